From an optimization exercise on the open Yosys and OpenROAD flow, aimed at small area, a short achievable clock period and few clock cycles per item; shortcuts taken in it are not production practice.
Where RTL was checked, it was by simulation tests only, not by an equivalence proof against the original.
The runs stand in the order in which they began. Some may have run side by side, so a run need not build on the results above it, and the first need not be the original design.
Not every run is shown, and edits may drop behaviour that the tests do not exercise.
No functional check of the RTL was part of runs 1, 5, 9 to 13, 16 to 18, 21, 25, 26, 31 and 39 to 41.
Power is estimated from default activity; no workload was simulated.

$ cat run.sh
#!/bin/bash
# synth_recipe.tcl (not shown) runs the flow's synth.tcl, then flattens the netlist and writes it again
# the make line also repeats each setting of config.mk as NAME=value (left out here)
make -C /OpenROAD-flow-scripts/flow DESIGN_CONFIG=/design/flow/config.mk WORK_HOME=/design/flow/orfs CLKGATE_MAP_FILE= SYNTH_SCRIPT=/design/flow/synth_recipe.tcl finish
$ cat config.mk
export PLATFORM = sky130hd
export DESIGN_NAME = multiplier
export DESIGN_NICKNAME = multiplier
export VERILOG_FILES = /design/flow/design.v
export SDC_FILE = /design/flow/constraint.sdc
export NUM_CORES = 4
export LEC_CHECK = 0
export CAP_MARGIN = 20
export CORE_MARGIN = 2
export CORE_UTILIZATION = 40
export SLEW_MARGIN = 20
$ cat constraint.sdc
create_clock -name core_clock -period 4.0 [get_ports {clk}]
set_input_delay 0.8000 -clock core_clock [delete_from_list [all_inputs] [get_ports {clk}]]
set_output_delay 0.8000 -clock core_clock [all_outputs]
set_load 0.01 [all_outputs]
$ cat design.v
module multiplier(
							output [63:0] prod,
							output busy,
							input [31:0] mc, 
							input [31:0] mp,
							input clk,
							input rst,
							input start);
reg [31:0] A, Q, M;
reg Q_1;
reg [5:0] count;
wire [32:0] sum, difference;
always @(posedge clk)
begin
   if (rst) begin
      count <= 6'd32;
   end
   else if (start) begin
      A <= 32'b0;      
      M <= mc;
      Q <= mp;
      Q_1 <= 1'b0;      
      count <= 6'b0;
   end
   else if(busy) begin
      case ({Q[0], Q_1})
         2'b0_1 : {A, Q, Q_1} <= {sum, Q};
         2'b1_0 : {A, Q, Q_1} <= {difference, Q};
         default: {A, Q, Q_1} <= {A[31], A, Q};
      endcase
      count <= count + 1;
   end
end
alu adder (sum, {A[31], A}, {M[31], M}, 1'b0);
alu subtracter (difference, {A[31], A}, ~{M[31], M}, 1'b1);
assign busy = (count <32);
assign prod = {A, Q};
endmodule
module alu(out, a, b, cin);
output [32:0] out;
input [32:0] a;
input [32:0] b;
input cin;
assign out = a + b + cin;
endmodule
==> results.ini, run 1 <==
[grt]
overflow = 0
grt_pass1_wl_mm = 36.49
grtUsageTotal = 0.2088
grt_antenna_before_repair = 0
grt_start_max_net_pins = 62
grt_pass1_vias = 6878

[run_status]
outcome = complete, no violations

[setup_path]
worstPathMaxFanout = 12
end_kind = flip-flop
reg2reg_to = A[27]
r2r_slack_ps = 660
startpoint_type = flip-flop
r2r_start = A[9]
worstPathRequired_ps = 4120
rr_worst_depth = 10
crit_type = reg -> reg
arrival_ps = 3450

[clocking]
clk_path_buf_depth = 2
cts_hold_buf = 0
cts_max_level = 3
cts.sinks = 103
clk_pin_slew_ps = 90
insertion_delay_ps = 380
post_cts_resized = 0
post_cts_buffers = 0
root_buffer = clkbuf_16
cts_tree = built
cts_buffers = 9

[detailed_routing]
drt_wl_total_mm = 22.52
m1WireLength_mm = 10.57
wl_met3_mm = 1.262
vias = 6956
top_layer = met4
first_pass_iters = 5
drc_errors = 0
drt-initial-drc-count = 510
wl_met2_mm = 10.41
routedWlPerCell_microns = 18.12
viasPerCell = 5.596
ant_nets = 0

[sta]
tns_ps = 0
skew_ps = 14.24
finalCriticalPeriod_ps = 3335
period_share = 0.8338
setup_ws_ps = 664.8
tightest_slew_ps = 768.7
slew_headroom = 0.4875
rsz0062_at_grt = false
setup_viol_count_final = 0
finalHoldViolCount = 0
maxSlewViolCount = 0
fmax_ghz = 0.2998

[synthesis]
synth_top_cells_by_area = edfxtp_1, ha_1, a21oi_1
async_reset_ff_frac = 0
yosysSeqAreaShare = 0.3712
synth_cell_type_count = 85
synth_edf_count = 97
synth_ff_type = edfxtp_1
netlist_instances = 865
yosysWarnings = 1
post_synth.cell_area_avg_sq_um = 9.445
synth_top_area_cell = edfxtp_1
synth_top_cell_area_share = 0.3565
ys_seq_elements = 103
mappedNetlistArea_sq_mm = 0.008170

[floorplan]
core_sq_mm = 0.02017
dieArea_sq_mm = 0.02159
die_y_microns = 146.9
die_w_microns = 146.9
initial_core_util = 0.4051
ios = 132
row_count = 52

[placement]
pre_cts_ws_ps = 691.5
io_buffers = 131
place_congestion = 0.8970
dp_hpwl_mm = 16.47

[cells_and_area]
drive_above_1_share = 0.09455
fin_nets = 1104
final_common_cell = clkdlybuf4s50_1
nFillCells = 1950
area_delta_synth_final_pct = 22.51
n_antenna_cell = 0
layout_common_cells = clkdlybuf4s50_1, edfxtp_1, nor2_1, inv_1, a21oi_1

[hold_path]
holdCritStartpoint = count[4]
hold_class = reg -> reg
worstHoldPathCells = 2
min_to = count[5]

[power_and_ir_drop]
p_leak_nw = 3.808
p_per_area_mw_per_mm2 = 355.8
vdd_ir_drop_max_mv = 0.2104

[run]
maxCapViolations = 0

registers in the layout, summed over array words and instances, names as in the netlist:
register,count
count,6
Q_1,1
A,32
M,32
Q,32
kinds of logic after synthesis:
kind of cell    after synthesis  synth area share
simple gates                256            0.1545
compound gates              226            0.2012
buf+inv                     126           0.06324
flops                       103            0.3712
fa+ha+maj                    69            0.1075
xor+xnor                     48           0.05146
mux                          37           0.05084
how the worst max path moves through the flow:
stage / startpoint / to / cells after the start
floorplan: start / A[31] / 4
global placement: A[9] / A[27] / 10
detailed placement: A[9] / A[27] / 10
CTS: A[9] / A[23] / 10
global route: A[9] / A[23] / 10
finish: A[9] / A[27] / 10
report_power, final:
part | internal [mW] | switching (mW) | total (mW)
combinational | 0.540 | 0.709 | 1.25
sequential | 1.28 | 0.0586 | 1.33
clock | 0.465 | 0.513 | 0.978
total | 2.28 | 1.28 | 3.56
worst max-delay path, cell delays in order (launching register included):
cell and delay [ps]:
edfxtp_1 440, ha_1 470, nor2b_1 360, o311ai_0 180, a21oi_1 180, a21oi_2 130
o311ai_4 390, a211oi_4 150, o31a_1 320, o41ai_1 340, nand3_1 100
synth_stat cells, types with 5 or more instances:
cell type   n
o211ai_1    7
a211oi_1    5
mux2_2     31
nand3_1    20
nor4_1     11
o21a_1      6
a21oi_1    71
nand2b_1   11
o21ai_0    24
nor2b_1    23
nand4_1     9
a21o_1     10
nor3_1     36
o41ai_1     5
buf_1       5
nor2_1     77
o31ai_1     8
a221oi_1   19
a31oi_1     6
edfxtp_1   97
buf_2       9
xor2_1      8
inv_1      73
ha_1       67
nand2_1    43
xnor2_1    40
o21bai_1   11
clkbuf_1   29
dfxtp_1     6
stage by stage:
stage / cells / power, mW / utilization / instance area (sq um) / hold WS (ps)
finish: 1243 / 3.561 / 0.4963 / 10010 / 504.3
global route: 1243 / 3.752 / 0.4963 / 10010 / 525.1
global placement: 1227 / 2.591 / 0.4800 / 9681 / 464.2
detailed placement: 1227 / 2.593 / 0.4800 / 9681 / 478.4
CTS: 1243 / 3.588 / 0.4963 / 10010 / 506.4
floorplan: 865 / 2.211 / - / 8174 / 446.8
metal layers:
layer,up-vias,track usage
met5,-,0
met4,0,0.05192
met3,20,0.04441
met2,191,0.3380
met1,3366,0.2869
li1,3379,-
layout make-up:
type | count | area (sq um) | share of cell area
clock inverter | 7 | 103.9 | 0.01038
clock buffer | 9 | 225.2 | 0.02250
inverter | 77 | 289.0 | 0.02887
multi-input combinational | 636 | 4639 | 0.4635
sequential | 103 | 3033 | 0.3030
tap | 270 | 337.8 | 0.03375
timing repair buffer | 141 | 1381 | 0.1380
==> inputs of run 2 (changes only) <==
==> design.v (replaced) <==
module multiplier(
  output [63:0] prod,
  output busy,
  input [31:0] mc,
  input [31:0] mp,
  input clk,
  input rst,
  input start);
reg [31:0] M, Q, S, C;
reg [7:0] Ls, Lc;
reg t, cl, busy_r;
reg [1:0] cnt;
reg [3:0] d_one, d_two, d_neg;
wire fin = busy_r & (cnt == 2'd3);
wire it = start | (busy_r & ~fin);
function [11:0] dec;
  input [8:0] b;
  integer k;
  reg [3:0] o, w, n;
  begin
    for (k = 0; k < 4; k = k + 1) begin
      o[k] = b[2*k+1] ^ b[2*k];
      w[k] = (b[2*k+2] & ~b[2*k+1] & ~b[2*k]) | (~b[2*k+2] & b[2*k+1] & b[2*k]);
      n[k] = b[2*k+2] & ~(b[2*k+1] & b[2*k]);
    end
    dec = {n, w, o};
  end
endfunction
wire [11:0] dec0 = dec({mp[7:0], 1'b0});
wire [11:0] decn = dec(start ? mp[15:7] : Q[15:7]);
wire [31:0] Me = start ? mc : M;
wire [3:0] oe = start ? dec0[3:0] : d_one;
wire [3:0] we = start ? dec0[7:4] : d_two;
wire [3:0] ne = start ? dec0[11:8] : d_neg;
wire [31:0] Se = start ? 32'd0 : S;
wire [31:0] Ce = start ? 32'd0 : C;
wire te = start | t;
wire [32:0] Mx = {Me[31], Me};
wire [33:0] Mx2 = {Mx, 1'b0};
wire [32:0] x0 = ({33{oe[0]}} & Mx) | ({33{we[0]}} & Mx2[32:0]);
wire [32:0] p0 = x0 ^ {33{ne[0]}};
wire [33:0] pp0 = {~p0[32], p0};
wire [32:0] x1 = ({33{oe[1]}} & Mx) | ({33{we[1]}} & Mx2[32:0]);
wire [32:0] p1 = x1 ^ {33{ne[1]}};
wire [33:0] pp1 = {~p1[32], p1};
wire [32:0] x2 = ({33{oe[2]}} & Mx) | ({33{we[2]}} & Mx2[32:0]);
wire [32:0] p2 = x2 ^ {33{ne[2]}};
wire [33:0] pp2 = {~p2[32], p2};
wire [32:0] x3 = ({33{oe[3]}} & Mx) | ({33{we[3]}} & Mx2[32:0]);
wire [32:0] p3 = x3 ^ {33{ne[3]}};
wire [33:0] pp3 = {~p3[32], p3};
wire fs1 = Se[0] ^ Ce[0] ^ ne[0];
wire fc2 = (Se[0] & Ce[0]) | (ne[0] & (Se[0] ^ Ce[0]));
wire fs3 = Se[1] ^ Ce[1] ^ pp0[1];
wire fc4 = (Se[1] & Ce[1]) | (pp0[1] & (Se[1] ^ Ce[1]));
wire fs5 = Se[2] ^ Ce[2] ^ ne[1];
wire fc6 = (Se[2] & Ce[2]) | (ne[1] & (Se[2] ^ Ce[2]));
wire fs7 = pp0[2] ^ pp1[0] ^ fs5;
wire fc8 = (pp0[2] & pp1[0]) | (fs5 & (pp0[2] ^ pp1[0]));
wire fs9 = Se[3] ^ Ce[3] ^ pp0[3];
wire fc10 = (Se[3] & Ce[3]) | (pp0[3] & (Se[3] ^ Ce[3]));
wire fs11 = pp1[1] ^ fc6 ^ fs9;
wire fc12 = (pp1[1] & fc6) | (fs9 & (pp1[1] ^ fc6));
wire fs13 = Se[4] ^ Ce[4] ^ ne[2];
wire fc14 = (Se[4] & Ce[4]) | (ne[2] & (Se[4] ^ Ce[4]));
wire fs15 = pp0[4] ^ pp1[2] ^ pp2[0];
wire fc16 = (pp0[4] & pp1[2]) | (pp2[0] & (pp0[4] ^ pp1[2]));
wire fs17 = fs13 ^ fc10 ^ fs15;
wire fc18 = (fs13 & fc10) | (fs15 & (fs13 ^ fc10));
wire fs19 = Se[5] ^ Ce[5] ^ pp0[5];
wire fc20 = (Se[5] & Ce[5]) | (pp0[5] & (Se[5] ^ Ce[5]));
wire fs21 = pp1[3] ^ pp2[1] ^ fc14;
wire fc22 = (pp1[3] & pp2[1]) | (fc14 & (pp1[3] ^ pp2[1]));
wire fs23 = fc16 ^ fs19 ^ fs21;
wire fc24 = (fc16 & fs19) | (fs21 & (fc16 ^ fs19));
wire fs25 = Se[6] ^ Ce[6] ^ ne[3];
wire fc26 = (Se[6] & Ce[6]) | (ne[3] & (Se[6] ^ Ce[6]));
wire fs27 = pp0[6] ^ pp1[4] ^ pp2[2];
wire fc28 = (pp0[6] & pp1[4]) | (pp2[2] & (pp0[6] ^ pp1[4]));
wire fs29 = pp3[0] ^ fs25 ^ fc20;
wire fc30 = (pp3[0] & fs25) | (fc20 & (pp3[0] ^ fs25));
wire fs31 = fc22 ^ fs27 ^ fs29;
wire fc32 = (fc22 & fs27) | (fs29 & (fc22 ^ fs27));
wire fs33 = Se[7] ^ Ce[7] ^ pp0[7];
wire fc34 = (Se[7] & Ce[7]) | (pp0[7] & (Se[7] ^ Ce[7]));
wire fs35 = pp1[5] ^ pp2[3] ^ pp3[1];
wire fc36 = (pp1[5] & pp2[3]) | (pp3[1] & (pp1[5] ^ pp2[3]));
wire fs37 = fc26 ^ fc28 ^ fs33;
wire fc38 = (fc26 & fc28) | (fs33 & (fc26 ^ fc28));
wire fs39 = fs35 ^ fc30 ^ fs37;
wire fc40 = (fs35 & fc30) | (fs37 & (fs35 ^ fc30));
wire fs41 = Se[8] ^ Ce[8] ^ pp0[8];
wire fc42 = (Se[8] & Ce[8]) | (pp0[8] & (Se[8] ^ Ce[8]));
wire fs43 = pp1[6] ^ pp2[4] ^ pp3[2];
wire fc44 = (pp1[6] & pp2[4]) | (pp3[2] & (pp1[6] ^ pp2[4]));
wire fs45 = fc34 ^ fc36 ^ fs41;
wire fc46 = (fc34 & fc36) | (fs41 & (fc34 ^ fc36));
wire fs47 = fs43 ^ fc38 ^ fs45;
wire fc48 = (fs43 & fc38) | (fs45 & (fs43 ^ fc38));
wire fs49 = Se[9] ^ Ce[9] ^ pp0[9];
wire fc50 = (Se[9] & Ce[9]) | (pp0[9] & (Se[9] ^ Ce[9]));
wire fs51 = pp1[7] ^ pp2[5] ^ pp3[3];
wire fc52 = (pp1[7] & pp2[5]) | (pp3[3] & (pp1[7] ^ pp2[5]));
wire fs53 = fc42 ^ fc44 ^ fs49;
wire fc54 = (fc42 & fc44) | (fs49 & (fc42 ^ fc44));
wire fs55 = fs51 ^ fc46 ^ fs53;
wire fc56 = (fs51 & fc46) | (fs53 & (fs51 ^ fc46));
wire fs57 = Se[10] ^ Ce[10] ^ pp0[10];
wire fc58 = (Se[10] & Ce[10]) | (pp0[10] & (Se[10] ^ Ce[10]));
wire fs59 = pp1[8] ^ pp2[6] ^ pp3[4];
wire fc60 = (pp1[8] & pp2[6]) | (pp3[4] & (pp1[8] ^ pp2[6]));
wire fs61 = fc50 ^ fc52 ^ fs57;
wire fc62 = (fc50 & fc52) | (fs57 & (fc50 ^ fc52));
wire fs63 = fs59 ^ fc54 ^ fs61;
wire fc64 = (fs59 & fc54) | (fs61 & (fs59 ^ fc54));
wire fs65 = Se[11] ^ Ce[11] ^ pp0[11];
wire fc66 = (Se[11] & Ce[11]) | (pp0[11] & (Se[11] ^ Ce[11]));
wire fs67 = pp1[9] ^ pp2[7] ^ pp3[5];
wire fc68 = (pp1[9] & pp2[7]) | (pp3[5] & (pp1[9] ^ pp2[7]));
wire fs69 = fc58 ^ fc60 ^ fs65;
wire fc70 = (fc58 & fc60) | (fs65 & (fc58 ^ fc60));
wire fs71 = fs67 ^ fc62 ^ fs69;
wire fc72 = (fs67 & fc62) | (fs69 & (fs67 ^ fc62));
wire fs73 = Se[12] ^ Ce[12] ^ pp0[12];
wire fc74 = (Se[12] & Ce[12]) | (pp0[12] & (Se[12] ^ Ce[12]));
wire fs75 = pp1[10] ^ pp2[8] ^ pp3[6];
wire fc76 = (pp1[10] & pp2[8]) | (pp3[6] & (pp1[10] ^ pp2[8]));
wire fs77 = fc66 ^ fc68 ^ fs73;
wire fc78 = (fc66 & fc68) | (fs73 & (fc66 ^ fc68));
wire fs79 = fs75 ^ fc70 ^ fs77;
wire fc80 = (fs75 & fc70) | (fs77 & (fs75 ^ fc70));
wire fs81 = Se[13] ^ Ce[13] ^ pp0[13];
wire fc82 = (Se[13] & Ce[13]) | (pp0[13] & (Se[13] ^ Ce[13]));
wire fs83 = pp1[11] ^ pp2[9] ^ pp3[7];
wire fc84 = (pp1[11] & pp2[9]) | (pp3[7] & (pp1[11] ^ pp2[9]));
wire fs85 = fc74 ^ fc76 ^ fs81;
wire fc86 = (fc74 & fc76) | (fs81 & (fc74 ^ fc76));
wire fs87 = fs83 ^ fc78 ^ fs85;
wire fc88 = (fs83 & fc78) | (fs85 & (fs83 ^ fc78));
wire fs89 = Se[14] ^ Ce[14] ^ pp0[14];
wire fc90 = (Se[14] & Ce[14]) | (pp0[14] & (Se[14] ^ Ce[14]));
wire fs91 = pp1[12] ^ pp2[10] ^ pp3[8];
wire fc92 = (pp1[12] & pp2[10]) | (pp3[8] & (pp1[12] ^ pp2[10]));
wire fs93 = fc82 ^ fc84 ^ fs89;
wire fc94 = (fc82 & fc84) | (fs89 & (fc82 ^ fc84));
wire fs95 = fs91 ^ fc86 ^ fs93;
wire fc96 = (fs91 & fc86) | (fs93 & (fs91 ^ fc86));
wire fs97 = Se[15] ^ Ce[15] ^ pp0[15];
wire fc98 = (Se[15] & Ce[15]) | (pp0[15] & (Se[15] ^ Ce[15]));
wire fs99 = pp1[13] ^ pp2[11] ^ pp3[9];
wire fc100 = (pp1[13] & pp2[11]) | (pp3[9] & (pp1[13] ^ pp2[11]));
wire fs101 = fc90 ^ fc92 ^ fs97;
wire fc102 = (fc90 & fc92) | (fs97 & (fc90 ^ fc92));
wire fs103 = fs99 ^ fc94 ^ fs101;
wire fc104 = (fs99 & fc94) | (fs101 & (fs99 ^ fc94));
wire fs105 = Se[16] ^ Ce[16] ^ pp0[16];
wire fc106 = (Se[16] & Ce[16]) | (pp0[16] & (Se[16] ^ Ce[16]));
wire fs107 = pp1[14] ^ pp2[12] ^ pp3[10];
wire fc108 = (pp1[14] & pp2[12]) | (pp3[10] & (pp1[14] ^ pp2[12]));
wire fs109 = fc98 ^ fc100 ^ fs105;
wire fc110 = (fc98 & fc100) | (fs105 & (fc98 ^ fc100));
wire fs111 = fs107 ^ fc102 ^ fs109;
wire fc112 = (fs107 & fc102) | (fs109 & (fs107 ^ fc102));
wire fs113 = Se[17] ^ Ce[17] ^ pp0[17];
wire fc114 = (Se[17] & Ce[17]) | (pp0[17] & (Se[17] ^ Ce[17]));
wire fs115 = pp1[15] ^ pp2[13] ^ pp3[11];
wire fc116 = (pp1[15] & pp2[13]) | (pp3[11] & (pp1[15] ^ pp2[13]));
wire fs117 = fc106 ^ fc108 ^ fs113;
wire fc118 = (fc106 & fc108) | (fs113 & (fc106 ^ fc108));
wire fs119 = fs115 ^ fc110 ^ fs117;
wire fc120 = (fs115 & fc110) | (fs117 & (fs115 ^ fc110));
wire fs121 = Se[18] ^ Ce[18] ^ pp0[18];
wire fc122 = (Se[18] & Ce[18]) | (pp0[18] & (Se[18] ^ Ce[18]));
wire fs123 = pp1[16] ^ pp2[14] ^ pp3[12];
wire fc124 = (pp1[16] & pp2[14]) | (pp3[12] & (pp1[16] ^ pp2[14]));
wire fs125 = fc114 ^ fc116 ^ fs121;
wire fc126 = (fc114 & fc116) | (fs121 & (fc114 ^ fc116));
wire fs127 = fs123 ^ fc118 ^ fs125;
wire fc128 = (fs123 & fc118) | (fs125 & (fs123 ^ fc118));
wire fs129 = Se[19] ^ Ce[19] ^ pp0[19];
wire fc130 = (Se[19] & Ce[19]) | (pp0[19] & (Se[19] ^ Ce[19]));
wire fs131 = pp1[17] ^ pp2[15] ^ pp3[13];
wire fc132 = (pp1[17] & pp2[15]) | (pp3[13] & (pp1[17] ^ pp2[15]));
wire fs133 = fc122 ^ fc124 ^ fs129;
wire fc134 = (fc122 & fc124) | (fs129 & (fc122 ^ fc124));
wire fs135 = fs131 ^ fc126 ^ fs133;
wire fc136 = (fs131 & fc126) | (fs133 & (fs131 ^ fc126));
wire fs137 = Se[20] ^ Ce[20] ^ pp0[20];
wire fc138 = (Se[20] & Ce[20]) | (pp0[20] & (Se[20] ^ Ce[20]));
wire fs139 = pp1[18] ^ pp2[16] ^ pp3[14];
wire fc140 = (pp1[18] & pp2[16]) | (pp3[14] & (pp1[18] ^ pp2[16]));
wire fs141 = fc130 ^ fc132 ^ fs137;
wire fc142 = (fc130 & fc132) | (fs137 & (fc130 ^ fc132));
wire fs143 = fs139 ^ fc134 ^ fs141;
wire fc144 = (fs139 & fc134) | (fs141 & (fs139 ^ fc134));
wire fs145 = Se[21] ^ Ce[21] ^ pp0[21];
wire fc146 = (Se[21] & Ce[21]) | (pp0[21] & (Se[21] ^ Ce[21]));
wire fs147 = pp1[19] ^ pp2[17] ^ pp3[15];
wire fc148 = (pp1[19] & pp2[17]) | (pp3[15] & (pp1[19] ^ pp2[17]));
wire fs149 = fc138 ^ fc140 ^ fs145;
wire fc150 = (fc138 & fc140) | (fs145 & (fc138 ^ fc140));
wire fs151 = fs147 ^ fc142 ^ fs149;
wire fc152 = (fs147 & fc142) | (fs149 & (fs147 ^ fc142));
wire fs153 = Se[22] ^ Ce[22] ^ pp0[22];
wire fc154 = (Se[22] & Ce[22]) | (pp0[22] & (Se[22] ^ Ce[22]));
wire fs155 = pp1[20] ^ pp2[18] ^ pp3[16];
wire fc156 = (pp1[20] & pp2[18]) | (pp3[16] & (pp1[20] ^ pp2[18]));
wire fs157 = fc146 ^ fc148 ^ fs153;
wire fc158 = (fc146 & fc148) | (fs153 & (fc146 ^ fc148));
wire fs159 = fs155 ^ fc150 ^ fs157;
wire fc160 = (fs155 & fc150) | (fs157 & (fs155 ^ fc150));
wire fs161 = Se[23] ^ Ce[23] ^ pp0[23];
wire fc162 = (Se[23] & Ce[23]) | (pp0[23] & (Se[23] ^ Ce[23]));
wire fs163 = pp1[21] ^ pp2[19] ^ pp3[17];
wire fc164 = (pp1[21] & pp2[19]) | (pp3[17] & (pp1[21] ^ pp2[19]));
wire fs165 = fc154 ^ fc156 ^ fs161;
wire fc166 = (fc154 & fc156) | (fs161 & (fc154 ^ fc156));
wire fs167 = fs163 ^ fc158 ^ fs165;
wire fc168 = (fs163 & fc158) | (fs165 & (fs163 ^ fc158));
wire fs169 = Se[24] ^ Ce[24] ^ pp0[24];
wire fc170 = (Se[24] & Ce[24]) | (pp0[24] & (Se[24] ^ Ce[24]));
wire fs171 = pp1[22] ^ pp2[20] ^ pp3[18];
wire fc172 = (pp1[22] & pp2[20]) | (pp3[18] & (pp1[22] ^ pp2[20]));
wire fs173 = fc162 ^ fc164 ^ fs169;
wire fc174 = (fc162 & fc164) | (fs169 & (fc162 ^ fc164));
wire fs175 = fs171 ^ fc166 ^ fs173;
wire fc176 = (fs171 & fc166) | (fs173 & (fs171 ^ fc166));
wire fs177 = Se[25] ^ Ce[25] ^ pp0[25];
wire fc178 = (Se[25] & Ce[25]) | (pp0[25] & (Se[25] ^ Ce[25]));
wire fs179 = pp1[23] ^ pp2[21] ^ pp3[19];
wire fc180 = (pp1[23] & pp2[21]) | (pp3[19] & (pp1[23] ^ pp2[21]));
wire fs181 = fc170 ^ fc172 ^ fs177;
wire fc182 = (fc170 & fc172) | (fs177 & (fc170 ^ fc172));
wire fs183 = fs179 ^ fc174 ^ fs181;
wire fc184 = (fs179 & fc174) | (fs181 & (fs179 ^ fc174));
wire fs185 = Se[26] ^ Ce[26] ^ pp0[26];
wire fc186 = (Se[26] & Ce[26]) | (pp0[26] & (Se[26] ^ Ce[26]));
wire fs187 = pp1[24] ^ pp2[22] ^ pp3[20];
wire fc188 = (pp1[24] & pp2[22]) | (pp3[20] & (pp1[24] ^ pp2[22]));
wire fs189 = fc178 ^ fc180 ^ fs185;
wire fc190 = (fc178 & fc180) | (fs185 & (fc178 ^ fc180));
wire fs191 = fs187 ^ fc182 ^ fs189;
wire fc192 = (fs187 & fc182) | (fs189 & (fs187 ^ fc182));
wire fs193 = Se[27] ^ Ce[27] ^ pp0[27];
wire fc194 = (Se[27] & Ce[27]) | (pp0[27] & (Se[27] ^ Ce[27]));
wire fs195 = pp1[25] ^ pp2[23] ^ pp3[21];
wire fc196 = (pp1[25] & pp2[23]) | (pp3[21] & (pp1[25] ^ pp2[23]));
wire fs197 = fc186 ^ fc188 ^ fs193;
wire fc198 = (fc186 & fc188) | (fs193 & (fc186 ^ fc188));
wire fs199 = fs195 ^ fc190 ^ fs197;
wire fc200 = (fs195 & fc190) | (fs197 & (fs195 ^ fc190));
wire fs201 = Se[28] ^ Ce[28] ^ pp0[28];
wire fc202 = (Se[28] & Ce[28]) | (pp0[28] & (Se[28] ^ Ce[28]));
wire fs203 = pp1[26] ^ pp2[24] ^ pp3[22];
wire fc204 = (pp1[26] & pp2[24]) | (pp3[22] & (pp1[26] ^ pp2[24]));
wire fs205 = fc194 ^ fc196 ^ fs201;
wire fc206 = (fc194 & fc196) | (fs201 & (fc194 ^ fc196));
wire fs207 = fs203 ^ fc198 ^ fs205;
wire fc208 = (fs203 & fc198) | (fs205 & (fs203 ^ fc198));
wire fs209 = Se[29] ^ Ce[29] ^ pp0[29];
wire fc210 = (Se[29] & Ce[29]) | (pp0[29] & (Se[29] ^ Ce[29]));
wire fs211 = pp1[27] ^ pp2[25] ^ pp3[23];
wire fc212 = (pp1[27] & pp2[25]) | (pp3[23] & (pp1[27] ^ pp2[25]));
wire fs213 = fc202 ^ fc204 ^ fs209;
wire fc214 = (fc202 & fc204) | (fs209 & (fc202 ^ fc204));
wire fs215 = fs211 ^ fc206 ^ fs213;
wire fc216 = (fs211 & fc206) | (fs213 & (fs211 ^ fc206));
wire fs217 = Se[30] ^ Ce[30] ^ pp0[30];
wire fc218 = (Se[30] & Ce[30]) | (pp0[30] & (Se[30] ^ Ce[30]));
wire fs219 = pp1[28] ^ pp2[26] ^ pp3[24];
wire fc220 = (pp1[28] & pp2[26]) | (pp3[24] & (pp1[28] ^ pp2[26]));
wire fs221 = fc210 ^ fc212 ^ fs217;
wire fc222 = (fc210 & fc212) | (fs217 & (fc210 ^ fc212));
wire fs223 = fs219 ^ fc214 ^ fs221;
wire fc224 = (fs219 & fc214) | (fs221 & (fs219 ^ fc214));
wire fs225 = Se[31] ^ Ce[31] ^ pp0[31];
wire fc226 = (Se[31] & Ce[31]) | (pp0[31] & (Se[31] ^ Ce[31]));
wire fs227 = pp1[29] ^ pp2[27] ^ pp3[25];
wire fc228 = (pp1[29] & pp2[27]) | (pp3[25] & (pp1[29] ^ pp2[27]));
wire fs229 = fc218 ^ fc220 ^ fs225;
wire fc230 = (fc218 & fc220) | (fs225 & (fc218 ^ fc220));
wire fs231 = fs227 ^ fc222 ^ fs229;
wire fc232 = (fs227 & fc222) | (fs229 & (fs227 ^ fc222));
wire fs233 = ~te ^ pp0[32] ^ pp1[30];
wire fc234 = (~te & pp0[32]) | (pp1[30] & (~te ^ pp0[32]));
wire fs235 = pp2[28] ^ pp3[26] ^ fc226;
wire fc236 = (pp2[28] & pp3[26]) | (fc226 & (pp2[28] ^ pp3[26]));
wire fs237 = fc228 ^ fs233 ^ fc230;
wire fc238 = (fc228 & fs233) | (fc230 & (fc228 ^ fs233));
wire hs239 = fs235 ^ fc232;
wire hc240 = fs235 & fc232;
wire fs241 = te ^ pp0[33] ^ pp1[31];
wire fc242 = (te & pp0[33]) | (pp1[31] & (te ^ pp0[33]));
wire fs243 = pp2[29] ^ pp3[27] ^ fc234;
wire fc244 = (pp2[29] & pp3[27]) | (fc234 & (pp2[29] ^ pp3[27]));
wire fs245 = fs241 ^ fc236 ^ fs243;
wire fc246 = (fs241 & fc236) | (fs243 & (fs241 ^ fc236));
wire hs247 = fc238 ^ fs245;
wire hc248 = fc238 & fs245;
wire fs249 = 1'b1 ^ pp1[32] ^ pp2[30];
wire fc250 = (1'b1 & pp1[32]) | (pp2[30] & (1'b1 ^ pp1[32]));
wire fs251 = pp3[28] ^ fc242 ^ fs249;
wire fc252 = (pp3[28] & fc242) | (fs249 & (pp3[28] ^ fc242));
wire fs253 = fc244 ^ fs251 ^ fc246;
wire fc254 = (fc244 & fs251) | (fc246 & (fc244 ^ fs251));
wire fs255 = pp1[33] ^ pp2[31] ^ pp3[29];
wire fc256 = (pp1[33] & pp2[31]) | (pp3[29] & (pp1[33] ^ pp2[31]));
wire fs257 = fc250 ^ fs255 ^ fc252;
wire fc258 = (fc250 & fs255) | (fc252 & (fc250 ^ fs255));
wire fs259 = 1'b1 ^ pp2[32] ^ pp3[30];
wire fc260 = (1'b1 & pp2[32]) | (pp3[30] & (1'b1 ^ pp2[32]));
wire hs261 = fc256 ^ fs259;
wire hc262 = fc256 & fs259;
wire fs263 = pp2[33] ^ pp3[31] ^ fc260;
wire fc264 = (pp2[33] & pp3[31]) | (fc260 & (pp2[33] ^ pp3[31]));
wire hs265 = 1'b1 ^ pp3[32];
wire hc266 = 1'b1 & pp3[32];
wire [40:0] R0 = {1'b0, pp3[33], hs265, hc262, hs261, fs257, hc248, hc240, fs237, fc224, fc216, fc208, fc200, fc192, fc184, fc176, fc168, fc160, fc152, fc144, fc136, fc128, fc120, fc112, fc104, fc96, fc88, fc80, fc72, fc64, fc56, fc48, fc40, fc32, fc24, fc18, fc12, fc8, fc4, fc2, pp0[0]};
wire [40:0] R1 = {1'b0, hc266, fc264, fs263, fc258, fc254, fs253, hs247, hs239, fs231, fs223, fs215, fs207, fs199, fs191, fs183, fs175, fs167, fs159, fs151, fs143, fs135, fs127, fs119, fs111, fs103, fs95, fs87, fs79, fs71, fs63, fs55, fs47, fs39, fs31, fs23, fs17, fs11, fs7, fs3, fs1};
wire [40:0] Fx = {S, Ls, 1'b1} + {C, Lc, cl};
wire [39:0] F = Fx[40:1];
wire c8 = F[8] ^ S[0] ^ C[0];
always @(posedge clk) begin
  if (rst) busy_r <= 1'b0;
  else if (start) busy_r <= 1'b1;
  else if (fin) busy_r <= 1'b0;
  cnt <= start ? 2'd0 : cnt + 2'd1;
  M <= Me;
  if (start) Q <= {8'd0, mp[31:8]};
  else if (busy_r) Q <= {F[7:0], Q[31:8]};
  d_one <= decn[3:0];
  d_two <= decn[7:4];
  d_neg <= decn[11:8];
  S <= it ? R0[39:8] : F[39:8];
  C <= it ? R1[39:8] : 32'd0;
  t <= R0[40] | R1[40];
  Ls <= R0[7:0];
  Lc <= it ? R1[7:0] : 8'd0;
  cl <= busy_r & ~fin & c8;
end
assign busy = busy_r;
assign prod = {S, Q};
endmodule
==> run 2 against run 1 <==
Net effect:
- core utilization is 0.34 points lower
- sequential power is 110% higher
- non-clock buffer count is 51 higher
- final area is 59% higher
- combinational power grew to 7.4 times the previous value
- die area is 58% higher
- critical path depth is 3 higher
- clock skew is 0.58 ps higher
- power grew to 3.8 times the previous value
- largest cell class unchanged
- largest power group is now combinational cells
==> results.ini, run 2 <==
[sta]
fmax_ghz = 0.2547  ; -15%
tns_ps = 0  ; unchanged
period_share = 0.9817  ; +0.1479
slew_headroom = 0.3530  ; -0.1345
maxSlewViolCount = 0  ; unchanged
setup_viol_count_final = 0  ; unchanged
finalCriticalPeriod_ps = 3927  ; +591.8 ps
skew_ps = 14.82  ; +0.5800 ps
finalHoldViolCount = 0  ; unchanged
tightest_slew_ps = 970.5  ; +201.8 ps

[cells_and_area]
final_common_cell = dfxtp_1
area_delta_synth_final_pct = 21.93
register_area_sq_mm = 0.003443  ; +14%
nFillCells = 3066  ; +57%
drive_above_1_share = 0.1242  ; +0.02970
n_antenna_cell = 0  ; unchanged
layout_common_cells = dfxtp_1, clkdlybuf4s50_1, fa_1, a22oi_1, nand2_1
fin_nets = 1731  ; +57%
multi_input_area_sq_mm = 0.009084  ; +96%

[setup_path]
critPathLaunch = mp[3]
arrival_ps = 4260  ; +810 ps
slowest_stage = fa_1
r2r_slack_ps = 860  ; +200 ps
worstPathRequired_ps = 4330  ; +210 ps
cp_common_cell = fa_1
worstPathMaxFanout = 8  ; -4
critPathMaxStageDelay_ps = 550  ; +80 ps
startpoint_type = input pin
end_kind = flip-flop
r2r_start = d_one[0]
crit_type = in -> reg
path_cells = clkdlybuf4s50_1, buf_4, or3b_2, a31oi_4, buf_4, clkbuf_16, a22oi_1, xor2_1, fa_1, inv_1, fa_1, fa_1, nor2_1

[power_and_ir_drop]
p_per_area_mw_per_mm2 = 852.4  ; +140%
pwr-share-comb = 0.676  ; +0.325
pwr-share-seq = 0.200  ; -0.175
vdd_ir_drop_max_mv = 0.4564  ; +120%
swShare = 0.4707  ; +0.1112
power_mw = 13.60  ; +280%
p_leak_nw = 6.543  ; +72%
p_int_mw = 7.200  ; +220%
pwr-share-clk = 0.124  ; -0.151
p_switching_mw = 6.402  ; +400%

[detailed_routing]
vias = 10270  ; +48%
drc_errors = 0  ; unchanged
drt-initial-drc-count = 712  ; +40%
first_pass_iters = 5  ; unchanged
drt_wl_total_mm = 38.34  ; +70%
routedWlPerCell_microns = 19.77  ; +9.1%
ant_nets = 0  ; unchanged
viasPerCell = 5.299  ; -5.3%

[clocking]
cts_max_level = 4  ; +1
clk_pin_slew_ps = 80  ; about the same
insertion_delay_ps = 450  ; +70 ps
cts.sinks = 160  ; +55%
cts_tree = built
cts_buffers = 17  ; +8
cts_hold_buf = 0  ; unchanged
clk_path_buf_depth = 2  ; unchanged
root_buffer = clkbuf_16

[floorplan]
dieArea_sq_mm = 0.03418  ; +58%
core_sq_mm = 0.03237  ; +60%
row_count = 66  ; +27%
die_w_microns = 184.9  ; +26%
die_y_microns = 184.9  ; +26%
initial_core_util = 0.4043  ; -0.0008274
ios = 132  ; unchanged

[synthesis]
synth_cell_type_count = 70  ; -18%
post_synth.cell_area_avg_sq_um = 9.694  ; +2.6%
yosysSeqAreaShare = 0.2631  ; -0.1081
synth_edf_count = 24  ; -75%
yosysWarnings = 1  ; unchanged
ys_top_cells_by_count = dfxtp_1, fa_1, a22oi_1
synth_top_cell_area_share = 0.2081  ; -0.1485
ys_seq_elements = 160  ; +55%
mappedNetlistArea_sq_mm = 0.01309  ; +60%
synth_ff_type = dfxtp_1
synth_top_cells_by_area = dfxtp_1, fa_1, a22oi_1
async_reset_ff_frac = 0  ; unchanged
synth_top_area_cell = dfxtp_1
netlist_instances = 1350  ; +56%
yosysMostFrequentCell = dfxtp_1

[run]
maxCapViolations = 0  ; unchanged

[placement]
place_congestion = 0.8869  ; -1.1%
dp_hpwl_mm = 29.88  ; +81%
io_buffers = 131  ; unchanged

[grt]
overflow = 0  ; unchanged
grtUsageTotal = 0.2332  ; +0.02433
grt_start_max_net_pins = 60  ; -3.2%
grt_antenna_before_repair = 0  ; unchanged
grt_pass1_vias = 10660  ; +55%
grt_pass1_wl_mm = 60.40  ; +65%

[hold_path]
hold_class = reg -> reg
holdCritStartpoint = cnt[0]

[run_status]
outcome = complete, no violations

## run 2: final cells by class
class                      count  share of cell area
clock inverter                14            0.009488
clock buffer                  18             0.02823
sequential                   160              0.2158
tap                          442             0.03466
inverter                      98             0.02305
timing repair buffer         192              0.1195
multi-input combinational   1015              0.5693
## run 2: metrics by stage
stage	setup WS, ps	instance area [sq um]	hold WS (ps)	util	cells
2_1_floorplan	2.142	13110	389.6	-	1350
3_3_place_gp	-445.3	15190	401.7	0.4692	1900
3_5_place_dp	-499.0	15190	420.8	0.4692	1900
4_1_cts	0.7274	15800	432.7	0.4881	1933
5_1_grt	-3.030	15960	467.0	0.4929	1939
6_report	73.06	15960	423.6	0.4929	1939
## run 2: timing repair
| item | 4_1_cts | 5_1_grt |
|---|---|---|
| resized for setup | 0 | 13 |
| cloned | 1 | 2 |
| pin swaps | 0 | 5 |
| endpoints found under the hold margin | 0 | 0 |
| endpoints found under the setup margin | 4 | 33 |
| setup buffers | 0 | 4 |
## run 2: worst paths after layout
check / endpoint / cells past startpoint
worst max-delay path: C[10] / 13
worst min-delay path: cnt[0] / 1
worst max register to register: S[22] / 10
worst min register to register: cnt[0] / 1
## run 2: logic make-up (layout without fill, tap and decap cells)
family / Yosys count / count (layout) / share of synthesized area
xor+xnor: 165 / 165 / 0.1104
fa+ha+maj: 180 / 180 / 0.2455
mux: 81 / 81 / 0.06731
buf+inv: 176 / 322 / 0.05459
compound gates: 301 / 302 / 0.1580
flops: 160 / 160 / 0.2631
simple gates: 287 / 287 / 0.1011
## run 2: metal layers
layer | share of wire | routed length [microns] | track usage | vias up
li1 | - | - | - | 4898
met1 | 0.41 | 15830 | 0.2841 | 5047
met2 | 0.52 | 19940 | 0.4235 | 269
met3 | 0.041 | 1559 | 0.03067 | 60
met4 | 0.027 | 1020 | 0.07714 | 0
met5 | 0 | 0 | 0 | -
## run 2: power groups by stage
| stage | clock, mW | sequential, mW | combinational [mW] |
|---|---|---|---|
| 2_1_floorplan | 0 | 2.66 | 6.39 |
| 3_3_place_gp | 0 | 2.76 | 9.04 |
| 3_5_place_dp | 0 | 2.77 | 9.16 |
| 4_1_cts | 1.71 | 2.74 | 9.24 |
| 5_1_grt | 1.78 | 2.77 | 10.4 |
| 6_report | 1.69 | 2.73 | 9.19 |
## run 2: critical path: cells and delay by family
kind / cells / cell delay (ps)
adders and majority gates: 3 / 1440
buffers and inverters: 5 / 990
and+or+nand+nor: 2 / 560
AOI/OAI and AO/OA: 2 / 280
xor gates and xnor gates: 1 / 170
Testbench counts for the RTL of run 2, summed over its fixed seeds: cycles 16,000, items 3,200.
==> inputs of run 3 (changes only) <==
--- a/config.mk
+++ b/config.mk
@@ -8,4 +8,5 @@
 export CAP_MARGIN = 20
 export CORE_MARGIN = 2
 export CORE_UTILIZATION = 40
+export SETUP_SLACK_MARGIN = 1.8
 export SLEW_MARGIN = 20
==> run 3 against run 2 <==
Net effect:
- worst setup slack improved by 470 ps
- register-to-register slack improved by 50 ps
- critical endpoint is now C[24]
- largest power group unchanged
- critical path depth rose by 3
==> results.ini, run 3 <==
[power_and_ir_drop]
pwr-share-clk = 0.110  ; -0.014
p_int_mw = 8.067  ; +12%
p_leak_nw = 7.716  ; +18%
p_switching_mw = 7.064  ; +10%
power_mw = 15.13  ; +11%
pwr-share-comb = 0.708  ; +0.032
pwr-share-seq = 0.182  ; -0.018
p_per_area_mw_per_mm2 = 811.7  ; -4.8%
vdd_ir_drop_max_mv = 0.4150  ; -9.1%
swShare = 0.4669  ; -0.003795

[setup_path]
arrival_ps = 3800  ; -460 ps
critPathLaunch = mp[5]
startpoint_type = input pin
slowest_stage = fa_2
path_cells = buf_8, buf_6, buf_6, nand3b_1, a31oi_4, buf_6, buf_12, a22oi_2, xor2_1, fa_2, inv_2, fa_2, inv_2, fa_2, ha_4, and2_1
rr_worst_depth = 11  ; +1
reg2reg_to = C[24]
worstPathRequired_ps = 4350  ; +20 ps
end_kind = flip-flop
r2r_start = d_one[0]
critPathMaxStageDelay_ps = 520  ; -30 ps
crit_type = in -> reg
worst-path-buf-inv = 7  ; +2
crit_family = adder cells
r2r_slack_ps = 910  ; +50 ps
worstPathMaxFanout = 6  ; -2

[hold_path]
min_to = cnt[0]
worstHoldPathCells = 1  ; unchanged
hold_class = reg -> reg
holdCritStartpoint = cnt[0]

[floorplan]
initial_core_util = 0.4043  ; unchanged
die_w_microns = 184.9  ; unchanged
ios = 132  ; unchanged
die_y_microns = 184.9  ; unchanged
row_count = 66  ; unchanged
core_sq_mm = 0.03237  ; unchanged
dieArea_sq_mm = 0.03418  ; unchanged

[cells_and_area]
fin_cells = 2046  ; +5.5%
layout_common_cells = dfxtp_1, nand2_1, nor2_1, buf_4, xor2_1
area_delta_synth_final_pct = 42.44
multi_input_area_sq_mm = 0.01029  ; +13%
final_common_cell = dfxtp_1
nFillCells = 2730  ; -11%
drive_above_1_share = 0.3597  ; +0.2355
register_area_sq_mm = 0.003471  ; +0.80%
n_antenna_cell = 0  ; unchanged
fin_nets = 1838  ; +6.2%
postLayoutCoreUtil = 0.5758  ; +0.08291

[synthesis]
ys_top_cells_by_count = dfxtp_1, fa_1, a22oi_1
yosysSeqAreaShare = 0.2631  ; unchanged
mappedNetlistArea_sq_mm = 0.01309  ; unchanged
synth_ff_type = dfxtp_1
yosysWarnings = 1  ; unchanged
ys_seq_elements = 160  ; unchanged
yosysMostFrequentCell = dfxtp_1
synth_top_cells_by_area = dfxtp_1, fa_1, a22oi_1
synth_cell_type_count = 70  ; unchanged
post_synth.cell_area_avg_sq_um = 9.694  ; unchanged
netlist_instances = 1350  ; unchanged
synth_edf_count = 24  ; unchanged
synth_top_area_cell = dfxtp_1
async_reset_ff_frac = 0  ; unchanged
synth_top_cell_area_share = 0.2081  ; unchanged

[detailed_routing]
drc_errors = 0  ; unchanged
drt-initial-drc-count = 897  ; +26%
drt_wl_total_mm = 43.84  ; +14%
routedWlPerCell_microns = 21.43  ; +8.3%
first_pass_iters = 6  ; +1
ant_nets = 0  ; unchanged
vias = 11260  ; +9.6%
viasPerCell = 5.505  ; +3.9%

[grt]
grt_pass1_wl_mm = 66.70  ; +10%
grt_start_max_net_pins = 49  ; -18%
grtUsageTotal = 0.2593  ; +0.02610
overflow = 0  ; unchanged
grt_pass1_vias = 11600  ; +8.9%
grt_antenna_before_repair = 0  ; unchanged

[sta]
finalCriticalPeriod_ps = 3454  ; -472.9 ps
tightest_slew_ps = 738.6  ; -231.9 ps
whs_ps = 420.9  ; -2.682 ps
slew_headroom = 0.5066  ; +0.1536
maxSlewViolCount = 0  ; unchanged
skew_ps = 18.20  ; +3.388 ps
setup_viol_count_final = 0  ; unchanged
period_share = 0.8635  ; -0.1182
rsz0062_at_grt = true
fmax_ghz = 0.2895  ; +14%
finalHoldViolCount = 0  ; unchanged

[clocking]
cts_hold_buf = 0  ; unchanged
root_buffer = clkbuf_16
clk_pin_slew_ps = 70  ; about the same
clk_path_buf_depth = 2  ; unchanged
insertion_delay_ps = 470  ; +20 ps
cts_buffers = 17  ; unchanged
cts_tree = built
cts_max_level = 4  ; unchanged
cts.sinks = 160  ; unchanged

[placement]
io_buffers = 131  ; unchanged
place_congestion = 0.8693  ; -2.0%
placedCellCount = 1912  ; +0.63%
dp_hpwl_mm = 30.36  ; +1.6%

[run_status]
outcome = complete, no violations

[run]
maxCapViolations = 0  ; unchanged

run 3: cell counts after synthesis:
No cell type changed its count.
run 3: cells by family (layout without fill, tap and decap cells):
family / count (synthesis) / after routing / synth area share
AOI/OAI and AO/OA: 301 / 302 / 0.1580
and+or+nand+nor: 287 / 287 / 0.1011
adders and majority gates: 180 / 180 / 0.2455
buffers and inverters: 176 / 428 / 0.05459
xor gates and xnor gates: 165 / 165 / 0.1104
DFF: 160 / 160 / 0.2631
muxes: 81 / 82 / 0.06731
run 3: metal layers:
metal | up-vias | routed length, microns | track usage | part of all wire
met5 | - | 0 | 0 | 0
met4 | 0 | 1301 | 0.08413 | 0.030
met3 | 79 | 2254 | 0.03834 | 0.051
met2 | 423 | 22160 | 0.4544 | 0.51
met1 | 5638 | 18120 | 0.3276 | 0.41
li1 | 5123 | - | - | -
run 3: through the flow:
step                cell area [sq um]  worst slack, ps  setup TNS, ps
floorplan                       13550            302.5              0
CTS                             18110            641.7              0
global route                    18640            481.0              0
detailed placement              15550           -321.1         -12930
global placement                15550           -335.1         -11990
finish                          18640            545.9              0
run 3: worst max path at each step:
stage | endpoint | slack [ps] | cells past startpoint
finish | C[24] | 550 | 16
global route | C[24] | 480 | 16
CTS | S[26] | 640 | 14
detailed placement | S[18] | -320 | 12
global placement | S[18] | -340 | 12
floorplan | S[26] | 300 | 15
run 3: power by group through the flow:
| stage | clock network, mW | logic (mW) | registers, mW |
|---|---|---|---|
| 3_3_place_gp | 0 | 9.27 | 2.77 |
| 3_5_place_dp | 0 | 9.38 | 2.77 |
| 2_1_floorplan | 0 | 6.59 | 2.68 |
| 4_1_cts | 1.68 | 10.3 | 2.74 |
| 6_report | 1.66 | 10.7 | 2.75 |
| 5_1_grt | 1.74 | 11.8 | 2.81 |
run 3: worst reg2reg max path: cells and delay by family, from the launching register on:
family / cells / cell delay, ps
AOI/OAI and AO/OA: 1 / 190
xor gates and xnor gates: 1 / 80
adders and majority gates: 4 / 1630
and+or+nand+nor: 1 / 120
DFF: 1 / 360
buffers and inverters: 3 / 250
muxes: 1 / 360
run 3: timing repair:
item / 4_1_cts / 5_1_grt
endpoints found under the setup margin: 119 / 93
pin swaps: 173 / 55
resized for setup: 377 / 79
buffers inserted: 63 / 20
cloned: 18 / 1
run 3: layout make-up:
cell class | count | area share
clock buffer | 18 | 0.02302
clock inverter | 14 | 0.007786
inverter | 98 | 0.02007
multi-input combinational | 1016 | 0.5522
sequential | 160 | 0.1862
tap | 442 | 0.02967
timing repair buffer | 298 | 0.1811
==> inputs of run 4 (changes only) <==
--- a/design.v
+++ b/design.v
@@ -12,7 +12,7 @@
 reg [1:0] cnt;
 reg [3:0] d_one, d_two, d_neg;
 wire fin = busy_r & (cnt == 2'd3);
-wire it = start | (busy_r & ~fin);
+wire it = busy_r;
 function [11:0] dec;
   input [8:0] b;
   integer k;
@@ -26,15 +26,14 @@
     dec = {n, w, o};
   end
 endfunction
-wire [11:0] dec0 = dec({mp[7:0], 1'b0});
-wire [11:0] decn = dec(start ? mp[15:7] : Q[15:7]);
-wire [31:0] Me = start ? mc : M;
-wire [3:0] oe = start ? dec0[3:0] : d_one;
-wire [3:0] we = start ? dec0[7:4] : d_two;
-wire [3:0] ne = start ? dec0[11:8] : d_neg;
-wire [31:0] Se = start ? 32'd0 : S;
-wire [31:0] Ce = start ? 32'd0 : C;
-wire te = start | t;
+wire [11:0] decn = dec(start ? {mp[7:0], 1'b0} : Q[15:7]);
+wire [31:0] Me = M;
+wire [3:0] oe = d_one;
+wire [3:0] we = d_two;
+wire [3:0] ne = d_neg;
+wire [31:0] Se = S;
+wire [31:0] Ce = C;
+wire te = t;
 wire [32:0] Mx = {Me[31], Me};
 wire [33:0] Mx2 = {Mx, 1'b0};
 wire [32:0] x0 = ({33{oe[0]}} & Mx) | ({33{we[0]}} & Mx2[32:0]);
@@ -325,19 +324,21 @@
   else if (start) busy_r <= 1'b1;
   else if (fin) busy_r <= 1'b0;
   cnt <= start ? 2'd0 : cnt + 2'd1;
-  M <= Me;
-  if (start) Q <= {8'd0, mp[31:8]};
-  else if (busy_r) Q <= {F[7:0], Q[31:8]};
+  if (start) M <= mc;
+  if (start) Q <= mp;
+  else if (it) Q <= {F[7:0], Q[31:8]};
   d_one <= decn[3:0];
   d_two <= decn[7:4];
   d_neg <= decn[11:8];
-  S <= it ? R0[39:8] : F[39:8];
-  C <= it ? R1[39:8] : 32'd0;
-  t <= R0[40] | R1[40];
-  Ls <= R0[7:0];
-  Lc <= it ? R1[7:0] : 8'd0;
-  cl <= busy_r & ~fin & c8;
+  if (start | it) begin
+    S <= R0[39:8] & {32{~start}};
+    C <= R1[39:8] & {32{~start}};
+    t <= R0[40] | R1[40] | start;
+    Ls <= R0[7:0] & {8{~start}};
+    Lc <= R1[7:0] & {8{~start}};
+    cl <= c8 & ~start;
+  end
 end
 assign busy = busy_r;
-assign prod = {S, Q};
+assign prod = {F, Q[31:8]};
 endmodule
--- a/config.mk
+++ b/config.mk
@@ -8,5 +8,4 @@
 export CAP_MARGIN = 20
 export CORE_MARGIN = 2
 export CORE_UTILIZATION = 40
-export SETUP_SLACK_MARGIN = 1.8
 export SLEW_MARGIN = 20
==> run 4 against run 3 <==
Net effect:
- now fails the layout checks on setup timing
- highest routed layer unchanged
- die area up 1.7%
- core utilization down 8.7 points
- register-to-register slack worse by 210 ps
- non-clock buffer count down 98
- cell count down 13%
- largest cell class unchanged
- via count down 15%
- critical path depth down 4
- fmax down 14%
- global-route usage down 5.6 points
- area after synthesis up 1.8%
- synthesized cell count down 9.2%
==> results.ini, run 4 <==
[sta]
setup_viol_count_final = 3  ; +3
finalHoldViolCount = 0  ; unchanged
setup_ws_ps = -26.82  ; -572.8 ps
whs_ps = 424.7  ; +3.803 ps
skew_ps = 9.731  ; -8.473 ps
finalCriticalPeriod_ps = 4027  ; +572.8 ps
slew_headroom = 0.5661  ; +0.05955
maxSlewViolCount = 0  ; unchanged
rsz0062_at_grt = true
period_share = 1.007  ; +0.1432
fmax_ghz = 0.2483  ; -14%
tightest_slew_ps = 649.9  ; -88.69 ps

[setup_path]
worstPathRequired_ps = 3200  ; -1150 ps
rr_worst_depth = 9  ; -2
path_cells = ha_2, nand4_1, nor4_2, a22oi_1, a31oi_2, buf_4, o21ai_4, a21oi_4, buf_6, nor4b_4, a311o_1, buf_2
worst-path-buf-inv = 3  ; -4
crit_end = prod[63]
crit_type = reg -> out
critPathLaunch = S[13]
r2r_slack_ps = 700  ; -210 ps
cp.depth = 12  ; -4
reg2reg_to = C[24]
end_kind = output pin
slowest_stage = ha_2
arrival_ps = 3230  ; -570 ps
critPathMaxStageDelay_ps = 420  ; -100 ps
r2r_start = d_neg[3]
startpoint_type = flip-flop
crit_family = compound AO/OA/AOI/OAI gates
worstPathMaxFanout = 5  ; -1

[floorplan]
core_sq_mm = 0.03270  ; +1.0%
die_w_microns = 186.5  ; +0.86%
row_count = 66  ; unchanged
ios = 132  ; unchanged
dieArea_sq_mm = 0.03477  ; +1.7%
initial_core_util = 0.4072  ; +0.002957
die_y_microns = 186.5  ; +0.86%

[detailed_routing]
drt-initial-drc-count = 831  ; -7.4%
first_pass_iters = 5  ; -1
vias = 9533  ; -15%
viasPerCell = 5.365  ; -2.5%
drc_errors = 0  ; unchanged
ant_nets = 0  ; unchanged
drt_wl_total_mm = 35.20  ; -20%
routedWlPerCell_microns = 19.81  ; -7.6%

[synthesis]
yosysSeqAreaShare = 0.3337  ; +0.07062
yosysMostFrequentCell = edfxtp_1
synth_edf_count = 138  ; +480%
ys_seq_elements = 153  ; -4.4%
async_reset_ff_frac = 0  ; unchanged
mappedNetlistArea_sq_mm = 0.01332  ; +1.8%
synth_top_cell_area_share = 0.3112  ; +0.1031
yosysWarnings = 1  ; unchanged
synth_top_cells_by_area = edfxtp_1, fa_1, a22oi_1
synth_cell_type_count = 66  ; -5.7%
post_synth.cell_area_avg_sq_um = 10.86  ; +12%
ys_top_cells_by_count = edfxtp_1, fa_1, a22oi_1
synth_ff_type = edfxtp_1
netlist_instances = 1226  ; -9.2%
synth_top_area_cell = edfxtp_1

[grt]
grtUsageTotal = 0.2036  ; -0.05563
grt_start_max_net_pins = 57  ; +16%
overflow = 0  ; unchanged
grt_antenna_before_repair = 0  ; unchanged
grt_pass1_wl_mm = 55.39  ; -17%
grt_pass1_vias = 9593  ; -17%

[cells_and_area]
layout_common_cells = edfxtp_1, fa_1, a22oi_1, clkdlybuf4s50_1, inv_1
area_delta_synth_final_pct = 19.96
reg_top3 = C: 32 flops, M: 32 flops, S: 31 flops
nFillCells = 3053  ; +12%
multi_input_area_sq_mm = 0.008195  ; -20%
fin_nets = 1567  ; -15%
n_antenna_cell = 0  ; unchanged
register_area_sq_mm = 0.004447  ; +28%
final_common_cell = edfxtp_1
drive_above_1_share = 0.1446  ; -0.2152

[clocking]
cts_hold_buf = 0  ; unchanged
clk_path_buf_depth = 2  ; unchanged
cts_tree = built
cts_max_level = 4  ; unchanged
cts_buffers = 17  ; unchanged
root_buffer = clkbuf_16
clk_pin_slew_ps = 70  ; about the same
cts.sinks = 153  ; -4.4%
insertion_delay_ps = 440  ; -30 ps

[placement]
io_buffers = 131  ; unchanged
dp_hpwl_mm = 26.71  ; -12%
place_congestion = 0.8401  ; -3.4%

[run_status]
outcome = finished with violations
so.violations = setup timing

[run]
maxCapViolations = 0  ; unchanged

[hold_path]
hold_class = reg -> reg

-- run 4: cell type report --
class,count,area share
clock inverters,15,0.01034
flip-flops and latches,153,0.2784
well taps,442,0.03462
clock buffers,17,0.02663
multi-input cells,846,0.5130
repair buffers,200,0.1126
inverters,104,0.02444
-- run 4: layer usage --
layer	part of all wire	GRT usage
met4	0.020	0.05495
met2	0.45	0.3067
met1	0.48	0.3010
met3	0.051	0.03818
met5	0	0
-- run 4: cells by family (layout without fill, tap and decap cells) --
| family | Yosys count | in the layout | synth area share |
|---|---|---|---|
| adders and majority gates | 178 | 178 | 0.2394 |
| buffers and inverters | 227 | 336 | 0.07404 |
| xor gates and xnor gates | 171 | 171 | 0.1125 |
| muxes | 33 | 33 | 0.02706 |
| AOI/OAI and AO/OA | 273 | 273 | 0.1472 |
| DFF | 153 | 153 | 0.3337 |
| and+or+nand+nor | 191 | 191 | 0.06605 |
-- run 4: worst min-delay path by stage --
stage / from / endpoint / slack, ps / cells past startpoint
final: cnt[0] / cnt[0] / 420 / 1
after global routing: cnt[0] / cnt[0] / 450 / 1
after CTS: cnt[0] / cnt[0] / 430 / 1
after global placement: cnt[0] / cnt[0] / 400 / 1
after detailed placement: cnt[0] / cnt[0] / 420 / 1
after floorplan: cnt[0] / cnt[0] / 390 / 1
-- run 4: worst register-to-register path, cell delays in order (launching register included) --
cell      delay [ps]
dfxtp_1          490
clkinv_1         350
buf_4            290
xnor2_1          160
fa_1             480
fa_1             440
fa_1             400
inv_1             70
ha_1             220
nor2b_1          130
-- run 4: what timing repair did --
item	in CTS	in global routing
pin swaps	14	16
setup endpoints to repair	23	22
setup buffers	24	9
resized for setup	58	42
-- run 4: metrics by stage --
stage / instance area, sq um / utilization / setup WS [ps] / std cells / TNS (ps)
2_1_floorplan: 13320 / - / 395.5 / 1226 / 0
3_3_place_gp: 14870 / 0.4547 / 117.7 / 1712 / 0
3_5_place_dp: 14870 / 0.4547 / 61.93 / 1712 / 0
4_1_cts: 15760 / 0.4820 / -54.10 / 1768 / -62.18
5_1_grt: 15970 / 0.4885 / -143.1 / 1777 / -529.5
6_report: 15970 / 0.4885 / -26.82 / 1777 / -65.04
Testbench counts for the RTL of run 4, summed over its fixed seeds: cycles 16,000, items 3,200.
Power of run 4 is not shown: the default activity estimate is doubtful for this run.
==> inputs of run 5 (changes only) <==
--- a/design.v
+++ b/design.v
@@ -9,10 +9,10 @@
 reg [31:0] M, Q, S, C;
 reg [7:0] Ls, Lc;
 reg t, cl, busy_r;
-reg [1:0] cnt;
+reg [2:0] cnt;
 reg [3:0] d_one, d_two, d_neg;
-wire fin = busy_r & (cnt == 2'd3);
-wire it = busy_r;
+wire fin = busy_r & cnt[2];
+wire it = busy_r & ~cnt[2];
 function [11:0] dec;
   input [8:0] b;
   integer k;
@@ -323,22 +323,20 @@
   if (rst) busy_r <= 1'b0;
   else if (start) busy_r <= 1'b1;
   else if (fin) busy_r <= 1'b0;
-  cnt <= start ? 2'd0 : cnt + 2'd1;
+  cnt <= start ? 3'd0 : cnt + 3'd1;
   if (start) M <= mc;
   if (start) Q <= mp;
-  else if (it) Q <= {F[7:0], Q[31:8]};
+  else if (busy_r) Q <= {F[7:0], Q[31:8]};
   d_one <= decn[3:0];
   d_two <= decn[7:4];
   d_neg <= decn[11:8];
-  if (start | it) begin
-    S <= R0[39:8] & {32{~start}};
-    C <= R1[39:8] & {32{~start}};
-    t <= R0[40] | R1[40] | start;
-    Ls <= R0[7:0] & {8{~start}};
-    Lc <= R1[7:0] & {8{~start}};
-    cl <= c8 & ~start;
-  end
+  S <= it ? R0[39:8] : (F[39:8] & {32{~start}});
+  C <= it ? R1[39:8] : 32'd0;
+  t <= it ? (R0[40] | R1[40]) : 1'b1;
+  Ls <= it ? R0[7:0] : 8'd0;
+  Lc <= it ? R1[7:0] : 8'd0;
+  cl <= it & c8;
 end
 assign busy = busy_r;
-assign prod = {F, Q[31:8]};
+assign prod = {S, Q};
 endmodule
==> run 5 against run 4 <==
Net effect:
- global-route usage up 3.0 points
- now clean on timing, DRC and antenna
- core utilization down 1.8 points
- non-clock buffer count down 46
- wire length up 8.9%
- worst hold slack worse by 7.2 ps
- final area down 4.9%
==> results.ini, run 5 <==
[clocking]
cts_hold_buf = 0  ; unchanged
cts.sinks = 162  ; +5.9%
root_buffer = clkbuf_16
cts_buffers = 17  ; unchanged
clk_path_buf_depth = 2  ; unchanged
insertion_delay_ps = 440  ; about the same
post_cts_resized = 0  ; -100%
cts_tree = built
post_cts_buffers = 0  ; -100%
cts_max_level = 4  ; unchanged
clk_pin_slew_ps = 70  ; about the same

[detailed_routing]
routedWlPerCell_microns = 20.75  ; +4.8%
first_pass_iters = 5  ; unchanged
drt-initial-drc-count = 710  ; -15%
viasPerCell = 5.427  ; +1.2%
vias = 10020  ; +5.2%
drt_wl_total_mm = 38.33  ; +8.9%
ant_nets = 0  ; unchanged
drc_errors = 0  ; unchanged

[setup_path]
r2r_slack_ps = 920  ; +220 ps
startpoint_type = flip-flop
crit_type = reg -> reg
slowest_stage = dfxtp_1
worstPathMaxFanout = 21  ; +16
worstPathRequired_ps = 4290  ; +1090 ps
crit_family = adder cells
end_kind = flip-flop
cp_common_cell = fa_1
worst-path-buf-inv = 2  ; -1
path_cells = buf_4, a22oi_1, xnor2_1, fa_1, inv_1, fa_1, fa_1, nor2_1
critPathMaxStageDelay_ps = 670  ; +250 ps
arrival_ps = 3360  ; +130 ps

[synthesis]
post_synth.cell_area_avg_sq_um = 9.839  ; -9.4%
async_reset_ff_frac = 0  ; unchanged
synth_top_area_cell = fa_1
mappedNetlistArea_sq_mm = 0.01303  ; -2.2%
synth_ff_type = dfxtp_1
netlist_instances = 1324  ; +8.0%
synth_top_cells_by_area = fa_1, dfxtp_1, edfxtp_1
synth_top_cell_area_share = 0.1967  ; -0.1145
ys_seq_elements = 162  ; +5.9%
synth_cell_type_count = 62  ; -6.1%
yosysSeqAreaShare = 0.2981  ; -0.03559
ys_top_cells_by_count = inv_1, xnor2_1, fa_1
synth_edf_count = 64  ; -54%
yosysWarnings = 1  ; unchanged
yosysMostFrequentCell = inv_1

[power_and_ir_drop]
pwr-share-comb = 0.622
vdd_ir_drop_max_mv = 0.4728
p_int_mw = 6.113
swShare = 0.4605
p_per_area_mw_per_mm2 = 746.0
pwr-share-seq = 0.233
p_switching_mw = 5.217
p_leak_nw = 5.944
pwr-share-clk = 0.145

[hold_path]
hold_class = reg -> reg

[grt]
grt_pass1_wl_mm = 59.48  ; +7.4%
grt_pass1_vias = 10280  ; +7.2%
overflow = 0  ; unchanged
grtUsageTotal = 0.2339  ; +0.03027
grt_antenna_before_repair = 0  ; unchanged
grt_start_max_net_pins = 61  ; +7.0%

[placement]
io_buffers = 131  ; unchanged
dp_hpwl_mm = 29.86  ; +12%
dpl_cell_area_sq_mm = 0.01463  ; -1.6%
place_congestion = 0.9209  ; +9.6%

[run]
maxCapViolations = 0  ; unchanged

[sta]
maxSlewViolCount = 0  ; unchanged
slew_headroom = 0.3621  ; -0.2040
rsz0062_at_grt = false
tightest_slew_ps = 950.3  ; +300.4 ps
setup_viol_count_final = 0  ; -3
finalHoldViolCount = 0  ; unchanged
tns_ps = 0  ; +65.04 ps
period_share = 0.7689  ; -0.2379
skew_ps = 14.37  ; +4.635 ps
finalCriticalPeriod_ps = 3075  ; -951.4 ps
fmax_ghz = 0.3252  ; +31%

[floorplan]
die_w_microns = 184.5  ; -1.1%
row_count = 66  ; unchanged
initial_core_util = 0.4034  ; -0.003783
core_sq_mm = 0.03229  ; -1.3%
ios = 132  ; unchanged
die_y_microns = 184.5  ; -1.1%
dieArea_sq_mm = 0.03403  ; -2.1%

[cells_and_area]
area_delta_synth_final_pct = 16.59
final_common_cell = inv_1
n_antenna_cell = 0  ; unchanged
fin_nets = 1637  ; +4.5%
layout_common_cells = inv_1, xnor2_1, clkdlybuf4s50_1, fa_1, a22oi_1
fin_area_sq_mm = 0.01519  ; -4.9%
drive_above_1_share = 0.06548  ; -0.07909
nFillCells = 3016  ; -1.2%

[run_status]
outcome = complete, no violations

-- run 5: worst paths after layout --
check / start / end / cells past startpoint
setup / recovery: d_one[2] / C[1] / 8
setup reg to reg: d_one[2] / C[1] / 8
hold reg to reg: cnt[0] / cnt[0] / 1
hold / removal: cnt[0] / cnt[0] / 1
-- run 5: stage by stage --
step	utilization	setup WS (ps)	hold slack (ps)	total power [mW]	cells
CTS	0.4704	949.4	419.4	11.42	1847
global route	0.4704	791.8	425.0	12.37	1847
finish	0.4704	924.6	417.5	11.33	1847
floorplan	-	674.0	389.6	7.365	1324
detailed placement	0.4530	965.4	408.4	9.730	1815
global placement	0.4530	1002	398.3	9.662	1815
-- run 5: power groups by stage --
stage | combinational, mW | sequential (mW) | clock (mW)
floorplan | 4.86 | 2.51 | 0
global placement | 6.98 | 2.68 | 0
detailed placement | 7.05 | 2.68 | 0
CTS | 7.12 | 2.65 | 1.66
global route | 7.95 | 2.69 | 1.72
finish | 7.04 | 2.64 | 1.64
-- run 5: metal layers --
layer  global-route usage  up-vias  part of all wire
li1                     -     4640                 -
met1               0.2989     5046              0.42
met2               0.4202      293              0.52
met3              0.02549       45             0.042
met4              0.06144        0             0.019
met5                    0        -                 0
-- run 5: kinds of logic after synthesis --
logic type | synth area share
AND/OR/NAND/NOR | 0.07780
flip-flops | 0.2981
buffers and inverters | 0.08030
adder cells (fa/ha/maj) | 0.2447
XOR/XNOR | 0.1083
AO/OA/AOI/OAI | 0.1696
multiplexers | 0.02113
-- run 5: area by class of cell --
| type | count | area [sq um] | share of cell area |
|---|---|---|---|
| sequential | 162 | 3886 | 0.2559 |
| tap | 442 | 553.0 | 0.03641 |
| clock buffer | 17 | 425.4 | 0.02801 |
| timing repair buffer | 154 | 1481 | 0.09754 |
| inverter | 162 | 608.1 | 0.04004 |
| clock inverter | 15 | 136.4 | 0.008980 |
| multi-input combinational | 895 | 8097 | 0.5331 |
==> inputs of run 6 (changes only) <==
--- a/design.v
+++ b/design.v
@@ -9,10 +9,10 @@
 reg [31:0] M, Q, S, C;
 reg [7:0] Ls, Lc;
 reg t, cl, busy_r;
-reg [2:0] cnt;
+reg [1:0] cnt;
 reg [3:0] d_one, d_two, d_neg;
-wire fin = busy_r & cnt[2];
-wire it = busy_r & ~cnt[2];
+wire fin = busy_r & (cnt == 2'd2);
+wire it = start | busy_r;
 function [11:0] dec;
   input [8:0] b;
   integer k;
@@ -26,14 +26,15 @@
     dec = {n, w, o};
   end
 endfunction
-wire [11:0] decn = dec(start ? {mp[7:0], 1'b0} : Q[15:7]);
-wire [31:0] Me = M;
-wire [3:0] oe = d_one;
-wire [3:0] we = d_two;
-wire [3:0] ne = d_neg;
-wire [31:0] Se = S;
-wire [31:0] Ce = C;
-wire te = t;
+wire [11:0] dec0 = dec({mp[7:0], 1'b0});
+wire [11:0] decn = dec(start ? mp[15:7] : Q[15:7]);
+wire [31:0] Me = start ? mc : M;
+wire [3:0] oe = start ? dec0[3:0] : d_one;
+wire [3:0] we = start ? dec0[7:4] : d_two;
+wire [3:0] ne = start ? dec0[11:8] : d_neg;
+wire [31:0] Se = start ? 32'd0 : S;
+wire [31:0] Ce = start ? 32'd0 : C;
+wire te = start | t;
 wire [32:0] Mx = {Me[31], Me};
 wire [33:0] Mx2 = {Mx, 1'b0};
 wire [32:0] x0 = ({33{oe[0]}} & Mx) | ({33{we[0]}} & Mx2[32:0]);
@@ -323,20 +324,22 @@
   if (rst) busy_r <= 1'b0;
   else if (start) busy_r <= 1'b1;
   else if (fin) busy_r <= 1'b0;
-  cnt <= start ? 3'd0 : cnt + 3'd1;
-  if (start) M <= mc;
-  if (start) Q <= mp;
+  cnt <= start ? 2'd0 : cnt + 2'd1;
+  M <= Me;
+  if (start) Q <= {8'd0, mp[31:8]};
   else if (busy_r) Q <= {F[7:0], Q[31:8]};
   d_one <= decn[3:0];
   d_two <= decn[7:4];
   d_neg <= decn[11:8];
-  S <= it ? R0[39:8] : (F[39:8] & {32{~start}});
-  C <= it ? R1[39:8] : 32'd0;
-  t <= it ? (R0[40] | R1[40]) : 1'b1;
-  Ls <= it ? R0[7:0] : 8'd0;
-  Lc <= it ? R1[7:0] : 8'd0;
-  cl <= it & c8;
+  if (it) begin
+    S <= R0[39:8];
+    C <= R1[39:8];
+    t <= R0[40] | R1[40];
+    Ls <= R0[7:0];
+    Lc <= R1[7:0];
+    cl <= c8 & ~start;
+  end
 end
 assign busy = busy_r;
-assign prod = {S, Q};
+assign prod = {F, Q[31:8]};
 endmodule
==> run 6 against run 5 <==
Net effect:
- the layout now fails its checks (setup timing)
- non-clock buffer count rose by 153
- area after synthesis grew 1.2%
- sequential cell count shrank 10
- worst setup slack worse by 950 ps
- global-route usage shrank 1.7 points
- via count is 1.7% higher
- cell count grew 6.1%
- sequential share of layout area decreased by 2.1 points
- wire length shrank 5.5%
- synthesized cell count decreased by 4.4%
- fmax down 24%
- critical path type is now reg -> out
==> results.ini, run 6 <==
[synthesis]
synth_edf_count = 97  ; +52%
yosysSeqAreaShare = 0.3045  ; +0.006334
post_synth.cell_area_avg_sq_um = 10.41  ; +5.8%
async_reset_ff_frac = 0  ; unchanged
mappedNetlistArea_sq_mm = 0.01318  ; +1.2%
yosysMostFrequentCell = inv_1
synth_ff_type = edfxtp_1
synth_top_cell_area_share = 0.2210  ; +0.02424
netlist_instances = 1266  ; -4.4%
synth_cell_type_count = 60  ; -3.2%
synth_top_area_cell = edfxtp_1
ys_seq_elements = 152  ; -6.2%
ys_top_cells_by_count = inv_1, fa_1, a22oi_1
synth_top_cells_by_area = edfxtp_1, fa_1, dfxtp_1
yosysWarnings = 1  ; unchanged

[cells_and_area]
fin_cells = 1959  ; +6.1%
n_antenna_cell = 0  ; unchanged
area_delta_synth_final_pct = 29.37
layout_common_cells = buf_4, inv_1, fa_1, a22oi_1, clkdlybuf4s50_1
drive_above_1_share = 0.2215  ; +0.1560
fin_nets = 1751  ; +7.0%
postLayoutCoreUtil = 0.5242  ; +0.05379
reg_top3 = C: 32 flops, M: 32 flops, S: 31 flops
final_common_cell = buf_4

[detailed_routing]
drc_errors = 0  ; unchanged
ant_nets = 0  ; unchanged
viasPerCell = 5.202  ; -4.2%
routedWlPerCell_microns = 18.50  ; -11%
vias = 10190  ; +1.7%
first_pass_iters = 6  ; +1
drt-initial-drc-count = 788  ; +11%
drt_wl_total_mm = 36.24  ; -5.5%

[setup_path]
arrival_ps = 3220  ; -140 ps
reg2reg_to = C[11]
critPathLaunch = S[0]
rr_worst_depth = 9  ; +1
end_kind = output pin
worstPathRequired_ps = 3200  ; -1090 ps
r2r_start = d_one[0]
worstPathMaxFanout = 4  ; -81%
r2r_slack_ps = 920  ; about the same
crit_end = prod[56]
startpoint_type = flip-flop
crit_type = reg -> out

[clocking]
clk_pin_slew_ps = 70  ; about the same
cts_buffers = 17  ; unchanged
cts_tree = built
clk_path_buf_depth = 2  ; unchanged
insertion_delay_ps = 440  ; about the same
cts_max_level = 4  ; unchanged
cts_hold_buf = 0  ; unchanged
cts.sinks = 152  ; -6.2%
root_buffer = clkbuf_16

[sta]
tightest_slew_ps = 595.9  ; -354.4 ps
finalHoldViolCount = 0  ; unchanged
setup_viol_count_final = 1  ; +1
fmax_ghz = 0.2485  ; -24%
finalCriticalPeriod_ps = 4025  ; +949.5 ps
tns_ps = -24.89  ; -24.89 ps
slew_headroom = 0.6022  ; +0.2400
skew_ps = 14.62  ; +0.2575 ps
period_share = 1.006  ; +0.2374
setup_ws_ps = -24.89  ; -949.5 ps
maxSlewViolCount = 0  ; unchanged
rsz0062_at_grt = true

[grt]
overflow = 0  ; unchanged
grt_start_max_net_pins = 46  ; -25%
grt_pass1_wl_mm = 57.17  ; -3.9%
grt_antenna_before_repair = 0  ; unchanged
grtUsageTotal = 0.2165  ; -0.01738
grt_pass1_vias = 10520  ; +2.3%

[floorplan]
dieArea_sq_mm = 0.03443  ; +1.2%
ios = 132  ; unchanged
row_count = 66  ; unchanged
die_y_microns = 185.5  ; +0.59%
die_w_microns = 185.5  ; +0.59%
initial_core_util = 0.4052  ; +0.001735
core_sq_mm = 0.03254  ; +0.77%

[run_status]
outcome = finished with violations
so.violations = setup timing

[placement]
placedCellCount = 1917  ; +5.6%
place_congestion = 0.8999  ; -2.3%
io_buffers = 131  ; unchanged
dp_hpwl_mm = 28.23  ; -5.5%

[hold_path]
hold_class = reg -> reg

[run]
maxCapViolations = 0  ; unchanged

==> run 6: cell types whose count changed after synthesis, moves of 33 or more <==
cell,previous run,this run
edfxtp_1,64,97
xnor2_1,141,75
nand2_1,52,97
mux2_2,20,53
xor2_1,20,98
dfxtp_1,98,55
==> run 6: worst max-delay path, cell delays in order, from the launching register on <==
cell	delay [ps]
edfxtp_1	440
ha_4	280
buf_6	110
and4_4	180
a221oi_4	250
o21ai_2	120
a21oi_4	210
o221ai_4	160
a311o_1	360
a21o_1	230
a31oi_2	190
xnor2_1	120
buf_2	140
==> run 6: kinds of logic after synthesis <==
group           synth area share
compound gates            0.1431
buf+inv                  0.06957
simple gates             0.06748
fa+ha+maj                 0.2437
xor+xnor                  0.1149
flops                     0.3045
mux                      0.05666
==> run 6: layer usage <==
| layer | part of all wire | GRT usage | wire (microns) | vias up |
|---|---|---|---|---|
| met5 | 0 | 0 | 0 | - |
| met4 | 0.019 | 0.05417 | 688 | 0 |
| met3 | 0.046 | 0.03267 | 1667 | 44 |
| met2 | 0.50 | 0.3657 | 17980 | 282 |
| met1 | 0.44 | 0.2922 | 15900 | 5069 |
| li1 | - | - | - | 4795 |
==> run 6: worst min-delay path by stage <==
stage               startpoint  endpoint  slack, ps  depth (start not counted)
global route            cnt[0]    cnt[0]        440                          1
finish                  cnt[0]    cnt[0]        400                          1
global placement        cnt[0]    cnt[0]        390                          1
CTS                     cnt[0]    cnt[0]        410                          1
floorplan               cnt[0]    cnt[0]        390                          1
detailed placement      cnt[0]    cnt[0]        400                          1
==> run 6: cell type report <==
| type | count | area, sq um |
|---|---|---|
| Fill cell | 2960 | 15480 |
| Multi-Input combinational cell | 894 | 8652 |
| Sequential cell | 152 | 4014 |
| Timing Repair Buffer | 307 | 2770 |
| Tap cell | 442 | 553.0 |
| Inverter | 132 | 495.5 |
| Clock buffer | 17 | 425.4 |
| Clock inverter | 15 | 143.9 |
==> run 6: timing repair <==
action,in CTS,in global routing
endpoints found under the setup margin,26,23
pin swaps,17,24
hold endpoints to repair,0,0
setup buffers,4,8
resized for setup,74,48
==> run 6: through the flow <==
stage / hold slack [ps] / worst slack [ps] / instance area, sq um
3_3_place_gp: 394.8 / -271.2 / 16110
3_5_place_dp: 395.4 / -321.2 / 16110
5_1_grt: 435.4 / -144.7 / 17050
4_1_cts: 405.8 / -50.92 / 16790
6_report: 404.9 / -24.89 / 17050
2_1_floorplan: 385.6 / -9.944 / 13190
Testbench counts for the RTL of run 6, summed over its fixed seeds: cycles 12,800, items 3,200.
Power of run 6 is not shown: the default activity estimate is doubtful for this run.
==> inputs of run 7 (changes only) <==
--- a/config.mk
+++ b/config.mk
@@ -8,4 +8,5 @@
 export CAP_MARGIN = 20
 export CORE_MARGIN = 2
 export CORE_UTILIZATION = 40
+export SETUP_SLACK_MARGIN = 0.4
 export SLEW_MARGIN = 20
==> run 7 against run 6 <==
Net effect:
- the run now finishes clean
- wire length rose by 5.0%
- core utilization up 1.9 points
- sequential cell count unchanged
- critical path depth is 1 lower
- global-route usage grew 0.88 points
- register-to-register slack worse by 50 ps
- fmax is 2.1% higher
- sequential share of layout area fell by 0.81 points
- cell count grew 0.20%
- largest cell class unchanged
- clock skew is 4.2 ps higher
- worst setup slack improved by 82 ps
- via count rose by 1.1%
==> results.ini, run 7 <==
[floorplan]
dieArea_sq_mm = 0.03443  ; unchanged
die_y_microns = 185.5  ; unchanged
initial_core_util = 0.4052  ; unchanged
ios = 132  ; unchanged
row_count = 66  ; unchanged
core_sq_mm = 0.03254  ; unchanged
die_w_microns = 185.5  ; unchanged

[synthesis]
yosysWarnings = 1  ; unchanged
ys_seq_elements = 152  ; unchanged
yosysSeqAreaShare = 0.3045  ; unchanged
synth_cell_type_count = 60  ; unchanged
synth_edf_count = 97  ; unchanged
netlist_instances = 1266  ; unchanged
synth_top_area_cell = edfxtp_1
async_reset_ff_frac = 0  ; unchanged
synth_top_cell_area_share = 0.2210  ; unchanged
yosysMostFrequentCell = inv_1
synth_top_cells_by_area = edfxtp_1, fa_1, dfxtp_1
mappedNetlistArea_sq_mm = 0.01318  ; unchanged
post_synth.cell_area_avg_sq_um = 10.41  ; unchanged
ys_top_cells_by_count = inv_1, fa_1, a22oi_1
synth_ff_type = edfxtp_1

[cells_and_area]
final_common_cell = buf_4
n_antenna_cell = 0  ; unchanged
reg_top3 = C: 32 flops, M: 32 flops, S: 31 flops
layout_common_cells = buf_4, inv_1, fa_1, a22oi_1, edfxtp_1
fin_nets = 1755  ; +0.23%
area_delta_synth_final_pct = 33.96
drive_above_1_share = 0.2906  ; +0.06911

[sta]
finalCriticalPeriod_ps = 3943  ; -82.05 ps
period_share = 0.9857  ; -0.02051
whs_ps = 408.1  ; +3.279 ps
rsz0062_at_grt = true
finalHoldViolCount = 0  ; unchanged
fmax_ghz = 0.2536  ; +2.1%
skew_ps = 18.77  ; +4.150 ps
tightest_slew_ps = 604.2  ; +8.341 ps
slew_headroom = 0.5966  ; -0.005568
setup_viol_count_final = 0  ; -1
maxSlewViolCount = 0  ; unchanged

[clocking]
cts.sinks = 152  ; unchanged
cts_max_level = 4  ; unchanged
cts_tree = built
insertion_delay_ps = 440  ; about the same
clk_path_buf_depth = 2  ; unchanged
clk_pin_slew_ps = 70  ; about the same
cts_buffers = 17  ; unchanged
root_buffer = clkbuf_16

[run_status]
outcome = complete, no violations

[setup_path]
slowest_stage = edfxtp_1
cp_common_cell = a21o_1
worstPathMaxFanout = 4  ; unchanged
path_cells = ha_1, a21o_1, a221oi_2, o21ai_2, a21oi_4, o221ai_4, a311o_1, a21o_1, a31oi_2, xnor2_1, buf_2
worstPathRequired_ps = 3200  ; about the same
critPathMaxStageDelay_ps = 380  ; -60 ps
arrival_ps = 3140  ; -80 ps
startpoint_type = flip-flop
end_kind = output pin
crit_type = reg -> out
rr_worst_depth = 8  ; -1

[grt]
grt_antenna_before_repair = 0  ; unchanged
grt_pass1_wl_mm = 59.22  ; +3.6%
grtUsageTotal = 0.2253  ; +0.008781
grt_start_max_net_pins = 47  ; +2.2%
grt_pass1_vias = 10600  ; +0.74%
overflow = 0  ; unchanged

[placement]
place_congestion = 0.8729  ; -3.0%
io_buffers = 131  ; unchanged
dp_hpwl_mm = 28.38  ; +0.53%

[detailed_routing]
ant_nets = 0  ; unchanged
vias = 10300  ; +1.1%
first_pass_iters = 5  ; -1
drc_errors = 0  ; unchanged
drt_wl_total_mm = 38.06  ; +5.0%
routedWlPerCell_microns = 19.39  ; +4.8%
drt-initial-drc-count = 860  ; +9.1%
viasPerCell = 5.248  ; +0.88%

[hold_path]
worstHoldPathCells = 1  ; unchanged
hold_class = reg -> reg

[run]
maxCapViolations = 0  ; unchanged

## run 7: cell count changes in the layout (fill, tap and decap cells not counted), moves of 14 or more
cell             before  now
fa_2                  1   20
fa_1                127  108
inv_2                 5   22
buf_6                 6   20
clkdlybuf4s50_1     104   88
a22oi_2               1   20
mux2_2               53   39
buf_4               157  137
inv_1               127  110
a22oi_1             123  104
mux2_4                0   15
## run 7: what timing repair did
item	in CTS	in global routing
setup endpoints to repair	83	61
hold buffers	0	0
gates cloned	6	1
pin swaps	48	67
resized for setup	191	102
hold endpoints to repair	0	0
buffers inserted	18	17
## run 7: area by class of cell
class / instances / area (sq um)
multi-input combinational: 895 / 9112
sequential: 152 / 4014
timing repair buffer: 310 / 2887
fill: 2932 / 14880
tap: 442 / 553.0
inverter: 132 / 495.5
clock inverter: 14 / 147.6
clock buffer: 18 / 450.4
## run 7: worst max-delay path: cells and delay by family, from the launching register on
| family | cells | cell delay (ps) |
|---|---|---|
| compound gates | 8 | 1740 |
| flops | 1 | 380 |
| fa+ha+maj | 1 | 330 |
| buf+inv | 1 | 140 |
| xor+xnor | 1 | 120 |
## run 7: worst paths after layout
| path | startpoint | endpoint | slack [ps] |
|---|---|---|---|
| min reg2reg | cnt[0] | cnt[0] | 410 |
| max reg2reg | d_one[0] | Lc[7] | 870 |
| min | cnt[0] | cnt[0] | 410 |
| max | Ls[5] | prod[56] | 60 |
## run 7: cells by family (layout without fill, tap and decap cells)
logic type | count (synthesis) | in the layout | synth area share
compound gates | 275 | 275 | 0.1431
xor+xnor | 173 | 173 | 0.1149
fa+ha+maj | 180 | 180 | 0.2437
buf+inv | 220 | 474 | 0.06957
flops | 152 | 152 | 0.3045
mux | 68 | 69 | 0.05666
simple gates | 198 | 198 | 0.06748
## run 7: stage by stage
step | cell area, sq um | cells | util | worst slack (ps) | setup TNS (ps)
finish | 17660 | 1963 | 0.5428 | 57.15 | 0
global route | 17660 | 1963 | 0.5428 | -75.86 | -317.5
CTS | 17230 | 1945 | 0.5295 | 38.99 | 0
detailed placement | 16020 | 1889 | 0.4923 | -258.8 | -8619
global placement | 16020 | 1889 | 0.4923 | -225.6 | -7444
floorplan | 13460 | 1266 | - | 371.0 | 0
## run 7: layer usage
layer / vias up / global-route usage / part of all wire
li1: 4799 / - / -
met1: 5149 / 0.3054 / 0.45
met2: 301 / 0.3813 / 0.49
met3: 52 / 0.02896 / 0.043
met4: 0 / 0.05921 / 0.020
met5: - / 0 / 0
Power of run 7 is not shown: the default activity estimate is doubtful for this run.
==> inputs of run 8 (changes only) <==
--- a/config.mk
+++ b/config.mk
@@ -7,6 +7,6 @@
 export LEC_CHECK = 0
 export CAP_MARGIN = 20
 export CORE_MARGIN = 2
-export CORE_UTILIZATION = 40
+export CORE_UTILIZATION = 65
 export SETUP_SLACK_MARGIN = 0.4
 export SLEW_MARGIN = 20
==> run 8 against run 7 <==
Net effect:
- now fails the layout checks on setup timing
- core utilization up 32 points
- synthesized cell count unchanged
- clock skew fell by 5.5 ps
- final area down 1.7%
- wire length up 13%
- worst setup slack got worse by 310 ps
- non-clock buffer count down 14
==> results.ini, run 8 <==
[run]
maxCapViolations = 0  ; unchanged

[clocking]
insertion_delay_ps = 450  ; about the same
cts_tree = built
clk_pin_slew_ps = 80  ; about the same
clk_path_buf_depth = 2  ; unchanged
cts_max_level = 4  ; unchanged
root_buffer = clkbuf_16
cts_hold_buf = 0  ; unchanged
cts_buffers = 17  ; unchanged
cts.sinks = 152  ; unchanged

[floorplan]
ios = 132  ; unchanged
core_sq_mm = 0.02004  ; -38%
die_y_microns = 146.4  ; -21%
dieArea_sq_mm = 0.02144  ; -38%
row_count = 52  ; -21%
initial_core_util = 0.6578  ; +0.2527
die_w_microns = 146.4  ; -21%

[sta]
period_share = 1.063  ; +0.07737
tightest_slew_ps = 847.0  ; +242.8 ps
skew_ps = 13.23  ; -5.543 ps
finalCriticalPeriod_ps = 4252  ; +309.5 ps
slew_headroom = 0.4353  ; -0.1613
setup_viol_count_final = 13  ; +13
fmax_ghz = 0.2352  ; -7.3%
finalHoldViolCount = 0  ; unchanged
tns_ps = -2016  ; -2016 ps
setup_ws_ps = -252.3  ; -309.5 ps
rsz0062_at_grt = true
maxSlewViolCount = 0  ; unchanged
whs_ps = 408.5  ; +0.3340 ps

[synthesis]
synth_edf_count = 97  ; unchanged
synth_top_area_cell = edfxtp_1
async_reset_ff_frac = 0  ; unchanged
post_synth.cell_area_avg_sq_um = 10.41  ; unchanged
mappedNetlistArea_sq_mm = 0.01318  ; unchanged
netlist_instances = 1266  ; unchanged
synth_top_cells_by_area = edfxtp_1, fa_1, dfxtp_1
synth_top_cell_area_share = 0.2210  ; unchanged
yosysWarnings = 1  ; unchanged
synth_cell_type_count = 60  ; unchanged
ys_seq_elements = 152  ; unchanged
yosysSeqAreaShare = 0.3045  ; unchanged
ys_top_cells_by_count = inv_1, fa_1, a22oi_1
synth_ff_type = edfxtp_1
yosysMostFrequentCell = inv_1

[setup_path]
cp_common_cell = a21o_1
worstPathMaxFanout = 3  ; -1
r2r_start = d_two[0]
r2r_slack_ps = 770  ; -100 ps
arrival_ps = 3450  ; +310 ps
crit_type = reg -> out
startpoint_type = flip-flop
crit_family = compound AO/OA/AOI/OAI gates
rr_worst_depth = 9  ; +1
reg2reg_to = C[7]
critPathMaxStageDelay_ps = 440  ; +60 ps
slowest_stage = edfxtp_1
end_kind = output pin
worst-path-buf-inv = 2  ; +1
worstPathRequired_ps = 3200  ; about the same
path_cells = buf_6, ha_4, a21o_1, nand4_1, a21oi_2, a21oi_4, o221ai_4, a311o_1, a21o_1, a31oi_2, xnor2_1, buf_2

[grt]
grt_antenna_before_repair = 0  ; unchanged
overflow = 0  ; unchanged
grtUsageTotal = 0.3729  ; +0.1476
grt_pass1_vias = 11050  ; +4.3%
grt_start_max_net_pins = 60  ; +28%
grt_pass1_wl_mm = 61.15  ; +3.3%

[cells_and_area]
reg_top3 = C: 32 flops, M: 32 flops, S: 31 flops
fin_nets = 1740  ; -0.85%
fin_cells = 1776  ; -9.5%
final_common_cell = buf_4
drive_above_1_share = 0.2769  ; -0.01371
layout_common_cells = buf_4, inv_1, a22oi_1, fa_1, xor2_1
area_delta_synth_final_pct = 31.71
n_antenna_cell = 0  ; unchanged

[detailed_routing]
drt_wl_total_mm = 43.04  ; +13%
vias = 11250  ; +9.2%
viasPerCell = 6.333  ; +21%
drc_errors = 0  ; unchanged
drt-initial-drc-count = 1236  ; +44%
first_pass_iters = 6  ; +1
ant_nets = 0  ; unchanged
routedWlPerCell_microns = 24.23  ; +25%

[placement]
dp_hpwl_mm = 27.59  ; -2.8%
io_buffers = 131  ; unchanged
placedCellCount = 1697  ; -10%
place_congestion = 0.9157  ; +4.9%

[run_status]
so.violations = setup timing
outcome = finished with violations

[hold_path]
hold_class = reg -> reg
holdCritStartpoint = cnt[0]
worstHoldPathCells = 1  ; unchanged
min_to = cnt[0]

-- run 8: worst reg2reg max path, stage by stage, from the launching register on --
cell and delay (ps):
dfxtp_1 300, a22o_2 310, buf_12 160, buf_4 140, a22oi_1 210, xnor2_1 130
fa_1 600, fa_1 590, inv_1 70, fa_1 470
-- run 8: worst max path at each step --
stage          startpoint       end  slack [ps]  cells past startpoint
2_1_floorplan       start     C[12]         370                     11
3_3_place_gp        mp[1]     C[25]        -260                     12
3_5_place_dp        mp[1]     C[25]        -280                     12
4_1_cts             Ls[7]  prod[56]         -20                     11
5_1_grt             Ls[0]  prod[60]        -340                     14
6_report            Ls[0]  prod[56]        -250                     12
-- run 8: area by class of cell --
cell class | count | area [sq um]
clock buffer | 17 | 425.4
clock inverter | 15 | 150.1
fill | 964 | 2676
inverter | 132 | 498.0
multi-input combinational | 894 | 9117
sequential | 152 | 4014
tap | 270 | 337.8
timing repair buffer | 296 | 2820
-- run 8: through the flow --
stage / util / setup WS, ps / instance area (sq um)
after floorplan: - / 371.0 / 13460
after global placement: 0.7824 / -260.7 / 15680
after detailed placement: 0.7824 / -281.7 / 15680
after CTS: 0.8420 / -18.11 / 16870
after global routing: 0.8664 / -344.4 / 17360
final: 0.8664 / -252.3 / 17360
-- run 8: logic make-up (layout without fill, tap and decap cells) --
family,Yosys count,count (layout),share of synthesized area
buffers and inverters,220,460,0.06957
and+or+nand+nor,198,198,0.06748
AOI/OAI and AO/OA,275,275,0.1431
adders and majority gates,180,180,0.2437
xor gates and xnor gates,173,173,0.1149
muxes,68,68,0.05666
DFF,152,152,0.3045
-- run 8: metal layers --
metal / global-route usage / vias up / wire length, microns
li1: - / 4779 / -
met1: 0.4921 / 5507 / 15770
met2: 0.6264 / 783 / 21260
met3: 0.05313 / 179 / 3909
met4: 0.1519 / 0 / 2103
met5: 0 / - / 0
-- run 8: repair_timing --
| action | 4_1_cts | 5_1_grt |
|---|---|---|
| endpoints found under the setup margin | 90 | 73 |
| gates resized for setup | 175 | 101 |
| setup buffers | 19 | 24 |
| pin swaps | 53 | 56 |
| cloned | 3 | 1 |
Power of run 8 is not shown: the default activity estimate is doubtful for this run.
==> run 9: too many edits to list; what changed since run 8 <==
design.v: 345 -> 912 lines; modules unchanged: 0
  multiplier: edited, 345 -> 912 lines, not shown
--- a/config.mk
+++ b/config.mk
@@ -7,6 +7,6 @@
 export LEC_CHECK = 0
 export CAP_MARGIN = 20
 export CORE_MARGIN = 2
-export CORE_UTILIZATION = 65
+export CORE_UTILIZATION = 40
 export SETUP_SLACK_MARGIN = 0.4
 export SLEW_MARGIN = 20
==> run 9 against run 8 <==
Net effect:
- critical endpoint is now prod[58]
- via count shrank 11%
- cell count is 9.6% higher
- sequential cell count decreased by 1
- still fails the layout checks on setup timing
- synthesized cell count shrank 3.0%
- register-to-register slack improved by 70 ps
- critical path type unchanged
- core utilization decreased by 33 points
- area after synthesis grew 0.55%
==> results.ini, run 9 <==
[detailed_routing]
first_pass_iters = 5  ; -1
drt-initial-drc-count = 697  ; -44%
drt_wl_total_mm = 35.33  ; -18%
ant_nets = 0  ; unchanged
routedWlPerCell_microns = 18.15  ; -25%
vias = 9994  ; -11%
viasPerCell = 5.133  ; -19%
drc_errors = 0  ; unchanged

[cells_and_area]
layout_common_cells = inv_1, a22oi_1, buf_4, xnor2_1, fa_1
area_delta_synth_final_pct = 32.74
multi_input_area_sq_mm = 0.008971  ; -1.6%
n_antenna_cell = 0  ; unchanged
reg_top3 = C: 32 flops, M: 32 flops, S: 31 flops
fin_nets = 1768  ; +1.6%
fin_cells = 1947  ; +9.6%
nFillCells = 2893  ; +200%
drive_above_1_share = 0.2664  ; -0.01045
final_common_cell = inv_1
register_area_sq_mm = 0.003994  ; -0.50%

[sta]
tightest_slew_ps = 544.3  ; -302.7 ps
period_share = 1.030  ; -0.03293
setup_viol_count_final = 7  ; -6
finalHoldViolCount = 0  ; unchanged
tns_ps = -441.3  ; +1575 ps
rsz0062_at_grt = true
maxSlewViolCount = 0  ; unchanged
skew_ps = 21.98  ; +8.746 ps
fmax_ghz = 0.2427  ; +3.2%
slew_headroom = 0.6366  ; +0.2013
finalCriticalPeriod_ps = 4121  ; -131.7 ps
setup_ws_ps = -120.6  ; +131.7 ps

[grt]
grt_pass1_vias = 10270  ; -7.1%
overflow = 0  ; unchanged
grt_pass1_wl_mm = 55.66  ; -9.0%
grt_start_max_net_pins = 41  ; -32%
grtUsageTotal = 0.2116  ; -0.1613
grt_antenna_before_repair = 1  ; +1

[setup_path]
worstPathRequired_ps = 3200  ; about the same
end_kind = output pin
startpoint_type = flip-flop
critPathMaxStageDelay_ps = 420  ; -20 ps
critPathLaunch = S[0]
slowest_stage = a221o_2
crit_type = reg -> out
arrival_ps = 3320  ; -130 ps
worstPathMaxFanout = 3  ; unchanged
r2r_start = d_one[0]
crit_family = compound AO/OA/AOI/OAI gates
path_cells = ha_1, a21o_1, a21bo_1, a221o_2, o211ai_1, a41o_2, buf_6, mux2_4, a211oi_2, buf_2
worst-path-buf-inv = 2  ; unchanged

[synthesis]
ys_seq_elements = 151  ; -0.66%
synth_top_cell_area_share = 0.2197  ; -0.001210
synth_cell_type_count = 66  ; +10%
yosysWarnings = 1  ; unchanged
yosysSeqAreaShare = 0.3013  ; -0.003177
synth_top_area_cell = edfxtp_1
synth_top_cells_by_area = edfxtp_1, fa_1, dfxtp_1
synth_ff_type = edfxtp_1
netlist_instances = 1228  ; -3.0%
yosysMostFrequentCell = inv_1
async_reset_ff_frac = 0  ; unchanged
ys_top_cells_by_count = inv_1, fa_1, a22oi_1
synth_edf_count = 97  ; unchanged
mappedNetlistArea_sq_mm = 0.01326  ; +0.55%
post_synth.cell_area_avg_sq_um = 10.79  ; +3.7%

[clocking]
cts.sinks = 151  ; -0.66%
clk_path_buf_depth = 2  ; unchanged
clk_pin_slew_ps = 80  ; about the same
cts_hold_buf = 0  ; unchanged
cts_tree = built
root_buffer = clkbuf_16
cts_max_level = 4  ; unchanged
insertion_delay_ps = 450  ; about the same
cts_buffers = 17  ; unchanged

[placement]
pre_cts_ws_ps = -256.1  ; +25.62 ps
placedCellCount = 1877  ; +11%
io_buffers = 131  ; unchanged
dp_hpwl_mm = 26.05  ; -5.6%
place_congestion = 0.8436  ; -7.9%

[floorplan]
initial_core_util = 0.4064  ; -0.2515
row_count = 66  ; +27%
die_w_microns = 186.0  ; +27%
core_sq_mm = 0.03262  ; +63%
ios = 132  ; unchanged
die_y_microns = 186.0  ; +27%
dieArea_sq_mm = 0.03461  ; +61%

[hold_path]
holdCritStartpoint = cnt[0]
hold_class = reg -> reg

[run_status]
so.violations = setup timing
outcome = finished with violations

[run]
maxCapViolations = 0  ; unchanged

## run 9: changes by cell type after synthesis, moves of 22 or more
cell,delta
a21oi_1,-26
buf_4,-24
clkbuf_1,-22
ha_1,+24
inv_1,+45
nand2_1,-67
nor2b_1,+51
xnor2_1,+46
xor2_1,-53
## run 9: layout make-up
| type | instances | share of cell area |
|---|---|---|
| timing repair buffer | 299 | 0.1599 |
| inverter | 178 | 0.03819 |
| clock inverter | 14 | 0.008675 |
| clock buffer | 18 | 0.02496 |
| multi-input combinational | 845 | 0.5098 |
| tap | 442 | 0.03143 |
| sequential | 151 | 0.2270 |
## run 9: final timing paths
path              end  slack [ps]  cells after the start
max          prod[58]        -120                     10
min reg2reg    cnt[0]         410                      1
max reg2reg     C[26]         840                      9
min            cnt[0]         410                      1
## run 9: logic make-up (layout without fill, tap and decap cells)
group / after synthesis / in the layout / share of synthesized area
flops: 151 / 151 / 0.3013
buf+inv: 233 / 509 / 0.06730
compound gates: 220 / 220 / 0.1195
fa+ha+maj: 209 / 209 / 0.2726
simple gates: 182 / 182 / 0.07381
mux: 67 / 68 / 0.05579
xor+xnor: 166 / 166 / 0.1097
## run 9: routing by layer
| layer | GRT usage | part of all wire |
|---|---|---|
| met5 | 0 | 0.00031 |
| met4 | 0.05197 | 0.017 |
| met3 | 0.03952 | 0.051 |
| met2 | 0.3530 | 0.49 |
| met1 | 0.2843 | 0.45 |
## run 9: per-stage QoR
stage,util,area (sq um),hold slack [ps]
global route,0.5394,17600,418.5
floorplan,-,13560,385.6
detailed placement,0.4979,16240,399.8
finish,0.5394,17600,405.6
CTS,0.5320,17350,412.0
global placement,0.4979,16240,394.2
## run 9: timing repair
action                                  CTS  global route
pin swaps                                56            46
buffers inserted                         18            13
endpoints found under the setup margin   77            86
resized for setup                       246            46
cloned                                    5             2
Power of run 9 is not shown: the default activity estimate is doubtful for this run.
## Run 10: large edit since run 9, in outline
design.v: 912 -> 1034 lines; modules unchanged: 0
  multiplier: edited, 912 -> 1034 lines, not shown
==> run 10 against run 9 <==
Net effect:
- still fails the layout checks on setup timing
- clock skew shrank 2.7 ps
- die area grew 24%
- via count grew 29%
- synthesized cell count grew 31%
- first-iteration DRC count grew 46%
- critical path depth grew 6
- critical path type unchanged
==> results.ini, run 10 <==
[detailed_routing]
vias = 12890  ; +29%
drt_wl_total_mm = 50.79  ; +44%
ant_nets = 0  ; unchanged
routedWlPerCell_microns = 20.83  ; +15%
viasPerCell = 5.289  ; +3.0%
drc_errors = 0  ; unchanged
drt-initial-drc-count = 1015  ; +46%
first_pass_iters = 5  ; unchanged

[setup_path]
worstPathRequired_ps = 3200  ; about the same
critPathMaxStageDelay_ps = 420  ; about the same
crit_type = reg -> out
arrival_ps = 3440  ; +120 ps
worstPathMaxFanout = 3  ; unchanged
cp_common_cell = buf_6
end_kind = output pin
slowest_stage = edfxtp_1
path_cells = ha_4, buf_6, o211ai_1, nor3_4, o21ai_2, o211a_4, a2111oi_4, buf_6, buf_6, buf_6, nor2_4, buf_6, o21ai_4, buf_6, xor2_2, buf_2
startpoint_type = flip-flop

[clocking]
clk_path_buf_depth = 2  ; unchanged
cts_hold_buf = 0  ; unchanged
insertion_delay_ps = 480  ; +30 ps
root_buffer = clkbuf_16
cts_tree = built
clk_pin_slew_ps = 80  ; about the same
cts_max_level = 4  ; unchanged
cts.sinks = 165  ; +9.3%
cts_buffers = 17  ; unchanged

[cells_and_area]
postLayoutCoreUtil = 0.5496  ; +0.01020
nFillCells = 3408  ; +18%
register_area_sq_mm = 0.004322  ; +8.2%
fin_nets = 2207  ; +25%
reg_top3 = C: 32 flops, M: 32 flops, S: 31 flops
multi_input_area_sq_mm = 0.01201  ; +34%
n_antenna_cell = 0  ; unchanged
fin_cells = 2438  ; +25%
final_common_cell = buf_4
drive_above_1_share = 0.3935  ; +0.1270
layout_common_cells = buf_4, xnor2_1, inv_1, nand2_1, a22oi_1
area_delta_synth_final_pct = 35.96

[sta]
whs_ps = 414.7  ; +9.102 ps
setup_ws_ps = -245.0  ; -124.4 ps
rsz0062_at_grt = true
tightest_slew_ps = 773.0  ; +228.6 ps
maxSlewViolCount = 0  ; unchanged
period_share = 1.061  ; +0.03109
finalHoldViolCount = 0  ; unchanged
fmax_ghz = 0.2356  ; -2.9%
setup_viol_count_final = 18  ; +11
skew_ps = 19.28  ; -2.701 ps
slew_headroom = 0.4840  ; -0.1526
finalCriticalPeriod_ps = 4245  ; +124.4 ps

[hold_path]
hold_class = reg -> reg

[floorplan]
die_y_microns = 206.9  ; +11%
dieArea_sq_mm = 0.04281  ; +24%
row_count = 74  ; +12%
ios = 132  ; unchanged
core_sq_mm = 0.04074  ; +25%
initial_core_util = 0.4043  ; -0.002098
die_w_microns = 206.9  ; +11%

[synthesis]
yosysSeqAreaShare = 0.2619  ; -0.03936
synth_cell_type_count = 58  ; -12%
mappedNetlistArea_sq_mm = 0.01647  ; +24%
post_synth.cell_area_avg_sq_um = 10.22  ; -5.3%
synth_ff_type = edfxtp_1
synth_edf_count = 101  ; +4.1%
synth_top_cell_area_share = 0.2370  ; +0.01728
async_reset_ff_frac = 0  ; unchanged
synth_top_area_cell = fa_1
synth_top_cells_by_area = fa_1, edfxtp_1, xnor2_1
ys_seq_elements = 165  ; +9.3%
yosysMostFrequentCell = inv_1
ys_top_cells_by_count = inv_1, xnor2_1, fa_1
yosysWarnings = 1  ; unchanged
netlist_instances = 1612  ; +31%

[placement]
dp_hpwl_mm = 36.57  ; +40%
io_buffers = 131  ; unchanged
pre_cts_ws_ps = -508.3  ; -252.2 ps
place_congestion = 0.9106  ; +7.9%
placedCellCount = 2339  ; +25%

[grt]
grt_pass1_wl_mm = 76.09  ; +37%
grtUsageTotal = 0.2384  ; +0.02675
grt_antenna_before_repair = 0  ; -1
grt_pass1_vias = 13270  ; +29%
overflow = 0  ; unchanged
grt_start_max_net_pins = 67  ; +63%

[run_status]
so.violations = setup timing
outcome = finished with violations

[run]
maxCapViolations = 0  ; unchanged

==> run 10: cell types whose count changed after synthesis, sizes merged, moves of 7 or more <==
cell / delta
xnor2: +75
clkbuf: +22
a22oi: +62
fa: +62
o21ai: +10
a21oi: +11
nand2: +101
buf: +74
a31oi: -7
nor2: +32
nor2b: -41
inv: +23
ha: -24
dfxtp: +10
==> run 10: cell type report <==
| cell class | instances | share of cell area |
|---|---|---|
| Clock inverter | 15 | 0.008829 |
| Timing Repair Buffer | 412 | 0.1789 |
| Clock buffer | 17 | 0.01900 |
| Inverter | 200 | 0.03409 |
| Multi-Input combinational cell | 1097 | 0.5364 |
| Sequential cell | 165 | 0.1930 |
| Tap cell | 532 | 0.02973 |
==> run 10: repair_timing <==
action | in CTS | in global routing
setup buffers | 29 | 27
resized for setup | 374 | 214
gates cloned | 7 | 4
pin swaps | 119 | 200
setup endpoints to repair | 98 | 90
==> run 10: layer usage <==
metal / global-route usage / part of all wire
met3: 0.04160 / 0.056
met2: 0.4014 / 0.50
met5: 0 / 0
met1: 0.3040 / 0.41
met4: 0.09701 / 0.035
==> run 10: final timing paths <==
path	start	end	slack (ps)	depth (start not counted)
hold / removal	cnt[0]	cnt[0]	410	1
setup reg to reg	d_one[0]	C[22]	300	10
setup / recovery	Lc[6]	prod[55]	-240	16
hold reg to reg	cnt[0]	cnt[0]	410	1
==> run 10: worst max-delay path: cells and delay by family (launching register included) <==
kind,cells,cell delay [ps]
buf+inv,7,840
fa+ha+maj,1,300
xor+xnor,1,130
compound gates,5,1020
simple gates,2,260
flops,1,420
==> run 10: cells by family after synthesis <==
| family | Yosys count | share of synthesized area |
|---|---|---|
| AO/OA/AOI/OAI | 282 | 0.1237 |
| XOR/XNOR | 240 | 0.1276 |
| adder cells (fa/ha/maj) | 247 | 0.2765 |
| buffers and inverters | 351 | 0.09580 |
| flip-flops | 165 | 0.2619 |
| multiplexers | 68 | 0.04490 |
| AND/OR/NAND/NOR | 259 | 0.06951 |
==> run 10: metrics by stage <==
stage	setup TNS (ps)	instance area (sq um)
3_5_place_dp	-25360	19640
4_1_cts	-2824	21420
3_3_place_gp	-23210	19640
6_report	-2884	22390
2_1_floorplan	-324.1	16760
5_1_grt	-6590	22390
Power of run 10 is not shown: the default activity estimate is doubtful for this run.
==> inputs of run 11 (changes only) <==
==> design.v: back to that of run 9 <==
==> flow/run.sh (new file) <==
#!/bin/bash
# Layout flow: the standard flow (standard synthesis and ORFS steps), except
# that the port buffers inserted before global placement are buf_2 cells
# instead of the delay-cell buffers ORFS picks by default. Every input and
# output port still gets its own buffer.
set -euo pipefail
export BUFFER_PORTS_ARGS="-buffer_cell sky130_fd_sc_hd__buf_2"
bash standard.sh finish > standard_flow.log 2>&1
==> standard.sh (new file) <==
#!/bin/bash
# synth_recipe.tcl (not shown) runs the flow's synth.tcl, then flattens the netlist and writes it again
# the make line also repeats each setting of config.mk as NAME=value (left out here)
make -C /OpenROAD-flow-scripts/flow DESIGN_CONFIG=/design/flow/config.mk WORK_HOME=/design/flow/orfs CLKGATE_MAP_FILE= SYNTH_SCRIPT=/design/flow/synth_recipe.tcl "${@:-finish}"
removed: run.sh
==> run 11 against run 10 <==
Net effect:
- still fails the layout checks on setup timing
- synthesized cell count shrank 24%
- via count shrank 27%
- final area shrank 29%
- first-iteration DRC count shrank 33%
- worst hold slack lost 8.2 ps
- fmax grew 3.1%
- critical path depth shrank 7
- wire length shrank 35%
- register-to-register slack gained 600 ps
- clock skew is essentially flat
- largest cell class unchanged
==> results.ini, run 11 <==
[run_status]
outcome = finished with violations
so.violations = setup timing

[detailed_routing]
top_layer = met4
drt_wl_total_mm = 32.95  ; -35%
vias = 9434  ; -27%
wl_met3_mm = 1.647  ; -42%
viasPerCell = 5.116  ; -3.3%
drt-initial-drc-count = 675  ; -33%
routedWlPerCell_microns = 17.87  ; -14%
wl_met2_mm = 16.06  ; -37%
first_pass_iters = 7  ; +2
m1WireLength_mm = 14.88  ; -28%
ant_nets = 0  ; unchanged
drc_errors = 0  ; unchanged

[cells_and_area]
reg_top3 = C: 32 flops, M: 32 flops, S: 31 flops
fin_nets = 1665  ; -25%
multi_input_area_sq_mm = 0.008781  ; -27%
fin_cells = 1844  ; -24%
drive_above_1_share = 0.2397  ; -0.1538
area_delta_synth_final_pct = 20.42
fin_area_sq_mm = 0.01596  ; -29%
layout_common_cells = inv_1, fa_1, buf_2, a22oi_1, xnor2_1
final_common_cell = inv_1
register_area_sq_mm = 0.003994  ; -7.6%
n_antenna_cell = 0  ; unchanged
nFillCells = 3015  ; -12%

[setup_path]
end_kind = output pin
critPathLaunch = C[2]
startpoint_type = flip-flop
path_cells = ha_4, a21oi_4, a21bo_1, a221o_2, o211ai_1, a41o_2, mux2_4, a211oi_2, buf_2
crit_type = reg -> out
r2r_start = d_one[0]
slowest_stage = a221o_2
crit_family = compound AO/OA/AOI/OAI gates
worstPathRequired_ps = 3200  ; about the same
worstPathMaxFanout = 4  ; +1
worst-path-buf-inv = 1  ; -6
critPathMaxStageDelay_ps = 460  ; +40 ps
arrival_ps = 3320  ; -120 ps

[clocking]
root_buffer = clkbuf_16
clk_pin_slew_ps = 80  ; about the same
insertion_delay_ps = 440  ; -40 ps
cts_buffers = 17  ; unchanged
cts_max_level = 4  ; unchanged
cts.sinks = 151  ; -8.5%
cts_tree = built
clk_path_buf_depth = 2  ; unchanged

[floorplan]
die_y_microns = 186.0  ; -10%
dieArea_sq_mm = 0.03461  ; -19%
row_count = 66  ; -11%
initial_core_util = 0.4064  ; +0.002098
ios = 132  ; unchanged
die_w_microns = 186.0  ; -10%
core_sq_mm = 0.03262  ; -20%

[synthesis]
synth_top_area_cell = edfxtp_1
synth_top_cell_area_share = 0.2197  ; -0.01728
synth_ff_type = edfxtp_1
synth_edf_count = 97  ; -4.0%
yosysWarnings = 1  ; unchanged
async_reset_ff_frac = 0  ; unchanged
mappedNetlistArea_sq_mm = 0.01326  ; -20%
netlist_instances = 1228  ; -24%
yosysSeqAreaShare = 0.3013  ; +0.03936
ys_top_cells_by_count = inv_1, fa_1, a22oi_1
ys_seq_elements = 151  ; -8.5%
synth_top_cells_by_area = edfxtp_1, fa_1, dfxtp_1
post_synth.cell_area_avg_sq_um = 10.79  ; +5.7%
synth_cell_type_count = 66  ; +14%
yosysMostFrequentCell = inv_1

[grt]
grt_pass1_wl_mm = 52.85  ; -31%
overflow = 0  ; unchanged
grt_pass1_vias = 9714  ; -27%
grt_start_max_net_pins = 94  ; +40%
grt_antenna_before_repair = 0  ; unchanged
grtUsageTotal = 0.1998  ; -0.03855

[placement]
dpl_cell_area_sq_mm = 0.01490  ; -24%
io_buffers = 131  ; unchanged
place_congestion = 0.8204  ; -9.9%
placedCellCount = 1786  ; -24%
dp_hpwl_mm = 24.94  ; -32%
pre_cts_ws_ps = 111.1  ; +619.3 ps

[sta]
rsz0062_at_grt = true
setup_viol_count_final = 8  ; -10
tightest_slew_ps = 619.2  ; -153.7 ps
fmax_ghz = 0.2430  ; +3.1%
skew_ps = 18.88  ; -0.3972 ps
setup_ws_ps = -115.7  ; +129.3 ps
slew_headroom = 0.5872  ; +0.1032
finalHoldViolCount = 0  ; unchanged
maxSlewViolCount = 0  ; unchanged
period_share = 1.029  ; -0.03234
finalCriticalPeriod_ps = 4116  ; -129.3 ps

[hold_path]
hold_class = reg -> reg
holdCritStartpoint = cnt[0]

[run]
maxCapViolations = 0  ; unchanged

## run 11: kinds of logic (layout without fill, tap and decap cells)
logic type	count (synthesis)	in the layout	share of synthesized area
buffers and inverters	233	407	0.06730
AO/OA/AOI/OAI	220	220	0.1195
adder cells (fa/ha/maj)	209	209	0.2726
AND/OR/NAND/NOR	182	182	0.07381
XOR/XNOR	166	166	0.1097
flip-flops	151	151	0.3013
multiplexers	67	67	0.05579
## run 11: timing repair
| item | in CTS | in global routing |
|---|---|---|
| gates resized for setup | 27 | 22 |
| hold buffers | 0 | 0 |
| pin swaps | 17 | 20 |
| setup buffers | 11 | 15 |
| endpoints found under the setup margin | 29 | 30 |
## run 11: area by class of cell
cell class | instances | share of cell area
clock buffer | 17 | 0.02665
clock inverter | 15 | 0.01207
inverter | 178 | 0.04186
multi-input combinational | 844 | 0.5501
sequential | 151 | 0.2502
tap | 442 | 0.03465
timing repair buffer | 197 | 0.08442
## run 11: per-stage QoR
| stage | setup TNS, ps | util | hold slack (ps) |
|---|---|---|---|
| after global routing | -1841 | 0.4893 | 429.5 |
| after detailed placement | 0 | 0.4567 | 396.2 |
| after CTS | -218.7 | 0.4826 | 407.8 |
| after floorplan | 0 | - | 385.6 |
| after global placement | 0 | 0.4567 | 396.0 |
| final | -480.6 | 0.4893 | 406.4 |
## run 11: worst paths after layout
kind / end / cells after the start / slack, ps
max: prod[58] / 9 / -120
max reg2reg: C[9] / 8 / 900
min: cnt[0] / 1 / 410
min reg2reg: cnt[0] / 1 / 410
## run 11: metal layers
| metal | track usage | vias up |
|---|---|---|
| li1 | - | 4487 |
| met2 | 0.3331 | 231 |
| met5 | 0 | - |
| met3 | 0.03639 | 20 |
| met4 | 0.04535 | 0 |
| met1 | 0.2707 | 4696 |
Power of run 11 is not shown: the default activity estimate is doubtful for this run.
--- run 12: outline of the changes from run 11 ---
design.v: 912 -> 910 lines; modules unchanged: 0
  multiplier: edited, 912 -> 910 lines, not shown
==> run 12 against run 11 <==
Net effect:
- now clean on timing, DRC and antenna
- register-to-register slack got worse by 270 ps
- die area is 1.0% higher
- final area grew 16%
- count of clock-buffer cells in the layout unchanged
- fmax rose by 6.2%
- sequential cell count down 1
- synthesized cell count up 6.4%
- non-clock buffer count is 101 higher
- largest cell class unchanged
==> results.ini, run 12 <==
[run_status]
outcome = complete, no violations

[sta]
rsz0062_at_grt = true
whs_ps = 413.2  ; +6.777 ps
skew_ps = 13.71  ; -5.166 ps
fmax_ghz = 0.2580  ; +6.2%
maxSlewViolCount = 0  ; unchanged
finalCriticalPeriod_ps = 3876  ; -239.4 ps
slew_headroom = 0.6638  ; +0.07661
period_share = 0.9691  ; -0.05986
setup_viol_count_final = 0  ; -8
finalHoldViolCount = 0  ; unchanged
tightest_slew_ps = 499.1  ; -120.2 ps

[synthesis]
yosys.area_share.xor_xnor = 0.1118  ; +0.002122
synth_top_cells_by_area = edfxtp_1, fa_1, dfxtp_1
synth_top_family_by_area = adder cells
async_reset_ff_frac = 0  ; unchanged
synthSimpleGateAreaFrac = 0.06370  ; -0.01011
yosysMostFrequentCell = inv_1
netlist_instances = 1307  ; +6.4%
yosysSeqAreaShare = 0.2959  ; -0.005394
yosys.area_share.adder = 0.2658  ; -0.006775
mappedNetlistArea_sq_mm = 0.01340  ; +1.1%
synth_ff_type = edfxtp_1
yosysWarnings = 1  ; unchanged
post_synth.cell_area_avg_sq_um = 10.25  ; -5.1%
synth_compound_area_frac = 0.1150  ; -0.004519
synth_edf_count = 96  ; -1.0%
ys_top_cells_by_count = inv_1, fa_1, a22oi_1
synth_top_cell_area_share = 0.2152  ; -0.004541
synth_cell_type_count = 47  ; -29%
synthMuxAreaShare = 0.05408  ; -0.001704
ys_seq_elements = 150  ; -0.66%
synth_top_area_cell = edfxtp_1

[detailed_routing]
drt_wl_total_mm = 37.39  ; +13%
drt-initial-drc-count = 635  ; -5.9%
vias = 10200  ; +8.1%
routedWlPerCell_microns = 18.39  ; +2.9%
viasPerCell = 5.018  ; -1.9%
ant_nets = 0  ; unchanged
drc_errors = 0  ; unchanged
first_pass_iters = 7  ; unchanged

[setup_path]
worstPathRequired_ps = 3200  ; about the same
startpoint_type = flip-flop
cp_common_cell = buf_6
crit_type = reg -> out
worstPathMaxFanout = 3  ; -1
slowest_stage = edfxtp_1
end_kind = output pin
arrival_ps = 3080  ; -240 ps
critPathMaxStageDelay_ps = 400  ; -60 ps
path_cells = buf_6, a211oi_4, nor2_2, a2111oi_4, buf_4, a2111oi_4, buf_6, o21ai_4, o311ai_4, buf_6, a221oi_4, xnor2_1, buf_2

[grt]
grt_start_max_net_pins = 47  ; -50%
grt_antenna_before_repair = 2  ; +2
grt_pass1_wl_mm = 55.22  ; +4.5%
grt_pass1_vias = 10150  ; +4.5%
met2_usage = 0.3444  ; +0.01135
top_usage_layer = met2
grt_use_met3 = 0.02458  ; -0.01181
grtUsageTotal = 0.2016  ; +0.001778
overflow = 0  ; unchanged
grtUsageMet1 = 0.2697  ; -0.0009690

[cells_and_area]
fin_area_sq_mm = 0.01858  ; +16%
reg_top3 = M: 32 flops, C: 31 flops, S: 31 flops
fin_nets = 1846  ; +11%
drive_above_1_share = 0.4447  ; +0.2051
top_register = M
largest_reg_flops = 32
layout_common_cells = inv_1, buf_2, buf_4, edfxtp_1, fa_1
final_common_cell = inv_1
area_delta_synth_final_pct = 38.72

[clocking]
root_buffer = clkbuf_16
clk_pin_slew_ps = 80  ; about the same
cts_buffers = 17  ; unchanged
insertion_delay_ps = 450  ; about the same
clk_path_buf_depth = 2  ; unchanged
cts_hold_buf = 0  ; unchanged
cts.sinks = 150  ; -0.66%
cts_tree = built
cts_max_level = 4  ; unchanged

[hold_path]
hold_class = reg -> reg

[floorplan]
core_sq_mm = 0.03328  ; +2.0%
ios = 132  ; unchanged
initial_core_util = 0.4025  ; -0.003871
dieArea_sq_mm = 0.03497  ; +1.0%
die_w_microns = 187  ; +0.52%
die_y_microns = 187  ; +0.52%
row_count = 67  ; +1.5%

[placement]
place_congestion = 0.8419  ; +2.6%
io_buffers = 131  ; unchanged
dp_hpwl_mm = 26.50  ; +6.2%
dpl_cell_area_sq_mm = 0.01591  ; +6.8%

[run]
maxCapViolations = 0  ; unchanged

==> run 12: cell types whose count changed after synthesis, moves of 11 or more <==
cell | previous run | this run
inv_1 | 174 | 273
xor2_1 | 45 | 70
xnor2_1 | 121 | 101
buf_2 | 13 | 1
clkbuf_1 | 34 | 46
nor2_1 | 40 | 52
nor2b_1 | 62 | 51
==> run 12: worst max-delay path, delay by kind of cell (launching register included) <==
family / cells / cell delay [ps]
flops: 1 / 400
xor+xnor: 1 / 160
compound gates: 6 / 1210
simple gates: 1 / 70
buf+inv: 5 / 770
==> run 12: final cells by class <==
class                      count  area (sq um)
clock inverter                15         197.7
tap                          448         560.5
multi-input combinational    828          9834
timing repair buffer         298          2556
inverter                     275          1039
clock buffer                  17         425.4
antenna                        2         5.005
fill                        2791         14700
sequential                   150          3964
==> run 12: layer usage <==
| layer | routed length (microns) | part of all wire | vias up |
|---|---|---|---|
| met5 | 0 | 0 | - |
| met1 | 16160 | 0.43 | 5076 |
| li1 | - | - | 4814 |
| met2 | 18880 | 0.50 | 254 |
| met3 | 1543 | 0.041 | 58 |
| met4 | 809 | 0.022 | 0 |
==> run 12: final timing paths <==
check | to | cells after the start | start | slack, ps
worst min-delay path | cnt[0] | 1 | cnt[0] | 410
worst min register to register | cnt[0] | 1 | cnt[0] | 410
worst max register to register | S[15] | 10 | d_one[0] | 630
worst max-delay path | prod[62] | 13 | S[4] | 120
==> run 12: per-stage QoR <==
stage,setup WS [ps],std cells,utilization,TNS (ps)
2_1_floorplan,116.9,1307,-,0
3_3_place_gp,-121.8,1919,0.4781,-860.7
3_5_place_dp,-120.8,1919,0.4781,-1258
4_1_cts,101.8,1971,0.5046,0
5_1_grt,-22.30,2033,0.5583,-32.17
6_report,123.8,2033,0.5583,0
==> run 12: cells by family (layout without fill, tap and decap cells) <==
group	Yosys count	after routing
buf+inv	332	605
other cells	0	2
fa+ha+maj	209	209
simple gates	172	172
xor+xnor	171	171
flops	150	150
mux	66	69
compound gates	207	207
==> run 12: repair_timing <==
action                                  in CTS  in global routing
pin swaps                                   20                185
buffers inserted                            19                 48
resized for setup                           22                243
cloned                                       1                 12
endpoints found under the setup margin      30                 63
Power of run 12 is not shown: the default activity estimate is doubtful for this run.
==> run 13: too many edits to list; what changed since run 12 <==
design.v: 910 -> 1036 lines; modules unchanged: 0
  multiplier: edited, 910 -> 1036 lines, not shown
==> run 13 against run 12 <==
Net effect:
- now fails the layout checks on setup timing
- area after synthesis grew 22%
- register-to-register slack lost 590 ps
- clock skew increased by 3.5 ps
- wire length increased by 39%
- core utilization decreased by 1.8 points
- worst setup slack got worse by 140 ps
- highest routed layer unchanged
- global-route usage grew 4.2 points
- worst hold slack improved by 14 ps
- critical path type is now in -> reg
- critical endpoint is now S[22]
- non-clock buffer count increased by 49
- first-iteration DRC count grew 32%
- sequential cell count increased by 14
==> results.ini, run 13 <==
[synthesis]
yosysSeqAreaShare = 0.2626  ; -0.03331
post_synth.cell_area_avg_sq_um = 10.38  ; +1.3%
synth_top_cells_by_area = fa_1, edfxtp_1, a22oi_1
synth_ff_type = edfxtp_1
netlist_instances = 1572  ; +20%
synth_cell_type_count = 47  ; unchanged
ys_top_cells_by_count = inv_1, fa_1, a22oi_1
mappedNetlistArea_sq_mm = 0.01631  ; +22%
ys_seq_elements = 164  ; +9.3%
synth_edf_count = 100  ; +4.2%
synth_top_cell_area_share = 0.2307  ; +0.01549
async_reset_ff_frac = 0  ; unchanged
yosysWarnings = 1  ; unchanged
synth_top_area_cell = fa_1
yosysMostFrequentCell = inv_1

[floorplan]
core_sq_mm = 0.04001  ; +20%
die_w_microns = 206.0  ; +10%
row_count = 73  ; +9.0%
ios = 132  ; unchanged
dieArea_sq_mm = 0.04242  ; +21%
die_y_microns = 206.0  ; +10%
initial_core_util = 0.4078  ; +0.005304

[setup_path]
critPathLaunch = start
r2r_start = d_one[0]
worstPathMaxFanout = 5  ; +2
end_kind = flip-flop
arrival_ps = 4250  ; +1170 ps
startpoint_type = input pin
crit_type = in -> reg
worstPathRequired_ps = 4240  ; +1040 ps
rr_worst_depth = 13  ; +3
r2r_slack_ps = 40  ; -590 ps

[run]
maxCapViolations = 0  ; unchanged

[sta]
setup_ws_ps = -15.85  ; -139.6 ps
slew_headroom = 0.4726  ; -0.1911
finalCriticalPeriod_ps = 4016  ; +139.6 ps
skew_ps = 17.22  ; +3.505 ps
fmax_ghz = 0.2490  ; -3.5%
period_share = 1.004  ; +0.03491
maxSlewViolCount = 0  ; unchanged
whs_ps = 427.0  ; +13.81 ps
tns_ps = -15.85  ; -15.85 ps
setup_viol_count_final = 1  ; +1
rsz0062_at_grt = true
finalHoldViolCount = 0  ; unchanged
tightest_slew_ps = 790.0  ; +290.9 ps

[run_status]
outcome = finished with violations
so.violations = setup timing

[detailed_routing]
first_pass_iters = 5  ; -2
viasPerCell = 5.384  ; +7.3%
drt_wl_total_mm = 51.84  ; +39%
ant_nets = 0  ; unchanged
routedWlPerCell_microns = 22.18  ; +21%
vias = 12580  ; +23%
drt-initial-drc-count = 840  ; +32%
drc_errors = 0  ; unchanged

[clocking]
cts_tree = built
insertion_delay_ps = 490  ; +40 ps
cts.sinks = 164  ; +9.3%
root_buffer = clkbuf_16
clk_pin_slew_ps = 80  ; about the same
cts_buffers = 17  ; unchanged
clk_path_buf_depth = 2  ; unchanged
cts_max_level = 4  ; unchanged

[grt]
grt_pass1_vias = 13090  ; +29%
grt_use_met3 = 0.04588  ; +0.02131
grtUsageTotal = 0.2440  ; +0.04246
top_usage_layer = met2
grt_antenna_before_repair = 1  ; -1
met2_usage = 0.4144  ; +0.06999
overflow = 0  ; unchanged
grt_start_max_net_pins = 54  ; +15%
grtUsageMet1 = 0.3046  ; +0.03481
grt_pass1_wl_mm = 76.48  ; +38%

[cells_and_area]
layout_common_cells = inv_1, a22oi_1, buf_4, buf_2, fa_1
final_common_cell = inv_1
reg_top3 = M: 32 flops, C: 31 flops, S: 31 flops
fin_area_sq_mm = 0.02162  ; +16%
largest_reg_flops = 32  ; unchanged
area_delta_synth_final_pct = 32.49
drive_above_1_share = 0.4224  ; -0.02231
postLayoutCoreUtil = 0.5403  ; -0.01802
top_register = M
fin_nets = 2113  ; +14%

[hold_path]
worstHoldPathCells = 1  ; unchanged
holdCritStartpoint = cnt[0]
hold_class = reg -> reg

[placement]
dpl_cell_area_sq_mm = 0.01846  ; +16%
io_buffers = 131  ; unchanged
place_congestion = 0.9004  ; +6.9%
dp_hpwl_mm = 37.91  ; +43%

## run 13: cell types whose count changed after synthesis, sizes merged, moves of 14 or more
cell | before | now
xor2 | 70 | 119
a22oi | 124 | 186
nand2 | 33 | 47
xnor2 | 101 | 125
fa | 126 | 188
inv | 273 | 225
ha | 83 | 60
buf | 11 | 91
## run 13: per-layer routing
layer	up-vias	share of wire
li1	5588	-
met1	6429	0.40
met2	466	0.50
met3	99	0.060
met4	0	0.033
met5	-	0
## run 13: what timing repair did
item / CTS / global route
endpoints found under the hold margin: 0 / 0
gates cloned: 8 / 6
pin swaps: 96 / 106
setup endpoints to repair: 89 / 98
setup buffers: 27 / 31
hold buffers: 0 / 0
gates resized for setup: 277 / 132
## run 13: area by class of cell
cell class                 instances  area [sq um]
multi-input combinational       1043         12030
clock inverter                    14         155.1
inverter                         225         857.1
fill                            3402         18390
sequential                       164          4294
tap                              525         656.9
antenna                            1         2.502
timing repair buffer             347          3168
clock buffer                      18         450.4
## run 13: critical path, stage by stage
cell and delay, ps:
buf_16 120, nor2b_4 150, buf_6 110, a22oi_2 80, xor2_2 180, fa_1 540, inv_1 50, fa_1 490
inv_2 50, fa_2 330, fa_2 530, inv_2 40, fa_2 520, inv_2 40, ha_4 200
## run 13: metrics by stage
step | instances | worst slack [ps]
floorplan | 1572 | -513.3
global placement | 2232 | -622.5
detailed placement | 2232 | -639.0
CTS | 2299 | -8.619
global route | 2337 | -97.66
finish | 2337 | -15.85
## run 13: logic make-up after synthesis
| logic type | after synthesis | synth area share |
|---|---|---|
| flip-flops | 164 | 0.2626 |
| adder cells (fa/ha/maj) | 248 | 0.2767 |
| AND/OR/NAND/NOR | 196 | 0.05890 |
| XOR/XNOR | 244 | 0.1310 |
| buffers and inverters | 365 | 0.1005 |
| multiplexers | 70 | 0.04655 |
| AO/OA/AOI/OAI | 285 | 0.1237 |
## run 13: path summary, 6_finish.rpt
| check | endpoint |
|---|---|
| hold / removal | cnt[0] |
| setup / recovery | S[22] |
| hold reg to reg | cnt[0] |
| setup reg to reg | S[12] |
Power of run 13 is not shown: the default activity estimate is doubtful for this run.
--- run 14: outline of the changes from run 13 ---
design.v: 1036 -> 910 lines; modules unchanged: 0
  multiplier: edited, 1036 -> 910 lines, not shown
--- a/config.mk
+++ b/config.mk
@@ -8,5 +8,5 @@
 export CAP_MARGIN = 20
 export CORE_MARGIN = 2
 export CORE_UTILIZATION = 40
-export SETUP_SLACK_MARGIN = 0.4
+export SETUP_SLACK_MARGIN = 0.2
 export SLEW_MARGIN = 20
==> run 14 against run 13 <==
Net effect:
- now clean on timing, DRC and antenna
- via count is 19% lower
- final area is 18% lower
- critical path depth is 3 lower
==> results.ini, run 14 <==
[run_status]
outcome = complete, no violations

[sta]
setup_viol_count_final = 0  ; -1
whs_ps = 414.3  ; -12.76 ps
rsz0062_at_grt = true
skew_ps = 10.08  ; -7.139 ps
setup_ws_ps = 166.5  ; +182.3 ps
tightest_slew_ps = 718.7  ; -71.31 ps
tns_ps = 0  ; +15.85 ps
finalCriticalPeriod_ps = 3834  ; -182.3 ps
maxSlewViolCount = 0  ; unchanged
period_share = 0.9584  ; -0.04558
finalHoldViolCount = 0  ; unchanged
slew_headroom = 0.5175  ; +0.04482
fmax_ghz = 0.2609  ; +4.8%

[setup_path]
arrival_ps = 3030  ; -1220 ps
startpoint_type = flip-flop
worstPathRequired_ps = 3200  ; -1040 ps
critPathLaunch = S[4]
r2r_slack_ps = 240  ; +200 ps
crit_family = compound AO/OA/AOI/OAI gates
worstPathMaxFanout = 6  ; +1
worst-path-buf-inv = 4  ; -2
r2r_start = busy_r
slowest_stage = or4_1
end_kind = output pin
path_cells = buf_4, a211oi_2, nor2_2, a2111oi_4, buf_4, a211oi_4, buf_4, o21a_1, o21a_1, or4_1, o311ai_1, buf_2
cp.depth = 12  ; -3
rr_worst_depth = 13  ; unchanged
reg2reg_to = S[5]
critPathMaxStageDelay_ps = 390  ; -150 ps
crit_type = reg -> out
crit_end = prod[50]
cp_common_cell = buf_4

[synthesis]
ys_top_cells_by_count = inv_1, xnor2_1, fa_1
mappedNetlistArea_sq_mm = 0.01330  ; -18%
yosysSeqAreaShare = 0.2981  ; +0.03546
yosysMostFrequentCell = inv_1
yosysWarnings = 1  ; unchanged
netlist_instances = 1338  ; -15%
synth_top_cell_area_share = 0.2168  ; -0.01393
ys_seq_elements = 150  ; -8.5%
async_reset_ff_frac = 0  ; unchanged
post_synth.cell_area_avg_sq_um = 9.939  ; -4.2%
synth_top_area_cell = edfxtp_1
synth_ff_type = edfxtp_1
synth_top_cells_by_area = edfxtp_1, fa_1, xnor2_1
synth_cell_type_count = 53  ; +13%
synth_edf_count = 96  ; -4.0%

[cells_and_area]
area_delta_synth_final_pct = 33.46
largest_reg_flops = 32  ; unchanged
fin_nets = 1835  ; -13%
n_antenna_cell = 0  ; -1
drive_above_1_share = 0.3079  ; -0.1145
fin_area_sq_mm = 0.01775  ; -18%
top_register = M
reg_top3 = M: 32 flops, C: 31 flops, S: 31 flops
final_common_cell = inv_1
layout_common_cells = inv_1, buf_2, xnor2_1, fa_1, edfxtp_1

[detailed_routing]
first_pass_iters = 5  ; unchanged
ant_nets = 0  ; unchanged
drc_errors = 0  ; unchanged
viasPerCell = 5.082  ; -5.6%
drt_wl_total_mm = 38.15  ; -26%
vias = 10240  ; -19%
drt-initial-drc-count = 871  ; +3.7%
routedWlPerCell_microns = 18.94  ; -15%

[power_and_ir_drop]
power_mw = 13.90
vdd_ir_drop_max_mv = 0.3763
p_per_area_mw_per_mm2 = 783.2
p_leak_nw = 7.873

[floorplan]
row_count = 66  ; -9.6%
core_sq_mm = 0.03262  ; -18%
initial_core_util = 0.4077  ; about the same
die_y_microns = 186.3  ; -9.5%
ios = 132  ; unchanged
dieArea_sq_mm = 0.03472  ; -18%
die_w_microns = 186.3  ; -9.5%

[placement]
io_buffers = 131  ; unchanged
place_congestion = 0.8602  ; -4.5%
dpl_cell_area_sq_mm = 0.01603  ; -13%
pre_cts_ws_ps = -221.9  ; +417.1 ps
dp_hpwl_mm = 28.14  ; -26%

[grt]
grtUsageTotal = 0.2076  ; -0.03640
grt_pass1_wl_mm = 56.19  ; -27%
grt_antenna_before_repair = 1  ; unchanged
overflow = 0  ; unchanged
grt_pass1_vias = 10120  ; -23%
grt_start_max_net_pins = 46  ; -15%

[clocking]
clk_pin_slew_ps = 60  ; -20 ps
cts.sinks = 150  ; -8.5%
clk_path_buf_depth = 2  ; unchanged
cts_tree = built
cts_max_level = 4  ; unchanged
root_buffer = clkbuf_16
cts_buffers = 17  ; unchanged
insertion_delay_ps = 450  ; -40 ps

[hold_path]
hold_class = reg -> reg

[run]
maxCapViolations = 0  ; unchanged

==> run 14: changes by cell type after synthesis, sizes merged, moves of 23 or more <==
cell   before  now
nor2b      56    3
and2        0   58
buf        91   15
a22oi     186    1
nand2      47   24
xnor2     125  154
mux2i      23   49
fa        188  126
o22ai       0  125
mux2       47   20
xor2      119   10
ha         60   83
inv       225  306
==> run 14: worst min-delay path by stage <==
stage | from | end | depth (start not counted)
2_1_floorplan | cnt[0] | cnt[0] | 1
3_3_place_gp | cnt[0] | cnt[0] | 1
3_5_place_dp | cnt[0] | cnt[0] | 1
4_1_cts | cnt[0] | cnt[0] | 1
5_1_grt | cnt[0] | cnt[0] | 1
6_report | cnt[0] | cnt[0] | 1
==> run 14: cells by family after synthesis <==
| logic type | share of synthesized area |
|---|---|
| buffers and inverters | 0.1041 |
| and+or+nand+nor | 0.06755 |
| AOI/OAI and AO/OA | 0.1008 |
| adders and majority gates | 0.2678 |
| DFF | 0.2981 |
| xor gates and xnor gates | 0.1080 |
| muxes | 0.05382 |
==> run 14: final cells by class <==
| class | instances | area (sq um) |
|---|---|---|
| Clock buffer | 17 | 425.4 |
| Clock inverter | 15 | 212.7 |
| Fill cell | 2847 | 14870 |
| Inverter | 307 | 1155 |
| Multi-Input combinational cell | 824 | 9265 |
| Sequential cell | 150 | 3968 |
| Tap cell | 442 | 553.0 |
| Timing Repair Buffer | 259 | 2171 |
==> run 14: power breakdown <==
part	internal [mW]	switching, mW	total, mW
sequential	2.83	0.481	3.31
combinational	3.82	4.97	8.79
clock	1.06	0.747	1.81
==> run 14: worst reg2reg max path, cell delays in order (launching register included) <==
cell and delay, ps:
dfxtp_4 350, buf_12 150, clkbuf_16 170, buf_4 150, a21oi_4 300, clkbuf_16 290
o22ai_2 110, xnor2_1 170, fa_2 420, fa_1 510, inv_1 50, fa_1 530
inv_1 40, ha_1 270
==> run 14: per-stage QoR <==
stage               utilization  std cells
floorplan                     -       1338
global route             0.5442       2014
CTS                      0.5155       1981
finish                   0.5442       2014
global placement         0.4913       1937
detailed placement       0.4913       1937
==> run 14: routing by layer <==
metal | up-vias | GRT usage | part of all wire
li1 | 4792 | - | -
met1 | 5003 | 0.3144 | 0.47
met2 | 391 | 0.3025 | 0.43
met3 | 47 | 0.04740 | 0.075
met4 | 2 | 0.04185 | 0.019
met5 | - | 0 | 0.00024
==> run 14: repair_timing <==
| item | 4_1_cts | 5_1_grt |
|---|---|---|
| buffers inserted | 12 | 20 |
| gates cloned | 0 | 13 |
| gates resized for setup | 10 | 79 |
| endpoints found under the setup margin | 17 | 43 |
| hold buffers | 0 | 0 |
| pin swaps | 6 | 75 |
Testbench counts for the RTL of run 14, summed over its fixed seeds: cycles 12,800, items 3,200.
==> inputs of run 15 (changes only) <==
--- a/config.mk
+++ b/config.mk
@@ -8,5 +8,5 @@
 export CAP_MARGIN = 20
 export CORE_MARGIN = 2
 export CORE_UTILIZATION = 40
-export SETUP_SLACK_MARGIN = 0.2
+export SETUP_SLACK_MARGIN = 0.0
 export SLEW_MARGIN = 20
==> run 15 against run 14 <==
Net effect:
- still clean on timing, DRC and antenna
- power fell by 5.5%
- area after synthesis stayed put
- sequential share of layout area increased by 2.1 points
- critical path depth increased by 1
- core utilization shrank 4.7 points
==> results.ini, run 15 <==
[run_status]
outcome = complete, no violations

[setup_path]
startpoint_type = flip-flop
worstPathRequired_ps = 3200  ; about the same
worstPathMaxFanout = 3  ; -3
crit_type = reg -> out
arrival_ps = 3110  ; +80 ps
end_kind = output pin

[detailed_routing]
vias = 9745  ; -4.8%
drc_errors = 0  ; unchanged
ant_nets = 0  ; unchanged
first_pass_iters = 4  ; -1
drt-initial-drc-count = 538  ; -38%
viasPerCell = 4.882  ; -3.9%
drt_wl_total_mm = 32.33  ; -15%
routedWlPerCell_microns = 16.20  ; -14%

[synthesis]
mappedNetlistArea_sq_mm = 0.01330  ; unchanged
synth_edf_count = 96  ; unchanged
synth_top_area_cell = edfxtp_1
yosysWarnings = 1  ; unchanged
synth_ff_type = edfxtp_1
post_synth.cell_area_avg_sq_um = 9.939  ; unchanged
ys_seq_elements = 150  ; unchanged
yosysMostFrequentCell = inv_1
synth_cell_type_count = 53  ; unchanged
synth_top_cells_by_area = edfxtp_1, fa_1, xnor2_1
ys_top_cells_by_count = inv_1, xnor2_1, fa_1
yosysSeqAreaShare = 0.2981  ; unchanged
netlist_instances = 1338  ; unchanged
async_reset_ff_frac = 0  ; unchanged
synth_top_cell_area_share = 0.2168  ; unchanged

[cells_and_area]
drive_above_1_share = 0.2209  ; -0.08703
nFillCells = 3018  ; +6.0%
final_common_cell = inv_1
area_delta_synth_final_pct = 22.05
fin_cells = 1996  ; -0.89%
layout_common_cells = inv_1, xnor2_1, buf_2, fa_1, o22ai_1
reg_top3 = M: 32 flops, C: 31 flops, S: 31 flops
fin_nets = 1816  ; -1.0%
top_register = M
largest_reg_flops = 32  ; unchanged

[power_and_ir_drop]
p_int_mw = 7.254  ; -5.9%
swShare = 0.4480  ; +0.002328
p_switching_mw = 5.888  ; -5.0%
pwr-share-seq = 0.251  ; +0.013
p_per_area_mw_per_mm2 = 809.6  ; +3.4%
pwr-share-clk = 0.124  ; -0.006
pwr-share-comb = 0.625  ; -0.007
p_leak_nw = 7.369  ; -6.4%
vdd_ir_drop_max_mv = 0.3223  ; -14%

[placement]
place_congestion = 0.8061  ; -6.3%
pre_cts_ws_ps = -520.7  ; -298.8 ps
io_buffers = 131  ; unchanged
placedCellCount = 1939  ; +0.10%
dp_hpwl_mm = 25.36  ; -9.9%

[sta]
slew_headroom = 0.5592  ; +0.04174
tightest_slew_ps = 661.2  ; -57.45 ps
finalCriticalPeriod_ps = 3914  ; +80.23 ps
finalHoldViolCount = 0  ; unchanged
whs_ps = 405.7  ; -8.532 ps
rsz0062_at_grt = true
tns_ps = 0  ; unchanged
setup_ws_ps = 86.23  ; -80.23 ps
skew_ps = 13.96  ; +3.882 ps
period_share = 0.9784  ; +0.02006
maxSlewViolCount = 0  ; unchanged
fmax_ghz = 0.2555  ; -2.1%
setup_viol_count_final = 0  ; unchanged

[clocking]
insertion_delay_ps = 450  ; about the same
clk_pin_slew_ps = 80  ; +20 ps
root_buffer = clkbuf_16
clk_path_buf_depth = 2  ; unchanged
cts_max_level = 4  ; unchanged
cts.sinks = 150  ; unchanged
cts_buffers = 17  ; unchanged
cts_tree = built

[floorplan]
dieArea_sq_mm = 0.03472  ; unchanged
core_sq_mm = 0.03262  ; unchanged
initial_core_util = 0.4077  ; unchanged
die_y_microns = 186.3  ; unchanged
row_count = 66  ; unchanged
die_w_microns = 186.3  ; unchanged
ios = 132  ; unchanged

[grt]
grt_pass1_wl_mm = 52.85  ; -6.0%
grt_pass1_vias = 10050  ; -0.67%
grt_antenna_before_repair = 1  ; unchanged
grtUsageTotal = 0.1924  ; -0.01520
overflow = 0  ; unchanged
grt_start_max_net_pins = 57  ; +24%

[hold_path]
hold_class = reg -> reg

[run]
maxCapViolations = 0  ; unchanged

-- run 15: cell counts after synthesis --
Identical to the previous run, type by type.
-- run 15: stage by stage --
step / total power [mW] / util / area, sq um
6_report: 13.14 / 0.4976 / 16230
5_1_grt: 14.69 / 0.4976 / 16230
4_1_cts: 13.25 / 0.4920 / 16050
3_5_place_dp: 11.45 / 0.4697 / 15320
3_3_place_gp: 11.22 / 0.4697 / 15320
2_1_floorplan: 8.601 / - / 13470
-- run 15: path summary, 6_finish.rpt --
kind                            startpoint  endpoint  slack [ps]  cells after the start
worst max-delay path                 Lc[7]  prod[62]          90                     13
worst min-delay path                cnt[0]    cnt[0]         410                      1
worst max register to register      busy_r     S[21]         200                     13
worst min register to register      cnt[0]    cnt[0]         410                      1
-- run 15: layout make-up --
cell class / count / area, sq um / share of cell area
Multi-Input combinational cell: 824 / 8253 / 0.5084
Sequential cell: 150 / 3968 / 0.2444
Timing Repair Buffer: 240 / 1707 / 0.1051
Inverter: 307 / 1152 / 0.07099
Tap cell: 442 / 553.0 / 0.03407
Clock buffer: 18 / 439.2 / 0.02706
Clock inverter: 14 / 157.7 / 0.009712
Antenna cell: 1 / 2.502 / 0.0001542
-- run 15: kinds of logic after synthesis --
family,count (synthesis),synth area share
xor+xnor,164,0.1080
mux,69,0.05382
compound gates,210,0.1008
flops,150,0.2981
fa+ha+maj,209,0.2678
buf+inv,364,0.1041
simple gates,172,0.06755
-- run 15: critical path, stage by stage (launching register included) --
cell	delay [ps]
edfxtp_1	430
a21oi_2	210
o21ai_1	140
a2111oi_4	300
buf_4	190
a211oi_4	60
buf_12	140
buf_4	140
o211ai_1	260
nand3b_1	140
buf_6	150
o31ai_4	200
xnor2_1	150
buf_2	150
-- run 15: power groups by stage --
stage	clock network (mW)	logic, mW	registers [mW]
finish	1.63	8.21	3.30
global route	1.73	9.58	3.38
detailed placement	0	8.10	3.34
CTS	1.67	8.29	3.30
floorplan	0	5.41	3.19
global placement	0	7.90	3.32
-- run 15: what timing repair did --
| item | 4_1_cts | 5_1_grt |
|---|---|---|
| pin swaps | 14 | 15 |
| setup buffers | 12 | 12 |
| hold buffers | 0 | 0 |
| resized for setup | 8 | 18 |
| setup endpoints to repair | 10 | 41 |
-- run 15: per-layer routing --
| layer | routed length [microns] | global-route usage |
|---|---|---|
| met5 | 0 | 0 |
| met4 | 501 | 0.05785 |
| met3 | 1071 | 0.02633 |
| met2 | 15900 | 0.3274 |
| met1 | 14860 | 0.2554 |
--- run 16: outline of the changes from run 15 ---
design.v: 910 -> 1036 lines; modules unchanged: 0
  multiplier: edited, 910 -> 1036 lines, not shown
==> run 16 against run 15 <==
Net effect:
- count of clock-buffer cells in the layout unchanged
- clock skew about the same
- critical path type is now reg -> reg
- highest routed layer unchanged
- now fails the layout checks on setup timing
- non-clock buffer count up 32
- largest power group unchanged
- largest cell class unchanged
- critical endpoint is now S[20]
==> results.ini, run 16 <==
[clocking]
cts_hold_buf = 0  ; unchanged
cts_max_level = 4  ; unchanged
cts_buffers = 17  ; unchanged
clk_path_buf_depth = 2  ; unchanged
clk_pin_slew_ps = 80  ; about the same
root_buffer = clkbuf_16
cts_tree = built
insertion_delay_ps = 470  ; +20 ps
cts.sinks = 164  ; +9.3%

[setup_path]
worstPathRequired_ps = 4220  ; +1020 ps
rr_worst_depth = 14  ; +1
slowest_stage = fa_1
crit_type = reg -> reg
critPathMaxStageDelay_ps = 510  ; +80 ps
worstPathMaxFanout = 6  ; +3
cp_common_cell = fa_1
r2r_slack_ps = -10  ; -210 ps
startpoint_type = flip-flop
r2r_start = busy_r
path_cells = buf_6, buf_4, and2_4, a22oi_2, xnor2_1, fa_1, fa_1, inv_1, fa_1, inv_2, fa_1, inv_2, ha_4, ha_2
reg2reg_to = S[20]
arrival_ps = 4230  ; +1120 ps
end_kind = flip-flop

[sta]
tns_ps = -12.83  ; -12.83 ps
skew_ps = 14.28  ; +0.3198 ps
period_share = 1.003  ; +0.02476
setup_viol_count_final = 1  ; +1
tightest_slew_ps = 637.6  ; -23.64 ps
finalCriticalPeriod_ps = 4013  ; +99.06 ps
rsz0062_at_grt = true
finalHoldViolCount = 0  ; unchanged
maxSlewViolCount = 0  ; unchanged
setup_ws_ps = -12.83  ; -99.06 ps
slew_headroom = 0.5750  ; +0.01576
fmax_ghz = 0.2492  ; -2.5%

[synthesis]
synth_ff_type = edfxtp_1
yosysMostFrequentCell = inv_1
async_reset_ff_frac = 0  ; unchanged
yosysSeqAreaShare = 0.2615  ; -0.03652
synth_top_area_cell = fa_1
yosysWarnings = 1  ; unchanged
synth_edf_count = 100  ; +4.2%
synth_cell_type_count = 62  ; +17%
netlist_instances = 1617  ; +21%
post_synth.cell_area_avg_sq_um = 10.13  ; +1.9%
ys_seq_elements = 164  ; +9.3%
mappedNetlistArea_sq_mm = 0.01638  ; +23%
synth_top_cells_by_area = fa_1, edfxtp_1, xnor2_1
ys_top_cells_by_count = inv_1, xnor2_1, fa_1
synth_top_cell_area_share = 0.2298  ; +0.01299

[detailed_routing]
routedWlPerCell_microns = 20.52  ; +27%
ant_nets = 0  ; unchanged
vias = 12270  ; +26%
drt-initial-drc-count = 944  ; +75%
drc_errors = 0  ; unchanged
viasPerCell = 5.305  ; +8.7%
drt_wl_total_mm = 47.43  ; +47%
first_pass_iters = 5  ; +1

[power_and_ir_drop]
p_leak_nw = 8.221  ; +12%
power_mw = 17.13  ; +30%
p_per_area_mw_per_mm2 = 880.7  ; +8.8%
vdd_ir_drop_max_mv = 0.5002  ; +55%

[cells_and_area]
layout_common_cells = inv_1, xnor2_1, buf_2, fa_1, o22ai_1
final_common_cell = inv_1
nFillCells = 3771  ; +25%
area_delta_synth_final_pct = 18.74
multi_input_area_sq_mm = 0.01096  ; +33%
n_antenna_cell = 0  ; -1
reg_top3 = M: 32 flops, C: 31 flops, S: 31 flops
largest_reg_flops = 32  ; unchanged
fin_nets = 2082  ; +15%
register_area_sq_mm = 0.004288  ; +8.1%
drive_above_1_share = 0.2865  ; +0.06565
top_register = M

[grt]
overflow = 0  ; unchanged
grtUsageTotal = 0.2274  ; +0.03494
grt_antenna_before_repair = 0  ; -1
grt_start_max_net_pins = 94  ; +65%
grt_pass1_vias = 12620  ; +26%
grt_pass1_wl_mm = 72.50  ; +37%

[floorplan]
ios = 132  ; unchanged
core_sq_mm = 0.04065  ; +25%
row_count = 74  ; +12%
die_w_microns = 206.4  ; +11%
initial_core_util = 0.4030  ; -0.004706
die_y_microns = 206.4  ; +11%
dieArea_sq_mm = 0.04259  ; +23%

[run_status]
so.violations = setup timing
outcome = finished with violations

[placement]
io_buffers = 131  ; unchanged
place_congestion = 0.8966  ; +11%
dp_hpwl_mm = 37.08  ; +46%

[run]
maxCapViolations = 0  ; unchanged

[hold_path]
holdCritStartpoint = cnt[0]
worstHoldPathCells = 1  ; unchanged
min_to = cnt[0]
hold_class = reg -> reg

-- run 16: area by class of cell --
cell class,instances,area share
well taps,532,0.03422
flip-flops and latches,164,0.2205
multi-input cells,1058,0.5635
inverters,254,0.04915
clock buffers,18,0.02206
clock inverters,14,0.006755
repair buffers,272,0.1038
-- run 16: cell families after synthesis --
logic type / synth area share
buffers and inverters: 0.1072
AO/OA/AOI/OAI: 0.1222
adder cells (fa/ha/maj): 0.2756
XOR/XNOR: 0.1294
AND/OR/NAND/NOR: 0.05828
flip-flops: 0.2615
multiplexers: 0.04575
-- run 16: power breakdown --
part / total [mW] / switching, mW / internal, mW / leakage [nW]
logic: 11.6 / 6.51 / 5.04 / 6.37
registers: 3.92 / 0.607 / 3.31 / 1.57
clock network: 1.66 / 0.829 / 0.828 / 0.282
total: 17.1 / 7.94 / 9.18 / 8.22
-- run 16: how the worst max path moves through the flow --
stage / from / to / cells past startpoint
after global placement: mc[31] / S[22] / 14
after floorplan: mc[31] / S[22] / 13
after detailed placement: mc[31] / S[20] / 14
after CTS: busy_r / S[22] / 14
final: busy_r / S[20] / 14
after global routing: busy_r / S[22] / 14
-- run 16: repair_timing --
item | 4_1_cts | 5_1_grt
setup endpoints to repair | 40 | 45
pin swaps | 9 | 22
buffers inserted | 10 | 1
resized for setup | 14 | 49
cloned | 0 | 3
-- run 16: critical path, delay by kind of cell, from the launching register on --
family / cells / cell delay (ps)
compound gates: 1 / 170
xor+xnor: 1 / 160
fa+ha+maj: 6 / 2490
buf+inv: 5 / 410
flops: 1 / 380
simple gates: 1 / 150
-- run 16: routing by layer --
| layer | track usage | wire length, microns | vias up |
|---|---|---|---|
| met1 | 0.3084 | 20440 | 6153 |
| met3 | 0.04604 | 3503 | 58 |
| li1 | - | - | 5619 |
| met5 | 0 | 0 | - |
| met4 | 0.05918 | 972 | 0 |
| met2 | 0.3712 | 22520 | 436 |
-- run 16: per-stage QoR --
stage	std cells	cell area, sq um	hold slack (ps)	worst slack, ps	utilization
after floorplan	1617	17120	389.6	-219.5	-
after global placement	2267	18520	399.6	-318.5	0.4556
after detailed placement	2267	18520	409.9	-351.6	0.4556
after CTS	2309	19210	421.2	-23.00	0.4726
after global routing	2312	19450	436.1	-110.7	0.4785
final	2312	19450	422.4	-12.83	0.4785
--- run 17: outline of the changes from run 16 ---
design.v: 1036 -> 921 lines; modules unchanged: 0
  multiplier: edited, 1036 -> 913 lines, not shown
  mul_fa: new, 4 lines
  mul_ha: new, 4 lines
==> module mul_fa as of run 17 <==
module mul_fa(input a, input b, input c, output s, output co);
  assign s = a ^ b ^ c;
  assign co = (a & b) | (c & (a ^ b));
endmodule
==> module mul_ha as of run 17 <==
module mul_ha(input a, input b, output s, output co);
  assign s = a ^ b;
  assign co = a & b;
endmodule
--- a/config.mk
+++ b/config.mk
@@ -10,3 +10,5 @@
 export CORE_UTILIZATION = 40
 export SETUP_SLACK_MARGIN = 0.0
 export SLEW_MARGIN = 20
+export SYNTH_HIERARCHICAL = 1
+export SYNTH_MINIMUM_KEEP_SIZE = 0
==> run 17 against run 16 <==
Net effect:
- now clean on timing, DRC and antenna
- combinational power shrank 33%
- final area shrank 22%
- largest cell class unchanged
- die area shrank 23%
- area after synthesis shrank 23%
- count of clock-buffer cells in the layout is the same
- critical endpoint is now prod[53]
==> results.ini, run 17 <==
[synthesis]
ys_seq_elements = 154  ; -6.1%
async_reset_ff_frac = 0  ; unchanged
yosysMostFrequentCell = xnor2_1
synth_top_cell_area_share = 0.2344  ; +0.004668
mappedNetlistArea_sq_mm = 0.01255  ; -23%
yosysWarnings = 7  ; +6
post_synth.cell_area_avg_sq_um = 11.44  ; +13%
synth_ff_type = edfxtp_1
synth_edf_count = 98  ; -2.0%
synth_top_cells_by_area = edfxtp_1, fa_1, xnor2_1
synth_top_area_cell = edfxtp_1
netlist_instances = 1097  ; -32%
synth_cell_type_count = 51  ; -18%
yosysSeqAreaShare = 0.3237  ; +0.06220
ys_top_cells_by_count = xnor2_1, fa_1, o22ai_1

[clocking]
cts_hold_buf = 0  ; unchanged
cts_max_level = 4  ; unchanged
insertion_delay_ps = 450  ; -20 ps
cts_tree = built
clk_pin_slew_ps = 70  ; about the same
cts_buffers = 17  ; unchanged
cts.sinks = 154  ; -6.1%
root_buffer = clkbuf_16
clk_path_buf_depth = 2  ; unchanged

[cells_and_area]
layout_common_cells = xnor2_1, buf_2, fa_1, o22ai_1, edfxtp_1
drive_above_1_share = 0.2388  ; -0.04776
reg_top3 = M: 32 flops, S: 32 flops, C: 31 flops
fin_nets = 1554  ; -25%
final_common_cell = xnor2_1
area_delta_synth_final_pct = 20.90

[setup_path]
cp_common_cell = o2111ai_4
worstPathRequired_ps = 3200  ; -1020 ps
slowest_stage = or4b_4
arrival_ps = 3160  ; -1070 ps
crit_type = reg -> out
path_cells = ha_2, o211ai_1, a21oi_2, o2111ai_4, o211ai_4, a22o_4, a41oi_4, buf_4, buf_6, or4b_4, o2111ai_4, buf_2
end_kind = output pin
startpoint_type = flip-flop
critPathMaxStageDelay_ps = 490  ; -20 ps
worstPathMaxFanout = 3  ; -3

[detailed_routing]
drc_errors = 0  ; unchanged
first_pass_iters = 5  ; unchanged
ant_nets = 0  ; unchanged
vias = 8977  ; -27%
drt_wl_total_mm = 31.68  ; -33%
drt-initial-drc-count = 567  ; -40%
routedWlPerCell_microns = 18.74  ; -8.6%
viasPerCell = 5.312  ; +0.12%

[grt]
grt_use_met3 = 0.03306  ; -0.01298
overflow = 0  ; unchanged
met2_usage = 0.3367  ; -0.03446
grt_start_max_net_pins = 65  ; -31%
grt_pass1_wl_mm = 50.94  ; -30%
grt_pass1_vias = 9247  ; -27%
grt_antenna_before_repair = 4  ; +4
top_usage_layer = met2
grtUsageMet1 = 0.2639  ; -0.04446
grtUsageTotal = 0.2001  ; -0.02734

[floorplan]
initial_core_util = 0.4082  ; +0.005239
ios = 132  ; unchanged
dieArea_sq_mm = 0.03282  ; -23%
die_y_microns = 181.2  ; -12%
core_sq_mm = 0.03075  ; -24%
row_count = 64  ; -14%
die_w_microns = 181.2  ; -12%

[sta]
finalCriticalPeriod_ps = 3959  ; -53.61 ps
whs_ps = 414.9  ; -7.531 ps
slew_headroom = 0.4969  ; -0.07809
tns_ps = 0  ; +12.83 ps
period_share = 0.9898  ; -0.01340
fmax_ghz = 0.2526  ; +1.4%
maxSlewViolCount = 0  ; unchanged
rsz0062_at_grt = true
finalHoldViolCount = 0  ; unchanged
skew_ps = 12.22  ; -2.060 ps
tightest_slew_ps = 754.7  ; +117.1 ps
setup_viol_count_final = 0  ; -1

[power_and_ir_drop]
vdd_ir_drop_max_mv = 0.4865  ; -2.7%
p_per_area_mw_per_mm2 = 844.8  ; -4.1%
p_leak_nw = 6.240  ; -24%

[run]
maxCapViolations = 0  ; unchanged

[placement]
place_congestion = 0.8513  ; -5.1%
io_buffers = 131  ; unchanged
dp_hpwl_mm = 23.69  ; -36%

[run_status]
outcome = complete, no violations

[hold_path]
hold_class = reg -> reg

==> run 17: cell types whose count changed after synthesis, moves of 11 or more <==
cell	previous run	this run
xor2_1	42	12
buf_4	64	0
inv_1	251	56
nor2b_1	0	59
buf_2	27	13
nand2_1	39	20
ha_1	60	82
fa_1	188	128
a22oi_1	62	1
xnor2_1	200	157
nor2_1	68	46
and2_1	46	4
o21ai_0	21	10
==> run 17: per-module statistics from Yosys, one instance, submodules excluded <==
module	flops+latches	cell area (sq um)	copies in the design
mul_ha	0	12.51	35
multiplier	154	9553	1
mul_fa	0	20.02	128
==> run 17: final cells by class <==
| class | instances | area (sq um) |
|---|---|---|
| fill | 2830 | 15570 |
| antenna | 4 | 10.01 |
| multi-input combinational | 832 | 8304 |
| timing repair buffer | 216 | 1503 |
| inverter | 56 | 210.2 |
| clock inverter | 14 | 156.4 |
| tap | 396 | 495.5 |
| sequential | 154 | 4069 |
| clock buffer | 18 | 429.2 |
==> run 17: per-layer routing <==
metal | part of all wire | vias to the layer above
met5 | 0 | -
met4 | 0.014 | 0
met3 | 0.037 | 23
met2 | 0.50 | 204
met1 | 0.45 | 4506
li1 | - | 4244
==> run 17: metrics by stage <==
stage | total power [mW] | std cells | setup slack, ps | cell area, sq um | util
after CTS | 12.86 | 1679 | -111.8 | 15050 | 0.4893
final | 12.82 | 1690 | 40.78 | 15180 | 0.4936
after floorplan | 8.208 | 1099 | 128.6 | 12560 | -
after global placement | 10.73 | 1643 | -260.7 | 14320 | 0.4658
after detailed placement | 10.93 | 1643 | -300.0 | 14320 | 0.4658
after global routing | 14.08 | 1690 | -197.1 | 15180 | 0.4936
==> run 17: path summary, 6_finish.rpt <==
kind	start	end	slack, ps	cells after the start
worst max-delay path	cl	prod[53]	40	12
worst min-delay path	cnt[0]	cnt[0]	410	1
worst max register to register	sel_r	S[2]	240	9
worst min register to register	cnt[0]	cnt[0]	410	1
==> run 17: logic make-up (layout without fill, tap and decap cells) <==
family / after synthesis / count (layout) / synth area share
other: 1 / 7 / 0.0002987
AOI/OAI and AO/OA: 214 / 214 / 0.1093
xor gates and xnor gates: 169 / 169 / 0.1179
and+or+nand+nor: 167 / 167 / 0.07087
muxes: 69 / 69 / 0.05691
adders and majority gates: 210 / 210 / 0.2859
buffers and inverters: 113 / 304 / 0.03508
DFF: 154 / 154 / 0.3237
==> run 17: critical path, delay by kind of cell (launching register included) <==
kind	cells	cell delay [ps]
and+or+nand+nor	1	490
AOI/OAI and AO/OA	7	1230
adders and majority gates	1	180
buffers and inverters	3	440
DFF	1	360
==> run 17: timing repair <==
item	4_1_cts	5_1_grt
setup buffers	4	8
pin swaps	16	13
setup endpoints to repair	18	17
gates resized for setup	20	14
==> run 17: report_power, final <==
| group | total [mW] | switching [mW] | leakage, nW | internal, mW |
|---|---|---|---|---|
| logic | 7.75 | 4.03 | 4.47 | 3.72 |
| registers | 3.42 | 0.546 | 1.48 | 2.88 |
| clock network | 1.65 | 0.768 | 0.286 | 0.886 |
| total | 12.8 | 5.34 | 6.24 | 7.48 |
--- run 18: outline of the changes from run 17 ---
design.v: 921 -> 1107 lines; modules unchanged: 2
  multiplier: edited, 913 -> 1099 lines, not shown
==> run 18 against run 17 <==
Net effect:
- final area up 29%
- non-clock buffer count up 65
- clock power down 4%
- the layout now fails its checks (setup timing)
- wire length up 45%
==> results.ini, run 18 <==
[floorplan]
die_w_microns = 204.6  ; +13%
core_sq_mm = 0.03973  ; +29%
dieArea_sq_mm = 0.04186  ; +28%
ios = 132  ; unchanged
die_y_microns = 204.6  ; +13%
initial_core_util = 0.4051  ; -0.003142
row_count = 73  ; +14%

[setup_path]
critPathMaxStageDelay_ps = 530  ; +40 ps
crit_type = in -> reg
slowest_stage = fa_2
r2r_slack_ps = 80  ; -160 ps
worstPathMaxFanout = 8  ; +5
arrival_ps = 4230  ; +1070 ps
path_cells = buf_6, or3b_4, a21oi_4, a21oi_4, buf_12, buf_12, o22ai_2, xnor2_1, fa_1, fa_2, fa_2, fa_1, ha_1
end_kind = flip-flop
startpoint_type = input pin
worstPathRequired_ps = 4210  ; +1010 ps

[detailed_routing]
drt_wl_total_mm = 45.90  ; +45%
vias = 11560  ; +29%
viasPerCell = 5.402  ; +1.7%
drc_errors = 0  ; unchanged
drt-initial-drc-count = 846  ; +49%
first_pass_iters = 6  ; +1
routedWlPerCell_microns = 21.45  ; +14%
ant_nets = 0  ; unchanged

[power_and_ir_drop]
p_leak_nw = 7.849  ; +26%
p_per_area_mw_per_mm2 = 901.3  ; +6.7%
vdd_ir_drop_max_mv = 0.5395  ; +11%
power_mw = 17.62  ; +37%

[placement]
place_congestion = 0.8928  ; +4.9%
placedCellCount = 2083  ; +27%
dp_hpwl_mm = 36.35  ; +53%
io_buffers = 131  ; unchanged

[run_status]
so.violations = setup timing
outcome = finished with violations

[cells_and_area]
reg_top3 = M: 32 flops, S: 32 flops, C: 31 flops
final_common_cell = xnor2_1
layout_common_cells = xnor2_1, fa_1, buf_2, buf_4, edfxtp_1
fin_nets = 1949  ; +25%
nFillCells = 3593  ; +27%
fin_cells = 2140  ; +27%
n_antenna_cell = 0  ; -4
multi_input_area_sq_mm = 0.01153  ; +39%
register_area_sq_mm = 0.004389  ; +7.9%
drive_above_1_share = 0.2978  ; +0.05907
postLayoutCoreUtil = 0.4921  ; -0.001460
area_delta_synth_final_pct = 21.48

[grt]
grt_antenna_before_repair = 1  ; -3
grt_pass1_vias = 12100  ; +31%
grtUsageTotal = 0.2242  ; +0.02412
overflow = 0  ; unchanged
grt_pass1_wl_mm = 70.52  ; +38%
grt_start_max_net_pins = 52  ; -20%

[sta]
rsz0062_at_grt = true
slew_headroom = 0.4934  ; -0.003505
fmax_ghz = 0.2486  ; -1.6%
setup_viol_count_final = 4  ; +4
tightest_slew_ps = 758.9  ; +4.220 ps
setup_ws_ps = -22.48  ; -63.26 ps
finalCriticalPeriod_ps = 4022  ; +63.26 ps
finalHoldViolCount = 0  ; unchanged
period_share = 1.006  ; +0.01582
skew_ps = 10.11  ; -2.111 ps
maxSlewViolCount = 0  ; unchanged

[synthesis]
synthSimpleGateAreaFrac = 0.05830  ; -0.01256
synth_cell_type_count = 55  ; +7.8%
yosysWarnings = 7  ; unchanged
mappedNetlistArea_sq_mm = 0.01610  ; +28%
synth_top_family_by_area = adder cells
synth_top_area_cell = fa_1
netlist_instances = 1443  ; +32%
yosys.area_share.adder = 0.3072  ; +0.02136
yosysMostFrequentCell = xnor2_1
synth_top_cell_area_share = 0.2388  ; +0.004380
ys_seq_elements = 168  ; +9.1%
synth_compound_area_frac = 0.1201  ; +0.01076
async_reset_ff_frac = 0  ; unchanged
yosysSeqAreaShare = 0.2724  ; -0.05134
yosys.area_share.xor_xnor = 0.1317  ; +0.01377
synthMuxAreaShare = 0.04594  ; -0.01097
synth_edf_count = 102  ; +4.1%
post_synth.cell_area_avg_sq_um = 11.15  ; -2.5%
synth_top_cells_by_area = fa_1, edfxtp_1, xnor2_1
synth_ff_type = edfxtp_1
ys_top_cells_by_count = xnor2_1, fa_1, o22ai_1

[clocking]
cts_hold_buf = 0  ; unchanged
insertion_delay_ps = 450  ; about the same
cts.sinks = 168  ; +9.1%
cts_tree = built
root_buffer = clkbuf_16
cts_max_level = 4  ; unchanged
cts_buffers = 17  ; unchanged
clk_path_buf_depth = 2  ; unchanged
clk_pin_slew_ps = 70  ; about the same

[hold_path]
hold_class = reg -> reg

[run]
maxCapViolations = 0  ; unchanged

[run 18: area by class of cell]
class,count,area share
repair buffers,281,0.1126
clock buffers,21,0.02310
clock inverters,11,0.004479
well taps,525,0.03360
multi-input cells,1070,0.5895
flip-flops and latches,168,0.2245
inverters,64,0.01229
[run 18: worst max-delay path: cells and delay by family]
| family | cells | cell delay [ps] |
|---|---|---|
| adders and majority gates | 5 | 2100 |
| buffers and inverters | 3 | 410 |
| and+or+nand+nor | 1 | 400 |
| AOI/OAI and AO/OA | 3 | 380 |
| xor gates and xnor gates | 1 | 150 |
[run 18: through the flow]
stage                     instance area (sq um)  worst slack [ps]  hold WS (ps)  TNS [ps]
after floorplan                           16530            -187.7         389.6     -2403
after global placement                    18300            -830.6         400.8    -41900
after detailed placement                  18300            -533.5         420.7    -22300
after CTS                                 18980            -28.62         431.7    -47.30
after global routing                      19550            -104.5         462.5     -1063
final                                     19550            -22.48         428.1    -48.82
[run 18: cell families after synthesis]
| kind of cell | after synthesis |
|---|---|
| other | 1 |
| multiplexers | 72 |
| flip-flops | 168 |
| adder cells (fa/ha/maj) | 280 |
| XOR/XNOR | 242 |
| buffers and inverters | 209 |
| AO/OA/AOI/OAI | 292 |
| AND/OR/NAND/NOR | 179 |
[run 18: report_power, final]
part / leakage [nW] / internal, mW / switching (mW) / total, mW
clock: 0.266 / 0.826 / 0.759 / 1.59
combinational: 5.97 / 5.73 / 6.21 / 11.9
sequential: 1.61 / 3.43 / 0.673 / 4.10
total: 7.85 / 9.98 / 7.64 / 17.6
[run 18: Yosys stat by module (local to each module, per instance)]
| module | flip-flops and latches | cells | area, sq um |
|---|---|---|---|
| multiplier | 168 | 1214 | 11790 |
| mul_fa | 0 | 1 | 20.02 |
| mul_ha | 0 | 1 | 12.51 |
[run 18: path summary, 6_finish.rpt]
kind	from	end	cells past startpoint
setup / recovery	mp[2]	S[2]	13
hold / removal	cnt[0]	cnt[0]	1
setup reg to reg	sel_r	S[18]	10
hold reg to reg	cnt[0]	cnt[0]	1
[run 18: metal layers]
layer / global-route usage / routed length [microns] / vias to the layer above
met5: 0 / 0 / -
met4: 0.05823 / 908 / 0
met3: 0.02959 / 2044 / 52
met2: 0.3906 / 23250 / 334
met1: 0.2932 / 19700 / 5877
li1: - / - / 5298
[run 18: repair_timing]
action / in CTS / in global routing
pin swaps: 14 / 46
gates resized for setup: 14 / 72
setup buffers: 8 / 17
gates cloned: 0 / 1
endpoints found under the setup margin: 20 / 44
--- run 19: outline of the changes from run 18 ---
design.v: 1107 -> 918 lines; modules unchanged: 2
  multiplier: edited, 1099 -> 910 lines, not shown
==> run 19 against run 18 <==
Net effect:
- now clean on timing, DRC and antenna
- count of clock-buffer cells in the layout fell by 2
- synthesized cell count fell by 24%
- register-to-register slack improved by 140 ps
- critical endpoint is now prod[56]
==> results.ini, run 19 <==
[sta]
setup_viol_count_final = 0  ; -4
finalCriticalPeriod_ps = 3860  ; -162.3 ps
maxSlewViolCount = 0  ; unchanged
tns_ps = 0  ; +48.82 ps
finalHoldViolCount = 0  ; unchanged
tightest_slew_ps = 505.7  ; -253.2 ps
skew_ps = 12.20  ; +2.094 ps
rsz0062_at_grt = true
period_share = 0.9650  ; -0.04058
whs_ps = 418.8  ; -9.272 ps
fmax_ghz = 0.2591  ; +4.2%
setup_ws_ps = 139.8  ; +162.3 ps
slew_headroom = 0.6629  ; +0.1695

[synthesis]
post_synth.cell_area_avg_sq_um = 11.41  ; +2.3%
mappedNetlistArea_sq_mm = 0.01251  ; -22%
synth_edf_count = 98  ; -3.9%
synth_top_cells_by_area = edfxtp_1, fa_1, xnor2_1
yosysSeqAreaShare = 0.3218  ; +0.04937
yosysWarnings = 7  ; unchanged
synth_ff_type = edfxtp_1
synth_cell_type_count = 52  ; -5.5%
netlist_instances = 1096  ; -24%
yosysMostFrequentCell = xnor2_1
ys_top_cells_by_count = xnor2_1, fa_1, o22ai_1
synth_top_area_cell = edfxtp_1
synth_top_cell_area_share = 0.2353  ; -0.003488
async_reset_ff_frac = 0  ; unchanged
ys_seq_elements = 152  ; -9.5%

[grt]
grt_pass1_wl_mm = 51.61  ; -27%
grtUsageTotal = 0.2003  ; -0.02389
grt_antenna_before_repair = 1  ; unchanged
grt_pass1_vias = 9388  ; -22%
grt_start_max_net_pins = 46  ; -12%
grtUsageMet1 = 0.2726  ; -0.02056
grt_use_met3 = 0.03568  ; +0.006089
met2_usage = 0.3276  ; -0.06296
top_usage_layer = met2
overflow = 0  ; unchanged

[placement]
io_buffers = 131  ; unchanged
place_congestion = 0.8369  ; -6.3%
pre_cts_ws_ps = -136.5  ; +397.0 ps
dp_hpwl_mm = 23.26  ; -36%

[detailed_routing]
vias = 8954  ; -23%
drt-initial-drc-count = 610  ; -28%
drt_wl_total_mm = 31.36  ; -32%
routedWlPerCell_microns = 18.60  ; -13%
viasPerCell = 5.311  ; -1.7%
ant_nets = 0  ; unchanged
first_pass_iters = 5  ; -1
drc_errors = 0  ; unchanged

[setup_path]
reg2reg_to = S[23]
critPathLaunch = S[8]
worstPathRequired_ps = 3200  ; -1010 ps
r2r_start = busy_r
slowest_stage = edfxtp_1
end_kind = output pin
worstPathMaxFanout = 6  ; -2
arrival_ps = 3060  ; -1170 ps
rr_worst_depth = 8  ; -2
critPathMaxStageDelay_ps = 500  ; -30 ps
path_cells = a21oi_2, o21ai_0, a221oi_2, buf_4, o21ai_0, nor2_2, o21ai_2, nand2_1, nand2_1, ha_1, nor2_1, xnor2_1, buf_2
crit_family = compound AO/OA/AOI/OAI gates
crit_type = reg -> out
startpoint_type = flip-flop
r2r_slack_ps = 220  ; +140 ps
crit_end = prod[56]
worst-path-buf-inv = 2  ; -1
cp.depth = 13  ; unchanged

[power_and_ir_drop]
p_per_area_mw_per_mm2 = 830.3  ; -7.9%
power_mw = 12.44  ; -29%
p_leak_nw = 6.194  ; -21%
vdd_ir_drop_max_mv = 0.4106  ; -24%

[floorplan]
row_count = 64  ; -12%
die_y_microns = 180.8  ; -12%
ios = 132  ; unchanged
core_sq_mm = 0.03067  ; -23%
dieArea_sq_mm = 0.03269  ; -22%
die_w_microns = 180.8  ; -12%
initial_core_util = 0.4078  ; +0.002658

[clocking]
clk_path_buf_depth = 2  ; unchanged
root_buffer = clkbuf_16
cts_buffers = 17  ; unchanged
cts_tree = built
cts_max_level = 4  ; unchanged
clk_pin_slew_ps = 70  ; about the same
cts.sinks = 152  ; -9.5%
insertion_delay_ps = 450  ; about the same

[cells_and_area]
area_delta_synth_final_pct = 19.84
fin_nets = 1553  ; -20%
drive_above_1_share = 0.2289  ; -0.06897
register_area_sq_mm = 0.004028  ; -8.2%
nFillCells = 2804  ; -22%
reg_top3 = M: 32 flops, S: 32 flops, C: 31 flops
final_common_cell = xnor2_1
layout_common_cells = xnor2_1, buf_2, fa_1, o22ai_1, edfxtp_1
multi_input_area_sq_mm = 0.008222  ; -29%

[run]
maxCapViolations = 0  ; unchanged

[hold_path]
worstHoldPathCells = 1  ; unchanged
hold_class = reg -> reg

[run_status]
outcome = complete, no violations

## run 19: metal layers
layer	vias up	wire, microns
met5	-	0
met4	0	506
met3	41	1313
met2	219	15320
met1	4466	14220
li1	4228	-
## run 19: repair_timing
item                       in CTS  in global routing
hold buffers                    0                  0
pin swaps                       2                  8
setup endpoints to repair      14                  7
resized for setup               7                  5
buffers inserted                4                 10
## run 19: how the worst min path moves through the flow
stage | slack (ps) | from | end
6_report | 420 | cnt[0] | cnt[0]
5_1_grt | 430 | cnt[0] | cnt[0]
4_1_cts | 420 | cnt[0] | cnt[0]
3_5_place_dp | 410 | cnt[0] | cnt[0]
3_3_place_gp | 390 | cnt[0] | cnt[0]
2_1_floorplan | 390 | cnt[0] | cnt[0]
## run 19: layout make-up
type | count | share of cell area
sequential | 152 | 0.2687
clock inverter | 13 | 0.009100
timing repair buffer | 214 | 0.09868
inverter | 51 | 0.01277
clock buffer | 19 | 0.02889
multi-input combinational | 840 | 0.5486
tap | 396 | 0.03306
antenna | 1 | 0.0001670
## run 19: kinds of logic after synthesis
kind of cell | share of synthesized area
other | 0.0002999
and+or+nand+nor | 0.07504
AOI/OAI and AO/OA | 0.1066
DFF | 0.3218
xor gates and xnor gates | 0.1191
buffers and inverters | 0.03322
adders and majority gates | 0.2869
muxes | 0.05713
## run 19: modules after synthesis, one instance, submodules excluded
module,area (sq um),cells,times used,flip-flops and latches
multiplier,9505,933,1,152
mul_fa,20.02,1,128,0
mul_ha,12.51,1,35,0
## run 19: per-stage QoR
step	cells	instance area [sq um]	util
2_1_floorplan	1098	12510	-
3_3_place_gp	1639	14250	0.4648
3_5_place_dp	1639	14250	0.4648
4_1_cts	1675	14880	0.4853
5_1_grt	1686	14990	0.4887
6_report	1686	14990	0.4887
## run 19: worst register-to-register path, delay by kind of cell (launching register included)
family / cells / cell delay [ps]
muxes: 1 / 420
AOI/OAI and AO/OA: 1 / 180
buffers and inverters: 1 / 300
DFF: 1 / 670
adders and majority gates: 4 / 1700
xor gates and xnor gates: 1 / 250
## run 19: where the power goes
group          switching [mW]  internal [mW]  leakage [nW]  total (mW)
sequential              0.519           2.86          1.47        3.37
combinational            3.92           3.54          4.46        7.46
clock                   0.737          0.876         0.269        1.61
Testbench counts for the RTL of run 19, summed over its fixed seeds: cycles 12,800, items 3,200.
--- run 20: outline of the changes from run 19 ---
design.v: 918 -> 1044 lines; modules unchanged: 2
  multiplier: edited, 910 -> 1036 lines, not shown
--- a/config.mk
+++ b/config.mk
@@ -8,7 +8,7 @@
 export CAP_MARGIN = 20
 export CORE_MARGIN = 2
 export CORE_UTILIZATION = 40
-export SETUP_SLACK_MARGIN = 0.0
+export SETUP_SLACK_MARGIN = 0.1
 export SLEW_MARGIN = 20
 export SYNTH_HIERARCHICAL = 1
 export SYNTH_MINIMUM_KEEP_SIZE = 0
==> run 20 against run 19 <==
Net effect:
- combinational power up about 50%
- core utilization increased by 0.78 points
- worst hold slack gained 20 ps
- critical endpoint is now S[22]
- wire length increased by 47%
==> results.ini, run 20 <==
[grt]
grt_pass1_vias = 11750  ; +25%
grtUsageTotal = 0.2229  ; +0.02264
grt_antenna_before_repair = 0  ; -1
overflow = 0  ; unchanged
grt_pass1_wl_mm = 69.26  ; +34%
grt_start_max_net_pins = 63  ; +37%

[sta]
finalHoldViolCount = 0  ; unchanged
period_share = 0.9796  ; +0.01460
maxSlewViolCount = 0  ; unchanged
finalCriticalPeriod_ps = 3919  ; +58.40 ps
tightest_slew_ps = 584.7  ; +78.99 ps
slew_headroom = 0.6102  ; -0.05266
fmax_ghz = 0.2552  ; -1.5%
setup_viol_count_final = 0  ; unchanged
skew_ps = 18.32  ; +6.120 ps
rsz0062_at_grt = true

[placement]
dp_hpwl_mm = 34.96  ; +50%
place_congestion = 0.8905  ; +6.4%
placedCellCount = 2041  ; +25%
io_buffers = 131  ; unchanged

[cells_and_area]
area_delta_synth_final_pct = 22.35
layout_common_cells = xnor2_1, buf_2, fa_1, edfxtp_1, buf_4
reg_top3 = M: 32 flops, S: 32 flops, C: 31 flops
fin_nets = 1879  ; +21%
multi_input_area_sq_mm = 0.01126  ; +37%
final_common_cell = xnor2_1
nFillCells = 3489  ; +24%
register_area_sq_mm = 0.004348  ; +8.0%
drive_above_1_share = 0.3213  ; +0.09241
fin_cells = 2093  ; +24%
n_antenna_cell = 0  ; -1

[synthesis]
ys_top_cells_by_count = xnor2_1, fa_1, o22ai_1
netlist_instances = 1417  ; +29%
synth_ff_type = edfxtp_1
post_synth.cell_area_avg_sq_um = 11.09  ; -2.8%
async_reset_ff_frac = 0  ; unchanged
yosysWarnings = 7  ; unchanged
synth_top_cells_by_area = fa_1, edfxtp_1, xnor2_1
yosysSeqAreaShare = 0.2764  ; -0.04537
synth_cell_type_count = 53  ; +1.9%
mappedNetlistArea_sq_mm = 0.01572  ; +26%
ys_seq_elements = 166  ; +9.2%
yosysMostFrequentCell = xnor2_1
synth_top_area_cell = fa_1
synth_edf_count = 102  ; +4.1%
synth_top_cell_area_share = 0.2445  ; +0.009229

[setup_path]
worstPathMaxFanout = 11  ; +5
end_kind = flip-flop
arrival_ps = 4130  ; +1070 ps
startpoint_type = flip-flop
worstPathRequired_ps = 4220  ; +1020 ps
crit_type = reg -> reg

[clocking]
insertion_delay_ps = 460  ; about the same
cts_hold_buf = 0  ; unchanged
cts.sinks = 166  ; +9.2%
clk_path_buf_depth = 2  ; unchanged
clk_pin_slew_ps = 80  ; about the same
cts_buffers = 17  ; unchanged
root_buffer = clkbuf_16
cts_tree = built
cts_max_level = 4  ; unchanged

[detailed_routing]
vias = 11470  ; +28%
first_pass_iters = 5  ; unchanged
routedWlPerCell_microns = 22.03  ; +18%
drc_errors = 0  ; unchanged
drt-initial-drc-count = 763  ; +25%
drt_wl_total_mm = 46.10  ; +47%
ant_nets = 0  ; unchanged
viasPerCell = 5.482  ; +3.2%

[floorplan]
ios = 132  ; unchanged
core_sq_mm = 0.03874  ; +26%
initial_core_util = 0.4057  ; -0.002010
die_w_microns = 202.2  ; +12%
die_y_microns = 202.2  ; +12%
dieArea_sq_mm = 0.04090  ; +25%
row_count = 72  ; +13%

[power_and_ir_drop]
p_leak_nw = 7.465  ; +21%
power_mw = 16.87  ; +36%
vdd_ir_drop_max_mv = 0.4531  ; +10%
p_per_area_mw_per_mm2 = 877.1  ; +5.6%

[run]
maxCapViolations = 0  ; unchanged

[run_status]
outcome = complete, no violations

[hold_path]
hold_class = reg -> reg

run 20: cell types whose count changed in the layout (fill, tap and decap cells not counted), moves of 6 or more:
cell      change
buf_4        +34
ha_1         -31
xnor2_1      +67
fa_2         +70
o22ai_2      +33
fa_1          -6
a22oi_2      +13
clkinv_8      +7
dfxtp_1      +10
inv_1        +10
a22oi_1      +48
o22ai_1      -33
mux2i_2      +11
run 20: worst paths after layout:
path              slack [ps]  cells past startpoint     end    from
hold reg to reg          440                      1  cnt[0]  cnt[0]
setup / recovery          80                     11   S[22]  busy_r
setup reg to reg          80                     11   S[22]  busy_r
hold / removal           440                      1  cnt[0]  cnt[0]
run 20: report_power, final:
part,internal (mW),switching [mW]
logic,5.32,5.84
registers,3.35,0.655
clock network,0.845,0.854
total,9.52,7.35
run 20: cell families (layout without fill, tap and decap cells):
group | Yosys count | count (layout) | synth area share
AOI/OAI and AO/OA | 290 | 290 | 0.1216
xor gates and xnor gates | 242 | 242 | 0.1349
adders and majority gates | 250 | 250 | 0.2907
buffers and inverters | 208 | 362 | 0.06631
DFF | 166 | 166 | 0.2764
muxes | 72 | 72 | 0.04705
other | 1 | 5 | 0.0002386
and+or+nand+nor | 188 | 188 | 0.06289
run 20: critical path, cell delays in order (launching register included):
cell     delay (ps)
dfxtp_4         380
and2_4          200
buf_12          160
o21ai_4         160
xnor2_2         130
buf_4           140
fa_2            470
fa_2            430
fa_2            390
fa_1            510
fa_1            440
ha_1            280
run 20: repair_timing:
action | CTS | global route
pin swaps | 9 | 42
resized for setup | 34 | 73
setup buffers | 5 | 10
gates cloned | 1 | 4
endpoints found under the hold margin | 0 | 0
setup endpoints to repair | 59 | 63
run 20: modules after synthesis (local to each module, per instance):
module / flops+latches / cells / area, sq um
multiplier: 166 / 1218 / 11790
mul_ha: 0 / 1 / 12.51
mul_fa: 0 / 1 / 20.02
run 20: per-layer routing:
metal / wire [microns] / vias up / part of all wire / track usage
met3: 2445 / 70 / 0.053 / 0.03886
met4: 1148 / 0 / 0.025 / 0.06387
li1: - / 5149 / - / -
met2: 22990 / 387 / 0.50 / 0.3781
met1: 19510 / 5868 / 0.42 / 0.2932
met5: 0 / - / 0 / 0
run 20: layout make-up:
| class | instances | area share |
|---|---|---|
| clock buffers | 17 | 0.02212 |
| clock inverters | 15 | 0.009565 |
| inverters | 63 | 0.01243 |
| multi-input cells | 1047 | 0.5856 |
| flip-flops and latches | 166 | 0.2261 |
| well taps | 518 | 0.03370 |
| repair buffers | 267 | 0.1105 |
run 20: stage by stage:
stage | hold WS (ps) | worst slack, ps | util | TNS [ps] | area, sq um
after detailed placement | 419.7 | -435.3 | 0.4612 | -19290 | 17860
after global routing | 451.5 | -21.30 | 0.4964 | -61.03 | 19230
final | 438.4 | 81.43 | 0.4964 | 0 | 19230
after CTS | 435.7 | 67.52 | 0.4820 | 0 | 18670
after floorplan | 389.6 | -88.96 | - | -797.6 | 16300
after global placement | 399.5 | -696.2 | 0.4605 | -38480 | 17840
Testbench counts for the RTL of run 20, summed over its fixed seeds: cycles 9,600, items 3,200.
==> run 21: too many edits to list; what changed since run 20 <==
design.v: 1044 -> 923 lines; modules unchanged: 2
  multiplier: edited, 1036 -> 410 lines, not shown
  mul_cpa: new, 505 lines, not shown
--- a/config.mk
+++ b/config.mk
@@ -8,7 +8,7 @@
 export CAP_MARGIN = 20
 export CORE_MARGIN = 2
 export CORE_UTILIZATION = 40
-export SETUP_SLACK_MARGIN = 0.1
+export SETUP_SLACK_MARGIN = 0.0
 export SLEW_MARGIN = 20
 export SYNTH_HIERARCHICAL = 1
 export SYNTH_MINIMUM_KEEP_SIZE = 0
==> run 21 against run 20 <==
Net effect:
- global-route usage down 2.9 points
- non-clock buffer count down 78
- die area fell by 16%
- power decreased by 25%
- worst hold slack lost 25 ps
- highest routed layer unchanged
- combinational power decreased by 32%
- core utilization decreased by 2.8 points
- via count fell by 22%
- sequential share of layout area up 4.0 points
- area after synthesis fell by 17%
- first-iteration DRC count fell by 11%
- critical endpoint is now prod[63]
- critical path type is now reg -> out
- register-to-register slack improved by 170 ps
==> results.ini, run 21 <==
[detailed_routing]
drc_errors = 0  ; unchanged
ant_nets = 0  ; unchanged
first_pass_iters = 5  ; unchanged
routedWlPerCell_microns = 18.53  ; -16%
vias = 8990  ; -22%
drt-initial-drc-count = 677  ; -11%
viasPerCell = 5.257  ; -4.1%
drt_wl_total_mm = 31.68  ; -31%

[floorplan]
ios = 132  ; unchanged
initial_core_util = 0.4042  ; -0.001567
die_y_microns = 184.9  ; -8.6%
core_sq_mm = 0.03237  ; -16%
die_w_microns = 184.9  ; -8.6%
row_count = 66  ; -8.3%
dieArea_sq_mm = 0.03417  ; -16%

[cells_and_area]
multi_input_area_sq_mm = 0.008473  ; -25%
reg_top3 = M: 32 flops, S: 32 flops, C: 31 flops
final_common_cell = xnor2_1
layout_common_cells = xnor2_1, buf_2, fa_1, o22ai_1, edfxtp_1
postLayoutCoreUtil = 0.4679  ; -0.02850
area_delta_synth_final_pct = 15.77
register_area_sq_mm = 0.004028  ; -7.4%
fin_nets = 1531  ; -19%
drive_above_1_share = 0.2368  ; -0.08449
nFillCells = 3055  ; -12%

[grt]
overflow = 0  ; unchanged
grt_antenna_before_repair = 1  ; +1
grt_start_max_net_pins = 65  ; +3.2%
grt_pass1_vias = 9089  ; -23%
grt_pass1_wl_mm = 50.76  ; -27%
grtUsageTotal = 0.1937  ; -0.02919

[setup_path]
arrival_ps = 3140  ; -990 ps
r2r_slack_ps = 250  ; +170 ps
crit_type = reg -> out
worstPathRequired_ps = 3200  ; -1020 ps
end_kind = output pin
startpoint_type = flip-flop
worstPathMaxFanout = 6  ; -5

[sta]
fmax_ghz = 0.2539  ; -0.51%
finalHoldViolCount = 0  ; unchanged
tightest_slew_ps = 588.4  ; +3.726 ps
rsz0062_at_grt = true
slew_headroom = 0.6077  ; -0.002484
period_share = 0.9847  ; +0.005066
maxSlewViolCount = 0  ; unchanged
finalCriticalPeriod_ps = 3939  ; +20.26 ps
setup_viol_count_final = 0  ; unchanged
skew_ps = 14.98  ; -3.349 ps

[power_and_ir_drop]
p_per_area_mw_per_mm2 = 833.1  ; -5.0%
p_leak_nw = 6.130  ; -18%
power_mw = 12.62  ; -25%
vdd_ir_drop_max_mv = 0.3643  ; -20%

[placement]
dp_hpwl_mm = 24.06  ; -31%
place_congestion = 0.8212  ; -7.8%
io_buffers = 131  ; unchanged

[synthesis]
post_synth.cell_area_avg_sq_um = 11.87  ; +7.0%
yosysWarnings = 7  ; unchanged
mappedNetlistArea_sq_mm = 0.01308  ; -17%
netlist_instances = 1102  ; -22%

[clocking]
clk_path_buf_depth = 2  ; unchanged
cts_tree = built
insertion_delay_ps = 450  ; about the same
cts_buffers = 17  ; unchanged
cts.sinks = 152  ; -8.4%
cts_hold_buf = 0  ; unchanged
clk_pin_slew_ps = 80  ; about the same
cts_max_level = 4  ; unchanged
root_buffer = clkbuf_16

[run]
maxCapViolations = 0  ; unchanged

[hold_path]
hold_class = reg -> reg

[run_status]
outcome = complete, no violations

## run 21: final timing paths
check | cells after the start | startpoint | end
setup / recovery | 9 | C[12] | prod[63]
hold / removal | 1 | cnt[0] | cnt[0]
hold reg to reg | 1 | cnt[0] | cnt[0]
setup reg to reg | 10 | busy_r | S[5]
## run 21: area by class of cell
| class | instances | share of cell area |
|---|---|---|
| Inverter | 50 | 0.01239 |
| Sequential cell | 152 | 0.2659 |
| Tap cell | 442 | 0.03651 |
| Antenna cell | 1 | 0.0001652 |
| Timing Repair Buffer | 189 | 0.08607 |
| Clock inverter | 15 | 0.01148 |
| Clock buffer | 17 | 0.02809 |
| Multi-Input combinational cell | 844 | 0.5594 |
## run 21: timing repair
item	in CTS	in global routing
endpoints found under the setup margin	3	3
buffers inserted	1	2
pin swaps	0	0
cloned	0	0
gates resized for setup	2	0
## run 21: where the power goes
group	leakage (nW)	total (mW)	switching, mW	internal, mW
combinational	4.38	7.57	4.02	3.55
sequential	1.47	3.41	0.531	2.87
clock	0.285	1.65	0.804	0.841
## run 21: critical path: stages, from the launching register on
cell and delay (ps):
edfxtp_1 470, a21o_1 190, a21o_1 160, a221o_1 450
a211o_1 360, o22ai_4 220, o211ai_2 170, a2111o_1 400
o311ai_1 90, buf_2 180
## run 21: per-layer routing
metal  GRT usage  vias up  routed length (microns)
met3     0.03637       32                     1551
met1      0.2708     4514                    14770
li1            -     4219                        -
met2      0.3070      225                    14850
met5           0        -                        0
met4     0.05619        0                      503
## run 21: through the flow
| stage | setup WS (ps) | setup TNS [ps] | std cells | hold WS, ps | instance area (sq um) |
|---|---|---|---|---|---|
| 3_5_place_dp | -100.1 | -476.0 | 1674 | 405.3 | 14510 |
| 2_1_floorplan | 228.7 | 0 | 1104 | 385.6 | 13090 |
| 6_report | 61.16 | 0 | 1710 | 413.6 | 15150 |
| 3_3_place_gp | -23.49 | -23.49 | 1674 | 397.8 | 14510 |
| 4_1_cts | 22.04 | 0 | 1707 | 416.3 | 15130 |
| 5_1_grt | -65.58 | -183.7 | 1709 | 471.7 | 15140 |
==> inputs of run 22 (changes only) <==
==> design.v: back to that of run 19 <==
--- a/config.mk
+++ b/config.mk
@@ -8,6 +8,7 @@
 export CAP_MARGIN = 20
 export CORE_MARGIN = 2
 export CORE_UTILIZATION = 40
+export CTS_BUF_LIST = sky130_fd_sc_hd__clkbuf_8
 export SETUP_SLACK_MARGIN = 0.0
 export SLEW_MARGIN = 20
 export SYNTH_HIERARCHICAL = 1
==> run 22 against run 21 <==
Net effect:
- clock skew up 4.6 ps
- worst setup slack better by 28 ps
- global-route usage increased by 0.52 points
- combinational power is 1% lower
- non-clock buffer count up 26
- wire length decreased by 1.2%
- register-to-register slack improved by 140 ps
- via count hardly changed
- final area is 2.1% lower
- cell count fell by 1.3%
- sequential share of layout area increased by 0.57 points
- critical endpoint is now prod[56]
==> results.ini, run 22 <==
[run_status]
outcome = complete, no violations

[grt]
grt_pass1_wl_mm = 51.26  ; +0.98%
grtUsageTotal = 0.1989  ; +0.005172
grt_antenna_before_repair = 1  ; unchanged
grt_pass1_vias = 9354  ; +2.9%
overflow = 0  ; unchanged
grt_start_max_net_pins = 46  ; -29%

[clocking]
cts_tree = built
cts_buffers = 17  ; unchanged
cts.sinks = 152  ; unchanged
cts_max_level = 4  ; unchanged
clk_pin_slew_ps = 100  ; +20 ps
insertion_delay_ps = 500  ; +50 ps
cts_hold_buf = 0  ; unchanged
root_buffer = clkbuf_8
clk_path_buf_depth = 2  ; unchanged

[placement]
pre_cts_ws_ps = -136.5  ; -36.38 ps
io_buffers = 131  ; unchanged
place_congestion = 0.8369  ; +1.9%
dp_hpwl_mm = 23.26  ; -3.3%

[detailed_routing]
drt_wl_total_mm = 31.31  ; -1.2%
viasPerCell = 5.332  ; +1.4%
routedWlPerCell_microns = 18.56  ; +0.17%
vias = 8995  ; +0.056%
first_pass_iters = 5  ; unchanged
drc_errors = 0  ; unchanged
ant_nets = 0  ; unchanged
drt-initial-drc-count = 661  ; -2.4%

[power_and_ir_drop]
p_switching_mw = 5.139  ; -4.0%
power_mw = 12.05  ; -4.5%
p_int_mw = 6.910  ; -4.9%
pwr-share-clk = 0.098  ; -0.032
pwr-share-seq = 0.280  ; +0.010
p_per_area_mw_per_mm2 = 812.5  ; -2.5%
vdd_ir_drop_max_mv = 0.3969  ; +9.0%
pwr-share-comb = 0.621  ; +0.021
swShare = 0.4265  ; +0.002185
p_leak_nw = 6.124  ; about the same

[synthesis]
netlist_instances = 1096  ; -0.54%
post_synth.cell_area_avg_sq_um = 11.41  ; -3.9%
synth_top_cells_by_area = edfxtp_1, fa_1, xnor2_1
synth_top_area_cell = edfxtp_1
synth_top_cell_area_share = 0.2353
synth_edf_count = 98
synth_ff_type = edfxtp_1
mappedNetlistArea_sq_mm = 0.01251  ; -4.4%
yosysWarnings = 7  ; unchanged
synth_cell_type_count = 52
async_reset_ff_frac = 0
yosysSeqAreaShare = 0.3218
ys_seq_elements = 152
yosysMostFrequentCell = xnor2_1
ys_top_cells_by_count = xnor2_1, fa_1, o22ai_1

[sta]
whs_ps = 422.8  ; +9.184 ps
period_share = 0.9778  ; -0.006934
fmax_ghz = 0.2557  ; +0.71%
skew_ps = 19.56  ; +4.581 ps
finalCriticalPeriod_ps = 3911  ; -27.74 ps
finalHoldViolCount = 0  ; unchanged
setup_ws_ps = 88.90  ; +27.74 ps
rsz0062_at_grt = true
maxSlewViolCount = 0  ; unchanged
setup_viol_count_final = 0  ; unchanged
tns_ps = 0  ; unchanged

[floorplan]
row_count = 64  ; -3.0%
initial_core_util = 0.4078  ; +0.003577
die_y_microns = 180.8  ; -2.2%
ios = 132  ; unchanged
die_w_microns = 180.8  ; -2.2%
core_sq_mm = 0.03067  ; -5.3%
dieArea_sq_mm = 0.03269  ; -4.3%

[cells_and_area]
postLayoutCoreUtil = 0.4835  ; +0.01560
layout_common_cells = xnor2_1, buf_2, fa_1, o22ai_1, edfxtp_1
final_common_cell = xnor2_1
area_delta_synth_final_pct = 18.58
fin_nets = 1554  ; +1.5%
reg_top3 = M: 32 flops, S: 32 flops, C: 31 flops
nFillCells = 2819  ; -7.7%
drive_above_1_share = 0.2295  ; -0.007322

[setup_path]
worstPathMaxFanout = 3  ; -3
end_kind = output pin
crit_type = reg -> out
worstPathRequired_ps = 3200  ; about the same
startpoint_type = flip-flop
path_cells = ha_2, o211ai_1, a21oi_2, o211ai_1, buf_4, a2111oi_4, buf_4, nor2_2, o21ai_2, nand2_1, nand2_1, ha_1, nor2_1, xnor2_1, buf_2
critPathMaxStageDelay_ps = 380  ; -90 ps
arrival_ps = 3110  ; -30 ps
rr_worst_depth = 8  ; -2
slowest_stage = edfxtp_1

[hold_path]
worstHoldPathCells = 1  ; unchanged
hold_class = reg -> reg

[run]
maxCapViolations = 0  ; unchanged

-- run 22: cells by family (layout without fill, tap and decap cells) --
logic type               Yosys count  in the layout  synth area share
AO/OA/AOI/OAI                    212            212            0.1066
adder cells (fa/ha/maj)          210            210            0.2869
AND/OR/NAND/NOR                  176            176           0.07504
XOR/XNOR                         170            170            0.1191
flip-flops                       152            152            0.3218
buffers and inverters            106            298           0.03322
multiplexers                      69             69           0.05713
other                              1              4         0.0002999
-- run 22: repair_timing --
action,4_1_cts,5_1_grt
endpoints found under the setup margin,16,9
cloned,0,0
resized for setup,9,6
pin swaps,2,8
setup buffers,5,10
-- run 22: final timing paths --
check / start / endpoint / slack, ps
max: cl / prod[56] / 90
min: cnt[0] / cnt[0] / 420
max reg2reg: busy_r / S[23] / 390
min reg2reg: cnt[0] / cnt[0] / 420
-- run 22: metal layers --
metal,vias up,GRT usage,part of all wire
met5,-,0,0
met4,0,0.05387,0.015
met3,34,0.03447,0.044
met2,221,0.3255,0.49
met1,4497,0.2728,0.45
li1,4243,-,-
-- run 22: Yosys stat by module (local to each module, per instance) --
module | cells | copies in the design | flops+latches | area (sq um)
mul_ha | 1 | 35 | 0 | 12.51
multiplier | 933 | 1 | 152 | 9505
mul_fa | 1 | 128 | 0 | 20.02
-- run 22: final cells by class --
class                      count  area, sq um  area share
tap                          396        495.5     0.03341
multi-input combinational    840         8240      0.5557
antenna                        1        2.502   0.0001687
inverter                      51        191.4     0.01291
clock buffer                  17        234.0     0.01578
sequential                   152         4028      0.2716
clock inverter                15        143.9    0.009703
timing repair buffer         215         1494      0.1007
-- run 22: power groups by stage --
| stage | Sequential (mW) | Combinational, mW | Clock [mW] |
|---|---|---|---|
| global placement | 3.41 | 7.14 | 0 |
| global route | 3.45 | 8.63 | 1.28 |
| detailed placement | 3.42 | 7.33 | 0 |
| finish | 3.38 | 7.49 | 1.19 |
| floorplan | 3.23 | 4.91 | 0 |
| CTS | 3.39 | 7.51 | 1.22 |
-- run 22: through the flow --
step	area, sq um	cells
2_1_floorplan	12510	1098
3_3_place_gp	14250	1639
3_5_place_dp	14250	1639
4_1_cts	14710	1676
5_1_grt	14830	1687
6_report	14830	1687
-- run 22: worst max-delay path, delay by kind of cell (launching register included) --
kind | cells | cell delay [ps]
xor gates and xnor gates | 1 | 130
buffers and inverters | 3 | 540
and+or+nand+nor | 4 | 260
DFF | 1 | 380
AOI/OAI and AO/OA | 5 | 960
adders and majority gates | 2 | 330
Testbench counts for the RTL of run 22, summed over its fixed seeds: cycles 12,800, items 3,200.
==> inputs of run 23 (changes only) <==
==> design.v: back to that of run 20 <==
==> flow/run.sh (replaced) <==
#!/bin/bash
# Layout flow: the standard flow (standard synthesis and ORFS steps), except
# that the port buffers inserted before global placement are buf_1 cells
# instead of the delay-cell buffers ORFS picks by default. Every input and
# output port still gets its own buffer.
set -euo pipefail
export BUFFER_PORTS_ARGS="-buffer_cell sky130_fd_sc_hd__buf_1"
bash standard.sh finish > standard_flow.log 2>&1
--- a/config.mk
+++ b/config.mk
@@ -8,8 +8,7 @@
 export CAP_MARGIN = 20
 export CORE_MARGIN = 2
 export CORE_UTILIZATION = 40
-export CTS_BUF_LIST = sky130_fd_sc_hd__clkbuf_8
-export SETUP_SLACK_MARGIN = 0.0
+export SETUP_SLACK_MARGIN = 0.1
 export SLEW_MARGIN = 20
 export SYNTH_HIERARCHICAL = 1
 export SYNTH_MINIMUM_KEEP_SIZE = 0
==> run 23 against run 22 <==
Net effect:
- via count rose by 28%
- wire length rose by 48%
- fmax rose by 0.41%
- area after synthesis rose by 26%
- sequential share of layout area fell by 4.6 points
- critical path type is now in -> reg
- register-to-register slack got worse by 290 ps
- critical endpoint is now S[2]
==> results.ini, run 23 <==
[run_status]
outcome = complete, no violations

[setup_path]
r2r_start = busy_r
worst-path-buf-inv = 3  ; unchanged
r2r_slack_ps = 100  ; -290 ps
worstPathMaxFanout = 6  ; +3
reg2reg_to = S[19]
crit_family = adder cells
path_cells = buf_1, or3b_4, a21oi_4, buf_4, a21oi_4, buf_4, o22ai_2, xnor2_1, fa_2, fa_2, fa_1, fa_1, ha_1
startpoint_type = input pin
end_kind = flip-flop
arrival_ps = 4120  ; +1010 ps
slowest_stage = fa_1
worstPathRequired_ps = 4220  ; +1020 ps
critPathMaxStageDelay_ps = 500  ; +120 ps
crit_type = in -> reg
rr_worst_depth = 10  ; +2

[sta]
rsz0062_at_grt = true
fmax_ghz = 0.2567  ; +0.41%
setup_viol_count_final = 0  ; unchanged
finalCriticalPeriod_ps = 3895  ; -16.03 ps
maxSlewViolCount = 0  ; unchanged
period_share = 0.9738  ; -0.004006
skew_ps = 13.44  ; -6.118 ps
tightest_slew_ps = 624.9
slew_headroom = 0.5834
whs_ps = 431.0  ; +8.211 ps
finalHoldViolCount = 0  ; unchanged

[cells_and_area]
postLayoutCoreUtil = 0.4983  ; +0.01477
reg_top3 = M: 32 flops, S: 32 flops, C: 31 flops
layout_common_cells = xnor2_1, buf_1, fa_1, buf_4, edfxtp_1
nFillCells = 3500  ; +24%
fin_nets = 1895  ; +22%
drive_above_1_share = 0.2571  ; +0.02761
area_delta_synth_final_pct = 22.81
final_common_cell = xnor2_1
n_antenna_cell = 0  ; -1

[synthesis]
ys_seq_elements = 166  ; +9.2%
yosysMostFrequentCell = xnor2_1
ys_top_cells_by_count = xnor2_1, fa_1, o22ai_1
async_reset_ff_frac = 0  ; unchanged
post_synth.cell_area_avg_sq_um = 11.09  ; -2.8%
yosysSeqAreaShare = 0.2764  ; -0.04537
synth_top_cells_by_area = fa_1, edfxtp_1, xnor2_1
synth_edf_count = 102  ; +4.1%
mappedNetlistArea_sq_mm = 0.01572  ; +26%
yosysWarnings = 7  ; unchanged
synth_top_area_cell = fa_1
synth_cell_type_count = 53  ; +1.9%
synth_ff_type = edfxtp_1
synth_top_cell_area_share = 0.2445  ; +0.009229
netlist_instances = 1417  ; +29%

[grt]
grtUsageTotal = 0.2281  ; +0.02917
overflow = 0  ; unchanged
grt_pass1_vias = 12000  ; +28%
grt_start_max_net_pins = 63  ; +37%
grt_antenna_before_repair = 0  ; -1
grt_pass1_wl_mm = 70.35  ; +37%

[detailed_routing]
routedWlPerCell_microns = 22.01  ; +19%
vias = 11480  ; +28%
drt-initial-drc-count = 817  ; +24%
ant_nets = 0  ; unchanged
viasPerCell = 5.444  ; +2.1%
drt_wl_total_mm = 46.41  ; +48%
first_pass_iters = 5  ; unchanged
drc_errors = 0  ; unchanged

[clocking]
cts_max_level = 4  ; unchanged
clk_pin_slew_ps = 80  ; -20 ps
insertion_delay_ps = 470  ; -30 ps
cts.sinks = 166  ; +9.2%
root_buffer = clkbuf_16
cts_buffers = 17  ; unchanged
clk_path_buf_depth = 2  ; unchanged
cts_tree = built
cts_hold_buf = 0  ; unchanged

[floorplan]
ios = 132  ; unchanged
die_y_microns = 202.2  ; +12%
core_sq_mm = 0.03874  ; +26%
row_count = 72  ; +13%
dieArea_sq_mm = 0.04090  ; +25%
initial_core_util = 0.4057  ; -0.002010
die_w_microns = 202.2  ; +12%

[hold_path]
holdCritStartpoint = cnt[0]
hold_class = reg -> reg
min_to = cnt[0]
worstHoldPathCells = 1  ; unchanged

[placement]
place_congestion = 0.8700  ; +4.0%
io_buffers = 131  ; unchanged
dp_hpwl_mm = 34.74  ; +49%

[power_and_ir_drop]
p_leak_nw = 7.254  ; +18%
p_per_area_mw_per_mm2 = 868.1  ; +6.8%
vdd_ir_drop_max_mv = 0.4118  ; +3.7%

[run]
maxCapViolations = 0  ; unchanged

==> run 23: cell count changes in the layout (fill, tap and decap cells not counted), sizes merged, moves of 5 or more <==
| cell | delta |
|---|---|
| fa | +64 |
| a22oi | +61 |
| and2 | +5 |
| clkbuf | +13 |
| o21bai | +6 |
| dfxtp | +10 |
| xnor2 | +72 |
| inv | +10 |
| buf | +54 |
| mux2i | +7 |
| ha | -24 |
| nor2 | +5 |
==> run 23: timing repair <==
action | in CTS | in global routing
gates cloned | 2 | 4
gates resized for setup | 36 | 97
setup endpoints to repair | 67 | 69
setup buffers | 6 | 26
pin swaps | 5 | 67
==> run 23: stage by stage <==
| step | worst slack [ps] | setup TNS (ps) | area, sq um | total power, mW | cells |
|---|---|---|---|---|---|
| after floorplan | -88.96 | -797.6 | 16300 | 11.54 | 1421 |
| after global placement | -463.5 | -21890 | 17720 | 14.07 | 2039 |
| after detailed placement | -493.2 | -23550 | 17720 | 14.43 | 2039 |
| after CTS | 42.20 | 0 | 18560 | 16.47 | 2079 |
| after global routing | -10.98 | -10.98 | 19300 | 18.49 | 2109 |
| final | 104.9 | 0 | 19300 | 16.76 | 2109 |
==> run 23: kinds of logic after synthesis <==
group / count (synthesis) / synth area share
flip-flops: 166 / 0.2764
multiplexers: 72 / 0.04705
adder cells (fa/ha/maj): 250 / 0.2907
buffers and inverters: 208 / 0.06631
other: 1 / 0.0002386
XOR/XNOR: 242 / 0.1349
AND/OR/NAND/NOR: 188 / 0.06289
AO/OA/AOI/OAI: 290 / 0.1216
==> run 23: metal layers <==
metal  track usage  wire length (microns)
met4       0.08968                   1271
met5             0                      0
met3       0.04579                   2714
met2        0.3817                  23120
met1        0.2908                  19310
==> run 23: worst max-delay path by stage <==
stage                start        to  cells past startpoint
global placement     mp[5]     S[22]                     11
finish               mp[4]      S[2]                     13
global route        busy_r     S[22]                     10
floorplan           busy_r     S[22]                     13
detailed placement   mp[3]      S[2]                     11
CTS                  Ls[0]  prod[52]                     12
==> run 23: Yosys stat by module (local to each module, per instance) <==
module,times used,cells inside,flip-flops and latches,area (sq um)
mul_fa,192,1,0,20.02
mul_ha,7,1,0,12.51
multiplier,1,1218,166,11790
==> run 23: power by group <==
| group | internal, mW | switching [mW] |
|---|---|---|
| sequential | 3.35 | 0.647 |
| combinational | 5.13 | 5.85 |
| clock | 0.952 | 0.823 |
| total | 9.43 | 7.32 |
==> run 23: layout make-up <==
class                           count  area (sq um)  area share
Clock inverter                     14         186.4    0.009658
Inverter                           63         239.0     0.01238
Clock buffer                       18         429.2     0.02223
Sequential cell                   166          4348      0.2253
Multi-Input combinational cell   1048         11310      0.5858
Tap cell                          518         648.1     0.03358
Timing Repair Buffer              282          2145      0.1111
Testbench counts for the RTL of run 23, summed over its fixed seeds: cycles 9,600, items 3,200.
==> inputs of run 24 (changes only) <==
==> flow/run.sh (replaced) <==
#!/bin/bash
# Layout flow: the standard flow (standard synthesis and ORFS steps), except
# that the port buffers inserted before global placement are buf_2 cells
# instead of the delay-cell buffers ORFS picks by default. Every input and
# output port still gets its own buffer.
set -euo pipefail
export BUFFER_PORTS_ARGS="-buffer_cell sky130_fd_sc_hd__buf_2"
bash standard.sh finish > standard_flow.log 2>&1
--- a/config.mk
+++ b/config.mk
@@ -8,6 +8,7 @@
 export CAP_MARGIN = 20
 export CORE_MARGIN = 2
 export CORE_UTILIZATION = 40
+export CTS_BUF_LIST = sky130_fd_sc_hd__clkbuf_8
 export SETUP_SLACK_MARGIN = 0.1
 export SLEW_MARGIN = 20
 export SYNTH_HIERARCHICAL = 1
==> run 24 against run 23 <==
Net effect:
- still clean
- critical path depth decreased by 1
- register-to-register slack got worse by 20 ps
- worst hold slack got worse by 4.4 ps
- clock power decreased by 28%
- core utilization decreased by 0.10 points
- area after synthesis unchanged
- clock skew increased by 17 ps
- count of clock-buffer cells in the layout decreased by 1
- first-iteration DRC count decreased by 2.9%
- sequential power about the same
- synthesized cell count unchanged
- largest power group unchanged
==> results.ini, run 24 <==
[power_and_ir_drop]
swShare = 0.4421  ; +0.005006
p_int_mw = 9.234  ; -2.1%
vdd_ir_drop_max_mv = 0.4546  ; +10%
pwr-share-clk = 0.077  ; -0.029
pwr-share-seq = 0.242  ; +0.003
p_per_area_mw_per_mm2 = 859.3  ; -1.0%
p_leak_nw = 7.521  ; +3.7%
p_switching_mw = 7.319  ; about the same
pwr-share-comb = 0.681  ; +0.026

[sta]
tightest_slew_ps = 584.6  ; -40.34 ps
slew_headroom = 0.6103  ; +0.02690
setup_ws_ps = 85.58  ; -19.35 ps
finalHoldViolCount = 0  ; unchanged
tns_ps = 0  ; unchanged
maxSlewViolCount = 0  ; unchanged
rsz0062_at_grt = true
skew_ps = 30.40  ; +16.97 ps
fmax_ghz = 0.2555  ; -0.49%
finalCriticalPeriod_ps = 3914  ; +19.35 ps
setup_viol_count_final = 0  ; unchanged
period_share = 0.9786  ; +0.004838

[clocking]
clk_pin_slew_ps = 110  ; +30 ps
clk_path_buf_depth = 2  ; unchanged
cts_hold_buf = 0  ; unchanged
root_buffer = clkbuf_8
insertion_delay_ps = 520  ; +50 ps
cts_tree = built
cts_max_level = 4  ; unchanged
cts.sinks = 166  ; unchanged
cts_buffers = 17  ; unchanged

[synthesis]
mappedNetlistArea_sq_mm = 0.01572  ; unchanged
synth_top_cells_by_area = fa_1, edfxtp_1, xnor2_1
netlist_instances = 1417  ; unchanged
yosysSeqAreaShare = 0.2764  ; unchanged
post_synth.cell_area_avg_sq_um = 11.09  ; unchanged
ys_seq_elements = 166  ; unchanged
synth_ff_type = edfxtp_1
synth_edf_count = 102  ; unchanged
async_reset_ff_frac = 0  ; unchanged
yosysWarnings = 7  ; unchanged
synth_top_area_cell = fa_1
synth_top_cell_area_share = 0.2445  ; unchanged
ys_top_cells_by_count = xnor2_1, fa_1, o22ai_1
synth_cell_type_count = 53  ; unchanged
yosysMostFrequentCell = xnor2_1

[setup_path]
end_kind = flip-flop
crit_type = reg -> reg
rr_worst_depth = 12  ; +2
arrival_ps = 4180  ; +60 ps
startpoint_type = flip-flop
path_cells = buf_4, nand2_1, inv_4, buf_12, buf_4, xnor2_1, fa_1, fa_2, fa_2, fa_1, fa_1, ha_1
critPathLaunch = busy_r
r2r_slack_ps = 90  ; -20 ps
critPathMaxStageDelay_ps = 510  ; about the same
crit_family = adder cells
worstPathRequired_ps = 4270  ; +50 ps
cp_common_cell = fa_1
reg2reg_to = S[5]
worstPathMaxFanout = 7  ; +1
slowest_stage = fa_1
worst-path-buf-inv = 4  ; +1
r2r_start = busy_r

[cells_and_area]
layout_common_cells = xnor2_1, buf_2, buf_4, fa_1, edfxtp_1
area_delta_synth_final_pct = 22.56
drive_above_1_share = 0.3329  ; +0.07585
final_common_cell = xnor2_1
reg_top3 = M: 32 flops, S: 32 flops, C: 31 flops
fin_area_sq_mm = 0.01926  ; -0.20%
fin_nets = 1902  ; +0.37%

[placement]
dp_hpwl_mm = 34.96  ; +0.64%
place_congestion = 0.8905  ; +2.4%
io_buffers = 131  ; unchanged
pre_cts_ws_ps = -435.3  ; +57.96 ps
dpl_cell_area_sq_mm = 0.01786  ; +0.80%

[hold_path]
hold_class = in -> reg
min_to = busy_r
holdCritStartpoint = rst
worstHoldPathCells = 2  ; +1

[detailed_routing]
ant_nets = 0  ; unchanged
vias = 11480  ; unchanged
drt-initial-drc-count = 793  ; -2.9%
drt_wl_total_mm = 46.28  ; -0.28%
routedWlPerCell_microns = 21.86  ; -0.66%
viasPerCell = 5.423  ; -0.38%
first_pass_iters = 5  ; unchanged
drc_errors = 0  ; unchanged

[grt]
grtUsageMet1 = 0.2985  ; +0.007692
grt_use_met3 = 0.03579  ; -0.009997
overflow = 0  ; unchanged
grtUsageTotal = 0.2261  ; -0.002009
grt_antenna_before_repair = 1  ; +1
grt_pass1_vias = 11830  ; -1.4%
grt_start_max_net_pins = 63  ; unchanged
met2_usage = 0.3860  ; +0.004296
top_usage_layer = met2
grt_pass1_wl_mm = 70.08  ; -0.38%

[run_status]
outcome = complete, no violations

[floorplan]
die_y_microns = 202.2  ; unchanged
die_w_microns = 202.2  ; unchanged
row_count = 72  ; unchanged
initial_core_util = 0.4057  ; unchanged
core_sq_mm = 0.03874  ; unchanged
ios = 132  ; unchanged
dieArea_sq_mm = 0.04090  ; unchanged

[run]
maxCapViolations = 0  ; unchanged

## run 24: per-stage QoR
stage	utilization	instances	hold WS, ps	total power, mW
after CTS	0.4826	2088	392.7	16.18
final	0.4973	2117	426.6	16.55
after global routing	0.4973	2117	402.0	18.21
after global placement	0.4605	2040	399.5	14.30
after detailed placement	0.4612	2041	419.7	14.53
after floorplan	-	1421	389.6	11.54
## run 24: final cells by class
| type | count | area [sq um] |
|---|---|---|
| fill | 3520 | 19470 |
| inverter | 63 | 239.0 |
| timing repair buffer | 290 | 2354 |
| sequential | 166 | 4348 |
| tap | 518 | 648.1 |
| multi-input combinational | 1047 | 11250 |
| antenna | 1 | 2.502 |
| clock buffer | 17 | 234.0 |
| clock inverter | 15 | 183.9 |
## run 24: worst max-delay path by stage
stage                          end  slack, ps  depth (start not counted)
after floorplan              S[22]        -90                         13
after global placement        S[1]       -700                         11
after detailed placement     S[18]       -440                         12
after CTS                 prod[63]         40                          8
after global routing          S[5]        -20                         12
final                         S[5]         90                         12
## run 24: routing by layer
metal	vias to the layer above	wire (microns)
met2	352	23010
li1	5194	-
met3	73	2342
met1	5862	19670
met5	-	0
met4	0	1266
## run 24: power by group through the flow
stage	logic [mW]	clock network, mW	registers [mW]
floorplan	7.79	0	3.75
global placement	10.3	0	4.03
detailed placement	10.5	0	4.04
CTS	10.9	1.32	3.99
global route	12.8	1.38	4.08
finish	11.3	1.28	4.01
## run 24: what timing repair did
| action | 4_1_cts | 5_1_grt |
|---|---|---|
| pin swaps | 29 | 37 |
| resized for setup | 54 | 60 |
| endpoints found under the setup margin | 65 | 66 |
| gates cloned | 3 | 3 |
| buffers inserted | 12 | 25 |
## run 24: per-module statistics from Yosys, one instance, submodules excluded
| module | copies in the design | flops+latches | cells |
|---|---|---|---|
| mul_ha | 7 | 0 | 1 |
| multiplier | 1 | 166 | 1218 |
| mul_fa | 192 | 0 | 1 |
## run 24: kinds of logic after synthesis
logic type / count (synthesis) / synth area share
compound gates: 290 / 0.1216
fa+ha+maj: 250 / 0.2907
xor+xnor: 242 / 0.1349
buf+inv: 208 / 0.06631
simple gates: 188 / 0.06289
flops: 166 / 0.2764
mux: 72 / 0.04705
other cells: 1 / 0.0002386
==> inputs of run 25 (changes only) <==
--- a/design.v
+++ b/design.v
@@ -15,21 +15,28 @@
 reg [5:0] d_one, d_two, d_neg;
 wire fin = busy_r & (cnt == 2'd1);
 wire it = start | busy_r;
-function [17:0] dec;
-  input [12:0] b;
-  integer k;
-  reg [5:0] o, w, n;
-  begin
-    for (k = 0; k < 6; k = k + 1) begin
-      o[k] = b[2*k+1] ^ b[2*k];
-      w[k] = (b[2*k+2] ^ b[2*k+1]) & ~(b[2*k+1] ^ b[2*k]);
-      n[k] = b[2*k+2];
-    end
-    dec = {n, w, o};
-  end
-endfunction
-wire [17:0] dec0 = dec({{mp[7:0], 4'd0}, 1'b0});
-wire [17:0] decn = dec(busy_r ? Q[12:0] : {mp[19:7]});
+wire [12:0] dec0_b = {{mp[7:0], 4'd0}, 1'b0};
+wire [5:0] dec0_o, dec0_w, dec0_n;
+assign dec0_o[0] = 1'b0;
+assign dec0_w[0] = 1'b0;
+assign dec0_o[1] = 1'b0;
+assign dec0_w[1] = 1'b0;
+mul_dec ud1 (.b(dec0_b[6:4]), .o(dec0_o[2]), .w(dec0_w[2]));
+mul_dec ud2 (.b(dec0_b[8:6]), .o(dec0_o[3]), .w(dec0_w[3]));
+mul_dec ud3 (.b(dec0_b[10:8]), .o(dec0_o[4]), .w(dec0_w[4]));
+mul_dec ud4 (.b(dec0_b[12:10]), .o(dec0_o[5]), .w(dec0_w[5]));
+assign dec0_n = {dec0_b[12], dec0_b[10], dec0_b[8], dec0_b[6], dec0_b[4], dec0_b[2]};
+wire [17:0] dec0 = {dec0_n, dec0_w, dec0_o};
+wire [12:0] decn_b = busy_r ? Q[12:0] : {mp[19:7]};
+wire [5:0] decn_o, decn_w, decn_n;
+mul_dec ud5 (.b(decn_b[2:0]), .o(decn_o[0]), .w(decn_w[0]));
+mul_dec ud6 (.b(decn_b[4:2]), .o(decn_o[1]), .w(decn_w[1]));
+mul_dec ud7 (.b(decn_b[6:4]), .o(decn_o[2]), .w(decn_w[2]));
+mul_dec ud8 (.b(decn_b[8:6]), .o(decn_o[3]), .w(decn_w[3]));
+mul_dec ud9 (.b(decn_b[10:8]), .o(decn_o[4]), .w(decn_w[4]));
+mul_dec ud10 (.b(decn_b[12:10]), .o(decn_o[5]), .w(decn_w[5]));
+assign decn_n = {decn_b[12], decn_b[10], decn_b[8], decn_b[6], decn_b[4], decn_b[2]};
+wire [17:0] decn = {decn_n, decn_w, decn_o};
 wire [31:0] Me = busy_r ? M : mc;
 wire [5:0] oe = busy_r ? d_one : dec0[5:0];
 wire [5:0] we = busy_r ? d_two : dec0[11:6];
@@ -64,47 +71,47 @@
 wire fs3, fc3;
 mul_fa u3 (.a(Ce[1]), .b(Se[2]), .c(ne[1]), .s(fs3), .co(fc3));
 wire fs4, fc4;
-mul_fa u4 (.a(fs3), .b(pp0[2]), .c(pp1[0]), .s(fs4), .co(fc4));
+mul_fa u4 (.a(pp0[2]), .b(pp1[0]), .c(fs3), .s(fs4), .co(fc4));
 wire fs5, fc5;
-mul_fa u5 (.a(Ce[2]), .b(Se[3]), .c(fc3), .s(fs5), .co(fc5));
+mul_fa u5 (.a(Ce[2]), .b(Se[3]), .c(pp0[3]), .s(fs5), .co(fc5));
 wire fs6, fc6;
-mul_fa u6 (.a(pp0[3]), .b(pp1[1]), .c(fs5), .s(fs6), .co(fc6));
+mul_fa u6 (.a(pp1[1]), .b(fc3), .c(fs5), .s(fs6), .co(fc6));
 wire fs7, fc7;
 mul_fa u7 (.a(Ce[3]), .b(Se[4]), .c(ne[2]), .s(fs7), .co(fc7));
 wire fs8, fc8;
 mul_fa u8 (.a(pp0[4]), .b(pp1[2]), .c(fs7), .s(fs8), .co(fc8));
 wire fs9, fc9;
-mul_fa u9 (.a(fc5), .b(pp2[0]), .c(fs8), .s(fs9), .co(fc9));
+mul_fa u9 (.a(fc5), .b(fs8), .c(pp2[0]), .s(fs9), .co(fc9));
 wire fs10, fc10;
 mul_fa u10 (.a(Ce[4]), .b(Se[5]), .c(pp0[5]), .s(fs10), .co(fc10));
 wire fs11, fc11;
 mul_fa u11 (.a(pp1[3]), .b(fc7), .c(fs10), .s(fs11), .co(fc11));
 wire fs12, fc12;
-mul_fa u12 (.a(pp2[1]), .b(fc8), .c(fs11), .s(fs12), .co(fc12));
+mul_fa u12 (.a(fc8), .b(pp2[1]), .c(fs11), .s(fs12), .co(fc12));
 wire fs13, fc13;
 mul_fa u13 (.a(Ce[5]), .b(Se[6]), .c(ne[3]), .s(fs13), .co(fc13));
 wire fs14, fc14;
 mul_fa u14 (.a(pp0[6]), .b(pp1[4]), .c(fs13), .s(fs14), .co(fc14));
 wire fs15, fc15;
-mul_fa u15 (.a(fc10), .b(pp2[2]), .c(pp3[0]), .s(fs15), .co(fc15));
+mul_fa u15 (.a(fc10), .b(fs14), .c(pp2[2]), .s(fs15), .co(fc15));
 wire fs16, fc16;
-mul_fa u16 (.a(fs14), .b(fc11), .c(fs15), .s(fs16), .co(fc16));
+mul_fa u16 (.a(pp3[0]), .b(fc11), .c(fs15), .s(fs16), .co(fc16));
 wire fs17, fc17;
 mul_fa u17 (.a(Ce[6]), .b(Se[7]), .c(pp0[7]), .s(fs17), .co(fc17));
 wire fs18, fc18;
 mul_fa u18 (.a(pp1[5]), .b(fc13), .c(fs17), .s(fs18), .co(fc18));
 wire fs19, fc19;
-mul_fa u19 (.a(pp2[3]), .b(pp3[1]), .c(fc14), .s(fs19), .co(fc19));
+mul_fa u19 (.a(fc14), .b(pp2[3]), .c(pp3[1]), .s(fs19), .co(fc19));
 wire fs20, fc20;
-mul_fa u20 (.a(fc15), .b(fs18), .c(fs19), .s(fs20), .co(fc20));
+mul_fa u20 (.a(fs18), .b(fc15), .c(fs19), .s(fs20), .co(fc20));
 wire fs21, fc21;
 mul_fa u21 (.a(Ce[7]), .b(Se[8]), .c(ne[4]), .s(fs21), .co(fc21));
 wire fs22, fc22;
 mul_fa u22 (.a(pp0[8]), .b(pp1[6]), .c(fs21), .s(fs22), .co(fc22));
 wire fs23, fc23;
-mul_fa u23 (.a(fc17), .b(pp2[4]), .c(pp3[2]), .s(fs23), .co(fc23));
+mul_fa u23 (.a(fc17), .b(fs22), .c(pp2[4]), .s(fs23), .co(fc23));
 wire fs24, fc24;
-mul_fa u24 (.a(pp4[0]), .b(fs22), .c(fc18), .s(fs24), .co(fc24));
+mul_fa u24 (.a(pp3[2]), .b(pp4[0]), .c(fc18), .s(fs24), .co(fc24));
 wire fs25, fc25;
 mul_fa u25 (.a(fc19), .b(fs23), .c(fs24), .s(fs25), .co(fc25));
 wire fs26, fc26;
@@ -112,19 +119,19 @@
 wire fs27, fc27;
 mul_fa u27 (.a(pp1[7]), .b(fc21), .c(fs26), .s(fs27), .co(fc27));
 wire fs28, fc28;
-mul_fa u28 (.a(pp2[5]), .b(pp3[3]), .c(pp4[1]), .s(fs28), .co(fc28));
+mul_fa u28 (.a(fc22), .b(pp2[5]), .c(pp3[3]), .s(fs28), .co(fc28));
 wire fs29, fc29;
-mul_fa u29 (.a(fc22), .b(fc23), .c(fs27), .s(fs29), .co(fc29));
+mul_fa u29 (.a(pp4[1]), .b(fs27), .c(fc23), .s(fs29), .co(fc29));
 wire fs30, fc30;
-mul_fa u30 (.a(fs28), .b(fc24), .c(fs29), .s(fs30), .co(fc30));
+mul_fa u30 (.a(fc24), .b(fs28), .c(fs29), .s(fs30), .co(fc30));
 wire fs31, fc31;
 mul_fa u31 (.a(Ce[9]), .b(Se[10]), .c(ne[5]), .s(fs31), .co(fc31));
 wire fs32, fc32;
 mul_fa u32 (.a(pp0[10]), .b(pp1[8]), .c(fs31), .s(fs32), .co(fc32));
 wire fs33, fc33;
-mul_fa u33 (.a(fc26), .b(pp2[6]), .c(pp3[4]), .s(fs33), .co(fc33));
+mul_fa u33 (.a(fc26), .b(fs32), .c(pp2[6]), .s(fs33), .co(fc33));
 wire fs34, fc34;
-mul_fa u34 (.a(pp4[2]), .b(pp5[0]), .c(fs32), .s(fs34), .co(fc34));
+mul_fa u34 (.a(pp3[4]), .b(pp4[2]), .c(pp5[0]), .s(fs34), .co(fc34));
 wire fs35, fc35;
 mul_fa u35 (.a(fc27), .b(fc28), .c(fs33), .s(fs35), .co(fc35));
 wire fs36, fc36;
@@ -134,13 +141,13 @@
 wire fs38, fc38;
 mul_fa u38 (.a(pp1[9]), .b(fc31), .c(fs37), .s(fs38), .co(fc38));
 wire fs39, fc39;
-mul_fa u39 (.a(pp2[7]), .b(pp3[5]), .c(pp4[3]), .s(fs39), .co(fc39));
+mul_fa u39 (.a(fc32), .b(pp2[7]), .c(pp3[5]), .s(fs39), .co(fc39));
 wire fs40, fc40;
-mul_fa u40 (.a(pp5[1]), .b(fc32), .c(fc33), .s(fs40), .co(fc40));
+mul_fa u40 (.a(pp4[3]), .b(pp5[1]), .c(fs38), .s(fs40), .co(fc40));
 wire fs41, fc41;
-mul_fa u41 (.a(fs38), .b(fs39), .c(fc34), .s(fs41), .co(fc41));
+mul_fa u41 (.a(fc33), .b(fc34), .c(fs39), .s(fs41), .co(fc41));
 wire fs42, fc42;
-mul_fa u42 (.a(fc35), .b(fs40), .c(fs41), .s(fs42), .co(fc42));
+mul_fa u42 (.a(fs40), .b(fc35), .c(fs41), .s(fs42), .co(fc42));
 wire fs43, fc43;
 mul_fa u43 (.a(Ce[11]), .b(Se[12]), .c(pp0[12]), .s(fs43), .co(fc43));
 wire fs44, fc44;
@@ -148,9 +155,9 @@
 wire fs45, fc45;
 mul_fa u45 (.a(pp2[8]), .b(pp3[6]), .c(pp4[4]), .s(fs45), .co(fc45));
 wire fs46, fc46;
-mul_fa u46 (.a(pp5[2]), .b(fc38), .c(fc39), .s(fs46), .co(fc46));
+mul_fa u46 (.a(pp5[2]), .b(fc38), .c(fs44), .s(fs46), .co(fc46));
 wire fs47, fc47;
-mul_fa u47 (.a(fs44), .b(fs45), .c(fc40), .s(fs47), .co(fc47));
+mul_fa u47 (.a(fc39), .b(fs45), .c(fc40), .s(fs47), .co(fc47));
 wire fs48, fc48;
 mul_fa u48 (.a(fs46), .b(fc41), .c(fs47), .s(fs48), .co(fc48));
 wire fs49, fc49;
@@ -160,9 +167,9 @@
 wire fs51, fc51;
 mul_fa u51 (.a(pp2[9]), .b(pp3[7]), .c(pp4[5]), .s(fs51), .co(fc51));
 wire fs52, fc52;
-mul_fa u52 (.a(pp5[3]), .b(fc44), .c(fc45), .s(fs52), .co(fc52));
+mul_fa u52 (.a(pp5[3]), .b(fc44), .c(fs50), .s(fs52), .co(fc52));
 wire fs53, fc53;
-mul_fa u53 (.a(fs50), .b(fs51), .c(fc46), .s(fs53), .co(fc53));
+mul_fa u53 (.a(fc45), .b(fs51), .c(fc46), .s(fs53), .co(fc53));
 wire fs54, fc54;
 mul_fa u54 (.a(fs52), .b(fc47), .c(fs53), .s(fs54), .co(fc54));
 wire fs55, fc55;
@@ -172,9 +179,9 @@
 wire fs57, fc57;
 mul_fa u57 (.a(pp2[10]), .b(pp3[8]), .c(pp4[6]), .s(fs57), .co(fc57));
 wire fs58, fc58;
-mul_fa u58 (.a(pp5[4]), .b(fc50), .c(fc51), .s(fs58), .co(fc58));
+mul_fa u58 (.a(pp5[4]), .b(fc50), .c(fs56), .s(fs58), .co(fc58));
 wire fs59, fc59;
-mul_fa u59 (.a(fs56), .b(fs57), .c(fc52), .s(fs59), .co(fc59));
+mul_fa u59 (.a(fc51), .b(fs57), .c(fc52), .s(fs59), .co(fc59));
 wire fs60, fc60;
 mul_fa u60 (.a(fs58), .b(fc53), .c(fs59), .s(fs60), .co(fc60));
 wire fs61, fc61;
@@ -184,9 +191,9 @@
 wire fs63, fc63;
 mul_fa u63 (.a(pp2[11]), .b(pp3[9]), .c(pp4[7]), .s(fs63), .co(fc63));
 wire fs64, fc64;
-mul_fa u64 (.a(pp5[5]), .b(fc56), .c(fc57), .s(fs64), .co(fc64));
+mul_fa u64 (.a(pp5[5]), .b(fc56), .c(fs62), .s(fs64), .co(fc64));
 wire fs65, fc65;
-mul_fa u65 (.a(fs62), .b(fs63), .c(fc58), .s(fs65), .co(fc65));
+mul_fa u65 (.a(fc57), .b(fs63), .c(fc58), .s(fs65), .co(fc65));
 wire fs66, fc66;
 mul_fa u66 (.a(fs64), .b(fc59), .c(fs65), .s(fs66), .co(fc66));
 wire fs67, fc67;
@@ -196,9 +203,9 @@
 wire fs69, fc69;
 mul_fa u69 (.a(pp2[12]), .b(pp3[10]), .c(pp4[8]), .s(fs69), .co(fc69));
 wire fs70, fc70;
-mul_fa u70 (.a(pp5[6]), .b(fc62), .c(fc63), .s(fs70), .co(fc70));
+mul_fa u70 (.a(pp5[6]), .b(fc62), .c(fs68), .s(fs70), .co(fc70));
 wire fs71, fc71;
-mul_fa u71 (.a(fs68), .b(fs69), .c(fc64), .s(fs71), .co(fc71));
+mul_fa u71 (.a(fc63), .b(fs69), .c(fc64), .s(fs71), .co(fc71));
 wire fs72, fc72;
 mul_fa u72 (.a(fs70), .b(fc65), .c(fs71), .s(fs72), .co(fc72));
 wire fs73, fc73;
@@ -208,9 +215,9 @@
 wire fs75, fc75;
 mul_fa u75 (.a(pp2[13]), .b(pp3[11]), .c(pp4[9]), .s(fs75), .co(fc75));
 wire fs76, fc76;
-mul_fa u76 (.a(pp5[7]), .b(fc68), .c(fc69), .s(fs76), .co(fc76));
+mul_fa u76 (.a(pp5[7]), .b(fc68), .c(fs74), .s(fs76), .co(fc76));
 wire fs77, fc77;
-mul_fa u77 (.a(fs74), .b(fs75), .c(fc70), .s(fs77), .co(fc77));
+mul_fa u77 (.a(fc69), .b(fs75), .c(fc70), .s(fs77), .co(fc77));
 wire fs78, fc78;
 mul_fa u78 (.a(fs76), .b(fc71), .c(fs77), .s(fs78), .co(fc78));
 wire fs79, fc79;
@@ -220,9 +227,9 @@
 wire fs81, fc81;
 mul_fa u81 (.a(pp2[14]), .b(pp3[12]), .c(pp4[10]), .s(fs81), .co(fc81));
 wire fs82, fc82;
-mul_fa u82 (.a(pp5[8]), .b(fc74), .c(fc75), .s(fs82), .co(fc82));
+mul_fa u82 (.a(pp5[8]), .b(fc74), .c(fs80), .s(fs82), .co(fc82));
 wire fs83, fc83;
-mul_fa u83 (.a(fs80), .b(fs81), .c(fc76), .s(fs83), .co(fc83));
+mul_fa u83 (.a(fc75), .b(fs81), .c(fc76), .s(fs83), .co(fc83));
 wire fs84, fc84;
 mul_fa u84 (.a(fs82), .b(fc77), .c(fs83), .s(fs84), .co(fc84));
 wire fs85, fc85;
@@ -232,9 +239,9 @@
 wire fs87, fc87;
 mul_fa u87 (.a(pp2[15]), .b(pp3[13]), .c(pp4[11]), .s(fs87), .co(fc87));
 wire fs88, fc88;
-mul_fa u88 (.a(pp5[9]), .b(fc80), .c(fc81), .s(fs88), .co(fc88));
+mul_fa u88 (.a(pp5[9]), .b(fc80), .c(fs86), .s(fs88), .co(fc88));
 wire fs89, fc89;
-mul_fa u89 (.a(fs86), .b(fs87), .c(fc82), .s(fs89), .co(fc89));
+mul_fa u89 (.a(fc81), .b(fs87), .c(fc82), .s(fs89), .co(fc89));
 wire fs90, fc90;
 mul_fa u90 (.a(fs88), .b(fc83), .c(fs89), .s(fs90), .co(fc90));
 wire fs91, fc91;
@@ -244,9 +251,9 @@
 wire fs93, fc93;
 mul_fa u93 (.a(pp2[16]), .b(pp3[14]), .c(pp4[12]), .s(fs93), .co(fc93));
 wire fs94, fc94;
-mul_fa u94 (.a(pp5[10]), .b(fc86), .c(fc87), .s(fs94), .co(fc94));
+mul_fa u94 (.a(pp5[10]), .b(fc86), .c(fs92), .s(fs94), .co(fc94));
 wire fs95, fc95;
-mul_fa u95 (.a(fs92), .b(fs93), .c(fc88), .s(fs95), .co(fc95));
+mul_fa u95 (.a(fc87), .b(fs93), .c(fc88), .s(fs95), .co(fc95));
 wire fs96, fc96;
 mul_fa u96 (.a(fs94), .b(fc89), .c(fs95), .s(fs96), .co(fc96));
 wire fs97, fc97;
@@ -256,9 +263,9 @@
 wire fs99, fc99;
 mul_fa u99 (.a(pp2[17]), .b(pp3[15]), .c(pp4[13]), .s(fs99), .co(fc99));
 wire fs100, fc100;
-mul_fa u100 (.a(pp5[11]), .b(fc92), .c(fc93), .s(fs100), .co(fc100));
+mul_fa u100 (.a(pp5[11]), .b(fc92), .c(fs98), .s(fs100), .co(fc100));
 wire fs101, fc101;
-mul_fa u101 (.a(fs98), .b(fs99), .c(fc94), .s(fs101), .co(fc101));
+mul_fa u101 (.a(fc93), .b(fs99), .c(fc94), .s(fs101), .co(fc101));
 wire fs102, fc102;
 mul_fa u102 (.a(fs100), .b(fc95), .c(fs101), .s(fs102), .co(fc102));
 wire fs103, fc103;
@@ -268,9 +275,9 @@
 wire fs105, fc105;
 mul_fa u105 (.a(pp2[18]), .b(pp3[16]), .c(pp4[14]), .s(fs105), .co(fc105));
 wire fs106, fc106;
-mul_fa u106 (.a(pp5[12]), .b(fc98), .c(fc99), .s(fs106), .co(fc106));
+mul_fa u106 (.a(pp5[12]), .b(fc98), .c(fs104), .s(fs106), .co(fc106));
 wire fs107, fc107;
-mul_fa u107 (.a(fs104), .b(fs105), .c(fc100), .s(fs107), .co(fc107));
+mul_fa u107 (.a(fc99), .b(fs105), .c(fc100), .s(fs107), .co(fc107));
 wire fs108, fc108;
 mul_fa u108 (.a(fs106), .b(fc101), .c(fs107), .s(fs108), .co(fc108));
 wire fs109, fc109;
@@ -280,9 +287,9 @@
 wire fs111, fc111;
 mul_fa u111 (.a(pp2[19]), .b(pp3[17]), .c(pp4[15]), .s(fs111), .co(fc111));
 wire fs112, fc112;
-mul_fa u112 (.a(pp5[13]), .b(fc104), .c(fc105), .s(fs112), .co(fc112));
+mul_fa u112 (.a(pp5[13]), .b(fc104), .c(fs110), .s(fs112), .co(fc112));
 wire fs113, fc113;
-mul_fa u113 (.a(fs110), .b(fs111), .c(fc106), .s(fs113), .co(fc113));
+mul_fa u113 (.a(fc105), .b(fs111), .c(fc106), .s(fs113), .co(fc113));
 wire fs114, fc114;
 mul_fa u114 (.a(fs112), .b(fc107), .c(fs113), .s(fs114), .co(fc114));
 wire fs115, fc115;
@@ -292,9 +299,9 @@
 wire fs117, fc117;
 mul_fa u117 (.a(pp2[20]), .b(pp3[18]), .c(pp4[16]), .s(fs117), .co(fc117));
 wire fs118, fc118;
-mul_fa u118 (.a(pp5[14]), .b(fc110), .c(fc111), .s(fs118), .co(fc118));
+mul_fa u118 (.a(pp5[14]), .b(fc110), .c(fs116), .s(fs118), .co(fc118));
 wire fs119, fc119;
-mul_fa u119 (.a(fs116), .b(fs117), .c(fc112), .s(fs119), .co(fc119));
+mul_fa u119 (.a(fc111), .b(fs117), .c(fc112), .s(fs119), .co(fc119));
 wire fs120, fc120;
 mul_fa u120 (.a(fs118), .b(fc113), .c(fs119), .s(fs120), .co(fc120));
 wire fs121, fc121;
@@ -304,9 +311,9 @@
 wire fs123, fc123;
 mul_fa u123 (.a(pp2[21]), .b(pp3[19]), .c(pp4[17]), .s(fs123), .co(fc123));
 wire fs124, fc124;
-mul_fa u124 (.a(pp5[15]), .b(fc116), .c(fc117), .s(fs124), .co(fc124));
+mul_fa u124 (.a(pp5[15]), .b(fc116), .c(fs122), .s(fs124), .co(fc124));
 wire fs125, fc125;
-mul_fa u125 (.a(fs122), .b(fs123), .c(fc118), .s(fs125), .co(fc125));
+mul_fa u125 (.a(fc117), .b(fs123), .c(fc118), .s(fs125), .co(fc125));
 wire fs126, fc126;
 mul_fa u126 (.a(fs124), .b(fc119), .c(fs125), .s(fs126), .co(fc126));
 wire fs127, fc127;
@@ -316,9 +323,9 @@
 wire fs129, fc129;
 mul_fa u129 (.a(pp2[22]), .b(pp3[20]), .c(pp4[18]), .s(fs129), .co(fc129));
 wire fs130, fc130;
-mul_fa u130 (.a(pp5[16]), .b(fc122), .c(fc123), .s(fs130), .co(fc130));
+mul_fa u130 (.a(pp5[16]), .b(fc122), .c(fs128), .s(fs130), .co(fc130));
 wire fs131, fc131;
-mul_fa u131 (.a(fs128), .b(fs129), .c(fc124), .s(fs131), .co(fc131));
+mul_fa u131 (.a(fc123), .b(fs129), .c(fc124), .s(fs131), .co(fc131));
 wire fs132, fc132;
 mul_fa u132 (.a(fs130), .b(fc125), .c(fs131), .s(fs132), .co(fc132));
 wire fs133, fc133;
@@ -328,9 +335,9 @@
 wire fs135, fc135;
 mul_fa u135 (.a(pp2[23]), .b(pp3[21]), .c(pp4[19]), .s(fs135), .co(fc135));
 wire fs136, fc136;
-mul_fa u136 (.a(pp5[17]), .b(fc128), .c(fc129), .s(fs136), .co(fc136));
+mul_fa u136 (.a(pp5[17]), .b(fc128), .c(fs134), .s(fs136), .co(fc136));
 wire fs137, fc137;
-mul_fa u137 (.a(fs134), .b(fs135), .c(fc130), .s(fs137), .co(fc137));
+mul_fa u137 (.a(fc129), .b(fs135), .c(fc130), .s(fs137), .co(fc137));
 wire fs138, fc138;
 mul_fa u138 (.a(fs136), .b(fc131), .c(fs137), .s(fs138), .co(fc138));
 wire fs139, fc139;
@@ -340,9 +347,9 @@
 wire fs141, fc141;
 mul_fa u141 (.a(pp2[24]), .b(pp3[22]), .c(pp4[20]), .s(fs141), .co(fc141));
 wire fs142, fc142;
-mul_fa u142 (.a(pp5[18]), .b(fc134), .c(fc135), .s(fs142), .co(fc142));
+mul_fa u142 (.a(pp5[18]), .b(fc134), .c(fs140), .s(fs142), .co(fc142));
 wire fs143, fc143;
-mul_fa u143 (.a(fs140), .b(fs141), .c(fc136), .s(fs143), .co(fc143));
+mul_fa u143 (.a(fc135), .b(fs141), .c(fc136), .s(fs143), .co(fc143));
 wire fs144, fc144;
 mul_fa u144 (.a(fs142), .b(fc137), .c(fs143), .s(fs144), .co(fc144));
 wire fs145, fc145;
@@ -352,9 +359,9 @@
 wire fs147, fc147;
 mul_fa u147 (.a(pp2[25]), .b(pp3[23]), .c(pp4[21]), .s(fs147), .co(fc147));
 wire fs148, fc148;
-mul_fa u148 (.a(pp5[19]), .b(fc140), .c(fc141), .s(fs148), .co(fc148));
+mul_fa u148 (.a(pp5[19]), .b(fc140), .c(fs146), .s(fs148), .co(fc148));
 wire fs149, fc149;
-mul_fa u149 (.a(fs146), .b(fs147), .c(fc142), .s(fs149), .co(fc149));
+mul_fa u149 (.a(fc141), .b(fs147), .c(fc142), .s(fs149), .co(fc149));
 wire fs150, fc150;
 mul_fa u150 (.a(fs148), .b(fc143), .c(fs149), .s(fs150), .co(fc150));
 wire fs151, fc151;
@@ -364,9 +371,9 @@
 wire fs153, fc153;
 mul_fa u153 (.a(pp2[26]), .b(pp3[24]), .c(pp4[22]), .s(fs153), .co(fc153));
 wire fs154, fc154;
-mul_fa u154 (.a(pp5[20]), .b(fc146), .c(fc147), .s(fs154), .co(fc154));
+mul_fa u154 (.a(pp5[20]), .b(fc146), .c(fs152), .s(fs154), .co(fc154));
 wire fs155, fc155;
-mul_fa u155 (.a(fs152), .b(fs153), .c(fc148), .s(fs155), .co(fc155));
+mul_fa u155 (.a(fc147), .b(fs153), .c(fc148), .s(fs155), .co(fc155));
 wire fs156, fc156;
 mul_fa u156 (.a(fs154), .b(fc149), .c(fs155), .s(fs156), .co(fc156));
 wire fs157, fc157;
@@ -376,9 +383,9 @@
 wire fs159, fc159;
 mul_fa u159 (.a(pp2[27]), .b(pp3[25]), .c(pp4[23]), .s(fs159), .co(fc159));
 wire fs160, fc160;
-mul_fa u160 (.a(pp5[21]), .b(fc152), .c(fc153), .s(fs160), .co(fc160));
+mul_fa u160 (.a(pp5[21]), .b(fc152), .c(fs158), .s(fs160), .co(fc160));
 wire fs161, fc161;
-mul_fa u161 (.a(fs158), .b(fs159), .c(fc154), .s(fs161), .co(fc161));
+mul_fa u161 (.a(fc153), .b(fs159), .c(fc154), .s(fs161), .co(fc161));
 wire fs162, fc162;
 mul_fa u162 (.a(fs160), .b(fc155), .c(fs161), .s(fs162), .co(fc162));
 wire fs163, fc163;
@@ -390,9 +397,9 @@
 wire fs166, fc166;
 mul_fa u166 (.a(fc158), .b(fc159), .c(fs164), .s(fs166), .co(fc166));
 wire fs167, fc167;
-mul_fa u167 (.a(fs165), .b(fc160), .c(fs166), .s(fs167), .co(fc167));
+mul_fa u167 (.a(fs165), .b(fc160), .c(fc161), .s(fs167), .co(fc167));
 wire hs168, hc168;
-mul_ha u168 (.a(fc161), .b(fs167), .s(hs168), .co(hc168));
+mul_ha u168 (.a(fs166), .b(fs167), .s(hs168), .co(hc168));
 wire fs169, fc169;
 mul_fa u169 (.a(te), .b(pp0[33]), .c(pp1[31]), .s(fs169), .co(fc169));
 wire fs170, fc170;
@@ -412,13 +419,13 @@
 wire fs177, fc177;
 mul_fa u177 (.a(pp5[24]), .b(fs175), .c(fc170), .s(fs177), .co(fc177));
 wire fs178, fc178;
-mul_fa u178 (.a(fc171), .b(fs176), .c(fc172), .s(fs178), .co(fc178));
+mul_fa u178 (.a(fc171), .b(fs176), .c(fs177), .s(fs178), .co(fc178));
 wire fs179, fc179;
-mul_fa u179 (.a(fs177), .b(fs178), .c(fc173), .s(fs179), .co(fc179));
+mul_fa u179 (.a(fc172), .b(fs178), .c(fc173), .s(fs179), .co(fc179));
 wire fs180, fc180;
-mul_fa u180 (.a(pp1[33]), .b(pp2[31]), .c(pp3[29]), .s(fs180), .co(fc180));
+mul_fa u180 (.a(pp1[33]), .b(fc175), .c(pp2[31]), .s(fs180), .co(fc180));
 wire fs181, fc181;
-mul_fa u181 (.a(pp4[27]), .b(pp5[25]), .c(fc175), .s(fs181), .co(fc181));
+mul_fa u181 (.a(pp3[29]), .b(pp4[27]), .c(pp5[25]), .s(fs181), .co(fc181));
 wire fs182, fc182;
 mul_fa u182 (.a(fc176), .b(fs180), .c(fs181), .s(fs182), .co(fc182));
 wire fs183, fc183;
@@ -428,7 +435,7 @@
 wire fs185, fc185;
 mul_fa u185 (.a(pp4[28]), .b(pp5[26]), .c(fc180), .s(fs185), .co(fc185));
 wire fs186, fc186;
-mul_fa u186 (.a(fs184), .b(fc181), .c(fs185), .s(fs186), .co(fc186));
+mul_fa u186 (.a(fc181), .b(fs184), .c(fs185), .s(fs186), .co(fc186));
 wire hs187, hc187;
 mul_ha u187 (.a(fc182), .b(fs186), .s(hs187), .co(hc187));
 wire fs188, fc188;
@@ -1034,6 +1041,10 @@
 wire [67:0] Pfull = {F, Q[23:0]};
 assign prod = Pfull[67:4];
 endmodule
+module mul_dec(input [2:0] b, output o, output w);
+  assign o = b[1] ^ b[0];
+  assign w = b[2] ? ~(b[1] | b[0]) : (b[1] & b[0]);
+endmodule
 module mul_fa(input a, input b, input c, output s, output co);
   assign s = a ^ b ^ c;
   assign co = (a & b) | (c & (a ^ b));
--- a/config.mk
+++ b/config.mk
@@ -8,7 +8,6 @@
 export CAP_MARGIN = 20
 export CORE_MARGIN = 2
 export CORE_UTILIZATION = 40
-export CTS_BUF_LIST = sky130_fd_sc_hd__clkbuf_8
 export SETUP_SLACK_MARGIN = 0.1
 export SLEW_MARGIN = 20
 export SYNTH_HIERARCHICAL = 1
==> run 25 against run 24 <==
Net effect:
- now fails the layout checks on setup timing
- final area rose by 4.8%
- die area rose by 2.0%
- wire length rose by 3.7%
- critical path depth fell by 1
- fmax fell by 3.2%
- area after synthesis rose by 2.1%
- highest routed layer unchanged
==> results.ini, run 25 <==
[run_status]
outcome = finished with violations
so.violations = setup timing

[synthesis]
netlist_instances = 1422  ; +0.35%
yosysWarnings = 7  ; unchanged
yosys.area_share.xor_xnor = 0.1261  ; -0.008730
yosysMostFrequentCell = xnor2_1
synthSimpleGateAreaFrac = 0.06029  ; -0.002596
synth_top_family_by_area = adder cells
synth_top_cells_by_area = fa_1, edfxtp_1, xnor2_1
synth_top_area_cell = fa_1
synth_cell_type_count = 61  ; +15%
mappedNetlistArea_sq_mm = 0.01604  ; +2.1%
async_reset_ff_frac = 0  ; unchanged
synth_ff_type = edfxtp_1
synthMuxAreaShare = 0.06193  ; +0.01488
synth_compound_area_frac = 0.1124  ; -0.009163
yosysSeqAreaShare = 0.2708  ; -0.005583
synth_top_cell_area_share = 0.2396  ; -0.004940
synth_edf_count = 102  ; unchanged
ys_top_cells_by_count = xnor2_1, fa_1, o22ai_1
ys_seq_elements = 166  ; unchanged
post_synth.cell_area_avg_sq_um = 11.28  ; +1.7%
yosys.area_share.adder = 0.3004  ; +0.009727

[setup_path]
slowest_stage = fa_1
r2r_start = busy_r
critPathMaxStageDelay_ps = 580  ; +70 ps
path_cells = and2_4, buf_12, buf_12, a22oi_2, xnor2_2, fa_1, fa_2, fa_2, fa_2, fa_2, ha_4
crit_family = adder cells
end_kind = flip-flop
cp_common_cell = fa_2
worstPathMaxFanout = 9  ; +2
startpoint_type = flip-flop
crit_type = reg -> reg
r2r_slack_ps = -40  ; -130 ps
arrival_ps = 4260  ; +80 ps
critPathLaunch = busy_r
worstPathRequired_ps = 4210  ; -60 ps
worst-path-buf-inv = 2  ; -2

[clocking]
insertion_delay_ps = 460  ; -60 ps
cts_hold_buf = 0  ; unchanged
cts_buffers = 17  ; unchanged
cts_max_level = 4  ; unchanged
root_buffer = clkbuf_16
cts.sinks = 166  ; unchanged
cts_tree = built
clk_pin_slew_ps = 80  ; -30 ps
clk_path_buf_depth = 2  ; unchanged

[run]
maxCapViolations = 0  ; unchanged

[sta]
setup_ws_ps = -42.55  ; -128.1 ps
rsz0062_at_grt = true
tightest_slew_ps = 690.8  ; +106.2 ps
slew_headroom = 0.5394  ; -0.07083
period_share = 1.011  ; +0.03203
fmax_ghz = 0.2474  ; -3.2%
finalHoldViolCount = 0  ; unchanged
skew_ps = 18.07  ; -12.33 ps
tns_ps = -60.01  ; -60.01 ps
finalCriticalPeriod_ps = 4043  ; +128.1 ps
setup_viol_count_final = 4  ; +4
whs_ps = 414.7  ; -11.90 ps
maxSlewViolCount = 0  ; unchanged

[cells_and_area]
n_antenna_cell = 0  ; -1
layout_common_cells = xnor2_1, buf_2, buf_4, fa_1, o22ai_1
nFillCells = 3485  ; -0.99%
reg_top3 = M: 32 flops, S: 32 flops, C: 31 flops
fin_nets = 1954  ; +2.7%
final_common_cell = xnor2_1
drive_above_1_share = 0.3626  ; +0.02966
area_delta_synth_final_pct = 25.88

[detailed_routing]
first_pass_iters = 5  ; unchanged
routedWlPerCell_microns = 22.27  ; +1.9%
drt-initial-drc-count = 972  ; +23%
ant_nets = 0  ; unchanged
drc_errors = 0  ; unchanged
vias = 11850  ; +3.2%
viasPerCell = 5.500  ; +1.4%
drt_wl_total_mm = 47.99  ; +3.7%

[floorplan]
core_sq_mm = 0.03964  ; +2.3%
die_y_microns = 204.3  ; +1.0%
ios = 132  ; unchanged
dieArea_sq_mm = 0.04172  ; +2.0%
row_count = 73  ; +1.4%
die_w_microns = 204.3  ; +1.0%
initial_core_util = 0.4047  ; -0.001072

[grt]
grt_pass1_wl_mm = 72.53  ; +3.5%
grtUsageTotal = 0.2322  ; +0.006129
grt_start_max_net_pins = 103  ; +63%
grt_pass1_vias = 12240  ; +3.4%
grt_antenna_before_repair = 0  ; -1
overflow = 0  ; unchanged

[hold_path]
hold_class = reg -> reg
holdCritStartpoint = cnt[0]

[placement]
pre_cts_ws_ps = -480.2  ; -44.93 ps
place_congestion = 0.8812  ; -1.0%
io_buffers = 131  ; unchanged
dp_hpwl_mm = 35.50  ; +1.5%

-- run 25: cell type report --
type / instances / area, sq um / share of cell area
inverter: 76 / 300.3 / 0.01487
multi-input combinational: 1042 / 11670 / 0.5779
timing repair buffer: 314 / 2605 / 0.1290
clock buffer: 17 / 425.4 / 0.02107
clock inverter: 15 / 187.7 / 0.009294
tap: 525 / 656.9 / 0.03253
sequential: 166 / 4348 / 0.2153
-- run 25: what timing repair did --
item / CTS / global route
buffers inserted: 37 / 18
gates resized for setup: 134 / 82
gates cloned: 6 / 1
endpoints found under the setup margin: 76 / 77
pin swaps: 66 / 72
hold endpoints to repair: 0 / 0
-- run 25: path summary, 6_finish.rpt --
check                              end  cells past startpoint
worst max-delay path             S[14]                     11
worst min-delay path            cnt[0]                      1
worst max register to register   S[14]                     11
worst min register to register  cnt[0]                      1
-- run 25: per-stage QoR --
stage | util | cells | cell area, sq um
after floorplan | - | 1427 | 16440
final | 0.5094 | 2155 | 20190
after global placement | 0.4539 | 2063 | 17990
after CTS | 0.4963 | 2137 | 19670
after detailed placement | 0.4539 | 2063 | 17990
after global routing | 0.5094 | 2155 | 20190
-- run 25: worst register-to-register path, delay by kind of cell (launching register included) --
family	cells	cell delay, ps
simple gates	1	160
flops	1	360
fa+ha+maj	6	2660
compound gates	1	220
xor+xnor	1	130
buf+inv	2	290
-- run 25: routing by layer --
metal,vias to the layer above,track usage,wire length (microns),part of all wire
met3,88,0.03842,3030,0.063
met4,0,0.07039,1354,0.028
met5,-,0,0,0
met1,6007,0.3081,20110,0.42
li1,5300,-,-,-
met2,457,0.3892,23500,0.49
-- run 25: cells by family after synthesis --
logic type,Yosys count
xor+xnor,231
fa+ha+maj,270
compound gates,266
mux,91
simple gates,177
buf+inv,219
flops,166
other cells,2
-- run 25: per-module statistics from Yosys, one instance, submodules excluded --
module / times used / cells
mul_dec: 10 / 5
multiplier: 1 / 1173
mul_fa: 192 / 1
mul_ha: 7 / 1
Power of run 25 is not shown: the default activity estimate is doubtful for this run.
==> run 26: too many edits to list; what changed since run 25 <==
design.v: 1055 -> 1047 lines; modules unchanged: 2
  multiplier: edited, 1043 -> 1039 lines, not shown
  removed: mul_dec
==> run 26 against run 25 <==
Net effect:
- the layout still fails its checks (setup timing)
- die area decreased by 1.6%
- worst setup slack improved by 42 ps
- sequential share of layout area increased by 1.4 points
- core utilization decreased by 2.0 points
- final area decreased by 5.9%
- fmax increased by 1.1%
- critical endpoint is now S[20]
- cell count decreased by 2.6%
- register-to-register slack improved by 40 ps
- clock skew decreased by 0.87 ps
- area after synthesis decreased by 1.6%
- non-clock buffer count decreased by 44
==> results.ini, run 26 <==
[synthesis]
ys_top_cells_by_count = xnor2_1, fa_1, o22ai_1
synth_edf_count = 102  ; unchanged
synth_compound_area_frac = 0.1238  ; +0.01145
yosysMostFrequentCell = xnor2_1
yosys.area_share.adder = 0.2895  ; -0.01090
synthMuxAreaShare = 0.04353  ; -0.01840
yosys.area_share.xor_xnor = 0.1376  ; +0.01151
yosysSeqAreaShare = 0.2753  ; +0.004466
synthSimpleGateAreaFrac = 0.06747  ; +0.007178
yosysWarnings = 7  ; unchanged
synth_ff_type = edfxtp_1
synth_top_cell_area_share = 0.2436  ; +0.003951
synth_cell_type_count = 56  ; -8.2%
synth_top_area_cell = fa_1
async_reset_ff_frac = 0  ; unchanged
synth_top_family_by_area = adder cells
mappedNetlistArea_sq_mm = 0.01578  ; -1.6%
netlist_instances = 1420  ; -0.14%
synth_top_cells_by_area = fa_1, edfxtp_1, xnor2_1
ys_seq_elements = 166  ; unchanged
post_synth.cell_area_avg_sq_um = 11.11  ; -1.5%

[sta]
slew_headroom = 0.5928  ; +0.05332
rsz0062_at_grt = true
period_share = 1.000  ; -0.01062
skew_ps = 17.20  ; -0.8700 ps
tns_ps = -0.07594  ; +59.93 ps
finalHoldViolCount = 0  ; unchanged
tightest_slew_ps = 610.9  ; -79.98 ps
finalCriticalPeriod_ps = 4000  ; -42.47 ps
fmax_ghz = 0.2500  ; +1.1%
maxSlewViolCount = 0  ; unchanged
setup_ws_ps = -0.07594  ; +42.47 ps
setup_viol_count_final = 1  ; -3

[detailed_routing]
drc_errors = 0  ; unchanged
viasPerCell = 5.412  ; -1.6%
first_pass_iters = 5  ; unchanged
routedWlPerCell_microns = 21.38  ; -4.0%
drt-initial-drc-count = 673  ; -31%
ant_nets = 0  ; unchanged
vias = 11360  ; -4.2%
drt_wl_total_mm = 44.88  ; -6.5%

[grt]
grtUsageTotal = 0.2222  ; -0.009969
grt_pass1_wl_mm = 69.66  ; -3.9%
grt_start_max_net_pins = 39  ; -62%
grt_antenna_before_repair = 0  ; unchanged
overflow = 0  ; unchanged
grt_pass1_vias = 11880  ; -2.9%

[run_status]
outcome = finished with violations
so.violations = setup timing

[placement]
pre_cts_ws_ps = -261.6  ; +218.6 ps
dp_hpwl_mm = 34.49  ; -2.8%
io_buffers = 131  ; unchanged
placedCellCount = 2045  ; -0.87%
dpl_cell_area_sq_mm = 0.01754  ; -2.5%
place_congestion = 0.9020  ; +2.4%

[floorplan]
initial_core_util = 0.4065  ; +0.001774
ios = 132  ; unchanged
dieArea_sq_mm = 0.04106  ; -1.6%
die_y_microns = 202.6  ; -0.80%
die_w_microns = 202.6  ; -0.80%
core_sq_mm = 0.03883  ; -2.1%
row_count = 72  ; -1.4%

[setup_path]
arrival_ps = 4230  ; -30 ps
startpoint_type = flip-flop
crit_type = reg -> reg
end_kind = flip-flop
worstPathRequired_ps = 4230  ; +20 ps
worstPathMaxFanout = 14  ; +5

[cells_and_area]
multi_input_area_sq_mm = 0.01121  ; -4.0%
register_area_sq_mm = 0.004358  ; +0.23%
reg_top3 = M: 32 flops, S: 32 flops, C: 31 flops
final_common_cell = xnor2_1
area_delta_synth_final_pct = 20.39
fin_cells = 2099  ; -2.6%
fin_area_sq_mm = 0.01900  ; -5.9%
layout_common_cells = xnor2_1, fa_1, buf_2, o22ai_1, buf_4
n_antenna_cell = 0  ; unchanged
nFillCells = 3499  ; +0.40%
drive_above_1_share = 0.2929  ; -0.06972
fin_nets = 1885  ; -3.5%

[clocking]
clk_path_buf_depth = 2  ; unchanged
cts_tree = built
root_buffer = clkbuf_16
cts_max_level = 4  ; unchanged
cts_buffers = 17  ; unchanged
insertion_delay_ps = 460  ; about the same
clk_pin_slew_ps = 80  ; about the same
cts.sinks = 166  ; unchanged

[power_and_ir_drop]
p_leak_nw = 7.477
swShare = 0.4310
vdd_ir_drop_max_mv = 0.5037
p_per_area_mw_per_mm2 = 908.3
pwr-share-clk = 0.106
pwr-share-seq = 0.225
pwr-share-comb = 0.670
p_switching_mw = 7.438
p_int_mw = 9.819

[run]
maxCapViolations = 0  ; unchanged

[hold_path]
hold_class = reg -> reg

## run 26: cell count changes after synthesis, sizes merged, moves of 5 or more
cell and change:
a211oi +14, a21o +7, a21oi +13, buf -14
clkbuf +16, ha -20, inv -26, mux2 -23
nor2 +34, nor3 -5, o21ai -11, xnor2 +10
xor2 +7
## run 26: path summary, 6_finish.rpt
path                  from     end  slack (ps)  depth (start not counted)
setup / recovery  d_one[0]   S[20]       -0.08                         10
hold / removal      cnt[0]  cnt[0]         430                          1
setup reg to reg  d_one[0]   S[20]       -0.08                         10
hold reg to reg     cnt[0]  cnt[0]         430                          1
## run 26: cells by family after synthesis
kind of cell,count (synthesis)
compound gates,289
xor+xnor,248
fa+ha+maj,250
buf+inv,195
flops,166
mux,67
other cells,1
simple gates,204
## run 26: what timing repair did
action | in CTS | in global routing
cloned | 0 | 1
setup endpoints to repair | 83 | 64
gates resized for setup | 49 | 80
hold buffers | 0 | 0
endpoints found under the hold margin | 0 | 0
setup buffers | 17 | 4
pin swaps | 30 | 34
## run 26: final cells by class
class | instances | area share
Multi-Input combinational cell | 1063 | 0.5899
Timing Repair Buffer | 270 | 0.1025
Sequential cell | 166 | 0.2294
Clock inverter | 15 | 0.01192
Clock buffer | 17 | 0.02239
Inverter | 50 | 0.009878
Tap cell | 518 | 0.03411
## run 26: stage by stage
step / total power, mW / hold slack, ps / util
6_report: 17.26 / 434.2 / 0.4893
5_1_grt: 18.84 / 466.2 / 0.4893
4_1_cts: 16.65 / 435.6 / 0.4773
3_5_place_dp: 14.36 / 419.6 / 0.4518
3_3_place_gp: 14.08 / 399.7 / 0.4518
2_1_floorplan: 11.21 / 389.6 / -
## run 26: power groups by stage
stage	Clock (mW)	Combinational [mW]	Sequential, mW
floorplan	0	7.54	3.67
global placement	0	10.2	3.89
detailed placement	0	10.5	3.89
CTS	1.85	11.0	3.85
global route	1.92	13.0	3.95
finish	1.82	11.6	3.88
## run 26: modules after synthesis (local to each module, per instance)
module	flip-flops and latches	copies in the design
mul_fa	0	192
mul_ha	0	7
multiplier	166	1
## run 26: per-layer routing
metal	track usage	up-vias	share of wire
li1	-	5197	-
met1	0.2991	5768	0.44
met2	0.3733	342	0.49
met3	0.03965	53	0.049
met4	0.05240	0	0.019
met5	0	-	0
## run 26: worst max-delay path, stage by stage, from the launching register on
cell     delay (ps)
dfxtp_4         370
buf_12          150
a22oi_2         180
xnor2_1         160
fa_1            470
fa_2            390
fa_2            570
fa_2            460
fa_2            580
ha_4            230
ha_4            200
==> inputs of run 27 (changes only) <==
==> design.v: back to that of run 20 <==
--- a/config.mk
+++ b/config.mk
@@ -8,7 +8,7 @@
 export CAP_MARGIN = 20
 export CORE_MARGIN = 2
 export CORE_UTILIZATION = 40
-export SETUP_SLACK_MARGIN = 0.1
+export SETUP_SLACK_MARGIN = 0.05
 export SLEW_MARGIN = 20
 export SYNTH_HIERARCHICAL = 1
 export SYNTH_MINIMUM_KEEP_SIZE = 0
==> run 27 against run 26 <==
Net effect:
- the run now finishes clean
- non-clock buffer count grew 6
- largest power group unchanged
- critical path type unchanged
- sequential share of layout area about the same
- fmax rose by 1.1%
- via count decreased by 0.16%
- count of clock-buffer cells in the layout grew 1
- largest cell class unchanged
- critical endpoint is now Ls[11]
- sequential power rose by 2%
- sequential cell count stayed put
- worst hold slack got worse by 5.3 ps
==> results.ini, run 27 <==
[setup_path]
crit_type = reg -> reg
worstPathRequired_ps = 4210  ; -20 ps
path_cells = buf_8, mux2i_4, inv_1, fa_1, fa_1, fa_1, fa_1, fa_1, ha_1
arrival_ps = 4170  ; -60 ps
critPathMaxStageDelay_ps = 530  ; -50 ps
cp_common_cell = fa_1
worstPathMaxFanout = 14  ; unchanged
slowest_stage = fa_1
startpoint_type = flip-flop
end_kind = flip-flop

[cells_and_area]
nFillCells = 3532  ; +0.94%
area_delta_synth_final_pct = 20.45  ; about the same
final_common_cell = xnor2_1
reg_top3 = M: 32 flops, S: 32 flops, C: 31 flops
fin_nets = 1888  ; +0.16%
fin_area_sq_mm = 0.01893  ; -0.36%
postLayoutCoreUtil = 0.4887  ; -0.0006070
drive_above_1_share = 0.3049  ; +0.01207
fin_cells = 2103  ; +0.19%
layout_common_cells = xnor2_1, buf_2, fa_1, buf_4, edfxtp_1

[clocking]
cts_hold_buf = 0  ; unchanged
root_buffer = clkbuf_16
insertion_delay_ps = 460  ; about the same
cts_buffers = 17  ; unchanged
cts.sinks = 166  ; unchanged
clk_pin_slew_ps = 70  ; about the same
clk_path_buf_depth = 2  ; unchanged
cts_max_level = 4  ; unchanged
cts_tree = built

[synthesis]
synth_cell_type_count = 53  ; -5.4%
ys_top_cells_by_count = xnor2_1, fa_1, o22ai_1
netlist_instances = 1417  ; -0.21%
yosysSeqAreaShare = 0.2764  ; +0.001118
mappedNetlistArea_sq_mm = 0.01572  ; -0.40%
yosysMostFrequentCell = xnor2_1
synth_top_cell_area_share = 0.2445  ; +0.0009888
synth_top_cells_by_area = fa_1, edfxtp_1, xnor2_1
post_synth.cell_area_avg_sq_um = 11.09  ; -0.19%
synth_top_area_cell = fa_1
synth_ff_type = edfxtp_1
async_reset_ff_frac = 0  ; unchanged
ys_seq_elements = 166  ; unchanged
synth_edf_count = 102  ; unchanged
yosysWarnings = 7  ; unchanged

[sta]
period_share = 0.9889  ; -0.01115
skew_ps = 15.55  ; -1.653 ps
setup_ws_ps = 44.52  ; +44.60 ps
slew_headroom = 0.6202  ; +0.02743
rsz0062_at_grt = true
finalCriticalPeriod_ps = 3955  ; -44.60 ps
setup_viol_count_final = 0  ; -1
whs_ps = 428.9  ; -5.284 ps
fmax_ghz = 0.2528  ; +1.1%
finalHoldViolCount = 0  ; unchanged
tns_ps = 0  ; +0.07594 ps
maxSlewViolCount = 0  ; unchanged
tightest_slew_ps = 569.7  ; -41.15 ps

[floorplan]
row_count = 72  ; unchanged
die_w_microns = 202.2  ; -0.20%
initial_core_util = 0.4057  ; -0.0007021
dieArea_sq_mm = 0.04090  ; -0.40%
core_sq_mm = 0.03874  ; -0.23%
ios = 132  ; unchanged
die_y_microns = 202.2  ; -0.20%

[detailed_routing]
drt_wl_total_mm = 45.27  ; +0.86%
routedWlPerCell_microns = 21.53  ; +0.67%
ant_nets = 0  ; unchanged
drc_errors = 0  ; unchanged
first_pass_iters = 5  ; unchanged
vias = 11340  ; -0.16%
drt-initial-drc-count = 790  ; +17%
viasPerCell = 5.393  ; -0.35%

[run_status]
outcome = complete, no violations

[placement]
place_congestion = 0.9043  ; +0.25%
dpl_cell_area_sq_mm = 0.01793  ; +2.2%
dp_hpwl_mm = 35.76  ; +3.7%
placedCellCount = 2051  ; +0.29%
pre_cts_ws_ps = -259.9  ; +1.680 ps
io_buffers = 131  ; unchanged

[grt]
grt_start_max_net_pins = 67  ; +72%
grt_pass1_wl_mm = 70.37  ; +1.0%
overflow = 0  ; unchanged
grt_antenna_before_repair = 1  ; +1
grt_pass1_vias = 11860  ; -0.15%
grtUsageTotal = 0.2267  ; +0.004484

[power_and_ir_drop]
p_leak_nw = 7.438  ; -0.52%
power_mw = 16.95  ; -1.8%
p_per_area_mw_per_mm2 = 895.1  ; -1.5%
vdd_ir_drop_max_mv = 0.5215  ; +3.5%

[run]
maxCapViolations = 0  ; unchanged

[hold_path]
hold_class = reg -> reg

## run 27: path summary, 6_finish.rpt
check / startpoint / endpoint / slack [ps] / cells after the start
setup / recovery: busy_r / Ls[11] / 40 / 9
hold / removal: cnt[0] / cnt[0] / 430 / 1
setup reg to reg: busy_r / Ls[11] / 40 / 9
hold reg to reg: cnt[0] / cnt[0] / 430 / 1
## run 27: power breakdown
part	internal (mW)	switching (mW)	total, mW
Clock	0.952	0.806	1.76
Sequential	3.35	0.615	3.97
Combinational	5.24	5.98	11.2
Total	9.55	7.40	16.9
## run 27: what timing repair did
action / CTS / global route
buffers inserted: 6 / 13
endpoints found under the setup margin: 35 / 47
pin swaps: 8 / 12
gates resized for setup: 21 / 43
## run 27: kinds of logic after synthesis
group / after synthesis / share of synthesized area
AO/OA/AOI/OAI: 290 / 0.1216
other: 1 / 0.0002386
XOR/XNOR: 242 / 0.1349
adder cells (fa/ha/maj): 250 / 0.2907
multiplexers: 72 / 0.04705
AND/OR/NAND/NOR: 188 / 0.06289
buffers and inverters: 208 / 0.06631
flip-flops: 166 / 0.2764
## run 27: cell type report
| class | instances | area [sq um] | area share |
|---|---|---|---|
| tap | 518 | 648.1 | 0.03423 |
| timing repair buffer | 276 | 2067 | 0.1092 |
| multi-input combinational | 1047 | 11020 | 0.5823 |
| clock buffer | 18 | 429.2 | 0.02267 |
| sequential | 166 | 4348 | 0.2297 |
| clock inverter | 14 | 176.4 | 0.009319 |
| antenna | 1 | 2.502 | 0.0001322 |
| inverter | 63 | 236.5 | 0.01249 |
## run 27: metal layers
layer,part of all wire,routed length (microns),global-route usage,vias to the layer above
li1,-,-,-,5177
met2,0.50,22460,0.3845,298
met1,0.43,19580,0.2945,5810
met5,0,0,0,-
met3,0.051,2309,0.04595,57
met4,0.020,916,0.06387,0
## run 27: Yosys stat by module, one instance, submodules excluded
module      times used  area (sq um)  cells inside
mul_fa             192         20.02             1
mul_ha               7         12.51             1
multiplier           1         11790          1218
## run 27: critical path: cells and delay by family, from the launching register on
kind                       cells  cell delay [ps]
adders and majority gates      6             2630
muxes                          1              320
buffers and inverters          2              360
DFF                            1              420
Testbench counts for the RTL of run 27, summed over its fixed seeds: cycles 9,600, items 3,200.
==> inputs of run 28 (changes only) <==
--- a/design.v
+++ b/design.v
@@ -15,6 +15,7 @@
 reg [5:0] d_one, d_two, d_neg;
 wire fin = busy_r & (cnt == 2'd1);
 wire it = start | busy_r;
+wire dkeep = ~rst & (start | (busy_r & ~fin));   
 function [17:0] dec;
   input [12:0] b;
   integer k;
@@ -39,11 +40,13 @@
 wire te = t | ~busy_r;
 wire [32:0] Mx = {Me[31], Me};
 wire [33:0] Mx2 = {Mx, 1'b0};
-wire [32:0] x0 = ({33{oe[0]}} & Mx) | ({33{we[0]}} & Mx2[32:0]);
-wire [32:0] p0 = x0 ^ {33{ne[0]}};
+wire [32:0] Mr = {M[31], M};
+wire [33:0] Mr2 = {Mr, 1'b0};
+wire [32:0] x0 = ({33{d_one[0]}} & Mr) | ({33{d_two[0]}} & Mr2[32:0]);
+wire [32:0] p0 = x0 ^ {33{d_neg[0]}};
 wire [33:0] pp0 = {~p0[32], p0};
-wire [32:0] x1 = ({33{oe[1]}} & Mx) | ({33{we[1]}} & Mx2[32:0]);
-wire [32:0] p1 = x1 ^ {33{ne[1]}};
+wire [32:0] x1 = ({33{d_one[1]}} & Mr) | ({33{d_two[1]}} & Mr2[32:0]);
+wire [32:0] p1 = x1 ^ {33{d_neg[1]}};
 wire [33:0] pp1 = {~p1[32], p1};
 wire [32:0] x2 = ({33{oe[2]}} & Mx) | ({33{we[2]}} & Mx2[32:0]);
 wire [32:0] p2 = x2 ^ {33{ne[2]}};
@@ -64,11 +67,11 @@
 wire fs3, fc3;
 mul_fa u3 (.a(Ce[1]), .b(Se[2]), .c(ne[1]), .s(fs3), .co(fc3));
 wire fs4, fc4;
-mul_fa u4 (.a(fs3), .b(pp0[2]), .c(pp1[0]), .s(fs4), .co(fc4));
+mul_fa u4 (.a(pp0[2]), .b(pp1[0]), .c(fs3), .s(fs4), .co(fc4));
 wire fs5, fc5;
-mul_fa u5 (.a(Ce[2]), .b(Se[3]), .c(fc3), .s(fs5), .co(fc5));
+mul_fa u5 (.a(Ce[2]), .b(Se[3]), .c(pp0[3]), .s(fs5), .co(fc5));
 wire fs6, fc6;
-mul_fa u6 (.a(pp0[3]), .b(pp1[1]), .c(fs5), .s(fs6), .co(fc6));
+mul_fa u6 (.a(pp1[1]), .b(fc3), .c(fs5), .s(fs6), .co(fc6));
 wire fs7, fc7;
 mul_fa u7 (.a(Ce[3]), .b(Se[4]), .c(ne[2]), .s(fs7), .co(fc7));
 wire fs8, fc8;
@@ -80,7 +83,7 @@
 wire fs11, fc11;
 mul_fa u11 (.a(pp1[3]), .b(fc7), .c(fs10), .s(fs11), .co(fc11));
 wire fs12, fc12;
-mul_fa u12 (.a(pp2[1]), .b(fc8), .c(fs11), .s(fs12), .co(fc12));
+mul_fa u12 (.a(fc8), .b(pp2[1]), .c(fs11), .s(fs12), .co(fc12));
 wire fs13, fc13;
 mul_fa u13 (.a(Ce[5]), .b(Se[6]), .c(ne[3]), .s(fs13), .co(fc13));
 wire fs14, fc14;
@@ -94,9 +97,9 @@
 wire fs18, fc18;
 mul_fa u18 (.a(pp1[5]), .b(fc13), .c(fs17), .s(fs18), .co(fc18));
 wire fs19, fc19;
-mul_fa u19 (.a(pp2[3]), .b(pp3[1]), .c(fc14), .s(fs19), .co(fc19));
+mul_fa u19 (.a(fc14), .b(pp2[3]), .c(pp3[1]), .s(fs19), .co(fc19));
 wire fs20, fc20;
-mul_fa u20 (.a(fc15), .b(fs18), .c(fs19), .s(fs20), .co(fc20));
+mul_fa u20 (.a(fs18), .b(fc15), .c(fs19), .s(fs20), .co(fc20));
 wire fs21, fc21;
 mul_fa u21 (.a(Ce[7]), .b(Se[8]), .c(ne[4]), .s(fs21), .co(fc21));
 wire fs22, fc22;
@@ -112,9 +115,9 @@
 wire fs27, fc27;
 mul_fa u27 (.a(pp1[7]), .b(fc21), .c(fs26), .s(fs27), .co(fc27));
 wire fs28, fc28;
-mul_fa u28 (.a(pp2[5]), .b(pp3[3]), .c(pp4[1]), .s(fs28), .co(fc28));
+mul_fa u28 (.a(fc22), .b(pp2[5]), .c(pp3[3]), .s(fs28), .co(fc28));
 wire fs29, fc29;
-mul_fa u29 (.a(fc22), .b(fc23), .c(fs27), .s(fs29), .co(fc29));
+mul_fa u29 (.a(pp4[1]), .b(fs27), .c(fc23), .s(fs29), .co(fc29));
 wire fs30, fc30;
 mul_fa u30 (.a(fs28), .b(fc24), .c(fs29), .s(fs30), .co(fc30));
 wire fs31, fc31;
@@ -134,13 +137,13 @@
 wire fs38, fc38;
 mul_fa u38 (.a(pp1[9]), .b(fc31), .c(fs37), .s(fs38), .co(fc38));
 wire fs39, fc39;
-mul_fa u39 (.a(pp2[7]), .b(pp3[5]), .c(pp4[3]), .s(fs39), .co(fc39));
+mul_fa u39 (.a(fc32), .b(pp2[7]), .c(pp3[5]), .s(fs39), .co(fc39));
 wire fs40, fc40;
-mul_fa u40 (.a(pp5[1]), .b(fc32), .c(fc33), .s(fs40), .co(fc40));
+mul_fa u40 (.a(pp4[3]), .b(pp5[1]), .c(fs38), .s(fs40), .co(fc40));
 wire fs41, fc41;
-mul_fa u41 (.a(fs38), .b(fs39), .c(fc34), .s(fs41), .co(fc41));
+mul_fa u41 (.a(fc33), .b(fc34), .c(fs39), .s(fs41), .co(fc41));
 wire fs42, fc42;
-mul_fa u42 (.a(fc35), .b(fs40), .c(fs41), .s(fs42), .co(fc42));
+mul_fa u42 (.a(fs40), .b(fc35), .c(fs41), .s(fs42), .co(fc42));
 wire fs43, fc43;
 mul_fa u43 (.a(Ce[11]), .b(Se[12]), .c(pp0[12]), .s(fs43), .co(fc43));
 wire fs44, fc44;
@@ -148,9 +151,9 @@
 wire fs45, fc45;
 mul_fa u45 (.a(pp2[8]), .b(pp3[6]), .c(pp4[4]), .s(fs45), .co(fc45));
 wire fs46, fc46;
-mul_fa u46 (.a(pp5[2]), .b(fc38), .c(fc39), .s(fs46), .co(fc46));
+mul_fa u46 (.a(pp5[2]), .b(fc38), .c(fs44), .s(fs46), .co(fc46));
 wire fs47, fc47;
-mul_fa u47 (.a(fs44), .b(fs45), .c(fc40), .s(fs47), .co(fc47));
+mul_fa u47 (.a(fc39), .b(fs45), .c(fc40), .s(fs47), .co(fc47));
 wire fs48, fc48;
 mul_fa u48 (.a(fs46), .b(fc41), .c(fs47), .s(fs48), .co(fc48));
 wire fs49, fc49;
@@ -160,9 +163,9 @@
 wire fs51, fc51;
 mul_fa u51 (.a(pp2[9]), .b(pp3[7]), .c(pp4[5]), .s(fs51), .co(fc51));
 wire fs52, fc52;
-mul_fa u52 (.a(pp5[3]), .b(fc44), .c(fc45), .s(fs52), .co(fc52));
+mul_fa u52 (.a(pp5[3]), .b(fc44), .c(fs50), .s(fs52), .co(fc52));
 wire fs53, fc53;
-mul_fa u53 (.a(fs50), .b(fs51), .c(fc46), .s(fs53), .co(fc53));
+mul_fa u53 (.a(fc45), .b(fs51), .c(fc46), .s(fs53), .co(fc53));
 wire fs54, fc54;
 mul_fa u54 (.a(fs52), .b(fc47), .c(fs53), .s(fs54), .co(fc54));
 wire fs55, fc55;
@@ -172,9 +175,9 @@
 wire fs57, fc57;
 mul_fa u57 (.a(pp2[10]), .b(pp3[8]), .c(pp4[6]), .s(fs57), .co(fc57));
 wire fs58, fc58;
-mul_fa u58 (.a(pp5[4]), .b(fc50), .c(fc51), .s(fs58), .co(fc58));
+mul_fa u58 (.a(pp5[4]), .b(fc50), .c(fs56), .s(fs58), .co(fc58));
 wire fs59, fc59;
-mul_fa u59 (.a(fs56), .b(fs57), .c(fc52), .s(fs59), .co(fc59));
+mul_fa u59 (.a(fc51), .b(fs57), .c(fc52), .s(fs59), .co(fc59));
 wire fs60, fc60;
 mul_fa u60 (.a(fs58), .b(fc53), .c(fs59), .s(fs60), .co(fc60));
 wire fs61, fc61;
@@ -184,9 +187,9 @@
 wire fs63, fc63;
 mul_fa u63 (.a(pp2[11]), .b(pp3[9]), .c(pp4[7]), .s(fs63), .co(fc63));
 wire fs64, fc64;
-mul_fa u64 (.a(pp5[5]), .b(fc56), .c(fc57), .s(fs64), .co(fc64));
+mul_fa u64 (.a(pp5[5]), .b(fc56), .c(fs62), .s(fs64), .co(fc64));
 wire fs65, fc65;
-mul_fa u65 (.a(fs62), .b(fs63), .c(fc58), .s(fs65), .co(fc65));
+mul_fa u65 (.a(fc57), .b(fs63), .c(fc58), .s(fs65), .co(fc65));
 wire fs66, fc66;
 mul_fa u66 (.a(fs64), .b(fc59), .c(fs65), .s(fs66), .co(fc66));
 wire fs67, fc67;
@@ -196,9 +199,9 @@
 wire fs69, fc69;
 mul_fa u69 (.a(pp2[12]), .b(pp3[10]), .c(pp4[8]), .s(fs69), .co(fc69));
 wire fs70, fc70;
-mul_fa u70 (.a(pp5[6]), .b(fc62), .c(fc63), .s(fs70), .co(fc70));
+mul_fa u70 (.a(pp5[6]), .b(fc62), .c(fs68), .s(fs70), .co(fc70));
 wire fs71, fc71;
-mul_fa u71 (.a(fs68), .b(fs69), .c(fc64), .s(fs71), .co(fc71));
+mul_fa u71 (.a(fc63), .b(fs69), .c(fc64), .s(fs71), .co(fc71));
 wire fs72, fc72;
 mul_fa u72 (.a(fs70), .b(fc65), .c(fs71), .s(fs72), .co(fc72));
 wire fs73, fc73;
@@ -208,9 +211,9 @@
 wire fs75, fc75;
 mul_fa u75 (.a(pp2[13]), .b(pp3[11]), .c(pp4[9]), .s(fs75), .co(fc75));
 wire fs76, fc76;
-mul_fa u76 (.a(pp5[7]), .b(fc68), .c(fc69), .s(fs76), .co(fc76));
+mul_fa u76 (.a(pp5[7]), .b(fc68), .c(fs74), .s(fs76), .co(fc76));
 wire fs77, fc77;
-mul_fa u77 (.a(fs74), .b(fs75), .c(fc70), .s(fs77), .co(fc77));
+mul_fa u77 (.a(fc69), .b(fs75), .c(fc70), .s(fs77), .co(fc77));
 wire fs78, fc78;
 mul_fa u78 (.a(fs76), .b(fc71), .c(fs77), .s(fs78), .co(fc78));
 wire fs79, fc79;
@@ -220,9 +223,9 @@
 wire fs81, fc81;
 mul_fa u81 (.a(pp2[14]), .b(pp3[12]), .c(pp4[10]), .s(fs81), .co(fc81));
 wire fs82, fc82;
-mul_fa u82 (.a(pp5[8]), .b(fc74), .c(fc75), .s(fs82), .co(fc82));
+mul_fa u82 (.a(pp5[8]), .b(fc74), .c(fs80), .s(fs82), .co(fc82));
 wire fs83, fc83;
-mul_fa u83 (.a(fs80), .b(fs81), .c(fc76), .s(fs83), .co(fc83));
+mul_fa u83 (.a(fc75), .b(fs81), .c(fc76), .s(fs83), .co(fc83));
 wire fs84, fc84;
 mul_fa u84 (.a(fs82), .b(fc77), .c(fs83), .s(fs84), .co(fc84));
 wire fs85, fc85;
@@ -232,9 +235,9 @@
 wire fs87, fc87;
 mul_fa u87 (.a(pp2[15]), .b(pp3[13]), .c(pp4[11]), .s(fs87), .co(fc87));
 wire fs88, fc88;
-mul_fa u88 (.a(pp5[9]), .b(fc80), .c(fc81), .s(fs88), .co(fc88));
+mul_fa u88 (.a(pp5[9]), .b(fc80), .c(fs86), .s(fs88), .co(fc88));
 wire fs89, fc89;
-mul_fa u89 (.a(fs86), .b(fs87), .c(fc82), .s(fs89), .co(fc89));
+mul_fa u89 (.a(fc81), .b(fs87), .c(fc82), .s(fs89), .co(fc89));
 wire fs90, fc90;
 mul_fa u90 (.a(fs88), .b(fc83), .c(fs89), .s(fs90), .co(fc90));
 wire fs91, fc91;
@@ -244,9 +247,9 @@
 wire fs93, fc93;
 mul_fa u93 (.a(pp2[16]), .b(pp3[14]), .c(pp4[12]), .s(fs93), .co(fc93));
 wire fs94, fc94;
-mul_fa u94 (.a(pp5[10]), .b(fc86), .c(fc87), .s(fs94), .co(fc94));
+mul_fa u94 (.a(pp5[10]), .b(fc86), .c(fs92), .s(fs94), .co(fc94));
 wire fs95, fc95;
-mul_fa u95 (.a(fs92), .b(fs93), .c(fc88), .s(fs95), .co(fc95));
+mul_fa u95 (.a(fc87), .b(fs93), .c(fc88), .s(fs95), .co(fc95));
 wire fs96, fc96;
 mul_fa u96 (.a(fs94), .b(fc89), .c(fs95), .s(fs96), .co(fc96));
 wire fs97, fc97;
@@ -256,9 +259,9 @@
 wire fs99, fc99;
 mul_fa u99 (.a(pp2[17]), .b(pp3[15]), .c(pp4[13]), .s(fs99), .co(fc99));
 wire fs100, fc100;
-mul_fa u100 (.a(pp5[11]), .b(fc92), .c(fc93), .s(fs100), .co(fc100));
+mul_fa u100 (.a(pp5[11]), .b(fc92), .c(fs98), .s(fs100), .co(fc100));
 wire fs101, fc101;
-mul_fa u101 (.a(fs98), .b(fs99), .c(fc94), .s(fs101), .co(fc101));
+mul_fa u101 (.a(fc93), .b(fs99), .c(fc94), .s(fs101), .co(fc101));
 wire fs102, fc102;
 mul_fa u102 (.a(fs100), .b(fc95), .c(fs101), .s(fs102), .co(fc102));
 wire fs103, fc103;
@@ -268,9 +271,9 @@
 wire fs105, fc105;
 mul_fa u105 (.a(pp2[18]), .b(pp3[16]), .c(pp4[14]), .s(fs105), .co(fc105));
 wire fs106, fc106;
-mul_fa u106 (.a(pp5[12]), .b(fc98), .c(fc99), .s(fs106), .co(fc106));
+mul_fa u106 (.a(pp5[12]), .b(fc98), .c(fs104), .s(fs106), .co(fc106));
 wire fs107, fc107;
-mul_fa u107 (.a(fs104), .b(fs105), .c(fc100), .s(fs107), .co(fc107));
+mul_fa u107 (.a(fc99), .b(fs105), .c(fc100), .s(fs107), .co(fc107));
 wire fs108, fc108;
 mul_fa u108 (.a(fs106), .b(fc101), .c(fs107), .s(fs108), .co(fc108));
 wire fs109, fc109;
@@ -280,9 +283,9 @@
 wire fs111, fc111;
 mul_fa u111 (.a(pp2[19]), .b(pp3[17]), .c(pp4[15]), .s(fs111), .co(fc111));
 wire fs112, fc112;
-mul_fa u112 (.a(pp5[13]), .b(fc104), .c(fc105), .s(fs112), .co(fc112));
+mul_fa u112 (.a(pp5[13]), .b(fc104), .c(fs110), .s(fs112), .co(fc112));
 wire fs113, fc113;
-mul_fa u113 (.a(fs110), .b(fs111), .c(fc106), .s(fs113), .co(fc113));
+mul_fa u113 (.a(fc105), .b(fs111), .c(fc106), .s(fs113), .co(fc113));
 wire fs114, fc114;
 mul_fa u114 (.a(fs112), .b(fc107), .c(fs113), .s(fs114), .co(fc114));
 wire fs115, fc115;
@@ -292,9 +295,9 @@
 wire fs117, fc117;
 mul_fa u117 (.a(pp2[20]), .b(pp3[18]), .c(pp4[16]), .s(fs117), .co(fc117));
 wire fs118, fc118;
-mul_fa u118 (.a(pp5[14]), .b(fc110), .c(fc111), .s(fs118), .co(fc118));
+mul_fa u118 (.a(pp5[14]), .b(fc110), .c(fs116), .s(fs118), .co(fc118));
 wire fs119, fc119;
-mul_fa u119 (.a(fs116), .b(fs117), .c(fc112), .s(fs119), .co(fc119));
+mul_fa u119 (.a(fc111), .b(fs117), .c(fc112), .s(fs119), .co(fc119));
 wire fs120, fc120;
 mul_fa u120 (.a(fs118), .b(fc113), .c(fs119), .s(fs120), .co(fc120));
 wire fs121, fc121;
@@ -304,9 +307,9 @@
 wire fs123, fc123;
 mul_fa u123 (.a(pp2[21]), .b(pp3[19]), .c(pp4[17]), .s(fs123), .co(fc123));
 wire fs124, fc124;
-mul_fa u124 (.a(pp5[15]), .b(fc116), .c(fc117), .s(fs124), .co(fc124));
+mul_fa u124 (.a(pp5[15]), .b(fc116), .c(fs122), .s(fs124), .co(fc124));
 wire fs125, fc125;
-mul_fa u125 (.a(fs122), .b(fs123), .c(fc118), .s(fs125), .co(fc125));
+mul_fa u125 (.a(fc117), .b(fs123), .c(fc118), .s(fs125), .co(fc125));
 wire fs126, fc126;
 mul_fa u126 (.a(fs124), .b(fc119), .c(fs125), .s(fs126), .co(fc126));
 wire fs127, fc127;
@@ -316,9 +319,9 @@
 wire fs129, fc129;
 mul_fa u129 (.a(pp2[22]), .b(pp3[20]), .c(pp4[18]), .s(fs129), .co(fc129));
 wire fs130, fc130;
-mul_fa u130 (.a(pp5[16]), .b(fc122), .c(fc123), .s(fs130), .co(fc130));
+mul_fa u130 (.a(pp5[16]), .b(fc122), .c(fs128), .s(fs130), .co(fc130));
 wire fs131, fc131;
-mul_fa u131 (.a(fs128), .b(fs129), .c(fc124), .s(fs131), .co(fc131));
+mul_fa u131 (.a(fc123), .b(fs129), .c(fc124), .s(fs131), .co(fc131));
 wire fs132, fc132;
 mul_fa u132 (.a(fs130), .b(fc125), .c(fs131), .s(fs132), .co(fc132));
 wire fs133, fc133;
@@ -328,9 +331,9 @@
 wire fs135, fc135;
 mul_fa u135 (.a(pp2[23]), .b(pp3[21]), .c(pp4[19]), .s(fs135), .co(fc135));
 wire fs136, fc136;
-mul_fa u136 (.a(pp5[17]), .b(fc128), .c(fc129), .s(fs136), .co(fc136));
+mul_fa u136 (.a(pp5[17]), .b(fc128), .c(fs134), .s(fs136), .co(fc136));
 wire fs137, fc137;
-mul_fa u137 (.a(fs134), .b(fs135), .c(fc130), .s(fs137), .co(fc137));
+mul_fa u137 (.a(fc129), .b(fs135), .c(fc130), .s(fs137), .co(fc137));
 wire fs138, fc138;
 mul_fa u138 (.a(fs136), .b(fc131), .c(fs137), .s(fs138), .co(fc138));
 wire fs139, fc139;
@@ -340,9 +343,9 @@
 wire fs141, fc141;
 mul_fa u141 (.a(pp2[24]), .b(pp3[22]), .c(pp4[20]), .s(fs141), .co(fc141));
 wire fs142, fc142;
-mul_fa u142 (.a(pp5[18]), .b(fc134), .c(fc135), .s(fs142), .co(fc142));
+mul_fa u142 (.a(pp5[18]), .b(fc134), .c(fs140), .s(fs142), .co(fc142));
 wire fs143, fc143;
-mul_fa u143 (.a(fs140), .b(fs141), .c(fc136), .s(fs143), .co(fc143));
+mul_fa u143 (.a(fc135), .b(fs141), .c(fc136), .s(fs143), .co(fc143));
 wire fs144, fc144;
 mul_fa u144 (.a(fs142), .b(fc137), .c(fs143), .s(fs144), .co(fc144));
 wire fs145, fc145;
@@ -352,9 +355,9 @@
 wire fs147, fc147;
 mul_fa u147 (.a(pp2[25]), .b(pp3[23]), .c(pp4[21]), .s(fs147), .co(fc147));
 wire fs148, fc148;
-mul_fa u148 (.a(pp5[19]), .b(fc140), .c(fc141), .s(fs148), .co(fc148));
+mul_fa u148 (.a(pp5[19]), .b(fc140), .c(fs146), .s(fs148), .co(fc148));
 wire fs149, fc149;
-mul_fa u149 (.a(fs146), .b(fs147), .c(fc142), .s(fs149), .co(fc149));
+mul_fa u149 (.a(fc141), .b(fs147), .c(fc142), .s(fs149), .co(fc149));
 wire fs150, fc150;
 mul_fa u150 (.a(fs148), .b(fc143), .c(fs149), .s(fs150), .co(fc150));
 wire fs151, fc151;
@@ -364,9 +367,9 @@
 wire fs153, fc153;
 mul_fa u153 (.a(pp2[26]), .b(pp3[24]), .c(pp4[22]), .s(fs153), .co(fc153));
 wire fs154, fc154;
-mul_fa u154 (.a(pp5[20]), .b(fc146), .c(fc147), .s(fs154), .co(fc154));
+mul_fa u154 (.a(pp5[20]), .b(fc146), .c(fs152), .s(fs154), .co(fc154));
 wire fs155, fc155;
-mul_fa u155 (.a(fs152), .b(fs153), .c(fc148), .s(fs155), .co(fc155));
+mul_fa u155 (.a(fc147), .b(fs153), .c(fc148), .s(fs155), .co(fc155));
 wire fs156, fc156;
 mul_fa u156 (.a(fs154), .b(fc149), .c(fs155), .s(fs156), .co(fc156));
 wire fs157, fc157;
@@ -376,9 +379,9 @@
 wire fs159, fc159;
 mul_fa u159 (.a(pp2[27]), .b(pp3[25]), .c(pp4[23]), .s(fs159), .co(fc159));
 wire fs160, fc160;
-mul_fa u160 (.a(pp5[21]), .b(fc152), .c(fc153), .s(fs160), .co(fc160));
+mul_fa u160 (.a(pp5[21]), .b(fc152), .c(fs158), .s(fs160), .co(fc160));
 wire fs161, fc161;
-mul_fa u161 (.a(fs158), .b(fs159), .c(fc154), .s(fs161), .co(fc161));
+mul_fa u161 (.a(fc153), .b(fs159), .c(fc154), .s(fs161), .co(fc161));
 wire fs162, fc162;
 mul_fa u162 (.a(fs160), .b(fc155), .c(fs161), .s(fs162), .co(fc162));
 wire fs163, fc163;
@@ -414,7 +417,7 @@
 wire fs178, fc178;
 mul_fa u178 (.a(fc171), .b(fs176), .c(fc172), .s(fs178), .co(fc178));
 wire fs179, fc179;
-mul_fa u179 (.a(fs177), .b(fs178), .c(fc173), .s(fs179), .co(fc179));
+mul_fa u179 (.a(fs177), .b(fc173), .c(fs178), .s(fs179), .co(fc179));
 wire fs180, fc180;
 mul_fa u180 (.a(pp1[33]), .b(pp2[31]), .c(pp3[29]), .s(fs180), .co(fc180));
 wire fs181, fc181;
@@ -1018,9 +1021,9 @@
   M <= Me;
   if (start) Q <= {11'd0, {mp[31:19]}};
   else if (busy_r) Q <= {F[11:0], Q[23:12]};
-  d_one <= decn[5:0];
-  d_two <= decn[11:6];
-  d_neg <= decn[17:12];
+  d_one <= decn[5:0] & {6{dkeep}};
+  d_two <= decn[11:6] & {6{dkeep}};
+  d_neg <= decn[17:12] & {6{dkeep}};
   if (it) begin
     S <= Tp[43:12];
     C <= Tg[42:12];
--- a/config.mk
+++ b/config.mk
@@ -8,7 +8,7 @@
 export CAP_MARGIN = 20
 export CORE_MARGIN = 2
 export CORE_UTILIZATION = 40
-export SETUP_SLACK_MARGIN = 0.05
+export SETUP_SLACK_MARGIN = 0.1
 export SLEW_MARGIN = 20
 export SYNTH_HIERARCHICAL = 1
 export SYNTH_MINIMUM_KEEP_SIZE = 0
==> run 28 against run 27 <==
Net effect:
- sequential power is 2% lower
- wire length increased by 3.4%
- critical path depth did not move
- via count up 4.3%
- worst hold slack improved by 7.1 ps
- largest cell class unchanged
- highest routed layer unchanged
==> results.ini, run 28 <==
[synthesis]
yosys.area_share.adder = 0.2848  ; -0.005939
synth_compound_area_frac = 0.1326  ; +0.01101
yosysWarnings = 7  ; unchanged
post_synth.cell_area_avg_sq_um = 11.00  ; -0.85%
synth_edf_count = 102  ; unchanged
async_reset_ff_frac = 0  ; unchanged
synth_top_cell_area_share = 0.2396  ; -0.004996
mappedNetlistArea_sq_mm = 0.01605  ; +2.1%
synth_ff_type = edfxtp_1
ys_top_cells_by_count = xnor2_1, fa_1, o22ai_1
yosysSeqAreaShare = 0.2707  ; -0.005647
synth_cell_type_count = 66  ; +25%
yosysMostFrequentCell = xnor2_1
synth_top_family_by_area = adder cells
ys_seq_elements = 166  ; unchanged
synth_top_cells_by_area = fa_1, edfxtp_1, xnor2_1
synth_top_area_cell = fa_1
synthSimpleGateAreaFrac = 0.07112  ; +0.008229
netlist_instances = 1459  ; +3.0%
synthMuxAreaShare = 0.04148  ; -0.005562
yosys.area_share.xor_xnor = 0.1354  ; +0.0005200

[power_and_ir_drop]
pwr-share-clk = 0.107  ; +0.003
p_int_mw = 9.059  ; -5.1%
pwr-share-seq = 0.241  ; +0.007
vdd_ir_drop_max_mv = 0.4285  ; -18%
p_per_area_mw_per_mm2 = 852.3  ; -4.8%
pwr-share-comb = 0.651  ; -0.011
p_leak_nw = 7.493  ; +0.74%
swShare = 0.4404  ; +0.003734
p_switching_mw = 7.131  ; -3.6%

[grt]
overflow = 0  ; unchanged
grt_pass1_wl_mm = 72.26  ; +2.7%
grtUsageTotal = 0.2300  ; +0.003329
grt_start_max_net_pins = 104  ; +55%
grt_pass1_vias = 12210  ; +3.0%
grt_antenna_before_repair = 1  ; unchanged

[setup_path]
rr_worst_depth = 9  ; unchanged
path_cells = buf_12, a22oi_1, xnor2_1, fa_1, fa_1, fa_1, fa_1, fa_1, ha_1
worstPathRequired_ps = 4220  ; about the same
cp_common_cell = fa_1
crit_type = reg -> reg
startpoint_type = flip-flop
arrival_ps = 4110  ; -60 ps
worstPathMaxFanout = 20  ; +6
end_kind = flip-flop
critPathMaxStageDelay_ps = 510  ; -20 ps
reg2reg_to = S[8]
slowest_stage = fa_1
r2r_start = d_one[0]
r2r_slack_ps = 110  ; +70 ps

[clocking]
root_buffer = clkbuf_16
cts_max_level = 4  ; unchanged
clk_path_buf_depth = 2  ; unchanged
clk_pin_slew_ps = 80  ; about the same
cts_hold_buf = 0  ; unchanged
cts.sinks = 166  ; unchanged
insertion_delay_ps = 470  ; about the same
cts_tree = built
cts_buffers = 17  ; unchanged

[floorplan]
core_sq_mm = 0.03964  ; +2.3%
die_y_microns = 204.3  ; +1.0%
dieArea_sq_mm = 0.04173  ; +2.0%
die_w_microns = 204.3  ; +1.0%
row_count = 73  ; +1.4%
initial_core_util = 0.4048  ; -0.0009769
ios = 132  ; unchanged

[cells_and_area]
area_delta_synth_final_pct = 18.38
fin_nets = 1926  ; +2.0%
layout_common_cells = xnor2_1, fa_1, buf_2, o22ai_1, buf_4
drive_above_1_share = 0.2565  ; -0.04845
reg_top3 = M: 32 flops, S: 32 flops, C: 31 flops
final_common_cell = xnor2_1

[sta]
skew_ps = 14.64  ; -0.9093 ps
slew_headroom = 0.5816  ; -0.03857
maxSlewViolCount = 0  ; unchanged
whs_ps = 436.1  ; +7.126 ps
setup_ws_ps = 110.6  ; +66.06 ps
fmax_ghz = 0.2571  ; +1.7%
rsz0062_at_grt = true
finalCriticalPeriod_ps = 3889  ; -66.06 ps
setup_viol_count_final = 0  ; unchanged
tightest_slew_ps = 627.6  ; +57.86 ps
period_share = 0.9724  ; -0.01652
tns_ps = 0  ; unchanged
finalHoldViolCount = 0  ; unchanged

[hold_path]
hold_class = reg -> reg
holdCritStartpoint = cnt[0]
min_to = cnt[0]
worstHoldPathCells = 1  ; unchanged

[detailed_routing]
drt_wl_total_mm = 46.82  ; +3.4%
ant_nets = 0  ; unchanged
drc_errors = 0  ; unchanged
drt-initial-drc-count = 923  ; +17%
first_pass_iters = 5  ; unchanged
viasPerCell = 5.508  ; +2.1%
routedWlPerCell_microns = 21.80  ; +1.3%
vias = 11830  ; +4.3%

[placement]
io_buffers = 131  ; unchanged
place_congestion = 0.8795  ; -2.7%
dp_hpwl_mm = 36.63  ; +2.4%
pre_cts_ws_ps = -561.8  ; -301.9 ps

[run]
maxCapViolations = 0  ; unchanged

[run_status]
outcome = complete, no violations

-- run 28: worst max-delay path, delay by kind of cell (launching register included) --
family,cells,cell delay [ps]
AO/OA/AOI/OAI,1,280
buffers and inverters,1,160
XOR/XNOR,1,190
adder cells (fa/ha/maj),6,2600
flip-flops,1,390
-- run 28: power by group through the flow --
stage	sequential (mW)	combinational [mW]	clock (mW)
finish	3.90	10.5	1.74
detailed placement	3.93	10.2	0
floorplan	3.68	7.24	0
global placement	3.92	9.85	0
CTS	3.89	10.5	1.78
global route	3.97	11.9	1.84
-- run 28: logic make-up (layout without fill, tap and decap cells) --
| family | after synthesis | count (layout) |
|---|---|---|
| DFF | 166 | 166 |
| buffers and inverters | 203 | 362 |
| other | 1 | 6 |
| adders and majority gates | 250 | 250 |
| xor gates and xnor gates | 248 | 248 |
| and+or+nand+nor | 218 | 218 |
| AOI/OAI and AO/OA | 308 | 308 |
| muxes | 65 | 65 |
-- run 28: repair_timing --
| action | in CTS | in global routing |
|---|---|---|
| pin swaps | 7 | 26 |
| gates cloned | 0 | 1 |
| setup buffers | 9 | 13 |
| setup endpoints to repair | 53 | 36 |
| hold endpoints to repair | 0 | 0 |
| resized for setup | 18 | 44 |
-- run 28: final cells by class --
class,count,area [sq um]
antenna,1,2.502
clock buffer,18,429.2
clock inverter,14,175.2
fill,3633,20650
inverter,59,221.5
multi-input combinational,1094,11130
sequential,166,4358
tap,525,656.9
timing repair buffer,271,2021
-- run 28: worst max-delay path by stage --
stage | from | to | cells past startpoint
CTS | Ls[0] | prod[57] | 11
global placement | mp[3] | S[13] | 11
finish | d_one[0] | S[8] | 9
global route | Ls[0] | prod[58] | 12
detailed placement | mp[3] | S[9] | 11
floorplan | mp[7] | S[0] | 9
-- run 28: routing by layer --
layer / wire length [microns] / up-vias / track usage
li1: - / 5355 / -
met1: 20000 / 6022 / 0.3081
met2: 23030 / 396 / 0.3837
met3: 2677 / 58 / 0.03763
met4: 1112 / 0 / 0.06703
met5: 0 / - / 0
-- run 28: Yosys stat by module (local to each module, per instance) --
| module | times used | area [sq um] |
|---|---|---|
| multiplier | 1 | 12110 |
| mul_ha | 7 | 12.51 |
| mul_fa | 192 | 20.02 |
-- run 28: through the flow --
step                      utilization  instance area [sq um]  cells  power, mW
after floorplan                     -                  16290   1463      10.92
after global placement         0.4511                  17880   2092      13.77
after detailed placement       0.4511                  17880   2092      14.16
after CTS                      0.4709                  18670   2133      16.12
after global routing           0.4792                  18990   2148      17.71
final                          0.4792                  18990   2148      16.19
Testbench counts for the RTL of run 28, summed over its fixed seeds: cycles 9,600, items 3,200.
==> inputs of run 29 (changes only) <==
--- a/config.mk
+++ b/config.mk
@@ -7,7 +7,7 @@
 export LEC_CHECK = 0
 export CAP_MARGIN = 20
 export CORE_MARGIN = 2
-export CORE_UTILIZATION = 40
+export CORE_UTILIZATION = 50
 export SETUP_SLACK_MARGIN = 0.1
 export SLEW_MARGIN = 20
 export SYNTH_HIERARCHICAL = 1
==> run 29 against run 28 <==
Net effect:
- still clean on timing, DRC and antenna
- clock skew decreased by 4.7 ps
- cell count decreased by 5.8%
- sequential power about the same
- die area decreased by 20%
- final area decreased by 1.4%
- power decreased by 0.79%
- critical path type unchanged
==> results.ini, run 29 <==
[clocking]
cts_max_level = 4  ; unchanged
cts_tree = built
clk_path_buf_depth = 2  ; unchanged
root_buffer = clkbuf_16
cts.sinks = 166  ; unchanged
cts_buffers = 17  ; unchanged
clk_pin_slew_ps = 70  ; about the same
insertion_delay_ps = 460  ; about the same

[detailed_routing]
drt_wl_total_mm = 45.61  ; -2.6%
first_pass_iters = 5  ; unchanged
routedWlPerCell_microns = 22.55  ; +3.4%
vias = 11660  ; -1.5%
drc_errors = 0  ; unchanged
viasPerCell = 5.763  ; +4.6%
ant_nets = 0  ; unchanged
drt-initial-drc-count = 858  ; -7.0%

[synthesis]
yosysWarnings = 7  ; unchanged
synth_top_cell_area_share = 0.2396  ; unchanged
netlist_instances = 1459  ; unchanged
synth_cell_type_count = 66  ; unchanged
mappedNetlistArea_sq_mm = 0.01605  ; unchanged
ys_top_cells_by_count = xnor2_1, fa_1, o22ai_1
yosysSeqAreaShare = 0.2707  ; unchanged
post_synth.cell_area_avg_sq_um = 11.00  ; unchanged
ys_seq_elements = 166  ; unchanged
async_reset_ff_frac = 0  ; unchanged
synth_ff_type = edfxtp_1
yosysMostFrequentCell = xnor2_1
synth_edf_count = 102  ; unchanged
synth_top_cells_by_area = fa_1, edfxtp_1, xnor2_1
synth_top_area_cell = fa_1

[setup_path]
worst-path-buf-inv = 1  ; unchanged
startpoint_type = flip-flop
cp_common_cell = fa_1
worstPathRequired_ps = 4210  ; about the same
slowest_stage = fa_1
arrival_ps = 4060  ; -50 ps
critPathMaxStageDelay_ps = 510  ; about the same
end_kind = flip-flop
worstPathMaxFanout = 18  ; -10%
crit_type = reg -> reg
crit_family = adder cells
path_cells = buf_12, a22oi_1, xnor2_1, fa_1, fa_1, fa_1, fa_1, fa_1, ha_1

[power_and_ir_drop]
p_per_area_mw_per_mm2 = 857.2  ; +0.58%
vdd_ir_drop_max_mv = 0.5455  ; +27%
pwr-share-seq = 0.242  ; about the same
pwr-share-comb = 0.639  ; -0.012
p_switching_mw = 6.875  ; -3.6%
p_leak_nw = 7.500  ; +0.10%
swShare = 0.4281  ; -0.01240
power_mw = 16.06  ; -0.79%
pwr-share-clk = 0.119  ; +0.012
p_int_mw = 9.186  ; +1.4%

[sta]
skew_ps = 9.902  ; -4.737 ps
setup_viol_count_final = 0  ; unchanged
slew_headroom = 0.5825  ; +0.0008600
fmax_ghz = 0.2598  ; +1.0%
whs_ps = 422.7  ; -13.34 ps
period_share = 0.9625  ; -0.009897
rsz0062_at_grt = true
tns_ps = 0  ; unchanged
finalHoldViolCount = 0  ; unchanged
tightest_slew_ps = 626.3  ; -1.291 ps
finalCriticalPeriod_ps = 3850  ; -39.59 ps
maxSlewViolCount = 0  ; unchanged

[placement]
placedCellCount = 1974  ; -5.6%
place_congestion = 0.9515  ; +8.2%
dp_hpwl_mm = 35.61  ; -2.8%
io_buffers = 131  ; unchanged

[floorplan]
row_count = 65  ; -11%
initial_core_util = 0.5085  ; +0.1037
die_w_microns = 183.1  ; -10%
core_sq_mm = 0.03156  ; -20%
dieArea_sq_mm = 0.03354  ; -20%
ios = 132  ; unchanged
die_y_microns = 183.1  ; -10%

[grt]
met2_usage = 0.4568  ; +0.07316
grt_pass1_vias = 12070  ; -1.1%
top_usage_layer = met2
grtUsageTotal = 0.2827  ; +0.05266
overflow = 0  ; unchanged
grt_antenna_before_repair = 0  ; -1
grt_use_met3 = 0.06612  ; +0.02850
grt_pass1_wl_mm = 70.56  ; -2.3%
grt_start_max_net_pins = 60  ; -42%
grtUsageMet1 = 0.3794  ; +0.07126

[cells_and_area]
n_antenna_cell = 0  ; -1
fin_nets = 1925  ; -0.052%
layout_common_cells = xnor2_1, fa_1, buf_2, o22ai_1, buf_4
fin_cells = 2023  ; -5.8%
drive_above_1_share = 0.2486  ; -0.007862
reg_top3 = M: 32 flops, S: 32 flops, C: 31 flops
area_delta_synth_final_pct = 16.77
postLayoutCoreUtil = 0.5937  ; +0.1146
final_common_cell = xnor2_1

[run_status]
outcome = complete, no violations

[hold_path]
hold_class = reg -> reg

[run]
maxCapViolations = 0  ; unchanged

run 29: cell counts after synthesis:
Identical to the previous run, type by type.
run 29: Yosys stat by module, one instance, submodules excluded:
module / copies in the design / area (sq um) / flops+latches / cells
mul_fa: 192 / 20.02 / 0 / 1
multiplier: 1 / 12110 / 166 / 1260
mul_ha: 7 / 12.51 / 0 / 1
run 29: cells by family (layout without fill, tap and decap cells):
family / count (synthesis) / count (layout) / synth area share
muxes: 65 / 65 / 0.04148
buffers and inverters: 203 / 361 / 0.06371
AOI/OAI and AO/OA: 308 / 308 / 0.1326
xor gates and xnor gates: 248 / 248 / 0.1354
other: 1 / 5 / 0.0002337
and+or+nand+nor: 218 / 218 / 0.07112
DFF: 166 / 166 / 0.2707
adders and majority gates: 250 / 250 / 0.2848
run 29: metrics by stage:
| step | cell area [sq um] | setup slack [ps] |
|---|---|---|
| floorplan | 16290 | -17.79 |
| finish | 18740 | 150.2 |
| global placement | 17760 | -150.7 |
| CTS | 18550 | 93.05 |
| detailed placement | 17760 | -160.9 |
| global route | 18740 | 55.55 |
run 29: final cells by class:
type | instances | area [sq um]
fill | 2684 | 12820
clock buffer | 19 | 452.9
multi-input combinational | 1094 | 11020
sequential | 166 | 4353
tap | 402 | 503.0
clock inverter | 13 | 216.5
inverter | 59 | 221.5
timing repair buffer | 270 | 1971
run 29: path summary, 6_finish.rpt:
kind,from,endpoint,slack (ps),cells after the start
worst max-delay path,d_one[0],S[3],150,9
worst min-delay path,cnt[0],cnt[0],420,1
worst min register to register,cnt[0],cnt[0],420,1
worst max register to register,d_one[0],S[3],150,9
run 29: power groups by stage:
| stage | sequential [mW] | combinational (mW) | clock, mW |
|---|---|---|---|
| final | 3.89 | 10.3 | 1.91 |
| after global routing | 3.96 | 11.6 | 2.00 |
| after CTS | 3.88 | 10.2 | 1.95 |
| after detailed placement | 3.92 | 10.1 | 0 |
| after global placement | 3.91 | 9.86 | 0 |
| after floorplan | 3.68 | 7.24 | 0 |
run 29: layer usage:
layer,routed length [microns],share of wire
met1,19350,0.42
met3,3399,0.075
met5,0,0
met4,1124,0.025
met2,21730,0.48
run 29: repair_timing:
| action | 4_1_cts | 5_1_grt |
|---|---|---|
| cloned | 0 | 1 |
| buffers inserted | 7 | 9 |
| gates resized for setup | 6 | 27 |
| hold buffers | 0 | 0 |
| endpoints found under the setup margin | 17 | 45 |
| pin swaps | 4 | 8 |
==> inputs of run 30 (changes only) <==
--- a/config.mk
+++ b/config.mk
@@ -7,8 +7,8 @@
 export LEC_CHECK = 0
 export CAP_MARGIN = 20
 export CORE_MARGIN = 2
-export CORE_UTILIZATION = 50
-export SETUP_SLACK_MARGIN = 0.1
+export CORE_UTILIZATION = 40
+export SETUP_SLACK_MARGIN = 0.05
 export SLEW_MARGIN = 20
 export SYNTH_HIERARCHICAL = 1
 export SYNTH_MINIMUM_KEEP_SIZE = 0
==> run 30 against run 29 <==
Net effect:
- sequential share of layout area rose by 0.073 points
- core utilization decreased by 12 points
- largest cell class unchanged
- wire length is 1.2% higher
- non-clock buffer count decreased by 6
- combinational power barely moved
- critical path type is now reg -> out
- worst setup slack lost 80 ps
- clock skew is 6.4 ps higher
- count of clock-buffer cells in the layout down 1
- critical endpoint is now prod[57]
- highest routed layer unchanged
- final area fell by 0.31%
- clock power fell by 8%
- synthesized cell count is the same
- global-route usage is 5.5 points lower
==> results.ini, run 30 <==
[setup_path]
crit_type = reg -> out
rr_worst_depth = 9  ; unchanged
worstPathRequired_ps = 3200  ; -1010 ps
worstPathMaxFanout = 5  ; -13
slowest_stage = edfxtp_1
crit_family = simple AND/OR/NAND/NOR gates
arrival_ps = 3130  ; -930 ps
cp.depth = 10  ; +1
critPathMaxStageDelay_ps = 470  ; -40 ps
end_kind = output pin
startpoint_type = flip-flop
worst-path-buf-inv = 2  ; +1
path_cells = nand4_2, nor3_1, nand3_1, a211oi_4, a2111oi_4, buf_4, o31ai_4, a21oi_2, xnor2_2, buf_2

[synthesis]
synth_top_cells_by_area = fa_1, edfxtp_1, xnor2_1
netlist_instances = 1459  ; unchanged
yosysSeqAreaShare = 0.2707  ; unchanged
yosysMostFrequentCell = xnor2_1
async_reset_ff_frac = 0  ; unchanged
synth_ff_type = edfxtp_1
synth_top_cell_area_share = 0.2396  ; unchanged
synth_edf_count = 102  ; unchanged
ys_top_cells_by_count = xnor2_1, fa_1, o22ai_1
mappedNetlistArea_sq_mm = 0.01605  ; unchanged
synth_cell_type_count = 66  ; unchanged
synth_top_area_cell = fa_1
post_synth.cell_area_avg_sq_um = 11.00  ; unchanged
ys_seq_elements = 166  ; unchanged
yosysWarnings = 7  ; unchanged

[clocking]
clk_path_buf_depth = 2  ; unchanged
cts_max_level = 4  ; unchanged
root_buffer = clkbuf_16
clk_pin_slew_ps = 80  ; about the same
cts_tree = built
cts_buffers = 17  ; unchanged
insertion_delay_ps = 480  ; +20 ps
cts.sinks = 166  ; unchanged

[power_and_ir_drop]
p_per_area_mw_per_mm2 = 850.7  ; -0.76%
swShare = 0.4414  ; +0.01335
p_int_mw = 8.875  ; -3.4%
p_leak_nw = 7.421  ; -1.1%
pwr-share-seq = 0.245  ; +0.003
pwr-share-comb = 0.644  ; +0.005
power_mw = 15.89  ; -1.1%
vdd_ir_drop_max_mv = 0.4390  ; -20%
p_switching_mw = 7.013  ; +2.0%
pwr-share-clk = 0.111  ; -0.008

[grt]
grt_pass1_vias = 12010  ; -0.49%
grt_start_max_net_pins = 54  ; -10%
overflow = 0  ; unchanged
grt_pass1_wl_mm = 71.13  ; +0.80%
grtUsageTotal = 0.2273  ; -0.05536
grt_antenna_before_repair = 0  ; unchanged

[detailed_routing]
drt-initial-drc-count = 830  ; -3.3%
ant_nets = 0  ; unchanged
first_pass_iters = 5  ; unchanged
viasPerCell = 5.453  ; -5.4%
drc_errors = 0  ; unchanged
drt_wl_total_mm = 46.17  ; +1.2%
routedWlPerCell_microns = 21.58  ; -4.3%
vias = 11670  ; +0.10%

[cells_and_area]
reg_top3 = M: 32 flops, S: 32 flops, C: 31 flops
final_common_cell = xnor2_1
fin_cells = 2140  ; +5.8%
drive_above_1_share = 0.2353  ; -0.01332
layout_common_cells = xnor2_1, fa_1, buf_2, o22ai_1, buf_4
area_delta_synth_final_pct = 16.40
n_antenna_cell = 0  ; unchanged
fin_nets = 1919  ; -0.31%

[floorplan]
row_count = 73  ; +12%
ios = 132  ; unchanged
die_y_microns = 204.3  ; +12%
core_sq_mm = 0.03964  ; +26%
die_w_microns = 204.3  ; +12%
initial_core_util = 0.4048  ; -0.1037
dieArea_sq_mm = 0.04173  ; +24%

[sta]
finalHoldViolCount = 0  ; unchanged
setup_viol_count_final = 0  ; unchanged
tns_ps = 0  ; unchanged
period_share = 0.9824  ; +0.01995
setup_ws_ps = 70.38  ; -79.80 ps
maxSlewViolCount = 0  ; unchanged
fmax_ghz = 0.2545  ; -2.0%
slew_headroom = 0.5790  ; -0.003512
tightest_slew_ps = 631.5  ; +5.269 ps
finalCriticalPeriod_ps = 3930  ; +79.80 ps
rsz0062_at_grt = true
skew_ps = 16.26  ; +6.360 ps

[hold_path]
worstHoldPathCells = 1  ; unchanged
hold_class = reg -> reg

[placement]
placedCellCount = 2092  ; +6.0%
dp_hpwl_mm = 36.54  ; +2.6%
place_congestion = 0.8786  ; -7.7%
io_buffers = 131  ; unchanged
pre_cts_ws_ps = -379.2  ; -218.3 ps

[run_status]
outcome = complete, no violations

[run]
maxCapViolations = 0  ; unchanged

==> run 30: per-module statistics from Yosys (local to each module, per instance) <==
module,cells inside,times used,area (sq um),flip-flops and latches
mul_ha,1,7,12.51,0
mul_fa,1,192,20.02,0
multiplier,1260,1,12110,166
==> run 30: cell type report <==
class / instances / area [sq um]
clock buffer: 18 / 439.2
clock inverter: 14 / 178.9
fill: 3679 / 20960
inverter: 59 / 221.5
multi-input combinational: 1094 / 10940
sequential: 166 / 4353
tap: 525 / 656.9
timing repair buffer: 264 / 1886
==> run 30: layer usage <==
metal,wire (microns),vias to the layer above,GRT usage
met3,2284,45,0.04098
met5,0,-,0
met2,23340,339,0.3849
met4,761,0,0.06444
li1,-,5323,-
met1,19790,5963,0.2979
==> run 30: per-stage QoR <==
stage / hold WS [ps] / instance area [sq um] / util
6_report: 435.4 / 18680 / 0.4712
5_1_grt: 477.6 / 18680 / 0.4712
4_1_cts: 435.7 / 18490 / 0.4664
3_5_place_dp: 422.2 / 17830 / 0.4498
3_3_place_gp: 399.0 / 17830 / 0.4498
2_1_floorplan: 389.6 / 16260 / -
==> run 30: final timing paths <==
path,from,to,slack [ps]
setup / recovery,S[7],prod[57],70
setup reg to reg,d_two[0],S[19],100
hold reg to reg,cnt[0],cnt[0],440
hold / removal,cnt[0],cnt[0],440
==> run 30: what timing repair did <==
item	CTS	global route
hold buffers	0	0
pin swaps	2	13
resized for setup	5	16
setup endpoints to repair	9	41
hold endpoints to repair	0	0
setup buffers	3	13
==> run 30: power groups by stage <==
stage	registers, mW	logic [mW]	clock network, mW
after floorplan	3.68	7.18	0
after CTS	3.90	10.2	1.79
after global placement	3.93	9.76	0
final	3.90	10.2	1.76
after detailed placement	3.95	10.1	0
after global routing	3.98	11.4	1.84
==> run 30: kinds of logic (layout without fill, tap and decap cells) <==
logic type               count (synthesis)  in the layout  share of synthesized area
adder cells (fa/ha/maj)                250            250                     0.2848
XOR/XNOR                               248            248                     0.1354
other                                    1              5                  0.0002337
AND/OR/NAND/NOR                        218            218                    0.07112
buffers and inverters                  203            355                    0.06371
AO/OA/AOI/OAI                          308            308                     0.1326
multiplexers                            65             65                    0.04148
flip-flops                             166            166                     0.2707
==> inputs of run 31 (changes only) <==
--- a/design.v
+++ b/design.v
@@ -12,7 +12,7 @@
 reg [11:0] Ls, Lc;
 reg t, cl, busy_r;
 reg [1:0] cnt;
-reg [5:0] d_one, d_two, d_neg;
+reg [1:0] r_one, r_two, r_neg;   
 wire fin = busy_r & (cnt == 2'd1);
 wire it = start | busy_r;
 wire dkeep = ~rst & (start | (busy_r & ~fin));   
@@ -29,12 +29,15 @@
     dec = {n, w, o};
   end
 endfunction
-wire [17:0] dec0 = dec({{mp[7:0], 4'd0}, 1'b0});
-wire [17:0] decn = dec(busy_r ? Q[12:0] : {mp[19:7]});
+wire [17:0] dhi = dec({busy_r ? Q[8:0] : {mp[7:0], 1'd0}, 4'd0});
+wire [17:0] dlo = dec({8'd0, busy_r ? Q[12:8] : {mp[11:7]}});
+wire [5:0] d_one = {dhi[5:2], r_one};
+wire [5:0] d_two = {dhi[11:8], r_two};
+wire [5:0] d_neg = {dhi[17:14], r_neg};
 wire [31:0] Me = busy_r ? M : mc;
-wire [5:0] oe = busy_r ? d_one : dec0[5:0];
-wire [5:0] we = busy_r ? d_two : dec0[11:6];
-wire [5:0] ne = busy_r ? d_neg : dec0[17:12];
+wire [5:0] oe = d_one;
+wire [5:0] we = d_two;
+wire [5:0] ne = d_neg;
 wire [31:0] Se = S & {32{busy_r}};
 wire [30:0] Ce = C & {31{busy_r}};
 wire te = t | ~busy_r;
@@ -1019,11 +1022,11 @@
   else if (fin) busy_r <= 1'b0;
   cnt <= start ? 2'd0 : cnt + 2'd1;
   M <= Me;
-  if (start) Q <= {11'd0, {mp[31:19]}};
+  if (start) Q <= {3'd0, {mp[31:11]}};
   else if (busy_r) Q <= {F[11:0], Q[23:12]};
-  d_one <= decn[5:0] & {6{dkeep}};
-  d_two <= decn[11:6] & {6{dkeep}};
-  d_neg <= decn[17:12] & {6{dkeep}};
+  r_one <= dlo[1:0] & {2{dkeep}};
+  r_two <= dlo[7:6] & {2{dkeep}};
+  r_neg <= dlo[13:12] & {2{dkeep}};
   if (it) begin
     S <= Tp[43:12];
     C <= Tg[42:12];
--- a/config.mk
+++ b/config.mk
@@ -7,8 +7,8 @@
 export LEC_CHECK = 0
 export CAP_MARGIN = 20
 export CORE_MARGIN = 2
-export CORE_UTILIZATION = 40
-export SETUP_SLACK_MARGIN = 0.05
+export CORE_UTILIZATION = 50
+export SETUP_SLACK_MARGIN = 0.1
 export SLEW_MARGIN = 20
 export SYNTH_HIERARCHICAL = 1
 export SYNTH_MINIMUM_KEEP_SIZE = 0
==> run 31 against run 30 <==
Net effect:
- still clean
- sequential power grew 2%
- largest cell class unchanged
- first-iteration DRC count grew 63%
- largest power group unchanged
- fmax grew 1.0%
- synthesized cell count grew 10%
==> results.ini, run 31 <==
[sta]
setup_viol_count_final = 0  ; unchanged
tns_ps = 0  ; unchanged
period_share = 0.9725  ; -0.009874
finalHoldViolCount = 0  ; unchanged
rsz0062_at_grt = true
skew_ps = 13.16  ; -3.101 ps
slew_headroom = 0.4759  ; -0.1031
maxSlewViolCount = 0  ; unchanged
tightest_slew_ps = 780.5  ; +149.0 ps
fmax_ghz = 0.2571  ; +1.0%
finalCriticalPeriod_ps = 3890  ; -39.50 ps
whs_ps = 417.7  ; -17.76 ps

[cells_and_area]
final_common_cell = fa_1
fin_nets = 2059  ; +7.3%
reg_top3 = M: 32 flops, S: 32 flops, C: 31 flops
layout_common_cells = fa_1, buf_4, buf_2, xnor2_1, o22ai_1
nFillCells = 2850  ; -23%
multi_input_area_sq_mm = 0.01143  ; +4.5%
register_area_sq_mm = 0.004198  ; -3.6%
area_delta_synth_final_pct = 17.66
postLayoutCoreUtil = 0.5988  ; +0.1277
drive_above_1_share = 0.2644  ; +0.02909
n_antenna_cell = 0  ; unchanged

[synthesis]
synth_top_cell_area_share = 0.2321  ; -0.007439
synth_cell_type_count = 63  ; -4.5%
yosysSeqAreaShare = 0.2527  ; -0.01808
yosys.area_share.adder = 0.2759  ; -0.008844
synth_top_area_cell = fa_1
synth_edf_count = 110  ; +7.8%
yosysMostFrequentCell = fa_1
async_reset_ff_frac = 0  ; unchanged
yosysWarnings = 7  ; unchanged
netlist_instances = 1612  ; +10%
synthSimpleGateAreaFrac = 0.05546  ; -0.01566
synth_compound_area_frac = 0.2191  ; +0.08655
synth_top_family_by_area = adder cells
synthMuxAreaShare = 0.04292  ; +0.001432
ys_top_cells_by_count = fa_1, xnor2_1, o22ai_1
mappedNetlistArea_sq_mm = 0.01656  ; +3.2%
ys_seq_elements = 154  ; -7.2%
post_synth.cell_area_avg_sq_um = 10.27  ; -6.6%
synth_ff_type = edfxtp_1
synth_top_cells_by_area = fa_1, edfxtp_1, xnor2_1
yosys.area_share.xor_xnor = 0.07775  ; -0.05762

[clocking]
clk_pin_slew_ps = 70  ; about the same
insertion_delay_ps = 450  ; -30 ps
cts_buffers = 17  ; unchanged
root_buffer = clkbuf_16
clk_path_buf_depth = 2  ; unchanged
cts_tree = built
cts_hold_buf = 0  ; unchanged
cts_max_level = 4  ; unchanged
cts.sinks = 154  ; -7.2%

[hold_path]
hold_class = reg -> reg
holdCritStartpoint = cnt[0]
min_to = cnt[0]
worstHoldPathCells = 1  ; unchanged

[run_status]
outcome = complete, no violations

[detailed_routing]
drc_errors = 0  ; unchanged
first_pass_iters = 7  ; +2
vias = 13800  ; +18%
drt-initial-drc-count = 1350  ; +63%
viasPerCell = 6.283  ; +15%
routedWlPerCell_microns = 24.30  ; +13%
drt_wl_total_mm = 53.40  ; +16%
ant_nets = 0  ; unchanged

[setup_path]
rr_worst_depth = 10  ; +1
worstPathRequired_ps = 4200  ; +1000 ps
reg2reg_to = S[0]
startpoint_type = flip-flop
crit_type = reg -> reg
end_kind = flip-flop
r2r_start = busy_r
critPathMaxStageDelay_ps = 620  ; +150 ps
slowest_stage = fa_1
arrival_ps = 4090  ; +960 ps
worstPathMaxFanout = 7  ; +2
r2r_slack_ps = 110  ; about the same
path_cells = buf_12, buf_12, buf_12, and2_1, fa_1, fa_1, fa_2, fa_1, fa_1, ha_1
cp.depth = 10  ; unchanged
cp_common_cell = fa_1
crit_family = adder cells
worst-path-buf-inv = 3  ; +1

[floorplan]
core_sq_mm = 0.03254  ; -18%
ios = 132  ; unchanged
die_y_microns = 186.0  ; -9.0%
die_w_microns = 186.0  ; -9.0%
initial_core_util = 0.5090  ; +0.1042
row_count = 66  ; -9.6%
dieArea_sq_mm = 0.03459  ; -17%

[grt]
grt_pass1_vias = 13540  ; +13%
overflow = 0  ; unchanged
grt_start_max_net_pins = 73  ; +35%
grtUsageTotal = 0.3095  ; +0.08214
grt_pass1_wl_mm = 80.03  ; +13%
grt_antenna_before_repair = 0  ; unchanged

[power_and_ir_drop]
vdd_ir_drop_max_mv = 0.7987  ; +82%
power_mw = 17.46  ; +9.9%
p_per_area_mw_per_mm2 = 896.0  ; +5.3%
p_leak_nw = 7.588  ; +2.3%

[run]
maxCapViolations = 0  ; unchanged

[placement]
dp_hpwl_mm = 40.05  ; +9.6%
io_buffers = 131  ; unchanged
place_congestion = 0.9600  ; +9.3%

[run 31: changes by cell type in the layout (fill, tap and decap cells not counted), sizes merged, moves of 38 or more]
cell | before | now
buf | 264 | 310
o221ai | 0 | 93
nor2 | 65 | 27
o21ai | 13 | 108
a21oi | 48 | 121
xnor2 | 230 | 132
[run 31: cell type report]
class / count / share of cell area
clock buffer: 17 / 0.02183
clock inverter: 15 / 0.009568
inverter: 60 / 0.01156
multi-input combinational: 1194 / 0.5866
sequential: 154 / 0.2155
tap: 442 / 0.02838
timing repair buffer: 315 / 0.1266
[run 31: power by group]
part           switching, mW  internal, mW
combinational           6.40          5.39
clock                  0.763         0.944
sequential             0.652          3.31
total                   7.81          9.64
[run 31: layer usage]
metal / vias up / share of wire / global-route usage / routed length (microns)
met1: 6889 / 0.42 / 0.4424 / 22650
met3: 69 / 0.086 / 0.04578 / 4605
li1: 6128 / - / - / -
met5: - / 0 / 0 / 0
met4: 0 / 0.022 / 0.07433 / 1170
met2: 718 / 0.47 / 0.4970 / 24970
[run 31: per-stage QoR]
stage	worst slack [ps]	area [sq um]	instances
after global routing	60.26	19480	2197
final	109.9	19480	2197
after floorplan	64.64	16770	1616
after global placement	-142.4	18380	2145
after detailed placement	-146.0	18380	2145
after CTS	121.6	19050	2179
[run 31: timing repair]
item	in CTS	in global routing
setup buffers	2	13
setup endpoints to repair	37	41
cloned	0	5
pin swaps	0	13
resized for setup	3	44
[run 31: cell families after synthesis]
kind of cell	Yosys count
flops	154
mux	68
other cells	1
fa+ha+maj	250
compound gates	555
buf+inv	268
simple gates	169
xor+xnor	147
[run 31: how the worst max path moves through the flow]
stage                       from  endpoint  slack (ps)
after floorplan           busy_r    Ls[11]          60
after global placement     mp[1]     S[20]        -140
after detailed placement   mp[2]    Ls[11]        -150
after CTS                   S[0]  prod[58]         120
after global routing      busy_r     S[22]          60
final                     busy_r      S[0]         110
[run 31: Yosys stat by module (local to each module, per instance)]
module      copies in the design  flops+latches  cells
mul_fa                       192              0      1
mul_ha                         7              0      1
multiplier                     1            154   1413
[run 31: worst reg2reg max path, delay by kind of cell, from the launching register on]
| family | cells | cell delay (ps) |
|---|---|---|
| adder cells (fa/ha/maj) | 6 | 2640 |
| AND/OR/NAND/NOR | 1 | 180 |
| buffers and inverters | 3 | 420 |
| flip-flops | 1 | 400 |
==> inputs of run 32 (changes only) <==
--- a/design.v
+++ b/design.v
@@ -12,7 +12,7 @@
 reg [11:0] Ls, Lc;
 reg t, cl, busy_r;
 reg [1:0] cnt;
-reg [1:0] r_one, r_two, r_neg;   
+reg [5:0] d_one, d_two, d_neg;
 wire fin = busy_r & (cnt == 2'd1);
 wire it = start | busy_r;
 wire dkeep = ~rst & (start | (busy_r & ~fin));   
@@ -29,15 +29,12 @@
     dec = {n, w, o};
   end
 endfunction
-wire [17:0] dhi = dec({busy_r ? Q[8:0] : {mp[7:0], 1'd0}, 4'd0});
-wire [17:0] dlo = dec({8'd0, busy_r ? Q[12:8] : {mp[11:7]}});
-wire [5:0] d_one = {dhi[5:2], r_one};
-wire [5:0] d_two = {dhi[11:8], r_two};
-wire [5:0] d_neg = {dhi[17:14], r_neg};
+wire [17:0] dec0 = dec({{mp[7:0], 4'd0}, 1'b0});
+wire [17:0] decn = dec(busy_r ? Q[12:0] : {mp[19:7]});
 wire [31:0] Me = busy_r ? M : mc;
-wire [5:0] oe = d_one;
-wire [5:0] we = d_two;
-wire [5:0] ne = d_neg;
+wire [5:0] oe = busy_r ? d_one : dec0[5:0];
+wire [5:0] we = busy_r ? d_two : dec0[11:6];
+wire [5:0] ne = busy_r ? d_neg : dec0[17:12];
 wire [31:0] Se = S & {32{busy_r}};
 wire [30:0] Ce = C & {31{busy_r}};
 wire te = t | ~busy_r;
@@ -1022,11 +1019,11 @@
   else if (fin) busy_r <= 1'b0;
   cnt <= start ? 2'd0 : cnt + 2'd1;
   M <= Me;
-  if (start) Q <= {3'd0, {mp[31:11]}};
+  if (start) Q <= {11'd0, {mp[31:19]}};
   else if (busy_r) Q <= {F[11:0], Q[23:12]};
-  r_one <= dlo[1:0] & {2{dkeep}};
-  r_two <= dlo[7:6] & {2{dkeep}};
-  r_neg <= dlo[13:12] & {2{dkeep}};
+  d_one <= decn[5:0] & {6{dkeep}};
+  d_two <= decn[11:6] & {6{dkeep}};
+  d_neg <= decn[17:12] & {6{dkeep}};
   if (it) begin
     S <= Tp[43:12];
     C <= Tg[42:12];
--- a/config.mk
+++ b/config.mk
@@ -8,7 +8,7 @@
 export CAP_MARGIN = 20
 export CORE_MARGIN = 2
 export CORE_UTILIZATION = 50
-export SETUP_SLACK_MARGIN = 0.1
+export SETUP_SLACK_MARGIN = 0.05
 export SLEW_MARGIN = 20
 export SYNTH_HIERARCHICAL = 1
 export SYNTH_MINIMUM_KEEP_SIZE = 0
==> run 32 against run 31 <==
Net effect:
- global-route usage decreased by 2.9 points
- power is 11% lower
- sequential cell count rose by 12
- final area fell by 4.5%
- clock skew grew 2.5 ps
- synthesized cell count is 9.5% lower
- wire length is 15% lower
- fmax up 0.84%
- register-to-register slack improved by 30 ps
- critical path type unchanged
- largest cell class unchanged
==> results.ini, run 32 <==
[run_status]
outcome = complete, no violations

[sta]
period_share = 0.9644  ; -0.008092
finalCriticalPeriod_ps = 3858  ; -32.37 ps
tightest_slew_ps = 659.2  ; -121.3 ps
setup_ws_ps = 142.2  ; +32.37 ps
slew_headroom = 0.5605  ; +0.08464
maxSlewViolCount = 0  ; unchanged
rsz0062_at_grt = true
finalHoldViolCount = 0  ; unchanged
setup_viol_count_final = 0  ; unchanged
tns_ps = 0  ; unchanged
skew_ps = 15.67  ; +2.508 ps
fmax_ghz = 0.2592  ; +0.84%

[synthesis]
synth_ff_type = edfxtp_1
yosys.area_share.xor_xnor = 0.1354  ; +0.05762
synth_edf_count = 102  ; -7.3%
async_reset_ff_frac = 0  ; unchanged
synth_top_family_by_area = adder cells
yosysMostFrequentCell = xnor2_1
ys_seq_elements = 166  ; +7.8%
synth_top_area_cell = fa_1
synth_cell_type_count = 66  ; +4.8%
synth_compound_area_frac = 0.1326  ; -0.08655
yosys.area_share.adder = 0.2848  ; +0.008844
synth_top_cell_area_share = 0.2396  ; +0.007439
mappedNetlistArea_sq_mm = 0.01605  ; -3.1%
yosysWarnings = 7  ; unchanged
synth_top_cells_by_area = fa_1, edfxtp_1, xnor2_1
synthMuxAreaShare = 0.04148  ; -0.001432
yosysSeqAreaShare = 0.2707  ; +0.01808
post_synth.cell_area_avg_sq_um = 11.00  ; +7.1%
netlist_instances = 1459  ; -9.5%
ys_top_cells_by_count = xnor2_1, fa_1, o22ai_1
synthSimpleGateAreaFrac = 0.07112  ; +0.01566

[setup_path]
crit_type = reg -> reg
worstPathRequired_ps = 4220  ; +20 ps
arrival_ps = 4080  ; about the same
worstPathMaxFanout = 42  ; +35
critPathMaxStageDelay_ps = 580  ; -40 ps
slowest_stage = fa_1
end_kind = flip-flop
startpoint_type = flip-flop
cp_common_cell = fa_1
path_cells = buf_12, buf_12, and2_1, fa_1, fa_1, fa_1, fa_1, fa_1, ha_1

[floorplan]
row_count = 65  ; -1.5%
core_sq_mm = 0.03156  ; -3.0%
initial_core_util = 0.5085  ; about the same
dieArea_sq_mm = 0.03354  ; -3.0%
die_y_microns = 183.1  ; -1.5%
die_w_microns = 183.1  ; -1.5%
ios = 132  ; unchanged

[clocking]
root_buffer = clkbuf_16
cts_buffers = 17  ; unchanged
clk_path_buf_depth = 2  ; unchanged
clk_pin_slew_ps = 80  ; about the same
cts_max_level = 4  ; unchanged
cts.sinks = 166  ; +7.8%
insertion_delay_ps = 470  ; +20 ps
cts_tree = built

[grt]
grt_antenna_before_repair = 2  ; +2
grt_pass1_vias = 11980  ; -12%
grt_pass1_wl_mm = 70.30  ; -12%
overflow = 0  ; unchanged
grt_start_max_net_pins = 104  ; +42%
grtUsageTotal = 0.2806  ; -0.02885

[cells_and_area]
fin_cells = 2024  ; -7.9%
area_delta_synth_final_pct = 15.94
fin_nets = 1925  ; -6.5%
fin_area_sq_mm = 0.01860  ; -4.5%
final_common_cell = xnor2_1
reg_top3 = M: 32 flops, S: 32 flops, C: 31 flops
drive_above_1_share = 0.2363  ; -0.02811
layout_common_cells = xnor2_1, fa_1, buf_2, o22ai_1, buf_4

[placement]
pre_cts_ws_ps = -261.0  ; -115.0 ps
placedCellCount = 1980  ; -7.7%
dp_hpwl_mm = 35.04  ; -13%
place_congestion = 0.9094  ; -5.3%
io_buffers = 131  ; unchanged
dpl_cell_area_sq_mm = 0.01778  ; -3.2%

[power_and_ir_drop]
p_per_area_mw_per_mm2 = 832.6  ; -7.1%
pwr-share-clk = 0.111  ; +0.013
p_switching_mw = 6.791  ; -13%
p_int_mw = 8.697  ; -9.8%
pwr-share-comb = 0.639  ; -0.036
p_leak_nw = 7.454  ; -1.8%
pwr-share-seq = 0.250  ; +0.023
vdd_ir_drop_max_mv = 0.4788  ; -40%
power_mw = 15.49  ; -11%
swShare = 0.4385  ; -0.009084

[detailed_routing]
drt-initial-drc-count = 1087  ; -19%
viasPerCell = 5.792  ; -7.8%
routedWlPerCell_microns = 22.39  ; -7.9%
ant_nets = 0  ; unchanged
drc_errors = 0  ; unchanged
drt_wl_total_mm = 45.32  ; -15%
first_pass_iters = 5  ; -2
vias = 11720  ; -15%

[hold_path]
hold_class = reg -> reg

[run]
maxCapViolations = 0  ; unchanged

## run 32: cell types whose count changed after synthesis, moves of 7 or more
cell	before	now
o221ai_1	93	0
mux2_2	24	12
xnor2_1	132	230
a21oi_1	120	44
dfxtp_1	44	64
buf_2	9	16
o21ai_0	103	9
mux2i_1	44	53
clkbuf_1	120	59
nor2_1	27	65
edfxtp_1	110	102
a211oi_1	6	20
buf_1	15	5
## run 32: final timing paths
check / from / endpoint / slack (ps) / cells past startpoint
worst max-delay path: busy_r / S[0] / 140 / 9
worst min-delay path: cnt[0] / cnt[0] / 430 / 1
worst max register to register: busy_r / S[0] / 140 / 9
worst min register to register: cnt[0] / cnt[0] / 430 / 1
## run 32: power by group through the flow
stage / Clock [mW] / Combinational [mW] / Sequential [mW]
global route: 1.80 / 11.2 / 3.96
global placement: 0 / 9.53 / 3.90
CTS: 1.74 / 9.93 / 3.87
detailed placement: 0 / 9.79 / 3.91
floorplan: 0 / 7.18 / 3.68
finish: 1.72 / 9.90 / 3.87
## run 32: repair_timing
action / CTS / global route
hold buffers: 0 / 0
gates cloned: 0 / 0
pin swaps: 3 / 3
hold endpoints to repair: 0 / 0
setup buffers: 2 / 9
resized for setup: 5 / 11
endpoints found under the setup margin: 13 / 45
## run 32: final cells by class
cell class / instances / area, sq um
Fill cell: 2721 / 12950
Clock buffer: 17 / 425.4
Tap cell: 402 / 503.0
Clock inverter: 15 / 180.2
Inverter: 59 / 221.5
Multi-Input combinational cell: 1094 / 10940
Antenna cell: 1 / 2.502
Timing Repair Buffer: 270 / 1978
Sequential cell: 166 / 4353
## run 32: per-layer routing
layer  vias to the layer above  global-route usage  part of all wire
met2                       448              0.4768              0.50
met5                         -                   0                 0
met1                      5874              0.3749              0.42
met4                         0             0.08288             0.019
met3                        46             0.04051             0.060
li1                       5354                   -                 -
## run 32: cells by family after synthesis
kind of cell	Yosys count
adder cells (fa/ha/maj)	250
flip-flops	166
buffers and inverters	203
AO/OA/AOI/OAI	308
multiplexers	65
XOR/XNOR	248
AND/OR/NAND/NOR	218
other	1
## run 32: metrics by stage
step / utilization / hold slack [ps]
4_1_cts: 0.5845 / 430.5
3_5_place_dp: 0.5636 / 417.6
5_1_grt: 0.5895 / 448.0
3_3_place_gp: 0.5636 / 401.3
2_1_floorplan: - / 389.6
6_report: 0.5895 / 431.8
## run 32: critical path, delay by kind of cell, from the launching register on
family | cells | cell delay, ps
buf+inv | 2 | 300
flops | 1 | 380
fa+ha+maj | 6 | 2720
simple gates | 1 | 180
## run 32: Yosys stat by module (local to each module, per instance)
module,area (sq um),flops+latches,cells,copies in the design
multiplier,12110,166,1260,1
mul_fa,20.02,0,1,192
mul_ha,12.51,0,1,7
Testbench counts for the RTL of run 32, summed over its fixed seeds: cycles 9,600, items 3,200.
==> inputs of run 33 (changes only) <==
--- a/config.mk
+++ b/config.mk
@@ -7,8 +7,8 @@
 export LEC_CHECK = 0
 export CAP_MARGIN = 20
 export CORE_MARGIN = 2
-export CORE_UTILIZATION = 50
-export SETUP_SLACK_MARGIN = 0.05
+export CORE_UTILIZATION = 60
+export SETUP_SLACK_MARGIN = 0.1
 export SLEW_MARGIN = 20
 export SYNTH_HIERARCHICAL = 1
 export SYNTH_MINIMUM_KEEP_SIZE = 0
==> run 33 against run 32 <==
Net effect:
- critical endpoint is now S[2]
- first-iteration DRC count unchanged
- critical path depth unchanged
- global-route usage up 5.5 points
- clock skew up 2.6 ps
- register-to-register slack worse by 20 ps
- via count up 2.4%
- largest cell class unchanged
- non-clock buffer count up 15
==> results.ini, run 33 <==
[run_status]
outcome = complete, no violations

[cells_and_area]
fin_cells = 1972  ; -2.6%
final_common_cell = xnor2_1
fin_area_sq_mm = 0.01878  ; +0.93%
layout_common_cells = xnor2_1, fa_1, buf_2, buf_4, o22ai_1
fin_nets = 1940  ; +0.78%
drive_above_1_share = 0.2567  ; +0.02045
area_delta_synth_final_pct = 17.01
reg_top3 = M: 32 flops, S: 32 flops, C: 31 flops

[synthesis]
synth_top_cell_area_share = 0.2396  ; unchanged
post_synth.cell_area_avg_sq_um = 11.00  ; unchanged
synth_compound_area_frac = 0.1326  ; unchanged
synthSimpleGateAreaFrac = 0.07112  ; unchanged
yosysSeqAreaShare = 0.2707  ; unchanged
netlist_instances = 1459  ; unchanged
yosysWarnings = 7  ; unchanged
synth_top_family_by_area = adder cells
synth_top_cells_by_area = fa_1, edfxtp_1, xnor2_1
mappedNetlistArea_sq_mm = 0.01605  ; unchanged
ys_top_cells_by_count = xnor2_1, fa_1, o22ai_1
yosysMostFrequentCell = xnor2_1
yosys.area_share.adder = 0.2848  ; unchanged
yosys.area_share.xor_xnor = 0.1354  ; unchanged
synth_edf_count = 102  ; unchanged
synthMuxAreaShare = 0.04148  ; unchanged
async_reset_ff_frac = 0  ; unchanged
synth_cell_type_count = 66  ; unchanged
ys_seq_elements = 166  ; unchanged
synth_ff_type = edfxtp_1
synth_top_area_cell = fa_1

[power_and_ir_drop]
p_leak_nw = 7.552  ; +1.3%
pwr-share-comb = 0.644  ; +0.005
p_int_mw = 8.874  ; +2.0%
pwr-share-clk = 0.110  ; about the same
swShare = 0.4434  ; +0.004984
p_switching_mw = 7.070  ; +4.1%
p_per_area_mw_per_mm2 = 849.2  ; +2.0%
vdd_ir_drop_max_mv = 0.4920  ; +2.7%
pwr-share-seq = 0.247  ; -0.003

[grt]
grtUsageTotal = 0.3353  ; +0.05471
grt_start_max_net_pins = 55  ; -47%
grt_pass1_vias = 12070  ; +0.76%
grt_antenna_before_repair = 1  ; -1
grt_pass1_wl_mm = 70.44  ; +0.20%
overflow = 0  ; unchanged

[setup_path]
worstPathMaxFanout = 6  ; -86%
critPathMaxStageDelay_ps = 580  ; about the same
arrival_ps = 4060  ; -20 ps
crit_type = reg -> reg
worstPathRequired_ps = 4180  ; -40 ps
path_cells = buf_6, a22oi_2, xnor2_1, fa_1, fa_2, fa_1, fa_1, fa_1, ha_1
startpoint_type = flip-flop
end_kind = flip-flop
crit_family = adder cells
slowest_stage = fa_1
cp_common_cell = fa_1
worst-path-buf-inv = 1  ; -1

[detailed_routing]
first_pass_iters = 16  ; +11
drc_errors = 0  ; unchanged
drt-initial-drc-count = 1087  ; unchanged
routedWlPerCell_microns = 23.26  ; +3.9%
vias = 12000  ; +2.4%
drt_wl_total_mm = 45.86  ; +1.2%
ant_nets = 0  ; unchanged
viasPerCell = 6.086  ; +5.1%

[sta]
setup_viol_count_final = 0  ; unchanged
fmax_ghz = 0.2579  ; -0.51%
finalHoldViolCount = 0  ; unchanged
skew_ps = 18.26  ; +2.595 ps
finalCriticalPeriod_ps = 3878  ; +19.86 ps
whs_ps = 420.4  ; -11.35 ps
rsz0062_at_grt = true
tightest_slew_ps = 542.4  ; -116.8 ps
period_share = 0.9694  ; +0.004964
maxSlewViolCount = 0  ; unchanged
slew_headroom = 0.6346  ; +0.07406

[clocking]
cts.sinks = 166  ; unchanged
cts_max_level = 4  ; unchanged
cts_hold_buf = 0  ; unchanged
insertion_delay_ps = 450  ; -20 ps
root_buffer = clkbuf_16
clk_pin_slew_ps = 70  ; about the same
cts_tree = built
cts_buffers = 17  ; unchanged
clk_path_buf_depth = 2  ; unchanged

[placement]
place_congestion = 0.9115  ; +0.23%
io_buffers = 131  ; unchanged
dpl_cell_area_sq_mm = 0.01763  ; -0.86%
placedCellCount = 1907  ; -3.7%
dp_hpwl_mm = 34.93  ; -0.31%

[floorplan]
dieArea_sq_mm = 0.02807  ; -16%
initial_core_util = 0.6140  ; +0.1055
core_sq_mm = 0.02613  ; -17%
die_y_microns = 167.5  ; -8.5%
row_count = 59  ; -9.2%
die_w_microns = 167.5  ; -8.5%
ios = 132  ; unchanged

[hold_path]
hold_class = reg -> reg

[run]
maxCapViolations = 0  ; unchanged

-- run 33: changes by cell type in the layout (fill, tap and decap cells not counted), sizes merged --
cell / previous run / this run
clkbuf: 17 / 18
clkinvlp: 1 / 0
buf: 270 / 285
-- run 33: per-module statistics from Yosys, one instance, submodules excluded --
| module | flops+latches | cells | cell area [sq um] |
|---|---|---|---|
| mul_ha | 0 | 1 | 12.51 |
| multiplier | 166 | 1260 | 12110 |
| mul_fa | 0 | 1 | 20.02 |
-- run 33: metrics by stage --
stage / total power, mW / TNS [ps] / setup WS (ps) / utilization
after floorplan: 10.92 / -46.64 / -17.79 / -
after global placement: 13.38 / -26210 / -548.6 / 0.6747
after detailed placement: 13.67 / -26890 / -570.3 / 0.6747
after CTS: 15.70 / 0 / 70.50 / 0.7040
after global routing: 17.30 / 0 / 49.60 / 0.7185
final: 15.94 / 0 / 122.4 / 0.7185
-- run 33: cell type report --
class,instances,area (sq um)
Clock inverter,14,176.4
Multi-Input combinational cell,1094,11100
Tap cell,335,419.2
Clock buffer,18,450.4
Antenna cell,1,2.502
Sequential cell,166,4354
Fill cell,1952,7357
Timing Repair Buffer,285,2054
Inverter,59,221.5
-- run 33: final timing paths --
| check | cells past startpoint | startpoint | endpoint | slack (ps) |
|---|---|---|---|---|
| min reg2reg | 1 | cnt[0] | cnt[0] | 420 |
| min | 1 | cnt[0] | cnt[0] | 420 |
| max | 9 | d_one[0] | S[2] | 120 |
| max reg2reg | 9 | d_one[0] | S[2] | 120 |
-- run 33: kinds of logic (layout without fill, tap and decap cells) --
logic type	after synthesis	after routing
AO/OA/AOI/OAI	308	308
adder cells (fa/ha/maj)	250	250
XOR/XNOR	248	248
AND/OR/NAND/NOR	218	218
buffers and inverters	203	376
flip-flops	166	166
multiplexers	65	65
other	1	6
-- run 33: metal layers --
metal / part of all wire / up-vias / track usage
met3: 0.095 / 76 / 0.08461
met5: 0 / - / 0
li1: - / 5379 / -
met4: 0.029 / 0 / 0.1130
met2: 0.46 / 589 / 0.5208
met1: 0.41 / 5958 / 0.4635
-- run 33: power by group through the flow --
| stage | sequential, mW | clock, mW | combinational (mW) |
|---|---|---|---|
| 3_5_place_dp | 3.97 | 0 | 9.70 |
| 3_3_place_gp | 3.96 | 0 | 9.42 |
| 2_1_floorplan | 3.68 | 0 | 7.24 |
| 5_1_grt | 4.01 | 1.83 | 11.5 |
| 6_report | 3.93 | 1.75 | 10.3 |
| 4_1_cts | 3.91 | 1.76 | 10.0 |
-- run 33: what timing repair did --
item / 4_1_cts / 5_1_grt
resized for setup: 11 / 34
pin swaps: 6 / 20
endpoints found under the setup margin: 65 / 41
setup buffers: 10 / 22
==> inputs of run 34 (changes only) <==
--- a/config.mk
+++ b/config.mk
@@ -7,8 +7,8 @@
 export LEC_CHECK = 0
 export CAP_MARGIN = 20
 export CORE_MARGIN = 2
-export CORE_UTILIZATION = 60
-export SETUP_SLACK_MARGIN = 0.1
+export CORE_UTILIZATION = 55
+export SETUP_SLACK_MARGIN = 0.05
 export SLEW_MARGIN = 20
 export SYNTH_HIERARCHICAL = 1
 export SYNTH_MINIMUM_KEEP_SIZE = 0
==> run 34 against run 33 <==
Net effect:
- worst setup slack barely moved
- combinational power about the same
- synthesized cell count is the same
- cell count grew 1.5%
- clock skew decreased by 1.8 ps
- via count is 2.8% lower
- sequential cell count unchanged
==> results.ini, run 34 <==
[sta]
tightest_slew_ps = 645.5  ; +103.1 ps
skew_ps = 16.50  ; -1.764 ps
whs_ps = 413.0  ; -7.480 ps
setup_viol_count_final = 0  ; unchanged
tns_ps = 0  ; unchanged
finalHoldViolCount = 0  ; unchanged
rsz0062_at_grt = true
period_share = 0.9695  ; about the same
fmax_ghz = 0.2579  ; about the same
finalCriticalPeriod_ps = 3878  ; +0.4580 ps
slew_headroom = 0.5697  ; -0.06491
maxSlewViolCount = 0  ; unchanged

[setup_path]
r2r_start = busy_r
reg2reg_to = S[22]
crit_family = adder cells
worstPathMaxFanout = 9  ; +3
startpoint_type = flip-flop
critPathMaxStageDelay_ps = 530  ; -50 ps
worstPathRequired_ps = 4190  ; about the same
path_cells = buf_12, mux2i_4, o22ai_1, xnor2_1, fa_1, fa_2, fa_1, fa_1, ha_1
cp_common_cell = fa_1
rr_worst_depth = 9  ; unchanged
crit_type = reg -> reg
slowest_stage = fa_1
arrival_ps = 4070  ; about the same
worst-path-buf-inv = 1  ; unchanged
end_kind = flip-flop
r2r_slack_ps = 120  ; about the same

[detailed_routing]
first_pass_iters = 5  ; -11
drt_wl_total_mm = 45.48  ; -0.82%
drc_errors = 0  ; unchanged
drt-initial-drc-count = 1035  ; -4.8%
viasPerCell = 5.830  ; -4.2%
ant_nets = 0  ; unchanged
vias = 11670  ; -2.8%
routedWlPerCell_microns = 22.72  ; -2.3%

[clocking]
cts.sinks = 166  ; unchanged
clk_path_buf_depth = 2  ; unchanged
cts_buffers = 17  ; unchanged
root_buffer = clkbuf_16
cts_max_level = 4  ; unchanged
clk_pin_slew_ps = 80  ; about the same
cts_tree = built
insertion_delay_ps = 460  ; about the same
cts_hold_buf = 0  ; unchanged

[synthesis]
ys_top_cells_by_count = xnor2_1, fa_1, o22ai_1
yosysWarnings = 7  ; unchanged
ys_seq_elements = 166  ; unchanged
synth_top_cell_area_share = 0.2396  ; unchanged
mappedNetlistArea_sq_mm = 0.01605  ; unchanged
yosysSeqAreaShare = 0.2707  ; unchanged
synth_cell_type_count = 66  ; unchanged
synth_top_area_cell = fa_1
synth_top_cells_by_area = fa_1, edfxtp_1, xnor2_1
synth_ff_type = edfxtp_1
post_synth.cell_area_avg_sq_um = 11.00  ; unchanged
async_reset_ff_frac = 0  ; unchanged
netlist_instances = 1459  ; unchanged
yosysMostFrequentCell = xnor2_1
synth_edf_count = 102  ; unchanged

[power_and_ir_drop]
power_mw = 15.72  ; -1.4%
p_leak_nw = 7.436  ; -1.5%
pwr-share-comb = 0.643  ; about the same
pwr-share-clk = 0.108  ; -0.002
p_int_mw = 8.778  ; -1.1%
vdd_ir_drop_max_mv = 0.6393  ; +30%
swShare = 0.4417  ; -0.001758
p_per_area_mw_per_mm2 = 845.3  ; -0.46%
p_switching_mw = 6.944  ; -1.8%
pwr-share-seq = 0.249  ; +0.002

[grt]
grt_pass1_vias = 12000  ; -0.60%
grt_pass1_wl_mm = 70.30  ; -0.19%
grt_start_max_net_pins = 104  ; +89%
overflow = 0  ; unchanged
grtUsageTotal = 0.3058  ; -0.02950
grt_antenna_before_repair = 0  ; -1

[floorplan]
die_w_microns = 174.8  ; +4.3%
row_count = 62  ; +5.1%
die_y_microns = 174.8  ; +4.3%
dieArea_sq_mm = 0.03056  ; +8.9%
core_sq_mm = 0.02870  ; +9.8%
ios = 132  ; unchanged
initial_core_util = 0.5590  ; -0.05498

[cells_and_area]
nFillCells = 2369  ; +21%
area_delta_synth_final_pct = 15.92
postLayoutCoreUtil = 0.6480  ; -0.07048
reg_top3 = M: 32 flops, S: 32 flops, C: 31 flops
final_common_cell = xnor2_1
layout_common_cells = xnor2_1, fa_1, buf_2, o22ai_1, buf_4
fin_cells = 2002  ; +1.5%
drive_above_1_share = 0.2460  ; -0.01074
n_antenna_cell = 0  ; -1
fin_nets = 1922  ; -0.93%

[placement]
place_congestion = 0.8895  ; -2.4%
placedCellCount = 1960  ; +2.8%
dp_hpwl_mm = 35.42  ; +1.4%
io_buffers = 131  ; unchanged

[hold_path]
hold_class = reg -> reg
holdCritStartpoint = cnt[0]
worstHoldPathCells = 1  ; unchanged
min_to = cnt[0]

[run]
maxCapViolations = 0  ; unchanged

[run_status]
outcome = complete, no violations

-- run 34: modules after synthesis (local to each module, per instance) --
module	area (sq um)	cells inside	times used
mul_fa	20.02	1	192
multiplier	12110	1260	1
mul_ha	12.51	1	7
-- run 34: cell type report --
cell class	count	area, sq um	share of cell area
Clock buffer	17	425.4	0.02287
Clock inverter	15	183.9	0.009889
Inverter	59	221.5	0.01191
Multi-Input combinational cell	1094	10980	0.5905
Sequential cell	166	4359	0.2344
Tap cell	384	480.5	0.02583
Timing Repair Buffer	267	1946	0.1046
-- run 34: logic make-up (layout without fill, tap and decap cells) --
family	after synthesis	count (layout)	synth area share
adder cells (fa/ha/maj)	250	250	0.2848
XOR/XNOR	248	248	0.1354
buffers and inverters	203	358	0.06371
multiplexers	65	65	0.04148
AND/OR/NAND/NOR	218	218	0.07112
AO/OA/AOI/OAI	308	308	0.1326
other	1	5	0.0002337
flip-flops	166	166	0.2707
-- run 34: repair_timing --
action,4_1_cts,5_1_grt
setup buffers,1,8
endpoints found under the hold margin,0,0
gates resized for setup,6,33
cloned,0,1
pin swaps,1,14
endpoints found under the setup margin,40,33
-- run 34: worst max path at each step --
stage,from,end,slack (ps),depth (start not counted)
6_report,busy_r,S[22],120,9
5_1_grt,d_one[0],S[10],30,9
4_1_cts,busy_r,S[22],-2,9
3_5_place_dp,mp[1],S[22],-290,10
3_3_place_gp,mp[1],S[22],-260,10
2_1_floorplan,mp[7],S[0],-20,9
-- run 34: routing by layer --
metal | share of wire | GRT usage
met4 | 0.020 | 0.07049
met2 | 0.48 | 0.4988
met3 | 0.061 | 0.05461
met5 | 0 | 0
met1 | 0.44 | 0.4285
-- run 34: metrics by stage --
step / instance area (sq um) / setup WS, ps
after floorplan: 16260 / -17.79
after global placement: 17720 / -262.5
after detailed placement: 17720 / -286.4
after CTS: 18370 / -2.191
after global routing: 18600 / 33.23
final: 18600 / 121.9
-- run 34: power groups by stage --
| stage | Sequential (mW) | Clock [mW] | Combinational, mW |
|---|---|---|---|
| floorplan | 3.68 | 0 | 7.18 |
| global placement | 3.93 | 0 | 9.70 |
| detailed placement | 3.94 | 0 | 9.94 |
| CTS | 3.90 | 1.74 | 10.1 |
| global route | 3.98 | 1.79 | 11.4 |
| finish | 3.91 | 1.70 | 10.1 |
==> inputs of run 35 (changes only) <==
--- a/config.mk
+++ b/config.mk
@@ -8,7 +8,7 @@
 export CAP_MARGIN = 20
 export CORE_MARGIN = 2
 export CORE_UTILIZATION = 55
-export SETUP_SLACK_MARGIN = 0.05
+export SETUP_SLACK_MARGIN = 0.1
 export SLEW_MARGIN = 20
 export SYNTH_HIERARCHICAL = 1
 export SYNTH_MINIMUM_KEEP_SIZE = 0
==> run 35 against run 34 <==
Net effect:
- final area shrank 0.12%
- critical endpoint is now S[0]
- register-to-register slack gained 30 ps
- largest power group unchanged
- highest routed layer unchanged
- first-iteration DRC count shrank 11%
- count of clock-buffer cells in the layout grew 2
- sequential power shrank 1%
- sequential cell count is the same
- critical path depth is the same
- die area is the same
- still clean
- critical path type unchanged
- clock power shrank 5%
==> results.ini, run 35 <==
[run_status]
outcome = complete, no violations

[synthesis]
ys_seq_elements = 166  ; unchanged
ys_top_cells_by_count = xnor2_1, fa_1, o22ai_1
synth_top_area_cell = fa_1
synth_edf_count = 102  ; unchanged
yosysWarnings = 7  ; unchanged
mappedNetlistArea_sq_mm = 0.01605  ; unchanged
post_synth.cell_area_avg_sq_um = 11.00  ; unchanged
synth_top_cell_area_share = 0.2396  ; unchanged
async_reset_ff_frac = 0  ; unchanged
synth_ff_type = edfxtp_1
yosysMostFrequentCell = xnor2_1
synth_top_cells_by_area = fa_1, edfxtp_1, xnor2_1
netlist_instances = 1459  ; unchanged
synth_cell_type_count = 66  ; unchanged
yosysSeqAreaShare = 0.2707  ; unchanged

[sta]
tightest_slew_ps = 619.0  ; -26.49 ps
fmax_ghz = 0.2596  ; +0.68%
setup_ws_ps = 148.1  ; +26.17 ps
whs_ps = 421.9  ; +8.949 ps
period_share = 0.9630  ; -0.006543
setup_viol_count_final = 0  ; unchanged
skew_ps = 15.94  ; -0.5621 ps
finalHoldViolCount = 0  ; unchanged
maxSlewViolCount = 0  ; unchanged
tns_ps = 0  ; unchanged
rsz0062_at_grt = true
finalCriticalPeriod_ps = 3852  ; -26.17 ps
slew_headroom = 0.5873  ; +0.01766

[detailed_routing]
first_pass_iters = 5  ; unchanged
routedWlPerCell_microns = 22.44  ; -1.2%
viasPerCell = 5.858  ; +0.48%
drc_errors = 0  ; unchanged
drt_wl_total_mm = 45.21  ; -0.60%
ant_nets = 0  ; unchanged
vias = 11800  ; +1.1%
drt-initial-drc-count = 923  ; -11%

[power_and_ir_drop]
p_switching_mw = 6.863  ; -1.2%
p_per_area_mw_per_mm2 = 843.7  ; -0.18%
p_leak_nw = 7.456  ; +0.28%
pwr-share-clk = 0.103  ; -0.005
pwr-share-comb = 0.651  ; +0.008
swShare = 0.4378  ; -0.003836
vdd_ir_drop_max_mv = 0.5731  ; -10%
p_int_mw = 8.811  ; +0.38%
power_mw = 15.67  ; -0.31%
pwr-share-seq = 0.247  ; -0.002

[clocking]
clk_pin_slew_ps = 80  ; about the same
clk_path_buf_depth = 2  ; unchanged
cts_buffers = 17  ; unchanged
cts_tree = built
cts.sinks = 166  ; unchanged
cts_hold_buf = 0  ; unchanged
root_buffer = clkbuf_16
insertion_delay_ps = 450  ; about the same
cts_max_level = 4  ; unchanged

[floorplan]
row_count = 62  ; unchanged
initial_core_util = 0.5590  ; unchanged
core_sq_mm = 0.02870  ; unchanged
ios = 132  ; unchanged
die_y_microns = 174.8  ; unchanged
dieArea_sq_mm = 0.03056  ; unchanged
die_w_microns = 174.8  ; unchanged

[cells_and_area]
area_delta_synth_final_pct = 15.78
layout_common_cells = xnor2_1, fa_1, buf_2, buf_4, o22ai_1
postLayoutCoreUtil = 0.6472  ; -0.0007850
drive_above_1_share = 0.2479  ; +0.001870
fin_nets = 1934  ; +0.62%
final_common_cell = xnor2_1
reg_top3 = M: 32 flops, S: 32 flops, C: 31 flops
nFillCells = 2391  ; +0.93%

[setup_path]
r2r_slack_ps = 150  ; +30 ps
slowest_stage = fa_1
r2r_start = d_one[0]
worstPathRequired_ps = 4200  ; about the same
rr_worst_depth = 9  ; unchanged
critPathMaxStageDelay_ps = 530  ; about the same
path_cells = buf_12, a22oi_1, xnor2_1, fa_1, fa_1, fa_1, fa_1, fa_1, ha_1
cp_common_cell = fa_1
arrival_ps = 4050  ; -20 ps
worstPathMaxFanout = 16  ; +7
startpoint_type = flip-flop
crit_type = reg -> reg
reg2reg_to = S[0]
end_kind = flip-flop

[placement]
dp_hpwl_mm = 35.56  ; +0.40%
pre_cts_ws_ps = -249.8  ; +36.58 ps
io_buffers = 131  ; unchanged
place_congestion = 0.9040  ; +1.6%

[hold_path]
worstHoldPathCells = 1  ; unchanged
min_to = cnt[0]
holdCritStartpoint = cnt[0]
hold_class = reg -> reg

[grt]
grt_pass1_vias = 11920  ; -0.65%
grt_antenna_before_repair = 1  ; +1
grtUsageMet1 = 0.4261  ; -0.002385
overflow = 0  ; unchanged
met2_usage = 0.4779  ; -0.02092
top_usage_layer = met2
grt_use_met3 = 0.04569  ; -0.008921
grt_pass1_wl_mm = 69.62  ; -0.97%
grtUsageTotal = 0.3022  ; -0.003591
grt_start_max_net_pins = 59  ; -43%

[run]
maxCapViolations = 0  ; unchanged

## run 35: final cells by class
| cell class | count | area, sq um | area share |
|---|---|---|---|
| multi-input combinational | 1094 | 10990 | 0.5915 |
| sequential | 166 | 4358 | 0.2346 |
| timing repair buffer | 279 | 1983 | 0.1068 |
| tap | 384 | 480.5 | 0.02586 |
| clock buffer | 19 | 432.9 | 0.02330 |
| inverter | 59 | 221.5 | 0.01192 |
| clock inverter | 13 | 110.1 | 0.005927 |
| antenna | 1 | 2.502 | 0.0001347 |
## run 35: cells by family (layout without fill, tap and decap cells)
family	Yosys count	after routing	synth area share
XOR/XNOR	248	248	0.1354
other	1	6	0.0002337
flip-flops	166	166	0.2707
buffers and inverters	203	370	0.06371
adder cells (fa/ha/maj)	250	250	0.2848
AND/OR/NAND/NOR	218	218	0.07112
AO/OA/AOI/OAI	308	308	0.1326
multiplexers	65	65	0.04148
## run 35: worst max-delay path, delay by kind of cell (launching register included)
kind,cells,cell delay (ps)
adder cells (fa/ha/maj),6,2670
buffers and inverters,1,160
XOR/XNOR,1,170
flip-flops,1,380
AO/OA/AOI/OAI,1,200
## run 35: worst max path at each step
stage               startpoint        to  slack, ps
floorplan                mp[7]      S[0]        -20
global placement         mp[3]      S[5]       -210
detailed placement       mp[3]      S[0]       -250
CTS                   d_one[0]     S[10]        100
global route              S[0]  prod[50]         40
finish                d_one[0]      S[0]        150
## run 35: modules after synthesis, one instance, submodules excluded
module / cells / times used
multiplier: 1260 / 1
mul_fa: 1 / 192
mul_ha: 1 / 7
## run 35: power groups by stage
stage | sequential [mW] | combinational, mW | clock (mW)
after CTS | 3.89 | 10.1 | 1.63
after detailed placement | 3.92 | 9.96 | 0
final | 3.87 | 10.2 | 1.61
after floorplan | 3.68 | 7.24 | 0
after global routing | 3.94 | 11.5 | 1.70
after global placement | 3.92 | 9.77 | 0
## run 35: timing repair
item / CTS / global route
gates cloned: 0 / 0
gates resized for setup: 3 / 33
pin swaps: 2 / 20
endpoints found under the setup margin: 22 / 65
setup buffers: 3 / 21
## run 35: through the flow
stage / instances / cell area (sq um)
6_report: 2015 / 18580
5_1_grt: 2015 / 18580
4_1_cts: 1993 / 18280
3_5_place_dp: 1958 / 17690
3_3_place_gp: 1958 / 17690
2_1_floorplan: 1463 / 16290
## run 35: per-layer routing
metal / part of all wire / vias to the layer above
met1: 0.44 / 5955
li1: - / 5371
met4: 0.030 / 0
met3: 0.057 / 75
met2: 0.47 / 402
met5: 0 / -
==> inputs of run 36 (changes only) <==
--- a/config.mk
+++ b/config.mk
@@ -8,7 +8,7 @@
 export CAP_MARGIN = 20
 export CORE_MARGIN = 2
 export CORE_UTILIZATION = 55
-export SETUP_SLACK_MARGIN = 0.1
+export SETUP_SLACK_MARGIN = 0.15
 export SLEW_MARGIN = 20
 export SYNTH_HIERARCHICAL = 1
 export SYNTH_MINIMUM_KEEP_SIZE = 0
==> run 36 against run 35 <==
Net effect:
- core utilization grew 0.73 points
- clock skew shrank 1.2 ps
- via count shrank 0.33%
- critical path depth is the same
- largest power group unchanged
- register-to-register slack gained 50 ps
- sequential cell count is the same
- synthesized cell count is the same
- die area is the same
- combinational power grew 4%
- final area grew 1.1%
- clock power grew 6%
- sequential power is essentially flat
==> results.ini, run 36 <==
[floorplan]
core_sq_mm = 0.02870  ; unchanged
row_count = 62  ; unchanged
ios = 132  ; unchanged
dieArea_sq_mm = 0.03056  ; unchanged
die_y_microns = 174.8  ; unchanged
initial_core_util = 0.5590  ; unchanged
die_w_microns = 174.8  ; unchanged

[setup_path]
arrival_ps = 3980  ; -70 ps
worst-path-buf-inv = 1  ; unchanged
rr_worst_depth = 9  ; unchanged
critPathMaxStageDelay_ps = 540  ; about the same
cp.depth = 9  ; unchanged
cp_common_cell = fa_1
crit_family = adder cells
end_kind = flip-flop
slowest_stage = fa_1
path_cells = buf_12, a22oi_2, xnor2_1, fa_1, fa_1, fa_1, fa_1, fa_1, ha_1
crit_type = reg -> reg
startpoint_type = flip-flop
worstPathRequired_ps = 4180  ; -20 ps
worstPathMaxFanout = 11  ; -5

[power_and_ir_drop]
vdd_ir_drop_max_mv = 0.4555  ; -21%
p_per_area_mw_per_mm2 = 861.0  ; +2.0%
p_leak_nw = 7.461  ; about the same

[synthesis]
synthMuxAreaShare = 0.04148  ; unchanged
mappedNetlistArea_sq_mm = 0.01605  ; unchanged
synthSimpleGateAreaFrac = 0.07112  ; unchanged
yosys.area_share.adder = 0.2848  ; unchanged
synth_compound_area_frac = 0.1326  ; unchanged
synth_edf_count = 102  ; unchanged
yosysWarnings = 7  ; unchanged
post_synth.cell_area_avg_sq_um = 11.00  ; unchanged
async_reset_ff_frac = 0  ; unchanged
yosys.area_share.xor_xnor = 0.1354  ; unchanged
synth_top_family_by_area = adder cells
synth_top_cells_by_area = fa_1, edfxtp_1, xnor2_1
netlist_instances = 1459  ; unchanged
ys_top_cells_by_count = xnor2_1, fa_1, o22ai_1
synth_top_cell_area_share = 0.2396  ; unchanged
synth_ff_type = edfxtp_1
synth_cell_type_count = 66  ; unchanged
yosysMostFrequentCell = xnor2_1
synth_top_area_cell = fa_1
yosysSeqAreaShare = 0.2707  ; unchanged
ys_seq_elements = 166  ; unchanged

[cells_and_area]
drive_above_1_share = 0.2688  ; +0.02090
multi_input_area_sq_mm = 0.01116  ; +1.6%
area_delta_synth_final_pct = 17.08
fin_area_sq_mm = 0.01879  ; +1.1%
register_area_sq_mm = 0.004358  ; unchanged
reg_top3 = M: 32 flops, S: 32 flops, C: 31 flops
final_common_cell = xnor2_1
fin_nets = 1930  ; -0.21%
nFillCells = 2406  ; +0.63%
layout_common_cells = xnor2_1, fa_1, buf_2, o22ai_1, buf_4

[grt]
grt_antenna_before_repair = 1  ; unchanged
grt_pass1_wl_mm = 70.86  ; +1.8%
grt_pass1_vias = 12120  ; +1.7%
overflow = 0  ; unchanged
grt_start_max_net_pins = 65  ; +10%
grtUsageTotal = 0.3089  ; +0.006663

[sta]
finalHoldViolCount = 0  ; unchanged
maxSlewViolCount = 0  ; unchanged
slew_headroom = 0.5720  ; -0.01529
tns_ps = 0  ; unchanged
fmax_ghz = 0.2633  ; +1.4%
setup_viol_count_final = 0  ; unchanged
skew_ps = 14.77  ; -1.171 ps
finalCriticalPeriod_ps = 3798  ; -53.76 ps
rsz0062_at_grt = true
period_share = 0.9495  ; -0.01344
tightest_slew_ps = 641.9  ; +22.94 ps

[detailed_routing]
first_pass_iters = 7  ; +2
vias = 11760  ; -0.33%
drt-initial-drc-count = 807  ; -13%
drt_wl_total_mm = 45.67  ; +1.0%
viasPerCell = 5.850  ; -0.13%
routedWlPerCell_microns = 22.71  ; +1.2%
ant_nets = 0  ; unchanged
drc_errors = 0  ; unchanged

[clocking]
cts_tree = built
root_buffer = clkbuf_16
cts_buffers = 17  ; unchanged
cts.sinks = 166  ; unchanged
cts_hold_buf = 0  ; unchanged
clk_path_buf_depth = 2  ; unchanged
insertion_delay_ps = 440  ; about the same
cts_max_level = 4  ; unchanged
clk_pin_slew_ps = 70  ; about the same

[placement]
dpl_cell_area_sq_mm = 0.01774  ; +0.27%
io_buffers = 131  ; unchanged
dp_hpwl_mm = 35.58  ; about the same
place_congestion = 0.9052  ; +0.13%

[run]
maxCapViolations = 0  ; unchanged

[hold_path]
worstHoldPathCells = 1  ; unchanged
hold_class = reg -> reg

[run_status]
outcome = complete, no violations

## run 36: final timing paths
path,from,endpoint,slack [ps]
worst max-delay path,d_one[0],S[1],200
worst min-delay path,cnt[0],cnt[0],420
worst max register to register,d_one[0],S[1],200
worst min register to register,cnt[0],cnt[0],420
## run 36: worst reg2reg max path, stage by stage (launching register included)
cell,delay (ps)
dfxtp_4,390
buf_12,160
a22oi_2,180
xnor2_1,170
fa_1,480
fa_1,500
fa_1,400
fa_1,540
fa_1,440
ha_1,290
## run 36: modules after synthesis, one instance, submodules excluded
module / cells / flops+latches
mul_ha: 1 / 0
mul_fa: 1 / 0
multiplier: 1260 / 166
## run 36: repair_timing
action,CTS,global route
resized for setup,12,49
buffers inserted,6,15
gates cloned,0,0
pin swaps,4,23
endpoints found under the setup margin,53,64
## run 36: cell families after synthesis
logic type                 after synthesis
AOI/OAI and AO/OA                      308
buffers and inverters                  203
adders and majority gates              250
other                                    1
xor gates and xnor gates               248
and+or+nand+nor                        218
muxes                                   65
DFF                                    166
## run 36: routing by layer
layer,global-route usage,share of wire,up-vias
met5,0,0,-
met4,0.08611,0.024,0
met3,0.05070,0.064,50
met2,0.5089,0.48,404
met1,0.4252,0.43,5955
li1,-,-,5355
## run 36: final cells by class
cell class | instances | area share
multi-input combinational | 1094 | 0.5942
sequential | 166 | 0.2320
timing repair buffer | 275 | 0.1049
tap | 384 | 0.02558
clock buffer | 18 | 0.02338
inverter | 59 | 0.01179
clock inverter | 14 | 0.008059
antenna | 1 | 0.0001332
## run 36: metrics by stage
step           std cells  utilization  hold slack, ps  setup slack (ps)  power (mW)
2_1_floorplan       1463            -           389.6            -17.79       10.97
3_3_place_gp        1957       0.6181           398.6            -144.1       13.84
3_5_place_dp        1957       0.6181           408.3            -199.1       14.09
4_1_cts             1995       0.6429           421.5             132.8       16.03
5_1_grt             2011       0.6545           438.3             95.62       17.61
6_report            2011       0.6545           423.9             201.9       16.17
## run 36: power by group
group          leakage [nW]  internal (mW)  total, mW  switching (mW)
Clock                 0.292          0.906       1.71           0.805
Combinational          5.58           4.96       10.6            5.64
Sequential             1.59           3.23       3.87           0.643
==> inputs of run 37 (changes only) <==
--- a/config.mk
+++ b/config.mk
@@ -8,7 +8,8 @@
 export CAP_MARGIN = 20
 export CORE_MARGIN = 2
 export CORE_UTILIZATION = 55
-export SETUP_SLACK_MARGIN = 0.15
+export CTS_BUF_LIST = sky130_fd_sc_hd__clkbuf_8
+export SETUP_SLACK_MARGIN = 0.1
 export SLEW_MARGIN = 20
 export SYNTH_HIERARCHICAL = 1
 export SYNTH_MINIMUM_KEEP_SIZE = 0
==> run 37 against run 36 <==
Net effect:
- clock power shrank 31%
- clock skew grew 8.4 ps
- via count grew 0.31%
- power shrank 5.8%
- sequential power is essentially flat
- core utilization shrank 1.3 points
- global-route usage shrank 0.67 points
- final area shrank 2.0%
- synthesized cell count is the same
- sequential share of layout area grew 0.47 points
- worst setup slack lost 44 ps
- cell count grew 0.25%
- largest cell class unchanged
==> results.ini, run 37 <==
[sta]
maxSlewViolCount = 0  ; unchanged
tightest_slew_ps = 607.3  ; -34.60 ps
setup_viol_count_final = 0  ; unchanged
skew_ps = 23.19  ; +8.418 ps
period_share = 0.9606  ; +0.01106
finalCriticalPeriod_ps = 3842  ; +44.25 ps
finalHoldViolCount = 0  ; unchanged
rsz0062_at_grt = true
slew_headroom = 0.5951  ; +0.02307
fmax_ghz = 0.2603  ; -1.2%

[floorplan]
die_w_microns = 174.8  ; unchanged
initial_core_util = 0.5590  ; unchanged
row_count = 62  ; unchanged
die_y_microns = 174.8  ; unchanged
core_sq_mm = 0.02870  ; unchanged
ios = 132  ; unchanged
dieArea_sq_mm = 0.03056  ; unchanged

[synthesis]
synthMuxAreaShare = 0.04148  ; unchanged
synth_top_area_cell = fa_1
post_synth.cell_area_avg_sq_um = 11.00  ; unchanged
synthSimpleGateAreaFrac = 0.07112  ; unchanged
synth_ff_type = edfxtp_1
mappedNetlistArea_sq_mm = 0.01605  ; unchanged
netlist_instances = 1459  ; unchanged
async_reset_ff_frac = 0  ; unchanged
yosysSeqAreaShare = 0.2707  ; unchanged
yosysMostFrequentCell = xnor2_1
synth_top_cell_area_share = 0.2396  ; unchanged
yosys.area_share.xor_xnor = 0.1354  ; unchanged
yosys.area_share.adder = 0.2848  ; unchanged
yosysWarnings = 7  ; unchanged
synth_compound_area_frac = 0.1326  ; unchanged
synth_cell_type_count = 66  ; unchanged
ys_top_cells_by_count = xnor2_1, fa_1, o22ai_1
synth_top_family_by_area = adder cells
ys_seq_elements = 166  ; unchanged
synth_top_cells_by_area = fa_1, edfxtp_1, xnor2_1
synth_edf_count = 102  ; unchanged

[grt]
grt_pass1_wl_mm = 69.66  ; -1.7%
grt_antenna_before_repair = 1  ; unchanged
overflow = 0  ; unchanged
grtUsageTotal = 0.3022  ; -0.006710
grt_use_met3 = 0.04069  ; -0.01001
met2_usage = 0.4789  ; -0.02997
grt_start_max_net_pins = 59  ; -9.2%
grt_pass1_vias = 11950  ; -1.4%
grtUsageMet1 = 0.4277  ; +0.002432
top_usage_layer = met2

[cells_and_area]
fin_nets = 1935  ; +0.26%
reg_top3 = M: 32 flops, S: 32 flops, C: 31 flops
fin_cells = 2016  ; +0.25%
fin_area_sq_mm = 0.01842  ; -2.0%
drive_above_1_share = 0.2508  ; -0.01799
nFillCells = 2406  ; unchanged
final_common_cell = xnor2_1
layout_common_cells = xnor2_1, fa_1, buf_2, buf_4, o22ai_1
area_delta_synth_final_pct = 14.77

[clocking]
cts_hold_buf = 0  ; unchanged
cts_max_level = 4  ; unchanged
cts.sinks = 166  ; unchanged
cts_tree = built
root_buffer = clkbuf_8
cts_buffers = 17  ; unchanged
clk_path_buf_depth = 2  ; unchanged
clk_pin_slew_ps = 110  ; +40 ps
insertion_delay_ps = 500  ; +60 ps

[power_and_ir_drop]
swShare = 0.4458  ; +0.007740
pwr-share-seq = 0.254  ; +0.015
pwr-share-clk = 0.078  ; -0.028
vdd_ir_drop_max_mv = 0.5724  ; +26%
pwr-share-comb = 0.669  ; +0.014
p_per_area_mw_per_mm2 = 827.6  ; -3.9%
p_switching_mw = 6.794  ; -4.1%
p_int_mw = 8.446  ; -7.1%
p_leak_nw = 7.388  ; -0.98%

[setup_path]
worstPathRequired_ps = 4250  ; +70 ps
startpoint_type = flip-flop
slowest_stage = fa_1
end_kind = flip-flop
cp_common_cell = fa_1
worst-path-buf-inv = 1  ; unchanged
crit_type = reg -> reg
critPathMaxStageDelay_ps = 520  ; -20 ps
path_cells = buf_4, a22oi_1, xnor2_1, fa_1, fa_1, fa_1, fa_1, fa_1, ha_1
crit_family = adder cells
worstPathMaxFanout = 6  ; -5
arrival_ps = 4100  ; +120 ps

[placement]
dp_hpwl_mm = 35.56  ; about the same
place_congestion = 0.9040  ; -0.13%
placedCellCount = 1958  ; +0.051%
dpl_cell_area_sq_mm = 0.01769  ; -0.27%
io_buffers = 131  ; unchanged

[detailed_routing]
ant_nets = 0  ; unchanged
drt_wl_total_mm = 44.95  ; -1.6%
vias = 11800  ; +0.31%
viasPerCell = 5.854  ; about the same
routedWlPerCell_microns = 22.29  ; -1.8%
drc_errors = 0  ; unchanged
drt-initial-drc-count = 902  ; +12%
first_pass_iters = 8  ; +1

[run_status]
outcome = complete, no violations

[run]
maxCapViolations = 0  ; unchanged

[hold_path]
hold_class = reg -> reg

## run 37: area by class of cell
cell class,instances,area (sq um),area share
well taps,384,480.5,0.02609
clock buffers,17,234.0,0.01271
repair buffers,280,2003,0.1088
clock inverters,15,117.6,0.006387
diodes,1,2.502,0.0001359
multi-input cells,1094,11000,0.5972
flip-flops and latches,166,4359,0.2367
inverters,59,221.5,0.01203
## run 37: repair_timing
action | in CTS | in global routing
setup endpoints to repair | 32 | 71
resized for setup | 7 | 34
cloned | 0 | 0
pin swaps | 2 | 23
buffers inserted | 3 | 22
## run 37: cell families after synthesis
kind of cell,after synthesis
AND/OR/NAND/NOR,218
flip-flops,166
buffers and inverters,203
multiplexers,65
adder cells (fa/ha/maj),250
other,1
AO/OA/AOI/OAI,308
XOR/XNOR,248
## run 37: path summary, 6_finish.rpt
| path | startpoint | endpoint | slack, ps | depth (start not counted) |
|---|---|---|---|---|
| min | cnt[0] | cnt[0] | 420 | 1 |
| max | d_two[0] | S[0] | 160 | 9 |
| max reg2reg | d_two[0] | S[0] | 160 | 9 |
| min reg2reg | cnt[0] | cnt[0] | 420 | 1 |
## run 37: stage by stage
step | total power [mW] | hold slack, ps | worst slack, ps | util | setup TNS (ps)
CTS | 15.17 | 426.0 | 93.21 | 0.6308 | 0
global placement | 13.69 | 400.5 | -211.1 | 0.6165 | -7786
detailed placement | 13.88 | 411.9 | -249.8 | 0.6165 | -8637
floorplan | 10.92 | 389.6 | -17.79 | - | -46.64
global route | 16.69 | 459.1 | 1.402 | 0.6416 | 0
finish | 15.24 | 424.0 | 157.6 | 0.6416 | 0
## run 37: routing by layer
layer / vias to the layer above / wire length [microns]
met1: 5961 / 19710
met2: 407 / 21320
met5: - / 0
li1: 5368 / -
met4: 0 / 1374
met3: 65 / 2543
## run 37: power groups by stage
stage	Combinational [mW]	Sequential (mW)	Clock (mW)
floorplan	7.24	3.68	0
global placement	9.77	3.92	0
detailed placement	9.96	3.92	0
CTS	10.1	3.89	1.20
global route	11.5	3.94	1.27
finish	10.2	3.86	1.18
## run 37: modules after synthesis, one instance, submodules excluded
module	cells inside	flip-flops and latches
multiplier	1260	166
mul_fa	1	0
mul_ha	1	0
==> inputs of run 38 (changes only) <==
--- a/config.mk
+++ b/config.mk
@@ -9,7 +9,7 @@
 export CORE_MARGIN = 2
 export CORE_UTILIZATION = 55
 export CTS_BUF_LIST = sky130_fd_sc_hd__clkbuf_8
-export SETUP_SLACK_MARGIN = 0.1
+export SETUP_SLACK_MARGIN = 0.15
 export SLEW_MARGIN = 20
 export SYNTH_HIERARCHICAL = 1
 export SYNTH_MINIMUM_KEEP_SIZE = 0
==> run 38 against run 37 <==
Net effect:
- worst setup slack better by 28 ps
- fmax increased by 0.73%
- via count barely moved
- critical endpoint is now prod[62]
==> results.ini, run 38 <==
[synthesis]
synth_cell_type_count = 66  ; unchanged
yosysWarnings = 7  ; unchanged
synth_edf_count = 102  ; unchanged
ys_top_cells_by_count = xnor2_1, fa_1, o22ai_1
synth_top_cell_area_share = 0.2396  ; unchanged
mappedNetlistArea_sq_mm = 0.01605  ; unchanged
ys_seq_elements = 166  ; unchanged
synth_ff_type = edfxtp_1
async_reset_ff_frac = 0  ; unchanged
yosysMostFrequentCell = xnor2_1
yosysSeqAreaShare = 0.2707  ; unchanged
synth_top_cells_by_area = fa_1, edfxtp_1, xnor2_1
netlist_instances = 1459  ; unchanged
post_synth.cell_area_avg_sq_um = 11.00  ; unchanged
synth_top_area_cell = fa_1

[power_and_ir_drop]
vdd_ir_drop_max_mv = 0.4531  ; -21%
p_leak_nw = 7.384  ; about the same
power_mw = 15.73  ; +3.2%
p_per_area_mw_per_mm2 = 844.9  ; +2.1%

[cells_and_area]
reg_top3 = M: 32 flops, S: 32 flops, C: 31 flops
nFillCells = 2437  ; +1.3%
drive_above_1_share = 0.2758  ; +0.02503
final_common_cell = xnor2_1
area_delta_synth_final_pct = 16.02
fin_nets = 1932  ; -0.16%
layout_common_cells = xnor2_1, fa_1, buf_2, buf_4, o22ai_1
fin_area_sq_mm = 0.01862  ; +1.1%

[grt]
grt_pass1_wl_mm = 70.71  ; +1.5%
overflow = 0  ; unchanged
grtUsageTotal = 0.3074  ; +0.005172
grt_start_max_net_pins = 65  ; +10%
grt_pass1_vias = 12090  ; +1.2%
grt_antenna_before_repair = 1  ; unchanged

[hold_path]
min_to = cnt[0]
worstHoldPathCells = 1  ; unchanged
hold_class = reg -> reg
holdCritStartpoint = cnt[0]

[sta]
setup_viol_count_final = 0  ; unchanged
finalHoldViolCount = 0  ; unchanged
whs_ps = 428.0  ; +4.078 ps
tightest_slew_ps = 634.3  ; +26.96 ps
setup_ws_ps = 185.4  ; +27.84 ps
skew_ps = 20.39  ; -2.797 ps
tns_ps = 0  ; unchanged
slew_headroom = 0.5771  ; -0.01797
maxSlewViolCount = 0  ; unchanged
rsz0062_at_grt = true
finalCriticalPeriod_ps = 3815  ; -27.84 ps
fmax_ghz = 0.2622  ; +0.73%
period_share = 0.9536  ; -0.006960

[floorplan]
die_y_microns = 174.8  ; unchanged
initial_core_util = 0.5590  ; unchanged
row_count = 62  ; unchanged
dieArea_sq_mm = 0.03056  ; unchanged
die_w_microns = 174.8  ; unchanged
ios = 132  ; unchanged
core_sq_mm = 0.02870  ; unchanged

[setup_path]
worstPathMaxFanout = 5  ; -1
end_kind = output pin
rr_worst_depth = 9  ; unchanged
startpoint_type = flip-flop
reg2reg_to = S[12]
r2r_slack_ps = 190  ; +30 ps
r2r_start = d_two[0]
worstPathRequired_ps = 3200  ; -1050 ps
arrival_ps = 3010  ; -1090 ps
crit_type = reg -> out

[placement]
place_congestion = 0.9052  ; +0.13%
pre_cts_ws_ps = -199.1  ; +50.74 ps
dp_hpwl_mm = 35.58  ; about the same
dpl_cell_area_sq_mm = 0.01774  ; +0.27%
io_buffers = 131  ; unchanged

[detailed_routing]
drt-initial-drc-count = 922  ; +2.2%
first_pass_iters = 7  ; -1
routedWlPerCell_microns = 22.56  ; +1.2%
drt_wl_total_mm = 45.42  ; +1.1%
viasPerCell = 5.860  ; +0.12%
vias = 11800  ; -0.034%
ant_nets = 0  ; unchanged
drc_errors = 0  ; unchanged

[clocking]
insertion_delay_ps = 480  ; -20 ps
clk_path_buf_depth = 2  ; unchanged
cts.sinks = 166  ; unchanged
cts_max_level = 4  ; unchanged
cts_buffers = 17  ; unchanged
root_buffer = clkbuf_8
cts_tree = built
clk_pin_slew_ps = 100  ; about the same

[run]
maxCapViolations = 0  ; unchanged

[run_status]
outcome = complete, no violations

run 38: timing repair:
action                                  CTS  global route
resized for setup                        15            50
setup buffers                            12            11
pin swaps                                 5            32
endpoints found under the setup margin   55            38
hold buffers                              0             0
run 38: critical path, stage by stage, from the launching register on:
cell and delay (ps):
edfxtp_1 540, a21oi_2 260, o21ai_2 150, a221oi_2 310, buf_4 180, a211oi_2 100, o2111ai_1 230, buf_4 180
nand3b_1 130, a21oi_2 190, xnor2_1 120, buf_2 140
run 38: per-layer routing:
layer / global-route usage / vias up / part of all wire
met3: 0.05244 / 50 / 0.072
li1: - / 5365 / -
met1: 0.4261 / 5945 / 0.42
met5: 0 / - / 0
met2: 0.5068 / 437 / 0.48
met4: 0.07465 / 0 / 0.023
run 38: modules after synthesis (local to each module, per instance):
module	copies in the design	area, sq um	flip-flops and latches	cells
mul_ha	7	12.51	0	1
mul_fa	192	20.02	0	1
multiplier	1	12110	166	1260
run 38: final cells by class:
class                           count  area, sq um  area share
Antenna cell                        1        2.502   0.0001344
Clock buffer                       18        247.7     0.01331
Clock inverter                     14        151.4    0.008133
Inverter                           59        221.5     0.01190
Multi-Input combinational cell   1094        11180      0.6007
Sequential cell                   166         4358      0.2341
Tap cell                          384        480.5     0.02581
Timing Repair Buffer              277         1971      0.1059
run 38: worst max path at each step:
stage	startpoint	end	slack, ps
5_1_grt	Ls[0]	prod[50]	60
2_1_floorplan	mp[7]	S[0]	-20
3_3_place_gp	mp[3]	S[10]	-140
4_1_cts	cl	prod[50]	140
3_5_place_dp	mp[3]	S[2]	-200
6_report	S[8]	prod[62]	190
run 38: through the flow:
step,instances,utilization
after CTS,2001,0.6382
after global routing,2013,0.6486
after floorplan,1463,-
final,2013,0.6486
after global placement,1957,0.6181
after detailed placement,1957,0.6181
run 38: logic make-up after synthesis:
kind of cell	Yosys count	share of synthesized area
other	1	0.0002337
DFF	166	0.2707
AOI/OAI and AO/OA	308	0.1326
and+or+nand+nor	218	0.07112
adders and majority gates	250	0.2848
xor gates and xnor gates	248	0.1354
muxes	65	0.04148
buffers and inverters	203	0.06371
run 38: report_power, final:
group	internal, mW	leakage [nW]	switching, mW
sequential	3.22	1.59	0.628
combinational	4.95	5.59	5.62
clock	0.540	0.205	0.758
total	8.72	7.38	7.01
==> inputs of run 39 (changes only) <==
--- a/design.v
+++ b/design.v
@@ -8,7 +8,7 @@
   input start);
 reg [31:0] M, S;
 reg [30:0] C;
-reg [23:0] Q;
+reg [19:0] Q;
 reg [11:0] Ls, Lc;
 reg t, cl, busy_r;
 reg [1:0] cnt;
@@ -1019,11 +1019,11 @@
   else if (fin) busy_r <= 1'b0;
   cnt <= start ? 2'd0 : cnt + 2'd1;
   M <= Me;
-  if (start) Q <= {11'd0, {mp[31:19]}};
-  else if (busy_r) Q <= {F[11:0], Q[23:12]};
-  d_one <= decn[5:0] & {6{dkeep}};
-  d_two <= decn[11:6] & {6{dkeep}};
-  d_neg <= decn[17:12] & {6{dkeep}};
+  if (start) Q <= {7'd0, {mp[31:19]}};
+  else if (busy_r) Q <= {F[11:0], Q[19:12]};
+  d_one <= decn[5:0] & {{4{1'b1}}, {2{dkeep}}};
+  d_two <= decn[11:6] & {{4{1'b1}}, {2{dkeep}}};
+  d_neg <= decn[17:12] & {{4{1'b1}}, {2{dkeep}}};
   if (it) begin
     S <= Tp[43:12];
     C <= Tg[42:12];
@@ -1034,8 +1034,7 @@
   end
 end
 assign busy = busy_r;
-wire [67:0] Pfull = {F, Q[23:0]};
-assign prod = Pfull[67:4];
+assign prod = {F, Q[19:0]};   
 endmodule
 module mul_fa(input a, input b, input c, output s, output co);
   assign s = a ^ b ^ c;
--- a/config.mk
+++ b/config.mk
@@ -5,11 +5,12 @@
 export SDC_FILE = /design/flow/constraint.sdc
 export NUM_CORES = 4
 export LEC_CHECK = 0
+export ABC_AREA = 1
 export CAP_MARGIN = 20
 export CORE_MARGIN = 2
 export CORE_UTILIZATION = 55
 export CTS_BUF_LIST = sky130_fd_sc_hd__clkbuf_8
-export SETUP_SLACK_MARGIN = 0.15
+export SETUP_SLACK_MARGIN = 0.1
 export SLEW_MARGIN = 20
 export SYNTH_HIERARCHICAL = 1
 export SYNTH_MINIMUM_KEEP_SIZE = 0
==> run 39 against run 38 <==
Net effect:
- area after synthesis shrank 0.76%
- first-iteration DRC count grew 13%
- count of clock-buffer cells in the layout is the same
- largest power group unchanged
==> results.ini, run 39 <==
[sta]
rsz0062_at_grt = true
setup_viol_count_final = 0  ; unchanged
finalCriticalPeriod_ps = 3878  ; +63.09 ps
finalHoldViolCount = 0  ; unchanged
skew_ps = 18.06  ; -2.328 ps
whs_ps = 425.4  ; -2.671 ps
slew_headroom = 0.5869  ; +0.009772
period_share = 0.9694  ; +0.01577
tightest_slew_ps = 619.6  ; -14.66 ps
fmax_ghz = 0.2579  ; -1.6%
tns_ps = 0  ; unchanged
maxSlewViolCount = 0  ; unchanged

[run_status]
outcome = complete, no violations

[clocking]
cts_tree = built
cts.sinks = 162  ; -2.4%
cts_hold_buf = 0  ; unchanged
insertion_delay_ps = 510  ; +30 ps
cts_buffers = 17  ; unchanged
clk_pin_slew_ps = 100  ; about the same
clk_path_buf_depth = 2  ; unchanged
cts_max_level = 4  ; unchanged
root_buffer = clkbuf_8

[setup_path]
arrival_ps = 4140  ; +1130 ps
r2r_start = d_one[0]
crit_type = reg -> reg
worstPathMaxFanout = 9  ; +4
startpoint_type = flip-flop
worstPathRequired_ps = 4260  ; +1060 ps
end_kind = flip-flop
r2r_slack_ps = 120  ; -60 ps
rr_worst_depth = 10  ; +1
reg2reg_to = S[7]

[synthesis]
synth_top_area_cell = fa_1
post_synth.cell_area_avg_sq_um = 8.852  ; -20%
synth_top_cell_area_share = 0.2414  ; +0.001826
yosysSeqAreaShare = 0.2678  ; -0.002965
async_reset_ff_frac = 0  ; unchanged
synth_edf_count = 102  ; unchanged
yosysWarnings = 7  ; unchanged
ys_top_cells_by_count = nand2_1, inv_1, xor2_1
ys_seq_elements = 162  ; -2.4%
synth_ff_type = edfxtp_1
mappedNetlistArea_sq_mm = 0.01592  ; -0.76%
synth_cell_type_count = 42  ; -36%
netlist_instances = 1799  ; +23%
yosysMostFrequentCell = nand2_1
synth_top_cells_by_area = fa_1, edfxtp_1, xor2_1

[power_and_ir_drop]
vdd_ir_drop_max_mv = 0.4948  ; +9.2%
p_switching_mw = 7.328  ; +4.5%
pwr-share-clk = 0.084  ; about the same
swShare = 0.4557  ; +0.009945
pwr-share-seq = 0.237  ; -0.008
p_int_mw = 8.753  ; +0.41%
p_per_area_mw_per_mm2 = 876.8  ; +3.8%
pwr-share-comb = 0.679  ; +0.006
p_leak_nw = 9.359  ; +27%
power_mw = 16.08  ; +2.2%

[cells_and_area]
multi_input_area_sq_mm = 0.01063  ; -5.0%
area_delta_synth_final_pct = 15.17
nFillCells = 2447  ; +0.41%
reg_top3 = M: 32 flops, S: 32 flops, C: 31 flops
final_common_cell = nand2_1
register_area_sq_mm = 0.004275  ; -1.9%
drive_above_1_share = 0.1869  ; -0.08890
layout_common_cells = nand2_1, inv_1, xor2_1, fa_1, o22ai_1
fin_nets = 2273  ; +18%
n_antenna_cell = 0  ; -1

[floorplan]
core_sq_mm = 0.02863  ; -0.27%
dieArea_sq_mm = 0.03033  ; -0.74%
ios = 132  ; unchanged
row_count = 62  ; unchanged
initial_core_util = 0.5563  ; -0.002725
die_w_microns = 174.2  ; -0.37%
die_y_microns = 174.2  ; -0.37%

[grt]
grt_use_met3 = 0.06759  ; +0.01515
grt_pass1_vias = 12670  ; +4.8%
grt_antenna_before_repair = 1  ; unchanged
grtUsageMet1 = 0.4336  ; +0.007461
grtUsageTotal = 0.3044  ; -0.002965
grt_start_max_net_pins = 90  ; +38%
top_usage_layer = met2
met2_usage = 0.4783  ; -0.02850
grt_pass1_wl_mm = 70.48  ; -0.32%
overflow = 0  ; unchanged

[hold_path]
min_to = cnt[0]
worstHoldPathCells = 1  ; unchanged
hold_class = reg -> reg
holdCritStartpoint = cnt[0]

[detailed_routing]
first_pass_iters = 6  ; -1
drt_wl_total_mm = 44.78  ; -1.4%
ant_nets = 0  ; unchanged
vias = 12720  ; +7.8%
drc_errors = 0  ; unchanged
viasPerCell = 5.405  ; -7.8%
routedWlPerCell_microns = 19.03  ; -16%
drt-initial-drc-count = 1038  ; +13%

[placement]
dp_hpwl_mm = 34.93  ; -1.8%
place_congestion = 0.8959  ; -1.0%
io_buffers = 131  ; unchanged

[run]
maxCapViolations = 0  ; unchanged

-- run 39: cell types whose count changed after synthesis, sizes merged, moves of 25 or more --
cell    before  now
a22oi       62    1
xnor2      230   11
o21ai       13   38
inv         59  246
and2        65    1
xor2        18  207
clkbuf      59   20
nand2       31  479
o22ai      124  152
mux2i       53    3
-- run 39: cell type report --
type,instances,area share
multi-input cells,1313,0.5794
well taps,384,0.02620
flip-flops and latches,162,0.2331
repair buffers,215,0.08630
clock inverters,14,0.009688
inverters,247,0.05178
clock buffers,18,0.01351
-- run 39: logic make-up (layout without fill, tap and decap cells) --
logic type,Yosys count,count (layout),share of synthesized area
mux,3,3,0.001886
simple gates,591,591,0.1462
compound gates,246,246,0.09295
flops,162,162,0.2678
buf+inv,328,494,0.08407
other cells,1,5,0.0002355
xor+xnor,218,218,0.1199
fa+ha+maj,250,250,0.2869
-- run 39: what timing repair did --
item / CTS / global route
cloned: 0 / 4
setup endpoints to repair: 23 / 37
gates resized for setup: 5 / 61
pin swaps: 3 / 19
buffers inserted: 1 / 0
-- run 39: through the flow --
step                  util  cell area, sq um  worst slack [ps]  std cells
global route        0.6407             18340             46.53       2353
CTS                 0.6272             17950             115.9       2349
detailed placement  0.6115             17510            -117.8       2316
finish              0.6407             18340             122.4       2353
global placement    0.6115             17510            -93.89       2316
floorplan                -             16000             44.70       1803
-- run 39: how the worst max path moves through the flow --
stage                        start  endpoint  slack [ps]  cells past startpoint
final                     d_one[0]      S[7]         120                     10
after CTS                 d_one[0]      S[3]         120                     10
after floorplan              mp[7]    Ls[11]          40                     11
after detailed placement     mp[2]      S[8]        -120                     12
after global routing      d_one[0]     S[22]          50                     11
after global placement       mp[4]     S[22]         -90                     12
-- run 39: per-module statistics from Yosys (local to each module, per instance) --
module / cell area (sq um) / cells inside
mul_ha: 12.51 / 1
mul_fa: 20.02 / 1
multiplier: 11990 / 1600
-- run 39: power groups by stage --
stage                     combinational [mW]  sequential (mW)  clock (mW)
final                                   10.9             3.81        1.35
after global routing                    12.4             3.89        1.43
after CTS                               10.7             3.81        1.37
after detailed placement                10.6             3.85           0
after global placement                  10.3             3.84           0
after floorplan                         6.96             3.67           0
-- run 39: routing by layer --
metal / routed length, microns / vias up
li1: - / 6018
met1: 19870 / 6155
met2: 20530 / 484
met3: 3508 / 61
met4: 878 / 0
met5: 0 / -
-- run 39: critical path: stages, from the launching register on --
cell	delay (ps)
dfxtp_4	390
inv_8	60
clkbuf_16	170
o22ai_2	180
xor2_1	210
fa_1	460
fa_1	510
fa_1	400
fa_1	510
fa_1	450
ha_1	280
==> inputs of run 40 (changes only) <==
--- a/config.mk
+++ b/config.mk
@@ -5,11 +5,9 @@
 export SDC_FILE = /design/flow/constraint.sdc
 export NUM_CORES = 4
 export LEC_CHECK = 0
-export ABC_AREA = 1
 export CAP_MARGIN = 20
 export CORE_MARGIN = 2
 export CORE_UTILIZATION = 55
-export CTS_BUF_LIST = sky130_fd_sc_hd__clkbuf_8
 export SETUP_SLACK_MARGIN = 0.1
 export SLEW_MARGIN = 20
 export SYNTH_HIERARCHICAL = 1
==> run 40 against run 39 <==
Net effect:
- combinational power is 7% higher
- sequential cell count stayed put
- core utilization is 4.5 points higher
- clock skew is 2.6 ps higher
- worst hold slack worse by 3.1 ps
- non-clock buffer count is 56 higher
- die area is 5.1% lower
- sequential share of layout area is 0.18 points lower
- first-iteration DRC count is 6.2% higher
- wire length is 1.4% higher
- sequential power is 6.0% higher
- via count is 8.8% lower
- largest cell class unchanged
==> results.ini, run 40 <==
[synthesis]
mappedNetlistArea_sq_mm = 0.01509  ; -5.2%
synth_top_cell_area_share = 0.2546  ; +0.01327
ys_seq_elements = 162  ; unchanged
yosysMostFrequentCell = xnor2_1
ys_top_cells_by_count = xnor2_1, fa_1, o22ai_1
synth_ff_type = edfxtp_1
async_reset_ff_frac = 0  ; unchanged
synth_cell_type_count = 52  ; +24%
synth_top_cells_by_area = fa_1, edfxtp_1, xnor2_1
yosysSeqAreaShare = 0.2825  ; +0.01472
yosysWarnings = 7  ; unchanged
netlist_instances = 1341  ; -25%
synth_edf_count = 102  ; unchanged
post_synth.cell_area_avg_sq_um = 11.26  ; +27%
synth_top_area_cell = fa_1

[cells_and_area]
fin_nets = 1875  ; -18%
postLayoutCoreUtil = 0.6857  ; +0.04495
register_area_sq_mm = 0.004275  ; unchanged
drive_above_1_share = 0.2807  ; +0.09382
multi_input_area_sq_mm = 0.01095  ; +3.1%
area_delta_synth_final_pct = 22.42
nFillCells = 2097  ; -14%
layout_common_cells = xnor2_1, fa_1, buf_2, o22ai_1, buf_4
fin_area_sq_mm = 0.01848  ; +0.76%
n_antenna_cell = 0  ; unchanged
reg_top3 = M: 32 flops, S: 32 flops, C: 31 flops
fin_cells = 1912  ; -19%
final_common_cell = xnor2_1

[clocking]
clk_path_buf_depth = 2  ; unchanged
cts_buffers = 17  ; unchanged
cts.sinks = 162  ; unchanged
cts_tree = built
cts_hold_buf = 0  ; unchanged
root_buffer = clkbuf_16
cts_max_level = 4  ; unchanged
clk_pin_slew_ps = 80  ; -20 ps
insertion_delay_ps = 450  ; -60 ps

[setup_path]
worstPathRequired_ps = 4200  ; -60 ps
arrival_ps = 4110  ; -30 ps
critPathLaunch = d_one[0]
critPathMaxStageDelay_ps = 600  ; +90 ps
crit_type = reg -> reg
cp_common_cell = fa_1
startpoint_type = flip-flop
worstPathMaxFanout = 8  ; -1
slowest_stage = fa_1
r2r_start = d_one[0]
path_cells = buf_12, buf_6, a22oi_2, xnor2_2, fa_1, fa_1, fa_2, fa_1, fa_1, ha_1
end_kind = flip-flop

[power_and_ir_drop]
power_mw = 17.54  ; +9.1%
pwr-share-comb = 0.667  ; -0.012
p_per_area_mw_per_mm2 = 949.1  ; +8.2%
swShare = 0.4474  ; -0.008356
p_int_mw = 9.692  ; +11%
p_leak_nw = 7.330  ; -22%
vdd_ir_drop_max_mv = 0.6868  ; +39%
pwr-share-clk = 0.102  ; +0.018
pwr-share-seq = 0.230  ; -0.007
p_switching_mw = 7.846  ; +7.1%

[floorplan]
die_y_microns = 169.7  ; -2.6%
row_count = 60  ; -3.2%
dieArea_sq_mm = 0.02879  ; -5.1%
ios = 132  ; unchanged
initial_core_util = 0.5601  ; +0.003776
core_sq_mm = 0.02695  ; -5.8%
die_w_microns = 169.7  ; -2.6%

[sta]
setup_ws_ps = 88.47  ; -33.89 ps
maxSlewViolCount = 0  ; unchanged
period_share = 0.9779  ; +0.008474
whs_ps = 422.3  ; -3.062 ps
finalCriticalPeriod_ps = 3912  ; +33.89 ps
fmax_ghz = 0.2557  ; -0.87%
rsz0062_at_grt = true
finalHoldViolCount = 0  ; unchanged
tns_ps = 0  ; unchanged
setup_viol_count_final = 0  ; unchanged
tightest_slew_ps = 629.4  ; +9.819 ps
skew_ps = 20.64  ; +2.582 ps
slew_headroom = 0.5776  ; -0.009361

[hold_path]
hold_class = reg -> reg
holdCritStartpoint = cnt[0]

[placement]
placedCellCount = 1858  ; -20%
dpl_cell_area_sq_mm = 0.01719  ; -1.8%
place_congestion = 0.8985  ; +0.29%
dp_hpwl_mm = 33.52  ; -4.0%
pre_cts_ws_ps = -453.8  ; -336.0 ps
io_buffers = 131  ; unchanged

[grt]
grt_pass1_wl_mm = 68.86  ; -2.3%
grtUsageTotal = 0.3217  ; +0.01733
grt_pass1_vias = 11500  ; -9.2%
grt_antenna_before_repair = 0  ; -1
grt_start_max_net_pins = 54  ; -40%
overflow = 0  ; unchanged

[run]
maxCapViolations = 0  ; unchanged

[detailed_routing]
vias = 11600  ; -8.8%
ant_nets = 0  ; unchanged
drt-initial-drc-count = 1102  ; +6.2%
routedWlPerCell_microns = 23.74  ; +25%
first_pass_iters = 8  ; +2
viasPerCell = 6.069  ; +12%
drt_wl_total_mm = 45.40  ; +1.4%
drc_errors = 0  ; unchanged

[run_status]
outcome = complete, no violations

run 40: cell families after synthesis:
logic type	count (synthesis)	share of synthesized area
multiplexers	66	0.04501
adder cells (fa/ha/maj)	250	0.3027
other	1	0.0002484
AO/OA/AOI/OAI	289	0.1253
flip-flops	162	0.2825
XOR/XNOR	246	0.1427
buffers and inverters	129	0.03332
AND/OR/NAND/NOR	198	0.06814
run 40: critical path: cells and delay by family (launching register included):
kind / cells / cell delay (ps)
xor+xnor: 1 / 110
flops: 1 / 380
buf+inv: 2 / 280
fa+ha+maj: 6 / 2700
compound gates: 1 / 190
run 40: power by group through the flow:
stage / combinational [mW] / clock, mW / sequential (mW)
global placement: 10.9 / 0 / 4.01
global route: 13.1 / 1.87 / 4.12
detailed placement: 11.2 / 0 / 4.01
finish: 11.7 / 1.79 / 4.04
floorplan: 7.10 / 0 / 3.82
CTS: 11.5 / 1.81 / 3.99
run 40: per-module statistics from Yosys (local to each module, per instance):
module	flip-flops and latches	copies in the design	cell area, sq um
multiplier	162	1	11160
mul_fa	0	192	20.02
mul_ha	0	7	12.51
run 40: repair_timing:
action / in CTS / in global routing
setup buffers: 10 / 8
setup endpoints to repair: 29 / 46
pin swaps: 7 / 45
resized for setup: 18 / 69
gates cloned: 1 / 3
run 40: worst paths after layout:
| kind | to | slack, ps | depth (start not counted) |
|---|---|---|---|
| setup / recovery | S[15] | 90 | 10 |
| setup reg to reg | S[15] | 90 | 10 |
| hold / removal | cnt[0] | 420 | 1 |
| hold reg to reg | cnt[0] | 420 | 1 |
run 40: layout make-up:
class | count | share of cell area
Sequential cell | 162 | 0.2314
Clock buffer | 17 | 0.02302
Inverter | 51 | 0.01036
Tap cell | 341 | 0.02309
Timing Repair Buffer | 271 | 0.1085
Clock inverter | 15 | 0.01090
Multi-Input combinational cell | 1055 | 0.5928
run 40: per-layer routing:
layer | vias to the layer above | routed length, microns | track usage
met4 | 0 | 1378 | 0.07692
li1 | 5156 | - | -
met3 | 93 | 3661 | 0.05644
met2 | 529 | 21720 | 0.5342
met1 | 5825 | 18640 | 0.4436
met5 | - | 0 | 0
==> run 41: too many edits to list; what changed since run 40 <==
design.v: 1046 -> 1052 lines; modules unchanged: 2
  multiplier: edited, 1038 -> 491 lines, not shown
  mul_cpa: new, 553 lines, not shown
==> run 41 against run 40 <==
Net effect:
- still clean on timing, DRC and antenna
- core utilization decreased by 3.1 points
- via count is 0.72% lower
- sequential cell count increased by 4
- wire length down 2.0%
- clock skew decreased by 3.1 ps
- clock power shrank 4%
- first-iteration DRC count is 9.6% lower
- global-route usage shrank 2.3 points
- count of clock-buffer cells in the layout grew 1
- non-clock buffer count decreased by 13
- largest cell class unchanged
- highest routed layer unchanged
==> results.ini, run 41 <==
[run_status]
outcome = complete, no violations

[placement]
io_buffers = 131  ; unchanged
place_congestion = 0.9091  ; +1.2%
dp_hpwl_mm = 34.60  ; +3.2%
placedCellCount = 1903  ; +2.4%

[synthesis]
netlist_instances = 1375  ; +2.5%
post_synth.cell_area_avg_sq_um = 11.56  ; +2.7%
yosysWarnings = 7  ; unchanged
mappedNetlistArea_sq_mm = 0.01590  ; +5.3%

[clocking]
cts_buffers = 17  ; unchanged
cts.sinks = 166  ; +2.5%
root_buffer = clkbuf_16
cts_tree = built
cts_max_level = 4  ; unchanged
insertion_delay_ps = 460  ; about the same
clk_pin_slew_ps = 80  ; about the same
clk_path_buf_depth = 2  ; unchanged

[grt]
grt_pass1_wl_mm = 67.99  ; -1.3%
top_usage_layer = met2
grtUsageTotal = 0.2984  ; -0.02338
grtUsageMet1 = 0.4181  ; -0.02559
grt_pass1_vias = 11680  ; +1.5%
met2_usage = 0.4645  ; -0.06969
grt_start_max_net_pins = 57  ; +5.6%
grt_use_met3 = 0.07743  ; +0.02099
grt_antenna_before_repair = 1  ; +1
overflow = 0  ; unchanged

[sta]
tightest_slew_ps = 655.1  ; +25.70 ps
rsz0062_at_grt = true
finalHoldViolCount = 0  ; unchanged
setup_viol_count_final = 0  ; unchanged
period_share = 0.9585  ; -0.01935
slew_headroom = 0.5632  ; -0.01432
maxSlewViolCount = 0  ; unchanged
skew_ps = 17.55  ; -3.091 ps
fmax_ghz = 0.2608  ; +2.0%
finalCriticalPeriod_ps = 3834  ; -77.40 ps

[floorplan]
initial_core_util = 0.5569  ; -0.003141
ios = 132  ; unchanged
dieArea_sq_mm = 0.03028  ; +5.2%
core_sq_mm = 0.02855  ; +5.9%
die_w_microns = 174.0  ; +2.6%
die_y_microns = 174.0  ; +2.6%
row_count = 62  ; +3.3%

[detailed_routing]
viasPerCell = 5.899  ; -2.8%
drt-initial-drc-count = 996  ; -9.6%
first_pass_iters = 5  ; -3
vias = 11520  ; -0.72%
ant_nets = 0  ; unchanged
routedWlPerCell_microns = 22.78  ; -4.0%
drt_wl_total_mm = 44.50  ; -2.0%
drc_errors = 0  ; unchanged

[setup_path]
critPathMaxStageDelay_ps = 590  ; about the same
crit_family = adder cells
path_cells = buf_4, buf_16, and2_1, fa_1, fa_1, fa_1, fa_1, fa_1, ha_1
r2r_start = busy_r
crit_type = reg -> reg
cp_common_cell = fa_1
worstPathRequired_ps = 4200  ; about the same
startpoint_type = flip-flop
worstPathMaxFanout = 18  ; +10
arrival_ps = 4030  ; -80 ps
worst-path-buf-inv = 2  ; unchanged
critPathLaunch = busy_r
end_kind = flip-flop
slowest_stage = fa_1

[cells_and_area]
n_antenna_cell = 0  ; unchanged
final_common_cell = xnor2_1
reg_top3 = M: 32 flops, S: 32 flops, C: 31 flops
drive_above_1_share = 0.2690  ; -0.01175
area_delta_synth_final_pct = 17.49
layout_common_cells = xnor2_1, fa_1, buf_2, o22ai_1, edfxtp_1
postLayoutCoreUtil = 0.6544  ; -0.03129
fin_cells = 1953  ; +2.1%
fin_nets = 1873  ; -0.11%

[run]
maxCapViolations = 0  ; unchanged

[power_and_ir_drop]
p_leak_nw = 7.413  ; +1.1%
vdd_ir_drop_max_mv = 0.4795  ; -30%
p_per_area_mw_per_mm2 = 908.5  ; -4.3%

[hold_path]
hold_class = reg -> reg
holdCritStartpoint = cnt[0]

run 41: path summary, 6_finish.rpt:
check,slack [ps],depth (start not counted),end
setup reg to reg,170,9,S[1]
setup / recovery,170,9,S[1]
hold / removal,450,1,cnt[0]
hold reg to reg,450,1,cnt[0]
run 41: per-stage QoR:
stage	area [sq um]	worst slack, ps	TNS [ps]	hold WS (ps)	power, mW
finish	18680	165.9	0	447.4	16.97
global route	18680	25.70	0	463.4	18.52
CTS	18360	103.1	0	450.6	16.78
detailed placement	17720	-258.9	-9246	429.4	14.91
global placement	17720	-252.2	-7608	401.3	14.63
floorplan	16050	38.38	0	389.6	11.02
run 41: repair_timing:
action | 4_1_cts | 5_1_grt
buffers inserted | 1 | 15
hold buffers | 0 | 0
setup endpoints to repair | 12 | 53
gates cloned | 0 | 2
gates resized for setup | 7 | 30
pin swaps | 1 | 13
hold endpoints to repair | 0 | 0
run 41: routing by layer:
layer / wire, microns / share of wire / vias to the layer above
li1: - / - / 5199
met1: 19170 / 0.43 / 5830
met2: 20480 / 0.46 / 438
met3: 3883 / 0.087 / 53
met4: 966 / 0.022 / 0
met5: 0 / 0 / -
run 41: power by group:
part | total (mW) | internal, mW | leakage (nW) | switching, mW
logic | 11.3 | 5.28 | 5.53 | 5.99
clock network | 1.71 | 0.893 | 0.293 | 0.819
registers | 3.99 | 3.37 | 1.59 | 0.621
total | 17.0 | 9.54 | 7.41 | 7.43
run 41: layout make-up:
| class | instances | area (sq um) |
|---|---|---|
| Fill cell | 2314 | 9867 |
| Multi-Input combinational cell | 1062 | 11020 |
| Clock inverter | 14 | 158.9 |
| Clock buffer | 18 | 429.2 |
| Sequential cell | 166 | 4358 |
| Inverter | 51 | 191.4 |
| Tap cell | 384 | 480.5 |
| Timing Repair Buffer | 258 | 2046 |
==> inputs of run 42 (changes only) <==
==> design.v: back to that of run 28 <==
--- a/config.mk
+++ b/config.mk
@@ -8,7 +8,9 @@
 export CAP_MARGIN = 20
 export CORE_MARGIN = 2
 export CORE_UTILIZATION = 55
+export CTS_BUF_LIST = sky130_fd_sc_hd__clkbuf_8
 export SETUP_SLACK_MARGIN = 0.1
 export SLEW_MARGIN = 20
 export SYNTH_HIERARCHICAL = 1
 export SYNTH_MINIMUM_KEEP_SIZE = 0
+export TNS_END_PERCENT = 40
==> run 42 against run 41 <==
Net effect:
- power shrank 9.1%
- sequential power down 3%
- combinational power down 9.7%
- worst setup slack worse by 4.7 ps
- clock power is 25% lower
- still clean on timing, DRC and antenna
- largest cell class unchanged
- clock skew grew 8.8 ps
- core utilization decreased by 1.3 points
- first-iteration DRC count fell by 6.1%
- cell count rose by 2.5%
- critical endpoint is now S[0]
==> results.ini, run 42 <==
[detailed_routing]
drt_wl_total_mm = 44.45  ; about the same
routedWlPerCell_microns = 22.20  ; -2.5%
first_pass_iters = 5  ; unchanged
drc_errors = 0  ; unchanged
vias = 11670  ; +1.3%
viasPerCell = 5.830  ; -1.2%
ant_nets = 0  ; unchanged
drt-initial-drc-count = 935  ; -6.1%

[setup_path]
worstPathMaxFanout = 6  ; -12
critPathLaunch = d_two[0]
r2r_start = d_two[0]
end_kind = flip-flop
startpoint_type = flip-flop
rr_worst_depth = 9  ; unchanged
worstPathRequired_ps = 4240  ; +40 ps
r2r_slack_ps = 160  ; about the same
arrival_ps = 4070  ; +40 ps
reg2reg_to = S[0]
crit_type = reg -> reg
crit_end = S[0]

[clocking]
insertion_delay_ps = 500  ; +40 ps
cts.sinks = 166  ; unchanged
cts_max_level = 4  ; unchanged
root_buffer = clkbuf_8
clk_pin_slew_ps = 100  ; +20 ps
clk_path_buf_depth = 2  ; unchanged
cts_buffers = 17  ; unchanged
cts_tree = built
cts_hold_buf = 0  ; unchanged

[cells_and_area]
final_common_cell = xnor2_1
n_antenna_cell = 0  ; unchanged
fin_area_sq_mm = 0.01841  ; -1.5%
reg_top3 = M: 32 flops, S: 32 flops, C: 31 flops
layout_common_cells = xnor2_1, fa_1, buf_2, o22ai_1, buf_4
area_delta_synth_final_pct = 14.71
drive_above_1_share = 0.2435  ; -0.02545
fin_nets = 1922  ; +2.6%

[synthesis]
synth_top_area_cell = fa_1
synth_top_cell_area_share = 0.2396
async_reset_ff_frac = 0
synth_cell_type_count = 66
yosysSeqAreaShare = 0.2707
yosysWarnings = 7  ; unchanged
yosysMostFrequentCell = xnor2_1
synth_ff_type = edfxtp_1
netlist_instances = 1459  ; +6.1%
synth_edf_count = 102
ys_seq_elements = 166
ys_top_cells_by_count = xnor2_1, fa_1, o22ai_1
mappedNetlistArea_sq_mm = 0.01605  ; +0.92%
synth_top_cells_by_area = fa_1, edfxtp_1, xnor2_1
post_synth.cell_area_avg_sq_um = 11.00  ; -4.9%

[placement]
dpl_cell_area_sq_mm = 0.01765  ; -0.38%
io_buffers = 131  ; unchanged
dp_hpwl_mm = 34.94  ; +0.97%
place_congestion = 0.9088  ; about the same

[grt]
grt_antenna_before_repair = 0  ; -1
overflow = 0  ; unchanged
grt_pass1_vias = 11650  ; -0.25%
grt_pass1_wl_mm = 68.92  ; +1.4%
grtUsageTotal = 0.3004  ; +0.002077
grt_start_max_net_pins = 57  ; unchanged

[floorplan]
die_y_microns = 174.8  ; +0.45%
core_sq_mm = 0.02870  ; +0.54%
initial_core_util = 0.5590  ; +0.002090
die_w_microns = 174.8  ; +0.45%
row_count = 62  ; unchanged
ios = 132  ; unchanged
dieArea_sq_mm = 0.03056  ; +0.90%

[power_and_ir_drop]
power_mw = 15.43  ; -9.1%
p_per_area_mw_per_mm2 = 838.2  ; -7.7%
p_leak_nw = 7.359  ; -0.73%
vdd_ir_drop_max_mv = 0.5659  ; +18%

[sta]
slew_headroom = 0.6184  ; +0.05518
tns_ps = 0  ; unchanged
whs_ps = 419.8  ; -27.57 ps
finalHoldViolCount = 0  ; unchanged
finalCriticalPeriod_ps = 3839  ; +4.704 ps
maxSlewViolCount = 0  ; unchanged
skew_ps = 26.33  ; +8.783 ps
period_share = 0.9597  ; +0.001176
fmax_ghz = 0.2605  ; -0.12%
tightest_slew_ps = 572.4  ; -82.78 ps
rsz0062_at_grt = true
setup_viol_count_final = 0  ; unchanged

[hold_path]
hold_class = reg -> reg

[run_status]
outcome = complete, no violations

[run]
maxCapViolations = 0  ; unchanged

[run 42: cell types whose count changed in the layout (fill, tap and decap cells not counted), sizes merged, moves of 9 or more]
cell	change
a21oi	+20
buf	+11
nand2	+11
a211oi	+20
nor2	+9
o21ai	-9
[run 42: per-module statistics from Yosys, one instance, submodules excluded]
module	times used	cell area (sq um)
multiplier	1	12110
mul_fa	192	20.02
mul_ha	7	12.51
[run 42: where the power goes]
part | switching [mW] | total, mW | internal (mW) | leakage, nW
Combinational | 5.44 | 10.2 | 4.81 | 5.56
Clock | 0.765 | 1.29 | 0.523 | 0.207
Sequential | 0.669 | 3.89 | 3.22 | 1.59
Total | 6.87 | 15.4 | 8.56 | 7.36
[run 42: cells by family (layout without fill, tap and decap cells)]
| family | count (synthesis) | count (layout) | synth area share |
|---|---|---|---|
| AOI/OAI and AO/OA | 308 | 308 | 0.1326 |
| xor gates and xnor gates | 248 | 248 | 0.1354 |
| adders and majority gates | 250 | 250 | 0.2848 |
| buffers and inverters | 203 | 358 | 0.06371 |
| DFF | 166 | 166 | 0.2707 |
| muxes | 65 | 65 | 0.04148 |
| other | 1 | 5 | 0.0002337 |
| and+or+nand+nor | 218 | 218 | 0.07112 |
[run 42: stage by stage]
step                      cells    util  setup slack, ps
after floorplan            1463       -           -17.79
after global placement     1949  0.6150           -190.8
after detailed placement   1949  0.6150           -217.2
after CTS                  1985  0.6316            84.40
after global routing       2002  0.6412            42.02
final                      2002  0.6412            161.2
[run 42: how the worst min path moves through the flow]
stage | cells past startpoint | to | slack, ps | from
global route | 1 | cnt[0] | 440 | cnt[0]
global placement | 1 | cnt[0] | 400 | cnt[0]
floorplan | 1 | cnt[0] | 390 | cnt[0]
finish | 1 | cnt[0] | 420 | cnt[0]
detailed placement | 1 | cnt[0] | 400 | cnt[0]
CTS | 1 | cnt[0] | 420 | cnt[0]
[run 42: area by class of cell]
type | instances | area, sq um
fill | 2385 | 10300
inverter | 59 | 221.5
multi-input combinational | 1094 | 11020
timing repair buffer | 267 | 1932
sequential | 166 | 4357
clock buffer | 17 | 234.0
clock inverter | 15 | 161.4
tap | 384 | 480.5
[run 42: what timing repair did]
action / 4_1_cts / 5_1_grt
pin swaps: 3 / 21
endpoints found under the setup margin: 14 / 48
setup buffers: 4 / 17
gates resized for setup: 6 / 35
[run 42: critical path, cell delays in order (launching register included)]
cell and delay (ps):
dfxtp_2 400, buf_4 210, a22oi_1 100, xnor2_1 230, fa_1 510, fa_1 520
fa_1 400, fa_1 520, fa_1 420, ha_1 270
[run 42: per-layer routing]
| layer | global-route usage | up-vias | routed length (microns) | share of wire |
|---|---|---|---|---|
| met1 | 0.4273 | 5894 | 19630 | 0.44 |
| li1 | - | 5328 | - | - |
| met5 | 0 | - | 0 | 0 |
| met3 | 0.04983 | 50 | 2700 | 0.061 |
| met4 | 0.08681 | 0 | 979 | 0.022 |
| met2 | 0.4773 | 400 | 21150 | 0.48 |
Testbench counts for the RTL of run 42, summed over its fixed seeds: cycles 9,600, items 3,200.
==> inputs of run 43 (changes only) <==
--- a/config.mk
+++ b/config.mk
@@ -13,4 +13,4 @@
 export SLEW_MARGIN = 20
 export SYNTH_HIERARCHICAL = 1
 export SYNTH_MINIMUM_KEEP_SIZE = 0
-export TNS_END_PERCENT = 40
+export TNS_END_PERCENT = 10
==> run 43 against run 42 <==
Net effect:
- register-to-register slack got worse by 90 ps
- critical path type unchanged
- clock skew decreased by 8.2 ps
- wire length increased by 4.7%
- sequential cell count unchanged
- global-route usage increased by 1.1 points
==> results.ini, run 43 <==
[setup_path]
end_kind = flip-flop
rr_worst_depth = 9  ; unchanged
crit_type = reg -> reg
startpoint_type = flip-flop
arrival_ps = 4210  ; +140 ps
worstPathRequired_ps = 4280  ; +40 ps
worstPathMaxFanout = 24  ; +18

[cells_and_area]
reg_top3 = M: 32 flops, S: 32 flops, C: 31 flops
multi_input_area_sq_mm = 0.01107  ; +0.43%
area_delta_synth_final_pct = 15.11
nFillCells = 2405  ; +0.84%
final_common_cell = xnor2_1
fin_nets = 1930  ; +0.42%
drive_above_1_share = 0.2552  ; +0.01172
layout_common_cells = xnor2_1, fa_1, buf_2, buf_4, o22ai_1
n_antenna_cell = 0  ; unchanged
fin_area_sq_mm = 0.01847  ; +0.35%
postLayoutCoreUtil = 0.6435  ; +0.002267
register_area_sq_mm = 0.004358  ; about the same

[sta]
setup_viol_count_final = 0  ; unchanged
maxSlewViolCount = 0  ; unchanged
period_share = 0.9824  ; +0.02272
whs_ps = 424.9  ; +5.091 ps
skew_ps = 18.13  ; -8.205 ps
finalCriticalPeriod_ps = 3930  ; +90.89 ps
fmax_ghz = 0.2545  ; -2.3%
tightest_slew_ps = 769.5  ; +197.1 ps
rsz0062_at_grt = true
tns_ps = 0  ; unchanged
slew_headroom = 0.4870  ; -0.1314
finalHoldViolCount = 0  ; unchanged

[clocking]
clk_path_buf_depth = 2  ; unchanged
cts_tree = built
root_buffer = clkbuf_8
clk_pin_slew_ps = 110  ; about the same
cts_buffers = 17  ; unchanged
cts.sinks = 166  ; unchanged
cts_max_level = 4  ; unchanged
insertion_delay_ps = 520  ; +20 ps
cts_hold_buf = 0  ; unchanged

[grt]
grt_antenna_before_repair = 0  ; unchanged
grt_pass1_vias = 12010  ; +3.1%
grt_pass1_wl_mm = 70.86  ; +2.8%
grt_start_max_net_pins = 53  ; -7.0%
grtUsageTotal = 0.3113  ; +0.01082
overflow = 0  ; unchanged

[power_and_ir_drop]
pwr-share-seq = 0.257  ; +0.005
vdd_ir_drop_max_mv = 0.6316  ; +12%
p_switching_mw = 6.894  ; +0.33%
pwr-share-comb = 0.658  ; -0.006
p_int_mw = 8.416  ; -1.6%
pwr-share-clk = 0.085  ; +0.002
p_leak_nw = 7.372  ; +0.18%
swShare = 0.4503  ; +0.004881
p_per_area_mw_per_mm2 = 828.9  ; -1.1%

[detailed_routing]
vias = 11780  ; +0.93%
first_pass_iters = 5  ; unchanged
drc_errors = 0  ; unchanged
drt-initial-drc-count = 948  ; +1.4%
viasPerCell = 5.861  ; +0.53%
ant_nets = 0  ; unchanged
drt_wl_total_mm = 46.54  ; +4.7%
routedWlPerCell_microns = 23.15  ; +4.3%

[synthesis]
yosysWarnings = 7  ; unchanged
synth_cell_type_count = 66  ; unchanged
yosysMostFrequentCell = xnor2_1
post_synth.cell_area_avg_sq_um = 11.00  ; unchanged
mappedNetlistArea_sq_mm = 0.01605  ; unchanged
yosysSeqAreaShare = 0.2707  ; unchanged
ys_seq_elements = 166  ; unchanged
synth_ff_type = edfxtp_1
async_reset_ff_frac = 0  ; unchanged
synth_top_cells_by_area = fa_1, edfxtp_1, xnor2_1
synth_top_cell_area_share = 0.2396  ; unchanged
synth_edf_count = 102  ; unchanged
netlist_instances = 1459  ; unchanged
ys_top_cells_by_count = xnor2_1, fa_1, o22ai_1
synth_top_area_cell = fa_1

[placement]
dpl_cell_area_sq_mm = 0.01764  ; about the same
dp_hpwl_mm = 36.19  ; +3.6%
io_buffers = 131  ; unchanged
place_congestion = 0.8844  ; -2.7%

[floorplan]
row_count = 62  ; unchanged
die_y_microns = 174.8  ; unchanged
die_w_microns = 174.8  ; unchanged
core_sq_mm = 0.02870  ; unchanged
dieArea_sq_mm = 0.03056  ; unchanged
initial_core_util = 0.5590  ; unchanged
ios = 132  ; unchanged

[hold_path]
hold_class = reg -> reg
worstHoldPathCells = 1  ; unchanged

[run_status]
outcome = complete, no violations

[run]
maxCapViolations = 0  ; unchanged

-- run 43: cell count changes in the layout (fill, tap and decap cells not counted), sizes merged --
cell,delta
buf,+7
clkinv,+3
inv,-2
a21oi,+1
bufinv,-1
-- run 43: Yosys stat by module (local to each module, per instance) --
| module | cells | flip-flops and latches | copies in the design | cell area (sq um) |
|---|---|---|---|---|
| multiplier | 1260 | 166 | 1 | 12110 |
| mul_fa | 1 | 0 | 192 | 20.02 |
| mul_ha | 1 | 0 | 7 | 12.51 |
-- run 43: routing by layer --
layer | up-vias | GRT usage | wire length, microns
li1 | 5365 | - | -
met5 | - | 0 | 0
met4 | 0 | 0.1090 | 1536
met3 | 72 | 0.07006 | 3153
met2 | 413 | 0.5071 | 22560
met1 | 5931 | 0.4117 | 19290
-- run 43: timing repair --
action	in CTS	in global routing
buffers inserted	5	19
setup endpoints to repair	51	53
pin swaps	4	29
resized for setup	8	47
cloned	0	1
hold endpoints to repair	0	0
-- run 43: path summary, 6_finish.rpt --
kind | from | endpoint | slack [ps]
max | busy_r | Ls[11] | 70
min | cnt[0] | cnt[0] | 420
max reg2reg | busy_r | Ls[11] | 70
min reg2reg | cnt[0] | cnt[0] | 420
-- run 43: per-stage QoR --
step	power [mW]	std cells	worst slack, ps
finish	15.31	2010	70.27
global route	16.73	2010	-50.11
CTS	15.14	1990	61.61
detailed placement	13.69	1953	-346.8
global placement	13.41	1953	-696.0
floorplan	10.86	1463	-17.79
-- run 43: critical path, stage by stage, from the launching register on --
cell	delay [ps]
dfxtp_4	450
buf_12	210
mux2i_4	270
inv_2	110
fa_1	520
fa_2	490
fa_2	380
fa_2	550
fa_2	430
ha_1	280
-- run 43: layout make-up --
class                           count  share of cell area
Multi-Input combinational cell   1095              0.5992
Clock buffer                       17             0.01267
Inverter                           59             0.01199
Sequential cell                   166              0.2359
Timing Repair Buffer              274              0.1047
Clock inverter                     15            0.009484
Tap cell                          384             0.02601
-- run 43: cells by family (layout without fill, tap and decap cells) --
kind of cell,after synthesis,after routing,synth area share
compound gates,308,309,0.1326
fa+ha+maj,250,250,0.2848
other cells,1,5,0.0002337
flops,166,166,0.2707
mux,65,65,0.04148
xor+xnor,248,248,0.1354
buf+inv,203,365,0.06371
simple gates,218,218,0.07112
-- run 43: power groups by stage --
stage               Sequential [mW]  Combinational (mW)  Clock [mW]
detailed placement             3.99                9.70           0
finish                         3.94                10.1        1.29
global placement               3.98                9.43           0
floorplan                      3.68                7.18           0
CTS                            3.94                9.88        1.32
global route                   4.00                11.3        1.38

==> re-timing with driven ports <==
The flow's constraints put no driver on any port. The routed layouts listed below were extracted and timed again, unchanged, in two steps.
Step 1 sets driving cells, clkbuf_16 on the clock port and buf_2 on the other inputs (assumed; they add their load-dependent delay and slew).
Step 2 times the ports against the registers' clock, not the clock port: input delays grow and output delays shrink by t, the midpoint of the rising clock arrivals with the driver on.
Three values: no drivers, after step 1, after step 2; two values: the first two.
run | t (ns) | setup slack, ns | hold WS [ns]
run 1 | 0.415 | 0.665 / 0.665 / 0.665 | 0.504 / 0.504 / 0.504
run 2 | 0.496 | 0.073 / 0.103 / -0.393 | 0.424 / 0.424 / 0.424
run 3 | 0.507 | 0.546 / 0.523 / 0.016 | 0.421 / 0.421 / 0.421
run 4 | 0.482 | -0.027 / -0.076 / 0.407 | 0.425 / 0.425 / 0.425
run 5 | 0.486 | 0.925 / 0.925 / 0.925 | 0.418 / 0.418 / 0.418
run 6 | 0.480 | -0.025 / -0.074 / -0.330 | 0.405 / 0.405 / 0.405
run 7 | 0.484 | 0.057 / 0.007 / -0.016 | 0.408 / 0.408 / 0.408
run 8 | 0.492 | -0.252 / -0.302 / -0.076 | 0.408 / 0.408 / 0.408
run 9 | 0.489 | -0.121 / -0.171 / 0.035 | 0.406 / 0.406 / 0.406
run 10 | 0.518 | -0.245 / -0.297 / -0.280 | 0.415 / 0.415 / 0.415
run 11 | 0.484 | -0.116 / -0.163 / 0.083 | 0.406 / 0.406 / 0.406
run 12 | 0.492 | 0.124 / 0.073 / -0.229 | 0.413 / 0.413 / 0.413
run 13 | 0.528 | -0.016 / -0.146 / -0.673 | 0.427 / 0.427 / 0.427
run 14 | 0.495 | 0.166 / 0.113 / -0.216 | 0.414 / 0.414 / 0.414
run 15 | 0.501 | 0.086 / 0.034 / -0.370 | 0.406 / 0.406 / 0.406
run 16 | 0.514 | -0.013 / -0.013 / -0.343 | 0.422 / 0.422 / 0.422
run 17 | 0.490 | 0.041 / -0.008 / -0.293 | 0.415 / 0.415 / 0.415
run 18 | 0.496 | -0.022 / -0.024 / -0.520 | 0.428 / 0.428 / 0.428
run 19 | 0.489 | 0.140 / 0.092 / -0.135 | 0.419 / 0.419 / 0.419
run 20 | 0.499 | 0.081 / 0.081 / -0.385 | 0.438 / 0.438 / 0.438
run 21 | 0.495 | 0.061 / 0.012 / -0.120 | 0.414 / 0.414 / 0.414
run 22 | 0.534 | 0.089 / 0.043 / -0.139 | 0.423 / 0.423 / 0.423
run 23 | 0.520 | 0.105 / 0.106 / -0.392 | 0.431 / 0.431 / 0.431
run 24 | 0.551 | 0.086 / 0.086 / -0.319 | 0.427 / 0.420 / 0.444
run 25 | 0.504 | -0.043 / -0.043 / -0.382 | 0.415 / 0.415 / 0.415
run 26 | 0.514 | 0.000 / -0.002 / -0.258 | 0.434 / 0.434 / 0.434
run 27 | 0.506 | 0.045 / 0.045 / -0.296 | 0.429 / 0.429 / 0.429
run 28 | 0.513 | 0.111 / 0.058 / -0.291 | 0.436 / 0.436 / 0.436
run 29 | 0.510 | 0.150 / 0.142 / -0.229 | 0.423 / 0.423 / 0.423
run 30 | 0.526 | 0.070 / 0.018 / -0.305 | 0.435 / 0.435 / 0.435
run 31 | 0.500 | 0.110 / 0.110 / -0.121 | 0.418 / 0.418 / 0.418
run 32 | 0.511 | 0.142 / 0.091 / -0.248 | 0.432 / 0.432 / 0.432
run 33 | 0.492 | 0.122 / 0.122 / -0.333 | 0.420 / 0.420 / 0.420
run 34 | 0.502 | 0.122 / 0.122 / -0.216 | 0.413 / 0.413 / 0.413
run 35 | 0.495 | 0.148 / 0.148 / -0.236 | 0.422 / 0.422 / 0.422
run 36 | 0.488 | 0.202 / 0.174 / -0.215 | 0.424 / 0.424 / 0.424
run 37 | 0.532 | 0.158 / 0.158 / -0.259 | 0.424 / 0.424 / 0.424
run 38 | 0.522 | 0.185 / 0.138 / -0.223 | 0.428 / 0.428 / 0.428
run 39 | 0.552 | 0.122 / 0.122 / -0.127 | 0.425 / 0.425 / 0.425
run 40 | 0.489 | 0.088 / 0.088 / -0.268 | 0.422 / 0.422 / 0.422
run 41 | 0.504 | 0.166 / 0.117 / -0.304 | 0.447 / 0.447 / 0.447
run 42 | 0.532 | 0.161 / 0.130 / -0.220 | 0.420 / 0.420 / 0.420
run 43 | 0.556 | 0.070 / 0.070 / -0.328 | 0.425 / 0.425 / 0.425
For run 13, which loses most, drivers alone change the setup slack by -0.130 ns; drivers and shift together by -0.657 ns.
